Context: an optimization exercise on an open-source flow, tuned for small area, a short achievable clock period and few clock cycles per item. The choices shown serve that exercise and are no tape-out recipe.
At most, simulation tests tie the RTL to the original design; equivalence was not proved.
Runs are listed by start time; runs that overlapped did not see each other's results, and the first one shown may already differ from the original design.
Not every run is shown, and edits may drop behaviour that the tests do not exercise.
No functional check of the RTL was part of runs 2 to 8, 11, 14, 15, 17, 20 to 23, 25, 26, 31 and 32.

[design/flow/constraint.sdc]
create_clock -name core_clock -period 20.0 [get_ports {clk}]
set_input_delay 4.0000 -clock core_clock [delete_from_list [all_inputs] [get_ports {clk}]]
set_output_delay 4.0000 -clock core_clock [all_outputs]
set_load 0.01 [all_outputs]
[design/flow/config.mk]
export PLATFORM = sky130hd
export DESIGN_NAME = givens8_cordic
export DESIGN_NICKNAME = givens8_cordic
export VERILOG_FILES = /design/flow/design.v
export SDC_FILE = /design/flow/constraint.sdc
export NUM_CORES = 4
export LEC_CHECK = 0
export CAP_MARGIN = 20
export CORE_MARGIN = 2
export CORE_UTILIZATION = 40
export SLEW_MARGIN = 20
[design/flow/run.sh]
#!/bin/bash
# synth_recipe.tcl (not shown) runs the flow's synth.tcl, then flattens the netlist and writes it again
# the make line also repeats each setting of config.mk as NAME=value (left out here)
make -C /OpenROAD-flow-scripts/flow DESIGN_CONFIG=/design/flow/config.mk WORK_HOME=/design/flow/orfs CLKGATE_MAP_FILE= SYNTH_SCRIPT=/design/flow/synth_recipe.tcl finish
[design/flow/design.v]
module add_sub
#(
	WIDTH = 24
)
(
input signed 	[WIDTH -1:0] 	a,b,
input				sign,		
output signed	[WIDTH -1:0] 	result
);
assign	result = sign? (a+b) :(a-b);
endmodule
module shift
#(
	parameter WIDTH= 24,
	parameter WIDTH_SHIFT_BIT= 4  
)
(
	input						[WIDTH_SHIFT_BIT-1:0]	shift_bit,  
	input 		signed	[WIDTH-1:0] 				data_in,
	output  					[WIDTH-1:0] 				data_out
);
	assign data_out = data_in >>> shift_bit;
endmodule
module mulk
#(
	parameter WIDTH=24
)
(
	input		signed	[WIDTH-1:0]		data_in,
	output 		 		[WIDTH-1:0]		data_out
);
  assign data_out = (data_in>>>1)+(data_in>>>4)+(data_in>>>5)+(data_in>>>7)+(data_in>>>8)+(data_in>>>10)+(data_in>>>11)+(data_in>>>12)
         +(data_in>>>14)+(data_in>>>17)+(data_in>>>18)+(data_in>>>19)+(data_in>>>21)+(data_in>>>22)+(data_in>>>24)+(data_in>>>25);
endmodule
module rotation90
#(
  parameter WIDTH = 24     
)
(
  input 								sign_rotation,
  input signed [WIDTH-1 : 0] x_in,
  input signed [WIDTH-1 : 0] y_in,
  output       [WIDTH-1 : 0] x_out,
  output       [WIDTH-1 : 0 ] y_out
);
  assign x_out = (sign_rotation)? (-y_in) : y_in  ;
  assign y_out = (sign_rotation)? (x_in) : (-x_in);
endmodule
module mux
#(
	parameter WIDTH =24
)
(
	input 	clk,
	input		rst,
	input	[WIDTH-1:0]	in0,
	input	[WIDTH-1:0]	in1,
	input					sel,
	input                    ce,	
	output reg [WIDTH-1:0]	out,
	output				msb
);
assign msb= out[WIDTH-1];
always @(posedge clk or negedge rst) begin
	if(!rst) begin
		out<=0;
	end
	else begin 
		if(ce) begin
			if(sel) begin	
				out<= in1;
			end	
			else begin
				out<=in0;
			end
		end
	end
end
endmodule
module mux4x1
(
	input 	clk,
	input		rst,
	input		in0,
	input		in1,
	input		in2,
	input		in3,
	input	 	[1:0]		sel,
	input             ce,	
	output 	 			out
);
assign out=	(sel[1])?((sel[0])?in3:in2):((sel[0])?in1:in0);
endmodule
module control
#(
	parameter 	WIDTH=24,
	parameter	WIDTH_SHIFT_BIT= 4
)
(
	input 		rst_n,
	input 		clk,
	input			start,	 
	output 		sel,
	output reg	[WIDTH_SHIFT_BIT-1:0]	shift_bit,count
);
always @(posedge clk) begin
	if(!rst_n) begin
		count	<=	4'b0000;
		shift_bit<=4'b0000;
	end
	else begin
		if(start) begin
			count<=count+4'b1;
			shift_bit<=count;
		end
	end
end
assign sel=(count==4'b0000)?1'b0:1'b1;
endmodule
module process
#(
	parameter WIDTH=24,
	parameter WIDTH_SHIFT_BIT= 4  
)
(
	input										sign_rotation,
	input 									clk,
	input										rst_n,
	input 	[WIDTH-1:0] 				x_in,
	input 	[WIDTH-1:0] 				y_in,
	input		[WIDTH_SHIFT_BIT-1:0]	shift_bit,
	input 									sign_in,
	input										sel,
	input										ce,
	output 									sign_out,
	output 	[WIDTH-1:0]					x_out,
	output	[WIDTH-1:0]					y_out,
	output 	[WIDTH-1:0]		wir_mux_x,wir_mux_y,
	output 	[WIDTH-1:0]		wir_shift_x,wir_shift_y,
	output	[WIDTH-1:0]		wir_add_sub_x,wir_add_sub_y,
	output 	[WIDTH-1:0] 	wir_rot_x,wir_rot_y
);
rotation90
#(
  .WIDTH (WIDTH)     
)
rotation90_process
(
	.sign_rotation(sign_rotation),
	.x_in  (x_in),
	.y_in  (y_in),
	.x_out (wir_rot_x),
	.y_out (wir_rot_y)
);
mux
#(
	.WIDTH (WIDTH)
)
mux_x
(
	.clk(clk),
	.rst(rst_n),
	.in0(wir_rot_x),
	.in1(wir_add_sub_x),
	.ce(ce),
	.sel(sel),
	.out(wir_mux_x), 
	.msb()
);
mux
#(
	.WIDTH (WIDTH)
)
mux_y
(
	.clk(clk),
	.rst(rst_n),
	.in0(wir_rot_y),
	.in1(wir_add_sub_y),
	.ce(ce),
	.sel(sel),
	.out(wir_mux_y),
	.msb(sign_out)
);
shift
#(
	.WIDTH				(WIDTH),
	.WIDTH_SHIFT_BIT	(WIDTH_SHIFT_BIT)
)
shift_x
(
	.shift_bit	(shift_bit),  
	.data_in		(wir_mux_y),
	.data_out	(wir_shift_x)
);
shift
#(
	.WIDTH				(WIDTH),
	.WIDTH_SHIFT_BIT	(WIDTH_SHIFT_BIT)
)
shift_y
(
	.shift_bit	(shift_bit),  
	.data_in		(wir_mux_x),
	.data_out	(wir_shift_y)
);
add_sub
#(
	.WIDTH	(WIDTH)
)
add_sub_x
(
	.b			(wir_shift_x)	,
	.a			(wir_mux_x)	,
	.sign		(!sign_in)	,		
	.result	(wir_add_sub_x)	
);
add_sub
#(
	.WIDTH	(WIDTH)
)
add_sub_y
(
	.b			(wir_shift_y)	,
	.a			(wir_mux_y)	,
	.sign		(sign_in)	,		
	.result	(wir_add_sub_y)	
);
mulk
#(
	.WIDTH		(WIDTH)
)
mulk_x
(
	.data_in		(wir_add_sub_x),
	.data_out	(x_out)
);
mulk
#(
	.WIDTH	(WIDTH)
)
mulk_y
(
	.data_in		(wir_add_sub_y),
	.data_out	(y_out)
);
endmodule
module process2x4
#(
	parameter 	WIDTH=24,
	parameter	WIDTH_SHIFT_BIT=4,
	parameter	WIDTH_INDEX=2
)
(
	input									clk,
	input									rst_n,
	input		[WIDTH-1:0]				x_in0,
	input		[WIDTH-1:0]				y_in0,
	input		[WIDTH-1:0]				x_in1,
	input		[WIDTH-1:0]				y_in1,
	input		[WIDTH-1:0]				x_in2,
	input		[WIDTH-1:0]				y_in2,
	input		[WIDTH-1:0]				x_in3,
	input		[WIDTH-1:0]				y_in3,
	input		[1:0]						index,		 
	input									ce,	 
	input									sel,  
	input									sign_in,
	input	[WIDTH_SHIFT_BIT-1:0]	shift,
	input	[WIDTH_SHIFT_BIT-1:0]	count,	
	output								sign_out,
	output 		[WIDTH-1:0]				x_out0,
	output		[WIDTH-1:0]				y_out0,
	output 		[WIDTH-1:0]				x_out1,
	output		[WIDTH-1:0]				y_out1,
	output 		[WIDTH-1:0]				x_out2,
	output		[WIDTH-1:0]				y_out2,
	output 		[WIDTH-1:0]				x_out3,
	output		[WIDTH-1:0]				y_out3,
	input									sign_rotation,
	output	[WIDTH-1:0]wir_mux_x,
	output	[WIDTH-1:0]wir_mux_y,
	output	[WIDTH-1:0]wir_shift_x,
	output	[WIDTH-1:0]wir_shift_y,
	output	[WIDTH-1:0]wir_add_sub_x,
	output	[WIDTH-1:0]wir_add_sub_y,
	output	[WIDTH-1:0]wir_rot_x,
	output	[WIDTH-1:0]wir_rot_y
);
wire									msb0,msb1,msb2,msb3;
process
#(
	.WIDTH				(WIDTH				),
	.WIDTH_SHIFT_BIT	(WIDTH_SHIFT_BIT	) 
)
process0
(
	.clk(clk),
	.rst_n(rst_n),
	.x_in(x_in0),
	.y_in(y_in0),
	.shift_bit(shift),
	.sign_in(sign_in),
	.sign_rotation(sign_rotation),
	.sel(sel),
	.ce(ce),
	.sign_out(msb0),
	.x_out(x_out0),
	.y_out(y_out0)
);
process
#(
	.WIDTH				(WIDTH				),
	.WIDTH_SHIFT_BIT	(WIDTH_SHIFT_BIT	) 
)
process1
(
	.clk(clk),
	.rst_n(rst_n),
	.x_in(x_in1),
	.y_in(y_in1),
	.shift_bit(shift),
	.sign_in(sign_in),
	.sign_rotation(sign_rotation),
	.sel(sel),
	.ce(ce),
	.sign_out(msb1),
	.x_out(x_out1),
	.y_out(y_out1)
);
process
#(
	.WIDTH				(WIDTH				),
	.WIDTH_SHIFT_BIT	(WIDTH_SHIFT_BIT	) 
)
process2
(
	.clk(clk),
	.rst_n(rst_n),
	.x_in(x_in2),
	.y_in(y_in2),
	.shift_bit(shift),
	.sign_in(sign_in),
	.sign_rotation(sign_rotation),
	.sel(sel),
	.ce(ce),
	.sign_out(msb2),
	.x_out(x_out2),
	.y_out(y_out2)
);
process
#(
	.WIDTH				(WIDTH				),
	.WIDTH_SHIFT_BIT	(WIDTH_SHIFT_BIT	) 
)
process3
(
	.clk(clk),
	.rst_n(rst_n),
	.x_in(x_in3),
	.y_in(y_in3),
	.shift_bit(shift),
	.sign_in(sign_in),
	.sign_rotation(sign_rotation),
	.sel(sel),
	.ce(ce),
	.sign_out(msb3),
	.x_out(x_out3),
	.y_out(y_out3),
	.wir_mux_x(				wir_mux_x),
	.wir_mux_y(             wir_mux_y),
	.wir_shift_x(           wir_shift_x),
	.wir_shift_y(           wir_shift_y),
	.wir_add_sub_x(         wir_add_sub_x),
	.wir_add_sub_y(         wir_add_sub_y),
	.wir_rot_x(             wir_rot_x),
	.wir_rot_y(             wir_rot_y)
);
mux4x1 mux4x1
(
	.clk(clk)	,
	.rst(rst_n)	,
	.in0(msb0)	,
	.in1(msb1)	,
	.in2(msb2)	,
	.in3(msb3)	,
	.sel(index),
	.ce (ce)	,	
	.out(sign_out)
);
endmodule
module cordic2x8_A
#(
	parameter	WIDTH=24,
	parameter 	WIDTH_SHIFT_BIT=4,
	parameter	WIDTH_INDEX=3
)
(
	input 								clk,
	input 								rst_n,
	input			[383:0]	data_in,
	input									ce1,ce0,
	input		[WIDTH_INDEX-1:0]		index,
	output	[WIDTH_SHIFT_BIT-1:0]	shift,count,
	output								sign_out,
	output 								sign_out0,sign_out1,
	output			[383:0]	data_out,
	output					sel,
	output					sign_rotation,
	output	[WIDTH-1:0]wir_mux_x,
	output	[WIDTH-1:0]wir_mux_y,
	output	[WIDTH-1:0]wir_shift_x,
	output	[WIDTH-1:0]wir_shift_y,
	output	[WIDTH-1:0]wir_add_sub_x,
	output	[WIDTH-1:0]wir_add_sub_y,
	output	[WIDTH-1:0]wir_rot_x,
	output	[WIDTH-1:0]wir_rot_y
);
	wire	[WIDTH-1:0]				x_out0,x_out1,x_out2,x_out3,x_out4,x_out5,x_out6,x_out7;
	wire	[WIDTH-1:0]				y_out0,y_out1,y_out2,y_out3,y_out4,y_out5,y_out6,y_out7;
	wire 	[WIDTH-1:0]				x_in0,x_in1,x_in2,x_in3,x_in4,x_in5,x_in6,x_in7;		
	wire 	[WIDTH-1:0]				y_in0,y_in1,y_in2,y_in3,y_in4,y_in5,y_in6,y_in7;
	assign {y_in7,y_in6,y_in5,y_in4,y_in3,y_in2,y_in1,y_in0,x_in7,x_in6,x_in5,x_in4,x_in3,x_in2,x_in1,x_in0} = data_in;
	assign data_out = {y_out7,y_out6,y_out5,y_out4,y_out3,y_out2,y_out1,y_out0,x_out7,x_out6,x_out5,x_out4,x_out3,x_out2,x_out1,x_out0};
process2x4
#(
	.WIDTH					(WIDTH),
	.WIDTH_SHIFT_BIT		(WIDTH_SHIFT_BIT),
	.WIDTH_INDEX			(WIDTH_INDEX)
)
process2x4_0
(
	.clk		(clk),
	.rst_n	(rst_n),
	.x_in0	(x_in0),
	.y_in0	(y_in0),
	.x_in1	(x_in1),
	.y_in1	(y_in1),
	.x_in2	(x_in2),
	.y_in2	(y_in2),
	.x_in3	(x_in3),
	.y_in3	(y_in3),
	.index	(index[1:0]),
	.ce		(ce0),
	.sel		(sel),
	.shift	(shift),
	.sign_rotation(sign_rotation),
	.sign_in(sign_out),
	.sign_out(sign_out0),
	.x_out0	(wire_x_out0),
	.y_out0	(wire_y_out0),
	.x_out1	(wire_x_out1),
	.y_out1	(wire_y_out1),
	.x_out2	(wire_x_out2),
	.y_out2	(wire_y_out2),
	.x_out3	(wire_x_out3),
	.y_out3	(wire_y_out3),
	.count(count),
	.wir_mux_x(				wir_mux_x),
	.wir_mux_y(             wir_mux_y),
	.wir_shift_x(           wir_shift_x),
	.wir_shift_y(           wir_shift_y),
	.wir_add_sub_x(         wir_add_sub_x),
	.wir_add_sub_y(         wir_add_sub_y),
	.wir_rot_x(             wir_rot_x),
	.wir_rot_y(             wir_rot_y)
);
process2x4
#(
	.WIDTH					(WIDTH),
	.WIDTH_SHIFT_BIT		(WIDTH_SHIFT_BIT),
	.WIDTH_INDEX			(WIDTH_INDEX)
)
process2x4_1
(
	.clk		(clk),
	.rst_n	(rst_n),
	.x_in0	(x_in4),
	.y_in0	(y_in4),
	.x_in1	(x_in5),
	.y_in1	(y_in5),
	.x_in2	(x_in6),
	.y_in2	(y_in6),
	.x_in3	(x_in7),
	.y_in3	(y_in7),
	.index	(index[1:0]),
	.ce		(ce1),
	.sel		(sel),
	.shift	(shift),
	.sign_rotation(sign_rotation),
	.count(count),
	.sign_in(sign_out),
	.sign_out(sign_out1),
	.x_out0	(wire_x_out4),
	.y_out0	(wire_y_out4),
	.x_out1	(wire_x_out5),
	.y_out1	(wire_y_out5),
	.x_out2	(wire_x_out6),
	.y_out2	(wire_y_out6),
	.x_out3	(wire_x_out7),
	.y_out3	(wire_y_out7)
);
control
#(
	.WIDTH				(WIDTH),
	.WIDTH_SHIFT_BIT	(WIDTH_SHIFT_BIT)
)
control
(
	.rst_n	(rst_n),
	.clk		(clk),
	.sel		(sel),
	.shift_bit(shift),
	.count(count),
	.start(ce0||ce1)
);
assign	sign_out= (index[2])?sign_out1:sign_out0;
assign sign_rotation= (index==3'b000)?y_in0[WIDTH-1]:((index==3'b001)?y_in1[WIDTH-1]:((index==3'b010)?y_in2[WIDTH-1]:((index==3'b011)?y_in3[WIDTH-1]:((index==3'b100)?y_in4[WIDTH-1]:((index==3'b101)?y_in5[WIDTH-1]:((index==3'b110)?y_in6[WIDTH-1]:((index==3'b111)?y_in7[WIDTH-1]:1'b0)))))));
wire  	[WIDTH-1:0]				wire_x_out0;
wire 		[WIDTH-1:0]				wire_y_out0;
wire 		[WIDTH-1:0]				wire_x_out1;
wire 		[WIDTH-1:0]				wire_y_out1;
wire 		[WIDTH-1:0]				wire_x_out2;
wire 		[WIDTH-1:0]				wire_y_out2;
wire 		[WIDTH-1:0]				wire_x_out3;
wire 		[WIDTH-1:0]				wire_y_out3;
wire  		[WIDTH-1:0]				wire_x_out4;
wire 		[WIDTH-1:0]				wire_y_out4;
wire 		[WIDTH-1:0]				wire_x_out5;
wire 		[WIDTH-1:0]				wire_y_out5;
wire 		[WIDTH-1:0]				wire_x_out6;
wire 		[WIDTH-1:0]				wire_y_out6;
wire 		[WIDTH-1:0]				wire_x_out7;
wire 		[WIDTH-1:0]				wire_y_out7;
assign x_out0 =wire_x_out0;
assign x_out1 =wire_x_out1;
assign x_out2 =wire_x_out2;
assign x_out3 =wire_x_out3;
assign x_out4 =wire_x_out4;
assign x_out5 =wire_x_out5;
assign x_out6 =wire_x_out6;
assign x_out7 =wire_x_out7;
assign y_out0 =wire_y_out0;
assign y_out1 =wire_y_out1;
assign y_out2 =wire_y_out2;
assign y_out3 =wire_y_out3;
assign y_out4 =wire_y_out4;
assign y_out5 =wire_y_out5;
assign y_out6 =wire_y_out6;
assign y_out7 =wire_y_out7;
endmodule
module givens8_cordic
(
	input						clk,
	input						rst_n,
	input						start,
	input		[2:0]			index,
	input		[383:0]		data_in,
	output	[383:0]		data_out,
	output					done
);
	reg		[383:0]		din_r;
	reg		[2:0]			idx_r;
	reg						run;
	reg		[3:0]			cnt;
	reg						done_r;
	wire go = start & ~run;
	assign done = done_r;
	always @(posedge clk or negedge rst_n) begin
		if (!rst_n) begin
			run    <= 1'b0;
			cnt    <= 4'd0;
			done_r <= 1'b0;
		end
		else if (go) begin
			run    <= 1'b1;
			cnt    <= 4'd0;
			done_r <= 1'b0;
		end
		else if (run) begin
			cnt <= cnt + 4'd1;
			if (cnt == 4'd15) begin
				run    <= 1'b0;
				done_r <= 1'b1;
			end
		end
	end
	always @(posedge clk) begin
		if (go) begin
			din_r <= data_in;
			idx_r <= index;
		end
	end
	cordic2x8_A #(
		.WIDTH				(24),
		.WIDTH_SHIFT_BIT	(4),
		.WIDTH_INDEX		(3)
	)
	cordic_2x8_A (
		.clk				(clk),
		.rst_n			(rst_n),
		.data_in			(din_r),
		.ce0				(run),
		.ce1				(run),
		.index			(idx_r),
		.shift			(),
		.count			(),
		.sign_out		(),
		.sign_out0		(),
		.sign_out1		(),
		.data_out		(data_out),
		.sel				(),
		.sign_rotation	(),
		.wir_mux_x		(),
		.wir_mux_y		(),
		.wir_shift_x	(),
		.wir_shift_y	(),
		.wir_add_sub_x	(),
		.wir_add_sub_y	(),
		.wir_rot_x		(),
		.wir_rot_y		()
	);
endmodule
==> impl_metrics.prom, run 1 <==
# TYPE chip_impl_metric gauge
chip_impl_metric{name="route.detailed.wl_per_inst",unit="um"} 23.3
chip_impl_metric{name="synth_fp_nets",unit=""} 19892
chip_impl_metric{name="setup-violations-final",unit=""} 0
chip_impl_metric{name="postSynthCellCount",unit=""} 16345
chip_impl_metric{name="detail_route.first_pass.iterations",unit=""} 6
chip_impl_metric{name="yosysWarningCount",unit=""} 3
chip_impl_metric{name="syn-mean-instance-area",unit="sq um"} 9.11
chip_impl_metric{name="fin_skew",unit="ps"} 64.6
chip_impl_metric{name="cts_inserted_buffers",unit=""} 119
chip_impl_metric{name="final_util",unit="%"} 44.9
chip_impl_metric{name="ctsLongestPathBuffers",unit=""} 4
chip_impl_metric{name="grt_antenna_before_repair",unit=""} 33
chip_impl_info{name="status",value="finished clean"} 1
chip_impl_metric{name="grt_first_pass_wirelength",unit="mm"} 768
chip_impl_metric{name="post-synth-top-area-fraction",unit="%"} 18.1
chip_impl_metric{name="num_vias",unit=""} 122849
chip_impl_info{name="rsz0062_at_grt",value="false"} 1
chip_impl_info{name="crit_path_top_delay_cell",value="a2111oi_0"} 1
chip_impl_metric{name="cap_violations",unit=""} 0
chip_impl_metric{name="clock.fmax",unit="GHz"} 0.0533
chip_impl_info{name="synth_area_leader_cell",value="fa_1"} 1
chip_impl_info{name="synth_top_cells_by_count",value="inv_1, ha_1, fa_1"} 1
chip_impl_metric{name="critical_path_peak_fanout",unit=""} 66
chip_impl_metric{name="synth_cell_type_count",unit=""} 111
chip_impl_info{name="hold_path_class",value="register to register"} 1
chip_impl_metric{name="place_congestion",unit=""} 0.976
chip_impl_metric{name="final.hold.worst_slack",unit="ps"} 519
chip_impl_metric{name="finalWorstPathRequiredPeriod",unit="ps"} 18770
chip_impl_info{name="crit_path_start_kind",value="register"} 1
chip_impl_metric{name="cts.sinks",unit=""} 785
chip_impl_metric{name="timing_worst_slew_pin_value",unit="ps"} 1300
chip_impl_metric{name="grt_pass1_vias",unit=""} 120253
chip_impl_metric{name="cts_hold_buffers",unit=""} 0
chip_impl_metric{name="hpwl",unit="mm"} 419
chip_impl_metric{name="drtAntennaViolNets",unit=""} 0
chip_impl_metric{name="dpl_cell_area",unit="sq um"} 163000
chip_impl_metric{name="globalRoute.totalOverflow",unit=""} 0
chip_impl_metric{name="slew_headroom",unit="%"} 12.4
chip_impl_metric{name="die_h",unit="um"} 614
chip_impl_metric{name="timing_hold_violations_final",unit=""} 0
chip_impl_metric{name="initial_core_util",unit="%"} 40.1
chip_impl_metric{name="final_layout_size_suffix_gt1_share",unit="%"} 7.01
chip_impl_metric{name="postRouteWirelength",unit="mm"} 512
chip_impl_metric{name="floorplan.io_pins",unit=""} 775
chip_impl_metric{name="core_area",unit="sq um"} 371000
chip_impl_info{name="cts_tree",value="built"} 1
chip_impl_metric{name="grt_usage",unit="%"} 26.6
chip_impl_metric{name="synth-seq-area-share",unit="%"} 14.5
chip_impl_metric{name="async_flop_share",unit="%"} 49.7
chip_impl_metric{name="final_cell_area",unit="sq um"} 167000
chip_impl_metric{name="flow.area_growth_from_synthesis",unit="%"} 12.0
chip_impl_metric{name="io_buffer_count",unit=""} 774
chip_impl_metric{name="synth.ff_latch_count",unit=""} 785
chip_impl_metric{name="fp-row-count",unit=""} 224
chip_impl_metric{name="tcrit_tclk_final",unit="%"} 93.8
chip_impl_metric{name="synth-edff-count",unit=""} 387
chip_impl_metric{name="num-nets-final",unit=""} 20463
chip_impl_metric{name="filler_cell_count",unit=""} 35992
chip_impl_info{name="yosys-top-cells-area",value="fa_1, ha_1, edfxtp_1"} 1
chip_impl_metric{name="worst-endpoint-arrival",unit="ps"} 14770
chip_impl_metric{name="timing.setup.tns",unit="ps"} 0
chip_impl_info{name="worstSetupPathType",value="register to primary output"} 1
chip_impl_metric{name="drt_drc_violations_left",unit=""} 0
chip_impl_info{name="synth-main-ff-cell",value="dfrtp_1"} 1
chip_impl_metric{name="ctsHtreeMaxLevel",unit=""} 3
chip_impl_metric{name="final_max_slew_viol_count",unit=""} 0
chip_impl_info{name="synth.most_common_cell",value="inv_1"} 1
chip_impl_metric{name="crit_path_max_incr_delay",unit="ps"} 950
chip_impl_metric{name="post_cts_resized",unit=""} 0
chip_impl_info{name="worst_setup_path_end_kind",value="primary output"} 1
chip_impl_metric{name="mappedNetlistArea",unit="sq um"} 149000
chip_impl_metric{name="worst_path_clk_slew",unit="ps"} 60
chip_impl_metric{name="floorplan.die.width",unit="um"} 614
chip_impl_metric{name="design.die.area",unit="sq um"} 377000
chip_impl_info{name="clock-root-buffer",value="clkbuf_16"} 1
chip_impl_metric{name="insertion_delay",unit="ps"} 910
chip_impl_metric{name="critPathRequiredTime",unit="ps"} 16000
chip_impl_metric{name="drt_iter0_markers",unit=""} 11251
chip_impl_metric{name="drt-vias-per-instance",unit=""} 5.58
chip_impl_metric{name="post_cts_setup_buffer_count",unit=""} 0
chip_impl_metric{name="largest_net_degree_at_the_start_of_global_routing",unit=""} 182
layout by cell type, fill, tap and decap left out, types with 120 or more instances in the layout:
cell	synthesis	final
nor2b_1	127	125
nand2_1	1150	1145
buf_4	35	265
fa_1	1344	1344
clkbuf_16	0	120
xor2_1	698	697
ha_1	1813	1813
dfrtp_1	390	389
mux4_2	354	354
inv_1	2304	2302
mux2_2	210	208
clkdlybuf4s50_1	0	773
a21oi_1	1013	1012
o211ai_1	291	291
nand3_1	168	168
edfxtp_1	387	387
xnor2_1	1051	1041
a31oi_1	152	152
mux2i_1	256	254
nor3_1	216	215
nand2b_1	145	145
nor2_1	883	877
o21ai_0	917	917
a21o_1	425	425
routing by layer:
layer,up-vias,global-route usage [%],wire (um),part of all wire [%]
met4,20,9.89,21700,4.2
met3,646,4.63,41700,8.1
met1,60287,37.6,227000,44
met5,-,0,132,0.026
li1,57373,-,-,-
met2,4523,40.5,222000,43
state kept, by name, summed over array words and instances (netlist names), 3 cells and up:
| signal | flops |
|---|---|
| cordic_2x8_A.process2x4_1.process3.mux_x.out | 24 |
| cordic_2x8_A.process2x4_1.process2.mux_y.out | 24 |
| cordic_2x8_A.process2x4_0.process2.mux_y.out | 24 |
| cordic_2x8_A.process2x4_1.process3.mux_y.out | 24 |
| cordic_2x8_A.process2x4_0.process1.mux_x.out | 24 |
| cordic_2x8_A.control.count | 4 |
| cordic_2x8_A.process2x4_1.process0.mux_x.out | 24 |
| cordic_2x8_A.process2x4_1.process1.mux_y.out | 24 |
| cordic_2x8_A.process2x4_0.process0.mux_x.out | 24 |
| idx_r | 3 |
| cordic_2x8_A.process2x4_1.process2.mux_x.out | 24 |
| cordic_2x8_A.control.shift_bit | 4 |
| cordic_2x8_A.process2x4_0.process3.mux_x.out | 24 |
| cnt | 4 |
| cordic_2x8_A.process2x4_0.process3.mux_y.out | 24 |
| cordic_2x8_A.process2x4_0.process2.mux_x.out | 24 |
| din_r | 384 |
| cordic_2x8_A.process2x4_1.process1.mux_x.out | 24 |
| cordic_2x8_A.process2x4_0.process0.mux_y.out | 24 |
| cordic_2x8_A.process2x4_1.process0.mux_y.out | 24 |
| cordic_2x8_A.process2x4_0.process1.mux_y.out | 24 |
stage by stage:
stage	setup WS, ps	std cells
global placement	2640	21766
CTS	1360	21988
detailed placement	2480	21767
global route	269	21989
finish	1230	22003
floorplan	3870	16345
path summary, 6_finish.rpt:
check	depth (start not counted)	startpoint	slack [ps]	end
max in group asynchronous	4	rst_n	14230	run
worst max-delay path	43	cordic_2x8_A.control.shift_bit[1]	1230	data_out[190]
worst max register to register	21	cordic_2x8_A.control.shift_bit[1]	12040	cordic_2x8_A.process2x4_1.process3.mux_x.out[21]
worst min-delay path	1	cnt[0]	520	cnt[0]
min in group asynchronous	1	rst_n	3030	cordic_2x8_A.process2x4_1.process2.mux_y.out[2]
worst min register to register	1	cnt[0]	520	cnt[0]
cell families after synthesis:
logic type / Yosys count / synth area share (%)
AO/OA/AOI/OAI: 3625 / 15.2
AND/OR/NAND/NOR: 3234 / 10.0
XOR/XNOR: 1755 / 10.4
adder cells (fa/ha/maj): 3199 / 33.6
flip-flops: 785 / 14.5
buffers and inverters: 2919 / 7.63
multiplexers: 828 / 8.74
layout make-up:
class / count / area [sq um] / area share [%]
well taps: 4972 / 6220 / 3.73
clock buffers: 140 / 3110 / 1.86
repair buffers: 1053 / 10000 / 6.01
multi-input cells: 12641 / 116000 / 69.7
inverters: 2316 / 8720 / 5.22
diodes: 15 / 37.5 / 0.0225
flip-flops and latches: 785 / 21600 / 12.9
clock inverters: 81 / 887 / 0.532
worst max-delay path: cells and delay by family, from the launching register on:
| family | cells | cell delay (ps) |
|---|---|---|
| AOI/OAI and AO/OA | 17 | 4490 |
| adders and majority gates | 8 | 3210 |
| buffers and inverters | 7 | 2090 |
| and+or+nand+nor | 6 | 1470 |
| DFF | 1 | 930 |
| muxes | 2 | 900 |
| xor gates and xnor gates | 3 | 550 |
Testbench counts, summed over its fixed seeds: cycles 54,408, items 3,200.
Power of run 1 is left out: the tool's default activity adds up to more than one toggle a clock period on the data nets, which glitch-free logic cannot reach.
==> inputs of run 2 (changes only) <==
==> design/flow/design.v (replaced) <==
module givens8_cordic
(
	input						clk,
	input						rst_n,
	input						start,
	input		[2:0]			index,
	input		[383:0]		data_in,
	output	[383:0]		data_out,
	output					done
);
	reg		[383:0]		r;			 
	reg		[2:0]			idx;
	reg						busy;
	reg						done_r;
	reg						pre;		 
	reg						scl;		 
	reg		[4:0]			cnt;
	reg		[3:0]			k;
	reg						s;			 
	wire go = start & ~busy;
	assign done = done_r;
	assign data_out = r;
	wire [7:0] ymsb;
	genvar i;
	generate for (i = 0; i < 8; i = i + 1) begin : g_msb
		assign ymsb[i] = r[192 + 24*i + 23];
	end endgenerate
	wire sgn = pre ? ymsb[idx] : s;
	wire [383:0] lane;
	generate for (i = 0; i < 8; i = i + 1) begin : g_lane
		wire signed [23:0] xv = r[24*i +: 24];
		wire signed [23:0] yv = r[192 + 24*i +: 24];
		wire [23:0] ax = pre ? 24'd0 : xv;
		wire [23:0] ay = pre ? 24'd0 : yv;
		wire [23:0] ysh = yv >>> k;
		wire [23:0] xsh = xv >>> k;
		wire [24:0] sx = {ax, 1'b1} + {ysh ^ {24{sgn}}, sgn};
		wire [24:0] sy = {ay, 1'b1} + {xsh ^ {24{~sgn}}, ~sgn};
		assign lane[24*i +: 24]       = sx[24:1];
		assign lane[192 + 24*i +: 24] = sy[24:1];
	end endgenerate
	wire [7:0] lmsb;
	generate for (i = 0; i < 8; i = i + 1) begin : g_lmsb
		assign lmsb[i] = lane[192 + 24*i + 23];
	end endgenerate
	wire [383:0] ring;
	generate for (i = 0; i < 4; i = i + 1) begin : g_ring
		wire [23:0] e0 = r[24*(2*i)       +: 24];
		wire [23:0] e1 = r[192 + 24*(2*i) +: 24];
		wire [23:0] e2 = r[24*(2*i+1)     +: 24];
		wire signed [23:0] e3 = r[192 + 24*(2*i+1) +: 24];
		wire [23:0] m = (e3>>>1)+(e3>>>4)+(e3>>>5)+(e3>>>7)+(e3>>>8)+(e3>>>10)+(e3>>>11)+(e3>>>12)
			+(e3>>>14)+(e3>>>17)+(e3>>>18)+(e3>>>19)+(e3>>>21)+(e3>>>22)+(e3>>>24)+(e3>>>25);
		assign ring[24*(2*i)       +: 24] = m;
		assign ring[192 + 24*(2*i) +: 24] = e0;
		assign ring[24*(2*i+1)     +: 24] = e1;
		assign ring[192 + 24*(2*i+1) +: 24] = e2;
	end endgenerate
	always @(posedge clk) begin
		if (go) begin
			r   <= data_in;
			idx <= index;
		end
		else if (busy) begin
			r <= scl ? ring : lane;
		end
	end
	always @(posedge clk or negedge rst_n) begin
		if (!rst_n) begin
			busy   <= 1'b0;
			done_r <= 1'b0;
			pre    <= 1'b0;
			scl    <= 1'b0;
			cnt    <= 5'd0;
			k      <= 4'd0;
			s      <= 1'b0;
		end
		else if (go) begin
			busy   <= 1'b1;
			done_r <= 1'b0;
			pre    <= 1'b1;
			scl    <= 1'b0;
			cnt    <= 5'd0;
			k      <= 4'd0;
		end
		else if (busy) begin
			cnt <= cnt + 5'd1;
			pre <= 1'b0;
			s   <= lmsb[idx];
			if (!pre) k <= k + 4'd1;
			if (cnt == 5'd16) scl <= 1'b1;
			if (cnt == 5'd20) begin
				busy   <= 1'b0;
				done_r <= 1'b1;
				scl    <= 1'b0;
			end
		end
	end
endmodule
==> impl_metrics.prom, run 2 <==
# TYPE chip_impl_metric gauge
chip_impl_metric{name="drtAntennaViolNets",unit=""} 0
chip_impl_info{name="final_cell_mix",value="a21oi_1, nand2_1, nor2_1, clkdlybuf4s50_1, inv_1"} 1
chip_impl_info{name="synth.most_common_cell",value="a21oi_1"} 1
chip_impl_metric{name="insertion_delay",unit="ps"} 760
chip_impl_info{name="yosys-top-cells-area",value="edfxtp_1, fa_1, ha_1"} 1
chip_impl_metric{name="slew_headroom",unit="%"} 19.2
chip_impl_metric{name="ctsLongestPathBuffers",unit=""} 3
chip_impl_info{name="synth-main-ff-cell",value="edfxtp_1"} 1
chip_impl_metric{name="grt_usage",unit="%"} 33.9
chip_impl_metric{name="grtUsageMet2",unit="%"} 53.5
chip_impl_metric{name="core_area",unit="sq um"} 190000
chip_impl_metric{name="globalRoute.totalOverflow",unit=""} 0
chip_impl_metric{name="ctsHtreeMaxLevel",unit=""} 2
chip_impl_info{name="mostFrequentLayoutCell",value="a21oi_1"} 1
chip_impl_info{name="rsz0062_at_grt",value="false"} 1
chip_impl_info{name="cts_tree",value="built"} 1
chip_impl_info{name="synth_top_cells_by_count",value="a21oi_1, nand2_1, nor2_1"} 1
chip_impl_metric{name="setup-violations-final",unit=""} 0
chip_impl_metric{name="detail_route.first_pass.iterations",unit=""} 6
chip_impl_metric{name="synth_cell_type_count",unit=""} 92
chip_impl_metric{name="post_cts_setup_buffer_count",unit=""} 0
chip_impl_metric{name="flip_flop_count_of_the_largest_register_after_layout",unit=""} 384
chip_impl_metric{name="largest_net_degree_at_the_start_of_global_routing",unit=""} 153
chip_impl_metric{name="fp-row-count",unit=""} 160
chip_impl_metric{name="drt_iter0_markers",unit=""} 7976
chip_impl_metric{name="met1_usage",unit="%"} 44.2
chip_impl_metric{name="clock.fmax",unit="GHz"} 0.127
chip_impl_metric{name="yosysWarningCount",unit=""} 1
chip_impl_metric{name="final_cell_area",unit="sq um"} 88700
chip_impl_metric{name="num_vias",unit=""} 75102
chip_impl_info{name="synth_area_leader_cell",value="edfxtp_1"} 1
chip_impl_info{name="worstSetupPathType",value="register to register"} 1
chip_impl_metric{name="cts.sinks",unit=""} 401
chip_impl_metric{name="finalWorstPathRequiredPeriod",unit="ps"} 7890
chip_impl_metric{name="floorplan.io_pins",unit=""} 775
chip_impl_metric{name="tcrit_tclk_final",unit="%"} 39.5
chip_impl_metric{name="hpwl",unit="mm"} 265
chip_impl_metric{name="critPathRequiredTime",unit="ps"} 20470
chip_impl_metric{name="fin_skew",unit="ps"} 38.3
chip_impl_info{name="largest_registers",value="r: 384 flops, cnt: 5 flops, k: 4 flops"} 1
chip_impl_metric{name="io_buffer_count",unit=""} 774
chip_impl_info{name="clock-root-buffer",value="clkbuf_16"} 1
chip_impl_metric{name="async_flop_share",unit="%"} 3.49
chip_impl_metric{name="die_h",unit="um"} 442
chip_impl_metric{name="final_max_slew_viol_count",unit=""} 0
chip_impl_metric{name="synth-edff-count",unit=""} 387
chip_impl_metric{name="drt-vias-per-instance",unit=""} 6.05
chip_impl_metric{name="syn-mean-instance-area",unit="sq um"} 8.13
chip_impl_metric{name="flow.area_growth_from_synthesis",unit="%"} 15.7
chip_impl_metric{name="synth.ff_latch_count",unit=""} 401
chip_impl_info{name="largest-register",value="r"} 1
chip_impl_metric{name="grt_pass1_vias",unit=""} 72818
chip_impl_metric{name="grt_use_met3",unit="%"} 5.54
chip_impl_metric{name="initial_core_util",unit="%"} 40.3
chip_impl_metric{name="synth_fp_nets",unit=""} 10902
chip_impl_metric{name="cts_hold_buffers",unit=""} 0
chip_impl_metric{name="timing.setup.tns",unit="ps"} 0
chip_impl_metric{name="grt_first_pass_wirelength",unit="mm"} 497
chip_impl_info{name="status",value="finished clean"} 1
chip_impl_metric{name="route.detailed.wl_per_inst",unit="um"} 27.8
chip_impl_metric{name="cap_violations",unit=""} 0
chip_impl_metric{name="post-synth-top-area-fraction",unit="%"} 15.1
chip_impl_info{name="crit_path_start_kind",value="register"} 1
chip_impl_metric{name="grt_antenna_before_repair",unit=""} 29
chip_impl_metric{name="drt_drc_violations_left",unit=""} 0
chip_impl_metric{name="post_cts_resized",unit=""} 0
chip_impl_info{name="worst_setup_path_end_kind",value="register"} 1
chip_impl_info{name="hold_path_class",value="register to register"} 1
chip_impl_metric{name="worst-endpoint-arrival",unit="ps"} 8360
chip_impl_metric{name="timing_worst_slew_pin_value",unit="ps"} 1210
chip_impl_metric{name="design.die.area",unit="sq um"} 195000
chip_impl_metric{name="timing_hold_violations_final",unit=""} 0
chip_impl_metric{name="mappedNetlistArea",unit="sq um"} 76700
chip_impl_metric{name="cts_inserted_buffers",unit=""} 60
chip_impl_metric{name="place_congestion",unit=""} 0.997
chip_impl_metric{name="postSynthCellCount",unit=""} 9433
chip_impl_metric{name="synth-seq-area-share",unit="%"} 15.6
chip_impl_metric{name="postRouteWirelength",unit="mm"} 345
chip_impl_metric{name="worst_path_clk_slew",unit="ps"} 70
chip_impl_metric{name="dpl_cell_area",unit="sq um"} 86600
chip_impl_metric{name="critical_path_peak_fanout",unit=""} 54
chip_impl_metric{name="floorplan.die.width",unit="um"} 442
chip_impl_info{name="grt_most_used_layer",value="met2"} 1
chip_impl_metric{name="final_layout_size_suffix_gt1_share",unit="%"} 5.39
chip_impl_metric{name="num-nets-final",unit=""} 11309
[run 2: cell types whose count changed after synthesis, moves of 245 or more]
cell / previous run / this run
dfrtp_1: 390 / 14
fa_1: 1344 / 432
ha_1: 1813 / 647
inv_1: 2304 / 738
nand2_1: 1150 / 822
nor2b_1: 127 / 372
xnor2_1: 1051 / 652
xor2_1: 698 / 131
[run 2: final timing paths]
check,from,cells past startpoint,endpoint,slack [ps]
max reg2reg,r[383],20,r[214],12110
max,r[383],20,r[214],12110
min reg2reg,cnt[0],1,cnt[0],580
min,cnt[0],1,cnt[0],580
max in group asynchronous,rst_n,1,pre,15790
min in group asynchronous,rst_n,1,cnt[2],3670
[run 2: cells by family after synthesis]
| kind of cell | Yosys count | share of synthesized area (%) |
|---|---|---|
| AOI/OAI and AO/OA | 2583 | 20.3 |
| xor gates and xnor gates | 784 | 8.97 |
| adders and majority gates | 1079 | 21.8 |
| buffers and inverters | 1286 | 6.42 |
| DFF | 401 | 15.6 |
| muxes | 686 | 11.2 |
| and+or+nand+nor | 2614 | 15.7 |
[run 2: worst max-delay path: stages, from the launching register on]
cell	delay, ps
edfxtp_1	630
buf_4	310
mux2i_1	280
a22oi_2	160
a31oi_4	730
buf_4	890
buf_4	710
buf_4	720
xnor2_1	160
ha_1	400
a21o_1	190
a21oi_1	220
nand2_1	90
a21oi_1	160
o21bai_1	100
o31ai_1	500
nor3_1	120
o41ai_1	650
nand2b_1	220
mux2i_1	180
a31oi_1	90
[run 2: layer usage]
| layer | part of all wire [%] | up-vias |
|---|---|---|
| met2 | 45 | 3487 |
| met4 | 6.3 | 6 |
| met5 | 0.011 | - |
| met3 | 7.9 | 689 |
| li1 | - | 33983 |
| met1 | 41 | 36937 |
[run 2: area by class of cell]
cell class	count	area, sq um
Sequential cell	401	12000
Clock buffer	71	1570
Timing Repair Buffer	891	8710
Tap cell	2511	3140
Clock inverter	43	529
Inverter	740	2820
Antenna cell	18	45.0
Multi-Input combinational cell	7746	59900
Fill cell	18871	102000
[run 2: metrics by stage]
stage | util [%] | worst slack [ps] | instances | hold WS (ps)
3_3_place_gp | 45.5 | 11690 | 12289 | 553
2_1_floorplan | - | 7730 | 9433 | 518
5_1_grt | 46.6 | 11770 | 12418 | 604
6_report | 46.6 | 12110 | 12421 | 579
4_1_cts | 46.6 | 12120 | 12403 | 583
3_5_place_dp | 45.5 | 11640 | 12289 | 571
Power of run 2 is left out for the same reason.
==> inputs of run 3 (changes only) <==
--- a/design/flow/design.v
+++ b/design/flow/design.v
@@ -22,8 +22,8 @@
 	assign data_out = r;
-	wire [7:0] ymsb;
+	wire [7:0] imsb;
 	genvar i;
 	generate for (i = 0; i < 8; i = i + 1) begin : g_msb
-		assign ymsb[i] = r[192 + 24*i + 23];
+		assign imsb[i] = data_in[192 + 24*i + 23];
 	end endgenerate
-	wire sgn = pre ? ymsb[idx] : s;
+	wire sgn = s;
 	wire [383:0] lane;
@@ -84,2 +84,3 @@
 			k      <= 4'd0;
+			s      <= imsb[index];
 		end
==> impl_metrics.prom, run 3 <==
# TYPE chip_impl_metric gauge
chip_impl_metric{name="arithmetic_cell_share_of_the_synthesized_area_counting_full_adders_half_adders_and_majority_gates",unit="%"} 22.3
chip_impl_metric{name="tcrit_tclk_final",unit="%"} 39.3
chip_impl_metric{name="design.die.area",unit="sq um"} 191000
chip_impl_info{name="synth_top_cells_by_count",value="a21oi_1, nor2_1, nand2_1"} 1
chip_impl_metric{name="clock.fmax",unit="GHz"} 0.127
chip_impl_metric{name="synth_compound_gate_area_share",unit="%"} 18.4
chip_impl_info{name="worst_setup_path_end_kind",value="register"} 1
chip_impl_metric{name="worst_path_clk_slew",unit="ps"} 70
chip_impl_metric{name="synthMuxAreaShare",unit="%"} 12.2
chip_impl_metric{name="drt_drc_violations_left",unit=""} 0
chip_impl_metric{name="fin_skew",unit="ps"} 58.7
chip_impl_metric{name="route.detailed.wl_per_inst",unit="um"} 27.4
chip_impl_info{name="yosys-top-cells-area",value="edfxtp_1, fa_1, ha_1"} 1
chip_impl_metric{name="reg2reg_depth",unit=""} 24
chip_impl_info{name="worstReg2RegEnd",value="r[118]"} 1
chip_impl_info{name="critical_path.endpoint",value="r[118]"} 1
chip_impl_metric{name="num-nets-final",unit=""} 11019
chip_impl_metric{name="grt_first_pass_wirelength",unit="mm"} 480
chip_impl_metric{name="synth-edff-count",unit=""} 387
chip_impl_info{name="hold_path.startpoint",value="cnt[4]"} 1
chip_impl_metric{name="worst-endpoint-arrival",unit="ps"} 8440
chip_impl_metric{name="critical_path_peak_fanout",unit=""} 8
chip_impl_metric{name="finalWorstPathRequiredPeriod",unit="ps"} 7860
chip_impl_info{name="final_cell_mix",value="a21oi_1, nor2_1, nand2_1, clkdlybuf4s50_1, inv_1"} 1
chip_impl_metric{name="num_vias",unit=""} 72619
chip_impl_metric{name="die_h",unit="um"} 437
chip_impl_info{name="crit_top_cell",value="fa_1"} 1
chip_impl_metric{name="postSynthCellCount",unit=""} 9131
chip_impl_info{name="worst_path_dominant_cell_family",value="adder cells"} 1
chip_impl_metric{name="grt_antenna_before_repair",unit=""} 23
chip_impl_info{name="synth.most_common_cell",value="a21oi_1"} 1
chip_impl_metric{name="synth.ff_latch_count",unit=""} 401
chip_impl_info{name="dominant_combinational_cell_family_by_area_after_synthesis",value="adder cells"} 1
chip_impl_metric{name="floorplan.io_pins",unit=""} 775
chip_impl_metric{name="filler_cell_count",unit=""} 18506
chip_impl_metric{name="floorplan.die.width",unit="um"} 437
chip_impl_metric{name="cap_violations",unit=""} 0
chip_impl_metric{name="insertion_delay",unit="ps"} 760
chip_impl_metric{name="flow.area_growth_from_synthesis",unit="%"} 15.9
chip_impl_info{name="cts_tree",value="built"} 1
chip_impl_metric{name="ctsLongestPathBuffers",unit=""} 3
chip_impl_info{name="clock-root-buffer",value="clkbuf_16"} 1
chip_impl_info{name="crit_path_top_delay_cell",value="a2111oi_0"} 1
chip_impl_metric{name="place_congestion",unit=""} 0.973
chip_impl_info{name="largest_registers",value="r: 384 flops, cnt: 5 flops, k: 4 flops"} 1
chip_impl_metric{name="globalRoute.totalOverflow",unit=""} 0
chip_impl_metric{name="drt-vias-per-instance",unit=""} 6.00
chip_impl_metric{name="critPathRequiredTime",unit="ps"} 20580
chip_impl_metric{name="fp-row-count",unit=""} 159
chip_impl_info{name="hold_path_class",value="register to register"} 1
chip_impl_info{name="ordered_list_of_cells_on_the_worst_path",value="inv_1 -> fa_1 -> fa_1 -> inv_1 -> fa_1 -> fa_1 -> inv_1 -> fa_1 -> inv_1 -> ha_1 -> fa_1 -> a21o_1 -> a21oi_1 -> o21bai_1 -> a2111oi_0 -> o31ai_1 -> a221o_1 -> a21oi_1 -> o21ai_0 -> a21o_1 -> a21oi_1 -> xnor2_1 -> nor2_1 -> a311oi_1"} 1
chip_impl_info{name="crit_path_start_kind",value="register"} 1
chip_impl_info{name="synth_area_leader_cell",value="edfxtp_1"} 1
chip_impl_metric{name="core_area",unit="sq um"} 187000
chip_impl_metric{name="grt_pass1_vias",unit=""} 70448
chip_impl_info{name="largest-register",value="r"} 1
chip_impl_metric{name="grt_usage",unit="%"} 33.4
chip_impl_metric{name="hpwl",unit="mm"} 254
chip_impl_metric{name="synth_cell_type_count",unit=""} 98
chip_impl_metric{name="drt_iter0_markers",unit=""} 8132
chip_impl_metric{name="detail_route.first_pass.iterations",unit=""} 8
chip_impl_metric{name="crit_path_max_incr_delay",unit="ps"} 780
chip_impl_info{name="synth-main-ff-cell",value="edfxtp_1"} 1
chip_impl_metric{name="slew_headroom",unit="%"} 19.3
chip_impl_metric{name="initial_core_util",unit="%"} 40.1
chip_impl_metric{name="flip_flop_count_of_the_largest_register_after_layout",unit=""} 384
chip_impl_metric{name="post-synth-top-area-fraction",unit="%"} 15.5
chip_impl_metric{name="mappedNetlistArea",unit="sq um"} 75200
chip_impl_info{name="worst_setup_path_startpoint",value="r[324]"} 1
chip_impl_metric{name="worstPathBufferInverterCount",unit=""} 4
chip_impl_metric{name="timing_hold_violations_final",unit=""} 0
chip_impl_metric{name="post_cts_resized",unit=""} 0
chip_impl_metric{name="postRouteWirelength",unit="mm"} 332
chip_impl_metric{name="synth_fp_nets",unit=""} 10600
chip_impl_metric{name="largest_net_degree_at_the_start_of_global_routing",unit=""} 179
chip_impl_metric{name="timing.setup.tns",unit="ps"} 0
chip_impl_info{name="mostFrequentLayoutCell",value="a21oi_1"} 1
chip_impl_metric{name="yosysWarningCount",unit=""} 1
chip_impl_metric{name="post_cts_setup_buffer_count",unit=""} 0
chip_impl_metric{name="synth_xor_area_share",unit="%"} 9.23
chip_impl_metric{name="worst-path-stages",unit=""} 24
chip_impl_info{name="worstSetupPathType",value="register to register"} 1
chip_impl_metric{name="io_buffer_count",unit=""} 774
chip_impl_metric{name="cts_hold_buffers",unit=""} 0
chip_impl_metric{name="ctsHtreeMaxLevel",unit=""} 2
chip_impl_info{name="worst_r2r_startpoint",value="r[324]"} 1
chip_impl_metric{name="syn-mean-instance-area",unit="sq um"} 8.23
chip_impl_metric{name="async_flop_share",unit="%"} 3.49
chip_impl_metric{name="timing_worst_slew_pin_value",unit="ps"} 1210
chip_impl_metric{name="cts_inserted_buffers",unit=""} 58
chip_impl_metric{name="synthSimpleGateAreaFrac",unit="%"} 15.5
chip_impl_metric{name="synth-seq-area-share",unit="%"} 15.9
chip_impl_metric{name="final_max_slew_viol_count",unit=""} 0
chip_impl_metric{name="cts.sinks",unit=""} 401
chip_impl_metric{name="drtAntennaViolNets",unit=""} 0
chip_impl_info{name="status",value="finished clean"} 1
chip_impl_metric{name="setup-violations-final",unit=""} 0
chip_impl_metric{name="worst-r2r-setup-slack",unit="ps"} 12140
chip_impl_metric{name="final_layout_size_suffix_gt1_share",unit="%"} 5.67
chip_impl_info{name="rsz0062_at_grt",value="false"} 1
-- run 3: cell type report --
class                      count  area [sq um]  area share [%]
clock buffer                  65          1480            1.70
multi-input combinational   7454         58400            67.0
timing repair buffer         874          8610            9.89
sequential                   401         12000            13.8
tap                         2495          3120            3.58
clock inverter                42           532           0.611
inverter                     761          2910            3.34
antenna                       21          52.6          0.0603
-- run 3: logic make-up after synthesis --
family                   after synthesis
flip-flops                           401
adder cells (fa/ha/maj)             1079
multiplexers                         669
AND/OR/NAND/NOR                     2577
XOR/XNOR                             792
buffers and inverters               1276
AO/OA/AOI/OAI                       2337
-- run 3: worst min path at each step --
stage               depth (start not counted)  slack, ps     end
floorplan                                   1        510  cnt[4]
global placement                            1        530  cnt[4]
detailed placement                          1        550  cnt[4]
CTS                                         1        560  cnt[4]
global route                                1        590  cnt[4]
finish                                      1        570  cnt[4]
-- run 3: worst reg2reg max path, cell delays in order (launching register included) --
cell and delay, ps:
edfxtp_1 590, inv_1 280, fa_1 550, fa_1 550, inv_1 60, fa_1 510, fa_1 500, inv_1 50
fa_1 480, inv_1 40, ha_1 200, fa_1 470, a21o_1 200, a21oi_1 240, o21bai_1 120, a2111oi_0 780
o31ai_1 280, a221o_1 410, a21oi_1 310, o21ai_0 170, a21o_1 190, a21oi_1 170, xnor2_1 150, nor2_1 90
a311oi_1 280
-- run 3: metal layers --
metal	share of wire [%]	GRT usage, %	vias to the layer above
met5	0.0081	0	-
met2	46	53.8	3731
met4	6.5	19.3	4
li1	-	-	32608
met3	8.1	4.95	784
met1	39	42.7	35492
-- run 3: metrics by stage --
| stage | setup WS, ps | instances | utilization, % | hold WS [ps] | cell area (sq um) |
|---|---|---|---|---|---|
| floorplan | 7720 | 9131 | - | 510 | 75200 |
| global placement | 12230 | 11985 | 45.4 | 535 | 85000 |
| detailed placement | 12180 | 11985 | 45.4 | 547 | 85000 |
| CTS | 12180 | 12092 | 46.5 | 564 | 87000 |
| global route | 11630 | 12102 | 46.5 | 589 | 87100 |
| finish | 12140 | 12113 | 46.5 | 567 | 87100 |
Power of run 3 is left out for the same reason.
==> inputs of run 4 (changes only) <==
--- a/design/flow/config.mk
+++ b/design/flow/config.mk
@@ -7,5 +7,5 @@
 export LEC_CHECK = 0
-export CAP_MARGIN = 20
+export CAP_MARGIN = 50
 export CORE_MARGIN = 2
 export CORE_UTILIZATION = 40
-export SLEW_MARGIN = 20
+export SLEW_MARGIN = 70
==> impl_metrics.prom, run 4 <==
# TYPE chip_impl_metric gauge
chip_impl_metric{name="timing_worst_slew_pin_value",unit="ps"} 489
chip_impl_metric{name="synth-edff-count",unit=""} 387
chip_impl_info{name="mostFrequentLayoutCell",value="a21oi_1"} 1
chip_impl_info{name="worst_setup_path_end_kind",value="register"} 1
chip_impl_metric{name="num_vias",unit=""} 73632
chip_impl_metric{name="fp-row-count",unit=""} 159
chip_impl_info{name="largest_registers",value="r: 384 flops, cnt: 5 flops, k: 4 flops"} 1
chip_impl_metric{name="grt_first_pass_wirelength",unit="mm"} 483
chip_impl_info{name="synth_top_cells_by_count",value="a21oi_1, nor2_1, nand2_1"} 1
chip_impl_metric{name="floorplan.io_pins",unit=""} 775
chip_impl_metric{name="crit_path_max_incr_delay",unit="ps"} 590
chip_impl_metric{name="flow.area_growth_from_synthesis",unit="%"} 20.5
chip_impl_metric{name="route.detailed.wl_per_inst",unit="um"} 27.0
chip_impl_metric{name="ctsHtreeMaxLevel",unit=""} 2
chip_impl_metric{name="drtAntennaViolNets",unit=""} 0
chip_impl_metric{name="tcrit_tclk_final",unit="%"} 37.1
chip_impl_metric{name="final_max_slew_viol_count",unit=""} 0
chip_impl_info{name="worst_r2r_startpoint",value="r[324]"} 1
chip_impl_metric{name="timing.setup.tns",unit="ps"} 0
chip_impl_info{name="worst_setup_path_startpoint",value="r[324]"} 1
chip_impl_metric{name="cts_inserted_buffers",unit=""} 60
chip_impl_metric{name="setup-violations-final",unit=""} 0
chip_impl_metric{name="mappedNetlistArea",unit="sq um"} 75200
chip_impl_metric{name="floorplan.die.width",unit="um"} 437
chip_impl_metric{name="post_cts_resized",unit=""} 0
chip_impl_info{name="crit_path_top_delay_cell",value="edfxtp_1"} 1
chip_impl_metric{name="largest_net_degree_at_the_start_of_global_routing",unit=""} 84
chip_impl_metric{name="final_layout_size_suffix_gt1_share",unit="%"} 8.85
chip_impl_metric{name="final_cell_area",unit="sq um"} 90600
chip_impl_metric{name="synth_cell_type_count",unit=""} 98
chip_impl_metric{name="yosysWarningCount",unit=""} 1
chip_impl_metric{name="clock.fmax",unit="GHz"} 0.135
chip_impl_metric{name="synth_fp_nets",unit=""} 10600
chip_impl_metric{name="hpwl",unit="mm"} 265
chip_impl_info{name="final_cell_mix",value="a21oi_1, nor2_1, nand2_1, clkdlybuf4s50_1, inv_1"} 1
chip_impl_info{name="cts_tree",value="built"} 1
chip_impl_metric{name="timing_hold_violations_final",unit=""} 0
chip_impl_metric{name="synth.ff_latch_count",unit=""} 401
chip_impl_metric{name="worstPathBufferInverterCount",unit=""} 4
chip_impl_metric{name="critPathRequiredTime",unit="ps"} 20550
chip_impl_metric{name="core_area",unit="sq um"} 187000
chip_impl_metric{name="regArea",unit="sq um"} 12000
chip_impl_metric{name="worst_path_clk_slew",unit="ps"} 60
chip_impl_metric{name="design.die.area",unit="sq um"} 191000
chip_impl_info{name="largest-register",value="r"} 1
chip_impl_metric{name="drt_drc_violations_left",unit=""} 0
chip_impl_metric{name="place_congestion",unit=""} 0.973
chip_impl_metric{name="grt_pass1_vias",unit=""} 71699
chip_impl_metric{name="num-nets-final",unit=""} 11251
chip_impl_info{name="crit_top_cell",value="fa_1"} 1
chip_impl_info{name="status",value="finished clean"} 1
chip_impl_info{name="synth-main-ff-cell",value="edfxtp_1"} 1
chip_impl_metric{name="dpl_cell_area",unit="sq um"} 88100
chip_impl_info{name="rsz0062_at_grt",value="false"} 1
chip_impl_info{name="synth_area_leader_cell",value="edfxtp_1"} 1
chip_impl_metric{name="filler_cell_count",unit=""} 18079
chip_impl_metric{name="io_buffer_count",unit=""} 774
chip_impl_metric{name="final_util",unit="%"} 48.4
chip_impl_metric{name="globalRoute.totalOverflow",unit=""} 0
chip_impl_info{name="ordered_list_of_cells_on_the_worst_path",value="inv_1 -> fa_1 -> fa_1 -> inv_1 -> fa_1 -> fa_1 -> inv_1 -> fa_1 -> inv_1 -> ha_1 -> fa_1 -> a21o_1 -> a21oi_1 -> o21bai_1 -> a2111oi_4 -> o31ai_2 -> a221o_1 -> a21oi_1 -> o21ai_0 -> a21o_1 -> a21oi_1 -> xnor2_1 -> nor2_1 -> a311oi_1"} 1
chip_impl_metric{name="flip_flop_count_of_the_largest_register_after_layout",unit=""} 384
chip_impl_metric{name="cts_hold_buffers",unit=""} 0
chip_impl_metric{name="finalWorstPathRequiredPeriod",unit="ps"} 7430
chip_impl_metric{name="fin_skew",unit="ps"} 45.7
chip_impl_metric{name="postSynthCellCount",unit=""} 9131
chip_impl_metric{name="synth-seq-area-share",unit="%"} 15.9
chip_impl_info{name="synth.most_common_cell",value="a21oi_1"} 1
chip_impl_metric{name="dpl_worst_slack",unit="ps"} 12540
chip_impl_metric{name="cts.sinks",unit=""} 401
chip_impl_info{name="yosys-top-cells-area",value="edfxtp_1, fa_1, ha_1"} 1
chip_impl_metric{name="multiInputGateArea",unit="sq um"} 58900
chip_impl_metric{name="syn-mean-instance-area",unit="sq um"} 8.23
chip_impl_info{name="worstSetupPathType",value="register to register"} 1
chip_impl_metric{name="grt_usage",unit="%"} 33.6
chip_impl_metric{name="async_flop_share",unit="%"} 3.49
chip_impl_metric{name="detail_route.first_pass.iterations",unit=""} 6
chip_impl_info{name="clock-root-buffer",value="clkbuf_16"} 1
chip_impl_metric{name="critical_path_peak_fanout",unit=""} 8
chip_impl_info{name="hold_path.startpoint",value="cnt[4]"} 1
chip_impl_metric{name="post-synth-top-area-fraction",unit="%"} 15.5
chip_impl_metric{name="cap_violations",unit=""} 0
chip_impl_metric{name="initial_core_util",unit="%"} 40.1
chip_impl_metric{name="worst-endpoint-arrival",unit="ps"} 7980
chip_impl_metric{name="drt_iter0_markers",unit=""} 7751
chip_impl_metric{name="insertion_delay",unit="ps"} 740
chip_impl_metric{name="setup_slack",unit="ps"} 12570
chip_impl_info{name="crit_path_start_kind",value="register"} 1
chip_impl_metric{name="die_h",unit="um"} 437
chip_impl_info{name="worst_path_dominant_cell_family",value="adder cells"} 1
chip_impl_metric{name="slew_headroom",unit="%"} 67.2
chip_impl_metric{name="grt_antenna_before_repair",unit=""} 29
chip_impl_metric{name="postRouteWirelength",unit="mm"} 333
chip_impl_metric{name="drt-vias-per-instance",unit=""} 5.97
chip_impl_info{name="hold_path_class",value="register to register"} 1
chip_impl_metric{name="post_cts_setup_buffer_count",unit=""} 0
chip_impl_metric{name="ctsLongestPathBuffers",unit=""} 3
==> run 4: cell counts after synthesis <==
Identical to the previous run, type by type.
==> run 4: worst paths after layout <==
path,to,slack (ps),depth (start not counted)
worst max-delay path,r[118],12570,24
min in group asynchronous,k[0],3190,1
worst min-delay path,cnt[4],570,1
max in group asynchronous,k[2],16490,1
worst max register to register,r[118],12570,24
worst min register to register,cnt[4],570,1
==> run 4: layout make-up <==
cell class,count,area share [%]
Sequential cell,401,13.3
Tap cell,2495,3.45
Multi-Input combinational cell,7454,65.1
Timing Repair Buffer,1104,12.7
Antenna cell,15,0.0415
Inverter,761,3.28
Clock buffer,70,1.70
Clock inverter,42,0.499
==> run 4: cells by family after synthesis <==
family	after synthesis	share of synthesized area [%]
XOR/XNOR	792	9.23
buffers and inverters	1276	6.48
adder cells (fa/ha/maj)	1079	22.3
AND/OR/NAND/NOR	2577	15.5
flip-flops	401	15.9
AO/OA/AOI/OAI	2337	18.4
multiplexers	669	12.2
==> run 4: worst register-to-register path: cells and delay by family, from the launching register on <==
| kind | cells | cell delay, ps |
|---|---|---|
| adders and majority gates | 7 | 3270 |
| and+or+nand+nor | 1 | 80 |
| xor gates and xnor gates | 1 | 160 |
| AOI/OAI and AO/OA | 11 | 2710 |
| buffers and inverters | 4 | 440 |
| DFF | 1 | 590 |
==> run 4: metrics by stage <==
stage | hold slack (ps) | cells
2_1_floorplan | 510 | 9131
3_3_place_gp | 535 | 11985
3_5_place_dp | 554 | 12193
4_1_cts | 574 | 12305
5_1_grt | 594 | 12336
6_report | 571 | 12342
==> run 4: routing by layer <==
metal	routed length, um	up-vias	track usage [%]	part of all wire, %
met3	27900	825	5.75	8.4
met2	153000	3777	53.8	46
met5	81	-	0	0.024
met4	22500	14	20.1	6.7
li1	-	33101	-	-
met1	130000	35915	42.3	39
Power of run 4 is left out for the same reason.
==> inputs of run 5 (changes only) <==
==> design/flow/flow/run.sh (new file) <==
#!/bin/bash
# Standard synthesis and layout; the only change is the cell used for the
# port buffers (buffer_ports -buffer_cell) instead of the default delay buffer.
set -euo pipefail
bash standard.sh synth > synth.log 2>&1
export BUFFER_PORTS_ARGS="-buffer_cell sky130_fd_sc_hd__buf_2"
bash standard.sh finish > layout.log 2>&1
==> design/flow/standard.sh (new file) <==
#!/bin/bash
# synth_recipe.tcl (not shown) runs the flow's synth.tcl, then flattens the netlist and writes it again
# the make line also repeats each setting of config.mk as NAME=value (left out here)
make -C /OpenROAD-flow-scripts/flow DESIGN_CONFIG=/design/flow/config.mk WORK_HOME=/design/flow/orfs CLKGATE_MAP_FILE= SYNTH_SCRIPT=/design/flow/synth_recipe.tcl "${@:-finish}"
--- a/design/flow/config.mk
+++ b/design/flow/config.mk
@@ -7,5 +7,5 @@
 export LEC_CHECK = 0
-export CAP_MARGIN = 50
+export CAP_MARGIN = 20
 export CORE_MARGIN = 2
 export CORE_UTILIZATION = 40
-export SLEW_MARGIN = 70
+export SLEW_MARGIN = 20
removed: design/flow/run.sh
==> impl_metrics.prom, run 5 <==
# TYPE chip_impl_metric gauge
chip_impl_info{name="status",value="finished clean"} 1
chip_impl_metric{name="grt_first_pass_wirelength",unit="mm"} 470
chip_impl_metric{name="grt_antenna_before_repair",unit=""} 33
chip_impl_metric{name="post_cts_resized",unit=""} 0
chip_impl_metric{name="fin_skew",unit="ps"} 23.5
chip_impl_info{name="clock-root-buffer",value="clkbuf_16"} 1
chip_impl_info{name="worst_path_dominant_cell_family",value="buffers and inverters"} 1
chip_impl_metric{name="num_vias",unit=""} 72500
chip_impl_metric{name="worst-endpoint-arrival",unit="ps"} 8550
chip_impl_info{name="rsz0062_at_grt",value="false"} 1
chip_impl_metric{name="route.detailed.wl_per_inst",unit="um"} 26.7
chip_impl_info{name="worst_setup_path_end_kind",value="register"} 1
chip_impl_metric{name="final_layout_size_suffix_gt1_share",unit="%"} 13.7
chip_impl_metric{name="slew_headroom",unit="%"} 26.6
chip_impl_metric{name="crit_path_max_incr_delay",unit="ps"} 850
chip_impl_metric{name="final_max_slew_viol_count",unit=""} 0
chip_impl_metric{name="drt_iter0_markers",unit=""} 7990
chip_impl_info{name="crit_path_top_delay_cell",value="buf_4"} 1
chip_impl_metric{name="insertion_delay",unit="ps"} 750
chip_impl_metric{name="detail_route.first_pass.iterations",unit=""} 8
chip_impl_info{name="yosys-top-cells-area",value="edfxtp_1, fa_1, ha_1"} 1
chip_impl_metric{name="synth.ff_latch_count",unit=""} 401
chip_impl_metric{name="tcrit_tclk_final",unit="%"} 40.2
chip_impl_metric{name="core_area",unit="sq um"} 187000
chip_impl_metric{name="drtAntennaViolNets",unit=""} 0
chip_impl_metric{name="async_flop_share",unit="%"} 3.49
chip_impl_metric{name="drt-vias-per-instance",unit=""} 5.99
chip_impl_metric{name="syn-mean-instance-area",unit="sq um"} 8.23
chip_impl_metric{name="die_h",unit="um"} 437
chip_impl_metric{name="clock.fmax",unit="GHz"} 0.124
chip_impl_metric{name="worstPathBufferInverterCount",unit=""} 3
chip_impl_metric{name="timing_hold_violations_final",unit=""} 0
chip_impl_info{name="mostFrequentLayoutCell",value="a21oi_1"} 1
chip_impl_metric{name="synth-seq-area-share",unit="%"} 15.9
chip_impl_info{name="synth_top_cells_by_count",value="a21oi_1, nor2_1, nand2_1"} 1
chip_impl_info{name="hold_path_class",value="register to register"} 1
chip_impl_metric{name="yosysWarningCount",unit=""} 1
chip_impl_info{name="synth_area_leader_cell",value="edfxtp_1"} 1
chip_impl_metric{name="flip_flop_count_of_the_largest_register_after_layout",unit=""} 384
chip_impl_metric{name="ctsHtreeMaxLevel",unit=""} 2
chip_impl_metric{name="synth_cell_type_count",unit=""} 98
chip_impl_metric{name="critPathRequiredTime",unit="ps"} 20500
chip_impl_metric{name="postSynthCellCount",unit=""} 9131
chip_impl_info{name="worstSetupPathType",value="register to register"} 1
chip_impl_metric{name="num-nets-final",unit=""} 11021
chip_impl_metric{name="synth-edff-count",unit=""} 387
chip_impl_metric{name="grt_usage",unit="%"} 32.8
chip_impl_metric{name="floorplan.die.width",unit="um"} 437
chip_impl_metric{name="cts.sinks",unit=""} 401
chip_impl_metric{name="io_buffer_count",unit=""} 774
chip_impl_metric{name="largest_net_degree_at_the_start_of_global_routing",unit=""} 150
chip_impl_info{name="cts_tree",value="built"} 1
chip_impl_metric{name="initial_core_util",unit="%"} 40.1
chip_impl_metric{name="globalRoute.totalOverflow",unit=""} 0
chip_impl_metric{name="post-synth-top-area-fraction",unit="%"} 15.5
chip_impl_metric{name="grt_pass1_vias",unit=""} 70112
chip_impl_metric{name="post_cts_setup_buffer_count",unit=""} 0
chip_impl_info{name="largest_registers",value="r: 384 flops, cnt: 5 flops, k: 4 flops"} 1
chip_impl_metric{name="cts_inserted_buffers",unit=""} 61
chip_impl_metric{name="timing_worst_slew_pin_value",unit="ps"} 1100
chip_impl_metric{name="floorplan.io_pins",unit=""} 775
chip_impl_metric{name="drt_drc_violations_left",unit=""} 0
chip_impl_metric{name="timing.setup.tns",unit="ps"} 0
chip_impl_info{name="largest-register",value="r"} 1
chip_impl_metric{name="cts_hold_buffers",unit=""} 0
chip_impl_metric{name="mappedNetlistArea",unit="sq um"} 75200
chip_impl_metric{name="postRouteWirelength",unit="mm"} 324
chip_impl_metric{name="worst_path_clk_slew",unit="ps"} 60
chip_impl_info{name="final_cell_mix",value="a21oi_1, nor2_1, nand2_1, buf_2, inv_1"} 1
chip_impl_metric{name="synth_fp_nets",unit=""} 10600
chip_impl_metric{name="ctsLongestPathBuffers",unit=""} 3
chip_impl_metric{name="place_congestion",unit=""} 1.01
chip_impl_metric{name="setup-violations-final",unit=""} 0
chip_impl_metric{name="flow.area_growth_from_synthesis",unit="%"} 10.5
chip_impl_metric{name="design.die.area",unit="sq um"} 191000
chip_impl_metric{name="fp-row-count",unit=""} 159
chip_impl_metric{name="cap_violations",unit=""} 0
chip_impl_info{name="ordered_list_of_cells_on_the_worst_path",value="buf_4 -> buf_4 -> buf_4 -> mux2i_1 -> mux4_2 -> mux2i_1 -> xnor2_1 -> ha_1 -> nor2b_1 -> o21ai_0 -> a21boi_0 -> o21ai_0 -> nand2b_1 -> a21oi_1 -> o31ai_1 -> o31ai_1 -> a21oi_1 -> a21oi_1 -> o21bai_1 -> or4_1 -> and3_1"} 1
chip_impl_info{name="synth.most_common_cell",value="a21oi_1"} 1
chip_impl_metric{name="critical_path_peak_fanout",unit=""} 69
chip_impl_info{name="synth-main-ff-cell",value="edfxtp_1"} 1
chip_impl_info{name="crit_path_start_kind",value="register"} 1
chip_impl_metric{name="hpwl",unit="mm"} 250
chip_impl_metric{name="finalWorstPathRequiredPeriod",unit="ps"} 8050
-- run 5: per-layer routing --
layer  routed length [um]  vias up  GRT usage (%)
met4                23000        6           19.9
met5                   34        -              0
met3                26400      796           5.06
met2               146000     3630           52.1
li1                     -    32617              -
met1               129000    35451           42.0
-- run 5: cell type report --
cell class	instances	area, sq um
inverters	761	2910
diodes	11	27.5
well taps	2495	3120
clock inverters	38	388
fillers	18859	104000
repair buffers	873	4680
flip-flops and latches	401	12000
multi-input cells	7454	58400
clock buffers	71	1560
-- run 5: worst reg2reg max path, delay by kind of cell, from the launching register on --
family	cells	cell delay [ps]
DFF	1	740
AOI/OAI and AO/OA	9	2000
adders and majority gates	1	330
muxes	3	1250
and+or+nand+nor	4	820
xor gates and xnor gates	1	110
buffers and inverters	3	2550
-- run 5: worst paths after layout --
check / from / endpoint / slack, ps / cells past startpoint
hold reg to reg: done_r / done_r / 520 / 2
max in group asynchronous: rst_n / s / 16410 / 1
min in group asynchronous: rst_n / cnt[4] / 3210 / 1
hold / removal: done_r / done_r / 520 / 2
setup reg to reg: k[1] / r[330] / 11950 / 21
setup / recovery: k[1] / r[330] / 11950 / 21
-- run 5: cells by family after synthesis --
kind of cell | after synthesis | share of synthesized area (%)
simple gates | 2577 | 15.5
compound gates | 2337 | 18.4
buf+inv | 1276 | 6.48
fa+ha+maj | 1079 | 22.3
xor+xnor | 792 | 9.23
mux | 669 | 12.2
flops | 401 | 15.9
-- run 5: metrics by stage --
step                hold slack [ps]  util (%)  instances  setup WS, ps  area [sq um]
detailed placement              496      43.3      11984         12210         81100
global route                    534      44.4      12098         11590         83100
CTS                             514      44.4      12093         12150         83000
finish                          518      44.4      12104         11950         83100
global placement                488      43.3      11984         12380         81100
floorplan                       510         -       9131          7720         75200
Power of run 5 is left out for the same reason.
==> inputs of run 6 (changes only) <==
--- a/design/flow/design.v
+++ b/design/flow/design.v
@@ -10,16 +10,16 @@
 );
+	localparam [4:0] C_PRE  = 5'd31;	 
+	localparam [4:0] C_LAST = 5'd19;	 
+	localparam [4:0] C_IDLE = 5'd20;	 
 	reg		[383:0]		r;			 
 	reg		[2:0]			idx;
-	reg						busy;
 	reg						done_r;
-	reg						pre;		 
-	reg						scl;		 
-	reg		[4:0]			cnt;
-	reg		[3:0]			k;
-	reg						s;			 
-	wire go = start & ~busy;
+	reg		[4:0]			c [0:7];	 
+	reg		[7:0]			s;			 
+	wire busy = (c[0] != C_IDLE);
+	wire go   = start & ~busy;
 	assign done = done_r;
 	assign data_out = r;
+	genvar i;
 	wire [7:0] imsb;
-	genvar i;
 	generate for (i = 0; i < 8; i = i + 1) begin : g_msb
@@ -27,5 +27,11 @@
 	end endgenerate
-	wire sgn = s;
 	wire [383:0] lane;
+	wire [7:0] pre_p, scl_p, busy_p;
 	generate for (i = 0; i < 8; i = i + 1) begin : g_lane
+		wire pre = (c[i] == C_PRE);
+		wire [3:0] k = c[i][3:0] & {4{~pre}};
+		wire sgn = s[i];
+		assign pre_p[i]  = pre;
+		assign scl_p[i]  = c[i][4] & ~c[i][3] & ~c[i][2];
+		assign busy_p[i] = (c[i] != C_IDLE);
 		wire signed [23:0] xv = r[24*i +: 24];
@@ -45,2 +51,3 @@
 	end endgenerate
+	wire snext = lmsb[idx];
 	wire [383:0] ring;
@@ -58,42 +65,40 @@
 	end endgenerate
-	always @(posedge clk) begin
-		if (go) begin
-			r   <= data_in;
-			idx <= index;
-		end
-		else if (busy) begin
-			r <= scl ? ring : lane;
-		end
-	end
-	always @(posedge clk or negedge rst_n) begin
-		if (!rst_n) begin
-			busy   <= 1'b0;
-			done_r <= 1'b0;
-			pre    <= 1'b0;
-			scl    <= 1'b0;
-			cnt    <= 5'd0;
-			k      <= 4'd0;
-			s      <= 1'b0;
-		end
-		else if (go) begin
-			busy   <= 1'b1;
-			done_r <= 1'b0;
-			pre    <= 1'b1;
-			scl    <= 1'b0;
-			cnt    <= 5'd0;
-			k      <= 4'd0;
-			s      <= imsb[index];
-		end
-		else if (busy) begin
-			cnt <= cnt + 5'd1;
-			pre <= 1'b0;
-			s   <= lmsb[idx];
-			if (!pre) k <= k + 4'd1;
-			if (cnt == 5'd16) scl <= 1'b1;
-			if (cnt == 5'd20) begin
-				busy   <= 1'b0;
-				done_r <= 1'b1;
-				scl    <= 1'b0;
+	generate for (i = 0; i < 8; i = i + 1) begin : g_reg
+		always @(posedge clk) begin
+			if (busy_p[i]) begin
+				r[24*i +: 24]       <= scl_p[i] ? ring[24*i +: 24]       : lane[24*i +: 24];
+				r[192 + 24*i +: 24] <= scl_p[i] ? ring[192 + 24*i +: 24] : lane[192 + 24*i +: 24];
+			end
+			else if (start) begin
+				r[24*i +: 24]       <= data_in[24*i +: 24];
+				r[192 + 24*i +: 24] <= data_in[192 + 24*i +: 24];
 			end
 		end
+	end endgenerate
+	always @(posedge clk) begin
+		if (go) idx <= index;
+	end
+	generate for (i = 0; i < 8; i = i + 1) begin : g_ctl
+		always @(posedge clk or negedge rst_n) begin
+			if (!rst_n) begin
+				c[i] <= C_IDLE;
+				s[i] <= 1'b0;
+			end
+			else if (go) begin
+				c[i] <= C_PRE;
+				s[i] <= imsb[index];
+			end
+			else if (busy_p[i]) begin
+				c[i] <= c[i] + 5'd1;
+				s[i] <= snext;
+			end
+		end
+	end endgenerate
+	always @(posedge clk or negedge rst_n) begin
+		if (!rst_n)
+			done_r <= 1'b0;
+		else if (go)
+			done_r <= 1'b0;
+		else if (c[0] == C_LAST)
+			done_r <= 1'b1;
 	end
==> design/flow/flow/run.sh (replaced) <==
#!/bin/bash
# Standard synthesis (standard.sh synth, unchanged) and the standard ORFS
# layout, with changes only to the cells the layout steps may insert:
# - port buffers are buf_2 (buffer_ports -buffer_cell) instead of the
#   default delay buffer;
# - each layout step marks the delay buffers clkdlybuf4s* don't-use, so the
#   resizer's buffers are ordinary buffers.
set -euo pipefail
bash standard.sh synth > synth.log 2>&1
export BUFFER_PORTS_ARGS="-buffer_cell sky130_fd_sc_hd__buf_2"
H="$PWD/flow/dont_use.tcl"
for step in FLOORPLAN GLOBAL_PLACE RESIZE DETAIL_PLACE REPAIR_TIMING_POST_PLACE CTS GLOBAL_ROUTE DETAIL_ROUTE; do
  export PRE_${step}_TCL="$H"
done
bash standard.sh finish > layout.log 2>&1
==> design/flow/flow/dont_use.tcl (new file) <==
# Sourced at the start of each layout step: keep the resizer from picking the
# slow delay buffers (clkdlybuf4s*) for the buffers it inserts.
set_dont_use [get_lib_cells sky130_fd_sc_hd__clkdlybuf4s*]
==> impl_metrics.prom, run 6 <==
# TYPE chip_impl_metric gauge
chip_impl_info{name="status",value="finished clean"} 1
chip_impl_metric{name="drt_drc_violations_left",unit=""} 0
chip_impl_metric{name="floorplan.io_pins",unit=""} 775
chip_impl_metric{name="ctsHtreeMaxLevel",unit=""} 3
chip_impl_metric{name="place_congestion",unit=""} 0.992
chip_impl_metric{name="fin_skew",unit="ps"} 39.7
chip_impl_info{name="synth_top_cells_by_count",value="a21oi_1, nor2_1, nand2_1"} 1
chip_impl_metric{name="postSynthCellCount",unit=""} 9602
chip_impl_metric{name="tcrit_tclk_final",unit="%"} 42.6
chip_impl_metric{name="grt_usage",unit="%"} 30.7
chip_impl_info{name="synth_area_leader_cell",value="edfxtp_1"} 1
chip_impl_metric{name="flow.area_growth_from_synthesis",unit="%"} 10.0
chip_impl_info{name="clock-root-buffer",value="clkbuf_16"} 1
chip_impl_metric{name="synth.ff_latch_count",unit=""} 436
chip_impl_metric{name="async_flop_share",unit="%"} 11.2
chip_impl_metric{name="timing.setup.tns",unit="ps"} 0
chip_impl_metric{name="cts_hold_buffers",unit=""} 0
chip_impl_metric{name="post_cts_resized",unit=""} 0
chip_impl_metric{name="worst_path_clk_slew",unit="ps"} 60
chip_impl_metric{name="regArea",unit="sq um"} 12900
chip_impl_metric{name="finalWorstPathRequiredPeriod",unit="ps"} 8530
chip_impl_metric{name="floorplan.die.width",unit="um"} 446
chip_impl_metric{name="critPathRequiredTime",unit="ps"} 20540
chip_impl_metric{name="drt-vias-per-instance",unit=""} 5.86
chip_impl_info{name="largest-register",value="r"} 1
chip_impl_metric{name="mappedNetlistArea",unit="sq um"} 78100
chip_impl_metric{name="setup-violations-final",unit=""} 0
chip_impl_info{name="final_cell_mix",value="a21oi_1, nor2_1, nand2_1, buf_2, inv_1"} 1
chip_impl_metric{name="fp-row-count",unit=""} 162
chip_impl_metric{name="worst-endpoint-arrival",unit="ps"} 9070
chip_impl_metric{name="num-nets-final",unit=""} 11540
chip_impl_metric{name="yosysWarningCount",unit=""} 2
chip_impl_info{name="mostFrequentLayoutCell",value="a21oi_1"} 1
chip_impl_metric{name="drt_iter0_markers",unit=""} 7053
chip_impl_metric{name="cap_violations",unit=""} 0
chip_impl_metric{name="flip_flop_count_of_the_largest_register_after_layout",unit=""} 384
chip_impl_info{name="crit_path_top_delay_cell",value="nand2_1"} 1
chip_impl_metric{name="initial_core_util",unit="%"} 40.2
chip_impl_metric{name="synth_fp_nets",unit=""} 11092
chip_impl_info{name="yosys-top-cells-area",value="edfxtp_1, fa_1, ha_1"} 1
chip_impl_info{name="cts_tree",value="built"} 1
chip_impl_metric{name="multiInputGateArea",unit="sq um"} 60200
chip_impl_metric{name="synth_cell_type_count",unit=""} 120
chip_impl_metric{name="crit_path_max_incr_delay",unit="ps"} 730
chip_impl_info{name="worstSetupPathType",value="register to register"} 1
chip_impl_metric{name="cts.sinks",unit=""} 436
chip_impl_metric{name="detail_route.first_pass.iterations",unit=""} 7
chip_impl_metric{name="layout.cells.non_filler",unit=""} 12668
chip_impl_metric{name="insertion_delay",unit="ps"} 730
chip_impl_info{name="hold_path_class",value="register to register"} 1
chip_impl_metric{name="critical_path_peak_fanout",unit=""} 36
chip_impl_info{name="synth-main-ff-cell",value="edfxtp_1"} 1
chip_impl_metric{name="slew_headroom",unit="%"} 24.5
chip_impl_metric{name="timing_hold_violations_final",unit=""} 0
chip_impl_metric{name="final_cell_area",unit="sq um"} 85900
chip_impl_metric{name="ctsLongestPathBuffers",unit=""} 3
chip_impl_metric{name="die_h",unit="um"} 446
chip_impl_metric{name="globalRoute.totalOverflow",unit=""} 0
chip_impl_metric{name="synth-edff-count",unit=""} 387
chip_impl_info{name="largest_registers",value="r: 384 flops, c: 40 flops, s: 8 flops"} 1
chip_impl_metric{name="route.detailed.wl_per_inst",unit="um"} 24.9
chip_impl_metric{name="syn-mean-instance-area",unit="sq um"} 8.13
chip_impl_metric{name="drtAntennaViolNets",unit=""} 0
chip_impl_metric{name="grt_pass1_vias",unit=""} 71829
chip_impl_metric{name="design.die.area",unit="sq um"} 199000
chip_impl_metric{name="clock.fmax",unit="GHz"} 0.117
chip_impl_metric{name="setup_slack",unit="ps"} 11470
chip_impl_metric{name="grt_antenna_before_repair",unit=""} 36
chip_impl_metric{name="dpl_cell_area",unit="sq um"} 83600
chip_impl_metric{name="post-synth-top-area-fraction",unit="%"} 14.9
chip_impl_metric{name="filler_cell_count",unit=""} 19559
chip_impl_metric{name="num_vias",unit=""} 74179
chip_impl_info{name="rsz0062_at_grt",value="false"} 1
chip_impl_metric{name="dpl_worst_slack",unit="ps"} 11520
chip_impl_metric{name="post_cts_setup_buffer_count",unit=""} 0
chip_impl_info{name="crit_top_cell",value="a211oi_1"} 1
chip_impl_metric{name="final_max_slew_viol_count",unit=""} 0
chip_impl_metric{name="hpwl",unit="mm"} 248
chip_impl_metric{name="cts_inserted_buffers",unit=""} 67
chip_impl_metric{name="final_layout_size_suffix_gt1_share",unit="%"} 11.7
chip_impl_info{name="worst_setup_path_end_kind",value="register"} 1
chip_impl_metric{name="largest_net_degree_at_the_start_of_global_routing",unit=""} 76
chip_impl_info{name="crit_path_start_kind",value="register"} 1
chip_impl_info{name="synth.most_common_cell",value="a21oi_1"} 1
chip_impl_metric{name="io_buffer_count",unit=""} 774
chip_impl_metric{name="core_area",unit="sq um"} 194000
chip_impl_metric{name="grt_first_pass_wirelength",unit="mm"} 464
chip_impl_metric{name="timing_worst_slew_pin_value",unit="ps"} 1130
chip_impl_metric{name="postRouteWirelength",unit="mm"} 315
chip_impl_metric{name="synth-seq-area-share",unit="%"} 16.5
chip_impl_metric{name="post-place-cells",unit=""} 12521
run 6: cell families (layout without fill, tap and decap cells):
logic type	count (synthesis)	after routing	synth area share, %
AND/OR/NAND/NOR	2840	2840	16.9
AO/OA/AOI/OAI	2364	2364	18.3
buffers and inverters	1318	1818	6.78
adder cells (fa/ha/maj)	1100	1100	21.8
XOR/XNOR	789	789	8.87
multiplexers	755	755	10.9
flip-flops	436	436	16.5
other	0	24	0
run 6: worst max-delay path, delay by kind of cell (launching register included):
| family | cells | cell delay [ps] |
|---|---|---|
| AOI/OAI and AO/OA | 10 | 2470 |
| xor gates and xnor gates | 2 | 580 |
| adders and majority gates | 3 | 1320 |
| buffers and inverters | 2 | 870 |
| DFF | 1 | 700 |
| muxes | 2 | 470 |
| and+or+nand+nor | 7 | 1950 |
run 6: area by class of cell:
class	count	area share, %
Multi-Input combinational cell	7848	70.0
Antenna cell	24	0.0699
Inverter	790	3.45
Timing Repair Buffer	907	5.21
Tap cell	2542	3.70
Clock inverter	40	0.481
Clock buffer	81	2.05
Sequential cell	436	15.0
run 6: worst paths after layout:
check | end | depth (start not counted) | slack (ps) | start
setup / recovery | s[7] | 26 | 11470 | c[0][0]
hold / removal | c[5][3] | 2 | 660 | c[5][3]
setup reg to reg | s[7] | 26 | 11470 | c[0][0]
hold reg to reg | c[5][3] | 2 | 660 | c[5][3]
max in group asynchronous | s[1] | 1 | 15870 | rst_n
min in group asynchronous | c[7][0] | 1 | 3380 | rst_n
run 6: per-stage QoR:
step                      utilization (%)  hold WS (ps)
final                                44.2           664
after global routing                 44.2           700
after CTS                            44.1           673
after detailed placement             43.0           661
after global placement               43.0           644
after floorplan                         -           529
run 6: routing by layer:
layer  global-route usage (%)  vias up  share of wire (%)
met5                        0        -              0.016
met4                     16.6        8                5.7
met3                     3.81      577                6.9
met2                     48.4     3046                 45
met1                     41.0    36239                 42
li1                         -    34309                  -
Power of run 6 is left out for the same reason.
==> inputs of run 7 (changes only) <==
--- a/design/flow/design.v
+++ b/design/flow/design.v
@@ -1 +1,300 @@
+module mulk_csa(input [23:0] v, output [23:0] s, output [23:0] c);
+  wire ns = ~v[23];
+  wire t1 = v[1] ^ v[4];
+  wire t2 = v[1] & v[4];
+  wire t3 = v[2] ^ v[5] ^ v[6];
+  wire t4 = (v[2] & v[5]) | (v[2] & v[6]) | (v[5] & v[6]);
+  wire t5 = v[8] ^ v[9];
+  wire t6 = v[8] & v[9];
+  wire t7 = v[3] ^ v[6] ^ v[7];
+  wire t8 = (v[3] & v[6]) | (v[3] & v[7]) | (v[6] & v[7]);
+  wire t9 = v[4] ^ v[7];
+  wire t10 = v[4] & v[7];
+  wire t11 = t1 ^ v[5] ^ v[7];
+  wire t12 = (t1 & v[5]) | (t1 & v[7]) | (v[5] & v[7]);
+  wire t13 = v[8] ^ v[10] ^ v[11];
+  wire t14 = (v[8] & v[10]) | (v[8] & v[11]) | (v[10] & v[11]);
+  wire t15 = t3 ^ t5 ^ v[11];
+  wire t16 = (t3 & t5) | (t3 & v[11]) | (t5 & v[11]);
+  wire t17 = v[12] ^ v[13] ^ v[15];
+  wire t18 = (v[12] & v[13]) | (v[12] & v[15]) | (v[13] & v[15]);
+  wire t19 = v[18] ^ v[19] ^ v[20];
+  wire t20 = (v[18] & v[19]) | (v[18] & v[20]) | (v[19] & v[20]);
+  wire t21 = t7 ^ v[9] ^ v[10];
+  wire t22 = (t7 & v[9]) | (t7 & v[10]) | (v[9] & v[10]);
+  wire t23 = v[12] ^ v[13] ^ v[14];
+  wire t24 = (v[12] & v[13]) | (v[12] & v[14]) | (v[13] & v[14]);
+  wire t25 = v[16] ^ v[19] ^ v[20];
+  wire t26 = (v[16] & v[19]) | (v[16] & v[20]) | (v[19] & v[20]);
+  wire t27 = v[21] ^ ns;
+  wire t28 = v[21] & ns;
+  wire t29 = t9 ^ v[8] ^ v[10];
+  wire t30 = (t9 & v[8]) | (t9 & v[10]) | (v[8] & v[10]);
+  wire t31 = v[11] ^ v[13] ^ v[14];
+  wire t32 = (v[11] & v[13]) | (v[11] & v[14]) | (v[13] & v[14]);
+  wire t33 = v[15] ^ v[17] ^ v[20];
+  wire t34 = (v[15] & v[17]) | (v[15] & v[20]) | (v[17] & v[20]);
+  wire t35 = v[21] ^ v[22] ^ 1'b1;
+  wire t36 = (v[21] & v[22]) | (v[21] & 1'b1) | (v[22] & 1'b1);
+  wire t37 = v[5] ^ v[8] ^ v[9];
+  wire t38 = (v[5] & v[8]) | (v[5] & v[9]) | (v[8] & v[9]);
+  wire t39 = v[11] ^ v[12] ^ v[14];
+  wire t40 = (v[11] & v[12]) | (v[11] & v[14]) | (v[12] & v[14]);
+  wire t41 = v[15] ^ v[16] ^ v[18];
+  wire t42 = (v[15] & v[16]) | (v[15] & v[18]) | (v[16] & v[18]);
+  wire t43 = v[21] ^ v[22] ^ ns;
+  wire t44 = (v[21] & v[22]) | (v[21] & ns) | (v[22] & ns);
+  wire t45 = v[6] ^ v[9] ^ v[10];
+  wire t46 = (v[6] & v[9]) | (v[6] & v[10]) | (v[9] & v[10]);
+  wire t47 = v[12] ^ v[13] ^ v[15];
+  wire t48 = (v[12] & v[13]) | (v[12] & v[15]) | (v[13] & v[15]);
+  wire t49 = v[16] ^ v[17] ^ v[19];
+  wire t50 = (v[16] & v[17]) | (v[16] & v[19]) | (v[17] & v[19]);
+  wire t51 = v[7] ^ v[10] ^ v[11];
+  wire t52 = (v[7] & v[10]) | (v[7] & v[11]) | (v[10] & v[11]);
+  wire t53 = v[13] ^ v[14] ^ v[16];
+  wire t54 = (v[13] & v[14]) | (v[13] & v[16]) | (v[14] & v[16]);
+  wire t55 = v[8] ^ v[11] ^ v[12];
+  wire t56 = (v[8] & v[11]) | (v[8] & v[12]) | (v[11] & v[12]);
+  wire t57 = v[14] ^ v[15];
+  wire t58 = v[14] & v[15];
+  wire t59 = v[9] ^ v[12] ^ v[13];
+  wire t60 = (v[9] & v[12]) | (v[9] & v[13]) | (v[12] & v[13]);
+  wire t61 = v[15] ^ v[16];
+  wire t62 = v[15] & v[16];
+  wire t63 = v[10] ^ v[13] ^ v[14];
+  wire t64 = (v[10] & v[13]) | (v[10] & v[14]) | (v[13] & v[14]);
+  wire t65 = v[11] ^ v[14];
+  wire t66 = v[11] & v[14];
+  wire t67 = t11 ^ t13 ^ v[12];
+  wire t68 = (t11 & t13) | (t11 & v[12]) | (t13 & v[12]);
+  wire t69 = v[14] ^ v[17];
+  wire t70 = v[14] & v[17];
+  wire t71 = t15 ^ t17 ^ t19;
+  wire t72 = (t15 & t17) | (t15 & t19) | (t17 & t19);
+  wire t73 = v[22] ^ ns ^ ns;
+  wire t74 = (v[22] & ns) | (v[22] & ns) | (ns & ns);
+  wire t75 = t2 ^ t12;
+  wire t76 = t2 & t12;
+  wire t77 = t21 ^ t23 ^ t25;
+  wire t78 = (t21 & t23) | (t21 & t25) | (t23 & t25);
+  wire t79 = t27 ^ t4 ^ t6;
+  wire t80 = (t27 & t4) | (t27 & t6) | (t4 & t6);
+  wire t81 = t16 ^ t18 ^ t20;
+  wire t82 = (t16 & t18) | (t16 & t20) | (t18 & t20);
+  wire t83 = t29 ^ t31 ^ t33;
+  wire t84 = (t29 & t31) | (t29 & t33) | (t31 & t33);
+  wire t85 = t35 ^ t8 ^ t22;
+  wire t86 = (t35 & t8) | (t35 & t22) | (t8 & t22);
+  wire t87 = t24 ^ t26 ^ t28;
+  wire t88 = (t24 & t26) | (t24 & t28) | (t26 & t28);
+  wire t89 = t37 ^ t39 ^ t41;
+  wire t90 = (t37 & t39) | (t37 & t41) | (t39 & t41);
+  wire t91 = t43 ^ t10 ^ t30;
+  wire t92 = (t43 & t10) | (t43 & t30) | (t10 & t30);
+  wire t93 = t32 ^ t34 ^ t36;
+  wire t94 = (t32 & t34) | (t32 & t36) | (t34 & t36);
+  wire t95 = t45 ^ t47 ^ t49;
+  wire t96 = (t45 & t47) | (t45 & t49) | (t47 & t49);
+  wire t97 = v[22] ^ ns ^ t38;
+  wire t98 = (v[22] & ns) | (v[22] & t38) | (ns & t38);
+  wire t99 = t40 ^ t42 ^ t44;
+  wire t100 = (t40 & t42) | (t40 & t44) | (t42 & t44);
+  wire t101 = t51 ^ t53 ^ v[17];
+  wire t102 = (t51 & t53) | (t51 & v[17]) | (t53 & v[17]);
+  wire t103 = v[18] ^ v[20] ^ ns;
+  wire t104 = (v[18] & v[20]) | (v[18] & ns) | (v[20] & ns);
+  wire t105 = t46 ^ t48 ^ t50;
+  wire t106 = (t46 & t48) | (t46 & t50) | (t48 & t50);
+  wire t107 = t55 ^ t57 ^ v[17];
+  wire t108 = (t55 & t57) | (t55 & v[17]) | (t57 & v[17]);
+  wire t109 = v[18] ^ v[19] ^ v[21];
+  wire t110 = (v[18] & v[19]) | (v[18] & v[21]) | (v[19] & v[21]);
+  wire t111 = 1'b1 ^ t52 ^ t54;
+  wire t112 = (1'b1 & t52) | (1'b1 & t54) | (t52 & t54);
+  wire t113 = t59 ^ t61 ^ v[18];
+  wire t114 = (t59 & t61) | (t59 & v[18]) | (t61 & v[18]);
+  wire t115 = v[19] ^ v[20] ^ v[22];
+  wire t116 = (v[19] & v[20]) | (v[19] & v[22]) | (v[20] & v[22]);
+  wire t117 = 1'b1 ^ t56 ^ t58;
+  wire t118 = (1'b1 & t56) | (1'b1 & t58) | (t56 & t58);
+  wire t119 = t63 ^ v[16] ^ v[17];
+  wire t120 = (t63 & v[16]) | (t63 & v[17]) | (v[16] & v[17]);
+  wire t121 = v[19] ^ v[20] ^ v[21];
+  wire t122 = (v[19] & v[20]) | (v[19] & v[21]) | (v[20] & v[21]);
+  wire t123 = ns ^ t60 ^ t62;
+  wire t124 = (ns & t60) | (ns & t62) | (t60 & t62);
+  wire t125 = t65 ^ v[15] ^ v[17];
+  wire t126 = (t65 & v[15]) | (t65 & v[17]) | (v[15] & v[17]);
+  wire t127 = v[18] ^ v[20] ^ v[21];
+  wire t128 = (v[18] & v[20]) | (v[18] & v[21]) | (v[20] & v[21]);
+  wire t129 = v[22] ^ 1'b1 ^ t64;
+  wire t130 = (v[22] & 1'b1) | (v[22] & t64) | (1'b1 & t64);
+  wire t131 = v[12] ^ v[15] ^ v[16];
+  wire t132 = (v[12] & v[15]) | (v[12] & v[16]) | (v[15] & v[16]);
+  wire t133 = v[18] ^ v[19] ^ v[21];
+  wire t134 = (v[18] & v[19]) | (v[18] & v[21]) | (v[19] & v[21]);
+  wire t135 = v[22] ^ ns ^ t66;
+  wire t136 = (v[22] & ns) | (v[22] & t66) | (ns & t66);
+  wire t137 = v[13] ^ v[16] ^ v[17];
+  wire t138 = (v[13] & v[16]) | (v[13] & v[17]) | (v[16] & v[17]);
+  wire t139 = v[19] ^ v[20] ^ v[22];
+  wire t140 = (v[19] & v[20]) | (v[19] & v[22]) | (v[20] & v[22]);
+  wire t141 = v[14] ^ v[17] ^ v[18];
+  wire t142 = (v[14] & v[17]) | (v[14] & v[18]) | (v[17] & v[18]);
+  wire t143 = v[15] ^ v[18];
+  wire t144 = v[15] & v[18];
+  wire t145 = t67 ^ t69 ^ v[18];
+  wire t146 = (t67 & t69) | (t67 & v[18]) | (t69 & v[18]);
+  wire t147 = t71 ^ t73 ^ t75;
+  wire t148 = (t71 & t73) | (t71 & t75) | (t73 & t75);
+  wire t149 = t14 ^ t68;
+  wire t150 = t14 & t68;
+  wire t151 = t77 ^ t79 ^ t81;
+  wire t152 = (t77 & t79) | (t77 & t81) | (t79 & t81);
+  wire t153 = t72 ^ t74 ^ t76;
+  wire t154 = (t72 & t74) | (t72 & t76) | (t74 & t76);
+  wire t155 = t83 ^ t85 ^ t87;
+  wire t156 = (t83 & t85) | (t83 & t87) | (t85 & t87);
+  wire t157 = t78 ^ t80 ^ t82;
+  wire t158 = (t78 & t80) | (t78 & t82) | (t80 & t82);
+  wire t159 = t89 ^ t91 ^ t93;
+  wire t160 = (t89 & t91) | (t89 & t93) | (t91 & t93);
+  wire t161 = t84 ^ t86 ^ t88;
+  wire t162 = (t84 & t86) | (t84 & t88) | (t86 & t88);
+  wire t163 = t95 ^ t97 ^ t99;
+  wire t164 = (t95 & t97) | (t95 & t99) | (t97 & t99);
+  wire t165 = t90 ^ t92 ^ t94;
+  wire t166 = (t90 & t92) | (t90 & t94) | (t92 & t94);
+  wire t167 = t101 ^ t103 ^ t105;
+  wire t168 = (t101 & t103) | (t101 & t105) | (t103 & t105);
+  wire t169 = t96 ^ t98 ^ t100;
+  wire t170 = (t96 & t98) | (t96 & t100) | (t98 & t100);
+  wire t171 = t107 ^ t109 ^ t111;
+  wire t172 = (t107 & t109) | (t107 & t111) | (t109 & t111);
+  wire t173 = t102 ^ t104 ^ t106;
+  wire t174 = (t102 & t104) | (t102 & t106) | (t104 & t106);
+  wire t175 = t113 ^ t115 ^ t117;
+  wire t176 = (t113 & t115) | (t113 & t117) | (t115 & t117);
+  wire t177 = t108 ^ t110 ^ t112;
+  wire t178 = (t108 & t110) | (t108 & t112) | (t110 & t112);
+  wire t179 = t119 ^ t121 ^ t123;
+  wire t180 = (t119 & t121) | (t119 & t123) | (t121 & t123);
+  wire t181 = t114 ^ t116 ^ t118;
+  wire t182 = (t114 & t116) | (t114 & t118) | (t116 & t118);
+  wire t183 = t125 ^ t127 ^ t129;
+  wire t184 = (t125 & t127) | (t125 & t129) | (t127 & t129);
+  wire t185 = t120 ^ t122 ^ t124;
+  wire t186 = (t120 & t122) | (t120 & t124) | (t122 & t124);
+  wire t187 = t131 ^ t133 ^ t135;
+  wire t188 = (t131 & t133) | (t131 & t135) | (t133 & t135);
+  wire t189 = t126 ^ t128 ^ t130;
+  wire t190 = (t126 & t128) | (t126 & t130) | (t128 & t130);
+  wire t191 = t137 ^ t139 ^ ns;
+  wire t192 = (t137 & t139) | (t137 & ns) | (t139 & ns);
+  wire t193 = t132 ^ t134 ^ t136;
+  wire t194 = (t132 & t134) | (t132 & t136) | (t134 & t136);
+  wire t195 = t141 ^ v[20] ^ v[21];
+  wire t196 = (t141 & v[20]) | (t141 & v[21]) | (v[20] & v[21]);
+  wire t197 = ns ^ t138 ^ t140;
+  wire t198 = (ns & t138) | (ns & t140) | (t138 & t140);
+  wire t199 = t143 ^ v[19] ^ v[21];
+  wire t200 = (t143 & v[19]) | (t143 & v[21]) | (v[19] & v[21]);
+  wire t201 = v[22] ^ 1'b1 ^ t142;
+  wire t202 = (v[22] & 1'b1) | (v[22] & t142) | (1'b1 & t142);
+  wire t203 = v[16] ^ v[19] ^ v[20];
+  wire t204 = (v[16] & v[19]) | (v[16] & v[20]) | (v[19] & v[20]);
+  wire t205 = v[22] ^ ns ^ t144;
+  wire t206 = (v[22] & ns) | (v[22] & t144) | (ns & t144);
+  wire t207 = v[17] ^ v[20] ^ v[21];
+  wire t208 = (v[17] & v[20]) | (v[17] & v[21]) | (v[20] & v[21]);
+  wire t209 = v[18] ^ v[21];
+  wire t210 = v[18] & v[21];
+  wire t211 = t145 ^ v[19];
+  wire t212 = t145 & v[19];
+  wire t213 = t147 ^ t149 ^ t70;
+  wire t214 = (t147 & t149) | (t147 & t70) | (t149 & t70);
+  wire t215 = t151 ^ t153 ^ t148;
+  wire t216 = (t151 & t153) | (t151 & t148) | (t153 & t148);
+  wire t217 = t155 ^ t157 ^ t152;
+  wire t218 = (t155 & t157) | (t155 & t152) | (t157 & t152);
+  wire t219 = t159 ^ t161 ^ t156;
+  wire t220 = (t159 & t161) | (t159 & t156) | (t161 & t156);
+  wire t221 = t163 ^ t165 ^ t160;
+  wire t222 = (t163 & t165) | (t163 & t160) | (t165 & t160);
+  wire t223 = t167 ^ t169 ^ t164;
+  wire t224 = (t167 & t169) | (t167 & t164) | (t169 & t164);
+  wire t225 = t171 ^ t173 ^ t168;
+  wire t226 = (t171 & t173) | (t171 & t168) | (t173 & t168);
+  wire t227 = t175 ^ t177 ^ t172;
+  wire t228 = (t175 & t177) | (t175 & t172) | (t177 & t172);
+  wire t229 = t179 ^ t181 ^ t176;
+  wire t230 = (t179 & t181) | (t179 & t176) | (t181 & t176);
+  wire t231 = t183 ^ t185 ^ t180;
+  wire t232 = (t183 & t185) | (t183 & t180) | (t185 & t180);
+  wire t233 = t187 ^ t189 ^ t184;
+  wire t234 = (t187 & t189) | (t187 & t184) | (t189 & t184);
+  wire t235 = t191 ^ t193 ^ t188;
+  wire t236 = (t191 & t193) | (t191 & t188) | (t193 & t188);
+  wire t237 = t195 ^ t197 ^ t192;
+  wire t238 = (t195 & t197) | (t195 & t192) | (t197 & t192);
+  wire t239 = t199 ^ t201 ^ t196;
+  wire t240 = (t199 & t201) | (t199 & t196) | (t201 & t196);
+  wire t241 = t203 ^ t205 ^ t200;
+  wire t242 = (t203 & t205) | (t203 & t200) | (t205 & t200);
+  wire t243 = t207 ^ ns ^ t204;
+  wire t244 = (t207 & ns) | (t207 & t204) | (ns & t204);
+  wire t245 = t209 ^ v[22] ^ 1'b1;
+  wire t246 = (t209 & v[22]) | (t209 & 1'b1) | (v[22] & 1'b1);
+  wire t247 = v[19] ^ v[22] ^ ns;
+  wire t248 = (v[19] & v[22]) | (v[19] & ns) | (v[22] & ns);
+  wire t249 = t211 ^ v[21];
+  wire t250 = t211 & v[21];
+  wire t251 = t213 ^ t146 ^ t212;
+  wire t252 = (t213 & t146) | (t213 & t212) | (t146 & t212);
+  wire t253 = t215 ^ t150 ^ t214;
+  wire t254 = (t215 & t150) | (t215 & t214) | (t150 & t214);
+  wire t255 = t217 ^ t154 ^ t216;
+  wire t256 = (t217 & t154) | (t217 & t216) | (t154 & t216);
+  wire t257 = t219 ^ t158 ^ t218;
+  wire t258 = (t219 & t158) | (t219 & t218) | (t158 & t218);
+  wire t259 = t221 ^ t162 ^ t220;
+  wire t260 = (t221 & t162) | (t221 & t220) | (t162 & t220);
+  wire t261 = t223 ^ t166 ^ t222;
+  wire t262 = (t223 & t166) | (t223 & t222) | (t166 & t222);
+  wire t263 = t225 ^ t170 ^ t224;
+  wire t264 = (t225 & t170) | (t225 & t224) | (t170 & t224);
+  wire t265 = t227 ^ t174 ^ t226;
+  wire t266 = (t227 & t174) | (t227 & t226) | (t174 & t226);
+  wire t267 = t229 ^ t178 ^ t228;
+  wire t268 = (t229 & t178) | (t229 & t228) | (t178 & t228);
+  wire t269 = t231 ^ t182 ^ t230;
+  wire t270 = (t231 & t182) | (t231 & t230) | (t182 & t230);
+  wire t271 = t233 ^ t186 ^ t232;
+  wire t272 = (t233 & t186) | (t233 & t232) | (t186 & t232);
+  wire t273 = t235 ^ t190 ^ t234;
+  wire t274 = (t235 & t190) | (t235 & t234) | (t190 & t234);
+  wire t275 = t237 ^ t194 ^ t236;
+  wire t276 = (t237 & t194) | (t237 & t236) | (t194 & t236);
+  wire t277 = t239 ^ t198 ^ t238;
+  wire t278 = (t239 & t198) | (t239 & t238) | (t198 & t238);
+  wire t279 = t241 ^ t202 ^ t240;
+  wire t280 = (t241 & t202) | (t241 & t240) | (t202 & t240);
+  wire t281 = t243 ^ t206 ^ t242;
+  wire t282 = (t243 & t206) | (t243 & t242) | (t206 & t242);
+  wire t283 = t245 ^ t208 ^ t244;
+  wire t284 = (t245 & t208) | (t245 & t244) | (t208 & t244);
+  wire t285 = t247 ^ t210 ^ t246;
+  wire t286 = (t247 & t210) | (t247 & t246) | (t210 & t246);
+  wire t287 = v[20] ^ ns ^ t248;
+  wire t288 = (v[20] & ns) | (v[20] & t248) | (ns & t248);
+  wire t289 = v[21] ^ 1'b1;
+  wire t290 = v[21] & 1'b1;
+  wire t291 = v[22] ^ 1'b1;
+  wire t292 = v[22] & 1'b1;
+  wire [23:0] r0 = {1'b1, ns, t291, t289, t287, t285, t283, t281, t279, t277, t275, t273, t271, t269, t267, t265, t263, t261, t259, t257, t255, t253, t251, t249};
+  wire [23:0] r1 = {1'b0, t292, t290, t288, t286, t284, t282, t280, t278, t276, t274, t272, t270, t268, t266, t264, t262, t260, t258, t256, t254, t252, t250, v[22]};
+  assign s = r0;
+  assign c = r1;
+endmodule
 module givens8_cordic
@@ -11,4 +310,4 @@
 	localparam [4:0] C_PRE  = 5'd31;	 
-	localparam [4:0] C_LAST = 5'd19;	 
-	localparam [4:0] C_IDLE = 5'd20;	 
+	localparam [4:0] C_LAST = 5'd20;	 
+	localparam [4:0] C_IDLE = 5'd21;	 
 	reg		[383:0]		r;			 
@@ -34,3 +333,3 @@
 		assign pre_p[i]  = pre;
-		assign scl_p[i]  = c[i][4] & ~c[i][3] & ~c[i][2];
+		assign scl_p[i]  = c[i][4] & ~c[i][3] & (~c[i][2] | (~c[i][1] & ~c[i][0]));
 		assign busy_p[i] = (c[i] != C_IDLE);
@@ -57,6 +356,11 @@
 		wire [23:0] e2 = r[24*(2*i+1)     +: 24];
-		wire signed [23:0] e3 = r[192 + 24*(2*i+1) +: 24];
-		wire [23:0] m = (e3>>>1)+(e3>>>4)+(e3>>>5)+(e3>>>7)+(e3>>>8)+(e3>>>10)+(e3>>>11)+(e3>>>12)
-			+(e3>>>14)+(e3>>>17)+(e3>>>18)+(e3>>>19)+(e3>>>21)+(e3>>>22)+(e3>>>24)+(e3>>>25);
-		assign ring[24*(2*i)       +: 24] = m;
+		wire [23:0] e3 = r[192 + 24*(2*i+1) +: 24];
+		wire [23:0] ps, pc;
+		reg  [23:0] qs, qc;
+		mulk_csa u_csa (.v(e3), .s(ps), .c(pc));
+		always @(posedge clk) begin
+			qs <= ps;
+			qc <= pc;
+		end
+		assign ring[24*(2*i)       +: 24] = qs + qc;
 		assign ring[192 + 24*(2*i) +: 24] = e0;
==> impl_metrics.prom, run 7 <==
# TYPE chip_impl_metric gauge
chip_impl_metric{name="drt_drc_violations_left",unit=""} 0
chip_impl_info{name="grt_most_used_layer",value="met2"} 1
chip_impl_info{name="synth_top_cells_by_count",value="a21oi_1, nor2_1, nand2_1"} 1
chip_impl_metric{name="final.hold.worst_slack",unit="ps"} 492
chip_impl_metric{name="yosysWarningCount",unit=""} 2
chip_impl_metric{name="cts.sinks",unit=""} 616
chip_impl_metric{name="mappedNetlistArea",unit="sq um"} 81700
chip_impl_metric{name="worst-endpoint-arrival",unit="ps"} 9320
chip_impl_metric{name="flip_flop_count_of_the_largest_register_after_layout",unit=""} 384
chip_impl_metric{name="grt_first_pass_wirelength",unit="mm"} 486
chip_impl_metric{name="tcrit_tclk_final",unit="%"} 43.4
chip_impl_metric{name="filler_cell_count",unit=""} 20187
chip_impl_metric{name="ctsHtreeMaxLevel",unit=""} 3
chip_impl_info{name="cts_tree",value="built"} 1
chip_impl_metric{name="post_cts_setup_buffer_count",unit=""} 0
chip_impl_metric{name="fin_skew",unit="ps"} 27.8
chip_impl_metric{name="globalRoute.totalOverflow",unit=""} 0
chip_impl_metric{name="post_cts_resized",unit=""} 0
chip_impl_metric{name="grt_use_met3",unit="%"} 4.84
chip_impl_metric{name="hpwl",unit="mm"} 255
chip_impl_metric{name="num-nets-final",unit=""} 11583
chip_impl_info{name="mostFrequentLayoutCell",value="a21oi_1"} 1
chip_impl_metric{name="core_area",unit="sq um"} 203000
chip_impl_metric{name="drtAntennaViolNets",unit=""} 0
chip_impl_metric{name="clock.fmax",unit="GHz"} 0.115
chip_impl_metric{name="route.detailed.wl_per_inst",unit="um"} 25.6
chip_impl_metric{name="critPathRequiredTime",unit="ps"} 20650
chip_impl_metric{name="fp-row-count",unit=""} 165
chip_impl_metric{name="synth.ff_latch_count",unit=""} 616
chip_impl_metric{name="synth-seq-area-share",unit="%"} 20.2
chip_impl_metric{name="setup_slack",unit="ps"} 11330
chip_impl_info{name="clock-root-buffer",value="clkbuf_16"} 1
chip_impl_metric{name="cap_violations",unit=""} 0
chip_impl_info{name="hold_path_class",value="register to register"} 1
chip_impl_metric{name="insertion_delay",unit="ps"} 750
chip_impl_metric{name="ctsLongestPathBuffers",unit=""} 3
chip_impl_metric{name="detail_route.first_pass.iterations",unit=""} 6
chip_impl_metric{name="async_flop_share",unit="%"} 7.95
chip_impl_info{name="worst_setup_path_end_kind",value="register"} 1
chip_impl_metric{name="timing_hold_violations_final",unit=""} 0
chip_impl_metric{name="drt-vias-per-instance",unit=""} 5.87
chip_impl_info{name="synth.most_common_cell",value="a21oi_1"} 1
chip_impl_metric{name="final_layout_size_suffix_gt1_share",unit="%"} 12.3
chip_impl_metric{name="post-synth-top-area-fraction",unit="%"} 14.2
chip_impl_metric{name="grt_pass1_vias",unit=""} 74835
chip_impl_metric{name="io_buffer_count",unit=""} 774
chip_impl_metric{name="largest_net_degree_at_the_start_of_global_routing",unit=""} 81
chip_impl_info{name="synth_area_leader_cell",value="edfxtp_1"} 1
chip_impl_metric{name="slew_headroom",unit="%"} 24.5
chip_impl_metric{name="grt_antenna_before_repair",unit=""} 43
chip_impl_metric{name="die_h",unit="um"} 456
chip_impl_metric{name="grtUsageMet2",unit="%"} 48.9
chip_impl_metric{name="postRouteWirelength",unit="mm"} 330
chip_impl_metric{name="cts_hold_buffers",unit=""} 0
chip_impl_metric{name="synth_cell_type_count",unit=""} 102
chip_impl_metric{name="final_util",unit="%"} 44.8
chip_impl_info{name="crit_path_start_kind",value="register"} 1
chip_impl_info{name="status",value="finished clean"} 1
chip_impl_metric{name="timing.setup.tns",unit="ps"} 0
chip_impl_info{name="rsz0062_at_grt",value="false"} 1
chip_impl_metric{name="met1_usage",unit="%"} 39.7
chip_impl_metric{name="worst_path_clk_slew",unit="ps"} 70
chip_impl_metric{name="drt_iter0_markers",unit=""} 7152
chip_impl_metric{name="multiInputGateArea",unit="sq um"} 60900
chip_impl_metric{name="floorplan.io_pins",unit=""} 775
chip_impl_metric{name="design.die.area",unit="sq um"} 208000
chip_impl_metric{name="flow.area_growth_from_synthesis",unit="%"} 11.1
chip_impl_info{name="yosys-top-cells-area",value="edfxtp_1, fa_1, mux2i_1"} 1
chip_impl_info{name="largest-register",value="r"} 1
chip_impl_metric{name="setup-violations-final",unit=""} 0
chip_impl_info{name="largest_registers",value="r: 384 flops, g_ring.qs: 92 flops, g_ring.qc: 88 flops"} 1
chip_impl_metric{name="syn-mean-instance-area",unit="sq um"} 8.46
chip_impl_info{name="synth-main-ff-cell",value="edfxtp_1"} 1
chip_impl_metric{name="num_vias",unit=""} 75691
chip_impl_metric{name="initial_core_util",unit="%"} 40.3
chip_impl_metric{name="postSynthCellCount",unit=""} 9658
chip_impl_metric{name="finalWorstPathRequiredPeriod",unit="ps"} 8670
chip_impl_metric{name="place_congestion",unit=""} 0.970
chip_impl_metric{name="synth-edff-count",unit=""} 387
chip_impl_metric{name="critical_path_peak_fanout",unit=""} 37
chip_impl_metric{name="timing_worst_slew_pin_value",unit="ps"} 1130
chip_impl_metric{name="synth_fp_nets",unit=""} 11104
chip_impl_info{name="worstSetupPathType",value="register to register"} 1
chip_impl_metric{name="dpl_worst_slack",unit="ps"} 11440
chip_impl_metric{name="grt_usage",unit="%"} 30.7
chip_impl_metric{name="cts_inserted_buffers",unit=""} 85
chip_impl_metric{name="regArea",unit="sq um"} 16500
chip_impl_metric{name="final_max_slew_viol_count",unit=""} 0
chip_impl_info{name="final_cell_mix",value="a21oi_1, nor2_1, buf_2, nand2_1, mux2i_1"} 1
chip_impl_metric{name="floorplan.die.width",unit="um"} 456
run 7: cell types whose count changed in the layout (fill, tap and decap cells not counted), moves of 61 or more:
cell | previous run | this run
dfxtp_1 | 0 | 180
ha_1 | 660 | 568
inv_1 | 784 | 689
mux2i_1 | 658 | 750
nand2_1 | 871 | 771
nor2_1 | 894 | 811
nor2b_1 | 365 | 427
xnor2_1 | 600 | 538
xor2_1 | 188 | 249
run 7: metrics by stage:
stage | std cells | cell area (sq um)
finish | 12900 | 90800
floorplan | 9658 | 81700
CTS | 12881 | 90700
global route | 12894 | 90800
detailed placement | 12721 | 87800
global placement | 12721 | 87800
run 7: kinds of logic after synthesis:
kind of cell             share of synthesized area, %
AND/OR/NAND/NOR                                  15.6
XOR/XNOR                                         8.43
flip-flops                                       20.2
AO/OA/AOI/OAI                                    17.5
adder cells (fa/ha/maj)                          20.6
buffers and inverters                            5.77
multiplexers                                     12.0
run 7: path summary, 6_finish.rpt:
kind                              start  cells past startpoint  slack, ps  endpoint
worst max-delay path            c[7][0]                     27      11330      s[3]
worst min-delay path             done_r                      2        490    done_r
worst max register to register  c[7][0]                     27      11330      s[3]
worst min register to register   done_r                      2        490    done_r
max in group asynchronous         rst_n                      1      15850      s[0]
min in group asynchronous         rst_n                      1       3370   c[7][3]
run 7: routing by layer:
metal / up-vias / share of wire, %
li1: 34737 / -
met3: 733 / 7.2
met2: 3216 / 46
met5: - / 0.032
met1: 36989 / 42
met4: 16 / 5.8
run 7: area by class of cell:
class / instances / area share, %
multi-input cells: 7812 / 67.0
flip-flops and latches: 616 / 18.2
repair buffers: 926 / 5.02
well taps: 2672 / 3.68
inverters: 696 / 2.88
clock buffers: 101 / 2.58
clock inverters: 59 / 0.580
diodes: 18 / 0.0496
run 7: critical path, stage by stage, from the launching register on:
cell and delay (ps):
dfstp_2 900, ha_1 280, and3_1 180, ha_2 540
clkinv_1 420, nand2_2 820, buf_1 890, mux2_2 420
nor2_1 90, a21oi_1 90, a211oi_1 300, a21oi_1 100
xnor2_1 190, ha_1 390, a21o_1 180, a21o_1 180
a21oi_1 210, nor2_1 90, a211oi_1 300, nand3_1 160
a31oi_1 280, o21ai_0 120, a21oi_1 200, xnor2_1 130
buf_1 480, o21ba_2 360, nand3_1 90, a21oi_1 150
Power of run 7 is left out for the same reason.
==> inputs of run 8 (changes only) <==
--- a/design/flow/design.v
+++ b/design/flow/design.v
@@ -309,5 +309,4 @@
 );
-	localparam [4:0] C_PRE  = 5'd31;	 
-	localparam [4:0] C_LAST = 5'd20;	 
-	localparam [4:0] C_IDLE = 5'd21;	 
+	localparam [4:0] C_ROT  = 5'd16;	 
+	localparam [4:0] C_LAST = 5'd21;	 
 	reg		[383:0]		r;			 
@@ -315,6 +314,8 @@
 	reg						done_r;
-	reg		[4:0]			c [0:7];	 
+	reg		[4:0]			c   [0:7];	 
+	reg		[3:0]			k   [0:7];	 
+	reg		[7:0]			busy;		 
+	reg		[7:0]			pre;		 
+	reg		[7:0]			scl;		 
 	reg		[7:0]			s;			 
-	wire busy = (c[0] != C_IDLE);
-	wire go   = start & ~busy;
 	assign done = done_r;
@@ -327,16 +328,11 @@
 	wire [383:0] lane;
-	wire [7:0] pre_p, scl_p, busy_p;
 	generate for (i = 0; i < 8; i = i + 1) begin : g_lane
-		wire pre = (c[i] == C_PRE);
-		wire [3:0] k = c[i][3:0] & {4{~pre}};
 		wire sgn = s[i];
-		assign pre_p[i]  = pre;
-		assign scl_p[i]  = c[i][4] & ~c[i][3] & (~c[i][2] | (~c[i][1] & ~c[i][0]));
-		assign busy_p[i] = (c[i] != C_IDLE);
+		wire [3:0] kk = k[i];
 		wire signed [23:0] xv = r[24*i +: 24];
 		wire signed [23:0] yv = r[192 + 24*i +: 24];
-		wire [23:0] ax = pre ? 24'd0 : xv;
-		wire [23:0] ay = pre ? 24'd0 : yv;
-		wire [23:0] ysh = yv >>> k;
-		wire [23:0] xsh = xv >>> k;
+		wire [23:0] ax = pre[i] ? 24'd0 : xv;
+		wire [23:0] ay = pre[i] ? 24'd0 : yv;
+		wire [23:0] ysh = yv >>> kk;
+		wire [23:0] xsh = xv >>> kk;
 		wire [24:0] sx = {ax, 1'b1} + {ysh ^ {24{sgn}}, sgn};
@@ -369,7 +365,8 @@
 	end endgenerate
-	generate for (i = 0; i < 8; i = i + 1) begin : g_reg
+	generate for (i = 0; i < 8; i = i + 1) begin : g_pair
+		wire go = start & ~busy[i];
 		always @(posedge clk) begin
-			if (busy_p[i]) begin
-				r[24*i +: 24]       <= scl_p[i] ? ring[24*i +: 24]       : lane[24*i +: 24];
-				r[192 + 24*i +: 24] <= scl_p[i] ? ring[192 + 24*i +: 24] : lane[192 + 24*i +: 24];
+			if (busy[i]) begin
+				r[24*i +: 24]       <= scl[i] ? ring[24*i +: 24]       : lane[24*i +: 24];
+				r[192 + 24*i +: 24] <= scl[i] ? ring[192 + 24*i +: 24] : lane[192 + 24*i +: 24];
 			end
@@ -380,19 +377,29 @@
 		end
-	end endgenerate
-	always @(posedge clk) begin
-		if (go) idx <= index;
-	end
-	generate for (i = 0; i < 8; i = i + 1) begin : g_ctl
 		always @(posedge clk or negedge rst_n) begin
 			if (!rst_n) begin
-				c[i] <= C_IDLE;
-				s[i] <= 1'b0;
+				busy[i] <= 1'b0;
+				pre[i]  <= 1'b0;
+				scl[i]  <= 1'b0;
+				c[i]    <= 5'd0;
+				k[i]    <= 4'd0;
+				s[i]    <= 1'b0;
 			end
 			else if (go) begin
-				c[i] <= C_PRE;
-				s[i] <= imsb[index];
+				busy[i] <= 1'b1;
+				pre[i]  <= 1'b1;
+				scl[i]  <= 1'b0;
+				c[i]    <= 5'd0;
+				k[i]    <= 4'd0;
+				s[i]    <= imsb[index];
 			end
-			else if (busy_p[i]) begin
-				c[i] <= c[i] + 5'd1;
-				s[i] <= snext;
+			else if (busy[i]) begin
+				pre[i] <= 1'b0;
+				c[i]   <= c[i] + 5'd1;
+				if (!pre[i]) k[i] <= k[i] + 4'd1;
+				s[i]   <= snext;
+				if (c[i] == C_ROT) scl[i] <= 1'b1;
+				if (c[i] == C_LAST) begin
+					busy[i] <= 1'b0;
+					scl[i]  <= 1'b0;
+				end
 			end
@@ -400,2 +407,5 @@
 	end endgenerate
+	always @(posedge clk) begin
+		if (start & ~busy[0]) idx <= index;
+	end
 	always @(posedge clk or negedge rst_n) begin
@@ -403,5 +413,5 @@
 			done_r <= 1'b0;
-		else if (go)
+		else if (start & ~busy[0])
 			done_r <= 1'b0;
-		else if (c[0] == C_LAST)
+		else if (busy[0] && c[0] == C_LAST)
 			done_r <= 1'b1;
==> impl_metrics.prom, run 8 <==
# TYPE chip_impl_metric gauge
chip_impl_info{name="status",value="finished clean"} 1
chip_impl_metric{name="grt_antenna_before_repair",unit=""} 33
chip_impl_metric{name="hpwl",unit="mm"} 254
chip_impl_info{name="synth-main-ff-cell",value="edfxtp_1"} 1
chip_impl_metric{name="core_area",unit="sq um"} 209000
chip_impl_metric{name="synth-seq-area-share",unit="%"} 21.3
chip_impl_info{name="grt_most_used_layer",value="met2"} 1
chip_impl_metric{name="place_congestion",unit=""} 0.985
chip_impl_metric{name="synth-edff-count",unit=""} 387
chip_impl_metric{name="ctsHtreeMaxLevel",unit=""} 3
chip_impl_metric{name="synth_fp_nets",unit=""} 11159
chip_impl_metric{name="async_flop_share",unit="%"} 15.6
chip_impl_info{name="worst_r2r_startpoint",value="k[5][2]"} 1
chip_impl_metric{name="globalRoute.totalOverflow",unit=""} 0
chip_impl_metric{name="synth.ff_latch_count",unit=""} 672
chip_impl_metric{name="setup-violations-final",unit=""} 0
chip_impl_info{name="worst_hold_path.endpoint",value="c[5][4]"} 1
chip_impl_info{name="worst_setup_path_end_kind",value="register"} 1
chip_impl_metric{name="drt_iter0_markers",unit=""} 7612
chip_impl_metric{name="worst-path-stages",unit=""} 19
chip_impl_metric{name="grt_pass1_vias",unit=""} 73482
chip_impl_metric{name="met1_usage",unit="%"} 41.2
chip_impl_metric{name="ctsLongestPathBuffers",unit=""} 3
chip_impl_info{name="largest-register",value="r"} 1
chip_impl_metric{name="syn-mean-instance-area",unit="sq um"} 8.64
chip_impl_metric{name="drt_drc_violations_left",unit=""} 0
chip_impl_metric{name="floorplan.die.width",unit="um"} 462
chip_impl_metric{name="design.die.area",unit="sq um"} 213000
chip_impl_info{name="synth_top_cells_by_count",value="a21oi_1, nor2_1, nand2_1"} 1
chip_impl_metric{name="final_layout_size_suffix_gt1_share",unit="%"} 13.9
chip_impl_metric{name="num-nets-final",unit=""} 11631
chip_impl_metric{name="tcrit_tclk_final",unit="%"} 34.1
chip_impl_metric{name="postSynthCellCount",unit=""} 9713
chip_impl_metric{name="fp-row-count",unit=""} 168
chip_impl_info{name="hold_path_class",value="register to register"} 1
chip_impl_info{name="yosys-top-cells-area",value="edfxtp_1, fa_1, ha_1"} 1
chip_impl_metric{name="grt_usage",unit="%"} 29.6
chip_impl_metric{name="cap_violations",unit=""} 0
chip_impl_info{name="ordered_list_of_cells_on_the_worst_path",value="inv_1 -> buf_1 -> mux2_2 -> nor2_1 -> a21oi_1 -> xnor2_1 -> ha_1 -> a2111oi_0 -> nor2b_1 -> o41ai_1 -> o2111ai_2 -> a211oi_1 -> o21ai_1 -> o22a_1 -> mux2i_1 -> and2_1 -> o21ai_1 -> o21ai_2 -> a21oi_1"} 1
chip_impl_metric{name="mappedNetlistArea",unit="sq um"} 83900
chip_impl_metric{name="floorplan.io_pins",unit=""} 775
chip_impl_metric{name="flow.area_growth_from_synthesis",unit="%"} 11.0
chip_impl_metric{name="post_cts_setup_buffer_count",unit=""} 0
chip_impl_metric{name="num_vias",unit=""} 75867
chip_impl_metric{name="yosysWarningCount",unit=""} 3
chip_impl_info{name="largest_registers",value="r: 384 flops, g_ring.qs: 92 flops, g_ring.qc: 88 flops"} 1
chip_impl_metric{name="die_h",unit="um"} 462
chip_impl_metric{name="post-synth-top-area-fraction",unit="%"} 13.9
chip_impl_metric{name="clock.fmax",unit="GHz"} 0.147
chip_impl_metric{name="initial_core_util",unit="%"} 40.2
chip_impl_info{name="rsz0062_at_grt",value="false"} 1
chip_impl_metric{name="slew_headroom",unit="%"} 24.5
chip_impl_metric{name="grt_use_met3",unit="%"} 5.52
chip_impl_info{name="clock-root-buffer",value="clkbuf_16"} 1
chip_impl_metric{name="drtAntennaViolNets",unit=""} 0
chip_impl_metric{name="worstPathBufferInverterCount",unit=""} 2
chip_impl_metric{name="cts_hold_buffers",unit=""} 0
chip_impl_info{name="synth_area_leader_cell",value="edfxtp_1"} 1
chip_impl_metric{name="flip_flop_count_of_the_largest_register_after_layout",unit=""} 384
chip_impl_metric{name="final.hold.worst_slack",unit="ps"} 563
chip_impl_metric{name="grt_first_pass_wirelength",unit="mm"} 478
chip_impl_info{name="synth.most_common_cell",value="a21oi_1"} 1
chip_impl_metric{name="critical_path_peak_fanout",unit=""} 22
chip_impl_metric{name="postRouteWirelength",unit="mm"} 326
chip_impl_metric{name="crit_path_max_incr_delay",unit="ps"} 820
chip_impl_metric{name="worst_path_clk_slew",unit="ps"} 60
chip_impl_info{name="worst_path_dominant_cell_family",value="compound AO/OA/AOI/OAI gates"} 1
chip_impl_metric{name="cts.sinks",unit=""} 672
chip_impl_metric{name="worstHoldPathCells",unit=""} 2
chip_impl_metric{name="timing_worst_slew_pin_value",unit="ps"} 1130
chip_impl_info{name="worstReg2RegEnd",value="s[1]"} 1
chip_impl_metric{name="detail_route.first_pass.iterations",unit=""} 8
chip_impl_metric{name="finalWorstPathRequiredPeriod",unit="ps"} 6820
chip_impl_info{name="mostFrequentLayoutCell",value="a21oi_1"} 1
chip_impl_metric{name="final_max_slew_viol_count",unit=""} 0
chip_impl_metric{name="cts_inserted_buffers",unit=""} 90
chip_impl_metric{name="io_buffer_count",unit=""} 774
chip_impl_metric{name="route.detailed.wl_per_inst",unit="um"} 24.9
chip_impl_metric{name="worst-endpoint-arrival",unit="ps"} 7390
chip_impl_metric{name="grtUsageMet2",unit="%"} 46.1
chip_impl_info{name="crit_path_top_delay_cell",value="inv_1"} 1
chip_impl_metric{name="drt-vias-per-instance",unit=""} 5.80
chip_impl_metric{name="reg2reg_depth",unit=""} 19
chip_impl_metric{name="timing_hold_violations_final",unit=""} 0
chip_impl_metric{name="filler_cell_count",unit=""} 20821
chip_impl_metric{name="synth_cell_type_count",unit=""} 94
chip_impl_metric{name="timing.setup.tns",unit="ps"} 0
chip_impl_info{name="hold_path.startpoint",value="c[5][4]"} 1
chip_impl_metric{name="largest_net_degree_at_the_start_of_global_routing",unit=""} 91
chip_impl_metric{name="insertion_delay",unit="ps"} 760
chip_impl_metric{name="worst-r2r-setup-slack",unit="ps"} 13180
chip_impl_info{name="crit_path_start_kind",value="register"} 1
chip_impl_info{name="final_cell_mix",value="a21oi_1, nor2_1, buf_2, nand2_1, inv_1"} 1
chip_impl_info{name="cts_tree",value="built"} 1
chip_impl_metric{name="post_cts_resized",unit=""} 0
chip_impl_metric{name="critPathRequiredTime",unit="ps"} 20570
chip_impl_metric{name="fin_skew",unit="ps"} 39.2
chip_impl_info{name="worstSetupPathType",value="register to register"} 1
-- run 8: layout make-up --
| type | count | area (sq um) | area share (%) |
|---|---|---|---|
| antenna | 13 | 32.5 | 0.0349 |
| clock buffer | 119 | 2610 | 2.80 |
| clock inverter | 50 | 539 | 0.579 |
| inverter | 728 | 2740 | 2.94 |
| multi-input combinational | 7790 | 61300 | 65.8 |
| sequential | 672 | 17900 | 19.3 |
| tap | 2805 | 3510 | 3.77 |
| timing repair buffer | 903 | 4460 | 4.79 |
-- run 8: worst max path at each step --
stage | from | to
4_1_cts | k[5][2] | s[1]
6_report | k[5][2] | s[1]
3_3_place_gp | start | r[193]
3_5_place_dp | start | r[196]
5_1_grt | k[5][2] | s[5]
2_1_floorplan | start | k[7][1]
-- run 8: worst register-to-register path: cells and delay by family, from the launching register on --
kind            cells  cell delay, ps
flops               1             590
buf+inv             2            1360
fa+ha+maj           1             390
compound gates     10            2750
xor+xnor            1             190
mux                 2             830
simple gates        3             540
-- run 8: stage by stage --
stage	setup WS, ps	cells	instance area, sq um	utilization, %
2_1_floorplan	14060	9713	83900	-
4_1_cts	13180	13067	93100	44.5
3_5_place_dp	13070	12898	89900	43.0
5_1_grt	12640	13073	93100	44.6
6_report	13180	13080	93100	44.6
3_3_place_gp	13130	12898	89900	43.0
-- run 8: logic make-up (layout without fill, tap and decap cells) --
| kind of cell | after synthesis | count (layout) | synth area share [%] |
|---|---|---|---|
| muxes | 771 | 771 | 12.5 |
| xor gates and xnor gates | 814 | 814 | 8.50 |
| AOI/OAI and AO/OA | 2418 | 2418 | 17.0 |
| and+or+nand+nor | 2731 | 2731 | 15.1 |
| other | 0 | 13 | 0 |
| adders and majority gates | 1056 | 1056 | 20.0 |
| buffers and inverters | 1251 | 1800 | 5.67 |
| DFF | 672 | 672 | 21.3 |
-- run 8: per-layer routing --
layer / vias up / share of wire, %
li1: 34856 / -
met4: 12 / 3.5
met2: 3274 / 44
met5: - / 0.023
met1: 37160 / 44
met3: 565 / 8.3
Power of run 8 is left out for the same reason.
==> inputs of run 9 (changes only) <==
==> design/flow/design.v (replaced) <==
module givens8_cordic
(
	input						clk,
	input						rst_n,
	input						start,
	input		[2:0]			index,
	input		[383:0]		data_in,
	output	[383:0]		data_out,
	output					done
);
	localparam [4:0] C_ROT  = 5'd16;	 
	localparam [4:0] C_LAST = 5'd20;	 
	reg		[383:0]		r;			 
	reg		[2:0]			idx;
	reg						done_r;
	reg		[4:0]			c   [0:7];	 
	reg		[3:0]			k   [0:7];	 
	reg		[7:0]			busy;		 
	reg		[7:0]			pre;		 
	reg		[7:0]			scl;		 
	reg		[7:0]			s;			 
	assign done = done_r;
	assign data_out = r;
	genvar i;
	wire [7:0] imsb;
	generate for (i = 0; i < 8; i = i + 1) begin : g_msb
		assign imsb[i] = data_in[192 + 24*i + 23];
	end endgenerate
	wire [383:0] lane;
	generate for (i = 0; i < 8; i = i + 1) begin : g_lane
		wire sgn = s[i];
		wire [3:0] kk = k[i];
		wire signed [23:0] xv = r[24*i +: 24];
		wire signed [23:0] yv = r[192 + 24*i +: 24];
		wire [23:0] ax = pre[i] ? 24'd0 : xv;
		wire [23:0] ay = pre[i] ? 24'd0 : yv;
		wire [23:0] ysh = yv >>> kk;
		wire [23:0] xsh = xv >>> kk;
		wire [24:0] sx = {ax, 1'b1} + {ysh ^ {24{sgn}}, sgn};
		wire [24:0] sy = {ay, 1'b1} + {xsh ^ {24{~sgn}}, ~sgn};
		assign lane[24*i +: 24]       = sx[24:1];
		assign lane[192 + 24*i +: 24] = sy[24:1];
	end endgenerate
	wire [7:0] lmsb;
	generate for (i = 0; i < 8; i = i + 1) begin : g_lmsb
		assign lmsb[i] = lane[192 + 24*i + 23];
	end endgenerate
	wire snext = lmsb[idx];
	wire [383:0] ring;
	generate for (i = 0; i < 4; i = i + 1) begin : g_ring
		wire [23:0] e0 = r[24*(2*i)       +: 24];
		wire [23:0] e1 = r[192 + 24*(2*i) +: 24];
		wire [23:0] e2 = r[24*(2*i+1)     +: 24];
		wire signed [23:0] e3 = r[192 + 24*(2*i+1) +: 24];
		wire [23:0] m = (e3>>>1)+(e3>>>4)+(e3>>>5)+(e3>>>7)+(e3>>>8)+(e3>>>10)+(e3>>>11)+(e3>>>12)
			+(e3>>>14)+(e3>>>17)+(e3>>>18)+(e3>>>19)+(e3>>>21)+(e3>>>22)+(e3>>>24)+(e3>>>25);
		assign ring[24*(2*i)       +: 24] = m;
		assign ring[192 + 24*(2*i) +: 24] = e0;
		assign ring[24*(2*i+1)     +: 24] = e1;
		assign ring[192 + 24*(2*i+1) +: 24] = e2;
	end endgenerate
	generate for (i = 0; i < 8; i = i + 1) begin : g_pair
		wire go = start & ~busy[i];
		always @(posedge clk) begin
			if (busy[i]) begin
				r[24*i +: 24]       <= scl[i] ? ring[24*i +: 24]       : lane[24*i +: 24];
				r[192 + 24*i +: 24] <= scl[i] ? ring[192 + 24*i +: 24] : lane[192 + 24*i +: 24];
			end
			else if (start) begin
				r[24*i +: 24]       <= data_in[24*i +: 24];
				r[192 + 24*i +: 24] <= data_in[192 + 24*i +: 24];
			end
		end
		always @(posedge clk or negedge rst_n) begin
			if (!rst_n) begin
				busy[i] <= 1'b0;
				pre[i]  <= 1'b0;
				scl[i]  <= 1'b0;
				c[i]    <= 5'd0;
				k[i]    <= 4'd0;
				s[i]    <= 1'b0;
			end
			else if (go) begin
				busy[i] <= 1'b1;
				pre[i]  <= 1'b1;
				scl[i]  <= 1'b0;
				c[i]    <= 5'd0;
				k[i]    <= 4'd0;
				s[i]    <= imsb[index];
			end
			else if (busy[i]) begin
				pre[i] <= 1'b0;
				c[i]   <= c[i] + 5'd1;
				if (!pre[i]) k[i] <= k[i] + 4'd1;
				s[i]   <= snext;
				if (c[i] == C_ROT) scl[i] <= 1'b1;
				if (c[i] == C_LAST) begin
					busy[i] <= 1'b0;
					scl[i]  <= 1'b0;
				end
			end
		end
	end endgenerate
	always @(posedge clk) begin
		if (start & ~busy[0]) idx <= index;
	end
	always @(posedge clk or negedge rst_n) begin
		if (!rst_n)
			done_r <= 1'b0;
		else if (start & ~busy[0])
			done_r <= 1'b0;
		else if (busy[0] && c[0] == C_LAST)
			done_r <= 1'b1;
	end
endmodule
==> impl_metrics.prom, run 9 <==
# TYPE chip_impl_metric gauge
chip_impl_metric{name="flow.area_growth_from_synthesis",unit="%"} 10.1
chip_impl_metric{name="synth_fp_nets",unit=""} 11079
chip_impl_metric{name="cts.sinks",unit=""} 492
chip_impl_info{name="worstSetupPathType",value="register to register"} 1
chip_impl_metric{name="insertion_delay",unit="ps"} 740
chip_impl_metric{name="async_flop_share",unit="%"} 21.3
chip_impl_info{name="synth-main-ff-cell",value="edfxtp_1"} 1
chip_impl_metric{name="drt-vias-per-instance",unit=""} 5.84
chip_impl_metric{name="io_buffer_count",unit=""} 774
chip_impl_info{name="synth.most_common_cell",value="a21oi_1"} 1
chip_impl_metric{name="dpl_cell_area",unit="sq um"} 85800
chip_impl_metric{name="worst-endpoint-arrival",unit="ps"} 7710
chip_impl_metric{name="grt_first_pass_wirelength",unit="mm"} 465
chip_impl_info{name="final_cell_mix",value="a21oi_1, nor2_1, nand2_1, inv_1, buf_2"} 1
chip_impl_metric{name="drt_iter0_markers",unit=""} 7057
chip_impl_info{name="synth_area_leader_cell",value="edfxtp_1"} 1
chip_impl_metric{name="num_vias",unit=""} 74431
chip_impl_metric{name="initial_core_util",unit="%"} 40.2
chip_impl_metric{name="largest_net_degree_at_the_start_of_global_routing",unit=""} 97
chip_impl_metric{name="critPathRequiredTime",unit="ps"} 20490
chip_impl_metric{name="timing_hold_violations_final",unit=""} 0
chip_impl_metric{name="core_area",unit="sq um"} 199000
chip_impl_info{name="rsz0062_at_grt",value="false"} 1
chip_impl_metric{name="ctsLongestPathBuffers",unit=""} 3
chip_impl_metric{name="grt_usage",unit="%"} 30.0
chip_impl_info{name="largest-register",value="r"} 1
chip_impl_metric{name="num-nets-final",unit=""} 11507
chip_impl_metric{name="final_cell_area",unit="sq um"} 88200
chip_impl_metric{name="hpwl",unit="mm"} 250
chip_impl_metric{name="synth_cell_type_count",unit=""} 94
chip_impl_metric{name="postSynthCellCount",unit=""} 9589
chip_impl_metric{name="final_layout_size_suffix_gt1_share",unit="%"} 13.5
chip_impl_metric{name="route.detailed.wl_per_inst",unit="um"} 24.8
chip_impl_metric{name="syn-mean-instance-area",unit="sq um"} 8.36
chip_impl_metric{name="detail_route.first_pass.iterations",unit=""} 8
chip_impl_metric{name="setup_slack",unit="ps"} 12780
chip_impl_metric{name="flip_flop_count_of_the_largest_register_after_layout",unit=""} 384
chip_impl_metric{name="slew_headroom",unit="%"} 20.6
chip_impl_metric{name="drtAntennaViolNets",unit=""} 0
chip_impl_metric{name="fin_skew",unit="ps"} 51.3
chip_impl_info{name="hold_path_class",value="register to register"} 1
chip_impl_metric{name="post_cts_resized",unit=""} 0
chip_impl_metric{name="grt_pass1_vias",unit=""} 72468
chip_impl_metric{name="mappedNetlistArea",unit="sq um"} 80100
chip_impl_metric{name="postRouteWirelength",unit="mm"} 316
chip_impl_metric{name="yosysWarningCount",unit=""} 3
chip_impl_metric{name="post-synth-top-area-fraction",unit="%"} 14.5
chip_impl_metric{name="drt_drc_violations_left",unit=""} 0
chip_impl_info{name="mostFrequentLayoutCell",value="a21oi_1"} 1
chip_impl_metric{name="synth.ff_latch_count",unit=""} 492
chip_impl_metric{name="post_cts_setup_buffer_count",unit=""} 0
chip_impl_metric{name="ctsHtreeMaxLevel",unit=""} 3
chip_impl_info{name="clock-root-buffer",value="clkbuf_16"} 1
chip_impl_info{name="worst_setup_path_end_kind",value="register"} 1
chip_impl_info{name="cts_tree",value="built"} 1
chip_impl_metric{name="fp-row-count",unit=""} 164
chip_impl_info{name="synth_top_cells_by_count",value="a21oi_1, nor2_1, inv_1, nand2_1, ha_1"} 1
chip_impl_metric{name="design.die.area",unit="sq um"} 204000
chip_impl_metric{name="clock.fmax",unit="GHz"} 0.138
chip_impl_metric{name="globalRoute.totalOverflow",unit=""} 0
chip_impl_metric{name="timing_worst_slew_pin_value",unit="ps"} 1190
chip_impl_metric{name="synth-seq-area-share",unit="%"} 17.8
chip_impl_metric{name="grt_antenna_before_repair",unit=""} 35
chip_impl_metric{name="finalWorstPathRequiredPeriod",unit="ps"} 7220
chip_impl_metric{name="cts_inserted_buffers",unit=""} 72
chip_impl_metric{name="dpl_worst_slack",unit="ps"} 12790
chip_impl_info{name="yosys-top-cells-area",value="edfxtp_1, fa_1, ha_1"} 1
chip_impl_metric{name="final_max_slew_viol_count",unit=""} 0
chip_impl_metric{name="die_h",unit="um"} 452
chip_impl_metric{name="floorplan.io_pins",unit=""} 775
chip_impl_metric{name="setup-violations-final",unit=""} 0
chip_impl_metric{name="critical_path_peak_fanout",unit=""} 14
chip_impl_info{name="largest_registers",value="r: 384 flops, c: 40 flops, k: 32 flops"} 1
chip_impl_metric{name="worst_path_clk_slew",unit="ps"} 60
chip_impl_metric{name="tcrit_tclk_final",unit="%"} 36.1
chip_impl_metric{name="final_util",unit="%"} 44.2
chip_impl_metric{name="floorplan.die.width",unit="um"} 452
chip_impl_metric{name="synth-edff-count",unit=""} 387
chip_impl_info{name="status",value="finished clean"} 1
chip_impl_metric{name="place_congestion",unit=""} 0.986
chip_impl_info{name="crit_path_start_kind",value="register"} 1
chip_impl_metric{name="timing.setup.tns",unit="ps"} 0
chip_impl_metric{name="cap_violations",unit=""} 0
chip_impl_metric{name="cts_hold_buffers",unit=""} 0
## run 9: changes by cell type after synthesis, moves of 14 or more
cell and delta:
fa_1 -48, inv_1 +108, ha_1 +92, nand2_1 +43, a21oi_1 -58, dfxtp_1 -180, a31oi_1 +17, nor2b_1 -76
mux2_2 -20, nor2_1 +17, clkbuf_1 -29, mux2i_1 -22, xor2_1 -14, buf_1 +16
## run 9: routing by layer
| metal | track usage (%) | vias to the layer above | routed length [um] |
|---|---|---|---|
| met5 | 0 | - | 113 |
| met4 | 16.6 | 20 | 18500 |
| met2 | 47.4 | 3085 | 145000 |
| met1 | 39.2 | 36327 | 130000 |
| li1 | - | 34328 | - |
| met3 | 4.53 | 671 | 22800 |
## run 9: through the flow
step                hold WS (ps)  cells
floorplan                    464   9589
detailed placement           491  12597
CTS                          502  12731
global placement             497  12597
finish                       498  12751
global route                 529  12750
## run 9: path summary, 6_finish.rpt
path | startpoint | endpoint | slack, ps | cells after the start
max in group asynchronous | rst_n | busy[5] | 15340 | 2
min | c[5][3] | c[5][3] | 500 | 1
max | r[380] | r[167] | 12780 | 23
max reg2reg | r[380] | r[167] | 12780 | 23
min in group asynchronous | rst_n | k[6][2] | 3220 | 1
min reg2reg | c[5][3] | c[5][3] | 500 | 1
## run 9: logic make-up (layout without fill, tap and decap cells)
family / after synthesis / after routing / share of synthesized area, %
xor gates and xnor gates: 811 / 811 / 8.87
buffers and inverters: 1352 / 1840 / 6.41
adders and majority gates: 1100 / 1100 / 21.2
and+or+nand+nor: 2700 / 2700 / 15.3
AOI/OAI and AO/OA: 2407 / 2407 / 18.1
DFF: 492 / 492 / 17.8
muxes: 727 / 727 / 12.4
other: 0 / 18 / 0
## run 9: critical path: stages (launching register included)
cell and delay (ps):
edfxtp_1 670, fa_1 630, inv_1 50, fa_1 500, fa_1 540, inv_1 60
fa_1 530, inv_1 50, fa_1 480, inv_1 60, ha_1 270, a21o_1 150
a21o_1 200, a2111oi_0 670, nor3_1 190, o31a_1 390, a31o_2 290, a211oi_1 240
nor2_1 100, or4_1 410, a31oi_1 210, xnor2_1 90, a21oi_1 140, a21oi_1 80
## run 9: layout make-up
| class | count | area, sq um |
|---|---|---|
| flip-flops and latches | 492 | 14300 |
| inverters | 835 | 3130 |
| clock buffers | 97 | 1990 |
| clock inverters | 37 | 324 |
| fillers | 20200 | 111000 |
| multi-input cells | 7745 | 60700 |
| well taps | 2656 | 3320 |
| repair buffers | 871 | 4340 |
| diodes | 18 | 45.0 |
Testbench counts for the RTL of run 9, summed over its fixed seeds: cycles 70,408, items 3,200.
Power of run 9 is left out for the same reason.
==> inputs of run 10 (changes only) <==
==> design/flow/design.v (replaced) <==
module mulk_csa(input [23:0] v, output [23:0] s, output [23:0] c);
  wire ns = ~v[23];
  wire t1 = v[1] ^ v[4];
  wire t2 = v[1] & v[4];
  wire t3 = v[2] ^ v[5] ^ v[6];
  wire t4 = (v[2] & v[5]) | (v[2] & v[6]) | (v[5] & v[6]);
  wire t5 = v[8] ^ v[9];
  wire t6 = v[8] & v[9];
  wire t7 = v[3] ^ v[6] ^ v[7];
  wire t8 = (v[3] & v[6]) | (v[3] & v[7]) | (v[6] & v[7]);
  wire t9 = v[4] ^ v[7];
  wire t10 = v[4] & v[7];
  wire t11 = t1 ^ v[5] ^ v[7];
  wire t12 = (t1 & v[5]) | (t1 & v[7]) | (v[5] & v[7]);
  wire t13 = v[8] ^ v[10] ^ v[11];
  wire t14 = (v[8] & v[10]) | (v[8] & v[11]) | (v[10] & v[11]);
  wire t15 = t3 ^ t5 ^ v[11];
  wire t16 = (t3 & t5) | (t3 & v[11]) | (t5 & v[11]);
  wire t17 = v[12] ^ v[13] ^ v[15];
  wire t18 = (v[12] & v[13]) | (v[12] & v[15]) | (v[13] & v[15]);
  wire t19 = v[18] ^ v[19] ^ v[20];
  wire t20 = (v[18] & v[19]) | (v[18] & v[20]) | (v[19] & v[20]);
  wire t21 = t7 ^ v[9] ^ v[10];
  wire t22 = (t7 & v[9]) | (t7 & v[10]) | (v[9] & v[10]);
  wire t23 = v[12] ^ v[13] ^ v[14];
  wire t24 = (v[12] & v[13]) | (v[12] & v[14]) | (v[13] & v[14]);
  wire t25 = v[16] ^ v[19] ^ v[20];
  wire t26 = (v[16] & v[19]) | (v[16] & v[20]) | (v[19] & v[20]);
  wire t27 = v[21] ^ ns;
  wire t28 = v[21] & ns;
  wire t29 = t9 ^ v[8] ^ v[10];
  wire t30 = (t9 & v[8]) | (t9 & v[10]) | (v[8] & v[10]);
  wire t31 = v[11] ^ v[13] ^ v[14];
  wire t32 = (v[11] & v[13]) | (v[11] & v[14]) | (v[13] & v[14]);
  wire t33 = v[15] ^ v[17] ^ v[20];
  wire t34 = (v[15] & v[17]) | (v[15] & v[20]) | (v[17] & v[20]);
  wire t35 = v[21] ^ v[22] ^ 1'b1;
  wire t36 = (v[21] & v[22]) | (v[21] & 1'b1) | (v[22] & 1'b1);
  wire t37 = v[5] ^ v[8] ^ v[9];
  wire t38 = (v[5] & v[8]) | (v[5] & v[9]) | (v[8] & v[9]);
  wire t39 = v[11] ^ v[12] ^ v[14];
  wire t40 = (v[11] & v[12]) | (v[11] & v[14]) | (v[12] & v[14]);
  wire t41 = v[15] ^ v[16] ^ v[18];
  wire t42 = (v[15] & v[16]) | (v[15] & v[18]) | (v[16] & v[18]);
  wire t43 = v[21] ^ v[22] ^ ns;
  wire t44 = (v[21] & v[22]) | (v[21] & ns) | (v[22] & ns);
  wire t45 = v[6] ^ v[9] ^ v[10];
  wire t46 = (v[6] & v[9]) | (v[6] & v[10]) | (v[9] & v[10]);
  wire t47 = v[12] ^ v[13] ^ v[15];
  wire t48 = (v[12] & v[13]) | (v[12] & v[15]) | (v[13] & v[15]);
  wire t49 = v[16] ^ v[17] ^ v[19];
  wire t50 = (v[16] & v[17]) | (v[16] & v[19]) | (v[17] & v[19]);
  wire t51 = v[7] ^ v[10] ^ v[11];
  wire t52 = (v[7] & v[10]) | (v[7] & v[11]) | (v[10] & v[11]);
  wire t53 = v[13] ^ v[14] ^ v[16];
  wire t54 = (v[13] & v[14]) | (v[13] & v[16]) | (v[14] & v[16]);
  wire t55 = v[8] ^ v[11] ^ v[12];
  wire t56 = (v[8] & v[11]) | (v[8] & v[12]) | (v[11] & v[12]);
  wire t57 = v[14] ^ v[15];
  wire t58 = v[14] & v[15];
  wire t59 = v[9] ^ v[12] ^ v[13];
  wire t60 = (v[9] & v[12]) | (v[9] & v[13]) | (v[12] & v[13]);
  wire t61 = v[15] ^ v[16];
  wire t62 = v[15] & v[16];
  wire t63 = v[10] ^ v[13] ^ v[14];
  wire t64 = (v[10] & v[13]) | (v[10] & v[14]) | (v[13] & v[14]);
  wire t65 = v[11] ^ v[14];
  wire t66 = v[11] & v[14];
  wire t67 = t11 ^ t13 ^ v[12];
  wire t68 = (t11 & t13) | (t11 & v[12]) | (t13 & v[12]);
  wire t69 = v[14] ^ v[17];
  wire t70 = v[14] & v[17];
  wire t71 = t15 ^ t17 ^ t19;
  wire t72 = (t15 & t17) | (t15 & t19) | (t17 & t19);
  wire t73 = v[22] ^ ns ^ ns;
  wire t74 = (v[22] & ns) | (v[22] & ns) | (ns & ns);
  wire t75 = t2 ^ t12;
  wire t76 = t2 & t12;
  wire t77 = t21 ^ t23 ^ t25;
  wire t78 = (t21 & t23) | (t21 & t25) | (t23 & t25);
  wire t79 = t27 ^ t4 ^ t6;
  wire t80 = (t27 & t4) | (t27 & t6) | (t4 & t6);
  wire t81 = t16 ^ t18 ^ t20;
  wire t82 = (t16 & t18) | (t16 & t20) | (t18 & t20);
  wire t83 = t29 ^ t31 ^ t33;
  wire t84 = (t29 & t31) | (t29 & t33) | (t31 & t33);
  wire t85 = t35 ^ t8 ^ t22;
  wire t86 = (t35 & t8) | (t35 & t22) | (t8 & t22);
  wire t87 = t24 ^ t26 ^ t28;
  wire t88 = (t24 & t26) | (t24 & t28) | (t26 & t28);
  wire t89 = t37 ^ t39 ^ t41;
  wire t90 = (t37 & t39) | (t37 & t41) | (t39 & t41);
  wire t91 = t43 ^ t10 ^ t30;
  wire t92 = (t43 & t10) | (t43 & t30) | (t10 & t30);
  wire t93 = t32 ^ t34 ^ t36;
  wire t94 = (t32 & t34) | (t32 & t36) | (t34 & t36);
  wire t95 = t45 ^ t47 ^ t49;
  wire t96 = (t45 & t47) | (t45 & t49) | (t47 & t49);
  wire t97 = v[22] ^ ns ^ t38;
  wire t98 = (v[22] & ns) | (v[22] & t38) | (ns & t38);
  wire t99 = t40 ^ t42 ^ t44;
  wire t100 = (t40 & t42) | (t40 & t44) | (t42 & t44);
  wire t101 = t51 ^ t53 ^ v[17];
  wire t102 = (t51 & t53) | (t51 & v[17]) | (t53 & v[17]);
  wire t103 = v[18] ^ v[20] ^ ns;
  wire t104 = (v[18] & v[20]) | (v[18] & ns) | (v[20] & ns);
  wire t105 = t46 ^ t48 ^ t50;
  wire t106 = (t46 & t48) | (t46 & t50) | (t48 & t50);
  wire t107 = t55 ^ t57 ^ v[17];
  wire t108 = (t55 & t57) | (t55 & v[17]) | (t57 & v[17]);
  wire t109 = v[18] ^ v[19] ^ v[21];
  wire t110 = (v[18] & v[19]) | (v[18] & v[21]) | (v[19] & v[21]);
  wire t111 = 1'b1 ^ t52 ^ t54;
  wire t112 = (1'b1 & t52) | (1'b1 & t54) | (t52 & t54);
  wire t113 = t59 ^ t61 ^ v[18];
  wire t114 = (t59 & t61) | (t59 & v[18]) | (t61 & v[18]);
  wire t115 = v[19] ^ v[20] ^ v[22];
  wire t116 = (v[19] & v[20]) | (v[19] & v[22]) | (v[20] & v[22]);
  wire t117 = 1'b1 ^ t56 ^ t58;
  wire t118 = (1'b1 & t56) | (1'b1 & t58) | (t56 & t58);
  wire t119 = t63 ^ v[16] ^ v[17];
  wire t120 = (t63 & v[16]) | (t63 & v[17]) | (v[16] & v[17]);
  wire t121 = v[19] ^ v[20] ^ v[21];
  wire t122 = (v[19] & v[20]) | (v[19] & v[21]) | (v[20] & v[21]);
  wire t123 = ns ^ t60 ^ t62;
  wire t124 = (ns & t60) | (ns & t62) | (t60 & t62);
  wire t125 = t65 ^ v[15] ^ v[17];
  wire t126 = (t65 & v[15]) | (t65 & v[17]) | (v[15] & v[17]);
  wire t127 = v[18] ^ v[20] ^ v[21];
  wire t128 = (v[18] & v[20]) | (v[18] & v[21]) | (v[20] & v[21]);
  wire t129 = v[22] ^ 1'b1 ^ t64;
  wire t130 = (v[22] & 1'b1) | (v[22] & t64) | (1'b1 & t64);
  wire t131 = v[12] ^ v[15] ^ v[16];
  wire t132 = (v[12] & v[15]) | (v[12] & v[16]) | (v[15] & v[16]);
  wire t133 = v[18] ^ v[19] ^ v[21];
  wire t134 = (v[18] & v[19]) | (v[18] & v[21]) | (v[19] & v[21]);
  wire t135 = v[22] ^ ns ^ t66;
  wire t136 = (v[22] & ns) | (v[22] & t66) | (ns & t66);
  wire t137 = v[13] ^ v[16] ^ v[17];
  wire t138 = (v[13] & v[16]) | (v[13] & v[17]) | (v[16] & v[17]);
  wire t139 = v[19] ^ v[20] ^ v[22];
  wire t140 = (v[19] & v[20]) | (v[19] & v[22]) | (v[20] & v[22]);
  wire t141 = v[14] ^ v[17] ^ v[18];
  wire t142 = (v[14] & v[17]) | (v[14] & v[18]) | (v[17] & v[18]);
  wire t143 = v[15] ^ v[18];
  wire t144 = v[15] & v[18];
  wire t145 = t67 ^ t69 ^ v[18];
  wire t146 = (t67 & t69) | (t67 & v[18]) | (t69 & v[18]);
  wire t147 = t71 ^ t73 ^ t75;
  wire t148 = (t71 & t73) | (t71 & t75) | (t73 & t75);
  wire t149 = t14 ^ t68;
  wire t150 = t14 & t68;
  wire t151 = t77 ^ t79 ^ t81;
  wire t152 = (t77 & t79) | (t77 & t81) | (t79 & t81);
  wire t153 = t72 ^ t74 ^ t76;
  wire t154 = (t72 & t74) | (t72 & t76) | (t74 & t76);
  wire t155 = t83 ^ t85 ^ t87;
  wire t156 = (t83 & t85) | (t83 & t87) | (t85 & t87);
  wire t157 = t78 ^ t80 ^ t82;
  wire t158 = (t78 & t80) | (t78 & t82) | (t80 & t82);
  wire t159 = t89 ^ t91 ^ t93;
  wire t160 = (t89 & t91) | (t89 & t93) | (t91 & t93);
  wire t161 = t84 ^ t86 ^ t88;
  wire t162 = (t84 & t86) | (t84 & t88) | (t86 & t88);
  wire t163 = t95 ^ t97 ^ t99;
  wire t164 = (t95 & t97) | (t95 & t99) | (t97 & t99);
  wire t165 = t90 ^ t92 ^ t94;
  wire t166 = (t90 & t92) | (t90 & t94) | (t92 & t94);
  wire t167 = t101 ^ t103 ^ t105;
  wire t168 = (t101 & t103) | (t101 & t105) | (t103 & t105);
  wire t169 = t96 ^ t98 ^ t100;
  wire t170 = (t96 & t98) | (t96 & t100) | (t98 & t100);
  wire t171 = t107 ^ t109 ^ t111;
  wire t172 = (t107 & t109) | (t107 & t111) | (t109 & t111);
  wire t173 = t102 ^ t104 ^ t106;
  wire t174 = (t102 & t104) | (t102 & t106) | (t104 & t106);
  wire t175 = t113 ^ t115 ^ t117;
  wire t176 = (t113 & t115) | (t113 & t117) | (t115 & t117);
  wire t177 = t108 ^ t110 ^ t112;
  wire t178 = (t108 & t110) | (t108 & t112) | (t110 & t112);
  wire t179 = t119 ^ t121 ^ t123;
  wire t180 = (t119 & t121) | (t119 & t123) | (t121 & t123);
  wire t181 = t114 ^ t116 ^ t118;
  wire t182 = (t114 & t116) | (t114 & t118) | (t116 & t118);
  wire t183 = t125 ^ t127 ^ t129;
  wire t184 = (t125 & t127) | (t125 & t129) | (t127 & t129);
  wire t185 = t120 ^ t122 ^ t124;
  wire t186 = (t120 & t122) | (t120 & t124) | (t122 & t124);
  wire t187 = t131 ^ t133 ^ t135;
  wire t188 = (t131 & t133) | (t131 & t135) | (t133 & t135);
  wire t189 = t126 ^ t128 ^ t130;
  wire t190 = (t126 & t128) | (t126 & t130) | (t128 & t130);
  wire t191 = t137 ^ t139 ^ ns;
  wire t192 = (t137 & t139) | (t137 & ns) | (t139 & ns);
  wire t193 = t132 ^ t134 ^ t136;
  wire t194 = (t132 & t134) | (t132 & t136) | (t134 & t136);
  wire t195 = t141 ^ v[20] ^ v[21];
  wire t196 = (t141 & v[20]) | (t141 & v[21]) | (v[20] & v[21]);
  wire t197 = ns ^ t138 ^ t140;
  wire t198 = (ns & t138) | (ns & t140) | (t138 & t140);
  wire t199 = t143 ^ v[19] ^ v[21];
  wire t200 = (t143 & v[19]) | (t143 & v[21]) | (v[19] & v[21]);
  wire t201 = v[22] ^ 1'b1 ^ t142;
  wire t202 = (v[22] & 1'b1) | (v[22] & t142) | (1'b1 & t142);
  wire t203 = v[16] ^ v[19] ^ v[20];
  wire t204 = (v[16] & v[19]) | (v[16] & v[20]) | (v[19] & v[20]);
  wire t205 = v[22] ^ ns ^ t144;
  wire t206 = (v[22] & ns) | (v[22] & t144) | (ns & t144);
  wire t207 = v[17] ^ v[20] ^ v[21];
  wire t208 = (v[17] & v[20]) | (v[17] & v[21]) | (v[20] & v[21]);
  wire t209 = v[18] ^ v[21];
  wire t210 = v[18] & v[21];
  wire t211 = t145 ^ v[19];
  wire t212 = t145 & v[19];
  wire t213 = t147 ^ t149 ^ t70;
  wire t214 = (t147 & t149) | (t147 & t70) | (t149 & t70);
  wire t215 = t151 ^ t153 ^ t148;
  wire t216 = (t151 & t153) | (t151 & t148) | (t153 & t148);
  wire t217 = t155 ^ t157 ^ t152;
  wire t218 = (t155 & t157) | (t155 & t152) | (t157 & t152);
  wire t219 = t159 ^ t161 ^ t156;
  wire t220 = (t159 & t161) | (t159 & t156) | (t161 & t156);
  wire t221 = t163 ^ t165 ^ t160;
  wire t222 = (t163 & t165) | (t163 & t160) | (t165 & t160);
  wire t223 = t167 ^ t169 ^ t164;
  wire t224 = (t167 & t169) | (t167 & t164) | (t169 & t164);
  wire t225 = t171 ^ t173 ^ t168;
  wire t226 = (t171 & t173) | (t171 & t168) | (t173 & t168);
  wire t227 = t175 ^ t177 ^ t172;
  wire t228 = (t175 & t177) | (t175 & t172) | (t177 & t172);
  wire t229 = t179 ^ t181 ^ t176;
  wire t230 = (t179 & t181) | (t179 & t176) | (t181 & t176);
  wire t231 = t183 ^ t185 ^ t180;
  wire t232 = (t183 & t185) | (t183 & t180) | (t185 & t180);
  wire t233 = t187 ^ t189 ^ t184;
  wire t234 = (t187 & t189) | (t187 & t184) | (t189 & t184);
  wire t235 = t191 ^ t193 ^ t188;
  wire t236 = (t191 & t193) | (t191 & t188) | (t193 & t188);
  wire t237 = t195 ^ t197 ^ t192;
  wire t238 = (t195 & t197) | (t195 & t192) | (t197 & t192);
  wire t239 = t199 ^ t201 ^ t196;
  wire t240 = (t199 & t201) | (t199 & t196) | (t201 & t196);
  wire t241 = t203 ^ t205 ^ t200;
  wire t242 = (t203 & t205) | (t203 & t200) | (t205 & t200);
  wire t243 = t207 ^ ns ^ t204;
  wire t244 = (t207 & ns) | (t207 & t204) | (ns & t204);
  wire t245 = t209 ^ v[22] ^ 1'b1;
  wire t246 = (t209 & v[22]) | (t209 & 1'b1) | (v[22] & 1'b1);
  wire t247 = v[19] ^ v[22] ^ ns;
  wire t248 = (v[19] & v[22]) | (v[19] & ns) | (v[22] & ns);
  wire t249 = t211 ^ v[21];
  wire t250 = t211 & v[21];
  wire t251 = t213 ^ t146 ^ t212;
  wire t252 = (t213 & t146) | (t213 & t212) | (t146 & t212);
  wire t253 = t215 ^ t150 ^ t214;
  wire t254 = (t215 & t150) | (t215 & t214) | (t150 & t214);
  wire t255 = t217 ^ t154 ^ t216;
  wire t256 = (t217 & t154) | (t217 & t216) | (t154 & t216);
  wire t257 = t219 ^ t158 ^ t218;
  wire t258 = (t219 & t158) | (t219 & t218) | (t158 & t218);
  wire t259 = t221 ^ t162 ^ t220;
  wire t260 = (t221 & t162) | (t221 & t220) | (t162 & t220);
  wire t261 = t223 ^ t166 ^ t222;
  wire t262 = (t223 & t166) | (t223 & t222) | (t166 & t222);
  wire t263 = t225 ^ t170 ^ t224;
  wire t264 = (t225 & t170) | (t225 & t224) | (t170 & t224);
  wire t265 = t227 ^ t174 ^ t226;
  wire t266 = (t227 & t174) | (t227 & t226) | (t174 & t226);
  wire t267 = t229 ^ t178 ^ t228;
  wire t268 = (t229 & t178) | (t229 & t228) | (t178 & t228);
  wire t269 = t231 ^ t182 ^ t230;
  wire t270 = (t231 & t182) | (t231 & t230) | (t182 & t230);
  wire t271 = t233 ^ t186 ^ t232;
  wire t272 = (t233 & t186) | (t233 & t232) | (t186 & t232);
  wire t273 = t235 ^ t190 ^ t234;
  wire t274 = (t235 & t190) | (t235 & t234) | (t190 & t234);
  wire t275 = t237 ^ t194 ^ t236;
  wire t276 = (t237 & t194) | (t237 & t236) | (t194 & t236);
  wire t277 = t239 ^ t198 ^ t238;
  wire t278 = (t239 & t198) | (t239 & t238) | (t198 & t238);
  wire t279 = t241 ^ t202 ^ t240;
  wire t280 = (t241 & t202) | (t241 & t240) | (t202 & t240);
  wire t281 = t243 ^ t206 ^ t242;
  wire t282 = (t243 & t206) | (t243 & t242) | (t206 & t242);
  wire t283 = t245 ^ t208 ^ t244;
  wire t284 = (t245 & t208) | (t245 & t244) | (t208 & t244);
  wire t285 = t247 ^ t210 ^ t246;
  wire t286 = (t247 & t210) | (t247 & t246) | (t210 & t246);
  wire t287 = v[20] ^ ns ^ t248;
  wire t288 = (v[20] & ns) | (v[20] & t248) | (ns & t248);
  wire t289 = v[21] ^ 1'b1;
  wire t290 = v[21] & 1'b1;
  wire t291 = v[22] ^ 1'b1;
  wire t292 = v[22] & 1'b1;
  wire [23:0] r0 = {1'b1, ns, t291, t289, t287, t285, t283, t281, t279, t277, t275, t273, t271, t269, t267, t265, t263, t261, t259, t257, t255, t253, t251, t249};
  wire [23:0] r1 = {1'b0, t292, t290, t288, t286, t284, t282, t280, t278, t276, t274, t272, t270, t268, t266, t264, t262, t260, t258, t256, t254, t252, t250, v[22]};
  assign s = r0;
  assign c = r1;
endmodule
module givens8_cordic
(
	input						clk,
	input						rst_n,
	input						start,
	input		[2:0]			index,
	input		[383:0]		data_in,
	output	[383:0]		data_out,
	output					done
);
	localparam [3:0] K_LAST = 4'd4;	 
	reg		[383:0]		r;			 
	reg		[2:0]			idx;
	reg						done_r;
	reg		[3:0]			ka  [0:7];	 
	reg		[3:0]			kb  [0:7];	 
	reg		[7:0]			busy;		 
	reg		[7:0]			pre;		 
	reg		[7:0]			rot;		 
	reg		[7:0]			scl;		 
	reg		[7:0]			s;			 
	assign done = done_r;
	assign data_out = r;
	genvar i;
	wire [7:0] imsb;
	generate for (i = 0; i < 8; i = i + 1) begin : g_msb
		assign imsb[i] = data_in[192 + 24*i + 23];
	end endgenerate
	wire [383:0] lane;
	generate for (i = 0; i < 8; i = i + 1) begin : g_lane
		wire sgn = s[i];
		wire [3:0] kya = ka[i];
		wire [3:0] kxb = kb[i];
		wire signed [23:0] xv = r[24*i +: 24];
		wire signed [23:0] yv = r[192 + 24*i +: 24];
		wire [23:0] ax = pre[i] ? 24'd0 : xv;
		wire [23:0] ay = pre[i] ? 24'd0 : yv;
		wire [23:0] ysh = yv >>> kya;
		wire [23:0] xsh = xv >>> kxb;
		wire [24:0] sx = {ax, 1'b1} + {ysh ^ {24{sgn}}, sgn};
		wire [24:0] sy = {ay, 1'b1} + {xsh ^ {24{~sgn}}, ~sgn};
		assign lane[24*i +: 24]       = sx[24:1];
		assign lane[192 + 24*i +: 24] = sy[24:1];
	end endgenerate
	wire [7:0] lmsb;
	generate for (i = 0; i < 8; i = i + 1) begin : g_lmsb
		assign lmsb[i] = lane[192 + 24*i + 23];
	end endgenerate
	wire snext = lmsb[idx];
	wire [383:0] ring;
	generate for (i = 0; i < 4; i = i + 1) begin : g_ring
		wire [23:0] e0 = r[24*(2*i)       +: 24];
		wire [23:0] e1 = r[192 + 24*(2*i) +: 24];
		wire [23:0] e2 = r[24*(2*i+1)     +: 24];
		wire [23:0] e3 = r[192 + 24*(2*i+1) +: 24];
		wire [23:0] ps, pc;
		reg  [23:0] qs, qc;
		mulk_csa u_csa (.v(e3), .s(ps), .c(pc));
		always @(posedge clk) begin
			qs <= ps;
			qc <= pc;
		end
		assign ring[24*(2*i)       +: 24] = qs + qc;
		assign ring[192 + 24*(2*i) +: 24] = e0;
		assign ring[24*(2*i+1)     +: 24] = e1;
		assign ring[192 + 24*(2*i+1) +: 24] = e2;
	end endgenerate
	generate for (i = 0; i < 8; i = i + 1) begin : g_pair
		wire go = start & ~busy[i];
		always @(posedge clk) begin
			if (busy[i] | start) begin
				r[24*i +: 24]       <= rot[i] ? lane[24*i +: 24] :
				                       scl[i] ? ring[24*i +: 24] : data_in[24*i +: 24];
				r[192 + 24*i +: 24] <= rot[i] ? lane[192 + 24*i +: 24] :
				                       scl[i] ? ring[192 + 24*i +: 24] : data_in[192 + 24*i +: 24];
			end
		end
		always @(posedge clk or negedge rst_n) begin
			if (!rst_n) begin
				busy[i] <= 1'b0;
				pre[i]  <= 1'b0;
				rot[i]  <= 1'b0;
				scl[i]  <= 1'b0;
				ka[i]   <= 4'd0;
				kb[i]   <= 4'd0;
				s[i]    <= 1'b0;
			end
			else if (go) begin
				busy[i] <= 1'b1;
				pre[i]  <= 1'b1;
				rot[i]  <= 1'b1;
				scl[i]  <= 1'b0;
				ka[i]   <= 4'd0;
				kb[i]   <= 4'd0;
				s[i]    <= imsb[index];
			end
			else if (busy[i]) begin
				pre[i] <= 1'b0;
				s[i]   <= snext;
				if (!pre[i]) begin
					ka[i] <= ka[i] + 4'd1;
					kb[i] <= kb[i] + 4'd1;
				end
				if (rot[i] && !pre[i] && ka[i] == 4'd15) begin
					rot[i] <= 1'b0;
					scl[i] <= 1'b1;
				end
				if (scl[i] && ka[i] == K_LAST) begin
					busy[i] <= 1'b0;
					scl[i]  <= 1'b0;
				end
			end
		end
	end endgenerate
	always @(posedge clk) begin
		if (start & ~busy[0]) idx <= index;
	end
	always @(posedge clk or negedge rst_n) begin
		if (!rst_n)
			done_r <= 1'b0;
		else if (start & ~busy[0])
			done_r <= 1'b0;
		else if (scl[0] && ka[0] == K_LAST)
			done_r <= 1'b1;
	end
endmodule
==> impl_metrics.prom, run 10 <==
# TYPE chip_impl_metric gauge
chip_impl_metric{name="detail_route.first_pass.iterations",unit=""} 6
chip_impl_metric{name="die_h",unit="um"} 461
chip_impl_info{name="mostFrequentLayoutCell",value="nand2_1"} 1
chip_impl_metric{name="worstHoldPathCells",unit=""} 2
chip_impl_metric{name="synth-seq-area-share",unit="%"} 21.4
chip_impl_metric{name="post_cts_setup_buffer_count",unit=""} 0
chip_impl_metric{name="synth_fp_nets",unit=""} 10895
chip_impl_metric{name="multiInputGateArea",unit="sq um"} 61000
chip_impl_metric{name="num-nets-final",unit=""} 11396
chip_impl_metric{name="drtAntennaViolNets",unit=""} 0
chip_impl_metric{name="initial_core_util",unit="%"} 40.3
chip_impl_metric{name="core_area",unit="sq um"} 207000
chip_impl_metric{name="fp-row-count",unit=""} 167
chip_impl_info{name="final_cell_mix",value="nand2_1, o21ai_0, buf_2, inv_1, mux2i_1"} 1
chip_impl_metric{name="yosysWarningCount",unit=""} 3
chip_impl_info{name="synth_top_cells_by_count",value="nand2_1, o21ai_0, inv_1"} 1
chip_impl_metric{name="drt_drc_violations_left",unit=""} 0
chip_impl_metric{name="grt_usage",unit="%"} 29.0
chip_impl_metric{name="critical_path_peak_fanout",unit=""} 32
chip_impl_metric{name="design.die.area",unit="sq um"} 213000
chip_impl_metric{name="largest_net_degree_at_the_start_of_global_routing",unit=""} 71
chip_impl_metric{name="final_cell_area",unit="sq um"} 92800
chip_impl_info{name="crit_path_start_kind",value="register"} 1
chip_impl_metric{name="worst_path_clk_slew",unit="ps"} 60
chip_impl_metric{name="fin_skew",unit="ps"} 34.1
chip_impl_metric{name="flow.area_growth_from_synthesis",unit="%"} 11.0
chip_impl_metric{name="cts_hold_buffers",unit=""} 0
chip_impl_metric{name="reg2reg_depth",unit=""} 18
chip_impl_info{name="largest_registers",value="r: 384 flops, g_ring.qs: 92 flops, g_ring.qc: 88 flops"} 1
chip_impl_metric{name="globalRoute.totalOverflow",unit=""} 0
chip_impl_metric{name="drt-vias-per-instance",unit=""} 5.78
chip_impl_metric{name="grt_pass1_vias",unit=""} 71670
chip_impl_metric{name="place_congestion",unit=""} 0.975
chip_impl_metric{name="clock.fmax",unit="GHz"} 0.148
chip_impl_info{name="worstSetupPathType",value="register to register"} 1
chip_impl_info{name="rsz0062_at_grt",value="false"} 1
chip_impl_metric{name="grt_first_pass_wirelength",unit="mm"} 467
chip_impl_metric{name="timing_hold_violations_final",unit=""} 0
chip_impl_metric{name="hpwl",unit="mm"} 252
chip_impl_metric{name="syn-mean-instance-area",unit="sq um"} 8.84
chip_impl_metric{name="final_max_slew_viol_count",unit=""} 0
chip_impl_metric{name="synth-edff-count",unit=""} 387
chip_impl_info{name="synth_area_leader_cell",value="edfxtp_1"} 1
chip_impl_metric{name="cts_inserted_buffers",unit=""} 91
chip_impl_metric{name="flip_flop_count_of_the_largest_register_after_layout",unit=""} 384
chip_impl_info{name="largest-register",value="r"} 1
chip_impl_info{name="yosys-top-cells-area",value="edfxtp_1, fa_1, ha_1"} 1
chip_impl_info{name="hold_path.startpoint",value="done_r"} 1
chip_impl_metric{name="regArea",unit="sq um"} 17900
chip_impl_metric{name="num_vias",unit=""} 74225
chip_impl_info{name="worst_setup_path_end_kind",value="register"} 1
chip_impl_metric{name="post_cts_resized",unit=""} 0
chip_impl_metric{name="io_buffer_count",unit=""} 774
chip_impl_metric{name="drt_iter0_markers",unit=""} 6918
chip_impl_metric{name="synth.ff_latch_count",unit=""} 672
chip_impl_metric{name="slew_headroom",unit="%"} 24.5
chip_impl_metric{name="worst-r2r-setup-slack",unit="ps"} 13220
chip_impl_metric{name="finalWorstPathRequiredPeriod",unit="ps"} 6780
chip_impl_info{name="status",value="finished clean"} 1
chip_impl_metric{name="route.detailed.wl_per_inst",unit="um"} 24.8
chip_impl_info{name="cts_tree",value="built"} 1
chip_impl_metric{name="tcrit_tclk_final",unit="%"} 33.9
chip_impl_metric{name="mappedNetlistArea",unit="sq um"} 83600
chip_impl_metric{name="postSynthCellCount",unit=""} 9457
chip_impl_info{name="hold_path_class",value="register to register"} 1
chip_impl_metric{name="critPathRequiredTime",unit="ps"} 20550
chip_impl_metric{name="postRouteWirelength",unit="mm"} 318
chip_impl_info{name="clock-root-buffer",value="clkbuf_16"} 1
chip_impl_info{name="synth.most_common_cell",value="nand2_1"} 1
chip_impl_metric{name="cap_violations",unit=""} 0
chip_impl_metric{name="post-synth-top-area-fraction",unit="%"} 13.9
chip_impl_metric{name="async_flop_share",unit="%"} 15.6
chip_impl_metric{name="worst-endpoint-arrival",unit="ps"} 7320
chip_impl_metric{name="timing.setup.tns",unit="ps"} 0
chip_impl_metric{name="synth_cell_type_count",unit=""} 84
chip_impl_metric{name="ctsHtreeMaxLevel",unit=""} 3
chip_impl_metric{name="filler_cell_count",unit=""} 20459
chip_impl_metric{name="dpl_cell_area",unit="sq um"} 89600
chip_impl_info{name="worst_hold_path.endpoint",value="done_r"} 1
chip_impl_info{name="synth-main-ff-cell",value="edfxtp_1"} 1
chip_impl_metric{name="ctsLongestPathBuffers",unit=""} 3
chip_impl_info{name="worstReg2RegEnd",value="s[6]"} 1
chip_impl_metric{name="timing_worst_slew_pin_value",unit="ps"} 1130
chip_impl_metric{name="cts.sinks",unit=""} 672
chip_impl_metric{name="floorplan.die.width",unit="um"} 461
chip_impl_metric{name="insertion_delay",unit="ps"} 730
chip_impl_metric{name="final_layout_size_suffix_gt1_share",unit="%"} 13.5
chip_impl_metric{name="setup-violations-final",unit=""} 0
chip_impl_metric{name="grt_antenna_before_repair",unit=""} 24
chip_impl_info{name="worst_r2r_startpoint",value="kb[3][0]"} 1
chip_impl_metric{name="floorplan.io_pins",unit=""} 775
==> run 10: changes by cell type after synthesis, moves of 100 or more <==
cell     delta
o21ai_0   +265
a21oi_1   -366
nor2_1    -412
mux2i_1   +294
dfxtp_1   +180
ha_1      -100
==> run 10: layout make-up <==
class	instances	share of cell area, %
inverters	746	3.02
clock buffers	120	2.81
clock inverters	48	0.499
flip-flops and latches	672	19.3
multi-input cells	7538	65.7
well taps	2788	3.76
diodes	18	0.0485
repair buffers	909	4.85
==> run 10: worst max-delay path by stage <==
stage          cells past startpoint  endpoint     start
2_1_floorplan                      4    r[144]     start
3_5_place_dp                       5    r[216]     start
5_1_grt                           18      s[7]  kb[3][0]
6_report                          18      s[6]  kb[3][0]
3_3_place_gp                       5     r[34]     start
4_1_cts                           20      s[6]  kb[1][1]
==> run 10: logic make-up after synthesis <==
family	Yosys count	synth area share (%)
buf+inv	1247	5.67
xor+xnor	765	8.02
fa+ha+maj	1048	20.0
simple gates	2465	14.1
mux	1007	14.7
flops	672	21.4
compound gates	2253	16.2
==> run 10: layer usage <==
metal | global-route usage [%] | vias up | share of wire (%)
li1 | - | 34203 | -
met1 | 40.5 | 36417 | 44
met2 | 44.6 | 3051 | 44
met3 | 5.18 | 542 | 8.2
met4 | 11.0 | 12 | 4.0
met5 | 0 | - | 0.024
==> run 10: critical path, stage by stage, from the launching register on <==
cell and delay (ps):
dfrtp_1 1030, clkinv_1 750, mux4_2 660, nor2_1 100
a21oi_1 60, xor2_1 170, ha_1 360, and3b_1 210
nor3_1 140, mux2i_1 110, a31oi_1 340, o21ai_0 190
o41a_1 460, a41oi_1 440, a211oi_1 160, o21ai_0 300
a311oi_1 190, o31ai_4 730, a21oi_1 150
==> run 10: through the flow <==
stage	cells	setup slack, ps	util, %	hold slack, ps
after floorplan	9457	13990	-	499
after global placement	12651	12910	43.2	545
after detailed placement	12652	12840	43.2	537
after CTS	12820	13130	44.7	571
after global routing	12828	12640	44.7	627
final	12839	13220	44.8	543
Testbench counts for the RTL of run 10, summed over its fixed seeds: cycles 73,608, items 3,200.
Power of run 10 is left out for the same reason.
==> inputs of run 11 (changes only) <==
==> design/flow/design.v (replaced) <==
module givens8_cordic
(
	input						clk,
	input						rst_n,
	input						start,
	input		[2:0]			index,
	input		[383:0]		data_in,
	output	[383:0]		data_out,
	output					done
);
	localparam [3:0] K_LAST = 4'd3;	 
	reg		[383:0]		r;			 
	reg		[2:0]			idx;
	reg						done_r;
	reg		[3:0]			ka  [0:7];	 
	reg		[3:0]			kb  [0:7];	 
	reg		[7:0]			busy;		 
	reg		[7:0]			pre;		 
	reg		[7:0]			rot;		 
	reg		[7:0]			scl;		 
	reg		[7:0]			s;			 
	assign done = done_r;
	assign data_out = r;
	genvar i;
	wire [7:0] imsb;
	generate for (i = 0; i < 8; i = i + 1) begin : g_msb
		assign imsb[i] = data_in[192 + 24*i + 23];
	end endgenerate
	wire [383:0] lane;
	generate for (i = 0; i < 8; i = i + 1) begin : g_lane
		wire sgn = s[i];
		wire [3:0] kya = ka[i];
		wire [3:0] kxb = kb[i];
		wire signed [23:0] xv = r[24*i +: 24];
		wire signed [23:0] yv = r[192 + 24*i +: 24];
		wire [23:0] ax = pre[i] ? 24'd0 : xv;
		wire [23:0] ay = pre[i] ? 24'd0 : yv;
		wire [23:0] ysh = yv >>> kya;
		wire [23:0] xsh = xv >>> kxb;
		wire [24:0] sx = {ax, 1'b1} + {ysh ^ {24{sgn}}, sgn};
		wire [24:0] sy = {ay, 1'b1} + {xsh ^ {24{~sgn}}, ~sgn};
		assign lane[24*i +: 24]       = sx[24:1];
		assign lane[192 + 24*i +: 24] = sy[24:1];
	end endgenerate
	wire [7:0] lmsb;
	generate for (i = 0; i < 8; i = i + 1) begin : g_lmsb
		assign lmsb[i] = lane[192 + 24*i + 23];
	end endgenerate
	wire snext = lmsb[idx];
	wire [383:0] ring;
	generate for (i = 0; i < 4; i = i + 1) begin : g_ring
		wire [23:0] e0 = r[24*(2*i)       +: 24];
		wire [23:0] e1 = r[192 + 24*(2*i) +: 24];
		wire [23:0] e2 = r[24*(2*i+1)     +: 24];
		wire signed [23:0] e3 = r[192 + 24*(2*i+1) +: 24];
		wire [23:0] m = (e3>>>1)+(e3>>>4)+(e3>>>5)+(e3>>>7)+(e3>>>8)+(e3>>>10)+(e3>>>11)+(e3>>>12)
			+(e3>>>14)+(e3>>>17)+(e3>>>18)+(e3>>>19)+(e3>>>21)+(e3>>>22)+(e3>>>24)+(e3>>>25);
		assign ring[24*(2*i)       +: 24] = m;
		assign ring[192 + 24*(2*i) +: 24] = e0;
		assign ring[24*(2*i+1)     +: 24] = e1;
		assign ring[192 + 24*(2*i+1) +: 24] = e2;
	end endgenerate
	generate for (i = 0; i < 8; i = i + 1) begin : g_pair
		wire go = start & ~busy[i];
		always @(posedge clk) begin
			if (busy[i] | start) begin
				r[24*i +: 24]       <= rot[i] ? lane[24*i +: 24] :
				                       scl[i] ? ring[24*i +: 24] : data_in[24*i +: 24];
				r[192 + 24*i +: 24] <= rot[i] ? lane[192 + 24*i +: 24] :
				                       scl[i] ? ring[192 + 24*i +: 24] : data_in[192 + 24*i +: 24];
			end
		end
		always @(posedge clk or negedge rst_n) begin
			if (!rst_n) begin
				busy[i] <= 1'b0;
				pre[i]  <= 1'b0;
				rot[i]  <= 1'b0;
				scl[i]  <= 1'b0;
				ka[i]   <= 4'd0;
				kb[i]   <= 4'd0;
				s[i]    <= 1'b0;
			end
			else if (go) begin
				busy[i] <= 1'b1;
				pre[i]  <= 1'b1;
				rot[i]  <= 1'b1;
				scl[i]  <= 1'b0;
				ka[i]   <= 4'd0;
				kb[i]   <= 4'd0;
				s[i]    <= imsb[index];
			end
			else if (busy[i]) begin
				pre[i] <= 1'b0;
				s[i]   <= snext;
				if (!pre[i]) begin
					ka[i] <= ka[i] + 4'd1;
					kb[i] <= kb[i] + 4'd1;
				end
				if (rot[i] && !pre[i] && ka[i] == 4'd15) begin
					rot[i] <= 1'b0;
					scl[i] <= 1'b1;
				end
				if (scl[i] && ka[i] == K_LAST) begin
					busy[i] <= 1'b0;
					scl[i]  <= 1'b0;
				end
			end
		end
	end endgenerate
	always @(posedge clk) begin
		if (start & ~busy[0]) idx <= index;
	end
	always @(posedge clk or negedge rst_n) begin
		if (!rst_n)
			done_r <= 1'b0;
		else if (start & ~busy[0])
			done_r <= 1'b0;
		else if (scl[0] && ka[0] == K_LAST)
			done_r <= 1'b1;
	end
endmodule
==> impl_metrics.prom, run 11 <==
# TYPE chip_impl_metric gauge
chip_impl_info{name="status",value="finished clean"} 1
chip_impl_metric{name="drt-vias-per-instance",unit=""} 5.79
chip_impl_metric{name="post_cts_setup_buffer_count",unit=""} 0
chip_impl_metric{name="grt_antenna_before_repair",unit=""} 31
chip_impl_metric{name="synth.ff_latch_count",unit=""} 492
chip_impl_metric{name="flip_flop_count_of_the_largest_register_after_layout",unit=""} 384
chip_impl_metric{name="worst_path_clk_slew",unit="ps"} 50
chip_impl_metric{name="mappedNetlistArea",unit="sq um"} 80600
chip_impl_metric{name="drt_iter0_markers",unit=""} 6607
chip_impl_metric{name="route.detailed.wl_per_inst",unit="um"} 24.6
chip_impl_metric{name="filler_cell_count",unit=""} 19962
chip_impl_info{name="crit_path_top_delay_cell",value="a2111oi_0"} 1
chip_impl_metric{name="insertion_delay",unit="ps"} 740
chip_impl_metric{name="grt_usage",unit="%"} 29.1
chip_impl_metric{name="finalWorstPathRequiredPeriod",unit="ps"} 7620
chip_impl_info{name="largest-register",value="r"} 1
chip_impl_info{name="synth.most_common_cell",value="nand2_1"} 1
chip_impl_metric{name="drt_drc_violations_left",unit=""} 0
chip_impl_info{name="crit_top_cell",value="fa_1"} 1
chip_impl_metric{name="ctsLongestPathBuffers",unit=""} 3
chip_impl_info{name="rsz0062_at_grt",value="false"} 1
chip_impl_info{name="synth-main-ff-cell",value="edfxtp_1"} 1
chip_impl_metric{name="worst-endpoint-arrival",unit="ps"} 8040
chip_impl_metric{name="synth_cell_type_count",unit=""} 87
chip_impl_metric{name="hpwl",unit="mm"} 249
chip_impl_metric{name="postSynthCellCount",unit=""} 9413
chip_impl_info{name="largest_registers",value="r: 384 flops, ka: 32 flops, kb: 32 flops"} 1
chip_impl_metric{name="synth_fp_nets",unit=""} 10895
chip_impl_metric{name="fin_skew",unit="ps"} 47.2
chip_impl_metric{name="async_flop_share",unit="%"} 21.3
chip_impl_metric{name="clock.fmax",unit="GHz"} 0.131
chip_impl_metric{name="design.die.area",unit="sq um"} 205000
chip_impl_info{name="synth_top_cells_by_count",value="nand2_1, o21ai_0, inv_1"} 1
chip_impl_info{name="yosys-top-cells-area",value="edfxtp_1, fa_1, ha_1"} 1
chip_impl_metric{name="floorplan.io_pins",unit=""} 775
chip_impl_info{name="hold_path_class",value="register to register"} 1
chip_impl_metric{name="cts_inserted_buffers",unit=""} 74
chip_impl_info{name="crit_path_start_kind",value="register"} 1
chip_impl_info{name="synth_area_leader_cell",value="edfxtp_1"} 1
chip_impl_metric{name="detail_route.first_pass.iterations",unit=""} 6
chip_impl_metric{name="critPathRequiredTime",unit="ps"} 20410
chip_impl_info{name="worst_path_dominant_cell_family",value="compound AO/OA/AOI/OAI gates"} 1
chip_impl_metric{name="floorplan.die.width",unit="um"} 453
chip_impl_metric{name="cts_hold_buffers",unit=""} 0
chip_impl_metric{name="grt_first_pass_wirelength",unit="mm"} 454
chip_impl_metric{name="grt_pass1_vias",unit=""} 70820
chip_impl_metric{name="timing_hold_violations_final",unit=""} 0
chip_impl_metric{name="timing.setup.tns",unit="ps"} 0
chip_impl_metric{name="die_h",unit="um"} 453
chip_impl_metric{name="syn-mean-instance-area",unit="sq um"} 8.57
chip_impl_metric{name="post_cts_resized",unit=""} 0
chip_impl_metric{name="initial_core_util",unit="%"} 40.3
chip_impl_info{name="ordered_list_of_cells_on_the_worst_path",value="fa_1 -> inv_1 -> fa_1 -> fa_1 -> inv_1 -> fa_1 -> inv_1 -> fa_1 -> inv_1 -> ha_1 -> a21o_1 -> a21oi_1 -> o21bai_1 -> a2111oi_0 -> o41a_1 -> o21ai_0 -> a21bo_2 -> a311oi_1 -> a21oi_1 -> xnor2_1 -> a2111oi_0 -> o311ai_0"} 1
chip_impl_metric{name="setup-violations-final",unit=""} 0
chip_impl_info{name="final_cell_mix",value="nand2_1, o21ai_0, buf_2, inv_1, mux2i_1"} 1
chip_impl_metric{name="critical_path_peak_fanout",unit=""} 15
chip_impl_info{name="worst_setup_path_end_kind",value="register"} 1
chip_impl_metric{name="timing_worst_slew_pin_value",unit="ps"} 1060
chip_impl_metric{name="flow.area_growth_from_synthesis",unit="%"} 10.5
chip_impl_metric{name="cap_violations",unit=""} 0
chip_impl_info{name="clock-root-buffer",value="clkbuf_16"} 1
chip_impl_metric{name="drtAntennaViolNets",unit=""} 0
chip_impl_metric{name="cts.sinks",unit=""} 492
chip_impl_metric{name="slew_headroom",unit="%"} 27.3
chip_impl_metric{name="crit_path_max_incr_delay",unit="ps"} 950
chip_impl_metric{name="place_congestion",unit=""} 1.01
chip_impl_metric{name="worstPathBufferInverterCount",unit=""} 4
chip_impl_metric{name="final_layout_size_suffix_gt1_share",unit="%"} 13.5
chip_impl_metric{name="final_max_slew_viol_count",unit=""} 0
chip_impl_metric{name="globalRoute.totalOverflow",unit=""} 0
chip_impl_metric{name="core_area",unit="sq um"} 200000
chip_impl_metric{name="yosysWarningCount",unit=""} 3
chip_impl_metric{name="synth-edff-count",unit=""} 387
chip_impl_info{name="cts_tree",value="built"} 1
chip_impl_metric{name="io_buffer_count",unit=""} 774
chip_impl_metric{name="largest_net_degree_at_the_start_of_global_routing",unit=""} 86
chip_impl_metric{name="synth-seq-area-share",unit="%"} 17.7
chip_impl_metric{name="post-synth-top-area-fraction",unit="%"} 14.4
chip_impl_metric{name="num-nets-final",unit=""} 11331
chip_impl_metric{name="tcrit_tclk_final",unit="%"} 38.1
chip_impl_metric{name="num_vias",unit=""} 72878
chip_impl_metric{name="postRouteWirelength",unit="mm"} 309
chip_impl_info{name="worstSetupPathType",value="register to register"} 1
chip_impl_metric{name="fp-row-count",unit=""} 164
chip_impl_info{name="mostFrequentLayoutCell",value="nand2_1"} 1
chip_impl_metric{name="ctsHtreeMaxLevel",unit=""} 3
==> run 11: changes by cell type in the layout (fill, tap and decap cells not counted), moves of 48 or more <==
cell,delta
nand2_1,+57
xnor2_1,+61
dfxtp_1,-180
inv_1,+74
ha_1,+92
nor2b_1,-52
fa_1,-48
==> run 11: final timing paths <==
kind                       startpoint        to  slack, ps  depth (start not counted)
setup / recovery               r[334]    r[119]      12380                         22
max in group asynchronous       rst_n    rot[1]      15250                          2
setup reg to reg               r[334]    r[119]      12380                         22
hold reg to reg                done_r    done_r        510                          2
hold / removal                 done_r    done_r        510                          2
min in group asynchronous       rst_n  ka[3][2]       3350                          1
==> run 11: logic make-up after synthesis <==
logic type | after synthesis | share of synthesized area (%)
XOR/XNOR | 786 | 8.54
AND/OR/NAND/NOR | 2448 | 14.3
buffers and inverters | 1333 | 6.25
multiplexers | 1021 | 15.5
flip-flops | 492 | 17.7
AO/OA/AOI/OAI | 2241 | 16.8
adder cells (fa/ha/maj) | 1092 | 21.0
==> run 11: through the flow <==
step	utilization [%]	std cells	area, sq um	worst slack (ps)	hold WS (ps)
after floorplan	-	9413	80600	13460	529
after CTS	44.5	12566	89100	12410	511
after detailed placement	43.2	12429	86400	12430	499
after global routing	44.5	12577	89100	12070	546
final	44.5	12584	89100	12380	506
after global placement	43.2	12428	86300	12360	481
==> run 11: worst reg2reg max path, delay by kind of cell, from the launching register on <==
kind | cells | cell delay, ps
flops | 1 | 800
compound gates | 11 | 3370
buf+inv | 4 | 250
xor+xnor | 1 | 160
fa+ha+maj | 6 | 2770
==> run 11: routing by layer <==
metal	routed length (um)	up-vias	global-route usage, %
li1	-	33931	-
met1	132000	35534	38.9
met2	140000	2864	46.1
met3	21700	541	4.38
met4	16000	8	14.0
met5	60	-	0
==> run 11: layout make-up <==
type	count	area, sq um	area share, %
antenna	18	45.0	0.0505
tap	2656	3320	3.73
clock buffer	92	2060	2.32
sequential	492	14300	16.0
multi-input combinational	7588	61400	68.8
clock inverter	45	627	0.703
inverter	818	3070	3.45
timing repair buffer	875	4360	4.89
Power of run 11 is left out for the same reason.
==> inputs of run 12 (changes only) <==
==> design/flow/design.v: back to that of run 10 <==
--- a/design/flow/config.mk
+++ b/design/flow/config.mk
@@ -10,2 +10,2 @@
 export CORE_UTILIZATION = 40
-export SLEW_MARGIN = 20
+export SLEW_MARGIN = 50
==> impl_metrics.prom, run 12 <==
# TYPE chip_impl_metric gauge
chip_impl_info{name="status",value="finished clean"} 1
chip_impl_metric{name="tcrit_tclk_final",unit="%"} 31.5
chip_impl_metric{name="syn-mean-instance-area",unit="sq um"} 8.84
chip_impl_metric{name="drt-vias-per-instance",unit=""} 5.78
chip_impl_metric{name="grtUsageMet2",unit="%"} 45.2
chip_impl_metric{name="filler_cell_count",unit=""} 20531
chip_impl_metric{name="place_congestion",unit=""} 0.975
chip_impl_metric{name="dpl_cell_area",unit="sq um"} 90100
chip_impl_metric{name="floorplan.die.width",unit="um"} 461
chip_impl_metric{name="final_max_slew_viol_count",unit=""} 0
chip_impl_info{name="cts_tree",value="built"} 1
chip_impl_info{name="synth_area_leader_cell",value="edfxtp_1"} 1
chip_impl_metric{name="design.die.area",unit="sq um"} 213000
chip_impl_metric{name="critical_path_peak_fanout",unit=""} 18
chip_impl_info{name="worst_r2r_startpoint",value="kb[1][1]"} 1
chip_impl_metric{name="finalWorstPathRequiredPeriod",unit="ps"} 6310
chip_impl_metric{name="timing_worst_slew_pin_value",unit="ps"} 848
chip_impl_metric{name="drt_drc_violations_left",unit=""} 0
chip_impl_metric{name="route.detailed.wl_per_inst",unit="um"} 24.9
chip_impl_metric{name="grt_usage",unit="%"} 29.2
chip_impl_metric{name="grt_pass1_vias",unit=""} 72119
chip_impl_info{name="hold_path_class",value="register to register"} 1
chip_impl_metric{name="final_layout_size_suffix_gt1_share",unit="%"} 15.0
chip_impl_metric{name="reg2reg_depth",unit=""} 21
chip_impl_metric{name="grt_use_met3",unit="%"} 4.70
chip_impl_metric{name="fin_skew",unit="ps"} 35.0
chip_impl_info{name="largest-register",value="r"} 1
chip_impl_info{name="clock-root-buffer",value="clkbuf_16"} 1
chip_impl_metric{name="post_cts_resized",unit=""} 0
chip_impl_info{name="synth.most_common_cell",value="nand2_1"} 1
chip_impl_metric{name="worst_path_clk_slew",unit="ps"} 60
chip_impl_info{name="crit_path_start_kind",value="register"} 1
chip_impl_metric{name="insertion_delay",unit="ps"} 730
chip_impl_info{name="worst_hold_path.endpoint",value="done_r"} 1
chip_impl_info{name="mostFrequentLayoutCell",value="buf_2"} 1
chip_impl_metric{name="slew_headroom",unit="%"} 41.8
chip_impl_metric{name="post_cts_setup_buffer_count",unit=""} 0
chip_impl_metric{name="hpwl",unit="mm"} 254
chip_impl_metric{name="synth_fp_nets",unit=""} 10895
chip_impl_metric{name="timing_hold_violations_final",unit=""} 0
chip_impl_metric{name="grt_antenna_before_repair",unit=""} 27
chip_impl_info{name="worstSetupPathType",value="register to register"} 1
chip_impl_metric{name="cts_hold_buffers",unit=""} 0
chip_impl_info{name="rsz0062_at_grt",value="false"} 1
chip_impl_metric{name="worst-endpoint-arrival",unit="ps"} 6930
chip_impl_metric{name="worst-r2r-setup-slack",unit="ps"} 13690
chip_impl_metric{name="die_h",unit="um"} 461
chip_impl_metric{name="initial_core_util",unit="%"} 40.3
chip_impl_metric{name="mappedNetlistArea",unit="sq um"} 83600
chip_impl_info{name="largest_registers",value="r: 384 flops, g_ring.qs: 92 flops, g_ring.qc: 88 flops"} 1
chip_impl_metric{name="setup-violations-final",unit=""} 0
chip_impl_metric{name="ctsHtreeMaxLevel",unit=""} 3
chip_impl_metric{name="num-nets-final",unit=""} 11425
chip_impl_metric{name="timing.setup.tns",unit="ps"} 0
chip_impl_metric{name="cap_violations",unit=""} 0
chip_impl_metric{name="async_flop_share",unit="%"} 15.6
chip_impl_info{name="synth_top_cells_by_count",value="nand2_1, o21ai_0, inv_1"} 1
chip_impl_info{name="final_cell_mix",value="buf_2, nand2_1, o21ai_0, inv_1, mux2i_1"} 1
chip_impl_info{name="synth-main-ff-cell",value="edfxtp_1"} 1
chip_impl_metric{name="grt_first_pass_wirelength",unit="mm"} 469
chip_impl_metric{name="final_cell_area",unit="sq um"} 93400
chip_impl_metric{name="floorplan.io_pins",unit=""} 775
chip_impl_metric{name="critPathRequiredTime",unit="ps"} 20630
chip_impl_metric{name="fp-row-count",unit=""} 167
chip_impl_metric{name="flip_flop_count_of_the_largest_register_after_layout",unit=""} 384
chip_impl_metric{name="postRouteWirelength",unit="mm"} 320
chip_impl_metric{name="detail_route.first_pass.iterations",unit=""} 8
chip_impl_metric{name="flow.area_growth_from_synthesis",unit="%"} 11.7
chip_impl_info{name="worstReg2RegEnd",value="s[7]"} 1
chip_impl_info{name="hold_path.startpoint",value="done_r"} 1
chip_impl_metric{name="drt_iter0_markers",unit=""} 7514
chip_impl_metric{name="clock.fmax",unit="GHz"} 0.159
chip_impl_metric{name="postSynthCellCount",unit=""} 9457
chip_impl_metric{name="drtAntennaViolNets",unit=""} 0
chip_impl_metric{name="post-synth-top-area-fraction",unit="%"} 13.9
chip_impl_metric{name="cts.sinks",unit=""} 672
chip_impl_metric{name="globalRoute.totalOverflow",unit=""} 0
chip_impl_info{name="grt_most_used_layer",value="met2"} 1
chip_impl_info{name="worst_setup_path_end_kind",value="register"} 1
chip_impl_metric{name="synth.ff_latch_count",unit=""} 672
chip_impl_metric{name="worstHoldPathCells",unit=""} 2
chip_impl_metric{name="io_buffer_count",unit=""} 774
chip_impl_metric{name="synth-seq-area-share",unit="%"} 21.4
chip_impl_metric{name="ctsLongestPathBuffers",unit=""} 3
chip_impl_metric{name="met1_usage",unit="%"} 40.8
chip_impl_info{name="yosys-top-cells-area",value="edfxtp_1, fa_1, ha_1"} 1
chip_impl_metric{name="synth_cell_type_count",unit=""} 84
chip_impl_metric{name="cts_inserted_buffers",unit=""} 89
chip_impl_metric{name="yosysWarningCount",unit=""} 3
chip_impl_metric{name="num_vias",unit=""} 74344
chip_impl_metric{name="core_area",unit="sq um"} 207000
chip_impl_metric{name="synth-edff-count",unit=""} 387
chip_impl_metric{name="largest_net_degree_at_the_start_of_global_routing",unit=""} 71
==> run 12: changes by cell type after synthesis, moves of 15 or more <==
cell,delta
ha_1,-92
nor3_1,+18
mux2i_1,-23
fa_1,+48
a21oi_1,+21
dfxtp_1,+180
nand2_1,-57
clkbuf_1,-15
xnor2_1,-62
mux2_2,+22
inv_1,-75
xor2_1,+41
nor2b_1,+52
==> run 12: per-layer routing <==
layer  wire, um  vias to the layer above
met3      24700                      510
met5         89                        -
li1           -                    34285
met1     141000                    36518
met4      11900                       14
met2     142000                     3017
==> run 12: worst max-delay path by stage <==
stage                        start  slack, ps  cells after the start     end
final                     kb[1][1]      13690                     21    s[7]
after floorplan              start      13990                      4  r[144]
after global placement       start      12910                      5   r[34]
after global routing      kb[1][1]      13290                     21    s[7]
after detailed placement     start      13420                      5  r[216]
after CTS                 kb[7][0]      13650                     19    s[7]
==> run 12: cell type report <==
type | instances | area [sq um] | share of cell area, %
clock buffer | 122 | 2740 | 2.93
multi-input combinational | 7538 | 61100 | 65.4
tap | 2788 | 3490 | 3.74
clock inverter | 44 | 318 | 0.340
inverter | 746 | 2830 | 3.03
antenna | 11 | 27.5 | 0.0295
timing repair buffer | 940 | 4940 | 5.29
sequential | 672 | 17900 | 19.2
==> run 12: worst max-delay path: stages, from the launching register on <==
cell      delay (ps)
dfrtp_1          710
buf_2            510
mux2_2           260
nor2_1            40
a21oi_1          240
mux2i_1          110
o21ai_0          560
xnor2_1          150
ha_1             400
a21o_1           200
a21o_1           170
a21oi_1          200
and2_1           150
a31oi_1          200
a31oi_1          610
o211ai_1         190
a211o_1          320
and3_1           230
a311oi_1         410
o31ai_4          190
buf_6            210
a21oi_1          150
==> run 12: kinds of logic after synthesis <==
| logic type | Yosys count | synth area share, % |
|---|---|---|
| xor+xnor | 765 | 8.02 |
| fa+ha+maj | 1048 | 20.0 |
| mux | 1007 | 14.7 |
| compound gates | 2253 | 16.2 |
| simple gates | 2465 | 14.1 |
| flops | 672 | 21.4 |
| buf+inv | 1247 | 5.67 |
==> run 12: stage by stage <==
step,cells,setup slack [ps],hold WS [ps],util [%]
2_1_floorplan,9457,13990,499,-
3_3_place_gp,12651,12910,545,43.2
3_5_place_dp,12677,13420,551,43.5
4_1_cts,12843,13650,575,44.9
5_1_grt,12855,13290,596,45.0
6_report,12861,13690,549,45.0
Testbench counts for the RTL of run 12, summed over its fixed seeds: cycles 73,608, items 3,200.
Power of run 12 is left out for the same reason.
==> inputs of run 13 (changes only) <==
--- a/design/flow/config.mk
+++ b/design/flow/config.mk
@@ -10,2 +10,2 @@
 export CORE_UTILIZATION = 40
-export SLEW_MARGIN = 50
+export SLEW_MARGIN = 80
==> impl_metrics.prom, run 13 <==
# TYPE chip_impl_metric gauge
chip_impl_metric{name="synth-edff-count",unit=""} 387
chip_impl_info{name="final_cell_mix",value="buf_2, nand2_1, inv_1, ha_1, a21oi_1"} 1
chip_impl_metric{name="cts.sinks",unit=""} 672
chip_impl_metric{name="post-synth-top-area-fraction",unit="%"} 13.9
chip_impl_metric{name="setup-violations-final",unit=""} 0
chip_impl_info{name="crit_path_start_kind",value="register"} 1
chip_impl_metric{name="grt_antenna_before_repair",unit=""} 26
chip_impl_metric{name="crit_path_max_incr_delay",unit="ps"} 480
chip_impl_metric{name="worst-endpoint-arrival",unit="ps"} 6490
chip_impl_metric{name="route.detailed.wl_per_inst",unit="um"} 23.8
chip_impl_info{name="crit_top_cell",value="buf_2"} 1
chip_impl_info{name="yosys-top-cells-area",value="edfxtp_1, fa_1, ha_1"} 1
chip_impl_metric{name="async_flop_share",unit="%"} 15.6
chip_impl_metric{name="worst_path_clk_slew",unit="ps"} 70
chip_impl_metric{name="slew_headroom",unit="%"} 78.0
chip_impl_metric{name="place_congestion",unit=""} 0.975
chip_impl_metric{name="io_buffer_count",unit=""} 774
chip_impl_info{name="largest-register",value="r"} 1
chip_impl_metric{name="insertion_delay",unit="ps"} 730
chip_impl_metric{name="postSynthCellCount",unit=""} 9457
chip_impl_info{name="worstSetupPathType",value="register to register"} 1
chip_impl_metric{name="synth_fp_nets",unit=""} 10895
chip_impl_metric{name="flip_flop_count_of_the_largest_register_after_layout",unit=""} 384
chip_impl_info{name="status",value="finished clean"} 1
chip_impl_metric{name="drtAntennaViolNets",unit=""} 0
chip_impl_info{name="synth.most_common_cell",value="nand2_1"} 1
chip_impl_metric{name="yosysWarningCount",unit=""} 3
chip_impl_metric{name="initial_core_util",unit="%"} 40.3
chip_impl_metric{name="design.die.area",unit="sq um"} 213000
chip_impl_info{name="synth_area_leader_cell",value="edfxtp_1"} 1
chip_impl_metric{name="floorplan.die.width",unit="um"} 461
chip_impl_info{name="synth_top_cells_by_count",value="nand2_1, o21ai_0, inv_1"} 1
chip_impl_metric{name="timing_worst_slew_pin_value",unit="ps"} 321
chip_impl_metric{name="cts_inserted_buffers",unit=""} 92
chip_impl_metric{name="syn-mean-instance-area",unit="sq um"} 8.84
chip_impl_metric{name="final_max_slew_viol_count",unit=""} 0
chip_impl_metric{name="clock.fmax",unit="GHz"} 0.169
chip_impl_metric{name="drt_iter0_markers",unit=""} 7553
chip_impl_metric{name="finalWorstPathRequiredPeriod",unit="ps"} 5910
chip_impl_metric{name="num_vias",unit=""} 78230
chip_impl_metric{name="timing.setup.tns",unit="ps"} 0
chip_impl_metric{name="drt-vias-per-instance",unit=""} 5.68
chip_impl_metric{name="synth-seq-area-share",unit="%"} 21.4
chip_impl_info{name="clock-root-buffer",value="clkbuf_16"} 1
chip_impl_metric{name="ctsHtreeMaxLevel",unit=""} 3
chip_impl_metric{name="timing_hold_violations_final",unit=""} 0
chip_impl_metric{name="drt_drc_violations_left",unit=""} 0
chip_impl_info{name="hold_path_class",value="register to register"} 1
chip_impl_metric{name="synth_cell_type_count",unit=""} 84
chip_impl_metric{name="floorplan.io_pins",unit=""} 775
chip_impl_metric{name="post_cts_resized",unit=""} 0
chip_impl_metric{name="hpwl",unit="mm"} 273
chip_impl_metric{name="final_layout_size_suffix_gt1_share",unit="%"} 28.8
chip_impl_info{name="crit_path_top_delay_cell",value="mux4_2"} 1
chip_impl_metric{name="post_cts_setup_buffer_count",unit=""} 0
chip_impl_metric{name="globalRoute.totalOverflow",unit=""} 0
chip_impl_metric{name="core_area",unit="sq um"} 207000
chip_impl_metric{name="grt_first_pass_wirelength",unit="mm"} 484
chip_impl_metric{name="fin_skew",unit="ps"} 34.0
chip_impl_metric{name="critical_path_peak_fanout",unit=""} 13
chip_impl_metric{name="tcrit_tclk_final",unit="%"} 29.6
chip_impl_metric{name="grt_usage",unit="%"} 29.8
chip_impl_metric{name="synth.ff_latch_count",unit=""} 672
chip_impl_metric{name="filler_cell_count",unit=""} 19443
chip_impl_info{name="synth-main-ff-cell",value="edfxtp_1"} 1
chip_impl_info{name="cts_tree",value="built"} 1
chip_impl_metric{name="mappedNetlistArea",unit="sq um"} 83600
chip_impl_metric{name="largest_net_degree_at_the_start_of_global_routing",unit=""} 44
chip_impl_info{name="rsz0062_at_grt",value="false"} 1
chip_impl_metric{name="postRouteWirelength",unit="mm"} 327
chip_impl_info{name="mostFrequentLayoutCell",value="buf_2"} 1
chip_impl_metric{name="flow.area_growth_from_synthesis",unit="%"} 25.1
chip_impl_metric{name="die_h",unit="um"} 461
chip_impl_metric{name="critPathRequiredTime",unit="ps"} 20580
chip_impl_metric{name="cts_hold_buffers",unit=""} 0
chip_impl_info{name="worst_setup_path_end_kind",value="register"} 1
chip_impl_metric{name="fp-row-count",unit=""} 167
chip_impl_metric{name="ctsLongestPathBuffers",unit=""} 3
chip_impl_metric{name="cap_violations",unit=""} 0
chip_impl_info{name="largest_registers",value="r: 384 flops, g_ring.qs: 92 flops, g_ring.qc: 88 flops"} 1
chip_impl_metric{name="grt_pass1_vias",unit=""} 76352
chip_impl_metric{name="num-nets-final",unit=""} 12340
chip_impl_metric{name="detail_route.first_pass.iterations",unit=""} 8
[run 13: cell counts after synthesis]
No cell type changed its count.
[run 13: routing by layer]
metal | track usage (%) | vias up | share of wire, %
li1 | - | 36151 | -
met1 | 41.4 | 38360 | 44
met2 | 46.7 | 3116 | 45
met3 | 4.22 | 589 | 7.2
met4 | 11.9 | 14 | 4.4
met5 | 0 | - | 0.027
[run 13: metrics by stage]
step	cells	utilization, %	worst slack, ps	instance area, sq um	hold WS (ps)
2_1_floorplan	9457	-	13990	83600	499
3_3_place_gp	12651	43.2	12910	89600	545
3_5_place_dp	13552	48.0	13860	99600	540
4_1_cts	13721	49.6	14040	103000	558
5_1_grt	13772	50.4	13830	105000	553
6_report	13774	50.4	14090	105000	520
[run 13: layout make-up]
type                            count  area [sq um]  area share (%)
Sequential cell                   672         18200            17.4
Clock inverter                     50           567           0.542
Clock buffer                      119          2680            2.56
Multi-Input combinational cell   7538         65700            62.8
Timing Repair Buffer             1852         10900            10.5
Tap cell                         2788          3490            3.34
Inverter                          746          3010            2.88
Antenna cell                        9          22.5          0.0215
[run 13: cells by family (layout without fill, tap and decap cells)]
| family | count (synthesis) | in the layout | share of synthesized area (%) |
|---|---|---|---|
| AND/OR/NAND/NOR | 2465 | 2465 | 14.1 |
| buffers and inverters | 1247 | 2767 | 5.67 |
| multiplexers | 1007 | 1007 | 14.7 |
| flip-flops | 672 | 672 | 21.4 |
| adder cells (fa/ha/maj) | 1048 | 1048 | 20.0 |
| AO/OA/AOI/OAI | 2253 | 2253 | 16.2 |
| XOR/XNOR | 765 | 765 | 8.02 |
| other | 0 | 9 | 0 |
[run 13: critical path, delay by kind of cell, from the launching register on]
family / cells / cell delay [ps]
buf+inv: 13 / 2330
compound gates: 9 / 1580
mux: 2 / 600
flops: 1 / 460
fa+ha+maj: 1 / 380
xor+xnor: 2 / 270
simple gates: 2 / 190
[run 13: final timing paths]
check | from | to | slack (ps) | depth (start not counted)
max in group asynchronous | rst_n | kb[0][3] | 15610 | 7
min in group asynchronous | rst_n | ka[1][1] | 3110 | 1
max | kb[7][0] | s[7] | 14090 | 29
max reg2reg | kb[7][0] | s[7] | 14090 | 29
min | busy[7] | pre[7] | 520 | 1
min reg2reg | busy[7] | pre[7] | 520 | 1
Power of run 13 is left out for the same reason.
==> inputs of run 14 (changes only) <==
--- a/design/flow/design.v
+++ b/design/flow/design.v
@@ -313,9 +313,8 @@
 	reg						done_r;
-	reg		[3:0]			ka  [0:7];	 
-	reg		[3:0]			kb  [0:7];	 
-	reg		[7:0]			busy;		 
-	reg		[7:0]			pre;		 
-	reg		[7:0]			rot;		 
-	reg		[7:0]			scl;		 
-	reg		[7:0]			s;			 
+	reg		[3:0]			k   [0:15];	 
+	reg		[15:0]		busy;		 
+	reg		[15:0]		pre;		 
+	reg		[15:0]		rot;		 
+	reg		[15:0]		scl;		 
+	reg		[15:0]		neg;		 
 	assign done = done_r;
@@ -328,16 +327,10 @@
 	wire [383:0] lane;
-	generate for (i = 0; i < 8; i = i + 1) begin : g_lane
-		wire sgn = s[i];
-		wire [3:0] kya = ka[i];
-		wire [3:0] kxb = kb[i];
-		wire signed [23:0] xv = r[24*i +: 24];
-		wire signed [23:0] yv = r[192 + 24*i +: 24];
-		wire [23:0] ax = pre[i] ? 24'd0 : xv;
-		wire [23:0] ay = pre[i] ? 24'd0 : yv;
-		wire [23:0] ysh = yv >>> kya;
-		wire [23:0] xsh = xv >>> kxb;
-		wire [24:0] sx = {ax, 1'b1} + {ysh ^ {24{sgn}}, sgn};
-		wire [24:0] sy = {ay, 1'b1} + {xsh ^ {24{~sgn}}, ~sgn};
-		assign lane[24*i +: 24]       = sx[24:1];
-		assign lane[192 + 24*i +: 24] = sy[24:1];
+	generate for (i = 0; i < 16; i = i + 1) begin : g_lane
+		wire [3:0] kk = k[i];
+		wire signed [23:0] ov = r[24*i +: 24];
+		wire signed [23:0] pv = r[24*(i ^ 8) +: 24];
+		wire [23:0] a = pre[i] ? 24'd0 : ov;
+		wire [23:0] psh = pv >>> kk;
+		wire [24:0] sum = {a, 1'b1} + {psh ^ {24{neg[i]}}, neg[i]};
+		assign lane[24*i +: 24] = sum[24:1];
 	end endgenerate
@@ -366,11 +359,9 @@
 	end endgenerate
-	generate for (i = 0; i < 8; i = i + 1) begin : g_pair
+	generate for (i = 0; i < 16; i = i + 1) begin : g_seq
 		wire go = start & ~busy[i];
+		wire isy = (i >= 8);
 		always @(posedge clk) begin
-			if (busy[i] | start) begin
-				r[24*i +: 24]       <= rot[i] ? lane[24*i +: 24] :
-				                       scl[i] ? ring[24*i +: 24] : data_in[24*i +: 24];
-				r[192 + 24*i +: 24] <= rot[i] ? lane[192 + 24*i +: 24] :
-				                       scl[i] ? ring[192 + 24*i +: 24] : data_in[192 + 24*i +: 24];
-			end
+			if (busy[i] | start)
+				r[24*i +: 24] <= rot[i] ? lane[24*i +: 24] :
+				                 scl[i] ? ring[24*i +: 24] : data_in[24*i +: 24];
 		end
@@ -382,5 +373,4 @@
 				scl[i]  <= 1'b0;
-				ka[i]   <= 4'd0;
-				kb[i]   <= 4'd0;
-				s[i]    <= 1'b0;
+				k[i]    <= 4'd0;
+				neg[i]  <= 1'b0;
 			end
@@ -391,5 +381,4 @@
 				scl[i]  <= 1'b0;
-				ka[i]   <= 4'd0;
-				kb[i]   <= 4'd0;
-				s[i]    <= imsb[index];
+				k[i]    <= 4'd0;
+				neg[i]  <= imsb[index] ^ isy;
 			end
@@ -397,8 +386,5 @@
 				pre[i] <= 1'b0;
-				s[i]   <= snext;
-				if (!pre[i]) begin
-					ka[i] <= ka[i] + 4'd1;
-					kb[i] <= kb[i] + 4'd1;
-				end
-				if (rot[i] && !pre[i] && ka[i] == 4'd15) begin
+				neg[i] <= snext ^ isy;
+				if (!pre[i]) k[i] <= k[i] + 4'd1;
+				if (rot[i] && !pre[i] && k[i] == 4'd15) begin
 					rot[i] <= 1'b0;
@@ -406,3 +392,3 @@
 				end
-				if (scl[i] && ka[i] == K_LAST) begin
+				if (scl[i] && k[i] == K_LAST) begin
 					busy[i] <= 1'b0;
@@ -421,3 +407,3 @@
 			done_r <= 1'b0;
-		else if (scl[0] && ka[0] == K_LAST)
+		else if (scl[0] && k[0] == K_LAST)
 			done_r <= 1'b1;
--- a/design/flow/config.mk
+++ b/design/flow/config.mk
@@ -10,2 +10,2 @@
 export CORE_UTILIZATION = 40
-export SLEW_MARGIN = 80
+export SLEW_MARGIN = 65
==> impl_metrics.prom, run 14 <==
# TYPE chip_impl_metric gauge
chip_impl_info{name="status",value="finished clean"} 1
chip_impl_metric{name="worst-endpoint-arrival",unit="ps"} 7530
chip_impl_metric{name="initial_core_util",unit="%"} 40.2
chip_impl_metric{name="final_max_slew_viol_count",unit=""} 0
chip_impl_metric{name="largest_net_degree_at_the_start_of_global_routing",unit=""} 70
chip_impl_metric{name="cap_violations",unit=""} 0
chip_impl_metric{name="drt_iter0_markers",unit=""} 6952
chip_impl_metric{name="synth_cell_type_count",unit=""} 89
chip_impl_metric{name="num-nets-final",unit=""} 11720
chip_impl_info{name="worstSetupPathType",value="register to register"} 1
chip_impl_metric{name="post-synth-top-area-fraction",unit="%"} 13.6
chip_impl_metric{name="timing_worst_slew_pin_value",unit="ps"} 545
chip_impl_info{name="synth.most_common_cell",value="nand2_1"} 1
chip_impl_info{name="crit_path_start_kind",value="register"} 1
chip_impl_metric{name="drt-vias-per-instance",unit=""} 5.72
chip_impl_info{name="synth_area_leader_cell",value="edfxtp_1"} 1
chip_impl_metric{name="yosysWarningCount",unit=""} 2
chip_impl_info{name="clock-root-buffer",value="clkbuf_16"} 1
chip_impl_metric{name="synth-seq-area-share",unit="%"} 22.1
chip_impl_metric{name="timing.setup.tns",unit="ps"} 0
chip_impl_metric{name="postSynthCellCount",unit=""} 9640
chip_impl_metric{name="worst_path_clk_slew",unit="ps"} 60
chip_impl_metric{name="final_layout_size_suffix_gt1_share",unit="%"} 17.1
chip_impl_metric{name="core_area",unit="sq um"} 212000
chip_impl_metric{name="synth.ff_latch_count",unit=""} 712
chip_impl_metric{name="floorplan.io_pins",unit=""} 775
chip_impl_info{name="largest-register",value="r"} 1
chip_impl_metric{name="grt_pass1_vias",unit=""} 74112
chip_impl_metric{name="die_h",unit="um"} 466
chip_impl_metric{name="worst-r2r-setup-slack",unit="ps"} 13140
chip_impl_info{name="crit_top_cell",value="o21ai_0"} 1
chip_impl_metric{name="grt_usage",unit="%"} 28.8
chip_impl_metric{name="finalWorstPathRequiredPeriod",unit="ps"} 6860
chip_impl_metric{name="io_buffer_count",unit=""} 774
chip_impl_metric{name="ctsLongestPathBuffers",unit=""} 3
chip_impl_metric{name="crit_path_max_incr_delay",unit="ps"} 690
chip_impl_metric{name="synth_fp_nets",unit=""} 11086
chip_impl_metric{name="fin_skew",unit="ps"} 25.0
chip_impl_metric{name="cts_hold_buffers",unit=""} 0
chip_impl_metric{name="postRouteWirelength",unit="mm"} 320
chip_impl_metric{name="grt_antenna_before_repair",unit=""} 34
chip_impl_metric{name="clock.fmax",unit="GHz"} 0.146
chip_impl_metric{name="detail_route.first_pass.iterations",unit=""} 6
chip_impl_info{name="largest_registers",value="r: 384 flops, g_ring.qs: 92 flops, g_ring.qc: 88 flops"} 1
chip_impl_metric{name="design.die.area",unit="sq um"} 217000
chip_impl_metric{name="globalRoute.totalOverflow",unit=""} 0
chip_impl_info{name="synth-main-ff-cell",value="edfxtp_1"} 1
chip_impl_metric{name="timing_hold_violations_final",unit=""} 0
chip_impl_info{name="worst_setup_path_end_kind",value="register"} 1
chip_impl_metric{name="post_cts_resized",unit=""} 0
chip_impl_metric{name="insertion_delay",unit="ps"} 760
chip_impl_info{name="worst_path_dominant_cell_family",value="compound AO/OA/AOI/OAI gates"} 1
chip_impl_metric{name="fp-row-count",unit=""} 169
chip_impl_metric{name="critPathRequiredTime",unit="ps"} 20670
chip_impl_metric{name="drt_drc_violations_left",unit=""} 0
chip_impl_metric{name="num_vias",unit=""} 75530
chip_impl_metric{name="flow.area_growth_from_synthesis",unit="%"} 13.1
chip_impl_info{name="mostFrequentLayoutCell",value="buf_2"} 1
chip_impl_metric{name="post_cts_setup_buffer_count",unit=""} 0
chip_impl_info{name="hold_path_class",value="register to register"} 1
chip_impl_info{name="yosys-top-cells-area",value="edfxtp_1, fa_1, ha_1"} 1
chip_impl_info{name="final_cell_mix",value="buf_2, nand2_1, o21ai_0, inv_1, mux2i_1"} 1
chip_impl_metric{name="hpwl",unit="mm"} 258
chip_impl_metric{name="synth-edff-count",unit=""} 387
chip_impl_metric{name="mappedNetlistArea",unit="sq um"} 85300
chip_impl_metric{name="ctsHtreeMaxLevel",unit=""} 3
chip_impl_metric{name="place_congestion",unit=""} 0.963
chip_impl_metric{name="drtAntennaViolNets",unit=""} 0
chip_impl_metric{name="tcrit_tclk_final",unit="%"} 34.3
chip_impl_info{name="cts_tree",value="built"} 1
chip_impl_metric{name="setup-violations-final",unit=""} 0
chip_impl_metric{name="route.detailed.wl_per_inst",unit="um"} 24.3
chip_impl_info{name="ordered_list_of_cells_on_the_worst_path",value="buf_2 -> mux2_2 -> o21ai_0 -> mux2i_1 -> a21oi_1 -> xnor2_1 -> ha_1 -> nor2b_1 -> and3_1 -> o41ai_2 -> a21oi_1 -> o21ai_0 -> o21ai_0 -> o41ai_2 -> o31ai_1 -> xnor2_2 -> nor2b_1 -> a2111oi_4 -> buf_2 -> or4_4 -> a21oi_2"} 1
chip_impl_metric{name="critical_path_peak_fanout",unit=""} 18
chip_impl_info{name="rsz0062_at_grt",value="false"} 1
chip_impl_metric{name="syn-mean-instance-area",unit="sq um"} 8.84
chip_impl_metric{name="slew_headroom",unit="%"} 62.6
chip_impl_info{name="synth_top_cells_by_count",value="nand2_1, o21ai_0, inv_1"} 1
chip_impl_metric{name="cts.sinks",unit=""} 712
chip_impl_metric{name="worstPathBufferInverterCount",unit=""} 2
chip_impl_metric{name="grt_first_pass_wirelength",unit="mm"} 474
chip_impl_metric{name="flip_flop_count_of_the_largest_register_after_layout",unit=""} 384
chip_impl_metric{name="floorplan.die.width",unit="um"} 466
chip_impl_metric{name="cts_inserted_buffers",unit=""} 96
chip_impl_metric{name="async_flop_share",unit="%"} 20.4
chip_impl_info{name="crit_path_top_delay_cell",value="or4_4"} 1
run 14: cell type report:
class | count | area [sq um]
diodes | 18 | 45.0
fillers | 20801 | 115000
clock inverters | 38 | 380
well taps | 2821 | 3530
repair buffers | 1057 | 5690
multi-input cells | 7622 | 61800
flip-flops and latches | 712 | 19000
clock buffers | 142 | 2940
inverters | 785 | 2990
run 14: kinds of logic (layout without fill, tap and decap cells):
logic type / count (synthesis) / in the layout / share of synthesized area (%)
simple gates: 2539 / 2539 / 14.0
compound gates: 2220 / 2220 / 15.7
buf+inv: 1306 / 2022 / 5.82
fa+ha+maj: 1056 / 1056 / 19.7
mux: 1011 / 1011 / 14.5
xor+xnor: 796 / 796 / 8.18
flops: 712 / 712 / 22.1
other cells: 0 / 18 / 0
run 14: final timing paths:
path	endpoint	start	cells after the start
max	neg[2]	k[9][1]	21
min	pre[15]	busy[15]	1
max reg2reg	neg[2]	k[9][1]	21
min reg2reg	pre[15]	busy[15]	1
max in group asynchronous	k[4][0]	rst_n	3
min in group asynchronous	k[9][2]	rst_n	1
run 14: per-stage QoR:
step | util, % | instances | area [sq um] | hold slack, ps | worst slack (ps)
finish | 45.5 | 13195 | 96400 | 508 | 13140
global route | 45.5 | 13185 | 96400 | 543 | 12720
CTS | 45.3 | 13162 | 96000 | 509 | 13250
detailed placement | 43.7 | 12982 | 92600 | 507 | 13290
global placement | 43.1 | 12863 | 91300 | 488 | 11790
floorplan | - | 9640 | 85300 | 464 | 14220
run 14: layer usage:
metal,wire [um],global-route usage [%],up-vias,share of wire [%]
li1,-,-,34954,-
met2,144000,45.3,2949,45
met5,54,0,-,0.017
met1,137000,38.7,37065,43
met4,15200,13.1,8,4.8
met3,23600,4.68,554,7.4
Power of run 14 is left out for the same reason.
==> inputs of run 15 (changes only) <==
==> design/flow/design.v: back to that of run 11 <==
==> impl_metrics.prom, run 15 <==
# TYPE chip_impl_metric gauge
chip_impl_metric{name="drtAntennaViolNets",unit=""} 0
chip_impl_metric{name="detail_route.first_pass.iterations",unit=""} 6
chip_impl_metric{name="final_max_slew_viol_count",unit=""} 0
chip_impl_metric{name="postSynthCellCount",unit=""} 9413
chip_impl_metric{name="synth.ff_latch_count",unit=""} 492
chip_impl_metric{name="num-nets-final",unit=""} 11423
chip_impl_metric{name="grt_usage",unit="%"} 29.3
chip_impl_metric{name="die_h",unit="um"} 453
chip_impl_metric{name="synth-edff-count",unit=""} 387
chip_impl_info{name="worst_setup_path_end_kind",value="register"} 1
chip_impl_metric{name="syn-mean-instance-area",unit="sq um"} 8.57
chip_impl_info{name="rsz0062_at_grt",value="false"} 1
chip_impl_info{name="synth.most_common_cell",value="nand2_1"} 1
chip_impl_metric{name="grt_pass1_vias",unit=""} 71022
chip_impl_metric{name="async_flop_share",unit="%"} 21.3
chip_impl_metric{name="route.detailed.wl_per_inst",unit="um"} 24.5
chip_impl_metric{name="drt-vias-per-instance",unit=""} 5.82
chip_impl_metric{name="grt_first_pass_wirelength",unit="mm"} 456
chip_impl_metric{name="num_vias",unit=""} 73740
chip_impl_metric{name="critPathRequiredTime",unit="ps"} 20420
chip_impl_metric{name="yosysWarningCount",unit=""} 3
chip_impl_metric{name="post_cts_resized",unit=""} 0
chip_impl_metric{name="worst_path_clk_slew",unit="ps"} 60
chip_impl_info{name="largest-register",value="r"} 1
chip_impl_metric{name="layout.cells.non_filler",unit=""} 12669
chip_impl_metric{name="hpwl",unit="mm"} 252
chip_impl_metric{name="synth_fp_nets",unit=""} 10895
chip_impl_metric{name="post_cts_setup_buffer_count",unit=""} 0
chip_impl_info{name="hold_path_class",value="register to register"} 1
chip_impl_metric{name="initial_core_util",unit="%"} 40.3
chip_impl_info{name="final_cell_mix",value="nand2_1, buf_2, o21ai_0, inv_1, mux2i_1"} 1
chip_impl_metric{name="synth-seq-area-share",unit="%"} 17.7
chip_impl_metric{name="globalRoute.totalOverflow",unit=""} 0
chip_impl_metric{name="flip_flop_count_of_the_largest_register_after_layout",unit=""} 384
chip_impl_metric{name="mappedNetlistArea",unit="sq um"} 80600
chip_impl_metric{name="post-synth-top-area-fraction",unit="%"} 14.4
chip_impl_metric{name="clock.fmax",unit="GHz"} 0.137
chip_impl_metric{name="timing_worst_slew_pin_value",unit="ps"} 572
chip_impl_info{name="clock-root-buffer",value="clkbuf_16"} 1
chip_impl_info{name="mostFrequentLayoutCell",value="nand2_1"} 1
chip_impl_metric{name="synth_cell_type_count",unit=""} 87
chip_impl_metric{name="ctsHtreeMaxLevel",unit=""} 3
chip_impl_info{name="cts_tree",value="built"} 1
chip_impl_metric{name="worst-endpoint-arrival",unit="ps"} 7710
chip_impl_metric{name="design.die.area",unit="sq um"} 205000
chip_impl_metric{name="filler_cell_count",unit=""} 19807
chip_impl_metric{name="insertion_delay",unit="ps"} 720
chip_impl_info{name="synth_area_leader_cell",value="edfxtp_1"} 1
chip_impl_info{name="yosys-top-cells-area",value="edfxtp_1, fa_1, ha_1"} 1
chip_impl_metric{name="multiInputGateArea",unit="sq um"} 61800
chip_impl_metric{name="setup-violations-final",unit=""} 0
chip_impl_metric{name="cap_violations",unit=""} 0
chip_impl_info{name="worstSetupPathType",value="register to register"} 1
chip_impl_metric{name="cts_hold_buffers",unit=""} 0
chip_impl_metric{name="cts_inserted_buffers",unit=""} 73
chip_impl_info{name="synth_top_cells_by_count",value="nand2_1, o21ai_0, inv_1"} 1
chip_impl_info{name="largest_registers",value="r: 384 flops, ka: 32 flops, kb: 32 flops"} 1
chip_impl_metric{name="core_area",unit="sq um"} 200000
chip_impl_metric{name="timing.setup.tns",unit="ps"} 0
chip_impl_metric{name="floorplan.io_pins",unit=""} 775
chip_impl_metric{name="post-place-cells",unit=""} 12500
chip_impl_metric{name="slew_headroom",unit="%"} 60.8
chip_impl_metric{name="flow.area_growth_from_synthesis",unit="%"} 12.1
chip_impl_info{name="crit_path_start_kind",value="register"} 1
chip_impl_metric{name="final_layout_size_suffix_gt1_share",unit="%"} 16.1
chip_impl_info{name="status",value="finished clean"} 1
chip_impl_metric{name="floorplan.die.width",unit="um"} 453
chip_impl_metric{name="largest_net_degree_at_the_start_of_global_routing",unit=""} 86
chip_impl_metric{name="fin_skew",unit="ps"} 44.2
chip_impl_metric{name="postRouteWirelength",unit="mm"} 311
chip_impl_metric{name="cts.sinks",unit=""} 492
chip_impl_metric{name="io_buffer_count",unit=""} 774
chip_impl_metric{name="tcrit_tclk_final",unit="%"} 36.5
chip_impl_metric{name="regArea",unit="sq um"} 14400
chip_impl_metric{name="finalWorstPathRequiredPeriod",unit="ps"} 7290
chip_impl_metric{name="critical_path_peak_fanout",unit=""} 8
chip_impl_metric{name="place_congestion",unit=""} 1.01
chip_impl_metric{name="drt_iter0_markers",unit=""} 7067
chip_impl_metric{name="ctsLongestPathBuffers",unit=""} 3
chip_impl_metric{name="fp-row-count",unit=""} 164
chip_impl_metric{name="grt_antenna_before_repair",unit=""} 27
chip_impl_metric{name="drt_drc_violations_left",unit=""} 0
chip_impl_info{name="synth-main-ff-cell",value="edfxtp_1"} 1
chip_impl_metric{name="timing_hold_violations_final",unit=""} 0
[run 15: cell types whose count changed in the layout (fill, tap and decap cells not counted), moves of 46 or more]
cell / change
dfxtp_1: -180
ha_1: +84
buf_2: -71
nor2_1: -68
o21ai_0: -51
a21oi_1: +49
fa_1: -48
inv_1: +46
[run 15: cell families (layout without fill, tap and decap cells)]
kind of cell,after synthesis,count (layout),synth area share [%]
fa+ha+maj,1092,1092,21.0
compound gates,2241,2241,16.8
mux,1021,1021,15.5
buf+inv,1333,1921,6.25
other cells,0,12,0
xor+xnor,786,786,8.54
simple gates,2448,2448,14.3
flops,492,492,17.7
[run 15: stage by stage]
step	hold slack [ps]	cell area (sq um)	setup slack (ps)	utilization [%]
finish	517	90400	12710	45.2
global route	544	90400	12400	45.2
CTS	510	90000	12800	45.0
detailed placement	498	87600	12810	43.8
global placement	481	86300	12360	43.2
floorplan	529	80600	13460	-
[run 15: per-layer routing]
metal	vias up	wire length [um]	GRT usage, %
met5	-	27	0
met4	4	15400	13.0
met3	532	22100	4.16
met2	3029	142000	46.9
met1	36006	131000	39.1
li1	34169	-	-
[run 15: layout make-up]
class                      instances  share of cell area (%)
timing repair buffer             968                    5.88
clock inverter                    37                   0.452
inverter                         818                    3.44
antenna                           12                  0.0332
clock buffer                      98                    2.24
multi-input combinational       7588                    68.3
sequential                       492                    15.9
tap                             2656                    3.68
[run 15: worst paths after layout]
| kind | from | slack [ps] | to | cells past startpoint |
|---|---|---|---|---|
| min reg2reg | done_r | 520 | done_r | 2 |
| min in group asynchronous | rst_n | 3120 | ka[2][2] | 1 |
| min | done_r | 520 | done_r | 2 |
| max in group asynchronous | rst_n | 16020 | kb[1][2] | 3 |
| max | r[334] | 12710 | r[119] | 25 |
| max reg2reg | r[334] | 12710 | r[119] | 25 |
[run 15: critical path, stage by stage (launching register included)]
cell and delay, ps:
edfxtp_1 440, buf_2 210, buf_4 190, fa_1 480, inv_1 50, fa_1 480, fa_1 520, inv_1 60
fa_1 530, inv_1 50, fa_1 480, inv_1 60, ha_1 270, a21o_1 160, a21oi_1 270, o21bai_1 150
a2111oi_2 360, buf_1 230, o41a_1 220, o21ai_0 170, a21bo_2 270, a311oi_1 470, a21oi_1 150, xnor2_1 160
a2111oi_0 410, o311ai_0 190
Power of run 15 is left out for the same reason.
==> inputs of run 16 (changes only) <==
==> design/flow/design.v: back to that of run 9 <==
==> impl_metrics.prom, run 16 <==
# TYPE chip_impl_metric gauge
chip_impl_metric{name="timing_worst_slew_pin_value",unit="ps"} 580
chip_impl_metric{name="num_vias",unit=""} 75001
chip_impl_info{name="clock-root-buffer",value="clkbuf_16"} 1
chip_impl_metric{name="dpl_worst_slack",unit="ps"} 12780
chip_impl_metric{name="post_cts_setup_buffer_count",unit=""} 0
chip_impl_metric{name="die_h",unit="um"} 452
chip_impl_metric{name="setup_slack",unit="ps"} 12790
chip_impl_info{name="crit_path_start_kind",value="register"} 1
chip_impl_metric{name="slew_headroom",unit="%"} 61.0
chip_impl_metric{name="largest_net_degree_at_the_start_of_global_routing",unit=""} 80
chip_impl_metric{name="cts.sinks",unit=""} 492
chip_impl_metric{name="filler_cell_count",unit=""} 19936
chip_impl_metric{name="final_util",unit="%"} 45.3
chip_impl_metric{name="hpwl",unit="mm"} 255
chip_impl_info{name="synth_area_leader_cell",value="edfxtp_1"} 1
chip_impl_metric{name="floorplan.io_pins",unit=""} 775
chip_impl_metric{name="ctsLongestPathBuffers",unit=""} 3
chip_impl_metric{name="flow.area_growth_from_synthesis",unit="%"} 12.8
chip_impl_metric{name="mappedNetlistArea",unit="sq um"} 80100
chip_impl_metric{name="worst-endpoint-arrival",unit="ps"} 7760
chip_impl_metric{name="fp-row-count",unit=""} 164
chip_impl_info{name="ordered_list_of_cells_on_the_worst_path",value="inv_1 -> fa_1 -> fa_1 -> inv_1 -> fa_1 -> fa_1 -> inv_1 -> fa_1 -> inv_1 -> ha_1 -> fa_1 -> a21o_1 -> a21oi_1 -> o21bai_1 -> a21oi_1 -> o21ai_0 -> a211oi_1 -> nor2_1 -> o41a_1 -> a41o_1 -> o41ai_1 -> xnor2_1 -> nand2_1 -> a31oi_1"} 1
chip_impl_metric{name="postRouteWirelength",unit="mm"} 317
chip_impl_metric{name="grt_pass1_vias",unit=""} 72592
chip_impl_info{name="synth-main-ff-cell",value="edfxtp_1"} 1
chip_impl_info{name="worstSetupPathType",value="register to register"} 1
chip_impl_metric{name="async_flop_share",unit="%"} 21.3
chip_impl_metric{name="final_layout_size_suffix_gt1_share",unit="%"} 16.0
chip_impl_metric{name="route.detailed.wl_per_inst",unit="um"} 24.6
chip_impl_metric{name="ctsHtreeMaxLevel",unit=""} 3
chip_impl_metric{name="grt_usage",unit="%"} 30.0
chip_impl_info{name="mostFrequentLayoutCell",value="a21oi_1"} 1
chip_impl_metric{name="critical_path_peak_fanout",unit=""} 7
chip_impl_metric{name="grt_first_pass_wirelength",unit="mm"} 467
chip_impl_info{name="yosys-top-cells-area",value="edfxtp_1, fa_1, ha_1"} 1
chip_impl_metric{name="postSynthCellCount",unit=""} 9589
chip_impl_metric{name="synth-seq-area-share",unit="%"} 17.8
chip_impl_metric{name="finalWorstPathRequiredPeriod",unit="ps"} 7210
chip_impl_info{name="hold_path_class",value="register to register"} 1
chip_impl_metric{name="cap_violations",unit=""} 0
chip_impl_info{name="status",value="finished clean"} 1
chip_impl_metric{name="crit_path_max_incr_delay",unit="ps"} 560
chip_impl_metric{name="synth_cell_type_count",unit=""} 94
chip_impl_metric{name="place_congestion",unit=""} 0.986
chip_impl_metric{name="timing.setup.tns",unit="ps"} 0
chip_impl_info{name="crit_top_cell",value="fa_1"} 1
chip_impl_metric{name="synth.ff_latch_count",unit=""} 492
chip_impl_info{name="synth_top_cells_by_count",value="a21oi_1, nor2_1, inv_1, nand2_1, ha_1"} 1
chip_impl_metric{name="worst_path_clk_slew",unit="ps"} 60
chip_impl_metric{name="clock.fmax",unit="GHz"} 0.139
chip_impl_info{name="synth.most_common_cell",value="a21oi_1"} 1
chip_impl_metric{name="cts_hold_buffers",unit=""} 0
chip_impl_metric{name="final_max_slew_viol_count",unit=""} 0
chip_impl_metric{name="synth_fp_nets",unit=""} 11079
chip_impl_metric{name="critPathRequiredTime",unit="ps"} 20550
chip_impl_info{name="largest_registers",value="r: 384 flops, c: 40 flops, k: 32 flops"} 1
chip_impl_metric{name="drt_iter0_markers",unit=""} 7030
chip_impl_metric{name="flip_flop_count_of_the_largest_register_after_layout",unit=""} 384
chip_impl_metric{name="drt_drc_violations_left",unit=""} 0
chip_impl_info{name="cts_tree",value="built"} 1
chip_impl_metric{name="num-nets-final",unit=""} 11639
chip_impl_info{name="rsz0062_at_grt",value="false"} 1
chip_impl_info{name="crit_path_top_delay_cell",value="edfxtp_1"} 1
chip_impl_metric{name="globalRoute.totalOverflow",unit=""} 0
chip_impl_metric{name="io_buffer_count",unit=""} 774
chip_impl_metric{name="insertion_delay",unit="ps"} 720
chip_impl_metric{name="cts_inserted_buffers",unit=""} 73
chip_impl_metric{name="grt_antenna_before_repair",unit=""} 36
chip_impl_info{name="largest-register",value="r"} 1
chip_impl_metric{name="floorplan.die.width",unit="um"} 452
chip_impl_metric{name="drt-vias-per-instance",unit=""} 5.82
chip_impl_metric{name="post-synth-top-area-fraction",unit="%"} 14.5
chip_impl_metric{name="synth-edff-count",unit=""} 387
chip_impl_metric{name="timing_hold_violations_final",unit=""} 0
chip_impl_metric{name="fin_skew",unit="ps"} 45.3
chip_impl_metric{name="tcrit_tclk_final",unit="%"} 36.0
chip_impl_metric{name="initial_core_util",unit="%"} 40.2
chip_impl_metric{name="yosysWarningCount",unit=""} 3
chip_impl_metric{name="design.die.area",unit="sq um"} 204000
chip_impl_metric{name="drtAntennaViolNets",unit=""} 0
chip_impl_metric{name="syn-mean-instance-area",unit="sq um"} 8.36
chip_impl_metric{name="post_cts_resized",unit=""} 0
chip_impl_metric{name="detail_route.first_pass.iterations",unit=""} 7
chip_impl_info{name="final_cell_mix",value="a21oi_1, nor2_1, buf_2, nand2_1, inv_1"} 1
chip_impl_info{name="worst_setup_path_end_kind",value="register"} 1
chip_impl_metric{name="setup-violations-final",unit=""} 0
chip_impl_metric{name="core_area",unit="sq um"} 199000
[run 16: through the flow]
step                std cells  cell area, sq um  hold slack (ps)
floorplan                9589             80100              464
global placement        12597             85800              497
detailed placement      12700             87400              491
CTS                     12833             89800              502
global route            12877             90300              528
finish                  12881             90400              496
[run 16: cell families after synthesis]
logic type	synth area share, %
buffers and inverters	6.41
and+or+nand+nor	15.3
xor gates and xnor gates	8.87
muxes	12.4
DFF	17.8
AOI/OAI and AO/OA	18.1
adders and majority gates	21.2
[run 16: cell type report]
type / count / area, sq um / share of cell area (%)
timing repair buffer: 1002 / 5850 / 6.48
clock buffer: 88 / 1970 / 2.18
clock inverter: 45 / 519 / 0.575
sequential: 492 / 14400 / 16.0
antenna: 18 / 45.0 / 0.0498
inverter: 835 / 3220 / 3.57
tap: 2656 / 3320 / 3.68
multi-input combinational: 7745 / 61000 / 67.5
[run 16: path summary, 6_finish.rpt]
check	start	endpoint	slack, ps	cells past startpoint
max	r[372]	r[166]	12790	24
min	c[5][3]	c[5][3]	500	1
max reg2reg	r[372]	r[166]	12790	24
min reg2reg	c[5][3]	c[5][3]	500	1
max in group asynchronous	rst_n	s[4]	15820	4
min in group asynchronous	rst_n	k[6][2]	3100	1
[run 16: critical path: cells and delay by family, from the launching register on]
kind | cells | cell delay [ps]
AO/OA/AOI/OAI | 10 | 2510
adder cells (fa/ha/maj) | 7 | 3230
XOR/XNOR | 1 | 160
AND/OR/NAND/NOR | 2 | 190
buffers and inverters | 4 | 410
flip-flops | 1 | 560
[run 16: metal layers]
| metal | GRT usage [%] | routed length, um | vias up |
|---|---|---|---|
| li1 | - | - | 34620 |
| met2 | 47.6 | 145000 | 3054 |
| met5 | 0 | 54 | - |
| met3 | 4.14 | 22500 | 670 |
| met4 | 16.6 | 19800 | 10 |
| met1 | 39.6 | 130000 | 36647 |
Testbench counts for the RTL of run 16, summed over its fixed seeds: cycles 70,408, items 3,200.
Power of run 16 is left out for the same reason.
==> inputs of run 17 (changes only) <==
==> design/flow/design.v (replaced) <==
module mulk_csa(input [23:0] v, output [23:0] s, output [23:0] c);
  wire ns = ~v[23];
  wire t1 = v[1] ^ v[4];
  wire t2 = v[1] & v[4];
  wire t3 = v[2] ^ v[5] ^ v[6];
  wire t4 = (v[2] & v[5]) | (v[2] & v[6]) | (v[5] & v[6]);
  wire t5 = v[8] ^ v[9];
  wire t6 = v[8] & v[9];
  wire t7 = v[3] ^ v[6] ^ v[7];
  wire t8 = (v[3] & v[6]) | (v[3] & v[7]) | (v[6] & v[7]);
  wire t9 = v[4] ^ v[7];
  wire t10 = v[4] & v[7];
  wire t11 = t1 ^ v[5] ^ v[7];
  wire t12 = (t1 & v[5]) | (t1 & v[7]) | (v[5] & v[7]);
  wire t13 = v[8] ^ v[10] ^ v[11];
  wire t14 = (v[8] & v[10]) | (v[8] & v[11]) | (v[10] & v[11]);
  wire t15 = t3 ^ t5 ^ v[11];
  wire t16 = (t3 & t5) | (t3 & v[11]) | (t5 & v[11]);
  wire t17 = v[12] ^ v[13] ^ v[15];
  wire t18 = (v[12] & v[13]) | (v[12] & v[15]) | (v[13] & v[15]);
  wire t19 = v[18] ^ v[19] ^ v[20];
  wire t20 = (v[18] & v[19]) | (v[18] & v[20]) | (v[19] & v[20]);
  wire t21 = t7 ^ v[9] ^ v[10];
  wire t22 = (t7 & v[9]) | (t7 & v[10]) | (v[9] & v[10]);
  wire t23 = v[12] ^ v[13] ^ v[14];
  wire t24 = (v[12] & v[13]) | (v[12] & v[14]) | (v[13] & v[14]);
  wire t25 = v[16] ^ v[19] ^ v[20];
  wire t26 = (v[16] & v[19]) | (v[16] & v[20]) | (v[19] & v[20]);
  wire t27 = v[21] ^ ns;
  wire t28 = v[21] & ns;
  wire t29 = t9 ^ v[8] ^ v[10];
  wire t30 = (t9 & v[8]) | (t9 & v[10]) | (v[8] & v[10]);
  wire t31 = v[11] ^ v[13] ^ v[14];
  wire t32 = (v[11] & v[13]) | (v[11] & v[14]) | (v[13] & v[14]);
  wire t33 = v[15] ^ v[17] ^ v[20];
  wire t34 = (v[15] & v[17]) | (v[15] & v[20]) | (v[17] & v[20]);
  wire t35 = v[21] ^ v[22] ^ 1'b1;
  wire t36 = (v[21] & v[22]) | (v[21] & 1'b1) | (v[22] & 1'b1);
  wire t37 = v[5] ^ v[8] ^ v[9];
  wire t38 = (v[5] & v[8]) | (v[5] & v[9]) | (v[8] & v[9]);
  wire t39 = v[11] ^ v[12] ^ v[14];
  wire t40 = (v[11] & v[12]) | (v[11] & v[14]) | (v[12] & v[14]);
  wire t41 = v[15] ^ v[16] ^ v[18];
  wire t42 = (v[15] & v[16]) | (v[15] & v[18]) | (v[16] & v[18]);
  wire t43 = v[21] ^ v[22] ^ ns;
  wire t44 = (v[21] & v[22]) | (v[21] & ns) | (v[22] & ns);
  wire t45 = v[6] ^ v[9] ^ v[10];
  wire t46 = (v[6] & v[9]) | (v[6] & v[10]) | (v[9] & v[10]);
  wire t47 = v[12] ^ v[13] ^ v[15];
  wire t48 = (v[12] & v[13]) | (v[12] & v[15]) | (v[13] & v[15]);
  wire t49 = v[16] ^ v[17] ^ v[19];
  wire t50 = (v[16] & v[17]) | (v[16] & v[19]) | (v[17] & v[19]);
  wire t51 = v[7] ^ v[10] ^ v[11];
  wire t52 = (v[7] & v[10]) | (v[7] & v[11]) | (v[10] & v[11]);
  wire t53 = v[13] ^ v[14] ^ v[16];
  wire t54 = (v[13] & v[14]) | (v[13] & v[16]) | (v[14] & v[16]);
  wire t55 = v[8] ^ v[11] ^ v[12];
  wire t56 = (v[8] & v[11]) | (v[8] & v[12]) | (v[11] & v[12]);
  wire t57 = v[14] ^ v[15];
  wire t58 = v[14] & v[15];
  wire t59 = v[9] ^ v[12] ^ v[13];
  wire t60 = (v[9] & v[12]) | (v[9] & v[13]) | (v[12] & v[13]);
  wire t61 = v[15] ^ v[16];
  wire t62 = v[15] & v[16];
  wire t63 = v[10] ^ v[13] ^ v[14];
  wire t64 = (v[10] & v[13]) | (v[10] & v[14]) | (v[13] & v[14]);
  wire t65 = v[11] ^ v[14];
  wire t66 = v[11] & v[14];
  wire t67 = t11 ^ t13 ^ v[12];
  wire t68 = (t11 & t13) | (t11 & v[12]) | (t13 & v[12]);
  wire t69 = v[14] ^ v[17];
  wire t70 = v[14] & v[17];
  wire t71 = t15 ^ t17 ^ t19;
  wire t72 = (t15 & t17) | (t15 & t19) | (t17 & t19);
  wire t73 = v[22] ^ ns ^ ns;
  wire t74 = (v[22] & ns) | (v[22] & ns) | (ns & ns);
  wire t75 = t2 ^ t12;
  wire t76 = t2 & t12;
  wire t77 = t21 ^ t23 ^ t25;
  wire t78 = (t21 & t23) | (t21 & t25) | (t23 & t25);
  wire t79 = t27 ^ t4 ^ t6;
  wire t80 = (t27 & t4) | (t27 & t6) | (t4 & t6);
  wire t81 = t16 ^ t18 ^ t20;
  wire t82 = (t16 & t18) | (t16 & t20) | (t18 & t20);
  wire t83 = t29 ^ t31 ^ t33;
  wire t84 = (t29 & t31) | (t29 & t33) | (t31 & t33);
  wire t85 = t35 ^ t8 ^ t22;
  wire t86 = (t35 & t8) | (t35 & t22) | (t8 & t22);
  wire t87 = t24 ^ t26 ^ t28;
  wire t88 = (t24 & t26) | (t24 & t28) | (t26 & t28);
  wire t89 = t37 ^ t39 ^ t41;
  wire t90 = (t37 & t39) | (t37 & t41) | (t39 & t41);
  wire t91 = t43 ^ t10 ^ t30;
  wire t92 = (t43 & t10) | (t43 & t30) | (t10 & t30);
  wire t93 = t32 ^ t34 ^ t36;
  wire t94 = (t32 & t34) | (t32 & t36) | (t34 & t36);
  wire t95 = t45 ^ t47 ^ t49;
  wire t96 = (t45 & t47) | (t45 & t49) | (t47 & t49);
  wire t97 = v[22] ^ ns ^ t38;
  wire t98 = (v[22] & ns) | (v[22] & t38) | (ns & t38);
  wire t99 = t40 ^ t42 ^ t44;
  wire t100 = (t40 & t42) | (t40 & t44) | (t42 & t44);
  wire t101 = t51 ^ t53 ^ v[17];
  wire t102 = (t51 & t53) | (t51 & v[17]) | (t53 & v[17]);
  wire t103 = v[18] ^ v[20] ^ ns;
  wire t104 = (v[18] & v[20]) | (v[18] & ns) | (v[20] & ns);
  wire t105 = t46 ^ t48 ^ t50;
  wire t106 = (t46 & t48) | (t46 & t50) | (t48 & t50);
  wire t107 = t55 ^ t57 ^ v[17];
  wire t108 = (t55 & t57) | (t55 & v[17]) | (t57 & v[17]);
  wire t109 = v[18] ^ v[19] ^ v[21];
  wire t110 = (v[18] & v[19]) | (v[18] & v[21]) | (v[19] & v[21]);
  wire t111 = 1'b1 ^ t52 ^ t54;
  wire t112 = (1'b1 & t52) | (1'b1 & t54) | (t52 & t54);
  wire t113 = t59 ^ t61 ^ v[18];
  wire t114 = (t59 & t61) | (t59 & v[18]) | (t61 & v[18]);
  wire t115 = v[19] ^ v[20] ^ v[22];
  wire t116 = (v[19] & v[20]) | (v[19] & v[22]) | (v[20] & v[22]);
  wire t117 = 1'b1 ^ t56 ^ t58;
  wire t118 = (1'b1 & t56) | (1'b1 & t58) | (t56 & t58);
  wire t119 = t63 ^ v[16] ^ v[17];
  wire t120 = (t63 & v[16]) | (t63 & v[17]) | (v[16] & v[17]);
  wire t121 = v[19] ^ v[20] ^ v[21];
  wire t122 = (v[19] & v[20]) | (v[19] & v[21]) | (v[20] & v[21]);
  wire t123 = ns ^ t60 ^ t62;
  wire t124 = (ns & t60) | (ns & t62) | (t60 & t62);
  wire t125 = t65 ^ v[15] ^ v[17];
  wire t126 = (t65 & v[15]) | (t65 & v[17]) | (v[15] & v[17]);
  wire t127 = v[18] ^ v[20] ^ v[21];
  wire t128 = (v[18] & v[20]) | (v[18] & v[21]) | (v[20] & v[21]);
  wire t129 = v[22] ^ 1'b1 ^ t64;
  wire t130 = (v[22] & 1'b1) | (v[22] & t64) | (1'b1 & t64);
  wire t131 = v[12] ^ v[15] ^ v[16];
  wire t132 = (v[12] & v[15]) | (v[12] & v[16]) | (v[15] & v[16]);
  wire t133 = v[18] ^ v[19] ^ v[21];
  wire t134 = (v[18] & v[19]) | (v[18] & v[21]) | (v[19] & v[21]);
  wire t135 = v[22] ^ ns ^ t66;
  wire t136 = (v[22] & ns) | (v[22] & t66) | (ns & t66);
  wire t137 = v[13] ^ v[16] ^ v[17];
  wire t138 = (v[13] & v[16]) | (v[13] & v[17]) | (v[16] & v[17]);
  wire t139 = v[19] ^ v[20] ^ v[22];
  wire t140 = (v[19] & v[20]) | (v[19] & v[22]) | (v[20] & v[22]);
  wire t141 = v[14] ^ v[17] ^ v[18];
  wire t142 = (v[14] & v[17]) | (v[14] & v[18]) | (v[17] & v[18]);
  wire t143 = v[15] ^ v[18];
  wire t144 = v[15] & v[18];
  wire t145 = t67 ^ t69 ^ v[18];
  wire t146 = (t67 & t69) | (t67 & v[18]) | (t69 & v[18]);
  wire t147 = t71 ^ t73 ^ t75;
  wire t148 = (t71 & t73) | (t71 & t75) | (t73 & t75);
  wire t149 = t14 ^ t68;
  wire t150 = t14 & t68;
  wire t151 = t77 ^ t79 ^ t81;
  wire t152 = (t77 & t79) | (t77 & t81) | (t79 & t81);
  wire t153 = t72 ^ t74 ^ t76;
  wire t154 = (t72 & t74) | (t72 & t76) | (t74 & t76);
  wire t155 = t83 ^ t85 ^ t87;
  wire t156 = (t83 & t85) | (t83 & t87) | (t85 & t87);
  wire t157 = t78 ^ t80 ^ t82;
  wire t158 = (t78 & t80) | (t78 & t82) | (t80 & t82);
  wire t159 = t89 ^ t91 ^ t93;
  wire t160 = (t89 & t91) | (t89 & t93) | (t91 & t93);
  wire t161 = t84 ^ t86 ^ t88;
  wire t162 = (t84 & t86) | (t84 & t88) | (t86 & t88);
  wire t163 = t95 ^ t97 ^ t99;
  wire t164 = (t95 & t97) | (t95 & t99) | (t97 & t99);
  wire t165 = t90 ^ t92 ^ t94;
  wire t166 = (t90 & t92) | (t90 & t94) | (t92 & t94);
  wire t167 = t101 ^ t103 ^ t105;
  wire t168 = (t101 & t103) | (t101 & t105) | (t103 & t105);
  wire t169 = t96 ^ t98 ^ t100;
  wire t170 = (t96 & t98) | (t96 & t100) | (t98 & t100);
  wire t171 = t107 ^ t109 ^ t111;
  wire t172 = (t107 & t109) | (t107 & t111) | (t109 & t111);
  wire t173 = t102 ^ t104 ^ t106;
  wire t174 = (t102 & t104) | (t102 & t106) | (t104 & t106);
  wire t175 = t113 ^ t115 ^ t117;
  wire t176 = (t113 & t115) | (t113 & t117) | (t115 & t117);
  wire t177 = t108 ^ t110 ^ t112;
  wire t178 = (t108 & t110) | (t108 & t112) | (t110 & t112);
  wire t179 = t119 ^ t121 ^ t123;
  wire t180 = (t119 & t121) | (t119 & t123) | (t121 & t123);
  wire t181 = t114 ^ t116 ^ t118;
  wire t182 = (t114 & t116) | (t114 & t118) | (t116 & t118);
  wire t183 = t125 ^ t127 ^ t129;
  wire t184 = (t125 & t127) | (t125 & t129) | (t127 & t129);
  wire t185 = t120 ^ t122 ^ t124;
  wire t186 = (t120 & t122) | (t120 & t124) | (t122 & t124);
  wire t187 = t131 ^ t133 ^ t135;
  wire t188 = (t131 & t133) | (t131 & t135) | (t133 & t135);
  wire t189 = t126 ^ t128 ^ t130;
  wire t190 = (t126 & t128) | (t126 & t130) | (t128 & t130);
  wire t191 = t137 ^ t139 ^ ns;
  wire t192 = (t137 & t139) | (t137 & ns) | (t139 & ns);
  wire t193 = t132 ^ t134 ^ t136;
  wire t194 = (t132 & t134) | (t132 & t136) | (t134 & t136);
  wire t195 = t141 ^ v[20] ^ v[21];
  wire t196 = (t141 & v[20]) | (t141 & v[21]) | (v[20] & v[21]);
  wire t197 = ns ^ t138 ^ t140;
  wire t198 = (ns & t138) | (ns & t140) | (t138 & t140);
  wire t199 = t143 ^ v[19] ^ v[21];
  wire t200 = (t143 & v[19]) | (t143 & v[21]) | (v[19] & v[21]);
  wire t201 = v[22] ^ 1'b1 ^ t142;
  wire t202 = (v[22] & 1'b1) | (v[22] & t142) | (1'b1 & t142);
  wire t203 = v[16] ^ v[19] ^ v[20];
  wire t204 = (v[16] & v[19]) | (v[16] & v[20]) | (v[19] & v[20]);
  wire t205 = v[22] ^ ns ^ t144;
  wire t206 = (v[22] & ns) | (v[22] & t144) | (ns & t144);
  wire t207 = v[17] ^ v[20] ^ v[21];
  wire t208 = (v[17] & v[20]) | (v[17] & v[21]) | (v[20] & v[21]);
  wire t209 = v[18] ^ v[21];
  wire t210 = v[18] & v[21];
  wire t211 = t145 ^ v[19];
  wire t212 = t145 & v[19];
  wire t213 = t147 ^ t149 ^ t70;
  wire t214 = (t147 & t149) | (t147 & t70) | (t149 & t70);
  wire t215 = t151 ^ t153 ^ t148;
  wire t216 = (t151 & t153) | (t151 & t148) | (t153 & t148);
  wire t217 = t155 ^ t157 ^ t152;
  wire t218 = (t155 & t157) | (t155 & t152) | (t157 & t152);
  wire t219 = t159 ^ t161 ^ t156;
  wire t220 = (t159 & t161) | (t159 & t156) | (t161 & t156);
  wire t221 = t163 ^ t165 ^ t160;
  wire t222 = (t163 & t165) | (t163 & t160) | (t165 & t160);
  wire t223 = t167 ^ t169 ^ t164;
  wire t224 = (t167 & t169) | (t167 & t164) | (t169 & t164);
  wire t225 = t171 ^ t173 ^ t168;
  wire t226 = (t171 & t173) | (t171 & t168) | (t173 & t168);
  wire t227 = t175 ^ t177 ^ t172;
  wire t228 = (t175 & t177) | (t175 & t172) | (t177 & t172);
  wire t229 = t179 ^ t181 ^ t176;
  wire t230 = (t179 & t181) | (t179 & t176) | (t181 & t176);
  wire t231 = t183 ^ t185 ^ t180;
  wire t232 = (t183 & t185) | (t183 & t180) | (t185 & t180);
  wire t233 = t187 ^ t189 ^ t184;
  wire t234 = (t187 & t189) | (t187 & t184) | (t189 & t184);
  wire t235 = t191 ^ t193 ^ t188;
  wire t236 = (t191 & t193) | (t191 & t188) | (t193 & t188);
  wire t237 = t195 ^ t197 ^ t192;
  wire t238 = (t195 & t197) | (t195 & t192) | (t197 & t192);
  wire t239 = t199 ^ t201 ^ t196;
  wire t240 = (t199 & t201) | (t199 & t196) | (t201 & t196);
  wire t241 = t203 ^ t205 ^ t200;
  wire t242 = (t203 & t205) | (t203 & t200) | (t205 & t200);
  wire t243 = t207 ^ ns ^ t204;
  wire t244 = (t207 & ns) | (t207 & t204) | (ns & t204);
  wire t245 = t209 ^ v[22] ^ 1'b1;
  wire t246 = (t209 & v[22]) | (t209 & 1'b1) | (v[22] & 1'b1);
  wire t247 = v[19] ^ v[22] ^ ns;
  wire t248 = (v[19] & v[22]) | (v[19] & ns) | (v[22] & ns);
  wire t249 = t211 ^ v[21];
  wire t250 = t211 & v[21];
  wire t251 = t213 ^ t146 ^ t212;
  wire t252 = (t213 & t146) | (t213 & t212) | (t146 & t212);
  wire t253 = t215 ^ t150 ^ t214;
  wire t254 = (t215 & t150) | (t215 & t214) | (t150 & t214);
  wire t255 = t217 ^ t154 ^ t216;
  wire t256 = (t217 & t154) | (t217 & t216) | (t154 & t216);
  wire t257 = t219 ^ t158 ^ t218;
  wire t258 = (t219 & t158) | (t219 & t218) | (t158 & t218);
  wire t259 = t221 ^ t162 ^ t220;
  wire t260 = (t221 & t162) | (t221 & t220) | (t162 & t220);
  wire t261 = t223 ^ t166 ^ t222;
  wire t262 = (t223 & t166) | (t223 & t222) | (t166 & t222);
  wire t263 = t225 ^ t170 ^ t224;
  wire t264 = (t225 & t170) | (t225 & t224) | (t170 & t224);
  wire t265 = t227 ^ t174 ^ t226;
  wire t266 = (t227 & t174) | (t227 & t226) | (t174 & t226);
  wire t267 = t229 ^ t178 ^ t228;
  wire t268 = (t229 & t178) | (t229 & t228) | (t178 & t228);
  wire t269 = t231 ^ t182 ^ t230;
  wire t270 = (t231 & t182) | (t231 & t230) | (t182 & t230);
  wire t271 = t233 ^ t186 ^ t232;
  wire t272 = (t233 & t186) | (t233 & t232) | (t186 & t232);
  wire t273 = t235 ^ t190 ^ t234;
  wire t274 = (t235 & t190) | (t235 & t234) | (t190 & t234);
  wire t275 = t237 ^ t194 ^ t236;
  wire t276 = (t237 & t194) | (t237 & t236) | (t194 & t236);
  wire t277 = t239 ^ t198 ^ t238;
  wire t278 = (t239 & t198) | (t239 & t238) | (t198 & t238);
  wire t279 = t241 ^ t202 ^ t240;
  wire t280 = (t241 & t202) | (t241 & t240) | (t202 & t240);
  wire t281 = t243 ^ t206 ^ t242;
  wire t282 = (t243 & t206) | (t243 & t242) | (t206 & t242);
  wire t283 = t245 ^ t208 ^ t244;
  wire t284 = (t245 & t208) | (t245 & t244) | (t208 & t244);
  wire t285 = t247 ^ t210 ^ t246;
  wire t286 = (t247 & t210) | (t247 & t246) | (t210 & t246);
  wire t287 = v[20] ^ ns ^ t248;
  wire t288 = (v[20] & ns) | (v[20] & t248) | (ns & t248);
  wire t289 = v[21] ^ 1'b1;
  wire t290 = v[21] & 1'b1;
  wire t291 = v[22] ^ 1'b1;
  wire t292 = v[22] & 1'b1;
  wire [23:0] r0 = {1'b1, ns, t291, t289, t287, t285, t283, t281, t279, t277, t275, t273, t271, t269, t267, t265, t263, t261, t259, t257, t255, t253, t251, t249};
  wire [23:0] r1 = {1'b0, t292, t290, t288, t286, t284, t282, t280, t278, t276, t274, t272, t270, t268, t266, t264, t262, t260, t258, t256, t254, t252, t250, v[22]};
  assign s = r0;
  assign c = r1;
endmodule
module givens8_cordic
(
	input						clk,
	input						rst_n,
	input						start,
	input		[2:0]			index,
	input		[383:0]		data_in,
	output	[383:0]		data_out,
	output					done
);
	localparam [3:0] K_LAST = 4'd4;	 
	reg		[383:0]		r;			 
	reg		[2:0]			idx [0:7];	 
	reg						done_r;
	reg		[3:0]			ka  [0:7];	 
	reg		[3:0]			kb  [0:7];	 
	reg		[7:0]			busy;		 
	reg		[7:0]			pre;		 
	reg		[7:0]			rot;		 
	reg		[7:0]			scl;		 
	assign done = done_r;
	assign data_out = r;
	genvar i;
	wire [7:0] ymsb;
	generate for (i = 0; i < 8; i = i + 1) begin : g_msb
		assign ymsb[i] = r[192 + 24*i + 23];
	end endgenerate
	wire [383:0] lane;
	generate for (i = 0; i < 8; i = i + 1) begin : g_lane
		wire [2:0] pi = idx[i];
		wire sgn = ymsb[pi];
		wire [3:0] kya = ka[i];
		wire [3:0] kxb = kb[i];
		wire signed [23:0] xv = r[24*i +: 24];
		wire signed [23:0] yv = r[192 + 24*i +: 24];
		wire [23:0] ax = pre[i] ? 24'd0 : xv;
		wire [23:0] ay = pre[i] ? 24'd0 : yv;
		wire [23:0] ysh = yv >>> kya;
		wire [23:0] xsh = xv >>> kxb;
		wire [24:0] sx = {ax, 1'b1} + {ysh ^ {24{sgn}}, sgn};
		wire [24:0] sy = {ay, 1'b1} + {xsh ^ {24{~sgn}}, ~sgn};
		assign lane[24*i +: 24]       = sx[24:1];
		assign lane[192 + 24*i +: 24] = sy[24:1];
	end endgenerate
	wire [383:0] ring;
	generate for (i = 0; i < 4; i = i + 1) begin : g_ring
		wire [23:0] e0 = r[24*(2*i)       +: 24];
		wire [23:0] e1 = r[192 + 24*(2*i) +: 24];
		wire [23:0] e2 = r[24*(2*i+1)     +: 24];
		wire [23:0] e3 = r[192 + 24*(2*i+1) +: 24];
		wire [23:0] ps, pc;
		reg  [23:0] qs, qc;
		mulk_csa u_csa (.v(e3), .s(ps), .c(pc));
		always @(posedge clk) begin
			qs <= ps;
			qc <= pc;
		end
		assign ring[24*(2*i)       +: 24] = qs + qc;
		assign ring[192 + 24*(2*i) +: 24] = e0;
		assign ring[24*(2*i+1)     +: 24] = e1;
		assign ring[192 + 24*(2*i+1) +: 24] = e2;
	end endgenerate
	generate for (i = 0; i < 8; i = i + 1) begin : g_pair
		wire go = start & ~busy[i];
		always @(posedge clk) begin
			if (busy[i] | start) begin
				r[24*i +: 24]       <= rot[i] ? lane[24*i +: 24] :
				                       scl[i] ? ring[24*i +: 24] : data_in[24*i +: 24];
				r[192 + 24*i +: 24] <= rot[i] ? lane[192 + 24*i +: 24] :
				                       scl[i] ? ring[192 + 24*i +: 24] : data_in[192 + 24*i +: 24];
			end
		end
		always @(posedge clk or negedge rst_n) begin
			if (!rst_n) begin
				busy[i] <= 1'b0;
				pre[i]  <= 1'b0;
				rot[i]  <= 1'b0;
				scl[i]  <= 1'b0;
				ka[i]   <= 4'd0;
				kb[i]   <= 4'd0;
				idx[i]  <= 3'd0;
			end
			else if (go) begin
				busy[i] <= 1'b1;
				pre[i]  <= 1'b1;
				rot[i]  <= 1'b1;
				scl[i]  <= 1'b0;
				ka[i]   <= 4'd0;
				kb[i]   <= 4'd0;
				idx[i]  <= index;
			end
			else if (busy[i]) begin
				pre[i] <= 1'b0;
				if (!pre[i]) begin
					ka[i] <= ka[i] + 4'd1;
					kb[i] <= kb[i] + 4'd1;
				end
				if (rot[i] && !pre[i] && ka[i] == 4'd15) begin
					rot[i] <= 1'b0;
					scl[i] <= 1'b1;
				end
				if (scl[i] && ka[i] == K_LAST) begin
					busy[i] <= 1'b0;
					scl[i]  <= 1'b0;
				end
			end
		end
	end endgenerate
	always @(posedge clk or negedge rst_n) begin
		if (!rst_n)
			done_r <= 1'b0;
		else if (start & ~busy[0])
			done_r <= 1'b0;
		else if (scl[0] && ka[0] == K_LAST)
			done_r <= 1'b1;
	end
endmodule
==> impl_metrics.prom, run 17 <==
# TYPE chip_impl_metric gauge
chip_impl_info{name="status",value="finished clean"} 1
chip_impl_metric{name="final_max_slew_viol_count",unit=""} 0
chip_impl_metric{name="core_area",unit="sq um"} 210000
chip_impl_metric{name="drt_iter0_markers",unit=""} 7509
chip_impl_metric{name="multiInputGateArea",unit="sq um"} 62400
chip_impl_info{name="cts_tree",value="built"} 1
chip_impl_metric{name="post_cts_setup_buffer_count",unit=""} 0
chip_impl_metric{name="worst_path_clk_slew",unit="ps"} 60
chip_impl_info{name="worst_setup_path_startpoint",value="r[383]"} 1
chip_impl_metric{name="io_buffer_count",unit=""} 774
chip_impl_info{name="mostFrequentLayoutCell",value="buf_2"} 1
chip_impl_metric{name="cts_hold_buffers",unit=""} 0
chip_impl_metric{name="synth.ff_latch_count",unit=""} 685
chip_impl_metric{name="synth-seq-area-share",unit="%"} 21.4
chip_impl_metric{name="timing_hold_violations_final",unit=""} 0
chip_impl_metric{name="grt_antenna_before_repair",unit=""} 38
chip_impl_metric{name="grt_first_pass_wirelength",unit="mm"} 476
chip_impl_metric{name="initial_core_util",unit="%"} 40.3
chip_impl_metric{name="grtUsageMet2",unit="%"} 45.5
chip_impl_metric{name="drtAntennaViolNets",unit=""} 0
chip_impl_info{name="worst_r2r_startpoint",value="kb[0][1]"} 1
chip_impl_metric{name="flow.area_growth_from_synthesis",unit="%"} 13.8
chip_impl_metric{name="syn-mean-instance-area",unit="sq um"} 8.95
chip_impl_metric{name="fp-row-count",unit=""} 168
chip_impl_metric{name="cts.sinks",unit=""} 685
chip_impl_metric{name="synth-edff-count",unit=""} 384
chip_impl_metric{name="regArea",unit="sq um"} 18300
chip_impl_info{name="synth_area_leader_cell",value="edfxtp_1"} 1
chip_impl_metric{name="met1_usage",unit="%"} 39.3
chip_impl_info{name="synth.most_common_cell",value="nand2_1"} 1
chip_impl_metric{name="drt-vias-per-instance",unit=""} 5.78
chip_impl_metric{name="floorplan.io_pins",unit=""} 775
chip_impl_info{name="clock-root-buffer",value="clkbuf_16"} 1
chip_impl_metric{name="grt_usage",unit="%"} 29.0
chip_impl_metric{name="post_cts_resized",unit=""} 0
chip_impl_info{name="rsz0062_at_grt",value="false"} 1
chip_impl_metric{name="post-synth-top-area-fraction",unit="%"} 13.6
chip_impl_info{name="largest_registers",value="r: 384 flops, g_ring.qs: 92 flops, g_ring.qc: 88 flops"} 1
chip_impl_info{name="synth_top_cells_by_count",value="nand2_1, o21ai_0, inv_1"} 1
chip_impl_metric{name="crit_path_max_incr_delay",unit="ps"} 650
chip_impl_metric{name="mappedNetlistArea",unit="sq um"} 84700
chip_impl_info{name="grt_most_used_layer",value="met2"} 1
chip_impl_metric{name="largest_net_degree_at_the_start_of_global_routing",unit=""} 83
chip_impl_metric{name="insertion_delay",unit="ps"} 760
chip_impl_metric{name="hpwl",unit="mm"} 255
chip_impl_metric{name="dpl_worst_slack",unit="ps"} 13900
chip_impl_metric{name="drt_drc_violations_left",unit=""} 0
chip_impl_metric{name="num-nets-final",unit=""} 11566
chip_impl_metric{name="final_layout_size_suffix_gt1_share",unit="%"} 17.6
chip_impl_metric{name="detail_route.first_pass.iterations",unit=""} 6
chip_impl_metric{name="timing_worst_slew_pin_value",unit="ps"} 577
chip_impl_info{name="crit_path_top_delay_cell",value="edfxtp_1"} 1
chip_impl_info{name="hold_path.startpoint",value="done_r"} 1
chip_impl_info{name="ordered_list_of_cells_on_the_worst_path",value="buf_4 -> buf_2"} 1
chip_impl_metric{name="die_h",unit="um"} 464
chip_impl_metric{name="worstPathBufferInverterCount",unit=""} 2
chip_impl_info{name="hold_path_class",value="register to register"} 1
chip_impl_metric{name="synth_fp_nets",unit=""} 10910
chip_impl_metric{name="final.hold.worst_slack",unit="ps"} 500
chip_impl_metric{name="grt_use_met3",unit="%"} 4.25
chip_impl_metric{name="design.die.area",unit="sq um"} 216000
chip_impl_info{name="worst_setup_path_end_kind",value="primary output"} 1
chip_impl_metric{name="yosysWarningCount",unit=""} 4
chip_impl_info{name="largest-register",value="r"} 1
chip_impl_metric{name="slew_headroom",unit="%"} 61.3
chip_impl_metric{name="async_flop_share",unit="%"} 17.7
chip_impl_metric{name="tcrit_tclk_final",unit="%"} 30.3
chip_impl_metric{name="critPathRequiredTime",unit="ps"} 16000
chip_impl_metric{name="critical_path_peak_fanout",unit=""} 16
chip_impl_info{name="worst_path_dominant_cell_family",value="flip-flops"} 1
chip_impl_metric{name="clock.fmax",unit="GHz"} 0.165
chip_impl_metric{name="setup_slack",unit="ps"} 13950
chip_impl_metric{name="num_vias",unit=""} 75253
chip_impl_metric{name="finalWorstPathRequiredPeriod",unit="ps"} 6050
chip_impl_metric{name="cts_inserted_buffers",unit=""} 94
chip_impl_metric{name="synth_cell_type_count",unit=""} 90
chip_impl_metric{name="postSynthCellCount",unit=""} 9472
chip_impl_info{name="crit_path_start_kind",value="register"} 1
chip_impl_info{name="synth-main-ff-cell",value="edfxtp_1"} 1
chip_impl_metric{name="worst-endpoint-arrival",unit="ps"} 2050
chip_impl_metric{name="ctsHtreeMaxLevel",unit=""} 3
chip_impl_metric{name="globalRoute.totalOverflow",unit=""} 0
chip_impl_info{name="final_cell_mix",value="buf_2, nand2_1, o21ai_0, inv_1, a21oi_1"} 1
chip_impl_metric{name="postRouteWirelength",unit="mm"} 321
chip_impl_metric{name="setup-violations-final",unit=""} 0
chip_impl_metric{name="cap_violations",unit=""} 0
chip_impl_metric{name="route.detailed.wl_per_inst",unit="um"} 24.6
chip_impl_metric{name="filler_cell_count",unit=""} 20361
chip_impl_info{name="worstSetupPathType",value="register to primary output"} 1
chip_impl_metric{name="ctsLongestPathBuffers",unit=""} 3
chip_impl_metric{name="fin_skew",unit="ps"} 44.6
chip_impl_metric{name="timing.setup.tns",unit="ps"} 0
chip_impl_metric{name="place_congestion",unit=""} 0.991
chip_impl_metric{name="grt_pass1_vias",unit=""} 73679
chip_impl_info{name="yosys-top-cells-area",value="edfxtp_1, fa_1, ha_1"} 1
chip_impl_metric{name="floorplan.die.width",unit="um"} 464
chip_impl_metric{name="flip_flop_count_of_the_largest_register_after_layout",unit=""} 384
-- run 17: cell types whose count changed after synthesis, sizes merged, moves of 67 or more --
cell   before  now
mux2i     403  644
a21oi     993  611
o21ai     561  820
ha        668  568
inv       828  747
a21o      186  261
dfxtp       0  180
nor2      962  518
a31oi     113   46
-- run 17: worst reg2reg max path, stage by stage (launching register included) --
cell and delay, ps:
dfrtp_2 600, buf_2 450, mux2_2 400, nor2_1 90
a21oi_1 80, mux4_2 510, xor2_1 160, ha_1 360
a21o_1 200, a21o_1 170, a21oi_1 210, o21ai_0 220
a2111oi_2 510, a211oi_2 190, a221o_1 390, a31o_2 260
a21oi_1 160, xor2_1 160, a21oi_1 80
-- run 17: path summary, 6_finish.rpt --
check	end	slack, ps	depth (start not counted)
min reg2reg	done_r	500	2
max reg2reg	r[212]	14520	18
max in group asynchronous	kb[6][0]	15900	3
min	done_r	500	2
max	data_out[383]	13950	2
min in group asynchronous	kb[2][2]	3090	1
-- run 17: per-layer routing --
metal | routed length (um) | part of all wire, %
met1 | 137000 | 43
met2 | 145000 | 45
met3 | 23300 | 7.3
met4 | 15900 | 4.9
met5 | 45 | 0.014
-- run 17: cell families (layout without fill, tap and decap cells) --
family                   Yosys count  after routing  share of synthesized area (%)
adder cells (fa/ha/maj)         1048           1048                           19.7
AND/OR/NAND/NOR                 2355           2355                           13.1
buffers and inverters           1261           1998                           5.64
other                              0             16                              0
multiplexers                    1005           1005                           15.1
AO/OA/AOI/OAI                   2328           2328                           16.8
XOR/XNOR                         790            790                           8.17
flip-flops                       685            685                           21.4
-- run 17: cell type report --
class | instances | area share [%]
diodes | 16 | 0.0415
clock buffers | 119 | 2.78
clock inverters | 58 | 0.649
inverters | 757 | 3.00
multi-input cells | 7526 | 64.7
flip-flops and latches | 685 | 19.0
well taps | 2805 | 3.64
repair buffers | 1064 | 6.22
-- run 17: metrics by stage --
stage / cell area, sq um / utilization, % / cells
after floorplan: 84700 / - / 9472
after global placement: 90900 / 43.3 / 12677
after detailed placement: 92600 / 44.1 / 12812
after CTS: 96000 / 45.7 / 12989
after global routing: 96400 / 45.9 / 13025
final: 96400 / 45.9 / 13030
Power of run 17 is left out for the same reason.
==> inputs of run 18 (changes only) <==
--- a/design/flow/design.v
+++ b/design/flow/design.v
@@ -311,3 +311,3 @@
 	reg		[383:0]		r;			 
-	reg		[2:0]			idx [0:7];	 
+	reg		[2:0]			idx;
 	reg						done_r;
@@ -319,2 +319,3 @@
 	reg		[7:0]			scl;		 
+	reg		[7:0]			s;			 
 	assign done = done_r;
@@ -322,5 +323,5 @@
 	genvar i;
-	wire [7:0] ymsb;
+	wire [7:0] imsb;
 	generate for (i = 0; i < 8; i = i + 1) begin : g_msb
-		assign ymsb[i] = r[192 + 24*i + 23];
+		assign imsb[i] = data_in[192 + 24*i + 23];
 	end endgenerate
@@ -328,4 +329,3 @@
 	generate for (i = 0; i < 8; i = i + 1) begin : g_lane
-		wire [2:0] pi = idx[i];
-		wire sgn = ymsb[pi];
+		wire sgn = s[i];
 		wire [3:0] kya = ka[i];
@@ -343,2 +343,7 @@
 	end endgenerate
+	wire [7:0] lmsb;
+	generate for (i = 0; i < 8; i = i + 1) begin : g_lmsb
+		assign lmsb[i] = lane[192 + 24*i + 23];
+	end endgenerate
+	wire snext = lmsb[idx];
 	wire [383:0] ring;
@@ -379,3 +384,3 @@
 				kb[i]   <= 4'd0;
-				idx[i]  <= 3'd0;
+				s[i]    <= 1'b0;
 			end
@@ -388,3 +393,3 @@
 				kb[i]   <= 4'd0;
-				idx[i]  <= index;
+				s[i]    <= imsb[index];
 			end
@@ -392,2 +397,3 @@
 				pre[i] <= 1'b0;
+				s[i]   <= snext;
 				if (!pre[i]) begin
@@ -407,2 +413,5 @@
 	end endgenerate
+	always @(posedge clk) begin
+		if (start & ~busy[0]) idx <= index;
+	end
 	always @(posedge clk or negedge rst_n) begin
--- a/design/flow/config.mk
+++ b/design/flow/config.mk
@@ -9,3 +9,3 @@
 export CORE_MARGIN = 2
-export CORE_UTILIZATION = 40
+export CORE_UTILIZATION = 55
 export SLEW_MARGIN = 65
==> impl_metrics.prom, run 18 <==
# TYPE chip_impl_metric gauge
chip_impl_info{name="status",value="finished clean"} 1
chip_impl_metric{name="timing_worst_slew_pin_value",unit="ps"} 588
chip_impl_metric{name="num_vias",unit=""} 75527
chip_impl_metric{name="layout.cells.non_filler",unit=""} 12202
chip_impl_metric{name="filler_cell_count",unit=""} 13530
chip_impl_metric{name="dpl_cell_area",unit="sq um"} 90100
chip_impl_metric{name="ctsLongestPathBuffers",unit=""} 3
chip_impl_metric{name="drt-vias-per-instance",unit=""} 6.19
chip_impl_metric{name="post-synth-top-area-fraction",unit="%"} 13.9
chip_impl_info{name="crit_path_start_kind",value="register"} 1
chip_impl_metric{name="post_cts_setup_buffer_count",unit=""} 0
chip_impl_info{name="clock-root-buffer",value="clkbuf_16"} 1
chip_impl_metric{name="synthSimpleGateAreaFrac",unit="%"} 14.1
chip_impl_metric{name="grt_first_pass_wirelength",unit="mm"} 456
chip_impl_metric{name="final_cell_area",unit="sq um"} 93700
chip_impl_metric{name="final.hold.worst_slack",unit="ps"} 507
chip_impl_metric{name="worst_path_clk_slew",unit="ps"} 60
chip_impl_info{name="synth_top_cells_by_count",value="nand2_1, o21ai_0, inv_1"} 1
chip_impl_info{name="largest-register",value="r"} 1
chip_impl_metric{name="initial_core_util",unit="%"} 55.2
chip_impl_metric{name="grt_pass1_vias",unit=""} 72734
chip_impl_metric{name="finalWorstPathRequiredPeriod",unit="ps"} 6110
chip_impl_info{name="largest_registers",value="r: 384 flops, g_ring.qs: 92 flops, g_ring.qc: 88 flops"} 1
chip_impl_metric{name="hpwl",unit="mm"} 243
chip_impl_metric{name="globalRoute.totalOverflow",unit=""} 0
chip_impl_metric{name="yosysWarningCount",unit=""} 3
chip_impl_metric{name="design.die.area",unit="sq um"} 155000
chip_impl_metric{name="synth_fp_nets",unit=""} 10895
chip_impl_metric{name="async_flop_share",unit="%"} 15.6
chip_impl_metric{name="cts.sinks",unit=""} 672
chip_impl_metric{name="io_buffer_count",unit=""} 774
chip_impl_info{name="worst_setup_path_end_kind",value="register"} 1
chip_impl_metric{name="largest_net_degree_at_the_start_of_global_routing",unit=""} 78
chip_impl_metric{name="ctsHtreeMaxLevel",unit=""} 3
chip_impl_metric{name="synth_xor_area_share",unit="%"} 8.02
chip_impl_info{name="synth-main-ff-cell",value="edfxtp_1"} 1
chip_impl_metric{name="clock.fmax",unit="GHz"} 0.164
chip_impl_metric{name="critPathRequiredTime",unit="ps"} 20560
chip_impl_metric{name="synth.ff_latch_count",unit=""} 672
chip_impl_metric{name="grt_usage",unit="%"} 38.3
chip_impl_metric{name="postSynthCellCount",unit=""} 9457
chip_impl_metric{name="drt_iter0_markers",unit=""} 7480
chip_impl_metric{name="cts_inserted_buffers",unit=""} 88
chip_impl_metric{name="drtAntennaViolNets",unit=""} 0
chip_impl_metric{name="detail_route.first_pass.iterations",unit=""} 7
chip_impl_info{name="synth.most_common_cell",value="nand2_1"} 1
chip_impl_metric{name="multiInputGateArea",unit="sq um"} 61400
chip_impl_metric{name="final_max_slew_viol_count",unit=""} 0
chip_impl_metric{name="critical_path_peak_fanout",unit=""} 22
chip_impl_metric{name="drt_drc_violations_left",unit=""} 0
chip_impl_info{name="yosys-top-cells-area",value="edfxtp_1, fa_1, ha_1"} 1
chip_impl_metric{name="insertion_delay",unit="ps"} 730
chip_impl_metric{name="postRouteWirelength",unit="mm"} 306
chip_impl_metric{name="core_area",unit="sq um"} 151000
chip_impl_info{name="worstSetupPathType",value="register to register"} 1
chip_impl_metric{name="setup-violations-final",unit=""} 0
chip_impl_metric{name="mappedNetlistArea",unit="sq um"} 83600
chip_impl_info{name="synth_area_leader_cell",value="edfxtp_1"} 1
chip_impl_info{name="mostFrequentLayoutCell",value="buf_2"} 1
chip_impl_metric{name="floorplan.io_pins",unit=""} 775
chip_impl_metric{name="final_layout_size_suffix_gt1_share",unit="%"} 16.7
chip_impl_metric{name="floorplan.die.width",unit="um"} 394
chip_impl_metric{name="place_congestion",unit=""} 0.989
chip_impl_metric{name="grt_antenna_before_repair",unit=""} 27
chip_impl_metric{name="worst-r2r-setup-slack",unit="ps"} 13890
chip_impl_info{name="rsz0062_at_grt",value="false"} 1
chip_impl_metric{name="route.detailed.wl_per_inst",unit="um"} 25.1
chip_impl_info{name="hold_path_class",value="register to register"} 1
chip_impl_metric{name="regArea",unit="sq um"} 18000
chip_impl_metric{name="tcrit_tclk_final",unit="%"} 30.5
chip_impl_metric{name="synth-seq-area-share",unit="%"} 21.4
chip_impl_metric{name="synthMuxAreaShare",unit="%"} 14.7
chip_impl_metric{name="synth_compound_gate_area_share",unit="%"} 16.2
chip_impl_metric{name="syn-mean-instance-area",unit="sq um"} 8.84
chip_impl_metric{name="num-nets-final",unit=""} 11527
chip_impl_metric{name="cts_hold_buffers",unit=""} 0
chip_impl_metric{name="synth-edff-count",unit=""} 387
chip_impl_metric{name="fp-row-count",unit=""} 143
chip_impl_metric{name="timing_hold_violations_final",unit=""} 0
chip_impl_metric{name="cap_violations",unit=""} 0
chip_impl_metric{name="slew_headroom",unit="%"} 60.8
chip_impl_info{name="dominant_combinational_cell_family_by_area_after_synthesis",value="adder cells"} 1
chip_impl_metric{name="arithmetic_cell_share_of_the_synthesized_area_counting_full_adders_half_adders_and_majority_gates",unit="%"} 20.0
chip_impl_metric{name="post-place-cells",unit=""} 12000
chip_impl_metric{name="die_h",unit="um"} 394
chip_impl_metric{name="fin_skew",unit="ps"} 34.0
chip_impl_metric{name="timing.setup.tns",unit="ps"} 0
chip_impl_metric{name="worst-endpoint-arrival",unit="ps"} 6670
chip_impl_info{name="final_cell_mix",value="buf_2, nand2_1, o21ai_0, inv_1, mux2i_1"} 1
chip_impl_info{name="cts_tree",value="built"} 1
chip_impl_metric{name="flow.area_growth_from_synthesis",unit="%"} 12.1
chip_impl_metric{name="flip_flop_count_of_the_largest_register_after_layout",unit=""} 384
chip_impl_metric{name="synth_cell_type_count",unit=""} 84
chip_impl_metric{name="post_cts_resized",unit=""} 0
[run 18: kinds of logic (layout without fill, tap and decap cells)]
group,Yosys count,after routing
compound gates,2253,2253
xor+xnor,765,765
fa+ha+maj,1048,1048
buf+inv,1247,1955
flops,672,672
mux,1007,1007
other cells,0,7
simple gates,2465,2465
[run 18: per-layer routing]
layer | vias to the layer above | GRT usage (%) | share of wire [%]
li1 | 34488 | - | -
met1 | 36777 | 52.9 | 42
met2 | 3543 | 57.9 | 43
met3 | 687 | 8.65 | 9.7
met4 | 32 | 16.2 | 4.8
met5 | - | 0 | 0.057
[run 18: worst paths after layout]
path | from | depth (start not counted) | to
worst min register to register | done_r | 2 | done_r
worst max register to register | kb[3][1] | 19 | s[3]
min in group asynchronous | rst_n | 1 | ka[5][1]
max in group asynchronous | rst_n | 3 | rot[0]
worst min-delay path | done_r | 2 | done_r
worst max-delay path | kb[3][1] | 19 | s[3]
[run 18: through the flow]
step	util (%)	worst slack (ps)
after detailed placement	59.5	13830
final	61.9	13890
after global routing	61.9	13620
after global placement	58.6	13320
after CTS	61.5	13930
after floorplan	-	13990
[run 18: cell type report]
class | count | share of cell area, %
diodes | 7 | 0.0187
clock buffers | 135 | 2.83
clock inverters | 31 | 0.363
inverters | 746 | 3.06
multi-input cells | 7538 | 65.5
flip-flops and latches | 672 | 19.3
well taps | 2030 | 2.71
repair buffers | 1043 | 6.27
[run 18: critical path, cell delays in order, from the launching register on]
cell	delay, ps
dfrtp_2	570
buf_2	460
mux2_2	400
o21ai_0	290
mux2i_1	160
a21oi_1	210
xor2_1	190
ha_1	290
and3b_1	210
nor3_1	140
mux2i_1	110
a31oi_1	340
o21ai_0	210
o41a_1	460
a41oi_1	400
a211oi_1	200
o21ai_1	440
a311oi_1	230
o31ai_4	490
a21oi_1	140
Testbench counts for the RTL of run 18, summed over its fixed seeds: cycles 73,608, items 3,200.
Power of run 18 is left out for the same reason.
==> inputs of run 19 (changes only) <==
--- a/design/flow/config.mk
+++ b/design/flow/config.mk
@@ -9,3 +9,3 @@
 export CORE_MARGIN = 2
-export CORE_UTILIZATION = 55
+export CORE_UTILIZATION = 40
 export SLEW_MARGIN = 65
==> impl_metrics.prom, run 19 <==
# TYPE chip_impl_metric gauge
chip_impl_metric{name="final_max_slew_viol_count",unit=""} 0
chip_impl_info{name="worst_hold_path.endpoint",value="done_r"} 1
chip_impl_info{name="largest_registers",value="r: 384 flops, g_ring.qs: 92 flops, g_ring.qc: 88 flops"} 1
chip_impl_metric{name="drt_drc_violations_left",unit=""} 0
chip_impl_info{name="cts_tree",value="built"} 1
chip_impl_metric{name="reg2reg_depth",unit=""} 20
chip_impl_metric{name="final_cell_area",unit="sq um"} 94800
chip_impl_metric{name="hpwl",unit="mm"} 256
chip_impl_info{name="largest-register",value="r"} 1
chip_impl_info{name="status",value="finished clean"} 1
chip_impl_metric{name="post_cts_setup_buffer_count",unit=""} 0
chip_impl_metric{name="die_h",unit="um"} 461
chip_impl_metric{name="drtAntennaViolNets",unit=""} 0
chip_impl_metric{name="cts_inserted_buffers",unit=""} 91
chip_impl_metric{name="synth.ff_latch_count",unit=""} 672
chip_impl_metric{name="largest_net_degree_at_the_start_of_global_routing",unit=""} 71
chip_impl_metric{name="worstHoldPathCells",unit=""} 2
chip_impl_info{name="synth-main-ff-cell",value="edfxtp_1"} 1
chip_impl_metric{name="critical_path_peak_fanout",unit=""} 20
chip_impl_metric{name="arithmetic_cell_share_of_the_synthesized_area_counting_full_adders_half_adders_and_majority_gates",unit="%"} 20.0
chip_impl_metric{name="finalWorstPathRequiredPeriod",unit="ps"} 5970
chip_impl_metric{name="yosysWarningCount",unit=""} 3
chip_impl_metric{name="num-nets-final",unit=""} 11527
chip_impl_metric{name="layout.cells.non_filler",unit=""} 12963
chip_impl_metric{name="drt_iter0_markers",unit=""} 7561
chip_impl_info{name="hold_path_class",value="register to register"} 1
chip_impl_metric{name="io_buffer_count",unit=""} 774
chip_impl_metric{name="slew_headroom",unit="%"} 61.1
chip_impl_metric{name="synth_fp_nets",unit=""} 10895
chip_impl_metric{name="grt_usage",unit="%"} 29.2
chip_impl_metric{name="core_area",unit="sq um"} 207000
chip_impl_metric{name="filler_cell_count",unit=""} 20355
chip_impl_metric{name="floorplan.die.width",unit="um"} 461
chip_impl_metric{name="fp-row-count",unit=""} 167
chip_impl_metric{name="post-synth-top-area-fraction",unit="%"} 13.9
chip_impl_metric{name="synthMuxAreaShare",unit="%"} 14.7
chip_impl_metric{name="synth-edff-count",unit=""} 387
chip_impl_metric{name="timing_hold_violations_final",unit=""} 0
chip_impl_info{name="yosys-top-cells-area",value="edfxtp_1, fa_1, ha_1"} 1
chip_impl_metric{name="design.die.area",unit="sq um"} 213000
chip_impl_metric{name="timing.setup.tns",unit="ps"} 0
chip_impl_metric{name="postSynthCellCount",unit=""} 9457
chip_impl_metric{name="fin_skew",unit="ps"} 39.0
chip_impl_info{name="worstReg2RegEnd",value="s[1]"} 1
chip_impl_metric{name="route.detailed.wl_per_inst",unit="um"} 24.7
chip_impl_metric{name="synthSimpleGateAreaFrac",unit="%"} 14.1
chip_impl_metric{name="mappedNetlistArea",unit="sq um"} 83600
chip_impl_metric{name="cts_hold_buffers",unit=""} 0
chip_impl_metric{name="detail_route.first_pass.iterations",unit=""} 6
chip_impl_metric{name="initial_core_util",unit="%"} 40.3
chip_impl_metric{name="worst-r2r-setup-slack",unit="ps"} 14030
chip_impl_info{name="mostFrequentLayoutCell",value="buf_2"} 1
chip_impl_metric{name="timing_worst_slew_pin_value",unit="ps"} 567
chip_impl_info{name="synth_area_leader_cell",value="edfxtp_1"} 1
chip_impl_metric{name="worst-endpoint-arrival",unit="ps"} 6590
chip_impl_info{name="clock-root-buffer",value="clkbuf_16"} 1
chip_impl_metric{name="tcrit_tclk_final",unit="%"} 29.8
chip_impl_metric{name="ctsLongestPathBuffers",unit=""} 3
chip_impl_metric{name="cts.sinks",unit=""} 672
chip_impl_info{name="synth.most_common_cell",value="nand2_1"} 1
chip_impl_metric{name="cap_violations",unit=""} 0
chip_impl_info{name="worstSetupPathType",value="register to register"} 1
chip_impl_info{name="crit_path_start_kind",value="register"} 1
chip_impl_metric{name="clock.fmax",unit="GHz"} 0.168
chip_impl_metric{name="flow.area_growth_from_synthesis",unit="%"} 13.4
chip_impl_metric{name="setup-violations-final",unit=""} 0
chip_impl_info{name="final_cell_mix",value="buf_2, nand2_1, o21ai_0, inv_1, mux2i_1"} 1
chip_impl_metric{name="synth-seq-area-share",unit="%"} 21.4
chip_impl_metric{name="postRouteWirelength",unit="mm"} 320
chip_impl_metric{name="final_layout_size_suffix_gt1_share",unit="%"} 17.1
chip_impl_info{name="rsz0062_at_grt",value="false"} 1
chip_impl_metric{name="grt_pass1_vias",unit=""} 72248
chip_impl_metric{name="synth_cell_type_count",unit=""} 84
chip_impl_metric{name="synth_compound_gate_area_share",unit="%"} 16.2
chip_impl_metric{name="flip_flop_count_of_the_largest_register_after_layout",unit=""} 384
chip_impl_metric{name="critPathRequiredTime",unit="ps"} 20630
chip_impl_metric{name="grt_first_pass_wirelength",unit="mm"} 469
chip_impl_info{name="dominant_combinational_cell_family_by_area_after_synthesis",value="adder cells"} 1
chip_impl_metric{name="floorplan.io_pins",unit=""} 775
chip_impl_info{name="worst_setup_path_end_kind",value="register"} 1
chip_impl_metric{name="grt_antenna_before_repair",unit=""} 31
chip_impl_info{name="synth_top_cells_by_count",value="nand2_1, o21ai_0, inv_1"} 1
chip_impl_metric{name="insertion_delay",unit="ps"} 740
chip_impl_metric{name="post-place-cells",unit=""} 12773
chip_impl_metric{name="syn-mean-instance-area",unit="sq um"} 8.84
chip_impl_metric{name="synth_xor_area_share",unit="%"} 8.02
chip_impl_metric{name="place_congestion",unit=""} 0.975
chip_impl_metric{name="drt-vias-per-instance",unit=""} 5.77
chip_impl_metric{name="num_vias",unit=""} 74741
chip_impl_metric{name="async_flop_share",unit="%"} 15.6
chip_impl_metric{name="ctsHtreeMaxLevel",unit=""} 3
chip_impl_metric{name="final.hold.worst_slack",unit="ps"} 539
chip_impl_info{name="hold_path.startpoint",value="done_r"} 1
chip_impl_metric{name="post_cts_resized",unit=""} 0
chip_impl_info{name="worst_r2r_startpoint",value="kb[3][1]"} 1
chip_impl_metric{name="worst_path_clk_slew",unit="ps"} 60
chip_impl_metric{name="dpl_cell_area",unit="sq um"} 91300
chip_impl_metric{name="globalRoute.totalOverflow",unit=""} 0
-- run 19: metal layers --
layer | vias to the layer above | global-route usage (%) | routed length [um]
met5 | - | 0 | 155
met1 | 36719 | 40.9 | 141000
met2 | 2994 | 45.3 | 142000
met4 | 24 | 10.5 | 12300
met3 | 500 | 4.75 | 25200
li1 | 34504 | - | -
-- run 19: kinds of logic after synthesis --
logic type / count (synthesis)
AND/OR/NAND/NOR: 2465
AO/OA/AOI/OAI: 2253
buffers and inverters: 1247
adder cells (fa/ha/maj): 1048
multiplexers: 1007
XOR/XNOR: 765
flip-flops: 672
-- run 19: how the worst max path moves through the flow --
stage | from | end
final | kb[3][1] | s[1]
after global routing | kb[3][1] | s[1]
after CTS | r[373] | data_out[373]
after detailed placement | start | r[216]
after global placement | start | r[34]
after floorplan | start | r[144]
-- run 19: worst max-delay path, cell delays in order (launching register included) --
cell and delay [ps]:
dfrtp_2 640, buf_2 460, mux2i_1 190, mux4_2 500, nor2_1 100, a21oi_1 60, xor2_1 160, ha_1 360
and3b_1 210, nor3_1 140, mux2i_1 100, a31oi_1 350, o21ai_0 210, o41a_1 470, a41oi_1 430, a211oi_1 150
or3_1 400, a311oi_1 420, o31ai_4 160, buf_4 200, a21oi_1 140
-- run 19: cell type report --
class / count / area [sq um] / share of cell area [%]
diodes: 13 / 32.5 / 0.0343
clock buffers: 121 / 2710 / 2.86
clock inverters: 45 / 427 / 0.450
inverters: 746 / 2860 / 3.02
multi-input cells: 7538 / 61500 / 64.8
flip-flops and latches: 672 / 18000 / 19.0
well taps: 2788 / 3490 / 3.68
repair buffers: 1040 / 5780 / 6.10
-- run 19: through the flow --
stage                     setup WS [ps]  utilization [%]
after floorplan                   13990                -
after global placement            12910             43.2
after detailed placement          13700             44.1
after CTS                         13890             45.6
after global routing              13710             45.7
final                             14030             45.7
Power of run 19 is left out for the same reason.
==> inputs of run 20 (changes only) <==
--- a/design/flow/design.v
+++ b/design/flow/design.v
@@ -311,3 +311,4 @@
 	reg		[383:0]		r;			 
-	reg		[2:0]			idx;
+	reg		[7:0]			ysn;		 
+	reg		[2:0]			idx [0:7];	 
 	reg						done_r;
@@ -319,3 +320,2 @@
 	reg		[7:0]			scl;		 
-	reg		[7:0]			s;			 
 	assign done = done_r;
@@ -323,9 +323,7 @@
 	genvar i;
-	wire [7:0] imsb;
-	generate for (i = 0; i < 8; i = i + 1) begin : g_msb
-		assign imsb[i] = data_in[192 + 24*i + 23];
-	end endgenerate
+	wire [7:0] ymsb = ~ysn;
 	wire [383:0] lane;
 	generate for (i = 0; i < 8; i = i + 1) begin : g_lane
-		wire sgn = s[i];
+		wire [2:0] pi = idx[i];
+		wire sgn = ymsb[pi];
 		wire [3:0] kya = ka[i];
@@ -343,7 +341,2 @@
 	end endgenerate
-	wire [7:0] lmsb;
-	generate for (i = 0; i < 8; i = i + 1) begin : g_lmsb
-		assign lmsb[i] = lane[192 + 24*i + 23];
-	end endgenerate
-	wire snext = lmsb[idx];
 	wire [383:0] ring;
@@ -368,8 +361,11 @@
 		wire go = start & ~busy[i];
+		wire [23:0] xd = rot[i] ? lane[24*i +: 24] :
+		                 scl[i] ? ring[24*i +: 24] : data_in[24*i +: 24];
+		wire [23:0] yd = rot[i] ? lane[192 + 24*i +: 24] :
+		                 scl[i] ? ring[192 + 24*i +: 24] : data_in[192 + 24*i +: 24];
 		always @(posedge clk) begin
 			if (busy[i] | start) begin
-				r[24*i +: 24]       <= rot[i] ? lane[24*i +: 24] :
-				                       scl[i] ? ring[24*i +: 24] : data_in[24*i +: 24];
-				r[192 + 24*i +: 24] <= rot[i] ? lane[192 + 24*i +: 24] :
-				                       scl[i] ? ring[192 + 24*i +: 24] : data_in[192 + 24*i +: 24];
+				r[24*i +: 24]       <= xd;
+				r[192 + 24*i +: 24] <= yd;
+				ysn[i]              <= ~yd[23];
 			end
@@ -384,3 +380,3 @@
 				kb[i]   <= 4'd0;
-				s[i]    <= 1'b0;
+				idx[i]  <= 3'd0;
 			end
@@ -393,3 +389,3 @@
 				kb[i]   <= 4'd0;
-				s[i]    <= imsb[index];
+				idx[i]  <= index;
 			end
@@ -397,3 +393,2 @@
 				pre[i] <= 1'b0;
-				s[i]   <= snext;
 				if (!pre[i]) begin
@@ -413,5 +408,2 @@
 	end endgenerate
-	always @(posedge clk) begin
-		if (start & ~busy[0]) idx <= index;
-	end
 	always @(posedge clk or negedge rst_n) begin
==> impl_metrics.prom, run 20 <==
# TYPE chip_impl_metric gauge
chip_impl_info{name="largest_registers",value="r: 384 flops, g_ring.qs: 92 flops, g_ring.qc: 88 flops"} 1
chip_impl_metric{name="drt-vias-per-instance",unit=""} 5.76
chip_impl_info{name="largest-register",value="r"} 1
chip_impl_metric{name="synth.ff_latch_count",unit=""} 693
chip_impl_metric{name="num-nets-final",unit=""} 11660
chip_impl_metric{name="cts_hold_buffers",unit=""} 0
chip_impl_metric{name="final_max_slew_viol_count",unit=""} 0
chip_impl_metric{name="synth_cell_type_count",unit=""} 96
chip_impl_info{name="yosys-top-cells-area",value="edfxtp_1, fa_1, ha_1"} 1
chip_impl_metric{name="post_cts_setup_buffer_count",unit=""} 0
chip_impl_metric{name="insertion_delay",unit="ps"} 770
chip_impl_info{name="worstReg2RegEnd",value="r[70]"} 1
chip_impl_metric{name="postSynthCellCount",unit=""} 9580
chip_impl_info{name="critical_path.endpoint",value="data_out[281]"} 1
chip_impl_info{name="synth_area_leader_cell",value="edfxtp_1"} 1
chip_impl_info{name="synth_top_cells_by_count",value="nand2_1, o21ai_0, inv_1"} 1
chip_impl_metric{name="dpl_cell_area",unit="sq um"} 93100
chip_impl_info{name="hold_path_class",value="register to register"} 1
chip_impl_metric{name="synth-edff-count",unit=""} 392
chip_impl_info{name="final_cell_mix",value="buf_2, nand2_1, o21ai_0, inv_1, mux2i_1"} 1
chip_impl_metric{name="final.hold.worst_slack",unit="ps"} 514
chip_impl_metric{name="place_congestion",unit=""} 0.950
chip_impl_metric{name="cts_inserted_buffers",unit=""} 97
chip_impl_info{name="dr.max_layer_used",value="met5"} 1
chip_impl_metric{name="design.die.area",unit="sq um"} 217000
chip_impl_metric{name="mappedNetlistArea",unit="sq um"} 85400
chip_impl_metric{name="cap_violations",unit=""} 0
chip_impl_metric{name="drt_iter0_markers",unit=""} 6989
chip_impl_metric{name="async_flop_share",unit="%"} 17.5
chip_impl_metric{name="floorplan.die.width",unit="um"} 466
chip_impl_metric{name="die_h",unit="um"} 466
chip_impl_metric{name="ctsHtreeMaxLevel",unit=""} 3
chip_impl_metric{name="timing_worst_slew_pin_value",unit="ps"} 571
chip_impl_metric{name="tcrit_tclk_final",unit="%"} 29.3
chip_impl_info{name="worst_setup_path_end_kind",value="primary output"} 1
chip_impl_metric{name="timing.setup.tns",unit="ps"} 0
chip_impl_metric{name="worst-r2r-setup-slack",unit="ps"} 14250
chip_impl_info{name="clock-root-buffer",value="clkbuf_16"} 1
chip_impl_metric{name="final_cell_area",unit="sq um"} 96800
chip_impl_info{name="synth-main-ff-cell",value="edfxtp_1"} 1
chip_impl_info{name="worstSetupPathType",value="register to primary output"} 1
chip_impl_info{name="mostFrequentLayoutCell",value="buf_2"} 1
chip_impl_metric{name="worst_path_clk_slew",unit="ps"} 60
chip_impl_metric{name="slew_headroom",unit="%"} 60.9
chip_impl_info{name="synth.most_common_cell",value="nand2_1"} 1
chip_impl_metric{name="core_area",unit="sq um"} 212000
chip_impl_info{name="worst_setup_path_startpoint",value="r[281]"} 1
chip_impl_metric{name="fin_skew",unit="ps"} 48.3
chip_impl_info{name="cts_tree",value="built"} 1
chip_impl_metric{name="initial_core_util",unit="%"} 40.2
chip_impl_metric{name="post-synth-top-area-fraction",unit="%"} 13.8
chip_impl_metric{name="setup-violations-final",unit=""} 0
chip_impl_metric{name="io_buffer_count",unit=""} 774
chip_impl_metric{name="synth_fp_nets",unit=""} 11018
chip_impl_metric{name="post_cts_resized",unit=""} 0
chip_impl_metric{name="drtAntennaViolNets",unit=""} 0
chip_impl_metric{name="final_layout_size_suffix_gt1_share",unit="%"} 17.4
chip_impl_metric{name="fp-row-count",unit=""} 169
chip_impl_metric{name="critPathRequiredTime",unit="ps"} 16000
chip_impl_metric{name="largest_net_degree_at_the_start_of_global_routing",unit=""} 72
chip_impl_metric{name="critical_path_peak_fanout",unit=""} 5
chip_impl_metric{name="ctsLongestPathBuffers",unit=""} 3
chip_impl_metric{name="grt_pass1_vias",unit=""} 73376
chip_impl_metric{name="timing_hold_violations_final",unit=""} 0
chip_impl_info{name="worst_r2r_startpoint",value="ka[2][1]"} 1
chip_impl_metric{name="flow.area_growth_from_synthesis",unit="%"} 13.4
chip_impl_metric{name="detail_route.first_pass.iterations",unit=""} 8
chip_impl_metric{name="grt_usage",unit="%"} 28.2
chip_impl_metric{name="postRouteWirelength",unit="mm"} 317
chip_impl_metric{name="hpwl",unit="mm"} 254
chip_impl_info{name="rsz0062_at_grt",value="false"} 1
chip_impl_metric{name="worst-endpoint-arrival",unit="ps"} 1860
chip_impl_metric{name="grt_antenna_before_repair",unit=""} 43
chip_impl_metric{name="route.met3.wl",unit="mm"} 22.2
chip_impl_metric{name="syn-mean-instance-area",unit="sq um"} 8.91
chip_impl_metric{name="floorplan.io_pins",unit=""} 775
chip_impl_metric{name="grt_first_pass_wirelength",unit="mm"} 467
chip_impl_metric{name="finalWorstPathRequiredPeriod",unit="ps"} 5860
chip_impl_info{name="crit_path_start_kind",value="register"} 1
chip_impl_metric{name="m1WireLength",unit="mm"} 137
chip_impl_metric{name="yosysWarningCount",unit=""} 4
chip_impl_metric{name="detailroute.wirelength.met2",unit="mm"} 144
chip_impl_info{name="status",value="finished clean"} 1
chip_impl_metric{name="route.detailed.wl_per_inst",unit="um"} 24.1
chip_impl_metric{name="num_vias",unit=""} 75725
chip_impl_metric{name="globalRoute.totalOverflow",unit=""} 0
chip_impl_metric{name="reg2reg_depth",unit=""} 18
chip_impl_metric{name="drt_drc_violations_left",unit=""} 0
chip_impl_metric{name="final_util",unit="%"} 45.6
chip_impl_metric{name="synth-seq-area-share",unit="%"} 21.6
chip_impl_metric{name="clock.fmax",unit="GHz"} 0.171
chip_impl_metric{name="cts.sinks",unit=""} 693
chip_impl_metric{name="flip_flop_count_of_the_largest_register_after_layout",unit=""} 384
-- run 20: changes by cell type in the layout (fill, tap and decap cells not counted), moves of 23 or more --
cell	change
xnor2_1	+81
a21o_1	+79
mux2i_1	-49
xor2_1	-48
mux4_2	+39
nor3_1	-29
o21ai_0	+26
nor2b_1	-24
dfrtp_1	+23
-- run 20: routing by layer --
| metal | vias up | global-route usage (%) |
|---|---|---|
| met5 | - | 0 |
| met4 | 16 | 12.6 |
| met3 | 512 | 3.95 |
| met2 | 2877 | 44.8 |
| met1 | 37297 | 38.1 |
| li1 | 35023 | - |
-- run 20: kinds of logic (layout without fill, tap and decap cells) --
group,Yosys count,after routing,share of synthesized area (%)
flops,693,693,21.6
xor+xnor,793,793,8.14
mux,1010,1010,15.0
fa+ha+maj,1048,1048,19.6
buf+inv,1252,1979,5.59
other cells,0,18,0
simple gates,2438,2438,13.5
compound gates,2346,2346,16.7
-- run 20: metrics by stage --
stage / setup WS [ps] / cells
after floorplan: 13710 / 9580
after global placement: 12930 / 12792
after detailed placement: 13690 / 12927
after CTS: 14100 / 13111
after global routing: 13910 / 13143
final: 14140 / 13146
-- run 20: critical path, cell delays in order (launching register included) --
cell	delay, ps
edfxtp_1	490
buf_2	260
buf_4	210
buf_2	150
-- run 20: worst min path at each step --
stage | start | endpoint | slack [ps] | cells past startpoint
after CTS | busy[7] | pre[7] | 510 | 1
after global routing | busy[7] | pre[7] | 560 | 1
after floorplan | idx[6][2] | idx[6][2] | 470 | 2
after detailed placement | busy[7] | pre[7] | 500 | 1
after global placement | pre[1] | pre[1] | 480 | 2
final | busy[7] | pre[7] | 510 | 1
-- run 20: cell type report --
cell class	instances	area (sq um)
clock inverters	53	492
clock buffers	131	2840
flip-flops and latches	693	18500
inverters	742	2830
multi-input cells	7635	62600
well taps	2821	3530
fillers	20635	115000
diodes	18	45.0
repair buffers	1053	5930
Power of run 20 is left out for the same reason.
==> inputs of run 21 (changes only) <==
--- a/design/flow/config.mk
+++ b/design/flow/config.mk
@@ -10,2 +10,5 @@
 export CORE_UTILIZATION = 40
+export CTS_BUF_LIST = sky130_fd_sc_hd__clkbuf_8 sky130_fd_sc_hd__clkbuf_16
+export CTS_CLUSTER_DIAMETER = 100
+export CTS_CLUSTER_SIZE = 20
 export SLEW_MARGIN = 65
==> impl_metrics.prom, run 21 <==
# TYPE chip_impl_metric gauge
chip_impl_metric{name="critical_path_peak_fanout",unit=""} 6
chip_impl_metric{name="drt_drc_violations_left",unit=""} 0
chip_impl_metric{name="ctsHtreeMaxLevel",unit=""} 2
chip_impl_metric{name="regArea",unit="sq um"} 18500
chip_impl_metric{name="arithmetic_cell_share_of_the_synthesized_area_counting_full_adders_half_adders_and_majority_gates",unit="%"} 19.6
chip_impl_metric{name="tcrit_tclk_final",unit="%"} 29.4
chip_impl_metric{name="setup-violations-final",unit=""} 0
chip_impl_metric{name="route.detailed.wl_per_inst",unit="um"} 24.1
chip_impl_metric{name="final.hold.worst_slack",unit="ps"} 520
chip_impl_info{name="largest_registers",value="r: 384 flops, g_ring.qs: 92 flops, g_ring.qc: 88 flops"} 1
chip_impl_metric{name="final_max_slew_viol_count",unit=""} 0
chip_impl_metric{name="slew_headroom",unit="%"} 61.9
chip_impl_info{name="final_cell_mix",value="buf_2, nand2_1, o21ai_0, inv_1, mux2i_1"} 1
chip_impl_metric{name="initial_core_util",unit="%"} 40.2
chip_impl_metric{name="cts.sinks",unit=""} 693
chip_impl_metric{name="synth-edff-count",unit=""} 392
chip_impl_metric{name="post_cts_setup_buffer_count",unit=""} 0
chip_impl_metric{name="synth_compound_gate_area_share",unit="%"} 16.7
chip_impl_metric{name="synthMuxAreaShare",unit="%"} 15.0
chip_impl_info{name="synth_area_leader_cell",value="edfxtp_1"} 1
chip_impl_metric{name="floorplan.io_pins",unit=""} 775
chip_impl_metric{name="post-place-cells",unit=""} 12927
chip_impl_metric{name="post-synth-top-area-fraction",unit="%"} 13.8
chip_impl_metric{name="globalRoute.totalOverflow",unit=""} 0
chip_impl_metric{name="clock.fmax",unit="GHz"} 0.170
chip_impl_metric{name="drt-vias-per-instance",unit=""} 5.76
chip_impl_metric{name="timing_hold_violations_final",unit=""} 0
chip_impl_metric{name="fp-row-count",unit=""} 169
chip_impl_metric{name="postRouteWirelength",unit="mm"} 316
chip_impl_info{name="crit_path_start_kind",value="register"} 1
chip_impl_metric{name="flip_flop_count_of_the_largest_register_after_layout",unit=""} 384
chip_impl_metric{name="io_buffer_count",unit=""} 774
chip_impl_metric{name="worst-endpoint-arrival",unit="ps"} 1890
chip_impl_metric{name="async_flop_share",unit="%"} 17.5
chip_impl_metric{name="worst-r2r-setup-slack",unit="ps"} 14250
chip_impl_metric{name="synth_xor_area_share",unit="%"} 8.14
chip_impl_info{name="hold_path_class",value="register to register"} 1
chip_impl_metric{name="cap_violations",unit=""} 0
chip_impl_info{name="worstSetupPathType",value="register to primary output"} 1
chip_impl_info{name="crit_top_cell",value="buf_4"} 1
chip_impl_metric{name="detail_route.first_pass.iterations",unit=""} 6
chip_impl_metric{name="mappedNetlistArea",unit="sq um"} 85400
chip_impl_metric{name="m1WireLength",unit="mm"} 136
chip_impl_metric{name="cts_inserted_buffers",unit=""} 59
chip_impl_info{name="crit_path_top_delay_cell",value="edfxtp_1"} 1
chip_impl_metric{name="multiInputGateArea",unit="sq um"} 62600
chip_impl_info{name="status",value="finished clean"} 1
chip_impl_metric{name="synth_cell_type_count",unit=""} 96
chip_impl_info{name="synth.most_common_cell",value="nand2_1"} 1
chip_impl_metric{name="place_congestion",unit=""} 0.950
chip_impl_info{name="worst_setup_path_end_kind",value="primary output"} 1
chip_impl_metric{name="critPathRequiredTime",unit="ps"} 16000
chip_impl_metric{name="cts_hold_buffers",unit=""} 0
chip_impl_metric{name="floorplan.die.width",unit="um"} 466
chip_impl_metric{name="synthSimpleGateAreaFrac",unit="%"} 13.5
chip_impl_info{name="synth-main-ff-cell",value="edfxtp_1"} 1
chip_impl_metric{name="filler_cell_count",unit=""} 20759
chip_impl_metric{name="final_layout_size_suffix_gt1_share",unit="%"} 16.8
chip_impl_metric{name="ctsLongestPathBuffers",unit=""} 3
chip_impl_metric{name="crit_path_max_incr_delay",unit="ps"} 540
chip_impl_metric{name="yosysWarningCount",unit=""} 4
chip_impl_metric{name="drt_iter0_markers",unit=""} 6925
chip_impl_metric{name="fin_skew",unit="ps"} 38.5
chip_impl_info{name="rsz0062_at_grt",value="false"} 1
chip_impl_metric{name="num_vias",unit=""} 75363
chip_impl_metric{name="detailroute.wirelength.met2",unit="mm"} 144
chip_impl_info{name="clock-root-buffer",value="clkbuf_16"} 1
chip_impl_info{name="synth_top_cells_by_count",value="nand2_1, o21ai_0, inv_1"} 1
chip_impl_metric{name="grt_antenna_before_repair",unit=""} 39
chip_impl_metric{name="grt_usage",unit="%"} 28.0
chip_impl_metric{name="post_cts_resized",unit=""} 0
chip_impl_metric{name="insertion_delay",unit="ps"} 760
chip_impl_metric{name="synth_fp_nets",unit=""} 11018
chip_impl_info{name="ordered_list_of_cells_on_the_worst_path",value="buf_4 -> buf_4 -> buf_2"} 1
chip_impl_info{name="worst_path_dominant_cell_family",value="buffers and inverters"} 1
chip_impl_metric{name="synth-seq-area-share",unit="%"} 21.6
chip_impl_metric{name="syn-mean-instance-area",unit="sq um"} 8.91
chip_impl_info{name="largest-register",value="r"} 1
chip_impl_metric{name="flow.area_growth_from_synthesis",unit="%"} 11.9
chip_impl_metric{name="worstPathBufferInverterCount",unit=""} 3
chip_impl_metric{name="worst_path_clk_slew",unit="ps"} 100
chip_impl_metric{name="synth.ff_latch_count",unit=""} 693
chip_impl_metric{name="route.met3.wl",unit="mm"} 21.7
chip_impl_info{name="cts_tree",value="built"} 1
chip_impl_info{name="dr.max_layer_used",value="met5"} 1
chip_impl_metric{name="postSynthCellCount",unit=""} 9580
chip_impl_info{name="dominant_combinational_cell_family_by_area_after_synthesis",value="adder cells"} 1
chip_impl_metric{name="layout.cells.non_filler",unit=""} 13075
chip_impl_info{name="yosys-top-cells-area",value="edfxtp_1, fa_1, ha_1"} 1
chip_impl_metric{name="grt_first_pass_wirelength",unit="mm"} 465
chip_impl_metric{name="core_area",unit="sq um"} 212000
chip_impl_metric{name="die_h",unit="um"} 466
chip_impl_metric{name="num-nets-final",unit=""} 11622
chip_impl_metric{name="timing.setup.tns",unit="ps"} 0
chip_impl_metric{name="timing_worst_slew_pin_value",unit="ps"} 572
chip_impl_metric{name="grt_pass1_vias",unit=""} 72817
chip_impl_metric{name="drtAntennaViolNets",unit=""} 0
chip_impl_info{name="mostFrequentLayoutCell",value="buf_2"} 1
chip_impl_metric{name="largest_net_degree_at_the_start_of_global_routing",unit=""} 72
chip_impl_metric{name="finalWorstPathRequiredPeriod",unit="ps"} 5890
chip_impl_metric{name="design.die.area",unit="sq um"} 217000
chip_impl_metric{name="hpwl",unit="mm"} 254
## run 21: cells by family (layout without fill, tap and decap cells)
kind of cell / count (synthesis) / count (layout)
AO/OA/AOI/OAI: 2346 / 2346
adder cells (fa/ha/maj): 1048 / 1048
buffers and inverters: 1252 / 1906
multiplexers: 1010 / 1010
AND/OR/NAND/NOR: 2438 / 2438
flip-flops: 693 / 693
other: 0 / 20
XOR/XNOR: 793 / 793
## run 21: metrics by stage
stage	util (%)	setup WS [ps]	area (sq um)
CTS	44.9	14070	95100
floorplan	-	13710	85400
global route	45.0	13910	95500
detailed placement	43.9	13690	93100
finish	45.0	14110	95500
global placement	43.1	12930	91400
## run 21: worst paths after layout
path / cells after the start / end / from
max: 3 / data_out[326] / r[326]
min: 1 / pre[7] / busy[7]
max reg2reg: 18 / r[70] / ka[2][1]
min reg2reg: 1 / pre[7] / busy[7]
max in group asynchronous: 4 / scl[4] / rst_n
min in group asynchronous: 2 / rot[7] / rst_n
## run 21: worst register-to-register path: stages, from the launching register on
cell and delay (ps):
dfrtp_2 630, buf_2 390, mux2_2 390, nor2_1 80, a21oi_1 80, mux4_2 530, xnor2_1 150, ha_1 350
and2_1 200, a221oi_1 420, o211ai_1 190, o211ai_1 310, a21oi_1 150, or4_1 520, a31oi_1 270, o22ai_1 170
a2111o_1 420, a21boi_0 180, a211oi_1 70
## run 21: area by class of cell
type	count	share of cell area [%]
multi-input cells	7635	65.5
flip-flops and latches	693	19.4
repair buffers	1053	6.21
well taps	2821	3.70
inverters	742	2.96
clock buffers	61	1.60
clock inverters	50	0.542
diodes	20	0.0524
## run 21: layer usage
layer / vias to the layer above / global-route usage [%]
li1: 34927 / -
met1: 37109 / 38.2
met2: 2847 / 44.8
met3: 468 / 3.70
met4: 12 / 11.4
met5: - / 0
Power of run 21 is left out for the same reason.
==> inputs of run 22 (changes only) <==
--- a/design/flow/config.mk
+++ b/design/flow/config.mk
@@ -10,5 +10,3 @@
 export CORE_UTILIZATION = 40
-export CTS_BUF_LIST = sky130_fd_sc_hd__clkbuf_8 sky130_fd_sc_hd__clkbuf_16
-export CTS_CLUSTER_DIAMETER = 100
-export CTS_CLUSTER_SIZE = 20
+export CTS_BUF_LIST = sky130_fd_sc_hd__clkbuf_4 sky130_fd_sc_hd__clkbuf_8
 export SLEW_MARGIN = 65
==> impl_metrics.prom, run 22 <==
# TYPE chip_impl_metric gauge
chip_impl_info{name="status",value="finished clean"} 1
chip_impl_info{name="mostFrequentLayoutCell",value="buf_2"} 1
chip_impl_metric{name="cap_violations",unit=""} 0
chip_impl_metric{name="post-place-cells",unit=""} 12927
chip_impl_metric{name="filler_cell_count",unit=""} 20672
chip_impl_metric{name="synth_cell_type_count",unit=""} 96
chip_impl_metric{name="synth.ff_latch_count",unit=""} 693
chip_impl_info{name="synth-main-ff-cell",value="edfxtp_1"} 1
chip_impl_metric{name="cts_hold_buffers",unit=""} 0
chip_impl_metric{name="critPathRequiredTime",unit="ps"} 16000
chip_impl_metric{name="fp-row-count",unit=""} 169
chip_impl_metric{name="ctsHtreeMaxLevel",unit=""} 4
chip_impl_metric{name="slew_headroom",unit="%"} 60.8
chip_impl_metric{name="flow.area_growth_from_synthesis",unit="%"} 13.5
chip_impl_metric{name="flip_flop_count_of_the_largest_register_after_layout",unit=""} 384
chip_impl_info{name="crit_path_start_kind",value="register"} 1
chip_impl_metric{name="postSynthCellCount",unit=""} 9580
chip_impl_info{name="rsz0062_at_grt",value="false"} 1
chip_impl_info{name="worst_r2r_startpoint",value="ka[2][1]"} 1
chip_impl_metric{name="cts_inserted_buffers",unit=""} 147
chip_impl_metric{name="grt_usage",unit="%"} 28.3
chip_impl_info{name="clock-root-buffer",value="clkbuf_8"} 1
chip_impl_metric{name="globalRoute.totalOverflow",unit=""} 0
chip_impl_info{name="worst_setup_path_end_kind",value="primary output"} 1
chip_impl_metric{name="detail_route.first_pass.iterations",unit=""} 8
chip_impl_metric{name="core_area",unit="sq um"} 212000
chip_impl_metric{name="drt_drc_violations_left",unit=""} 0
chip_impl_info{name="worstSetupPathType",value="register to primary output"} 1
chip_impl_info{name="hold_path.startpoint",value="busy[7]"} 1
chip_impl_metric{name="synth-edff-count",unit=""} 392
chip_impl_info{name="yosys-top-cells-area",value="edfxtp_1, fa_1, ha_1"} 1
chip_impl_metric{name="post-synth-top-area-fraction",unit="%"} 13.8
chip_impl_metric{name="hpwl",unit="mm"} 254
chip_impl_metric{name="tcrit_tclk_final",unit="%"} 30.3
chip_impl_metric{name="synth_fp_nets",unit=""} 11018
chip_impl_metric{name="setup-violations-final",unit=""} 0
chip_impl_metric{name="initial_core_util",unit="%"} 40.2
chip_impl_metric{name="worst-r2r-setup-slack",unit="ps"} 14260
chip_impl_info{name="largest_registers",value="r: 384 flops, g_ring.qs: 92 flops, g_ring.qc: 88 flops"} 1
chip_impl_metric{name="layout.cells.non_filler",unit=""} 13243
chip_impl_metric{name="design.die.area",unit="sq um"} 217000
chip_impl_metric{name="floorplan.io_pins",unit=""} 775
chip_impl_metric{name="timing_hold_violations_final",unit=""} 0
chip_impl_metric{name="num-nets-final",unit=""} 11710
chip_impl_metric{name="final_max_slew_viol_count",unit=""} 0
chip_impl_metric{name="place_congestion",unit=""} 0.950
chip_impl_metric{name="timing_worst_slew_pin_value",unit="ps"} 572
chip_impl_metric{name="insertion_delay",unit="ps"} 960
chip_impl_metric{name="drtAntennaViolNets",unit=""} 0
chip_impl_info{name="worstReg2RegEnd",value="r[70]"} 1
chip_impl_metric{name="largest_net_degree_at_the_start_of_global_routing",unit=""} 72
chip_impl_metric{name="timing.setup.tns",unit="ps"} 0
chip_impl_metric{name="syn-mean-instance-area",unit="sq um"} 8.91
chip_impl_metric{name="grt_first_pass_wirelength",unit="mm"} 468
chip_impl_metric{name="route.detailed.wl_per_inst",unit="um"} 24.0
chip_impl_info{name="final_cell_mix",value="buf_2, nand2_1, o21ai_0, inv_1, mux2i_1"} 1
chip_impl_info{name="hold_path_class",value="register to register"} 1
chip_impl_metric{name="worst_path_clk_slew",unit="ps"} 70
chip_impl_metric{name="postRouteWirelength",unit="mm"} 318
chip_impl_metric{name="final_layout_size_suffix_gt1_share",unit="%"} 18.1
chip_impl_metric{name="clock.fmax",unit="GHz"} 0.165
chip_impl_info{name="largest-register",value="r"} 1
chip_impl_metric{name="ctsLongestPathBuffers",unit=""} 3
chip_impl_metric{name="synth-seq-area-share",unit="%"} 21.6
chip_impl_metric{name="cts.sinks",unit=""} 693
chip_impl_metric{name="die_h",unit="um"} 466
chip_impl_info{name="synth_top_cells_by_count",value="nand2_1, o21ai_0, inv_1"} 1
chip_impl_metric{name="dpl_cell_area",unit="sq um"} 93100
chip_impl_metric{name="final_cell_area",unit="sq um"} 96900
chip_impl_metric{name="post_cts_resized",unit=""} 0
chip_impl_info{name="cts_tree",value="built"} 1
chip_impl_metric{name="async_flop_share",unit="%"} 17.5
chip_impl_metric{name="grt_pass1_vias",unit=""} 73800
chip_impl_metric{name="worstHoldPathCells",unit=""} 1
chip_impl_metric{name="io_buffer_count",unit=""} 774
chip_impl_info{name="synth.most_common_cell",value="nand2_1"} 1
chip_impl_metric{name="yosysWarningCount",unit=""} 4
chip_impl_metric{name="drt-vias-per-instance",unit=""} 5.76
chip_impl_metric{name="drt_iter0_markers",unit=""} 6843
chip_impl_metric{name="grt_antenna_before_repair",unit=""} 45
chip_impl_metric{name="post_cts_setup_buffer_count",unit=""} 0
chip_impl_metric{name="num_vias",unit=""} 76270
chip_impl_metric{name="critical_path_peak_fanout",unit=""} 5
chip_impl_metric{name="fin_skew",unit="ps"} 65.6
chip_impl_metric{name="finalWorstPathRequiredPeriod",unit="ps"} 6060
chip_impl_metric{name="mappedNetlistArea",unit="sq um"} 85400
chip_impl_info{name="synth_area_leader_cell",value="edfxtp_1"} 1
chip_impl_metric{name="floorplan.die.width",unit="um"} 466
chip_impl_info{name="worst_hold_path.endpoint",value="pre[7]"} 1
chip_impl_metric{name="reg2reg_depth",unit=""} 18
chip_impl_metric{name="worst-endpoint-arrival",unit="ps"} 2060
-- run 22: cell count changes in the layout (fill, tap and decap cells not counted), moves of 5 or more --
cell / change
clkbuf_16: -61
bufinv_16: +12
clkinv_2: +20
clkbuf_8: +171
clkbuf_4: +40
clkinv_1: +8
diode_2: +5
inv_1: -9
-- run 22: metrics by stage --
step	hold WS, ps	utilization [%]	worst slack, ps
global route	560	45.7	13850
finish	512	45.7	13940
CTS	513	45.5	13850
global placement	483	43.1	12930
detailed placement	504	43.9	13690
floorplan	468	-	13710
-- run 22: critical path, stage by stage, from the launching register on --
cell and delay, ps:
edfxtp_1 490, buf_2 250, buf_4 210, buf_2 150
-- run 22: cell families after synthesis --
| group | share of synthesized area (%) |
|---|---|
| AO/OA/AOI/OAI | 16.7 |
| multiplexers | 15.0 |
| adder cells (fa/ha/maj) | 19.6 |
| XOR/XNOR | 8.14 |
| flip-flops | 21.6 |
| buffers and inverters | 5.59 |
| AND/OR/NAND/NOR | 13.5 |
-- run 22: final cells by class --
type                            count  area [sq um]  area share (%)
Tap cell                         2821          3530            3.64
Clock inverter                     62           723           0.747
Antenna cell                       25          62.6          0.0646
Timing Repair Buffer             1053          5930            6.12
Multi-Input combinational cell   7635         62600            64.6
Clock buffer                      212          2660            2.75
Sequential cell                   693         18500            19.1
Inverter                          742          2830            2.92
-- run 22: worst max-delay path by stage --
stage	cells after the start	end	start
final	3	data_out[281]	r[281]
after global routing	3	data_out[281]	r[281]
after CTS	3	data_out[281]	r[281]
after detailed placement	5	r[25]	start
after global placement	5	r[40]	start
after floorplan	5	r[100]	start
-- run 22: layer usage --
layer  track usage (%)  vias to the layer above  routed length, um
met5                 0                        -                 60
met4              12.2                       10              14600
met3              4.44                      580              22500
met2              45.0                     3048             144000
met1              38.1                    37460             137000
li1                  -                    35172                  -
Power of run 22 is left out for the same reason.
==> inputs of run 23 (changes only) <==
--- a/design/flow/design.v
+++ b/design/flow/design.v
@@ -1 +1,143 @@
+module add24(input [23:0] a, input [23:0] b, input ci, output [23:0] s);
+  wire [23:0] p0 = a ^ b;
+  wire [23:0] g0 = a & b;
+  wire G0 = g0[0] | (p0[0] & ci);
+  wire P0 = 1'b0;
+  wire G1 = g0[2] | (p0[2] & g0[1]);
+  wire P1 = p0[2] & p0[1];
+  wire G2 = g0[4] | (p0[4] & g0[3]);
+  wire P2 = p0[4] & p0[3];
+  wire G3 = g0[6] | (p0[6] & g0[5]);
+  wire P3 = p0[6] & p0[5];
+  wire G4 = g0[8] | (p0[8] & g0[7]);
+  wire P4 = p0[8] & p0[7];
+  wire G5 = g0[10] | (p0[10] & g0[9]);
+  wire P5 = p0[10] & p0[9];
+  wire G6 = g0[12] | (p0[12] & g0[11]);
+  wire P6 = p0[12] & p0[11];
+  wire G7 = g0[14] | (p0[14] & g0[13]);
+  wire P7 = p0[14] & p0[13];
+  wire G8 = g0[16] | (p0[16] & g0[15]);
+  wire P8 = p0[16] & p0[15];
+  wire G9 = g0[18] | (p0[18] & g0[17]);
+  wire P9 = p0[18] & p0[17];
+  wire G10 = g0[20] | (p0[20] & g0[19]);
+  wire P10 = p0[20] & p0[19];
+  wire G11 = g0[22] | (p0[22] & g0[21]);
+  wire P11 = p0[22] & p0[21];
+  wire G12 = G1 | (P1 & G0);
+  wire P12 = P1 & P0;
+  wire G13 = G2 | (P2 & G1);
+  wire P13 = P2 & P1;
+  wire G14 = G3 | (P3 & G2);
+  wire P14 = P3 & P2;
+  wire G15 = G4 | (P4 & G3);
+  wire P15 = P4 & P3;
+  wire G16 = G5 | (P5 & G4);
+  wire P16 = P5 & P4;
+  wire G17 = G6 | (P6 & G5);
+  wire P17 = P6 & P5;
+  wire G18 = G7 | (P7 & G6);
+  wire P18 = P7 & P6;
+  wire G19 = G8 | (P8 & G7);
+  wire P19 = P8 & P7;
+  wire G20 = G9 | (P9 & G8);
+  wire P20 = P9 & P8;
+  wire G21 = G10 | (P10 & G9);
+  wire P21 = P10 & P9;
+  wire G22 = G11 | (P11 & G10);
+  wire P22 = P11 & P10;
+  wire G23 = G13 | (P13 & G0);
+  wire P23 = P13 & P0;
+  wire G24 = G14 | (P14 & G12);
+  wire P24 = P14 & P12;
+  wire G25 = G15 | (P15 & G13);
+  wire P25 = P15 & P13;
+  wire G26 = G16 | (P16 & G14);
+  wire P26 = P16 & P14;
+  wire G27 = G17 | (P17 & G15);
+  wire P27 = P17 & P15;
+  wire G28 = G18 | (P18 & G16);
+  wire P28 = P18 & P16;
+  wire G29 = G19 | (P19 & G17);
+  wire P29 = P19 & P17;
+  wire G30 = G20 | (P20 & G18);
+  wire P30 = P20 & P18;
+  wire G31 = G21 | (P21 & G19);
+  wire P31 = P21 & P19;
+  wire G32 = G22 | (P22 & G20);
+  wire P32 = P22 & P20;
+  wire G33 = G25 | (P25 & G0);
+  wire P33 = P25 & P0;
+  wire G34 = G26 | (P26 & G12);
+  wire P34 = P26 & P12;
+  wire G35 = G27 | (P27 & G23);
+  wire P35 = P27 & P23;
+  wire G36 = G28 | (P28 & G24);
+  wire P36 = P28 & P24;
+  wire G37 = G29 | (P29 & G25);
+  wire P37 = P29 & P25;
+  wire G38 = G30 | (P30 & G26);
+  wire P38 = P30 & P26;
+  wire G39 = G31 | (P31 & G27);
+  wire P39 = P31 & P27;
+  wire G40 = G32 | (P32 & G28);
+  wire P40 = P32 & P28;
+  wire G41 = G37 | (P37 & G0);
+  wire P41 = P37 & P0;
+  wire G42 = G38 | (P38 & G12);
+  wire P42 = P38 & P12;
+  wire G43 = G39 | (P39 & G23);
+  wire P43 = P39 & P23;
+  wire G44 = G40 | (P40 & G24);
+  wire P44 = P40 & P24;
+  wire G45 = g0[1] | (p0[1] & G0);
+  wire P45 = p0[1] & P0;
+  wire G46 = g0[3] | (p0[3] & G12);
+  wire P46 = p0[3] & P12;
+  wire G47 = g0[5] | (p0[5] & G23);
+  wire P47 = p0[5] & P23;
+  wire G48 = g0[7] | (p0[7] & G24);
+  wire P48 = p0[7] & P24;
+  wire G49 = g0[9] | (p0[9] & G33);
+  wire P49 = p0[9] & P33;
+  wire G50 = g0[11] | (p0[11] & G34);
+  wire P50 = p0[11] & P34;
+  wire G51 = g0[13] | (p0[13] & G35);
+  wire P51 = p0[13] & P35;
+  wire G52 = g0[15] | (p0[15] & G36);
+  wire P52 = p0[15] & P36;
+  wire G53 = g0[17] | (p0[17] & G41);
+  wire P53 = p0[17] & P41;
+  wire G54 = g0[19] | (p0[19] & G42);
+  wire P54 = p0[19] & P42;
+  wire G55 = g0[21] | (p0[21] & G43);
+  wire P55 = p0[21] & P43;
+  wire G56 = g0[23] | (p0[23] & G44);
+  wire P56 = p0[23] & P44;
+  assign s[0] = p0[0] ^ ci;
+  assign s[1] = p0[1] ^ G0;
+  assign s[2] = p0[2] ^ G45;
+  assign s[3] = p0[3] ^ G12;
+  assign s[4] = p0[4] ^ G46;
+  assign s[5] = p0[5] ^ G23;
+  assign s[6] = p0[6] ^ G47;
+  assign s[7] = p0[7] ^ G24;
+  assign s[8] = p0[8] ^ G48;
+  assign s[9] = p0[9] ^ G33;
+  assign s[10] = p0[10] ^ G49;
+  assign s[11] = p0[11] ^ G34;
+  assign s[12] = p0[12] ^ G50;
+  assign s[13] = p0[13] ^ G35;
+  assign s[14] = p0[14] ^ G51;
+  assign s[15] = p0[15] ^ G36;
+  assign s[16] = p0[16] ^ G52;
+  assign s[17] = p0[17] ^ G41;
+  assign s[18] = p0[18] ^ G53;
+  assign s[19] = p0[19] ^ G42;
+  assign s[20] = p0[20] ^ G54;
+  assign s[21] = p0[21] ^ G43;
+  assign s[22] = p0[22] ^ G55;
+  assign s[23] = p0[23] ^ G44;
+endmodule
 module mulk_csa(input [23:0] v, output [23:0] s, output [23:0] c);
@@ -354,3 +496,3 @@
 		end
-		assign ring[24*(2*i)       +: 24] = qs + qc;
+		add24 u_cpa (.a(qs), .b(qc), .ci(1'b0), .s(ring[24*(2*i) +: 24]));
 		assign ring[192 + 24*(2*i) +: 24] = e0;
--- a/design/flow/config.mk
+++ b/design/flow/config.mk
@@ -10,3 +10,5 @@
 export CORE_UTILIZATION = 40
-export CTS_BUF_LIST = sky130_fd_sc_hd__clkbuf_4 sky130_fd_sc_hd__clkbuf_8
+export CTS_BUF_LIST = sky130_fd_sc_hd__clkbuf_8 sky130_fd_sc_hd__clkbuf_16
+export CTS_CLUSTER_DIAMETER = 100
+export CTS_CLUSTER_SIZE = 20
 export SLEW_MARGIN = 65
==> impl_metrics.prom, run 23 <==
# TYPE chip_impl_metric gauge
chip_impl_info{name="synth_top_cells_by_count",value="nand2_1, o21ai_0, inv_1"} 1
chip_impl_info{name="final_cell_mix",value="nand2_1, buf_2, o21ai_0, inv_1, mux2i_1"} 1
chip_impl_metric{name="postSynthCellCount",unit=""} 9479
chip_impl_metric{name="post-place-cells",unit=""} 12832
chip_impl_metric{name="drtAntennaViolNets",unit=""} 0
chip_impl_metric{name="post_cts_resized",unit=""} 0
chip_impl_metric{name="largest_net_degree_at_the_start_of_global_routing",unit=""} 88
chip_impl_metric{name="drt_drc_violations_left",unit=""} 0
chip_impl_metric{name="fp-row-count",unit=""} 169
chip_impl_info{name="mostFrequentLayoutCell",value="nand2_1"} 1
chip_impl_metric{name="hpwl",unit="mm"} 250
chip_impl_info{name="worst_setup_path_end_kind",value="primary output"} 1
chip_impl_metric{name="cts_inserted_buffers",unit=""} 57
chip_impl_metric{name="cts_hold_buffers",unit=""} 0
chip_impl_metric{name="timing_worst_slew_pin_value",unit="ps"} 571
chip_impl_metric{name="route.detailed.wl_per_inst",unit="um"} 24.0
chip_impl_metric{name="final_util",unit="%"} 45.0
chip_impl_metric{name="cts.sinks",unit=""} 693
chip_impl_metric{name="grt_antenna_before_repair",unit=""} 26
chip_impl_metric{name="grt_first_pass_wirelength",unit="mm"} 461
chip_impl_metric{name="place_congestion",unit=""} 0.996
chip_impl_info{name="synth-main-ff-cell",value="edfxtp_1"} 1
chip_impl_info{name="yosys-top-cells-area",value="edfxtp_1, fa_1, ha_1"} 1
chip_impl_metric{name="worstHoldPathCells",unit=""} 0
chip_impl_metric{name="syn-mean-instance-area",unit="sq um"} 8.95
chip_impl_info{name="worstSetupPathType",value="register to primary output"} 1
chip_impl_metric{name="cap_violations",unit=""} 0
chip_impl_metric{name="timing.setup.tns",unit="ps"} 0
chip_impl_info{name="crit_path_start_kind",value="register"} 1
chip_impl_metric{name="globalRoute.totalOverflow",unit=""} 0
chip_impl_metric{name="synth-edff-count",unit=""} 392
chip_impl_metric{name="final.hold.worst_slack",unit="ps"} 518
chip_impl_metric{name="io_buffer_count",unit=""} 774
chip_impl_metric{name="critPathRequiredTime",unit="ps"} 16000
chip_impl_metric{name="floorplan.io_pins",unit=""} 775
chip_impl_info{name="rsz0062_at_grt",value="false"} 1
chip_impl_info{name="cts_tree",value="built"} 1
chip_impl_metric{name="synth.ff_latch_count",unit=""} 693
chip_impl_metric{name="async_flop_share",unit="%"} 17.5
chip_impl_info{name="largest_registers",value="r: 384 flops, g_ring.qs: 92 flops, g_ring.qc: 88 flops"} 1
chip_impl_metric{name="num_vias",unit=""} 73644
chip_impl_metric{name="critical_path_peak_fanout",unit=""} 4
chip_impl_metric{name="worst_path_clk_slew",unit="ps"} 100
chip_impl_metric{name="die_h",unit="um"} 464
chip_impl_info{name="hold_path_class",value="register to register"} 1
chip_impl_metric{name="post_cts_setup_buffer_count",unit=""} 0
chip_impl_metric{name="final_max_slew_viol_count",unit=""} 0
chip_impl_metric{name="flip_flop_count_of_the_largest_register_after_layout",unit=""} 384
chip_impl_metric{name="ctsLongestPathBuffers",unit=""} 3
chip_impl_metric{name="timing_hold_violations_final",unit=""} 0
chip_impl_metric{name="grt_usage",unit="%"} 27.8
chip_impl_metric{name="post-synth-top-area-fraction",unit="%"} 13.9
chip_impl_metric{name="setup-violations-final",unit=""} 0
chip_impl_metric{name="drt-vias-per-instance",unit=""} 5.67
chip_impl_metric{name="detail_route.first_pass.iterations",unit=""} 6
chip_impl_metric{name="initial_core_util",unit="%"} 40.1
chip_impl_info{name="status",value="finished clean"} 1
chip_impl_metric{name="clock.fmax",unit="GHz"} 0.168
chip_impl_info{name="clock-root-buffer",value="clkbuf_16"} 1
chip_impl_metric{name="postRouteWirelength",unit="mm"} 311
chip_impl_metric{name="flow.area_growth_from_synthesis",unit="%"} 12.2
chip_impl_metric{name="layout.cells.non_filler",unit=""} 12979
chip_impl_metric{name="reg2reg_depth",unit=""} 18
chip_impl_metric{name="core_area",unit="sq um"} 211000
chip_impl_metric{name="grt_pass1_vias",unit=""} 72412
chip_impl_metric{name="num-nets-final",unit=""} 11570
chip_impl_info{name="synth_area_leader_cell",value="edfxtp_1"} 1
chip_impl_metric{name="design.die.area",unit="sq um"} 216000
chip_impl_metric{name="ctsHtreeMaxLevel",unit=""} 2
chip_impl_metric{name="yosysWarningCount",unit=""} 4
chip_impl_metric{name="insertion_delay",unit="ps"} 760
chip_impl_metric{name="fin_skew",unit="ps"} 61.8
chip_impl_info{name="synth.most_common_cell",value="nand2_1"} 1
chip_impl_metric{name="drt_iter0_markers",unit=""} 6511
chip_impl_metric{name="mappedNetlistArea",unit="sq um"} 84800
chip_impl_info{name="largest-register",value="r"} 1
chip_impl_metric{name="finalWorstPathRequiredPeriod",unit="ps"} 5940
chip_impl_metric{name="tcrit_tclk_final",unit="%"} 29.7
chip_impl_metric{name="synth_fp_nets",unit=""} 10957
chip_impl_metric{name="synth_cell_type_count",unit=""} 92
chip_impl_metric{name="final_layout_size_suffix_gt1_share",unit="%"} 17.0
chip_impl_metric{name="synth-seq-area-share",unit="%"} 21.7
chip_impl_metric{name="slew_headroom",unit="%"} 60.9
chip_impl_metric{name="floorplan.die.width",unit="um"} 464
chip_impl_metric{name="worst-endpoint-arrival",unit="ps"} 1940
-- run 23: metrics by stage --
step                      setup WS [ps]  cell area, sq um
after floorplan                   13710             84800
after detailed placement          13670             92700
after global placement            12870             90800
after global routing              13960             95100
after CTS                         13980             94700
final                             14060             95200
-- run 23: logic make-up (layout without fill, tap and decap cells) --
kind of cell    after synthesis  in the layout  share of synthesized area, %
flops                       693            693                          21.7
compound gates             2266           2266                          16.0
mux                         998            998                          14.8
buf+inv                    1284           1946                          5.75
fa+ha+maj                  1088           1088                          20.7
xor+xnor                    789            789                          8.15
simple gates               2361           2361                          12.9
other cells                   0             17                             0
-- run 23: path summary, 6_finish.rpt --
path	slack [ps]	endpoint	startpoint
worst min register to register	520	g_ring[1].qc[0]	r[286]
worst min-delay path	520	g_ring[1].qc[0]	r[286]
worst max register to register	14300	ysn[1]	kb[1][1]
min in group asynchronous	3040	ka[6][1]	rst_n
max in group asynchronous	15740	scl[1]	rst_n
worst max-delay path	14060	data_out[380]	r[380]
-- run 23: final cells by class --
type,instances,area (sq um)
diodes,17,42.5
clock buffers,62,1530
clock inverters,46,449
fillers,20757,116000
inverters,772,2940
multi-input cells,7502,62100
flip-flops and latches,693,18500
well taps,2821,3530
repair buffers,1066,6080
-- run 23: routing by layer --
metal	track usage (%)	wire length [um]
met2	44.5	142000
met4	10.9	13100
met1	38.2	136000
met5	0	28
met3	3.56	20300
-- run 23: critical path: stages (launching register included) --
cell      delay, ps
edfxtp_1        470
buf_4           230
buf_1           280
buf_2           190
Power of run 23 is left out for the same reason.
==> inputs of run 24 (changes only) <==
--- a/design/flow/design.v
+++ b/design/flow/design.v
@@ -29,114 +29,84 @@
   wire P12 = P1 & P0;
-  wire G13 = G2 | (P2 & G1);
-  wire P13 = P2 & P1;
-  wire G14 = G3 | (P3 & G2);
-  wire P14 = P3 & P2;
-  wire G15 = G4 | (P4 & G3);
-  wire P15 = P4 & P3;
-  wire G16 = G5 | (P5 & G4);
-  wire P16 = P5 & P4;
-  wire G17 = G6 | (P6 & G5);
-  wire P17 = P6 & P5;
-  wire G18 = G7 | (P7 & G6);
-  wire P18 = P7 & P6;
-  wire G19 = G8 | (P8 & G7);
-  wire P19 = P8 & P7;
-  wire G20 = G9 | (P9 & G8);
-  wire P20 = P9 & P8;
-  wire G21 = G10 | (P10 & G9);
-  wire P21 = P10 & P9;
-  wire G22 = G11 | (P11 & G10);
-  wire P22 = P11 & P10;
-  wire G23 = G13 | (P13 & G0);
-  wire P23 = P13 & P0;
-  wire G24 = G14 | (P14 & G12);
-  wire P24 = P14 & P12;
-  wire G25 = G15 | (P15 & G13);
-  wire P25 = P15 & P13;
-  wire G26 = G16 | (P16 & G14);
-  wire P26 = P16 & P14;
-  wire G27 = G17 | (P17 & G15);
-  wire P27 = P17 & P15;
-  wire G28 = G18 | (P18 & G16);
-  wire P28 = P18 & P16;
-  wire G29 = G19 | (P19 & G17);
-  wire P29 = P19 & P17;
-  wire G30 = G20 | (P20 & G18);
-  wire P30 = P20 & P18;
-  wire G31 = G21 | (P21 & G19);
-  wire P31 = P21 & P19;
-  wire G32 = G22 | (P22 & G20);
-  wire P32 = P22 & P20;
-  wire G33 = G25 | (P25 & G0);
-  wire P33 = P25 & P0;
-  wire G34 = G26 | (P26 & G12);
-  wire P34 = P26 & P12;
-  wire G35 = G27 | (P27 & G23);
-  wire P35 = P27 & P23;
-  wire G36 = G28 | (P28 & G24);
-  wire P36 = P28 & P24;
-  wire G37 = G29 | (P29 & G25);
-  wire P37 = P29 & P25;
-  wire G38 = G30 | (P30 & G26);
-  wire P38 = P30 & P26;
-  wire G39 = G31 | (P31 & G27);
-  wire P39 = P31 & P27;
-  wire G40 = G32 | (P32 & G28);
-  wire P40 = P32 & P28;
-  wire G41 = G37 | (P37 & G0);
-  wire P41 = P37 & P0;
-  wire G42 = G38 | (P38 & G12);
-  wire P42 = P38 & P12;
-  wire G43 = G39 | (P39 & G23);
-  wire P43 = P39 & P23;
-  wire G44 = G40 | (P40 & G24);
-  wire P44 = P40 & P24;
-  wire G45 = g0[1] | (p0[1] & G0);
-  wire P45 = p0[1] & P0;
-  wire G46 = g0[3] | (p0[3] & G12);
-  wire P46 = p0[3] & P12;
-  wire G47 = g0[5] | (p0[5] & G23);
-  wire P47 = p0[5] & P23;
-  wire G48 = g0[7] | (p0[7] & G24);
-  wire P48 = p0[7] & P24;
-  wire G49 = g0[9] | (p0[9] & G33);
-  wire P49 = p0[9] & P33;
-  wire G50 = g0[11] | (p0[11] & G34);
-  wire P50 = p0[11] & P34;
-  wire G51 = g0[13] | (p0[13] & G35);
-  wire P51 = p0[13] & P35;
-  wire G52 = g0[15] | (p0[15] & G36);
-  wire P52 = p0[15] & P36;
-  wire G53 = g0[17] | (p0[17] & G41);
-  wire P53 = p0[17] & P41;
-  wire G54 = g0[19] | (p0[19] & G42);
-  wire P54 = p0[19] & P42;
-  wire G55 = g0[21] | (p0[21] & G43);
-  wire P55 = p0[21] & P43;
-  wire G56 = g0[23] | (p0[23] & G44);
-  wire P56 = p0[23] & P44;
+  wire G13 = G3 | (P3 & G2);
+  wire P13 = P3 & P2;
+  wire G14 = G5 | (P5 & G4);
+  wire P14 = P5 & P4;
+  wire G15 = G7 | (P7 & G6);
+  wire P15 = P7 & P6;
+  wire G16 = G9 | (P9 & G8);
+  wire P16 = P9 & P8;
+  wire G17 = G11 | (P11 & G10);
+  wire P17 = P11 & P10;
+  wire G18 = G13 | (P13 & G12);
+  wire P18 = P13 & P12;
+  wire G19 = G15 | (P15 & G14);
+  wire P19 = P15 & P14;
+  wire G20 = G17 | (P17 & G16);
+  wire P20 = P17 & P16;
+  wire G21 = G19 | (P19 & G18);
+  wire P21 = P19 & P18;
+  wire G22 = G20 | (P20 & G21);
+  wire P22 = P20 & P21;
+  wire G23 = G14 | (P14 & G18);
+  wire P23 = P14 & P18;
+  wire G24 = G16 | (P16 & G21);
+  wire P24 = P16 & P21;
+  wire G25 = G2 | (P2 & G12);
+  wire P25 = P2 & P12;
+  wire G26 = G4 | (P4 & G18);
+  wire P26 = P4 & P18;
+  wire G27 = G6 | (P6 & G23);
+  wire P27 = P6 & P23;
+  wire G28 = G8 | (P8 & G21);
+  wire P28 = P8 & P21;
+  wire G29 = G10 | (P10 & G24);
+  wire P29 = P10 & P24;
+  wire G30 = g0[1] | (p0[1] & G0);
+  wire P30 = p0[1] & P0;
+  wire G31 = g0[3] | (p0[3] & G12);
+  wire P31 = p0[3] & P12;
+  wire G32 = g0[5] | (p0[5] & G25);
+  wire P32 = p0[5] & P25;
+  wire G33 = g0[7] | (p0[7] & G18);
+  wire P33 = p0[7] & P18;
+  wire G34 = g0[9] | (p0[9] & G26);
+  wire P34 = p0[9] & P26;
+  wire G35 = g0[11] | (p0[11] & G23);
+  wire P35 = p0[11] & P23;
+  wire G36 = g0[13] | (p0[13] & G27);
+  wire P36 = p0[13] & P27;
+  wire G37 = g0[15] | (p0[15] & G21);
+  wire P37 = p0[15] & P21;
+  wire G38 = g0[17] | (p0[17] & G28);
+  wire P38 = p0[17] & P28;
+  wire G39 = g0[19] | (p0[19] & G24);
+  wire P39 = p0[19] & P24;
+  wire G40 = g0[21] | (p0[21] & G29);
+  wire P40 = p0[21] & P29;
+  wire G41 = g0[23] | (p0[23] & G22);
+  wire P41 = p0[23] & P22;
   assign s[0] = p0[0] ^ ci;
   assign s[1] = p0[1] ^ G0;
-  assign s[2] = p0[2] ^ G45;
+  assign s[2] = p0[2] ^ G30;
   assign s[3] = p0[3] ^ G12;
-  assign s[4] = p0[4] ^ G46;
-  assign s[5] = p0[5] ^ G23;
-  assign s[6] = p0[6] ^ G47;
-  assign s[7] = p0[7] ^ G24;
-  assign s[8] = p0[8] ^ G48;
-  assign s[9] = p0[9] ^ G33;
-  assign s[10] = p0[10] ^ G49;
-  assign s[11] = p0[11] ^ G34;
-  assign s[12] = p0[12] ^ G50;
-  assign s[13] = p0[13] ^ G35;
-  assign s[14] = p0[14] ^ G51;
-  assign s[15] = p0[15] ^ G36;
-  assign s[16] = p0[16] ^ G52;
-  assign s[17] = p0[17] ^ G41;
-  assign s[18] = p0[18] ^ G53;
-  assign s[19] = p0[19] ^ G42;
-  assign s[20] = p0[20] ^ G54;
-  assign s[21] = p0[21] ^ G43;
-  assign s[22] = p0[22] ^ G55;
-  assign s[23] = p0[23] ^ G44;
+  assign s[4] = p0[4] ^ G31;
+  assign s[5] = p0[5] ^ G25;
+  assign s[6] = p0[6] ^ G32;
+  assign s[7] = p0[7] ^ G18;
+  assign s[8] = p0[8] ^ G33;
+  assign s[9] = p0[9] ^ G26;
+  assign s[10] = p0[10] ^ G34;
+  assign s[11] = p0[11] ^ G23;
+  assign s[12] = p0[12] ^ G35;
+  assign s[13] = p0[13] ^ G27;
+  assign s[14] = p0[14] ^ G36;
+  assign s[15] = p0[15] ^ G21;
+  assign s[16] = p0[16] ^ G37;
+  assign s[17] = p0[17] ^ G28;
+  assign s[18] = p0[18] ^ G38;
+  assign s[19] = p0[19] ^ G24;
+  assign s[20] = p0[20] ^ G39;
+  assign s[21] = p0[21] ^ G29;
+  assign s[22] = p0[22] ^ G40;
+  assign s[23] = p0[23] ^ G22;
 endmodule
@@ -478,6 +448,4 @@
 		wire [23:0] xsh = xv >>> kxb;
-		wire [24:0] sx = {ax, 1'b1} + {ysh ^ {24{sgn}}, sgn};
-		wire [24:0] sy = {ay, 1'b1} + {xsh ^ {24{~sgn}}, ~sgn};
-		assign lane[24*i +: 24]       = sx[24:1];
-		assign lane[192 + 24*i +: 24] = sy[24:1];
+		add24 u_ax (.a(ax), .b(ysh ^ {24{sgn}}),  .ci(sgn),  .s(lane[24*i +: 24]));
+		add24 u_ay (.a(ay), .b(xsh ^ {24{~sgn}}), .ci(~sgn), .s(lane[192 + 24*i +: 24]));
 	end endgenerate
==> impl_metrics.prom, run 24 <==
# TYPE chip_impl_metric gauge
chip_impl_metric{name="postSynthCellCount",unit=""} 8437
chip_impl_metric{name="drtAntennaViolNets",unit=""} 0
chip_impl_metric{name="setup_slack",unit="ps"} 13960
chip_impl_info{name="yosys-top-cells-area",value="fa_1, edfxtp_1, ha_1"} 1
chip_impl_metric{name="worst_path_clk_slew",unit="ps"} 90
chip_impl_metric{name="syn-mean-instance-area",unit="sq um"} 9.73
chip_impl_info{name="rsz0062_at_grt",value="false"} 1
chip_impl_metric{name="initial_core_util",unit="%"} 40.2
chip_impl_metric{name="crit_path_max_incr_delay",unit="ps"} 650
chip_impl_metric{name="multiInputGateArea",unit="sq um"} 59300
chip_impl_metric{name="worstPathBufferInverterCount",unit=""} 2
chip_impl_metric{name="yosysWarningCount",unit=""} 4
chip_impl_metric{name="design.die.area",unit="sq um"} 209000
chip_impl_info{name="synth.most_common_cell",value="inv_1"} 1
chip_impl_metric{name="final_layout_size_suffix_gt1_share",unit="%"} 18.7
chip_impl_metric{name="grt_usage",unit="%"} 27.6
chip_impl_metric{name="flip_flop_count_of_the_largest_register_after_layout",unit=""} 384
chip_impl_info{name="final_cell_mix",value="buf_2, inv_1, fa_1, nand2_1, ha_1"} 1
chip_impl_metric{name="drt_iter0_markers",unit=""} 5754
chip_impl_metric{name="critical_path_peak_fanout",unit=""} 8
chip_impl_metric{name="worst-endpoint-arrival",unit="ps"} 2040
chip_impl_metric{name="timing_worst_slew_pin_value",unit="ps"} 590
chip_impl_metric{name="filler_cell_count",unit=""} 19680
chip_impl_metric{name="detail_route.first_pass.iterations",unit=""} 6
chip_impl_metric{name="synth-edff-count",unit=""} 392
chip_impl_info{name="largest_registers",value="r: 384 flops, g_ring.qs: 92 flops, g_ring.qc: 88 flops"} 1
chip_impl_metric{name="io_buffer_count",unit=""} 774
chip_impl_metric{name="tcrit_tclk_final",unit="%"} 30.2
chip_impl_metric{name="num-nets-final",unit=""} 10703
chip_impl_metric{name="floorplan.io_pins",unit=""} 775
chip_impl_info{name="ordered_list_of_cells_on_the_worst_path",value="buf_1 -> buf_2"} 1
chip_impl_metric{name="fin_skew",unit="ps"} 37.5
chip_impl_metric{name="regArea",unit="sq um"} 18600
chip_impl_metric{name="floorplan.die.width",unit="um"} 457
chip_impl_metric{name="clock.fmax",unit="GHz"} 0.166
chip_impl_metric{name="cts_inserted_buffers",unit=""} 58
chip_impl_metric{name="timing.setup.tns",unit="ps"} 0
chip_impl_metric{name="flow.area_growth_from_synthesis",unit="%"} 12.4
chip_impl_metric{name="synth_fp_nets",unit=""} 10075
chip_impl_metric{name="hpwl",unit="mm"} 238
chip_impl_metric{name="die_h",unit="um"} 457
chip_impl_metric{name="slew_headroom",unit="%"} 60.6
chip_impl_metric{name="synth_cell_type_count",unit=""} 84
chip_impl_metric{name="finalWorstPathRequiredPeriod",unit="ps"} 6040
chip_impl_metric{name="insertion_delay",unit="ps"} 750
chip_impl_metric{name="layout.cells.non_filler",unit=""} 11821
chip_impl_info{name="worst_path_dominant_cell_family",value="flip-flops"} 1
chip_impl_metric{name="synth-seq-area-share",unit="%"} 22.4
chip_impl_metric{name="final.hold.worst_slack",unit="ps"} 502
chip_impl_metric{name="grt_first_pass_wirelength",unit="mm"} 437
chip_impl_metric{name="cts_hold_buffers",unit=""} 0
chip_impl_info{name="synth_area_leader_cell",value="fa_1"} 1
chip_impl_metric{name="timing_hold_violations_final",unit=""} 0
chip_impl_metric{name="grt_antenna_before_repair",unit=""} 35
chip_impl_info{name="crit_path_start_kind",value="register"} 1
chip_impl_metric{name="ctsHtreeMaxLevel",unit=""} 2
chip_impl_info{name="largest-register",value="r"} 1
chip_impl_metric{name="fp-row-count",unit=""} 166
chip_impl_info{name="cts_tree",value="built"} 1
chip_impl_metric{name="route.detailed.wl_per_inst",unit="um"} 25.0
chip_impl_metric{name="setup-violations-final",unit=""} 0
chip_impl_metric{name="final_max_slew_viol_count",unit=""} 0
chip_impl_info{name="synth-main-ff-cell",value="edfxtp_1"} 1
chip_impl_metric{name="cap_violations",unit=""} 0
chip_impl_metric{name="grt_pass1_vias",unit=""} 67483
chip_impl_metric{name="drt_drc_violations_left",unit=""} 0
chip_impl_metric{name="async_flop_share",unit="%"} 17.5
chip_impl_info{name="status",value="finished clean"} 1
chip_impl_info{name="clock-root-buffer",value="clkbuf_16"} 1
chip_impl_metric{name="postRouteWirelength",unit="mm"} 295
chip_impl_metric{name="cts.sinks",unit=""} 693
chip_impl_metric{name="dpl_worst_slack",unit="ps"} 13870
chip_impl_metric{name="post_cts_setup_buffer_count",unit=""} 0
chip_impl_metric{name="critPathRequiredTime",unit="ps"} 16000
chip_impl_metric{name="mappedNetlistArea",unit="sq um"} 82100
chip_impl_metric{name="num_vias",unit=""} 66943
chip_impl_metric{name="post-place-cells",unit=""} 11663
chip_impl_metric{name="core_area",unit="sq um"} 204000
chip_impl_info{name="worst_setup_path_end_kind",value="primary output"} 1
chip_impl_metric{name="drt-vias-per-instance",unit=""} 5.66
chip_impl_metric{name="globalRoute.totalOverflow",unit=""} 0
chip_impl_metric{name="post-synth-top-area-fraction",unit="%"} 17.0
chip_impl_metric{name="largest_net_degree_at_the_start_of_global_routing",unit=""} 71
chip_impl_info{name="worstSetupPathType",value="register to primary output"} 1
chip_impl_metric{name="post_cts_resized",unit=""} 0
chip_impl_info{name="synth_top_cells_by_count",value="inv_1, fa_1, nand2_1"} 1
chip_impl_metric{name="ctsLongestPathBuffers",unit=""} 3
chip_impl_info{name="crit_path_top_delay_cell",value="edfxtp_1"} 1
chip_impl_info{name="mostFrequentLayoutCell",value="buf_2"} 1
chip_impl_metric{name="synth.ff_latch_count",unit=""} 693
chip_impl_metric{name="place_congestion",unit=""} 0.982
chip_impl_info{name="hold_path_class",value="register to register"} 1
-- run 24: cell count changes after synthesis, sizes merged, moves of 59 or more --
cell,change
nor2b,+61
fa,+176
nand2,-299
o21ai,-234
a21oi,-122
mux4,+59
xor2,-110
mux2i,-94
nand3,-63
o21bai,-60
a211oi,+66
nor2,-120
-- run 24: path summary, 6_finish.rpt --
check | cells past startpoint | startpoint | to | slack, ps
min in group asynchronous | 1 | rst_n | kb[4][1] | 3070
max in group asynchronous | 3 | rst_n | rot[7] | 15930
worst max register to register | 20 | ysn[0] | ysn[5] | 14270
worst min register to register | 1 | done_r | done_r | 500
worst min-delay path | 1 | done_r | done_r | 500
worst max-delay path | 2 | r[234] | data_out[234] | 13960
-- run 24: cell families after synthesis --
logic type / Yosys count / synth area share [%]
AND/OR/NAND/NOR: 1945 / 11.6
AO/OA/AOI/OAI: 1693 / 12.3
buffers and inverters: 1273 / 5.88
adder cells (fa/ha/maj): 1248 / 25.4
multiplexers: 951 / 15.6
flip-flops: 693 / 22.4
XOR/XNOR: 634 / 6.76
-- run 24: routing by layer --
layer	GRT usage, %	share of wire, %	up-vias
met5	0	0.027	-
met4	13.3	5.3	14
met3	3.53	6.1	486
met2	45.0	47	2355
met1	36.4	42	33628
li1	-	-	30460
-- run 24: area by class of cell --
type / instances / share of cell area, %
inverters: 805 / 3.34
clock buffers: 59 / 1.60
multi-input cells: 6471 / 64.3
clock inverters: 49 / 0.610
flip-flops and latches: 693 / 20.1
repair buffers: 1036 / 6.38
diodes: 20 / 0.0542
well taps: 2688 / 3.65
-- run 24: per-stage QoR --
stage,util (%),area [sq um]
floorplan,-,82100
global placement,43.1,88200
detailed placement,43.9,89700
CTS,44.9,91700
global route,45.1,92300
finish,45.1,92300
Testbench counts for the RTL of run 24, summed over its fixed seeds: cycles 73,608, items 3,200.
Power of run 24 is left out for the same reason.
==> inputs of run 25 (changes only) <==
--- a/design/flow/design.v
+++ b/design/flow/design.v
@@ -427,3 +427,2 @@
 	reg		[3:0]			ka  [0:7];	 
-	reg		[3:0]			kb  [0:7];	 
 	reg		[7:0]			busy;		 
@@ -441,3 +440,2 @@
 		wire [3:0] kya = ka[i];
-		wire [3:0] kxb = kb[i];
 		wire signed [23:0] xv = r[24*i +: 24];
@@ -447,3 +445,3 @@
 		wire [23:0] ysh = yv >>> kya;
-		wire [23:0] xsh = xv >>> kxb;
+		wire [23:0] xsh = xv >>> kya;
 		add24 u_ax (.a(ax), .b(ysh ^ {24{sgn}}),  .ci(sgn),  .s(lane[24*i +: 24]));
@@ -489,3 +487,2 @@
 				ka[i]   <= 4'd0;
-				kb[i]   <= 4'd0;
 				idx[i]  <= 3'd0;
@@ -498,3 +495,2 @@
 				ka[i]   <= 4'd0;
-				kb[i]   <= 4'd0;
 				idx[i]  <= index;
@@ -505,3 +501,2 @@
 					ka[i] <= ka[i] + 4'd1;
-					kb[i] <= kb[i] + 4'd1;
 				end
==> impl_metrics.prom, run 25 <==
# TYPE chip_impl_metric gauge
chip_impl_info{name="hold_path_class",value="register to register"} 1
chip_impl_metric{name="dpl_worst_slack",unit="ps"} 13590
chip_impl_metric{name="drtAntennaViolNets",unit=""} 0
chip_impl_info{name="synth.most_common_cell",value="nand2_1"} 1
chip_impl_metric{name="syn-mean-instance-area",unit="sq um"} 9.57
chip_impl_metric{name="postRouteWirelength",unit="mm"} 290
chip_impl_metric{name="synth_cell_type_count",unit=""} 85
chip_impl_metric{name="floorplan.io_pins",unit=""} 775
chip_impl_info{name="final_cell_mix",value="buf_2, nand2_1, inv_1, fa_1, o21ai_0"} 1
chip_impl_metric{name="grt_first_pass_wirelength",unit="mm"} 430
chip_impl_metric{name="reg2reg_depth",unit=""} 19
chip_impl_metric{name="postSynthCellCount",unit=""} 8432
chip_impl_metric{name="critPathRequiredTime",unit="ps"} 20580
chip_impl_metric{name="cts_inserted_buffers",unit=""} 52
chip_impl_info{name="largest-register",value="r"} 1
chip_impl_metric{name="place_congestion",unit=""} 0.960
chip_impl_metric{name="floorplan.die.width",unit="um"} 453
chip_impl_metric{name="synth_fp_nets",unit=""} 10062
chip_impl_metric{name="worstHoldPathCells",unit=""} 2
chip_impl_metric{name="clock.fmax",unit="GHz"} 0.166
chip_impl_info{name="mostFrequentLayoutCell",value="buf_2"} 1
chip_impl_metric{name="fp-row-count",unit=""} 164
chip_impl_info{name="crit_top_cell",value="a21oi_1"} 1
chip_impl_metric{name="drt_drc_violations_left",unit=""} 0
chip_impl_metric{name="timing.setup.tns",unit="ps"} 0
chip_impl_metric{name="yosysWarningCount",unit=""} 3
chip_impl_metric{name="num_vias",unit=""} 66809
chip_impl_metric{name="cap_violations",unit=""} 0
chip_impl_metric{name="largest_net_degree_at_the_start_of_global_routing",unit=""} 81
chip_impl_info{name="worstSetupPathType",value="register to register"} 1
chip_impl_metric{name="grt_usage",unit="%"} 27.7
chip_impl_metric{name="cts.sinks",unit=""} 661
chip_impl_info{name="yosys-top-cells-area",value="fa_1, edfxtp_1, ha_1"} 1
chip_impl_metric{name="crit_path_max_incr_delay",unit="ps"} 550
chip_impl_metric{name="slew_headroom",unit="%"} 61.9
chip_impl_metric{name="setup_slack",unit="ps"} 13980
chip_impl_metric{name="fin_skew",unit="ps"} 35.2
chip_impl_metric{name="flip_flop_count_of_the_largest_register_after_layout",unit=""} 384
chip_impl_metric{name="insertion_delay",unit="ps"} 730
chip_impl_metric{name="hpwl",unit="mm"} 233
chip_impl_metric{name="async_flop_share",unit="%"} 13.5
chip_impl_metric{name="timing_hold_violations_final",unit=""} 0
chip_impl_info{name="synth-main-ff-cell",value="edfxtp_1"} 1
chip_impl_info{name="clock-root-buffer",value="clkbuf_16"} 1
chip_impl_metric{name="ctsLongestPathBuffers",unit=""} 3
chip_impl_metric{name="finalWorstPathRequiredPeriod",unit="ps"} 6020
chip_impl_metric{name="critical_path_peak_fanout",unit=""} 15
chip_impl_metric{name="flow.area_growth_from_synthesis",unit="%"} 12.6
chip_impl_metric{name="synth-seq-area-share",unit="%"} 21.8
chip_impl_metric{name="worst_path_clk_slew",unit="ps"} 90
chip_impl_info{name="cts_tree",value="built"} 1
chip_impl_info{name="status",value="finished clean"} 1
chip_impl_metric{name="timing_worst_slew_pin_value",unit="ps"} 555
chip_impl_info{name="worst_setup_path_end_kind",value="register"} 1
chip_impl_info{name="ordered_list_of_cells_on_the_worst_path",value="buf_2 -> mux4_2 -> mux2i_4 -> clkinv_1 -> buf_2 -> xnor2_1 -> ha_1 -> a21oi_1 -> nor2b_1 -> o21ai_0 -> nand2b_1 -> a311oi_2 -> o21ai_1 -> a221o_1 -> o311ai_0 -> a21oi_1 -> a31oi_1 -> fa_1 -> a21oi_1"} 1
chip_impl_metric{name="num-nets-final",unit=""} 10706
chip_impl_info{name="crit_path_start_kind",value="register"} 1
chip_impl_metric{name="grt_antenna_before_repair",unit=""} 20
chip_impl_metric{name="globalRoute.totalOverflow",unit=""} 0
chip_impl_metric{name="mappedNetlistArea",unit="sq um"} 80700
chip_impl_metric{name="route.detailed.wl_per_inst",unit="um"} 24.6
chip_impl_metric{name="ctsHtreeMaxLevel",unit=""} 2
chip_impl_metric{name="initial_core_util",unit="%"} 40.3
chip_impl_metric{name="io_buffer_count",unit=""} 774
chip_impl_metric{name="core_area",unit="sq um"} 200000
chip_impl_metric{name="die_h",unit="um"} 453
chip_impl_info{name="crit_path_top_delay_cell",value="edfxtp_1"} 1
chip_impl_metric{name="final_util",unit="%"} 45.4
chip_impl_metric{name="final_layout_size_suffix_gt1_share",unit="%"} 18.0
chip_impl_info{name="largest_registers",value="r: 384 flops, g_ring.qs: 92 flops, g_ring.qc: 88 flops"} 1
chip_impl_metric{name="post-synth-top-area-fraction",unit="%"} 17.3
chip_impl_metric{name="final_max_slew_viol_count",unit=""} 0
chip_impl_metric{name="drt-vias-per-instance",unit=""} 5.66
chip_impl_metric{name="post_cts_setup_buffer_count",unit=""} 0
chip_impl_metric{name="grt_pass1_vias",unit=""} 67350
chip_impl_info{name="rsz0062_at_grt",value="false"} 1
chip_impl_metric{name="synth.ff_latch_count",unit=""} 661
chip_impl_metric{name="worst-endpoint-arrival",unit="ps"} 6600
chip_impl_metric{name="detail_route.first_pass.iterations",unit=""} 6
chip_impl_metric{name="drt_iter0_markers",unit=""} 5884
chip_impl_metric{name="design.die.area",unit="sq um"} 205000
chip_impl_metric{name="tcrit_tclk_final",unit="%"} 30.1
chip_impl_info{name="synth_top_cells_by_count",value="nand2_1, inv_1, fa_1"} 1
chip_impl_metric{name="synth-edff-count",unit=""} 392
chip_impl_metric{name="setup-violations-final",unit=""} 0
chip_impl_metric{name="cts_hold_buffers",unit=""} 0
chip_impl_info{name="synth_area_leader_cell",value="fa_1"} 1
chip_impl_metric{name="post_cts_resized",unit=""} 0
## run 25: changes by cell type in the layout (fill, tap and decap cells not counted), moves of 28 or more
| cell | previous run | this run |
|---|---|---|
| nor3_1 | 61 | 28 |
| nand2_1 | 647 | 802 |
| mux2_2 | 123 | 88 |
| o21ai_1 | 133 | 10 |
| o21ai_0 | 523 | 628 |
| mux2i_1 | 534 | 562 |
| dfrtp_2 | 42 | 14 |
## run 25: through the flow
stage          cell area (sq um)  hold slack, ps  std cells
6_report                   90800             530      11796
5_1_grt                    90800             551      11791
3_3_place_gp               86700             502      11508
4_1_cts                    90300             541      11747
3_5_place_dp               88500             517      11651
2_1_floorplan              80700             468       8432
## run 25: logic make-up (layout without fill, tap and decap cells)
family	count (synthesis)	count (layout)	synth area share [%]
AND/OR/NAND/NOR	2010	2010	11.9
AO/OA/AOI/OAI	1694	1694	12.5
buffers and inverters	1280	1966	6.05
adder cells (fa/ha/maj)	1240	1240	25.7
multiplexers	911	911	15.1
flip-flops	661	661	21.8
XOR/XNOR	636	636	6.91
other	0	22	0
## run 25: final cells by class
type | instances | area [sq um]
fill | 19225 | 109000
multi-input combinational | 6491 | 58600
sequential | 661 | 17700
timing repair buffer | 1065 | 6180
tap | 2656 | 3320
inverter | 805 | 3120
clock buffer | 57 | 1400
clock inverter | 39 | 398
antenna | 22 | 55.1
## run 25: worst paths after layout
check,to,slack (ps),from
max,r[381],13980,ysn[1]
min,idx[6][1],530,idx[6][1]
max reg2reg,r[381],13980,ysn[1]
min reg2reg,idx[6][1],530,idx[6][1]
max in group asynchronous,ka[3][0],15890,rst_n
min in group asynchronous,ka[6][2],3120,rst_n
## run 25: metal layers
layer | GRT usage, % | wire length, um | vias to the layer above
li1 | - | - | 30307
met1 | 36.7 | 120000 | 33385
met2 | 45.1 | 137000 | 2630
met3 | 4.12 | 20200 | 487
met4 | 11.6 | 13700 | 0
met5 | 0 | 0 | -
## run 25: critical path: cells and delay by family, from the launching register on
family / cells / cell delay (ps)
simple gates: 2 / 150
xor+xnor: 1 / 290
mux: 2 / 760
fa+ha+maj: 2 / 750
compound gates: 9 / 2290
flops: 1 / 550
buf+inv: 3 / 1100
Power of run 25 is left out for the same reason.
==> inputs of run 26 (changes only) <==
--- a/design/flow/design.v
+++ b/design/flow/design.v
@@ -27,86 +27,110 @@
   wire P11 = p0[22] & p0[21];
-  wire G12 = G1 | (P1 & G0);
-  wire P12 = P1 & P0;
-  wire G13 = G3 | (P3 & G2);
-  wire P13 = P3 & P2;
-  wire G14 = G5 | (P5 & G4);
-  wire P14 = P5 & P4;
-  wire G15 = G7 | (P7 & G6);
-  wire P15 = P7 & P6;
-  wire G16 = G9 | (P9 & G8);
-  wire P16 = P9 & P8;
-  wire G17 = G11 | (P11 & G10);
-  wire P17 = P11 & P10;
-  wire G18 = G13 | (P13 & G12);
-  wire P18 = P13 & P12;
-  wire G19 = G15 | (P15 & G14);
-  wire P19 = P15 & P14;
-  wire G20 = G17 | (P17 & G16);
-  wire P20 = P17 & P16;
-  wire G21 = G19 | (P19 & G18);
-  wire P21 = P19 & P18;
-  wire G22 = G20 | (P20 & G21);
-  wire P22 = P20 & P21;
-  wire G23 = G14 | (P14 & G18);
-  wire P23 = P14 & P18;
-  wire G24 = G16 | (P16 & G21);
-  wire P24 = P16 & P21;
-  wire G25 = G2 | (P2 & G12);
-  wire P25 = P2 & P12;
-  wire G26 = G4 | (P4 & G18);
-  wire P26 = P4 & P18;
-  wire G27 = G6 | (P6 & G23);
-  wire P27 = P6 & P23;
-  wire G28 = G8 | (P8 & G21);
-  wire P28 = P8 & P21;
-  wire G29 = G10 | (P10 & G24);
-  wire P29 = P10 & P24;
-  wire G30 = g0[1] | (p0[1] & G0);
-  wire P30 = p0[1] & P0;
-  wire G31 = g0[3] | (p0[3] & G12);
-  wire P31 = p0[3] & P12;
-  wire G32 = g0[5] | (p0[5] & G25);
-  wire P32 = p0[5] & P25;
-  wire G33 = g0[7] | (p0[7] & G18);
-  wire P33 = p0[7] & P18;
-  wire G34 = g0[9] | (p0[9] & G26);
-  wire P34 = p0[9] & P26;
-  wire G35 = g0[11] | (p0[11] & G23);
-  wire P35 = p0[11] & P23;
-  wire G36 = g0[13] | (p0[13] & G27);
-  wire P36 = p0[13] & P27;
-  wire G37 = g0[15] | (p0[15] & G21);
-  wire P37 = p0[15] & P21;
-  wire G38 = g0[17] | (p0[17] & G28);
-  wire P38 = p0[17] & P28;
-  wire G39 = g0[19] | (p0[19] & G24);
-  wire P39 = p0[19] & P24;
-  wire G40 = g0[21] | (p0[21] & G29);
-  wire P40 = p0[21] & P29;
-  wire G41 = g0[23] | (p0[23] & G22);
-  wire P41 = p0[23] & P22;
+  wire G12 = g0[1] | (p0[1] & G0);
+  wire P12 = p0[1] & P0;
+  wire G13 = G1 | (P1 & G0);
+  wire P13 = P1 & P0;
+  wire G14 = g0[5] | (p0[5] & G2);
+  wire P14 = p0[5] & P2;
+  wire G15 = G3 | (P3 & G2);
+  wire P15 = P3 & P2;
+  wire G16 = g0[9] | (p0[9] & G4);
+  wire P16 = p0[9] & P4;
+  wire G17 = G5 | (P5 & G4);
+  wire P17 = P5 & P4;
+  wire G18 = g0[13] | (p0[13] & G6);
+  wire P18 = p0[13] & P6;
+  wire G19 = G7 | (P7 & G6);
+  wire P19 = P7 & P6;
+  wire G20 = g0[17] | (p0[17] & G8);
+  wire P20 = p0[17] & P8;
+  wire G21 = G9 | (P9 & G8);
+  wire P21 = P9 & P8;
+  wire G22 = g0[21] | (p0[21] & G10);
+  wire P22 = p0[21] & P10;
+  wire G23 = G11 | (P11 & G10);
+  wire P23 = P11 & P10;
+  wire G24 = g0[3] | (p0[3] & G13);
+  wire P24 = p0[3] & P13;
+  wire G25 = G2 | (P2 & G13);
+  wire P25 = P2 & P13;
+  wire G26 = G14 | (P14 & G13);
+  wire P26 = P14 & P13;
+  wire G27 = G15 | (P15 & G13);
+  wire P27 = P15 & P13;
+  wire G28 = g0[11] | (p0[11] & G17);
+  wire P28 = p0[11] & P17;
+  wire G29 = G6 | (P6 & G17);
+  wire P29 = P6 & P17;
+  wire G30 = G18 | (P18 & G17);
+  wire P30 = P18 & P17;
+  wire G31 = G19 | (P19 & G17);
+  wire P31 = P19 & P17;
+  wire G32 = g0[19] | (p0[19] & G21);
+  wire P32 = p0[19] & P21;
+  wire G33 = G10 | (P10 & G21);
+  wire P33 = P10 & P21;
+  wire G34 = G22 | (P22 & G21);
+  wire P34 = P22 & P21;
+  wire G35 = G23 | (P23 & G21);
+  wire P35 = P23 & P21;
+  wire G36 = g0[7] | (p0[7] & G27);
+  wire P36 = p0[7] & P27;
+  wire G37 = G4 | (P4 & G27);
+  wire P37 = P4 & P27;
+  wire G38 = G16 | (P16 & G27);
+  wire P38 = P16 & P27;
+  wire G39 = G17 | (P17 & G27);
+  wire P39 = P17 & P27;
+  wire G40 = G28 | (P28 & G27);
+  wire P40 = P28 & P27;
+  wire G41 = G29 | (P29 & G27);
+  wire P41 = P29 & P27;
+  wire G42 = G30 | (P30 & G27);
+  wire P42 = P30 & P27;
+  wire G43 = G31 | (P31 & G27);
+  wire P43 = P31 & P27;
+  wire G44 = g0[23] | (p0[23] & G35);
+  wire P44 = p0[23] & P35;
+  wire G45 = g0[15] | (p0[15] & G43);
+  wire P45 = p0[15] & P43;
+  wire G46 = G8 | (P8 & G43);
+  wire P46 = P8 & P43;
+  wire G47 = G20 | (P20 & G43);
+  wire P47 = P20 & P43;
+  wire G48 = G21 | (P21 & G43);
+  wire P48 = P21 & P43;
+  wire G49 = G32 | (P32 & G43);
+  wire P49 = P32 & P43;
+  wire G50 = G33 | (P33 & G43);
+  wire P50 = P33 & P43;
+  wire G51 = G34 | (P34 & G43);
+  wire P51 = P34 & P43;
+  wire G52 = G35 | (P35 & G43);
+  wire P52 = P35 & P43;
+  wire G53 = G44 | (P44 & G43);
+  wire P53 = P44 & P43;
   assign s[0] = p0[0] ^ ci;
   assign s[1] = p0[1] ^ G0;
-  assign s[2] = p0[2] ^ G30;
-  assign s[3] = p0[3] ^ G12;
-  assign s[4] = p0[4] ^ G31;
+  assign s[2] = p0[2] ^ G12;
+  assign s[3] = p0[3] ^ G13;
+  assign s[4] = p0[4] ^ G24;
   assign s[5] = p0[5] ^ G25;
-  assign s[6] = p0[6] ^ G32;
-  assign s[7] = p0[7] ^ G18;
-  assign s[8] = p0[8] ^ G33;
-  assign s[9] = p0[9] ^ G26;
-  assign s[10] = p0[10] ^ G34;
-  assign s[11] = p0[11] ^ G23;
-  assign s[12] = p0[12] ^ G35;
-  assign s[13] = p0[13] ^ G27;
-  assign s[14] = p0[14] ^ G36;
-  assign s[15] = p0[15] ^ G21;
-  assign s[16] = p0[16] ^ G37;
-  assign s[17] = p0[17] ^ G28;
-  assign s[18] = p0[18] ^ G38;
-  assign s[19] = p0[19] ^ G24;
-  assign s[20] = p0[20] ^ G39;
-  assign s[21] = p0[21] ^ G29;
-  assign s[22] = p0[22] ^ G40;
-  assign s[23] = p0[23] ^ G22;
+  assign s[6] = p0[6] ^ G26;
+  assign s[7] = p0[7] ^ G27;
+  assign s[8] = p0[8] ^ G36;
+  assign s[9] = p0[9] ^ G37;
+  assign s[10] = p0[10] ^ G38;
+  assign s[11] = p0[11] ^ G39;
+  assign s[12] = p0[12] ^ G40;
+  assign s[13] = p0[13] ^ G41;
+  assign s[14] = p0[14] ^ G42;
+  assign s[15] = p0[15] ^ G43;
+  assign s[16] = p0[16] ^ G45;
+  assign s[17] = p0[17] ^ G46;
+  assign s[18] = p0[18] ^ G47;
+  assign s[19] = p0[19] ^ G48;
+  assign s[20] = p0[20] ^ G49;
+  assign s[21] = p0[21] ^ G50;
+  assign s[22] = p0[22] ^ G51;
+  assign s[23] = p0[23] ^ G52;
 endmodule
@@ -427,2 +451,3 @@
 	reg		[3:0]			ka  [0:7];	 
+	reg		[3:0]			kb  [0:7];	 
 	reg		[7:0]			busy;		 
@@ -440,2 +465,3 @@
 		wire [3:0] kya = ka[i];
+		wire [3:0] kxb = kb[i];
 		wire signed [23:0] xv = r[24*i +: 24];
@@ -445,3 +471,3 @@
 		wire [23:0] ysh = yv >>> kya;
-		wire [23:0] xsh = xv >>> kya;
+		wire [23:0] xsh = xv >>> kxb;
 		add24 u_ax (.a(ax), .b(ysh ^ {24{sgn}}),  .ci(sgn),  .s(lane[24*i +: 24]));
@@ -487,2 +513,3 @@
 				ka[i]   <= 4'd0;
+				kb[i]   <= 4'd0;
 				idx[i]  <= 3'd0;
@@ -495,2 +522,3 @@
 				ka[i]   <= 4'd0;
+				kb[i]   <= 4'd0;
 				idx[i]  <= index;
@@ -501,2 +529,3 @@
 					ka[i] <= ka[i] + 4'd1;
+					kb[i] <= kb[i] + 4'd1;
 				end
==> impl_metrics.prom, run 26 <==
# TYPE chip_impl_metric gauge
chip_impl_info{name="status",value="finished clean"} 1
chip_impl_metric{name="flow.area_growth_from_synthesis",unit="%"} 12.4
chip_impl_metric{name="die_h",unit="um"} 454
chip_impl_metric{name="cts_hold_buffers",unit=""} 0
chip_impl_metric{name="final_layout_size_suffix_gt1_share",unit="%"} 18.4
chip_impl_metric{name="mappedNetlistArea",unit="sq um"} 81000
chip_impl_metric{name="critical_path_peak_fanout",unit=""} 8
chip_impl_info{name="mostFrequentLayoutCell",value="buf_2"} 1
chip_impl_info{name="hold_path_class",value="register to register"} 1
chip_impl_metric{name="tcrit_tclk_final",unit="%"} 29.8
chip_impl_metric{name="design.die.area",unit="sq um"} 206000
chip_impl_metric{name="floorplan.io_pins",unit=""} 775
chip_impl_metric{name="fp-row-count",unit=""} 165
chip_impl_metric{name="drt-vias-per-instance",unit=""} 5.65
chip_impl_metric{name="grt_usage",unit="%"} 27.5
chip_impl_info{name="synth_area_leader_cell",value="edfxtp_1"} 1
chip_impl_metric{name="io_buffer_count",unit=""} 774
chip_impl_metric{name="initial_core_util",unit="%"} 40.2
chip_impl_metric{name="timing_worst_slew_pin_value",unit="ps"} 563
chip_impl_metric{name="post_cts_setup_buffer_count",unit=""} 0
chip_impl_metric{name="core_area",unit="sq um"} 202000
chip_impl_info{name="crit_path_top_delay_cell",value="edfxtp_1"} 1
chip_impl_metric{name="cts.sinks",unit=""} 693
chip_impl_info{name="hold_path.startpoint",value="done_r"} 1
chip_impl_metric{name="timing.setup.tns",unit="ps"} 0
chip_impl_info{name="final_cell_mix",value="buf_2, inv_1, o21ai_0, nand2_1, mux2i_1"} 1
chip_impl_info{name="synth_top_cells_by_count",value="inv_1, o21ai_0, nand2_1"} 1
chip_impl_metric{name="route.detailed.wl_per_inst",unit="um"} 24.5
chip_impl_info{name="cts_tree",value="built"} 1
chip_impl_metric{name="critPathRequiredTime",unit="ps"} 16000
chip_impl_info{name="worst_setup_path_end_kind",value="primary output"} 1
chip_impl_metric{name="synth-seq-area-share",unit="%"} 22.7
chip_impl_metric{name="post_cts_resized",unit=""} 0
chip_impl_metric{name="syn-mean-instance-area",unit="sq um"} 9.44
chip_impl_metric{name="cts_inserted_buffers",unit=""} 57
chip_impl_metric{name="timing_hold_violations_final",unit=""} 0
chip_impl_info{name="worst_r2r_startpoint",value="kb[3][1]"} 1
chip_impl_metric{name="flip_flop_count_of_the_largest_register_after_layout",unit=""} 384
chip_impl_metric{name="fin_skew",unit="ps"} 44.3
chip_impl_metric{name="synth-edff-count",unit=""} 392
chip_impl_metric{name="postSynthCellCount",unit=""} 8580
chip_impl_metric{name="layout.cells.non_filler",unit=""} 11937
chip_impl_metric{name="place_congestion",unit=""} 0.962
chip_impl_metric{name="final_max_slew_viol_count",unit=""} 0
chip_impl_metric{name="globalRoute.totalOverflow",unit=""} 0
chip_impl_info{name="synth-main-ff-cell",value="edfxtp_1"} 1
chip_impl_metric{name="drt_drc_violations_left",unit=""} 0
chip_impl_metric{name="post-synth-top-area-fraction",unit="%"} 14.5
chip_impl_metric{name="drtAntennaViolNets",unit=""} 0
chip_impl_metric{name="ctsLongestPathBuffers",unit=""} 3
chip_impl_metric{name="postRouteWirelength",unit="mm"} 292
chip_impl_info{name="largest-register",value="r"} 1
chip_impl_metric{name="setup-violations-final",unit=""} 0
chip_impl_info{name="yosys-top-cells-area",value="edfxtp_1, fa_1, ha_1"} 1
chip_impl_metric{name="hpwl",unit="mm"} 234
chip_impl_metric{name="clock.fmax",unit="GHz"} 0.168
chip_impl_metric{name="worst_path_clk_slew",unit="ps"} 90
chip_impl_info{name="synth.most_common_cell",value="inv_1"} 1
chip_impl_metric{name="num_vias",unit=""} 67490
chip_impl_metric{name="num-nets-final",unit=""} 10699
chip_impl_metric{name="cap_violations",unit=""} 0
chip_impl_metric{name="synth_cell_type_count",unit=""} 89
chip_impl_metric{name="detail_route.first_pass.iterations",unit=""} 8
chip_impl_info{name="worstSetupPathType",value="register to primary output"} 1
chip_impl_metric{name="async_flop_share",unit="%"} 17.5
chip_impl_metric{name="grt_antenna_before_repair",unit=""} 33
chip_impl_metric{name="drt_iter0_markers",unit=""} 5676
chip_impl_info{name="worst_setup_path_startpoint",value="r[330]"} 1
chip_impl_metric{name="synth_fp_nets",unit=""} 10078
chip_impl_metric{name="crit_path_max_incr_delay",unit="ps"} 610
chip_impl_metric{name="finalWorstPathRequiredPeriod",unit="ps"} 5960
chip_impl_metric{name="slew_headroom",unit="%"} 62.5
chip_impl_metric{name="grt_pass1_vias",unit=""} 67226
chip_impl_info{name="largest_registers",value="r: 384 flops, g_ring.qs: 92 flops, g_ring.qc: 88 flops"} 1
chip_impl_metric{name="grt_first_pass_wirelength",unit="mm"} 429
chip_impl_metric{name="yosysWarningCount",unit=""} 4
chip_impl_metric{name="largest_net_degree_at_the_start_of_global_routing",unit=""} 65
chip_impl_info{name="rsz0062_at_grt",value="false"} 1
chip_impl_info{name="crit_top_cell",value="buf_2"} 1
chip_impl_metric{name="insertion_delay",unit="ps"} 770
chip_impl_metric{name="floorplan.die.width",unit="um"} 454
chip_impl_info{name="ordered_list_of_cells_on_the_worst_path",value="buf_2 -> buf_2"} 1
chip_impl_metric{name="synth.ff_latch_count",unit=""} 693
chip_impl_info{name="crit_path_start_kind",value="register"} 1
chip_impl_info{name="clock-root-buffer",value="clkbuf_16"} 1
chip_impl_metric{name="post-place-cells",unit=""} 11798
chip_impl_metric{name="filler_cell_count",unit=""} 19469
chip_impl_metric{name="worst-endpoint-arrival",unit="ps"} 1960
chip_impl_metric{name="ctsHtreeMaxLevel",unit=""} 2
==> run 26: per-stage QoR <==
step	hold slack [ps]	setup slack (ps)	util [%]	instance area, sq um
CTS	525	13950	44.9	90600
detailed placement	512	13650	43.9	88600
floorplan	464	13980	-	81000
global route	546	13990	45.2	91100
finish	518	14040	45.2	91100
global placement	478	13120	43.1	87000
==> run 26: final timing paths <==
path | slack [ps] | depth (start not counted) | end
setup / recovery | 14040 | 2 | data_out[330]
setup reg to reg | 14480 | 19 | ysn[3]
min in group asynchronous | 3020 | 1 | ka[4][1]
max in group asynchronous | 16020 | 4 | rot[4]
hold reg to reg | 520 | 2 | done_r
hold / removal | 520 | 2 | done_r
==> run 26: metal layers <==
layer	track usage (%)	up-vias	routed length, um
met5	0	-	47
met2	44.6	2405	136000
met4	13.3	8	15800
li1	-	31050	-
met3	4.23	550	18400
met1	35.9	33477	122000
==> run 26: logic make-up (layout without fill, tap and decap cells) <==
| logic type | Yosys count | in the layout | synth area share (%) |
|---|---|---|---|
| compound gates | 1803 | 1803 | 13.3 |
| xor+xnor | 734 | 734 | 7.93 |
| buf+inv | 1261 | 1931 | 5.94 |
| other cells | 0 | 15 | 0 |
| mux | 986 | 986 | 16.0 |
| fa+ha+maj | 1108 | 1108 | 22.3 |
| flops | 693 | 693 | 22.7 |
| simple gates | 1995 | 1995 | 11.8 |
==> run 26: area by class of cell <==
type / count / area (sq um) / area share [%]
Clock buffer: 61 / 1520 / 1.66
Inverter: 791 / 3020 / 3.32
Sequential cell: 693 / 18600 / 20.4
Multi-Input combinational cell: 6626 / 58200 / 63.9
Tap cell: 2672 / 3340 / 3.67
Timing Repair Buffer: 1032 / 5910 / 6.48
Clock inverter: 47 / 524 / 0.576
Antenna cell: 15 / 37.5 / 0.0412
==> run 26: critical path, delay by kind of cell, from the launching register on <==
kind / cells / cell delay [ps]
buf+inv: 2 / 610
flops: 1 / 610
Power of run 26 is left out for the same reason.
==> inputs of run 27 (changes only) <==
--- a/design/flow/design.v
+++ b/design/flow/design.v
@@ -451,3 +451,2 @@
 	reg		[3:0]			ka  [0:7];	 
-	reg		[3:0]			kb  [0:7];	 
 	reg		[7:0]			busy;		 
@@ -465,3 +464,2 @@
 		wire [3:0] kya = ka[i];
-		wire [3:0] kxb = kb[i];
 		wire signed [23:0] xv = r[24*i +: 24];
@@ -471,3 +469,3 @@
 		wire [23:0] ysh = yv >>> kya;
-		wire [23:0] xsh = xv >>> kxb;
+		wire [23:0] xsh = xv >>> kya;
 		add24 u_ax (.a(ax), .b(ysh ^ {24{sgn}}),  .ci(sgn),  .s(lane[24*i +: 24]));
@@ -513,3 +511,2 @@
 				ka[i]   <= 4'd0;
-				kb[i]   <= 4'd0;
 				idx[i]  <= 3'd0;
@@ -522,3 +519,2 @@
 				ka[i]   <= 4'd0;
-				kb[i]   <= 4'd0;
 				idx[i]  <= index;
@@ -529,3 +525,2 @@
 					ka[i] <= ka[i] + 4'd1;
-					kb[i] <= kb[i] + 4'd1;
 				end
==> impl_metrics.prom, run 27 <==
# TYPE chip_impl_metric gauge
chip_impl_metric{name="cap_violations",unit=""} 0
chip_impl_info{name="synth_area_leader_cell",value="edfxtp_1"} 1
chip_impl_metric{name="async_flop_share",unit="%"} 13.5
chip_impl_metric{name="synthMuxAreaShare",unit="%"} 15.3
chip_impl_metric{name="detail_route.first_pass.iterations",unit=""} 6
chip_impl_info{name="rsz0062_at_grt",value="false"} 1
chip_impl_metric{name="flow.area_growth_from_synthesis",unit="%"} 12.8
chip_impl_metric{name="arithmetic_cell_share_of_the_synthesized_area_counting_full_adders_half_adders_and_majority_gates",unit="%"} 22.5
chip_impl_metric{name="die_h",unit="um"} 451
chip_impl_info{name="worst_hold_path.endpoint",value="done_r"} 1
chip_impl_metric{name="worst_path_clk_slew",unit="ps"} 100
chip_impl_metric{name="fp-row-count",unit=""} 163
chip_impl_info{name="worstSetupPathType",value="register to primary output"} 1
chip_impl_metric{name="final_max_slew_viol_count",unit=""} 0
chip_impl_info{name="synth.most_common_cell",value="nand2_1"} 1
chip_impl_metric{name="num-nets-final",unit=""} 10693
chip_impl_metric{name="setup-violations-final",unit=""} 0
chip_impl_metric{name="critical_path_peak_fanout",unit=""} 8
chip_impl_info{name="largest-register",value="r"} 1
chip_impl_metric{name="core_area",unit="sq um"} 198000
chip_impl_metric{name="tcrit_tclk_final",unit="%"} 30.0
chip_impl_metric{name="synth-edff-count",unit=""} 392
chip_impl_metric{name="timing_hold_violations_final",unit=""} 0
chip_impl_metric{name="cts_hold_buffers",unit=""} 0
chip_impl_metric{name="route.detailed.wl_per_inst",unit="um"} 24.8
chip_impl_metric{name="postRouteWirelength",unit="mm"} 296
chip_impl_metric{name="largest_net_degree_at_the_start_of_global_routing",unit=""} 63
chip_impl_metric{name="grt_antenna_before_repair",unit=""} 36
chip_impl_metric{name="synth_compound_gate_area_share",unit="%"} 13.8
chip_impl_metric{name="synth_cell_type_count",unit=""} 92
chip_impl_metric{name="synth.ff_latch_count",unit=""} 661
chip_impl_metric{name="synth_fp_nets",unit=""} 10066
chip_impl_info{name="status",value="finished clean"} 1
chip_impl_info{name="crit_path_start_kind",value="register"} 1
chip_impl_metric{name="synth-seq-area-share",unit="%"} 22.1
chip_impl_metric{name="clock.fmax",unit="GHz"} 0.167
chip_impl_metric{name="synth_xor_area_share",unit="%"} 7.86
chip_impl_info{name="largest_registers",value="r: 384 flops, g_ring.qs: 92 flops, g_ring.qc: 88 flops"} 1
chip_impl_metric{name="grt_first_pass_wirelength",unit="mm"} 438
chip_impl_metric{name="globalRoute.totalOverflow",unit=""} 0
chip_impl_info{name="worst_r2r_startpoint",value="ka[7][0]"} 1
chip_impl_metric{name="postSynthCellCount",unit=""} 8576
chip_impl_info{name="hold_path.startpoint",value="done_r"} 1
chip_impl_metric{name="floorplan.io_pins",unit=""} 775
chip_impl_info{name="worst_setup_path_end_kind",value="primary output"} 1
chip_impl_metric{name="io_buffer_count",unit=""} 774
chip_impl_metric{name="yosysWarningCount",unit=""} 3
chip_impl_metric{name="post-synth-top-area-fraction",unit="%"} 14.7
chip_impl_metric{name="insertion_delay",unit="ps"} 760
chip_impl_info{name="mostFrequentLayoutCell",value="buf_2"} 1
chip_impl_info{name="final_cell_mix",value="buf_2, nand2_1, inv_1, o21ai_0, fa_1"} 1
chip_impl_metric{name="drt_iter0_markers",unit=""} 5646
chip_impl_metric{name="worst-endpoint-arrival",unit="ps"} 1990
chip_impl_metric{name="fin_skew",unit="ps"} 51.4
chip_impl_metric{name="worst-r2r-setup-slack",unit="ps"} 14590
chip_impl_info{name="worstReg2RegEnd",value="ysn[7]"} 1
chip_impl_metric{name="mappedNetlistArea",unit="sq um"} 79800
chip_impl_metric{name="filler_cell_count",unit=""} 19296
chip_impl_info{name="cts_tree",value="built"} 1
chip_impl_metric{name="design.die.area",unit="sq um"} 203000
chip_impl_metric{name="initial_core_util",unit="%"} 40.3
chip_impl_metric{name="grt_pass1_vias",unit=""} 67845
chip_impl_info{name="synth-main-ff-cell",value="edfxtp_1"} 1
chip_impl_metric{name="worstHoldPathCells",unit=""} 2
chip_impl_metric{name="place_congestion",unit=""} 0.997
chip_impl_metric{name="ctsLongestPathBuffers",unit=""} 3
chip_impl_metric{name="post_cts_setup_buffer_count",unit=""} 0
chip_impl_metric{name="hpwl",unit="mm"} 238
chip_impl_metric{name="synthSimpleGateAreaFrac",unit="%"} 12.5
chip_impl_metric{name="critPathRequiredTime",unit="ps"} 16000
chip_impl_metric{name="drtAntennaViolNets",unit=""} 0
chip_impl_metric{name="syn-mean-instance-area",unit="sq um"} 9.31
chip_impl_metric{name="num_vias",unit=""} 68067
chip_impl_metric{name="ctsHtreeMaxLevel",unit=""} 2
chip_impl_info{name="hold_path_class",value="register to register"} 1
chip_impl_info{name="clock-root-buffer",value="clkbuf_16"} 1
chip_impl_info{name="yosys-top-cells-area",value="edfxtp_1, fa_1, ha_1"} 1
chip_impl_metric{name="flip_flop_count_of_the_largest_register_after_layout",unit=""} 384
chip_impl_metric{name="timing.setup.tns",unit="ps"} 0
chip_impl_metric{name="finalWorstPathRequiredPeriod",unit="ps"} 5990
chip_impl_metric{name="cts.sinks",unit=""} 661
chip_impl_metric{name="drt_drc_violations_left",unit=""} 0
chip_impl_info{name="synth_top_cells_by_count",value="nand2_1, inv_1, o21ai_0"} 1
chip_impl_metric{name="cts_inserted_buffers",unit=""} 53
chip_impl_metric{name="floorplan.die.width",unit="um"} 451
chip_impl_info{name="dominant_combinational_cell_family_by_area_after_synthesis",value="adder cells"} 1
chip_impl_metric{name="reg2reg_depth",unit=""} 19
chip_impl_metric{name="slew_headroom",unit="%"} 61.0
chip_impl_metric{name="post_cts_resized",unit=""} 0
chip_impl_metric{name="timing_worst_slew_pin_value",unit="ps"} 569
chip_impl_metric{name="drt-vias-per-instance",unit=""} 5.71
chip_impl_metric{name="final_layout_size_suffix_gt1_share",unit="%"} 18.1
chip_impl_metric{name="grt_usage",unit="%"} 28.4
[run 27: changes by cell type after synthesis, sizes merged, moves of 21 or more]
cell,previous run,this run
mux2i,619,568
nand2,695,783
a21oi,456,508
nor2b,449,472
mux2,137,97
dfrtp,121,89
xor2,268,229
xnor2,466,487
nor2,432,403
a211oi,117,146
o21ai,750,661
[run 27: stage by stage]
step	cells	cell area [sq um]	hold WS, ps	worst slack [ps]	utilization (%)
floorplan	8576	79800	468	14020	-
global placement	11637	85800	487	13260	43.4
detailed placement	11759	87600	486	13840	44.3
CTS	11859	89500	508	13930	45.2
global route	11914	90000	554	13930	45.5
finish	11916	90100	505	14010	45.5
[run 27: area by class of cell]
type,count,area [sq um],share of cell area (%)
diodes,28,70.1,0.0778
multi-input cells,6650,57900,64.3
well taps,2640,3300,3.67
clock inverters,42,469,0.521
flip-flops and latches,661,17700,19.7
repair buffers,1049,6090,6.77
inverters,788,3040,3.38
clock buffers,58,1430,1.59
[run 27: worst max-delay path by stage]
stage	slack [ps]	startpoint	endpoint	depth (start not counted)
2_1_floorplan	14020	start	r[100]	4
3_3_place_gp	13260	start	r[10]	5
3_5_place_dp	13840	start	r[10]	5
4_1_cts	13930	r[378]	data_out[378]	2
5_1_grt	13930	r[378]	data_out[378]	2
6_report	14010	r[381]	data_out[381]	2
[run 27: critical path: stages (launching register included)]
cell and delay, ps:
edfxtp_1 630, buf_2 390, buf_2 220
[run 27: cell families (layout without fill, tap and decap cells)]
| kind of cell | Yosys count | in the layout |
|---|---|---|
| AOI/OAI and AO/OA | 1838 | 1838 |
| xor gates and xnor gates | 716 | 716 |
| adders and majority gates | 1100 | 1100 |
| buffers and inverters | 1265 | 1937 |
| DFF | 661 | 661 |
| muxes | 904 | 904 |
| other | 0 | 28 |
| and+or+nand+nor | 2092 | 2092 |
[run 27: metal layers]
metal,vias to the layer above,part of all wire [%],track usage [%]
met4,6,6.4,15.7
met3,529,5.7,3.23
met2,2549,46,45.1
li1,31053,-,-
met1,33930,42,37.8
met5,-,0.014,0
Testbench counts for the RTL of run 27, summed over its fixed seeds: cycles 73,608, items 3,200.
Power of run 27 is left out for the same reason.
==> inputs of run 28 (changes only) <==
--- a/design/flow/config.mk
+++ b/design/flow/config.mk
@@ -13,2 +13,2 @@
 export CTS_CLUSTER_SIZE = 20
-export SLEW_MARGIN = 65
+export SLEW_MARGIN = 55
==> impl_metrics.prom, run 28 <==
# TYPE chip_impl_metric gauge
chip_impl_metric{name="drt_iter0_markers",unit=""} 5431
chip_impl_metric{name="grt_first_pass_wirelength",unit="mm"} 433
chip_impl_metric{name="cap_violations",unit=""} 0
chip_impl_metric{name="clock.fmax",unit="GHz"} 0.163
chip_impl_info{name="rsz0062_at_grt",value="false"} 1
chip_impl_metric{name="ctsHtreeMaxLevel",unit=""} 2
chip_impl_info{name="mostFrequentLayoutCell",value="buf_2"} 1
chip_impl_metric{name="ctsLongestPathBuffers",unit=""} 3
chip_impl_info{name="dominant_combinational_cell_family_by_area_after_synthesis",value="adder cells"} 1
chip_impl_metric{name="fp-row-count",unit=""} 163
chip_impl_metric{name="post-place-cells",unit=""} 11687
chip_impl_metric{name="layout.cells.non_filler",unit=""} 11825
chip_impl_metric{name="synth-edff-count",unit=""} 392
chip_impl_metric{name="synth_fp_nets",unit=""} 10066
chip_impl_info{name="clock-root-buffer",value="clkbuf_16"} 1
chip_impl_metric{name="async_flop_share",unit="%"} 13.5
chip_impl_info{name="synth.most_common_cell",value="nand2_1"} 1
chip_impl_metric{name="cts.sinks",unit=""} 661
chip_impl_metric{name="flow.area_growth_from_synthesis",unit="%"} 11.2
chip_impl_metric{name="postRouteWirelength",unit="mm"} 295
chip_impl_metric{name="die_h",unit="um"} 451
chip_impl_metric{name="design.die.area",unit="sq um"} 203000
chip_impl_metric{name="mappedNetlistArea",unit="sq um"} 79800
chip_impl_info{name="synth-main-ff-cell",value="edfxtp_1"} 1
chip_impl_info{name="final_cell_mix",value="buf_2, nand2_1, inv_1, o21ai_0, fa_1"} 1
chip_impl_metric{name="syn-mean-instance-area",unit="sq um"} 9.31
chip_impl_metric{name="worst_path_clk_slew",unit="ps"} 90
chip_impl_metric{name="drtAntennaViolNets",unit=""} 0
chip_impl_metric{name="floorplan.die.width",unit="um"} 451
chip_impl_metric{name="flip_flop_count_of_the_largest_register_after_layout",unit=""} 384
chip_impl_metric{name="synth.ff_latch_count",unit=""} 661
chip_impl_metric{name="arithmetic_cell_share_of_the_synthesized_area_counting_full_adders_half_adders_and_majority_gates",unit="%"} 22.5
chip_impl_metric{name="finalWorstPathRequiredPeriod",unit="ps"} 6130
chip_impl_metric{name="filler_cell_count",unit=""} 19442
chip_impl_metric{name="grt_antenna_before_repair",unit=""} 40
chip_impl_metric{name="regArea",unit="sq um"} 17700
chip_impl_metric{name="grt_pass1_vias",unit=""} 67000
chip_impl_info{name="synth_top_cells_by_count",value="nand2_1, inv_1, o21ai_0"} 1
chip_impl_metric{name="synthMuxAreaShare",unit="%"} 15.3
chip_impl_metric{name="yosysWarningCount",unit=""} 3
chip_impl_metric{name="globalRoute.totalOverflow",unit=""} 0
chip_impl_metric{name="timing_worst_slew_pin_value",unit="ps"} 739
chip_impl_metric{name="num-nets-final",unit=""} 10600
chip_impl_metric{name="place_congestion",unit=""} 0.997
chip_impl_metric{name="hpwl",unit="mm"} 236
chip_impl_metric{name="largest_net_degree_at_the_start_of_global_routing",unit=""} 97
chip_impl_info{name="largest-register",value="r"} 1
chip_impl_metric{name="timing_hold_violations_final",unit=""} 0
chip_impl_metric{name="final_layout_size_suffix_gt1_share",unit="%"} 16.4
chip_impl_info{name="worstSetupPathType",value="register to primary output"} 1
chip_impl_metric{name="critical_path_peak_fanout",unit=""} 8
chip_impl_metric{name="fin_skew",unit="ps"} 79.3
chip_impl_metric{name="io_buffer_count",unit=""} 774
chip_impl_metric{name="synth_compound_gate_area_share",unit="%"} 13.8
chip_impl_metric{name="drt-vias-per-instance",unit=""} 5.70
chip_impl_metric{name="post_cts_setup_buffer_count",unit=""} 0
chip_impl_info{name="crit_path_start_kind",value="register"} 1
chip_impl_info{name="cts_tree",value="built"} 1
chip_impl_metric{name="grt_usage",unit="%"} 28.2
chip_impl_metric{name="multiInputGateArea",unit="sq um"} 57600
chip_impl_metric{name="insertion_delay",unit="ps"} 780
chip_impl_metric{name="synth_cell_type_count",unit=""} 92
chip_impl_metric{name="tcrit_tclk_final",unit="%"} 30.7
chip_impl_metric{name="setup-violations-final",unit=""} 0
chip_impl_metric{name="slew_headroom",unit="%"} 49.3
chip_impl_metric{name="detail_route.first_pass.iterations",unit=""} 6
chip_impl_info{name="worst_r2r_startpoint",value="ysn[2]"} 1
chip_impl_info{name="worst_setup_path_end_kind",value="primary output"} 1
chip_impl_metric{name="final_max_slew_viol_count",unit=""} 0
chip_impl_metric{name="synth_xor_area_share",unit="%"} 7.86
chip_impl_metric{name="drt_drc_violations_left",unit=""} 0
chip_impl_metric{name="timing.setup.tns",unit="ps"} 0
chip_impl_metric{name="core_area",unit="sq um"} 198000
chip_impl_info{name="hold_path.startpoint",value="done_r"} 1
chip_impl_metric{name="synth-seq-area-share",unit="%"} 22.1
chip_impl_metric{name="cts_hold_buffers",unit=""} 0
chip_impl_info{name="yosys-top-cells-area",value="edfxtp_1, fa_1, ha_1"} 1
chip_impl_metric{name="post_cts_resized",unit=""} 0
chip_impl_metric{name="worst-endpoint-arrival",unit="ps"} 2130
chip_impl_metric{name="post-synth-top-area-fraction",unit="%"} 14.7
chip_impl_metric{name="num_vias",unit=""} 67390
chip_impl_info{name="worst_setup_path_startpoint",value="r[234]"} 1
chip_impl_metric{name="synthSimpleGateAreaFrac",unit="%"} 12.5
chip_impl_metric{name="postSynthCellCount",unit=""} 8576
chip_impl_info{name="status",value="finished clean"} 1
chip_impl_metric{name="floorplan.io_pins",unit=""} 775
chip_impl_metric{name="route.detailed.wl_per_inst",unit="um"} 24.9
chip_impl_metric{name="cts_inserted_buffers",unit=""} 55
chip_impl_metric{name="initial_core_util",unit="%"} 40.3
chip_impl_info{name="synth_area_leader_cell",value="edfxtp_1"} 1
chip_impl_info{name="hold_path_class",value="register to register"} 1
chip_impl_info{name="largest_registers",value="r: 384 flops, g_ring.qs: 92 flops, g_ring.qc: 88 flops"} 1
chip_impl_metric{name="critPathRequiredTime",unit="ps"} 16000
==> run 28: cell counts after synthesis <==
No cell type changed its count.
==> run 28: cell families after synthesis <==
logic type | after synthesis
AND/OR/NAND/NOR | 2092
AO/OA/AOI/OAI | 1838
buffers and inverters | 1265
adder cells (fa/ha/maj) | 1100
multiplexers | 904
XOR/XNOR | 716
flip-flops | 661
==> run 28: per-layer routing <==
layer,up-vias,GRT usage [%],routed length [um]
li1,30850,-,-
met3,507,3.08,16300
met4,10,15.1,17900
met1,33557,37.4,125000
met2,2466,45.1,136000
met5,-,0,60
==> run 28: area by class of cell <==
type	count	area share (%)
Clock inverter	41	0.529
Sequential cell	661	20.0
Antenna cell	29	0.0818
Timing Repair Buffer	954	5.70
Tap cell	2640	3.72
Multi-Input combinational cell	6650	64.9
Clock buffer	62	1.70
Inverter	788	3.39
==> run 28: path summary, 6_finish.rpt <==
check / end / slack, ps / cells past startpoint
worst max-delay path: data_out[234] / 13870 / 2
worst min-delay path: done_r / 530 / 2
worst max register to register: ysn[7] / 13960 / 17
worst min register to register: done_r / 530 / 2
max in group asynchronous: ka[0][0] / 15790 / 2
min in group asynchronous: ka[5][1] / 3180 / 1
==> run 28: metrics by stage <==
step / hold slack (ps) / util, % / worst slack, ps / instance area (sq um)
floorplan: 468 / - / 14020 / 79800
finish: 529 / 44.9 / 13870 / 88800
detailed placement: 514 / 43.8 / 13830 / 86600
CTS: 534 / 44.8 / 13760 / 88600
global route: 564 / 44.9 / 13730 / 88700
global placement: 487 / 43.4 / 13260 / 85800
==> run 28: worst max-delay path: stages (launching register included) <==
cell,delay (ps)
edfxtp_1,660
buf_1,500
buf_2,240
Power of run 28 is left out for the same reason.
==> inputs of run 29 (changes only) <==
--- a/design/flow/config.mk
+++ b/design/flow/config.mk
@@ -13,2 +13,2 @@
 export CTS_CLUSTER_SIZE = 20
-export SLEW_MARGIN = 55
+export SLEW_MARGIN = 75
==> impl_metrics.prom, run 29 <==
# TYPE chip_impl_metric gauge
chip_impl_info{name="status",value="finished clean"} 1
chip_impl_metric{name="place_congestion",unit=""} 0.997
chip_impl_info{name="crit_path_start_kind",value="register"} 1
chip_impl_metric{name="synth-seq-area-share",unit="%"} 22.1
chip_impl_metric{name="fin_skew",unit="ps"} 36.4
chip_impl_metric{name="grt_first_pass_wirelength",unit="mm"} 443
chip_impl_metric{name="worst_path_clk_slew",unit="ps"} 90
chip_impl_metric{name="num-nets-final",unit=""} 11051
chip_impl_metric{name="ctsHtreeMaxLevel",unit=""} 2
chip_impl_metric{name="timing_worst_slew_pin_value",unit="ps"} 392
chip_impl_metric{name="postSynthCellCount",unit=""} 8576
chip_impl_info{name="largest_registers",value="r: 384 flops, g_ring.qs: 92 flops, g_ring.qc: 88 flops"} 1
chip_impl_metric{name="flip_flop_count_of_the_largest_register_after_layout",unit=""} 384
chip_impl_info{name="synth_top_cells_by_count",value="nand2_1, inv_1, o21ai_0"} 1
chip_impl_info{name="synth.most_common_cell",value="nand2_1"} 1
chip_impl_metric{name="cap_violations",unit=""} 0
chip_impl_info{name="worst_r2r_startpoint",value="ysn[4]"} 1
chip_impl_metric{name="worst-r2r-setup-slack",unit="ps"} 14420
chip_impl_metric{name="die_h",unit="um"} 451
chip_impl_metric{name="synth-edff-count",unit=""} 392
chip_impl_metric{name="drtAntennaViolNets",unit=""} 0
chip_impl_metric{name="multiInputGateArea",unit="sq um"} 59300
chip_impl_info{name="final_cell_mix",value="buf_2, nand2_1, inv_1, o21ai_0, fa_1"} 1
chip_impl_info{name="ordered_list_of_cells_on_the_worst_path",value="buf_2 -> buf_2 -> buf_2 -> buf_2"} 1
chip_impl_metric{name="detail_route.first_pass.iterations",unit=""} 7
chip_impl_metric{name="drt_drc_violations_left",unit=""} 0
chip_impl_metric{name="grt_pass1_vias",unit=""} 69513
chip_impl_metric{name="largest_net_degree_at_the_start_of_global_routing",unit=""} 57
chip_impl_metric{name="grt_antenna_before_repair",unit=""} 37
chip_impl_metric{name="dpl_worst_slack",unit="ps"} 13970
chip_impl_metric{name="finalWorstPathRequiredPeriod",unit="ps"} 6000
chip_impl_metric{name="final.hold.worst_slack",unit="ps"} 517
chip_impl_metric{name="setup_slack",unit="ps"} 14000
chip_impl_info{name="synth-main-ff-cell",value="edfxtp_1"} 1
chip_impl_metric{name="synth_compound_gate_area_share",unit="%"} 13.8
chip_impl_metric{name="timing_hold_violations_final",unit=""} 0
chip_impl_metric{name="drt_iter0_markers",unit=""} 5853
chip_impl_metric{name="grt_usage",unit="%"} 28.6
chip_impl_metric{name="flow.area_growth_from_synthesis",unit="%"} 17.5
chip_impl_metric{name="clock.fmax",unit="GHz"} 0.167
chip_impl_info{name="worst_hold_path.endpoint",value="done_r"} 1
chip_impl_metric{name="filler_cell_count",unit=""} 18998
chip_impl_metric{name="layout.cells.non_filler",unit=""} 12275
chip_impl_metric{name="regArea",unit="sq um"} 17800
chip_impl_info{name="worstSetupPathType",value="register to primary output"} 1
chip_impl_metric{name="critPathRequiredTime",unit="ps"} 16000
chip_impl_metric{name="worst-endpoint-arrival",unit="ps"} 2000
chip_impl_info{name="clock-root-buffer",value="clkbuf_16"} 1
chip_impl_metric{name="syn-mean-instance-area",unit="sq um"} 9.31
chip_impl_info{name="mostFrequentLayoutCell",value="buf_2"} 1
chip_impl_metric{name="post_cts_setup_buffer_count",unit=""} 0
chip_impl_metric{name="crit_path_max_incr_delay",unit="ps"} 410
chip_impl_info{name="worst_setup_path_end_kind",value="primary output"} 1
chip_impl_metric{name="post-synth-top-area-fraction",unit="%"} 14.7
chip_impl_info{name="dominant_combinational_cell_family_by_area_after_synthesis",value="adder cells"} 1
chip_impl_metric{name="worstHoldPathCells",unit=""} 2
chip_impl_info{name="synth_area_leader_cell",value="edfxtp_1"} 1
chip_impl_metric{name="slew_headroom",unit="%"} 73.1
chip_impl_metric{name="globalRoute.totalOverflow",unit=""} 0
chip_impl_info{name="yosys-top-cells-area",value="edfxtp_1, fa_1, ha_1"} 1
chip_impl_metric{name="postRouteWirelength",unit="mm"} 299
chip_impl_metric{name="num_vias",unit=""} 69236
chip_impl_metric{name="synthSimpleGateAreaFrac",unit="%"} 12.5
chip_impl_metric{name="yosysWarningCount",unit=""} 3
chip_impl_metric{name="floorplan.die.width",unit="um"} 451
chip_impl_metric{name="fp-row-count",unit=""} 163
chip_impl_metric{name="drt-vias-per-instance",unit=""} 5.64
chip_impl_info{name="worstReg2RegEnd",value="ysn[3]"} 1
chip_impl_info{name="hold_path_class",value="register to register"} 1
chip_impl_info{name="crit_path_top_delay_cell",value="edfxtp_1"} 1
chip_impl_metric{name="cts_hold_buffers",unit=""} 0
chip_impl_info{name="rsz0062_at_grt",value="false"} 1
chip_impl_metric{name="post-place-cells",unit=""} 12108
chip_impl_info{name="dr.max_layer_used",value="met5"} 1
chip_impl_metric{name="worstPathBufferInverterCount",unit=""} 4
chip_impl_metric{name="m1WireLength",unit="mm"} 125
chip_impl_info{name="hold_path.startpoint",value="done_r"} 1
chip_impl_info{name="largest-register",value="r"} 1
chip_impl_metric{name="ctsLongestPathBuffers",unit=""} 3
chip_impl_metric{name="initial_core_util",unit="%"} 40.3
chip_impl_metric{name="mappedNetlistArea",unit="sq um"} 79800
chip_impl_metric{name="io_buffer_count",unit=""} 774
chip_impl_metric{name="route.met3.wl",unit="mm"} 17.5
chip_impl_metric{name="async_flop_share",unit="%"} 13.5
chip_impl_metric{name="synth_fp_nets",unit=""} 10066
chip_impl_metric{name="post_cts_resized",unit=""} 0
chip_impl_metric{name="final_layout_size_suffix_gt1_share",unit="%"} 23.4
chip_impl_metric{name="cts_inserted_buffers",unit=""} 52
chip_impl_metric{name="detailroute.wirelength.met2",unit="mm"} 139
chip_impl_metric{name="core_area",unit="sq um"} 198000
chip_impl_metric{name="reg2reg_depth",unit=""} 20
chip_impl_metric{name="synth.ff_latch_count",unit=""} 661
chip_impl_metric{name="hpwl",unit="mm"} 247
chip_impl_metric{name="arithmetic_cell_share_of_the_synthesized_area_counting_full_adders_half_adders_and_majority_gates",unit="%"} 22.5
chip_impl_metric{name="route.detailed.wl_per_inst",unit="um"} 24.3
chip_impl_metric{name="design.die.area",unit="sq um"} 203000
chip_impl_info{name="worst_path_dominant_cell_family",value="buffers and inverters"} 1
chip_impl_info{name="cts_tree",value="built"} 1
chip_impl_metric{name="synth_cell_type_count",unit=""} 92
chip_impl_metric{name="cts.sinks",unit=""} 661
chip_impl_metric{name="final_max_slew_viol_count",unit=""} 0
chip_impl_metric{name="tcrit_tclk_final",unit="%"} 30.0
chip_impl_metric{name="timing.setup.tns",unit="ps"} 0
chip_impl_metric{name="synthMuxAreaShare",unit="%"} 15.3
chip_impl_metric{name="synth_xor_area_share",unit="%"} 7.86
chip_impl_metric{name="critical_path_peak_fanout",unit=""} 6
chip_impl_metric{name="floorplan.io_pins",unit=""} 775
chip_impl_metric{name="insertion_delay",unit="ps"} 740
chip_impl_info{name="crit_top_cell",value="buf_2"} 1
chip_impl_metric{name="setup-violations-final",unit=""} 0
==> run 29: cell counts after synthesis <==
No cell type changed its count.
==> run 29: metal layers <==
metal | GRT usage (%) | up-vias
li1 | - | 31774
met1 | 37.8 | 34364
met2 | 46.3 | 2575
met3 | 3.21 | 519
met4 | 14.8 | 4
met5 | 0 | -
==> run 29: kinds of logic after synthesis <==
family | count (synthesis)
fa+ha+maj | 1100
compound gates | 1838
flops | 661
buf+inv | 1265
mux | 904
xor+xnor | 716
simple gates | 2092
==> run 29: metrics by stage <==
| step | util, % | cell area (sq um) |
|---|---|---|
| 2_1_floorplan | - | 79800 |
| 3_3_place_gp | 43.4 | 85800 |
| 3_5_place_dp | 46.0 | 91100 |
| 6_report | 47.4 | 93800 |
| 4_1_cts | 47.0 | 92900 |
| 5_1_grt | 47.4 | 93800 |
==> run 29: how the worst max path moves through the flow <==
stage            from             to  slack [ps]  cells past startpoint
2_1_floorplan   start         r[100]       14020                      4
3_3_place_gp    start          r[10]       13260                      5
3_5_place_dp    start           r[8]       13970                      6
4_1_cts        r[234]  data_out[234]       13920                      4
5_1_grt        r[234]  data_out[234]       13910                      4
6_report       r[234]  data_out[234]       14000                      4
==> run 29: worst register-to-register path: cells and delay by family, from the launching register on <==
| kind | cells | cell delay [ps] |
|---|---|---|
| compound gates | 8 | 1960 |
| buf+inv | 5 | 1120 |
| mux | 2 | 730 |
| flops | 1 | 510 |
| simple gates | 2 | 390 |
| xor+xnor | 2 | 300 |
| fa+ha+maj | 1 | 290 |
==> run 29: layout make-up <==
class                           count  area share [%]
Antenna cell                       30          0.0800
Clock buffer                       56            1.46
Clock inverter                     42           0.494
Inverter                          788            3.31
Multi-Input combinational cell   6650            63.2
Sequential cell                   661            19.0
Tap cell                         2640            3.52
Timing Repair Buffer             1408            8.93
Power of run 29 is left out for the same reason.
==> inputs of run 30 (changes only) <==
--- a/design/flow/design.v
+++ b/design/flow/design.v
@@ -448,9 +448,9 @@
 	reg		[7:0]			ysn;		 
-	reg		[2:0]			idx [0:7];	 
+	reg		[2:0]			idx [0:3];	 
 	reg						done_r;
-	reg		[3:0]			ka  [0:7];	 
-	reg		[7:0]			busy;		 
-	reg		[7:0]			pre;		 
-	reg		[7:0]			rot;		 
-	reg		[7:0]			scl;		 
+	reg		[3:0]			ka  [0:3];	 
+	reg		[3:0]			busy;		 
+	reg		[3:0]			pre;		 
+	reg		[3:0]			rot;		 
+	reg		[3:0]			scl;		 
 	assign done = done_r;
@@ -461,9 +461,9 @@
 	generate for (i = 0; i < 8; i = i + 1) begin : g_lane
-		wire [2:0] pi = idx[i];
+		wire [2:0] pi = idx[i/2];
 		wire sgn = ymsb[pi];
-		wire [3:0] kya = ka[i];
+		wire [3:0] kya = ka[i/2];
 		wire signed [23:0] xv = r[24*i +: 24];
 		wire signed [23:0] yv = r[192 + 24*i +: 24];
-		wire [23:0] ax = pre[i] ? 24'd0 : xv;
-		wire [23:0] ay = pre[i] ? 24'd0 : yv;
+		wire [23:0] ax = pre[i/2] ? 24'd0 : xv;
+		wire [23:0] ay = pre[i/2] ? 24'd0 : yv;
 		wire [23:0] ysh = yv >>> kya;
@@ -492,9 +492,8 @@
 	generate for (i = 0; i < 8; i = i + 1) begin : g_pair
-		wire go = start & ~busy[i];
-		wire [23:0] xd = rot[i] ? lane[24*i +: 24] :
-		                 scl[i] ? ring[24*i +: 24] : data_in[24*i +: 24];
-		wire [23:0] yd = rot[i] ? lane[192 + 24*i +: 24] :
-		                 scl[i] ? ring[192 + 24*i +: 24] : data_in[192 + 24*i +: 24];
+		wire [23:0] xd = rot[i/2] ? lane[24*i +: 24] :
+		                 scl[i/2] ? ring[24*i +: 24] : data_in[24*i +: 24];
+		wire [23:0] yd = rot[i/2] ? lane[192 + 24*i +: 24] :
+		                 scl[i/2] ? ring[192 + 24*i +: 24] : data_in[192 + 24*i +: 24];
 		always @(posedge clk) begin
-			if (busy[i] | start) begin
+			if (busy[i/2] | start) begin
 				r[24*i +: 24]       <= xd;
@@ -504,2 +503,5 @@
 		end
+	end endgenerate
+	generate for (i = 0; i < 4; i = i + 1) begin : g_seq
+		wire go = start & ~busy[i];
 		always @(posedge clk or negedge rst_n) begin
--- a/design/flow/config.mk
+++ b/design/flow/config.mk
@@ -13,2 +13,2 @@
 export CTS_CLUSTER_SIZE = 20
-export SLEW_MARGIN = 75
+export SLEW_MARGIN = 65
==> impl_metrics.prom, run 30 <==
# TYPE chip_impl_metric gauge
chip_impl_info{name="largest-register",value="r"} 1
chip_impl_info{name="cts_tree",value="built"} 1
chip_impl_metric{name="num_vias",unit=""} 66331
chip_impl_metric{name="grt_pass1_vias",unit=""} 65383
chip_impl_info{name="rsz0062_at_grt",value="false"} 1
chip_impl_metric{name="post-synth-top-area-fraction",unit="%"} 15.2
chip_impl_metric{name="io_buffer_count",unit=""} 774
chip_impl_metric{name="worst-endpoint-arrival",unit="ps"} 1960
chip_impl_metric{name="critical_path_peak_fanout",unit=""} 8
chip_impl_metric{name="synth.ff_latch_count",unit=""} 617
chip_impl_metric{name="worst_path_clk_slew",unit="ps"} 90
chip_impl_metric{name="drt_iter0_markers",unit=""} 6721
chip_impl_metric{name="fp-row-count",unit=""} 161
chip_impl_metric{name="synth_fp_nets",unit=""} 9780
chip_impl_info{name="worstSetupPathType",value="register to primary output"} 1
chip_impl_info{name="crit_top_cell",value="buf_2"} 1
chip_impl_metric{name="floorplan.io_pins",unit=""} 775
chip_impl_metric{name="final_layout_size_suffix_gt1_share",unit="%"} 18.3
chip_impl_metric{name="initial_core_util",unit="%"} 40.3
chip_impl_info{name="hold_path_class",value="register to register"} 1
chip_impl_info{name="final_cell_mix",value="buf_2, nand2_1, inv_1, o21ai_0, fa_1"} 1
chip_impl_metric{name="detail_route.first_pass.iterations",unit=""} 6
chip_impl_metric{name="slew_headroom",unit="%"} 62.4
chip_impl_info{name="yosys-top-cells-area",value="edfxtp_1, fa_1, ha_1"} 1
chip_impl_metric{name="layout.cells.non_filler",unit=""} 11531
chip_impl_metric{name="synth_cell_type_count",unit=""} 95
chip_impl_info{name="synth.most_common_cell",value="nand2_1"} 1
chip_impl_metric{name="postSynthCellCount",unit=""} 8298
chip_impl_metric{name="synth-edff-count",unit=""} 392
chip_impl_info{name="hold_path.startpoint",value="idx[1][1]"} 1
chip_impl_info{name="synth_area_leader_cell",value="edfxtp_1"} 1
chip_impl_metric{name="finalWorstPathRequiredPeriod",unit="ps"} 5960
chip_impl_metric{name="dpl_cell_area",unit="sq um"} 85500
chip_impl_info{name="mostFrequentLayoutCell",value="buf_2"} 1
chip_impl_metric{name="drt_drc_violations_left",unit=""} 0
chip_impl_metric{name="drtAntennaViolNets",unit=""} 0
chip_impl_metric{name="die_h",unit="um"} 444
chip_impl_info{name="crit_path_start_kind",value="register"} 1
chip_impl_metric{name="setup-violations-final",unit=""} 0
chip_impl_metric{name="grt_usage",unit="%"} 28.0
chip_impl_metric{name="post_cts_setup_buffer_count",unit=""} 0
chip_impl_metric{name="drt-vias-per-instance",unit=""} 5.75
chip_impl_metric{name="ctsHtreeMaxLevel",unit=""} 2
chip_impl_metric{name="worstPathBufferInverterCount",unit=""} 2
chip_impl_info{name="worst_setup_path_startpoint",value="r[378]"} 1
chip_impl_metric{name="hpwl",unit="mm"} 226
chip_impl_metric{name="core_area",unit="sq um"} 193000
chip_impl_metric{name="insertion_delay",unit="ps"} 720
chip_impl_metric{name="grt_first_pass_wirelength",unit="mm"} 420
chip_impl_info{name="ordered_list_of_cells_on_the_worst_path",value="buf_2 -> buf_2"} 1
chip_impl_info{name="largest_registers",value="r: 384 flops, g_ring.qs: 92 flops, g_ring.qc: 88 flops"} 1
chip_impl_metric{name="ctsLongestPathBuffers",unit=""} 3
chip_impl_metric{name="flow.area_growth_from_synthesis",unit="%"} 13.3
chip_impl_metric{name="timing_hold_violations_final",unit=""} 0
chip_impl_metric{name="place_congestion",unit=""} 0.962
chip_impl_metric{name="floorplan.die.width",unit="um"} 444
chip_impl_metric{name="postRouteWirelength",unit="mm"} 285
chip_impl_metric{name="final_cell_area",unit="sq um"} 87800
chip_impl_metric{name="design.die.area",unit="sq um"} 197000
chip_impl_metric{name="cts.sinks",unit=""} 617
chip_impl_metric{name="largest_net_degree_at_the_start_of_global_routing",unit=""} 95
chip_impl_metric{name="post_cts_resized",unit=""} 0
chip_impl_metric{name="grt_antenna_before_repair",unit=""} 30
chip_impl_metric{name="timing.setup.tns",unit="ps"} 0
chip_impl_metric{name="num-nets-final",unit=""} 10430
chip_impl_metric{name="synth-seq-area-share",unit="%"} 21.3
chip_impl_metric{name="critPathRequiredTime",unit="ps"} 16000
chip_impl_info{name="worst_r2r_startpoint",value="ka[3][0]"} 1
chip_impl_metric{name="syn-mean-instance-area",unit="sq um"} 9.34
chip_impl_metric{name="route.detailed.wl_per_inst",unit="um"} 24.7
chip_impl_info{name="status",value="finished clean"} 1
chip_impl_metric{name="yosysWarningCount",unit=""} 3
chip_impl_metric{name="fin_skew",unit="ps"} 44.7
chip_impl_info{name="worst_setup_path_end_kind",value="primary output"} 1
chip_impl_metric{name="timing_worst_slew_pin_value",unit="ps"} 564
chip_impl_info{name="worst_path_dominant_cell_family",value="flip-flops"} 1
chip_impl_metric{name="filler_cell_count",unit=""} 18679
chip_impl_metric{name="cts_inserted_buffers",unit=""} 51
chip_impl_metric{name="tcrit_tclk_final",unit="%"} 29.8
chip_impl_metric{name="globalRoute.totalOverflow",unit=""} 0
chip_impl_metric{name="final_max_slew_viol_count",unit=""} 0
chip_impl_metric{name="clock.fmax",unit="GHz"} 0.168
chip_impl_metric{name="final_util",unit="%"} 45.6
chip_impl_metric{name="mappedNetlistArea",unit="sq um"} 77500
chip_impl_metric{name="crit_path_max_incr_delay",unit="ps"} 650
chip_impl_metric{name="async_flop_share",unit="%"} 7.29
chip_impl_metric{name="cap_violations",unit=""} 0
chip_impl_metric{name="post-place-cells",unit=""} 11401
chip_impl_metric{name="cts_hold_buffers",unit=""} 0
chip_impl_metric{name="flip_flop_count_of_the_largest_register_after_layout",unit=""} 384
chip_impl_info{name="synth-main-ff-cell",value="edfxtp_1"} 1
chip_impl_info{name="crit_path_top_delay_cell",value="edfxtp_1"} 1
chip_impl_info{name="synth_top_cells_by_count",value="nand2_1, inv_1, o21ai_0"} 1
chip_impl_info{name="clock-root-buffer",value="clkbuf_16"} 1
==> run 30: changes by cell type after synthesis, moves of 37 or more <==
cell / delta
xor2_1: +85
buf_1: +45
xnor2_1: -87
dfrtp_1: -44
clkbuf_1: -55
nor2_1: -37
==> run 30: logic make-up after synthesis <==
group,count (synthesis),share of synthesized area [%]
xor gates and xnor gates,714,8.07
AOI/OAI and AO/OA,1780,13.7
adders and majority gates,1092,23.0
DFF,617,21.3
muxes,876,15.7
buffers and inverters,1223,6.06
and+or+nand+nor,1996,12.2
==> run 30: cell type report <==
class	count	area, sq um	share of cell area, %
Antenna cell	15	37.5	0.0427
Clock buffer	55	1370	1.55
Clock inverter	40	392	0.446
Inverter	755	2910	3.31
Multi-Input combinational cell	6458	56700	64.6
Sequential cell	617	16600	18.9
Tap cell	2526	3160	3.60
Timing Repair Buffer	1065	6640	7.56
==> run 30: worst register-to-register path, delay by kind of cell, from the launching register on <==
family | cells | cell delay (ps)
AOI/OAI and AO/OA | 9 | 2060
xor gates and xnor gates | 2 | 430
adders and majority gates | 1 | 300
buffers and inverters | 3 | 800
DFF | 1 | 580
muxes | 2 | 930
and+or+nand+nor | 3 | 320
==> run 30: through the flow <==
step                      hold slack, ps  worst slack (ps)
after floorplan                      468             13200
after global placement               477             13390
after detailed placement             539             14170
after CTS                            545             13970
after global routing                 588             13900
final                                555             14040
==> run 30: path summary, 6_finish.rpt <==
kind                                 end  slack, ps  cells past startpoint
max in group asynchronous         scl[0]      16170                      2
min in group asynchronous       ka[0][1]       3180                      1
min                            idx[1][1]        560                      2
max reg2reg                       ysn[7]      14310                     20
max                        data_out[378]      14040                      2
min reg2reg                    idx[1][1]        560                      2
==> run 30: per-layer routing <==
layer	up-vias	share of wire [%]	global-route usage (%)
met2	2782	46	44.5
met4	8	5.3	13.3
li1	30154	-	-
met5	-	0.018	0
met1	32827	42	37.6
met3	560	7.4	4.19
Testbench counts for the RTL of run 30, summed over its fixed seeds: cycles 73,608, items 3,200.
Power of run 30 is left out for the same reason.
==> inputs of run 31 (changes only) <==
--- a/design/flow/design.v
+++ b/design/flow/design.v
@@ -448,9 +448,9 @@
 	reg		[7:0]			ysn;		 
-	reg		[2:0]			idx [0:3];	 
+	reg		[2:0]			idx [0:1];	 
 	reg						done_r;
-	reg		[3:0]			ka  [0:3];	 
-	reg		[3:0]			busy;		 
-	reg		[3:0]			pre;		 
-	reg		[3:0]			rot;		 
-	reg		[3:0]			scl;		 
+	reg		[3:0]			ka  [0:1];	 
+	reg		[1:0]			busy;		 
+	reg		[1:0]			pre;		 
+	reg		[1:0]			rot;		 
+	reg		[1:0]			scl;		 
 	assign done = done_r;
@@ -461,9 +461,9 @@
 	generate for (i = 0; i < 8; i = i + 1) begin : g_lane
-		wire [2:0] pi = idx[i/2];
+		wire [2:0] pi = idx[i/4];
 		wire sgn = ymsb[pi];
-		wire [3:0] kya = ka[i/2];
+		wire [3:0] kya = ka[i/4];
 		wire signed [23:0] xv = r[24*i +: 24];
 		wire signed [23:0] yv = r[192 + 24*i +: 24];
-		wire [23:0] ax = pre[i/2] ? 24'd0 : xv;
-		wire [23:0] ay = pre[i/2] ? 24'd0 : yv;
+		wire [23:0] ax = pre[i/4] ? 24'd0 : xv;
+		wire [23:0] ay = pre[i/4] ? 24'd0 : yv;
 		wire [23:0] ysh = yv >>> kya;
@@ -492,8 +492,8 @@
 	generate for (i = 0; i < 8; i = i + 1) begin : g_pair
-		wire [23:0] xd = rot[i/2] ? lane[24*i +: 24] :
-		                 scl[i/2] ? ring[24*i +: 24] : data_in[24*i +: 24];
-		wire [23:0] yd = rot[i/2] ? lane[192 + 24*i +: 24] :
-		                 scl[i/2] ? ring[192 + 24*i +: 24] : data_in[192 + 24*i +: 24];
+		wire [23:0] xd = rot[i/4] ? lane[24*i +: 24] :
+		                 scl[i/4] ? ring[24*i +: 24] : data_in[24*i +: 24];
+		wire [23:0] yd = rot[i/4] ? lane[192 + 24*i +: 24] :
+		                 scl[i/4] ? ring[192 + 24*i +: 24] : data_in[192 + 24*i +: 24];
 		always @(posedge clk) begin
-			if (busy[i/2] | start) begin
+			if (busy[i/4] | start) begin
 				r[24*i +: 24]       <= xd;
@@ -504,3 +504,3 @@
 	end endgenerate
-	generate for (i = 0; i < 4; i = i + 1) begin : g_seq
+	generate for (i = 0; i < 2; i = i + 1) begin : g_seq
 		wire go = start & ~busy[i];
==> impl_metrics.prom, run 31 <==
# TYPE chip_impl_metric gauge
chip_impl_info{name="status",value="finished clean"} 1
chip_impl_info{name="cts_tree",value="built"} 1
chip_impl_metric{name="cts.sinks",unit=""} 595
chip_impl_metric{name="async_flop_share",unit="%"} 3.87
chip_impl_metric{name="timing_worst_slew_pin_value",unit="ps"} 606
chip_impl_metric{name="initial_core_util",unit="%"} 40.1
chip_impl_metric{name="reg2reg_depth",unit=""} 20
chip_impl_info{name="grt_most_used_layer",value="met2"} 1
chip_impl_info{name="hold_path.startpoint",value="r[286]"} 1
chip_impl_metric{name="synth-edff-count",unit=""} 392
chip_impl_metric{name="drt-vias-per-instance",unit=""} 5.82
chip_impl_metric{name="place_congestion",unit=""} 0.947
chip_impl_metric{name="num_vias",unit=""} 67001
chip_impl_metric{name="slew_headroom",unit="%"} 59.2
chip_impl_metric{name="yosysWarningCount",unit=""} 3
chip_impl_metric{name="ctsHtreeMaxLevel",unit=""} 2
chip_impl_metric{name="synth_cell_type_count",unit=""} 89
chip_impl_metric{name="floorplan.die.width",unit="um"} 443
chip_impl_metric{name="route.detailed.wl_per_inst",unit="um"} 26.0
chip_impl_metric{name="grt_antenna_before_repair",unit=""} 22
chip_impl_metric{name="finalWorstPathRequiredPeriod",unit="ps"} 6050
chip_impl_info{name="largest_registers",value="r: 384 flops, g_ring.qs: 92 flops, g_ring.qc: 88 flops"} 1
chip_impl_info{name="clock-root-buffer",value="clkbuf_16"} 1
chip_impl_metric{name="io_buffer_count",unit=""} 774
chip_impl_metric{name="syn-mean-instance-area",unit="sq um"} 9.32
chip_impl_metric{name="met1_usage",unit="%"} 39.7
chip_impl_metric{name="synth-seq-area-share",unit="%"} 20.7
chip_impl_info{name="worstSetupPathType",value="register to register"} 1
chip_impl_metric{name="synth.ff_latch_count",unit=""} 595
chip_impl_metric{name="timing.setup.tns",unit="ps"} 0
chip_impl_metric{name="post_cts_setup_buffer_count",unit=""} 0
chip_impl_metric{name="clock.fmax",unit="GHz"} 0.165
chip_impl_metric{name="fin_skew",unit="ps"} 52.9
chip_impl_metric{name="post-synth-top-area-fraction",unit="%"} 15.3
chip_impl_info{name="critical_path.endpoint",value="ysn[4]"} 1
chip_impl_metric{name="final_max_slew_viol_count",unit=""} 0
chip_impl_metric{name="fp-row-count",unit=""} 161
chip_impl_metric{name="worst_path_clk_slew",unit="ps"} 100
chip_impl_metric{name="design.die.area",unit="sq um"} 196000
chip_impl_info{name="largest-register",value="r"} 1
chip_impl_info{name="hold_path_class",value="register to register"} 1
chip_impl_metric{name="crit_path_max_incr_delay",unit="ps"} 630
chip_impl_metric{name="worst-endpoint-arrival",unit="ps"} 6570
chip_impl_metric{name="synth_fp_nets",unit=""} 9740
chip_impl_metric{name="flow.area_growth_from_synthesis",unit="%"} 13.9
chip_impl_metric{name="grt_usage",unit="%"} 29.8
chip_impl_info{name="worstReg2RegEnd",value="ysn[4]"} 1
chip_impl_info{name="worst_setup_path_startpoint",value="ka[1][0]"} 1
chip_impl_metric{name="timing_hold_violations_final",unit=""} 0
chip_impl_metric{name="tcrit_tclk_final",unit="%"} 30.2
chip_impl_metric{name="postRouteWirelength",unit="mm"} 300
chip_impl_metric{name="insertion_delay",unit="ps"} 750
chip_impl_info{name="synth-main-ff-cell",value="edfxtp_1"} 1
chip_impl_info{name="synth.most_common_cell",value="nand2_1"} 1
chip_impl_info{name="worst_r2r_startpoint",value="ka[1][0]"} 1
chip_impl_metric{name="postSynthCellCount",unit=""} 8262
chip_impl_metric{name="globalRoute.totalOverflow",unit=""} 0
chip_impl_metric{name="die_h",unit="um"} 443
chip_impl_metric{name="post_cts_resized",unit=""} 0
chip_impl_metric{name="flip_flop_count_of_the_largest_register_after_layout",unit=""} 384
chip_impl_metric{name="mappedNetlistArea",unit="sq um"} 77000
chip_impl_info{name="worst_setup_path_end_kind",value="register"} 1
chip_impl_metric{name="floorplan.io_pins",unit=""} 775
chip_impl_metric{name="hpwl",unit="mm"} 237
chip_impl_metric{name="worst-r2r-setup-slack",unit="ps"} 13950
chip_impl_metric{name="filler_cell_count",unit=""} 18493
chip_impl_metric{name="largest_net_degree_at_the_start_of_global_routing",unit=""} 97
chip_impl_metric{name="grt_first_pass_wirelength",unit="mm"} 440
chip_impl_metric{name="detail_route.first_pass.iterations",unit=""} 6
chip_impl_metric{name="final_layout_size_suffix_gt1_share",unit="%"} 18.3
chip_impl_info{name="crit_path_top_delay_cell",value="dfrtp_4"} 1
chip_impl_metric{name="setup-violations-final",unit=""} 0
chip_impl_info{name="rsz0062_at_grt",value="false"} 1
chip_impl_info{name="mostFrequentLayoutCell",value="buf_2"} 1
chip_impl_metric{name="core_area",unit="sq um"} 192000
chip_impl_metric{name="grt_pass1_vias",unit=""} 65800
chip_impl_info{name="synth_area_leader_cell",value="edfxtp_1"} 1
chip_impl_metric{name="cts_hold_buffers",unit=""} 0
chip_impl_metric{name="drtAntennaViolNets",unit=""} 0
chip_impl_info{name="yosys-top-cells-area",value="edfxtp_1, fa_1, ha_1"} 1
chip_impl_metric{name="grt_use_met3",unit="%"} 4.16
chip_impl_info{name="final_cell_mix",value="buf_2, nand2_1, inv_1, o21ai_0, xnor2_1"} 1
chip_impl_metric{name="drt_iter0_markers",unit=""} 6376
chip_impl_metric{name="num-nets-final",unit=""} 10413
chip_impl_info{name="synth_top_cells_by_count",value="nand2_1, inv_1, o21ai_0"} 1
chip_impl_metric{name="grtUsageMet2",unit="%"} 47.6
chip_impl_metric{name="critical_path_peak_fanout",unit=""} 42
chip_impl_metric{name="critPathRequiredTime",unit="ps"} 20520
chip_impl_metric{name="cap_violations",unit=""} 0
chip_impl_info{name="ordered_list_of_cells_on_the_worst_path",value="buf_12 -> buf_12 -> buf_8 -> buf_16 -> mux2_2 -> nor2_1 -> a21oi_1 -> mux4_2 -> xnor2_1 -> ha_1 -> and3_1 -> a221oi_1 -> o21ai_0 -> or2_2 -> o311ai_2 -> o211ai_1 -> a211oi_1 -> a21oi_1 -> xnor2_1 -> a21o_1"} 1
chip_impl_metric{name="drt_drc_violations_left",unit=""} 0
chip_impl_metric{name="cts_inserted_buffers",unit=""} 52
chip_impl_info{name="crit_path_start_kind",value="register"} 1
chip_impl_metric{name="ctsLongestPathBuffers",unit=""} 3
==> run 31: changes by cell type in the layout (fill, tap and decap cells not counted), moves of 15 or more <==
cell,delta
a21oi_1,-24
a21o_1,-21
o211ai_1,+20
and3_1,+15
mux2i_1,-23
xor2_1,-165
o31ai_1,-15
mux2_2,+28
nand3_1,-15
buf_1,+18
xnor2_1,+161
o21ai_0,-28
==> run 31: stage by stage <==
step / hold WS (ps) / setup slack, ps / instances / util [%] / area, sq um
global route: 479 / 13630 / 11508 / 45.7 / 87700
global placement: 521 / 13070 / 11216 / 43.2 / 83000
CTS: 546 / 13940 / 11473 / 45.4 / 87200
finish: 452 / 13950 / 11513 / 45.7 / 87700
detailed placement: 526 / 14030 / 11375 / 44.4 / 85300
floorplan: 484 / 11530 / 8262 / - / 77000
==> run 31: cell type report <==
cell class | count | area, sq um | share of cell area (%)
Tap cell | 2526 | 3160 | 3.60
Inverter | 757 | 2930 | 3.34
Clock buffer | 54 | 1340 | 1.53
Antenna cell | 8 | 20.0 | 0.0228
Multi-Input combinational cell | 6437 | 56700 | 64.7
Clock inverter | 44 | 527 | 0.601
Sequential cell | 595 | 16000 | 18.2
Timing Repair Buffer | 1092 | 6990 | 7.97
==> run 31: routing by layer <==
metal  share of wire, %  up-vias  routed length, um
li1                   -    30179                  -
met1                 41    33111             123000
met2                 46     3146             137000
met3                7.7      555              23000
met4                5.6       10              16800
met5              0.023        -                 68
==> run 31: logic make-up after synthesis <==
logic type	count (synthesis)	share of synthesized area (%)
mux	875	15.8
compound gates	1769	13.9
xor+xnor	710	8.07
simple gates	1995	12.2
buf+inv	1230	6.12
flops	595	20.7
fa+ha+maj	1088	23.1
==> run 31: critical path, delay by kind of cell (launching register included) <==
| kind | cells | cell delay [ps] |
|---|---|---|
| AOI/OAI and AO/OA | 8 | 2040 |
| muxes | 2 | 880 |
| adders and majority gates | 1 | 360 |
| and+or+nand+nor | 3 | 620 |
| xor gates and xnor gates | 2 | 320 |
| buffers and inverters | 4 | 890 |
| DFF | 1 | 630 |
==> run 31: worst min path at each step <==
stage	end	slack, ps	cells past startpoint
after floorplan	idx[0][1]	480	2
after global placement	idx[1][2]	520	2
after detailed placement	idx[1][2]	530	2
after CTS	idx[1][2]	550	2
after global routing	g_ring[1].qc[0]	480	0
final	g_ring[1].qc[0]	450	0
Power of run 31 is left out for the same reason.
==> inputs of run 32 (changes only) <==
--- a/design/flow/design.v
+++ b/design/flow/design.v
@@ -448,9 +448,9 @@
 	reg		[7:0]			ysn;		 
-	reg		[2:0]			idx [0:1];	 
+	reg		[2:0]			idx [0:3];	 
 	reg						done_r;
-	reg		[3:0]			ka  [0:1];	 
-	reg		[1:0]			busy;		 
-	reg		[1:0]			pre;		 
-	reg		[1:0]			rot;		 
-	reg		[1:0]			scl;		 
+	reg		[3:0]			ka  [0:3];	 
+	reg		[3:0]			busy;		 
+	reg		[3:0]			pre;		 
+	reg		[3:0]			rot;		 
+	reg		[3:0]			scl;		 
 	assign done = done_r;
@@ -461,9 +461,9 @@
 	generate for (i = 0; i < 8; i = i + 1) begin : g_lane
-		wire [2:0] pi = idx[i/4];
+		wire [2:0] pi = idx[i/2];
 		wire sgn = ymsb[pi];
-		wire [3:0] kya = ka[i/4];
+		wire [3:0] kya = ka[i/2];
 		wire signed [23:0] xv = r[24*i +: 24];
 		wire signed [23:0] yv = r[192 + 24*i +: 24];
-		wire [23:0] ax = pre[i/4] ? 24'd0 : xv;
-		wire [23:0] ay = pre[i/4] ? 24'd0 : yv;
+		wire [23:0] ax = pre[i/2] ? 24'd0 : xv;
+		wire [23:0] ay = pre[i/2] ? 24'd0 : yv;
 		wire [23:0] ysh = yv >>> kya;
@@ -480,9 +480,12 @@
 		wire [23:0] ps, pc;
-		reg  [23:0] qs, qc;
 		mulk_csa u_csa (.v(e3), .s(ps), .c(pc));
+		wire [12:0] lo = {1'b0, ps[11:0]} + {1'b0, pc[11:0]};
+		reg  [12:0] ql;		 
+		reg  [11:0] qs, qc;	 
 		always @(posedge clk) begin
-			qs <= ps;
-			qc <= pc;
+			ql <= lo;
+			qs <= ps[23:12];
+			qc <= pc[23:12];
 		end
-		add24 u_cpa (.a(qs), .b(qc), .ci(1'b0), .s(ring[24*(2*i) +: 24]));
+		assign ring[24*(2*i) +: 24] = {qs + qc + {11'd0, ql[12]}, ql[11:0]};
 		assign ring[192 + 24*(2*i) +: 24] = e0;
@@ -492,8 +495,8 @@
 	generate for (i = 0; i < 8; i = i + 1) begin : g_pair
-		wire [23:0] xd = rot[i/4] ? lane[24*i +: 24] :
-		                 scl[i/4] ? ring[24*i +: 24] : data_in[24*i +: 24];
-		wire [23:0] yd = rot[i/4] ? lane[192 + 24*i +: 24] :
-		                 scl[i/4] ? ring[192 + 24*i +: 24] : data_in[192 + 24*i +: 24];
+		wire [23:0] xd = rot[i/2] ? lane[24*i +: 24] :
+		                 scl[i/2] ? ring[24*i +: 24] : data_in[24*i +: 24];
+		wire [23:0] yd = rot[i/2] ? lane[192 + 24*i +: 24] :
+		                 scl[i/2] ? ring[192 + 24*i +: 24] : data_in[192 + 24*i +: 24];
 		always @(posedge clk) begin
-			if (busy[i/4] | start) begin
+			if (busy[i/2] | start) begin
 				r[24*i +: 24]       <= xd;
@@ -504,3 +507,3 @@
 	end endgenerate
-	generate for (i = 0; i < 2; i = i + 1) begin : g_seq
+	generate for (i = 0; i < 4; i = i + 1) begin : g_seq
 		wire go = start & ~busy[i];
==> impl_metrics.prom, run 32 <==
# TYPE chip_impl_metric gauge
chip_impl_metric{name="synth_cell_type_count",unit=""} 76
chip_impl_info{name="crit_path_start_kind",value="register"} 1
chip_impl_metric{name="cts_hold_buffers",unit=""} 0
chip_impl_metric{name="worst-endpoint-arrival",unit="ps"} 6670
chip_impl_metric{name="num-nets-final",unit=""} 10548
chip_impl_metric{name="design.die.area",unit="sq um"} 196000
chip_impl_metric{name="floorplan.io_pins",unit=""} 775
chip_impl_metric{name="synth_fp_nets",unit=""} 9924
chip_impl_metric{name="core_area",unit="sq um"} 192000
chip_impl_metric{name="ctsHtreeMaxLevel",unit=""} 2
chip_impl_metric{name="detail_route.first_pass.iterations",unit=""} 6
chip_impl_metric{name="critical_path_peak_fanout",unit=""} 4
chip_impl_metric{name="largest_net_degree_at_the_start_of_global_routing",unit=""} 99
chip_impl_info{name="mostFrequentLayoutCell",value="inv_1"} 1
chip_impl_metric{name="cap_violations",unit=""} 0
chip_impl_metric{name="grt_usage",unit="%"} 28.7
chip_impl_metric{name="floorplan.die.width",unit="um"} 443
chip_impl_metric{name="grt_pass1_vias",unit=""} 65522
chip_impl_info{name="final_cell_mix",value="inv_1, buf_2, nand2_1, o21ai_0, a21oi_1"} 1
chip_impl_metric{name="ctsLongestPathBuffers",unit=""} 3
chip_impl_info{name="largest_registers",value="r: 384 flops, g_ring.ql: 52 flops"} 1
chip_impl_metric{name="place_congestion",unit=""} 0.978
chip_impl_metric{name="worst_path_clk_slew",unit="ps"} 90
chip_impl_info{name="synth.most_common_cell",value="inv_1"} 1
chip_impl_metric{name="hpwl",unit="mm"} 229
chip_impl_metric{name="syn-mean-instance-area",unit="sq um"} 9.12
chip_impl_metric{name="die_h",unit="um"} 443
chip_impl_metric{name="final_layout_size_suffix_gt1_share",unit="%"} 17.6
chip_impl_info{name="hold_path_class",value="register to register"} 1
chip_impl_info{name="clock-root-buffer",value="clkbuf_16"} 1
chip_impl_metric{name="tcrit_tclk_final",unit="%"} 30.3
chip_impl_metric{name="grt_first_pass_wirelength",unit="mm"} 428
chip_impl_metric{name="postRouteWirelength",unit="mm"} 287
chip_impl_metric{name="synth.ff_latch_count",unit=""} 577
chip_impl_metric{name="setup-violations-final",unit=""} 0
chip_impl_metric{name="cts.sinks",unit=""} 577
chip_impl_metric{name="flip_flop_count_of_the_largest_register_after_layout",unit=""} 384
chip_impl_metric{name="yosysWarningCount",unit=""} 3
chip_impl_metric{name="async_flop_share",unit="%"} 7.80
chip_impl_metric{name="insertion_delay",unit="ps"} 730
chip_impl_metric{name="post_cts_setup_buffer_count",unit=""} 0
chip_impl_metric{name="clock.fmax",unit="GHz"} 0.165
chip_impl_metric{name="grt_antenna_before_repair",unit=""} 21
chip_impl_metric{name="timing_hold_violations_final",unit=""} 0
chip_impl_metric{name="post-synth-top-area-fraction",unit="%"} 15.3
chip_impl_metric{name="cts_inserted_buffers",unit=""} 50
chip_impl_metric{name="critPathRequiredTime",unit="ps"} 20610
chip_impl_metric{name="initial_core_util",unit="%"} 40.1
chip_impl_metric{name="timing_worst_slew_pin_value",unit="ps"} 556
chip_impl_metric{name="post_cts_resized",unit=""} 0
chip_impl_metric{name="globalRoute.totalOverflow",unit=""} 0
chip_impl_info{name="largest-register",value="r"} 1
chip_impl_info{name="synth-main-ff-cell",value="edfxtp_1"} 1
chip_impl_metric{name="drt_drc_violations_left",unit=""} 0
chip_impl_metric{name="io_buffer_count",unit=""} 774
chip_impl_metric{name="flow.area_growth_from_synthesis",unit="%"} 13.3
chip_impl_info{name="synth_top_cells_by_count",value="inv_1, nand2_1, o21ai_0"} 1
chip_impl_metric{name="fp-row-count",unit=""} 161
chip_impl_info{name="synth_area_leader_cell",value="edfxtp_1"} 1
chip_impl_metric{name="finalWorstPathRequiredPeriod",unit="ps"} 6060
chip_impl_metric{name="drt_iter0_markers",unit=""} 6612
chip_impl_metric{name="synth-seq-area-share",unit="%"} 20.4
chip_impl_metric{name="synth-edff-count",unit=""} 392
chip_impl_info{name="rsz0062_at_grt",value="false"} 1
chip_impl_metric{name="route.detailed.wl_per_inst",unit="um"} 24.6
chip_impl_metric{name="slew_headroom",unit="%"} 61.9
chip_impl_metric{name="postSynthCellCount",unit=""} 8450
chip_impl_metric{name="num_vias",unit=""} 66598
chip_impl_info{name="worst_setup_path_end_kind",value="register"} 1
chip_impl_metric{name="fin_skew",unit="ps"} 42.4
chip_impl_metric{name="drt-vias-per-instance",unit=""} 5.71
chip_impl_info{name="yosys-top-cells-area",value="edfxtp_1, fa_1, ha_1"} 1
chip_impl_metric{name="timing.setup.tns",unit="ps"} 0
chip_impl_metric{name="drtAntennaViolNets",unit=""} 0
chip_impl_info{name="worstSetupPathType",value="register to register"} 1
chip_impl_info{name="status",value="finished clean"} 1
chip_impl_metric{name="final_max_slew_viol_count",unit=""} 0
chip_impl_metric{name="mappedNetlistArea",unit="sq um"} 77000
chip_impl_info{name="cts_tree",value="built"} 1
[run 32: cell types whose count changed after synthesis, moves of 26 or more]
cell      change
a21oi_1      +80
dfxtp_1      -40
inv_1       +151
nand2_1      -49
nand2b_1     +49
nor2_1       +32
o211ai_1     -26
o21ai_0      +40
o21bai_1     +41
xnor2_1      -35
xor2_1       +64
[run 32: cells by family (layout without fill, tap and decap cells)]
group	after synthesis	count (layout)	share of synthesized area, %
other	0	13	0
and+or+nand+nor	1984	1984	12.2
muxes	842	842	15.2
DFF	577	577	20.4
buffers and inverters	1397	2063	6.87
adders and majority gates	1084	1084	23.0
xor gates and xnor gates	739	739	8.40
AOI/OAI and AO/OA	1827	1827	13.9
[run 32: cell type report]
cell class | count | area (sq um)
repair buffers | 1054 | 6480
flip-flops and latches | 577 | 15800
clock buffers | 56 | 1380
inverters | 915 | 3510
well taps | 2526 | 3160
clock inverters | 38 | 458
diodes | 13 | 32.5
fillers | 18649 | 105000
multi-input cells | 6476 | 56500
[run 32: critical path, stage by stage, from the launching register on]
cell and delay, ps:
edfxtp_1 510, buf_4 230, fa_1 500, fa_1 490
inv_1 50, fa_1 530, fa_1 450, fa_1 500
inv_1 50, fa_1 490, fa_1 450, a21o_1 180
a21oi_1 220, o21bai_1 90, a21oi_1 230, o21bai_1 100
a21oi_1 240, o21bai_1 110, a21oi_1 230, nor2b_1 70
o21ai_0 150, nand2b_1 70
[run 32: path summary, 6_finish.rpt]
path | start | end | slack (ps) | cells after the start
max | r[362] | g_ring[3].ql[12] | 13940 | 21
min | done_r | done_r | 510 | 2
max reg2reg | r[362] | g_ring[3].ql[12] | 13940 | 21
min reg2reg | done_r | done_r | 510 | 2
max in group asynchronous | rst_n | ka[2][2] | 16000 | 3
min in group asynchronous | rst_n | ka[2][3] | 3160 | 1
[run 32: routing by layer]
layer / vias up / global-route usage (%) / wire, um / part of all wire, %
met5: - / 0 / 32 / 0.011
met4: 6 / 13.1 / 14700 / 5.1
met2: 3060 / 43.9 / 127000 / 44
met1: 32749 / 40.3 / 121000 / 42
met3: 481 / 3.93 / 23700 / 8.3
li1: 30302 / - / - / -
[run 32: stage by stage]
| stage | area, sq um | hold WS (ps) | setup WS, ps | utilization, % | std cells |
|---|---|---|---|---|---|
| after global placement | 82900 | 485 | 13360 | 43.2 | 11386 |
| after detailed placement | 85000 | 503 | 14000 | 44.3 | 11531 |
| after CTS | 86800 | 527 | 13920 | 45.2 | 11625 |
| final | 87300 | 510 | 13940 | 45.5 | 11655 |
| after global routing | 87300 | 567 | 13620 | 45.5 | 11652 |
| after floorplan | 77000 | 504 | 13250 | - | 8450 |
Power of run 32 is left out for the same reason.
==> inputs of run 33 (changes only) <==
--- a/design/flow/design.v
+++ b/design/flow/design.v
@@ -480,12 +480,9 @@
 		wire [23:0] ps, pc;
+		reg  [23:0] qs, qc;
 		mulk_csa u_csa (.v(e3), .s(ps), .c(pc));
-		wire [12:0] lo = {1'b0, ps[11:0]} + {1'b0, pc[11:0]};
-		reg  [12:0] ql;		 
-		reg  [11:0] qs, qc;	 
 		always @(posedge clk) begin
-			ql <= lo;
-			qs <= ps[23:12];
-			qc <= pc[23:12];
+			qs <= ps;
+			qc <= pc;
 		end
-		assign ring[24*(2*i) +: 24] = {qs + qc + {11'd0, ql[12]}, ql[11:0]};
+		add24 u_cpa (.a(qs), .b(qc), .ci(1'b0), .s(ring[24*(2*i) +: 24]));
 		assign ring[192 + 24*(2*i) +: 24] = e0;
--- a/design/flow/config.mk
+++ b/design/flow/config.mk
@@ -12,3 +12,3 @@
 export CTS_CLUSTER_DIAMETER = 100
-export CTS_CLUSTER_SIZE = 20
+export CTS_CLUSTER_SIZE = 25
 export SLEW_MARGIN = 65
==> impl_metrics.prom, run 33 <==
# TYPE chip_impl_metric gauge
chip_impl_info{name="status",value="finished clean"} 1
chip_impl_info{name="worst_setup_path_end_kind",value="primary output"} 1
chip_impl_metric{name="globalRoute.totalOverflow",unit=""} 0
chip_impl_metric{name="clock.fmax",unit="GHz"} 0.168
chip_impl_metric{name="worst-r2r-setup-slack",unit="ps"} 14290
chip_impl_metric{name="flow.area_growth_from_synthesis",unit="%"} 13.5
chip_impl_info{name="worst_r2r_startpoint",value="ka[3][0]"} 1
chip_impl_metric{name="critical_path_peak_fanout",unit=""} 8
chip_impl_metric{name="grt_usage",unit="%"} 28.0
chip_impl_metric{name="synth-edff-count",unit=""} 392
chip_impl_info{name="worstReg2RegEnd",value="ysn[7]"} 1
chip_impl_metric{name="final_util",unit="%"} 45.7
chip_impl_metric{name="setup-violations-final",unit=""} 0
chip_impl_info{name="dominant_combinational_cell_family_by_area_after_synthesis",value="adder cells"} 1
chip_impl_metric{name="critPathRequiredTime",unit="ps"} 16000
chip_impl_metric{name="met1_usage",unit="%"} 37.7
chip_impl_metric{name="postRouteWirelength",unit="mm"} 284
chip_impl_metric{name="yosysWarningCount",unit=""} 3
chip_impl_metric{name="synth_compound_gate_area_share",unit="%"} 13.7
chip_impl_metric{name="drt_iter0_markers",unit=""} 6499
chip_impl_metric{name="synth_fp_nets",unit=""} 9780
chip_impl_metric{name="design.die.area",unit="sq um"} 197000
chip_impl_metric{name="cts.sinks",unit=""} 617
chip_impl_metric{name="floorplan.io_pins",unit=""} 775
chip_impl_info{name="worst_hold_path.endpoint",value="done_r"} 1
chip_impl_metric{name="flip_flop_count_of_the_largest_register_after_layout",unit=""} 384
chip_impl_info{name="synth.most_common_cell",value="nand2_1"} 1
chip_impl_info{name="synth_top_cells_by_count",value="nand2_1, inv_1, o21ai_0"} 1
chip_impl_metric{name="synth_cell_type_count",unit=""} 95
chip_impl_info{name="clock-root-buffer",value="clkbuf_16"} 1
chip_impl_metric{name="finalWorstPathRequiredPeriod",unit="ps"} 5960
chip_impl_metric{name="synthSimpleGateAreaFrac",unit="%"} 12.2
chip_impl_metric{name="layout.cells.non_filler",unit=""} 11535
chip_impl_metric{name="grt_antenna_before_repair",unit=""} 30
chip_impl_metric{name="core_area",unit="sq um"} 193000
chip_impl_metric{name="cts_hold_buffers",unit=""} 0
chip_impl_metric{name="worstHoldPathCells",unit=""} 2
chip_impl_info{name="hold_path.startpoint",value="done_r"} 1
chip_impl_metric{name="grt_use_met3",unit="%"} 4.04
chip_impl_metric{name="grt_first_pass_wirelength",unit="mm"} 420
chip_impl_metric{name="drt-vias-per-instance",unit=""} 5.75
chip_impl_metric{name="reg2reg_depth",unit=""} 20
chip_impl_metric{name="drtAntennaViolNets",unit=""} 0
chip_impl_metric{name="route.detailed.wl_per_inst",unit="um"} 24.7
chip_impl_metric{name="grtUsageMet2",unit="%"} 44.6
chip_impl_info{name="largest-register",value="r"} 1
chip_impl_metric{name="final_layout_size_suffix_gt1_share",unit="%"} 18.3
chip_impl_metric{name="io_buffer_count",unit=""} 774
chip_impl_metric{name="largest_net_degree_at_the_start_of_global_routing",unit=""} 95
chip_impl_info{name="cts_tree",value="built"} 1
chip_impl_metric{name="hpwl",unit="mm"} 226
chip_impl_metric{name="post_cts_resized",unit=""} 0
chip_impl_metric{name="dpl_worst_slack",unit="ps"} 14170
chip_impl_info{name="hold_path_class",value="register to register"} 1
chip_impl_metric{name="worst_path_clk_slew",unit="ps"} 110
chip_impl_metric{name="timing_worst_slew_pin_value",unit="ps"} 607
chip_impl_metric{name="arithmetic_cell_share_of_the_synthesized_area_counting_full_adders_half_adders_and_majority_gates",unit="%"} 23.0
chip_impl_metric{name="timing_hold_violations_final",unit=""} 0
chip_impl_metric{name="mappedNetlistArea",unit="sq um"} 77500
chip_impl_metric{name="post_cts_setup_buffer_count",unit=""} 0
chip_impl_metric{name="die_h",unit="um"} 444
chip_impl_metric{name="post-synth-top-area-fraction",unit="%"} 15.2
chip_impl_metric{name="ctsLongestPathBuffers",unit=""} 3
chip_impl_info{name="crit_path_start_kind",value="register"} 1
chip_impl_metric{name="num_vias",unit=""} 66360
chip_impl_info{name="final_cell_mix",value="buf_2, nand2_1, inv_1, o21ai_0, fa_1"} 1
chip_impl_metric{name="synth-seq-area-share",unit="%"} 21.3
chip_impl_info{name="largest_registers",value="r: 384 flops, g_ring.qs: 92 flops, g_ring.qc: 88 flops"} 1
chip_impl_metric{name="initial_core_util",unit="%"} 40.3
chip_impl_info{name="synth-main-ff-cell",value="edfxtp_1"} 1
chip_impl_metric{name="num-nets-final",unit=""} 10430
chip_impl_metric{name="async_flop_share",unit="%"} 7.29
chip_impl_info{name="grt_most_used_layer",value="met2"} 1
chip_impl_metric{name="filler_cell_count",unit=""} 18649
chip_impl_metric{name="place_congestion",unit=""} 0.962
chip_impl_metric{name="syn-mean-instance-area",unit="sq um"} 9.34
chip_impl_metric{name="tcrit_tclk_final",unit="%"} 29.8
chip_impl_info{name="worstSetupPathType",value="register to primary output"} 1
chip_impl_metric{name="detail_route.first_pass.iterations",unit=""} 8
chip_impl_metric{name="ctsHtreeMaxLevel",unit=""} 2
chip_impl_metric{name="synthMuxAreaShare",unit="%"} 15.7
chip_impl_info{name="mostFrequentLayoutCell",value="buf_2"} 1
chip_impl_metric{name="worst-endpoint-arrival",unit="ps"} 1960
chip_impl_info{name="yosys-top-cells-area",value="edfxtp_1, fa_1, ha_1"} 1
chip_impl_metric{name="timing.setup.tns",unit="ps"} 0
chip_impl_info{name="synth_area_leader_cell",value="edfxtp_1"} 1
chip_impl_metric{name="postSynthCellCount",unit=""} 8298
chip_impl_metric{name="synth.ff_latch_count",unit=""} 617
chip_impl_metric{name="drt_drc_violations_left",unit=""} 0
chip_impl_metric{name="post-place-cells",unit=""} 11401
chip_impl_metric{name="final_max_slew_viol_count",unit=""} 0
chip_impl_info{name="rsz0062_at_grt",value="false"} 1
chip_impl_metric{name="cts_inserted_buffers",unit=""} 50
chip_impl_metric{name="setup_slack",unit="ps"} 14040
chip_impl_metric{name="slew_headroom",unit="%"} 59.5
chip_impl_metric{name="fp-row-count",unit=""} 161
chip_impl_metric{name="fin_skew",unit="ps"} 55.7
chip_impl_metric{name="insertion_delay",unit="ps"} 730
chip_impl_metric{name="grt_pass1_vias",unit=""} 65389
chip_impl_metric{name="synth_xor_area_share",unit="%"} 8.07
chip_impl_metric{name="floorplan.die.width",unit="um"} 444
chip_impl_metric{name="cap_violations",unit=""} 0
==> run 33: worst max-delay path by stage <==
stage | startpoint | endpoint | depth (start not counted)
3_3_place_gp | start | r[79] | 4
3_5_place_dp | start | r[375] | 4
2_1_floorplan | start | ka[3][1] | 5
6_report | r[378] | data_out[378] | 2
5_1_grt | ka[2][0] | ysn[4] | 20
4_1_cts | r[378] | data_out[378] | 2
==> run 33: cell type report <==
| cell class | instances | area (sq um) | area share (%) |
|---|---|---|---|
| tap | 2526 | 3160 | 3.59 |
| timing repair buffer | 1066 | 6640 | 7.54 |
| sequential | 617 | 16600 | 18.9 |
| clock inverter | 42 | 643 | 0.731 |
| clock buffer | 51 | 1280 | 1.45 |
| inverter | 755 | 2910 | 3.31 |
| antenna | 20 | 50.0 | 0.0569 |
| multi-input combinational | 6458 | 56700 | 64.5 |
==> run 33: through the flow <==
| stage | instance area (sq um) | hold slack, ps |
|---|---|---|
| final | 88000 | 553 |
| after global routing | 88000 | 590 |
| after CTS | 87500 | 548 |
| after detailed placement | 85500 | 539 |
| after global placement | 83400 | 477 |
| after floorplan | 77500 | 468 |
==> run 33: cell families (layout without fill, tap and decap cells) <==
kind of cell / after synthesis / after routing
flip-flops: 617 / 617
multiplexers: 876 / 876
AND/OR/NAND/NOR: 1996 / 1996
other: 0 / 20
buffers and inverters: 1223 / 1914
AO/OA/AOI/OAI: 1780 / 1780
XOR/XNOR: 714 / 714
adder cells (fa/ha/maj): 1092 / 1092
==> run 33: routing by layer <==
| layer | wire, um | vias to the layer above | share of wire, % |
|---|---|---|---|
| met5 | 47 | - | 0.017 |
| met4 | 15200 | 8 | 5.4 |
| met3 | 21100 | 553 | 7.4 |
| met2 | 130000 | 2850 | 46 |
| met1 | 118000 | 32782 | 42 |
| li1 | - | 30167 | - |
==> run 33: critical path: stages (launching register included) <==
cell and delay, ps:
edfxtp_1 640, buf_2 380, buf_2 200
Testbench counts for the RTL of run 33, summed over its fixed seeds: cycles 73,608, items 3,200.
Power of run 33 is left out for the same reason.
==> inputs of run 34 (changes only) <==
--- a/design/flow/config.mk
+++ b/design/flow/config.mk
@@ -9,6 +9,6 @@
 export CORE_MARGIN = 2
-export CORE_UTILIZATION = 40
+export CORE_UTILIZATION = 45
 export CTS_BUF_LIST = sky130_fd_sc_hd__clkbuf_8 sky130_fd_sc_hd__clkbuf_16
 export CTS_CLUSTER_DIAMETER = 100
-export CTS_CLUSTER_SIZE = 25
+export CTS_CLUSTER_SIZE = 20
 export SLEW_MARGIN = 65
==> impl_metrics.prom, run 34 <==
# TYPE chip_impl_metric gauge
chip_impl_metric{name="grt_pass1_vias",unit=""} 64434
chip_impl_metric{name="slew_headroom",unit="%"} 62.5
chip_impl_metric{name="syn-mean-instance-area",unit="sq um"} 9.34
chip_impl_metric{name="worst-endpoint-arrival",unit="ps"} 1870
chip_impl_metric{name="timing_hold_violations_final",unit=""} 0
chip_impl_metric{name="timing_worst_slew_pin_value",unit="ps"} 547
chip_impl_metric{name="drt_iter0_markers",unit=""} 6504
chip_impl_metric{name="floorplan.io_pins",unit=""} 775
chip_impl_info{name="clock-root-buffer",value="clkbuf_16"} 1
chip_impl_metric{name="drt-vias-per-instance",unit=""} 5.86
chip_impl_metric{name="timing.setup.tns",unit="ps"} 0
chip_impl_info{name="yosys-top-cells-area",value="edfxtp_1, fa_1, ha_1"} 1
chip_impl_info{name="hold_path_class",value="register to register"} 1
chip_impl_info{name="cts_tree",value="built"} 1
chip_impl_metric{name="hpwl",unit="mm"} 221
chip_impl_metric{name="flow.area_growth_from_synthesis",unit="%"} 12.7
chip_impl_metric{name="clock.fmax",unit="GHz"} 0.170
chip_impl_info{name="largest-register",value="r"} 1
chip_impl_metric{name="detail_route.first_pass.iterations",unit=""} 6
chip_impl_metric{name="route.detailed.wl_per_inst",unit="um"} 24.7
chip_impl_metric{name="largest_net_degree_at_the_start_of_global_routing",unit=""} 89
chip_impl_info{name="crit_path_start_kind",value="register"} 1
chip_impl_metric{name="critical_path_peak_fanout",unit=""} 5
chip_impl_metric{name="setup_slack",unit="ps"} 14130
chip_impl_metric{name="grt_first_pass_wirelength",unit="mm"} 411
chip_impl_info{name="worstSetupPathType",value="register to primary output"} 1
chip_impl_metric{name="drt_drc_violations_left",unit=""} 0
chip_impl_metric{name="ctsLongestPathBuffers",unit=""} 3
chip_impl_metric{name="place_congestion",unit=""} 0.970
chip_impl_info{name="synth_top_cells_by_count",value="nand2_1, inv_1, o21ai_0"} 1
chip_impl_metric{name="postSynthCellCount",unit=""} 8298
chip_impl_metric{name="initial_core_util",unit="%"} 45.2
chip_impl_metric{name="globalRoute.totalOverflow",unit=""} 0
chip_impl_info{name="synth-main-ff-cell",value="edfxtp_1"} 1
chip_impl_metric{name="flip_flop_count_of_the_largest_register_after_layout",unit=""} 384
chip_impl_metric{name="die_h",unit="um"} 419
chip_impl_metric{name="cts_inserted_buffers",unit=""} 48
chip_impl_metric{name="finalWorstPathRequiredPeriod",unit="ps"} 5870
chip_impl_metric{name="filler_cell_count",unit=""} 16059
chip_impl_metric{name="setup-violations-final",unit=""} 0
chip_impl_metric{name="num_vias",unit=""} 66173
chip_impl_metric{name="synth-edff-count",unit=""} 392
chip_impl_metric{name="mappedNetlistArea",unit="sq um"} 77500
chip_impl_metric{name="post_cts_setup_buffer_count",unit=""} 0
chip_impl_info{name="synth_area_leader_cell",value="edfxtp_1"} 1
chip_impl_metric{name="design.die.area",unit="sq um"} 176000
chip_impl_metric{name="grt_antenna_before_repair",unit=""} 19
chip_impl_metric{name="cts_hold_buffers",unit=""} 0
chip_impl_metric{name="fin_skew",unit="ps"} 45.5
chip_impl_metric{name="core_area",unit="sq um"} 171000
chip_impl_info{name="status",value="finished clean"} 1
chip_impl_metric{name="insertion_delay",unit="ps"} 750
chip_impl_metric{name="synth_fp_nets",unit=""} 9780
chip_impl_metric{name="synth_cell_type_count",unit=""} 95
chip_impl_info{name="mostFrequentLayoutCell",value="buf_2"} 1
chip_impl_metric{name="synth.ff_latch_count",unit=""} 617
chip_impl_metric{name="io_buffer_count",unit=""} 774
chip_impl_metric{name="async_flop_share",unit="%"} 7.29
chip_impl_info{name="synth.most_common_cell",value="nand2_1"} 1
chip_impl_info{name="worst_setup_path_end_kind",value="primary output"} 1
chip_impl_metric{name="critPathRequiredTime",unit="ps"} 16000
chip_impl_metric{name="cts.sinks",unit=""} 617
chip_impl_metric{name="ctsHtreeMaxLevel",unit=""} 2
chip_impl_metric{name="synth-seq-area-share",unit="%"} 21.3
chip_impl_metric{name="post-synth-top-area-fraction",unit="%"} 15.2
chip_impl_metric{name="drtAntennaViolNets",unit=""} 0
chip_impl_metric{name="worst_path_clk_slew",unit="ps"} 100
chip_impl_info{name="final_cell_mix",value="buf_2, nand2_1, inv_1, o21ai_0, fa_1"} 1
chip_impl_metric{name="num-nets-final",unit=""} 10411
chip_impl_metric{name="postRouteWirelength",unit="mm"} 278
chip_impl_metric{name="fp-row-count",unit=""} 152
chip_impl_metric{name="cap_violations",unit=""} 0
chip_impl_metric{name="grt_usage",unit="%"} 31.0
chip_impl_info{name="largest_registers",value="r: 384 flops, g_ring.qs: 92 flops, g_ring.qc: 88 flops"} 1
chip_impl_metric{name="final_layout_size_suffix_gt1_share",unit="%"} 18.1
chip_impl_info{name="rsz0062_at_grt",value="false"} 1
chip_impl_metric{name="dpl_worst_slack",unit="ps"} 14220
chip_impl_metric{name="post_cts_resized",unit=""} 0
chip_impl_metric{name="tcrit_tclk_final",unit="%"} 29.3
chip_impl_metric{name="yosysWarningCount",unit=""} 3
chip_impl_metric{name="floorplan.die.width",unit="um"} 419
chip_impl_metric{name="final_max_slew_viol_count",unit=""} 0
==> run 34: metrics by stage <==
step	hold slack, ps	instance area, sq um	utilization (%)	instances
detailed placement	527	85100	49.7	11170
floorplan	468	77500	-	8298
finish	557	87400	51.0	11293
global placement	515	83100	48.5	11024
CTS	550	86900	50.7	11260
global route	586	87400	51.0	11288
==> run 34: cell families (layout without fill, tap and decap cells) <==
family | after synthesis | after routing | share of synthesized area [%]
AO/OA/AOI/OAI | 1780 | 1780 | 13.7
multiplexers | 876 | 876 | 15.7
AND/OR/NAND/NOR | 1996 | 1996 | 12.2
other | 0 | 14 | 0
flip-flops | 617 | 617 | 21.3
buffers and inverters | 1223 | 1894 | 6.06
adder cells (fa/ha/maj) | 1092 | 1092 | 23.0
XOR/XNOR | 714 | 714 | 8.07
==> run 34: critical path, stage by stage, from the launching register on <==
cell,delay (ps)
edfxtp_1,510
buf_2,260
buf_4,200
buf_2,150
==> run 34: layout make-up <==
class / instances / area, sq um / area share (%)
Multi-Input combinational cell: 6458 / 56700 / 64.9
Clock inverter: 33 / 350 / 0.401
Antenna cell: 14 / 35.0 / 0.0401
Sequential cell: 617 / 16600 / 19.0
Tap cell: 2310 / 2890 / 3.31
Inverter: 755 / 2900 / 3.31
Clock buffer: 57 / 1400 / 1.61
Timing Repair Buffer: 1049 / 6490 / 7.43
==> run 34: worst paths after layout <==
check / from / endpoint / slack, ps / depth (start not counted)
setup reg to reg: ysn[6] / r[47] / 14290 / 18
hold / removal: idx[3][1] / idx[3][1] / 560 / 2
hold reg to reg: idx[3][1] / idx[3][1] / 560 / 2
max in group asynchronous: rst_n / ka[2][2] / 16140 / 2
setup / recovery: r[377] / data_out[377] / 14130 / 3
min in group asynchronous: rst_n / scl[0] / 3190 / 1
==> run 34: metal layers <==
layer | GRT usage, % | vias to the layer above | part of all wire (%)
li1 | - | 30110 | -
met2 | 49.1 | 2923 | 46
met3 | 3.99 | 494 | 7.4
met1 | 42.5 | 32642 | 42
met4 | 13.6 | 4 | 4.8
met5 | 0 | - | 0.0086
Power of run 34 is left out for the same reason.
==> inputs of run 35 (changes only) <==
--- a/design/flow/config.mk
+++ b/design/flow/config.mk
@@ -9,3 +9,3 @@
 export CORE_MARGIN = 2
-export CORE_UTILIZATION = 45
+export CORE_UTILIZATION = 50
 export CTS_BUF_LIST = sky130_fd_sc_hd__clkbuf_8 sky130_fd_sc_hd__clkbuf_16
==> impl_metrics.prom, run 35 <==
# TYPE chip_impl_metric gauge
chip_impl_metric{name="ctsHtreeMaxLevel",unit=""} 2
chip_impl_metric{name="drt_iter0_markers",unit=""} 6715
chip_impl_metric{name="finalWorstPathRequiredPeriod",unit="ps"} 5970
chip_impl_info{name="worstSetupPathType",value="register to primary output"} 1
chip_impl_info{name="synth_area_leader_cell",value="edfxtp_1"} 1
chip_impl_metric{name="num_vias",unit=""} 66544
chip_impl_metric{name="core_area",unit="sq um"} 154000
chip_impl_metric{name="fin_skew",unit="ps"} 28.3
chip_impl_metric{name="final_util",unit="%"} 56.5
chip_impl_metric{name="final_max_slew_viol_count",unit=""} 0
chip_impl_metric{name="tcrit_tclk_final",unit="%"} 29.8
chip_impl_metric{name="cts.sinks",unit=""} 617
chip_impl_metric{name="layout.cells.non_filler",unit=""} 11028
chip_impl_info{name="crit_path_start_kind",value="register"} 1
chip_impl_metric{name="fp-row-count",unit=""} 144
chip_impl_metric{name="worst_path_clk_slew",unit="ps"} 90
chip_impl_metric{name="cts_inserted_buffers",unit=""} 46
chip_impl_metric{name="flip_flop_count_of_the_largest_register_after_layout",unit=""} 384
chip_impl_metric{name="synth.ff_latch_count",unit=""} 617
chip_impl_metric{name="design.die.area",unit="sq um"} 158000
chip_impl_metric{name="slew_headroom",unit="%"} 61.6
chip_impl_metric{name="postRouteWirelength",unit="mm"} 284
chip_impl_metric{name="post_cts_setup_buffer_count",unit=""} 0
chip_impl_metric{name="syn-mean-instance-area",unit="sq um"} 9.34
chip_impl_info{name="rsz0062_at_grt",value="false"} 1
chip_impl_metric{name="worst-r2r-setup-slack",unit="ps"} 14360
chip_impl_metric{name="floorplan.die.width",unit="um"} 398
chip_impl_metric{name="async_flop_share",unit="%"} 7.29
chip_impl_metric{name="post_cts_resized",unit=""} 0
chip_impl_info{name="largest-register",value="r"} 1
chip_impl_metric{name="num-nets-final",unit=""} 10421
chip_impl_metric{name="final_layout_size_suffix_gt1_share",unit="%"} 18.2
chip_impl_metric{name="critical_path_peak_fanout",unit=""} 5
chip_impl_metric{name="critPathRequiredTime",unit="ps"} 16000
chip_impl_metric{name="grt_first_pass_wirelength",unit="mm"} 419
chip_impl_metric{name="synth-edff-count",unit=""} 392
chip_impl_metric{name="dpl_worst_slack",unit="ps"} 14180
chip_impl_metric{name="place_congestion",unit=""} 0.992
chip_impl_info{name="largest_registers",value="r: 384 flops, g_ring.qs: 92 flops, g_ring.qc: 88 flops"} 1
chip_impl_metric{name="grt_antenna_before_repair",unit=""} 33
chip_impl_metric{name="setup-violations-final",unit=""} 0
chip_impl_info{name="cts_tree",value="built"} 1
chip_impl_info{name="clock-root-buffer",value="clkbuf_16"} 1
chip_impl_metric{name="setup_slack",unit="ps"} 14030
chip_impl_info{name="yosys-top-cells-area",value="edfxtp_1, fa_1, ha_1"} 1
chip_impl_metric{name="post-place-cells",unit=""} 10914
chip_impl_metric{name="drt-vias-per-instance",unit=""} 6.03
chip_impl_metric{name="grt_usage",unit="%"} 35.2
chip_impl_info{name="final_cell_mix",value="buf_2, nand2_1, inv_1, o21ai_0, fa_1"} 1
chip_impl_metric{name="worst-endpoint-arrival",unit="ps"} 1970
chip_impl_info{name="hold_path_class",value="register to register"} 1
chip_impl_metric{name="flow.area_growth_from_synthesis",unit="%"} 12.3
chip_impl_info{name="worst_setup_path_end_kind",value="primary output"} 1
chip_impl_metric{name="clock.fmax",unit="GHz"} 0.168
chip_impl_metric{name="initial_core_util",unit="%"} 50.3
chip_impl_metric{name="postSynthCellCount",unit=""} 8298
chip_impl_metric{name="globalRoute.totalOverflow",unit=""} 0
chip_impl_metric{name="synth-seq-area-share",unit="%"} 21.3
chip_impl_info{name="synth-main-ff-cell",value="edfxtp_1"} 1
chip_impl_metric{name="drtAntennaViolNets",unit=""} 0
chip_impl_metric{name="timing_worst_slew_pin_value",unit="ps"} 576
chip_impl_metric{name="synth_cell_type_count",unit=""} 95
chip_impl_metric{name="cts_hold_buffers",unit=""} 0
chip_impl_metric{name="floorplan.io_pins",unit=""} 775
chip_impl_metric{name="detail_route.first_pass.iterations",unit=""} 6
chip_impl_metric{name="largest_net_degree_at_the_start_of_global_routing",unit=""} 94
chip_impl_metric{name="die_h",unit="um"} 398
chip_impl_info{name="status",value="finished clean"} 1
chip_impl_metric{name="io_buffer_count",unit=""} 774
chip_impl_info{name="synth_top_cells_by_count",value="nand2_1, inv_1, o21ai_0"} 1
chip_impl_metric{name="timing_hold_violations_final",unit=""} 0
chip_impl_metric{name="mappedNetlistArea",unit="sq um"} 77500
chip_impl_metric{name="drt_drc_violations_left",unit=""} 0
chip_impl_metric{name="yosysWarningCount",unit=""} 3
chip_impl_metric{name="hpwl",unit="mm"} 227
chip_impl_metric{name="route.detailed.wl_per_inst",unit="um"} 25.7
chip_impl_info{name="synth.most_common_cell",value="nand2_1"} 1
chip_impl_metric{name="post-synth-top-area-fraction",unit="%"} 15.2
chip_impl_metric{name="synth_fp_nets",unit=""} 9780
chip_impl_info{name="mostFrequentLayoutCell",value="buf_2"} 1
chip_impl_metric{name="cap_violations",unit=""} 0
chip_impl_metric{name="timing.setup.tns",unit="ps"} 0
chip_impl_metric{name="grt_pass1_vias",unit=""} 64960
chip_impl_metric{name="insertion_delay",unit="ps"} 680
chip_impl_metric{name="ctsLongestPathBuffers",unit=""} 3
run 35: cell counts after synthesis:
No cell type changed its count.
run 35: stage by stage:
step                instance area, sq um  hold WS, ps
global route                       87100          547
global placement                   82800          483
floorplan                          77500          468
detailed placement                 84900          493
CTS                                86600          518
finish                             87100          509
run 35: layout make-up:
cell class | instances | area [sq um]
Fill cell | 14079 | 67000
Clock buffer | 54 | 1320
Clock inverter | 32 | 314
Antenna cell | 7 | 17.5
Sequential cell | 617 | 16600
Timing Repair Buffer | 1061 | 6570
Inverter | 755 | 2920
Multi-Input combinational cell | 6458 | 56800
Tap cell | 2044 | 2560
run 35: worst max-delay path, stage by stage (launching register included):
cell and delay (ps):
edfxtp_1 490, buf_2 230, buf_2 240, buf_4 200
buf_2 140
run 35: per-layer routing:
metal  wire length (um)  vias to the layer above  global-route usage, %
li1                   -                    30115                      -
met1             117000                    32840                   47.8
met2             129000                     3032                   55.6
met3              24400                      535                   6.28
met4              12900                       22                   14.0
met5                125                        -                      0
run 35: worst paths after layout:
check,to,startpoint,cells past startpoint
max in group asynchronous,scl[1],rst_n,2
min in group asynchronous,ka[0][1],rst_n,1
min,done_r,done_r,2
max,data_out[231],r[231],4
min reg2reg,done_r,done_r,2
max reg2reg,ysn[0],ka[0][1],19
run 35: kinds of logic after synthesis:
kind of cell / share of synthesized area, %
simple gates: 12.2
xor+xnor: 8.07
flops: 21.3
buf+inv: 6.06
fa+ha+maj: 23.0
mux: 15.7
compound gates: 13.7
Power of run 35 is left out for the same reason.
==> inputs of run 36 (changes only) <==
--- a/design/flow/config.mk
+++ b/design/flow/config.mk
@@ -9,3 +9,3 @@
 export CORE_MARGIN = 2
-export CORE_UTILIZATION = 50
+export CORE_UTILIZATION = 48
 export CTS_BUF_LIST = sky130_fd_sc_hd__clkbuf_8 sky130_fd_sc_hd__clkbuf_16
==> impl_metrics.prom, run 36 <==
# TYPE chip_impl_metric gauge
chip_impl_info{name="status",value="finished clean"} 1
chip_impl_metric{name="setup-violations-final",unit=""} 0
chip_impl_metric{name="yosysWarningCount",unit=""} 3
chip_impl_metric{name="critPathRequiredTime",unit="ps"} 16000
chip_impl_info{name="synth_top_cells_by_count",value="nand2_1, inv_1, o21ai_0"} 1
chip_impl_info{name="synth.most_common_cell",value="nand2_1"} 1
chip_impl_metric{name="dpl_worst_slack",unit="ps"} 14110
chip_impl_metric{name="setup_slack",unit="ps"} 14020
chip_impl_metric{name="worst-path-stages",unit=""} 3
chip_impl_metric{name="critical_path_peak_fanout",unit=""} 8
chip_impl_metric{name="drt_iter0_markers",unit=""} 6368
chip_impl_info{name="crit_path_start_kind",value="register"} 1
chip_impl_metric{name="grt_pass1_vias",unit=""} 65091
chip_impl_metric{name="cts.sinks",unit=""} 617
chip_impl_metric{name="synth_cell_type_count",unit=""} 95
chip_impl_metric{name="fp-row-count",unit=""} 147
chip_impl_info{name="clock-root-buffer",value="clkbuf_16"} 1
chip_impl_info{name="yosys-top-cells-area",value="edfxtp_1, fa_1, ha_1"} 1
chip_impl_info{name="worstReg2RegEnd",value="ysn[0]"} 1
chip_impl_metric{name="ctsLongestPathBuffers",unit=""} 3
chip_impl_info{name="hold_path.startpoint",value="done_r"} 1
chip_impl_metric{name="globalRoute.totalOverflow",unit=""} 0
chip_impl_info{name="worstSetupPathType",value="register to primary output"} 1
chip_impl_metric{name="num-nets-final",unit=""} 10416
chip_impl_metric{name="post_cts_setup_buffer_count",unit=""} 0
chip_impl_metric{name="grt_first_pass_wirelength",unit="mm"} 420
chip_impl_metric{name="timing_worst_slew_pin_value",unit="ps"} 543
chip_impl_metric{name="synth-seq-area-share",unit="%"} 21.3
chip_impl_metric{name="io_buffer_count",unit=""} 774
chip_impl_info{name="synth_area_leader_cell",value="edfxtp_1"} 1
chip_impl_metric{name="worstPathBufferInverterCount",unit=""} 3
chip_impl_metric{name="drtAntennaViolNets",unit=""} 0
chip_impl_info{name="final_cell_mix",value="buf_2, nand2_1, inv_1, o21ai_0, fa_1"} 1
chip_impl_metric{name="final_max_slew_viol_count",unit=""} 0
chip_impl_metric{name="slew_headroom",unit="%"} 62.8
chip_impl_metric{name="synth-edff-count",unit=""} 392
chip_impl_metric{name="final_util",unit="%"} 54.3
chip_impl_metric{name="insertion_delay",unit="ps"} 680
chip_impl_metric{name="largest_net_degree_at_the_start_of_global_routing",unit=""} 91
chip_impl_metric{name="drt_drc_violations_left",unit=""} 0
chip_impl_metric{name="postSynthCellCount",unit=""} 8298
chip_impl_metric{name="initial_core_util",unit="%"} 48.3
chip_impl_metric{name="route.detailed.wl_per_inst",unit="um"} 25.6
chip_impl_metric{name="mappedNetlistArea",unit="sq um"} 77500
chip_impl_metric{name="design.die.area",unit="sq um"} 165000
chip_impl_metric{name="worst-endpoint-arrival",unit="ps"} 1980
chip_impl_metric{name="flip_flop_count_of_the_largest_register_after_layout",unit=""} 384
chip_impl_metric{name="dpl_cell_area",unit="sq um"} 85100
chip_impl_metric{name="async_flop_share",unit="%"} 7.29
chip_impl_info{name="worst_setup_path_end_kind",value="primary output"} 1
chip_impl_metric{name="tcrit_tclk_final",unit="%"} 29.9
chip_impl_metric{name="timing.setup.tns",unit="ps"} 0
chip_impl_metric{name="detail_route.first_pass.iterations",unit=""} 5
chip_impl_info{name="hold_path_class",value="register to register"} 1
chip_impl_metric{name="place_congestion",unit=""} 0.987
chip_impl_metric{name="cts_hold_buffers",unit=""} 0
chip_impl_metric{name="num_vias",unit=""} 66794
chip_impl_info{name="ordered_list_of_cells_on_the_worst_path",value="buf_4 -> buf_1 -> buf_2"} 1
chip_impl_metric{name="syn-mean-instance-area",unit="sq um"} 9.34
chip_impl_info{name="cts_tree",value="built"} 1
chip_impl_info{name="worst_r2r_startpoint",value="ka[0][1]"} 1
chip_impl_metric{name="floorplan.die.width",unit="um"} 406
chip_impl_info{name="crit_path_top_delay_cell",value="edfxtp_1"} 1
chip_impl_metric{name="postRouteWirelength",unit="mm"} 286
chip_impl_metric{name="floorplan.io_pins",unit=""} 775
chip_impl_metric{name="core_area",unit="sq um"} 161000
chip_impl_metric{name="crit_path_max_incr_delay",unit="ps"} 550
chip_impl_metric{name="finalWorstPathRequiredPeriod",unit="ps"} 5980
chip_impl_metric{name="hpwl",unit="mm"} 228
chip_impl_metric{name="fin_skew",unit="ps"} 28.2
chip_impl_metric{name="final_cell_area",unit="sq um"} 87200
chip_impl_metric{name="flow.area_growth_from_synthesis",unit="%"} 12.5
chip_impl_metric{name="post_cts_resized",unit=""} 0
chip_impl_metric{name="timing_hold_violations_final",unit=""} 0
chip_impl_metric{name="final_layout_size_suffix_gt1_share",unit="%"} 18.2
chip_impl_info{name="worst_path_dominant_cell_family",value="buffers and inverters"} 1
chip_impl_metric{name="worst-r2r-setup-slack",unit="ps"} 14240
chip_impl_info{name="largest_registers",value="r: 384 flops, g_ring.qs: 92 flops, g_ring.qc: 88 flops"} 1
chip_impl_metric{name="drt-vias-per-instance",unit=""} 5.99
chip_impl_metric{name="worstHoldPathCells",unit=""} 2
chip_impl_info{name="synth-main-ff-cell",value="edfxtp_1"} 1
chip_impl_metric{name="synth_fp_nets",unit=""} 9780
chip_impl_metric{name="synth.ff_latch_count",unit=""} 617
chip_impl_metric{name="post-synth-top-area-fraction",unit="%"} 15.2
chip_impl_info{name="largest-register",value="r"} 1
chip_impl_metric{name="cap_violations",unit=""} 0
chip_impl_info{name="worst_hold_path.endpoint",value="done_r"} 1
chip_impl_metric{name="grt_usage",unit="%"} 34.0
chip_impl_metric{name="reg2reg_depth",unit=""} 19
chip_impl_metric{name="ctsHtreeMaxLevel",unit=""} 2
chip_impl_metric{name="cts_inserted_buffers",unit=""} 47
chip_impl_info{name="rsz0062_at_grt",value="false"} 1
chip_impl_info{name="mostFrequentLayoutCell",value="buf_2"} 1
chip_impl_metric{name="clock.fmax",unit="GHz"} 0.167
chip_impl_metric{name="worst_path_clk_slew",unit="ps"} 90
chip_impl_metric{name="die_h",unit="um"} 406
chip_impl_metric{name="grt_antenna_before_repair",unit=""} 34
[run 36: metrics by stage]
| step | hold WS (ps) | cells |
|---|---|---|
| 2_1_floorplan | 468 | 8298 |
| 6_report | 513 | 11144 |
| 4_1_cts | 509 | 11110 |
| 5_1_grt | 561 | 11134 |
| 3_5_place_dp | 489 | 11023 |
| 3_3_place_gp | 495 | 10874 |
[run 36: area by class of cell]
type	instances	area [sq um]
clock buffer	53	1290
clock inverter	34	320
sequential	617	16600
timing repair buffer	1055	6610
fill	14831	73300
tap	2160	2700
inverter	755	2920
multi-input combinational	6458	56800
antenna	12	30.0
[run 36: routing by layer]
| layer | global-route usage [%] | wire length, um | up-vias |
|---|---|---|---|
| met1 | 46.5 | 117000 | 33095 |
| met3 | 4.87 | 23900 | 560 |
| li1 | - | - | 30127 |
| met2 | 53.9 | 130000 | 2988 |
| met4 | 14.6 | 14500 | 24 |
| met5 | 0 | 133 | - |
[run 36: cells by family after synthesis]
family,Yosys count,synth area share (%)
buffers and inverters,1223,6.06
DFF,617,21.3
AOI/OAI and AO/OA,1780,13.7
muxes,876,15.7
and+or+nand+nor,1996,12.2
xor gates and xnor gates,714,8.07
adders and majority gates,1092,23.0
[run 36: worst max path at each step]
stage | slack (ps) | startpoint | end
after floorplan | 13200 | start | ka[3][1]
after global placement | 13530 | start | r[139]
after detailed placement | 14110 | start | r[264]
after CTS | 13970 | r[287] | data_out[287]
after global routing | 13880 | ka[3][0] | ysn[7]
final | 14020 | r[333] | data_out[333]
[run 36: worst reg2reg max path, cell delays in order, from the launching register on]
cell and delay [ps]:
dfrtp_4 610, buf_12 240, buf_12 200, buf_4 460
mux2_2 420, nor2_1 90, a21oi_1 100, mux4_2 510
xnor2_1 300, ha_1 310, and3_1 220, and2_1 180
a31oi_1 270, o31ai_2 140, a21oi_1 330, o21bai_1 170
o41ai_2 330, o21bai_1 160, xnor2_1 160, a21o_1 300
Power of run 36 is left out for the same reason.

what the ideal ports hide:
In the flow no input, the clock included, has a driving cell. The finished layouts below were timed again as built, in two steps. Step 1: set_driving_cell puts a clkbuf_16 on clk and a buf_2 on each other input, an assumption about the parent block. Step 2 also shifts input and output timing later by t, the mid clock arrival at the registers, as if the neighbouring blocks saw the same clock. Slacks: no drivers / after step 1 / after step 2; pairs: no drivers / after step 1.
run | t, ns | slack for setup (ns) | worst data-port slew with drivers (ns) | pins driven straight from the clock port
run 1 | 0.968 | 1.234 / 1.145 / 2.113 | 0.14 | 1
run 2 | 0.838 | 12.110 / 12.110 / 11.554 | 0.20 | 1
run 3 | 0.817 | 12.137 / 12.137 / 12.101 | 0.24 | 1
run 4 | 0.801 | 12.571 / 12.571 / 12.571 | 0.23 | 1
run 5 | 0.818 | 11.954 / 11.954 / 11.954 | 0.23 | 1
run 6 | 0.795 | 11.471 / 11.471 / 11.471 | 0.26 | 1
run 7 | 0.825 | 11.326 / 11.326 / 11.326 | 0.21 | 1
run 8 | 0.823 | 13.178 / 13.178 / 13.136 | 0.24 | 1
run 9 | 0.803 | 12.775 / 12.775 / 12.775 | 0.29 | 1
run 10 | 0.801 | 13.224 / 13.224 / 12.916 | 0.23 | 1
run 11 | 0.796 | 12.379 / 12.379 / 12.379 | 0.26 | 1
run 12 | 0.806 | 13.694 / 13.694 / 13.675 | 0.25 | 1
run 13 | 0.807 | 14.085 / 14.018 / 13.758 | 0.25 | 1
run 14 | 0.837 | 13.139 / 13.139 / 13.139 | 0.22 | 1
run 15 | 0.782 | 12.709 / 12.709 / 12.709 | 0.25 | 1
run 16 | 0.776 | 12.794 / 12.794 / 12.794 | 0.26 | 1
run 17 | 0.806 | 13.948 / 13.873 / 13.933 | 0.23 | 1
run 18 | 0.801 | 13.893 / 13.893 / 13.893 | 0.22 | 1
run 19 | 0.815 | 14.035 / 13.966 / 13.780 | 0.23 | 1
run 20 | 0.835 | 14.144 / 14.053 / 13.729 | 0.26 | 1
run 21 | 0.830 | 14.111 / 14.021 / 13.749 | 0.24 | 1
run 22 | 1.017 | 13.939 / 13.850 / 13.749 | 0.25 | 1
run 23 | 0.806 | 14.061 / 13.980 / 13.764 | 0.17 | 1
run 24 | 0.804 | 13.959 / 13.884 / 13.882 | 0.29 | 1
run 25 | 0.798 | 13.977 / 13.977 / 13.602 | 0.29 | 1
run 26 | 0.826 | 14.043 / 13.961 / 13.580 | 0.26 | 1
run 27 | 0.814 | 14.007 / 13.924 / 13.866 | 0.29 | 1
run 28 | 0.824 | 13.867 / 13.781 / 13.720 | 0.26 | 1
run 29 | 0.812 | 14.004 / 13.920 / 13.959 | 0.26 | 1
run 30 | 0.776 | 14.043 / 13.967 / 14.004 | 0.26 | 1
run 31 | 0.817 | 13.953 / 13.883 / 13.953 | 0.22 | 1
run 32 | 0.800 | 13.941 / 13.941 / 13.941 | 0.15 | 1
run 33 | 0.780 | 14.045 / 13.969 / 14.050 | 0.26 | 1
run 34 | 0.794 | 14.132 / 14.058 / 14.135 | 0.25 | 1
run 35 | 0.758 | 14.030 / 13.940 / 14.155 | 0.22 | 1
run 36 | 0.755 | 14.020 / 13.933 / 14.174 | 0.24 | 1
After both steps every run listed still meets setup and hold. For run 2, which loses most, drivers alone change the setup slack by 0.000 ns; drivers and shift together by -0.556 ns.
